Background: an optimization exercise with open tools, aiming at small area and a short achievable clock period. Do not read the settings as production practice.
At most, simulation tests tie the RTL to the original design; equivalence was not proved.
The runs stand in the order in which they began. Some may have run side by side, so a run need not build on the results above it, and the first need not be the original design.
The series may have gaps, and a smaller design here may also do less where the tests do not look.
The RTL of runs 2 to 6 and 24 was laid out without a check of its function.
The flow treats the clock pin as an ideal source, which a real chip does not have.
Power and IR drop assume default switching activity.

**design/flow/config.mk**
```make
export PLATFORM = sky130hd
export DESIGN_NAME = SMC_top
export DESIGN_NICKNAME = SMC_top
export VERILOG_FILES = /design/flow/design.v
export SDC_FILE = /design/flow/constraint.sdc
export NUM_CORES = 4
export LEC_CHECK = 0
export ABC_AREA = 1
export CAP_MARGIN = 20
export CORE_MARGIN = 2
export CORE_UTILIZATION = 40
export SLEW_MARGIN = 20
```
**design/flow/constraint.sdc**
```tcl
create_clock -name core_clock -period 30.0 [get_ports {clk}]
set_input_delay 6.0000 -clock core_clock [delete_from_list [all_inputs] [get_ports {clk}]]
set_output_delay 6.0000 -clock core_clock [all_outputs]
set_load 0.01 [all_outputs]
```
**design/flow/design.v**
```verilog
module SMC_top (
    input            clk,
    input      [1:0] mode,
    input      [2:0] Vgs0, Vgs1, Vgs2, Vgs3, Vgs4, Vgs5,
    input      [2:0] Vds0, Vds1, Vds2, Vds3, Vds4, Vds5,
    input      [2:0] W0, W1, W2, W3, W4, W5,
    output reg [9:0] out
);
    reg [1:0] r_mode;
    reg [2:0] r_Vgs0, r_Vgs1, r_Vgs2, r_Vgs3, r_Vgs4, r_Vgs5;
    reg [2:0] r_Vds0, r_Vds1, r_Vds2, r_Vds3, r_Vds4, r_Vds5;
    reg [2:0] r_W0, r_W1, r_W2, r_W3, r_W4, r_W5;
    wire [9:0] core_out;
    always @(posedge clk) begin
        r_mode <= mode;
        r_Vgs0 <= Vgs0; r_Vgs1 <= Vgs1; r_Vgs2 <= Vgs2;
        r_Vgs3 <= Vgs3; r_Vgs4 <= Vgs4; r_Vgs5 <= Vgs5;
        r_Vds0 <= Vds0; r_Vds1 <= Vds1; r_Vds2 <= Vds2;
        r_Vds3 <= Vds3; r_Vds4 <= Vds4; r_Vds5 <= Vds5;
        r_W0 <= W0; r_W1 <= W1; r_W2 <= W2;
        r_W3 <= W3; r_W4 <= W4; r_W5 <= W5;
        out <= core_out;
    end
    SMC core (
        .out(core_out), .mode(r_mode),
        .Vgs0(r_Vgs0), .Vgs1(r_Vgs1), .Vgs2(r_Vgs2), .Vgs3(r_Vgs3), .Vgs4(r_Vgs4), .Vgs5(r_Vgs5),
        .Vds0(r_Vds0), .Vds1(r_Vds1), .Vds2(r_Vds2), .Vds3(r_Vds3), .Vds4(r_Vds4), .Vds5(r_Vds5),
        .W0(r_W0), .W1(r_W1), .W2(r_W2), .W3(r_W3), .W4(r_W4), .W5(r_W5)
    );
endmodule

`timescale 1ns / 1ps
module Calc(
    output reg [9:0]Calc_Id_out0, output reg [9:0]Calc_Id_out1, output reg [9:0]Calc_Id_out2, output reg [9:0]Calc_Id_out3, output reg [9:0]Calc_Id_out4, output reg [9:0]Calc_Id_out5,
    output reg [9:0]Calc_gm_out0, output reg [9:0]Calc_gm_out1, output reg [9:0]Calc_gm_out2, output reg [9:0]Calc_gm_out3, output reg [9:0]Calc_gm_out4, output reg [9:0]Calc_gm_out5, 
    input [2:0]Vgs0, input [2:0]Vgs1, input [2:0]Vgs2, input [2:0]Vgs3, input [2:0]Vgs4, input [2:0]Vgs5,
    input [2:0]Vds0, input [2:0]Vds1, input [2:0]Vds2, input [2:0]Vds3, input [2:0]Vds4, input [2:0]Vds5,
    input [2:0]W0, input [2:0]W1, input [2:0]W2, input [2:0]W3, input [2:0]W4, input [2:0]W5);
    always @(*) begin
        if ((Vgs0-1)>Vds0) begin
            Calc_Id_out0 = W0*(2*(Vgs0-1)*Vds0-Vds0*Vds0)/3;
            Calc_gm_out0 = 2*(W0*Vds0)/3;
        end
        else begin
            Calc_Id_out0 = (W0*(Vgs0-1)*(Vgs0-1))/3;
            Calc_gm_out0 = 2*(W0*(Vgs0-1))/3;
        end
    end
    always @(*) begin
        if ((Vgs1-1)>Vds1) begin
            Calc_Id_out1 = W1*(2*(Vgs1-1)*Vds1-Vds1*Vds1)/3;
            Calc_gm_out1 = (2*(W1*Vds1))/3;
        end
        else begin
            Calc_Id_out1 = (W1*(Vgs1-1)*(Vgs1-1))/3;
            Calc_gm_out1 = 2*(W1*(Vgs1-1))/3;
        end
    end
    always @(*) begin
        if ((Vgs2-1)>Vds2) begin
            Calc_Id_out2 = W2*(2*(Vgs2-1)*Vds2-Vds2*Vds2)/3;
            Calc_gm_out2 = 2*(W2*Vds2)/3;
        end
        else begin
            Calc_Id_out2 = (W2*(Vgs2-1)*(Vgs2-1))/3;
            Calc_gm_out2 = 2*(W2*(Vgs2-1))/3;
        end
    end
    always @(*) begin
        if ((Vgs3-1)>Vds3) begin
            Calc_Id_out3 = W3*(2*(Vgs3-1)*Vds3-Vds3*Vds3)/3;
            Calc_gm_out3 = 2*(W3*Vds3)/3;
        end
        else begin
            Calc_Id_out3 = (W3*(Vgs3-1)*(Vgs3-1))/3;
            Calc_gm_out3 = 2*(W3*(Vgs3-1))/3;
        end
    end
    always @(*) begin
        if ((Vgs4-1)>Vds4) begin
            Calc_Id_out4 = W4*(2*(Vgs4-1)*Vds4-Vds4*Vds4)/3;
            Calc_gm_out4 = 2*(W4*Vds4)/3;
        end
        else begin
            Calc_Id_out4 = (W4*(Vgs4-1)*(Vgs4-1))/3;
            Calc_gm_out4 = 2*(W4*(Vgs4-1))/3;
        end
    end
    always @(*) begin
        if ((Vgs5-1)>Vds5) begin
            Calc_Id_out5 = W5*(2*(Vgs5-1)*Vds5-Vds5*Vds5)/3;
            Calc_gm_out5 = 2*(W5*Vds5)/3;
        end
        else begin
            Calc_Id_out5 = (W5*(Vgs5-1)*(Vgs5-1))/3;
            Calc_gm_out5 = 2*(W5*(Vgs5-1))/3;
        end
    end
endmodule
`timescale 1ns / 1ps
module Sort(output reg [9:0]n0,
            output reg [9:0]n1,
            output reg [9:0]n2,
            output reg [9:0]n3,
            output reg [9:0]n4,
            output reg [9:0]n5,
            input [9:0]Clac_out0,
            input [9:0]Clac_out1,
            input [9:0]Clac_out2,
            input [9:0]Clac_out3,
            input [9:0]Clac_out4,
            input [9:0]Clac_out5);
    integer i;
    reg [2:0]count;
    reg [9:0] tmp_n0, tmp_n1, tmp_n2, tmp_n3, tmp_n4, tmp_n5, tmp;
    always @(*) begin  
        tmp = 0;
        tmp_n0 = Clac_out0;
        tmp_n1 = Clac_out1;
        tmp_n2 = Clac_out2;
        tmp_n3 = Clac_out3;
        tmp_n4 = Clac_out4;
        tmp_n5 = Clac_out5;
        for (i = 0; i < 6; i = i + 1)begin
            count = i;
            if (count[0] == 0) begin
                if (tmp_n0 >= tmp_n1) begin
                    tmp_n0 = tmp_n0;
                    tmp_n1 = tmp_n1;
                end
                else begin
                    tmp = tmp_n0;
                    tmp_n0 = tmp_n1;
                    tmp_n1 = tmp;
                end
                if (tmp_n2 >= tmp_n3) begin
                    tmp_n2 = tmp_n2;
                    tmp_n3 = tmp_n3;
                end
                else begin
                    tmp = tmp_n2;
                    tmp_n2 = tmp_n3;
                    tmp_n3 = tmp;
                end
                if (tmp_n4 >= tmp_n5) begin
                    tmp_n4 = tmp_n4;
                    tmp_n5 = tmp_n5;
                end
                else begin
                    tmp = tmp_n4;
                    tmp_n4 = tmp_n5;
                    tmp_n5 = tmp;
                end
            end
            else begin
                if (tmp_n1 >= tmp_n2) begin
                    tmp_n1 = tmp_n1;
                    tmp_n2 = tmp_n2;
                end
                else begin
                    tmp = tmp_n1;
                    tmp_n1 = tmp_n2;
                    tmp_n2 = tmp;
                end
                if (tmp_n3 >= tmp_n4) begin
                    tmp_n3 = tmp_n3;
                    tmp_n4 = tmp_n4;
                end
                else begin
                    tmp = tmp_n3;
                    tmp_n3 = tmp_n4;
                    tmp_n4 = tmp;
                end
            end
            count = count + 1;
        end
        n0 = tmp_n0;
        n1 = tmp_n1;
        n2 = tmp_n2;
        n3 = tmp_n3;
        n4 = tmp_n4;
        n5 = tmp_n5;
    end
endmodule
`timescale 1ns / 1ps
module Choose(
    output reg [9:0]out,
    input [1:0]mode,
    input [9:0]n0,
    input [9:0]n1, 
    input [9:0]n2, 
    input [9:0]n3, 
    input [9:0]n4, 
    input [9:0]n5
);
    always@ (*) begin
        case (mode) 
            2'b00: out <= n3 + n4 + n5;
            2'b01: out <= 3*n3 + 4*n4 + 5*n5;
            2'b10: out <= n0 + n1 + n2;
            2'b11: out <= 3*n0 + 4*n1 + 5*n2;
            default : out <= 0;
        endcase
    end
endmodule
`timescale 1ns / 1ps
module SMC(output reg [9:0]out,
           input [1:0] mode,
           input [2:0] Vgs0, Vgs1, Vgs2, Vgs3, Vgs4, Vgs5,
           input [2:0] Vds0, Vds1, Vds2, Vds3, Vds4, Vds5,
           input [2:0] W0, W1, W2, W3, W4, W5
           );
    wire [9:0]Id_n0, Id_n1, Id_n2, Id_n3, Id_n4, Id_n5, gm_n0, gm_n1, gm_n2, gm_n3, gm_n4, gm_n5 ;
    wire [9:0]gm_out, Id_out;
    wire [9:0] Calc_Id_out0, Calc_Id_out1, Calc_Id_out2, Calc_Id_out3, Calc_Id_out4, Calc_Id_out5;
    wire [9:0] Calc_gm_out0, Calc_gm_out1, Calc_gm_out2, Calc_gm_out3, Calc_gm_out4, Calc_gm_out5;
    Calc Calc1(
    .Calc_Id_out0(Calc_Id_out0), .Calc_Id_out1(Calc_Id_out1), .Calc_Id_out2(Calc_Id_out2), .Calc_Id_out3(Calc_Id_out3), .Calc_Id_out4(Calc_Id_out4), .Calc_Id_out5(Calc_Id_out5),
    .Calc_gm_out0(Calc_gm_out0), .Calc_gm_out1(Calc_gm_out1), .Calc_gm_out2(Calc_gm_out2), .Calc_gm_out3(Calc_gm_out3), .Calc_gm_out4(Calc_gm_out4), .Calc_gm_out5(Calc_gm_out5), 
    .Vgs0(Vgs0), .Vgs1(Vgs1), .Vgs2(Vgs2), .Vgs3(Vgs3), .Vgs4(Vgs4), .Vgs5(Vgs5), .Vds0(Vds0), .Vds1(Vds1), .Vds2(Vds2), .Vds3(Vds3), .Vds4(Vds4), .Vds5(Vds5),
    .W0(W0), .W1(W1), .W2(W2), .W3(W3), .W4(W4), .W5(W5));
    Sort sort_Id(
                .n0(Id_n0),
                .n1(Id_n1),
                .n2(Id_n2),
                .n3(Id_n3),
                .n4(Id_n4),
                .n5(Id_n5),
                . Clac_out0(Calc_Id_out0),
                . Clac_out1(Calc_Id_out1),
                . Clac_out2(Calc_Id_out2),
                . Clac_out3(Calc_Id_out3),
                . Clac_out4(Calc_Id_out4),
                . Clac_out5(Calc_Id_out5)
                );
    Sort sort_gm(
                .n0(gm_n0),
                .n1(gm_n1),
                .n2(gm_n2),
                .n3(gm_n3),
                .n4(gm_n4),
                .n5(gm_n5),
                . Clac_out0(Calc_gm_out0),
                . Clac_out1(Calc_gm_out1),
                . Clac_out2(Calc_gm_out2),
                . Clac_out3(Calc_gm_out3),
                . Clac_out4(Calc_gm_out4),
                . Clac_out5(Calc_gm_out5)
                );
    Choose choose_gm(
    .out(gm_out),
    .mode(mode),
    .n0(gm_n0),
    .n1(gm_n1), 
    .n2(gm_n2), 
    .n3(gm_n3), 
    .n4(gm_n4), 
    .n5(gm_n5)
     );
    Choose choose_Id(
    .out(Id_out),
    .mode(mode),
    .n0(Id_n0),
    .n1(Id_n1), 
    .n2(Id_n2), 
    .n3(Id_n3), 
    .n4(Id_n4), 
    .n5(Id_n5)
    );
    always@(*) begin
        case (mode) 
            2'b00: out = gm_out;
            2'b01: out = Id_out;
            2'b10: out = gm_out;
            2'b11: out = Id_out;
            default : out = 0;
        endcase
    end
endmodule
```
**design/flow/run.sh**
```bash
#!/bin/bash
# synth_recipe.tcl (not shown) runs the flow's synth.tcl, then flattens the netlist and writes it again
# the make line also repeats each setting of config.mk as NAME=value (left out here)
make -C /OpenROAD-flow-scripts/flow DESIGN_CONFIG=/design/flow/config.mk WORK_HOME=/design/flow/orfs CLKGATE_MAP_FILE= SYNTH_SCRIPT=/design/flow/synth_recipe.tcl finish
```
==> results.ini, run 1 <==
[timing]
period_share=0.930
worst_pin_slew_ns=1.13
setup_viol=0
fin_skew_ns=0.0152
fmax_ghz=0.0358
period_minus_slack_ns=27.90
slew_viol_final=0
maxSlewHeadroom=0.241
hold_viol=0

[clock_tree]
numCtsBuffers=9
cts_tree=yes
cts_buffer_depth=2
cts_hold_buf=0
clkLatencyLatePin_ns=0.47
cts_sinks=66
htreeDepth=3
root_buffer=clkbuf_16
clkTransAtPathRegs_ns=0.08

[routing]
avgViaCountPerCell=5.08
drtIter0Drc=5254
wl_per_cell_um=14.4
drt-pass1-iter-count=6
drc=0
antenna_left=0
totalWireLength_um=247000
routed-via-count=87200

[critical_path]
crit_type=reg2reg
crit_path_end_kind=register
cp.arrival_ns=28.26
required_ns=30.36
max_stage_delay_ns=0.55
cp-start-kind=register
crit_top_cell=nand2_1
worst-path-max-fanout=28
critPathSlowestCell=fa_1

[final_layout]
num_antenna_cells=0
mostFrequentLayoutCell=nand2_1
layout_common_cells=nand2_1 (3862), inv_1 (2623), nor2_1 (1055)
layout.nets=16200
syn_to_final_growth_pct=10.3
final_core_util=0.445
drive_gt1_frac=0.0974

[die]
rows=169
core_um2=212000
initial_utilization=0.403
die_y_um=467
io_pins=67
die_x_um=467
dieArea_um2=218000

[logic_synthesis]
synth_cell_types=80
synth_area_leaders=fa_1 (18%), nand2_1 (17%), ha_1 (16%), inv_1 (12%), o21ai_0 (5.5%)
dominantRegCellSynth=dfxtp_1
syn-num-nets=16100
synth_edf_count=0
synthCells=14200
synth.avg_cell_area_um2=6.02
async_flop_share=0
ys_seq_elements=66
yosysSeqAreaShare=0.0154
yosysTopAreaCellShare=0.175
yosys_warnings=5
syn-cell-area_um2=85600
yosysTopAreaCell=fa_1

[global_routing]
grt_overflow=0
grt_pass1_wl_um=404000
grt_max_degree=72
grt_pass1_vias=80900
antenna_found_initial=3
grt_usage=0.220

[min_path]
hold_path.class=reg2reg

[place]
place.gp.congestion=0.952
dp.final_hpwl_um=209000
port_buffers=66

[job]
max-cap-violations=0

[status]
status=complete, no violations

what timing repair did:
action                                  in CTS  in global routing
endpoints found under the hold margin        0                  0
endpoints found under the setup margin       6                 10
pin swaps                                    0                143
buffers inserted                             6                157
gates cloned                                 1                 28
resized for setup                           23                907
cell type report:
cell class | instances | area, um^2
fill | 23000 | 118000
timing repair inverter | 12 | 73.8
inverter | 2746 | 10400
sequential | 66 | 1340
timing repair buffer | 383 | 3240
multi-input combinational | 11100 | 75500
clock inverter | 1 | 7.51
clock buffer | 15 | 278
tap | 2821 | 3530
synth_stat cells (45+ instances only):
cell      instances
o21ai_1         314
o21ai_2          51
fa_1            748
or2_2           104
ha_1           1094
a21oi_1         816
o21a_1           69
xor2_1          248
xnor2_1          97
inv_2            71
o21bai_1         52
nand3_1         704
nor2_1         1115
a31oi_1          45
dfxtp_1          66
o211ai_1         51
inv_1          2657
nand2_2          81
o21ai_0         937
nand4_1          99
nand2_1        3939
a21boi_0         47
clkbuf_1        189
a32oi_1          46
nor3_1          103
metal layers:
metal | share of wire | wire length, um | GRT usage
met3 | 0.040 | 9810 | 0.0134
met4 | 0.014 | 3420 | 0.0351
met1 | 0.49 | 122000 | 0.320
met2 | 0.45 | 112000 | 0.363
met5 | 0.00014 | 34 | 0
worst paths after layout:
kind,startpoint,to,slack [ns],cells after the start
worst max-delay path,r_Vgs0[1],out[9],2.10,192
worst min-delay path,r_mode[0],out[8],0.70,1
worst max register to register,r_Vgs0[1],out[9],2.10,192
worst min register to register,r_mode[0],out[8],0.70,1
flip-flops by register name (all words and copies together) (netlist names):
register  flops
out          10
r_Vds0        3
r_Vds1        3
r_Vds2        3
r_Vds3        3
r_Vds4        3
r_Vds5        3
r_Vgs0        3
r_Vgs1        3
r_Vgs2        3
r_Vgs3        3
r_Vgs4        3
r_Vgs5        3
r_W0          3
r_W1          3
r_W2          3
r_W3          3
r_W4          3
r_W5          3
r_mode        2
per-stage QoR:
| stage | cell area (um^2) | TNS [ns] | setup WS [ns] | hold slack (ns) | cells |
|---|---|---|---|---|---|
| 6_report | 94400 | 0 | 2.10 | 0.703 | 17200 |
| 3_3_place_gp | 89400 | -1.51 | -0.879 | 0.655 | 17000 |
| 3_5_place_dp | 89400 | -2.54 | -1.03 | 0.654 | 17000 |
| 2_1_floorplan | 85600 | 0 | 1.58 | 0.585 | 14200 |
| 5_1_grt | 94400 | -0.695 | -0.451 | 0.727 | 17200 |
| 4_1_cts | 89800 | 0 | 0.00217 | 0.674 | 17000 |
kinds of logic after synthesis:
group | Yosys count | synth area share
buf+inv | 3031 | 0.138
compound gates | 2607 | 0.171
simple gates | 6315 | 0.305
flops | 66 | 0.0154
fa+ha+maj | 1842 | 0.335
xor+xnor | 346 | 0.0355
critical path, delay by kind of cell, from the launching register on:
family                   cells  cell delay (ns)
AO/OA/AOI/OAI               52             7.79
XOR/XNOR                     4             0.73
adder cells (fa/ha/maj)     19             6.30
buffers and inverters       32             3.06
flip-flops                   1             0.36
AND/OR/NAND/NOR             85             9.57
Power of run 1 is left out: the tool's default activity adds up to more than one toggle a clock period on the data nets, which glitch-free logic cannot reach.
==> inputs of run 2 (changes only) <==
==> design/flow/design.v (replaced) <==
module SMC_top (
    input            clk,
    input      [1:0] mode,
    input      [2:0] Vgs0, Vgs1, Vgs2, Vgs3, Vgs4, Vgs5,
    input      [2:0] Vds0, Vds1, Vds2, Vds3, Vds4, Vds5,
    input      [2:0] W0, W1, W2, W3, W4, W5,
    output reg [9:0] out
);
    reg [1:0] r_mode;
    reg [2:0] r_Vgs0, r_Vgs1, r_Vgs2, r_Vgs3, r_Vgs4, r_Vgs5;
    reg [2:0] r_Vds0, r_Vds1, r_Vds2, r_Vds3, r_Vds4, r_Vds5;
    reg [2:0] r_W0, r_W1, r_W2, r_W3, r_W4, r_W5;
    wire [9:0] core_out;
    always @(posedge clk) begin
        r_mode <= mode;
        r_Vgs0 <= Vgs0; r_Vgs1 <= Vgs1; r_Vgs2 <= Vgs2;
        r_Vgs3 <= Vgs3; r_Vgs4 <= Vgs4; r_Vgs5 <= Vgs5;
        r_Vds0 <= Vds0; r_Vds1 <= Vds1; r_Vds2 <= Vds2;
        r_Vds3 <= Vds3; r_Vds4 <= Vds4; r_Vds5 <= Vds5;
        r_W0 <= W0; r_W1 <= W1; r_W2 <= W2;
        r_W3 <= W3; r_W4 <= W4; r_W5 <= W5;
        out <= core_out;
    end
    SMC core (
        .out(core_out), .mode(r_mode),
        .Vgs0(r_Vgs0), .Vgs1(r_Vgs1), .Vgs2(r_Vgs2), .Vgs3(r_Vgs3), .Vgs4(r_Vgs4), .Vgs5(r_Vgs5),
        .Vds0(r_Vds0), .Vds1(r_Vds1), .Vds2(r_Vds2), .Vds3(r_Vds3), .Vds4(r_Vds4), .Vds5(r_Vds5),
        .W0(r_W0), .W1(r_W1), .W2(r_W2), .W3(r_W3), .W4(r_W4), .W5(r_W5)
    );
endmodule

module Calc(
    output [6:0] val,
    input m,
    input [2:0] Vgs, Vds, W);
    wire [2:0] v = Vgs - 3'd1;
    wire [2:0] x = (v > Vds) ? Vds : v;
    wire [3:0] a;
    wire [1:0] b;
    wire [2:0] c;
    assign a[0] = (m & x[1] & x[0]) | (m & v[2] & v[0] & ~x[2]) | (~m & x[2] & x[0]) | (~m & ~x[2] & x[1] & ~x[0]) | (m & v[1] & x[0]) | (~v[2] & ~v[0] & x[1]) | (m & ~v[1] & ~v[0] & x[2]);
    assign a[1] = (~m & x[1] & x[0]) | (m & v[2] & v[1] & ~x[2] & ~x[0]) | (~m & x[2] & ~x[1]) | (m & v[2] & ~x[2] & ~x[1]) | (v[1] & x[2] & ~x[1]) | (v[0] & x[1] & x[0]) | (m & v[1] & v[0] & x[1]);
    assign a[2] = (m & ~v[1] & x[1]) | (x[2] & x[1]) | (m & ~v[1] & ~v[0] & x[2]) | (m & v[2] & ~x[2] & ~x[0]);
    assign a[3] = (m & v[1] & x[2]) | (m & v[0] & x[2]) | (m & v[2] & v[1] & x[1] & x[0]);
    assign b[0] = (~m & x[2] & x[0]) | (~m & ~x[2] & x[1] & ~x[0]) | (m & v[2] & ~v[1] & ~v[0] & ~x[1]) | (~v[2] & ~v[0] & x[1]) | (v[0] & x[2] & x[0]) | (m & ~v[2] & ~v[1] & v[0]) | (~v[1] & v[0] & x[1] & ~x[0]);
    assign b[1] = (v[1] & v[0] & ~x[1]) | (m & v[2] & v[1] & ~x[2] & ~x[0]) | (~m & ~x[2] & ~x[1] & x[0]) | (~m & x[2] & ~x[1] & ~x[0]) | (m & v[2] & v[1] & ~x[1]) | (m & ~v[2] & v[0] & ~x[0]);
    assign c[0] = (b[1] & ~W[2] & ~W[0]) | (b[0] & W[2] & ~W[1]) | (b[0] & ~W[2] & W[1] & W[0]) | (b[1] & W[2] & ~W[1] & W[0]);
    assign c[1] = (b[1] & ~W[2] & W[1] & W[0]) | (b[1] & W[2] & ~W[1]) | (b[0] & W[2] & W[1]);
    assign c[2] = (b[1] & W[2] & W[1]);
    assign val = ({3'b0, {4{W[0]}} & a}) + ({2'b0, {4{W[1]}} & a, 1'b0})
               + ({1'b0, {4{W[2]}} & a, 2'b0}) + {4'b0, c};
endmodule
module Sort(
    output [5:0] r0, r1, r2, r3, r4, r5,
    input [6:0] n0, n1, n2, n3, n4, n5);
    wire [6:0] n [0:5];
    assign n[0] = n0; assign n[1] = n1; assign n[2] = n2;
    assign n[3] = n3; assign n[4] = n4; assign n[5] = n5;
    function ge7(input [6:0] a, input [6:0] b);
        reg [6:0] g, e;
        reg g10, e10, g32, e32, g54, e54, g30, e30, g64;
        begin
            g = a & ~b;
            e = ~(a ^ b);
            g10 = g[1] | (e[1] & (g[0] | e[0]));
            g32 = g[3] | (e[3] & g[2]); e32 = e[3] & e[2];
            g54 = g[5] | (e[5] & g[4]); e54 = e[5] & e[4];
            g30 = g32 | (e32 & g10);
            g64 = g[6] | (e[6] & g54); 
            ge7 = g64 | (e[6] & e54 & g30);
        end
    endfunction
    wire [5:0] beat [0:5];    
    genvar i, j;
    generate
        for (i = 0; i < 6; i = i + 1) begin : gi
            for (j = 0; j < 6; j = j + 1) begin : gj
                if (j < i) begin : lo
                    assign beat[i][j] = ge7(n[j], n[i]);
                end else if (j > i) begin : hi
                    assign beat[i][j] = ~ge7(n[i], n[j]);
                end
            end
        end
    endgenerate
    generate
        for (i = 0; i < 6; i = i + 1) begin : gc
            wire [4:0] b;
            if (i == 0) begin : b0 assign b = {beat[0][5], beat[0][4], beat[0][3], beat[0][2], beat[0][1]}; end
            if (i == 1) begin : b1 assign b = {beat[1][5], beat[1][4], beat[1][3], beat[1][2], beat[1][0]}; end
            if (i == 2) begin : b2 assign b = {beat[2][5], beat[2][4], beat[2][3], beat[2][1], beat[2][0]}; end
            if (i == 3) begin : b3 assign b = {beat[3][5], beat[3][4], beat[3][2], beat[3][1], beat[3][0]}; end
            if (i == 4) begin : b4 assign b = {beat[4][5], beat[4][3], beat[4][2], beat[4][1], beat[4][0]}; end
            if (i == 5) begin : b5 assign b = {beat[5][4], beat[5][3], beat[5][2], beat[5][1], beat[5][0]}; end
            wire p0 = ~b[0] & ~b[1], p1 = b[0] ^ b[1], p2 = b[0] & b[1];
            wire t0 = ~b[2] & ~b[3] & ~b[4];
            wire t3 = b[2] & b[3] & b[4];
            wire t1 = (b[2] ^ b[3] ^ b[4]) & ~t3;
            wire t2 = ~(b[2] ^ b[3] ^ b[4]) & ~t0;
            assign r0[i] = p0 & t0;
            assign r1[i] = (p0 & t1) | (p1 & t0);
            assign r2[i] = (p0 & t2) | (p1 & t1) | (p2 & t0);
            assign r3[i] = (p0 & t3) | (p1 & t2) | (p2 & t1);
            assign r4[i] = (p1 & t3) | (p2 & t2);
            assign r5[i] = p2 & t3;
        end
    endgenerate
endmodule
module Choose(
    output [9:0] out,
    input [1:0] mode,
    input [5:0] sp, sq, sr,
    input [6:0] n0, n1, n2, n3, n4, n5);
    wire [6:0] P = ({7{sp[0]}} & n0) | ({7{sp[1]}} & n1) | ({7{sp[2]}} & n2)
                 | ({7{sp[3]}} & n3) | ({7{sp[4]}} & n4) | ({7{sp[5]}} & n5);
    wire [6:0] Q = ({7{sq[0]}} & n0) | ({7{sq[1]}} & n1) | ({7{sq[2]}} & n2)
                 | ({7{sq[3]}} & n3) | ({7{sq[4]}} & n4) | ({7{sq[5]}} & n5);
    wire [6:0] R = ({7{sr[0]}} & n0) | ({7{sr[1]}} & n1) | ({7{sr[2]}} & n2)
                 | ({7{sr[3]}} & n3) | ({7{sr[4]}} & n4) | ({7{sr[5]}} & n5);
    wire [9:0] sum = P + Q + R;
    wire [9:0] wsum = {P, 1'b0} + P + {Q, 2'b0} + {R, 2'b0} + R;
    assign out = mode[0] ? wsum : sum;
endmodule
module SMC(output [9:0] out,
           input [1:0] mode,
           input [2:0] Vgs0, Vgs1, Vgs2, Vgs3, Vgs4, Vgs5,
           input [2:0] Vds0, Vds1, Vds2, Vds3, Vds4, Vds5,
           input [2:0] W0, W1, W2, W3, W4, W5
           );
    wire [6:0] n0, n1, n2, n3, n4, n5;
    Calc c0(.val(n0), .m(mode[0]), .Vgs(Vgs0), .Vds(Vds0), .W(W0));
    Calc c1(.val(n1), .m(mode[0]), .Vgs(Vgs1), .Vds(Vds1), .W(W1));
    Calc c2(.val(n2), .m(mode[0]), .Vgs(Vgs2), .Vds(Vds2), .W(W2));
    Calc c3(.val(n3), .m(mode[0]), .Vgs(Vgs3), .Vds(Vds3), .W(W3));
    Calc c4(.val(n4), .m(mode[0]), .Vgs(Vgs4), .Vds(Vds4), .W(W4));
    Calc c5(.val(n5), .m(mode[0]), .Vgs(Vgs5), .Vds(Vds5), .W(W5));
    wire [5:0] r0, r1, r2, r3, r4, r5;
    Sort sort_val(.r0(r0), .r1(r1), .r2(r2), .r3(r3), .r4(r4), .r5(r5),
                  .n0(n0), .n1(n1), .n2(n2), .n3(n3), .n4(n4), .n5(n5));
    wire [5:0] sp = mode[1] ? r0 : r3;
    wire [5:0] sq = mode[1] ? r1 : r4;
    wire [5:0] sr = mode[1] ? r2 : r5;
    Choose choose_out(.out(out), .mode(mode), .sp(sp), .sq(sq), .sr(sr),
                      .n0(n0), .n1(n1), .n2(n2), .n3(n3), .n4(n4), .n5(n5));
endmodule
==> results.ini, run 2 <==
[status]
status=complete, no violations  ; unchanged

[logic_synthesis]
synth_common_cells=nand2_1 (404), inv_1 (285), ha_1 (217), nand3_1 (188), nor2_1 (155)  ; was nand2_1 (3939), inv_1 (2657), nor2_1 (1115), ha_1 (1094), o21ai_0 (937)
synth_area_leaders=ha_1 (23%), nand2_1 (13%), dfxtp_1 (11%), fa_1 (9.5%), inv_1 (9.0%)  ; was fa_1 (18%), nand2_1 (17%), ha_1 (16%), inv_1 (12%), o21ai_0 (5.5%)
synth_edf_count=0  ; unchanged
syn-num-nets=2112  ; was 16100
syn-cell-area_um2=12000  ; was 85600 um^2
yosys_warnings=2  ; was 5
yosysSeqAreaShare=0.111  ; was 0.0154
yosysMostFrequentCell=nand2_1  ; unchanged
dominantRegCellSynth=dfxtp_1  ; unchanged
synth.avg_cell_area_um2=6.71  ; was 6.02 um^2
async_flop_share=0  ; unchanged
synth_cell_types=55  ; was 80
synthCells=1781  ; was 14200
yosysTopAreaCell=ha_1  ; was fa_1
ys_seq_elements=66  ; unchanged
yosysTopAreaCellShare=0.227  ; was 0.175

[timing]
fin_skew_ns=0.0178  ; was 0.0152 ns
maxSlewHeadroom=0.252  ; was 0.241
rsz0062_at_grt=no
hold_viol=0  ; unchanged
fin_tns_setup_ns=0  ; unchanged
period_minus_slack_ns=11.92  ; was 27.90 ns
slew_viol_final=0  ; unchanged
period_share=0.397  ; was 0.930
fmax_ghz=0.0839  ; was 0.0358 GHz
worst_pin_slew_ns=1.12  ; was 1.13 ns
setup_viol=0  ; unchanged

[critical_path]
cp.arrival_ns=12.16  ; was 28.26 ns
critPathTopFamily=adder cells  ; was simple AND/OR/NAND/NOR gates
max_stage_delay_ns=0.89  ; was 0.55 ns
crit_path_end_kind=register  ; unchanged
worst-path-max-fanout=8  ; was 28
cp-start-kind=register  ; unchanged
critPathSlowestCell=xor2_1  ; was fa_1
path_buf_inv=11  ; was 32
crit_type=reg2reg  ; unchanged
crit_top_cell=inv_1  ; was nand2_1
required_ns=30.24  ; was 30.36 ns

[die]
rows=63  ; was 169
die_y_um=177  ; was 467 um
dieArea_um2=31300  ; was 218000 um^2
die_x_um=177  ; was 467 um
initial_utilization=0.404  ; was 0.403
core_um2=29600  ; was 212000 um^2
io_pins=67  ; unchanged

[final_layout]
num_antenna_cells=0  ; unchanged
layout.nets=2179  ; was 16200
drive_gt1_frac=0.0535  ; was 0.0974
largest_reg_flops=10  ; unchanged
mostFrequentLayoutCell=nand2_1  ; unchanged
largest-register=out  ; unchanged
syn_to_final_growth_pct=11.9  ; was 10.3%
nFillCells=3037  ; was 23000
ff_latch_area_um2=1320  ; was 1340 um^2
layout_common_cells=nand2_1 (404), inv_1 (285), ha_1 (217)  ; was nand2_1 (3862), inv_1 (2623), nor2_1 (1055)
multi_input_area_um2=9460  ; was 75500 um^2

[clock_tree]
post-cts-setup-buffers=0  ; was 6
cts_sinks=66  ; unchanged
root_buffer=clkbuf_16  ; unchanged
cts_hold_buf=0  ; unchanged
clkTransAtPathRegs_ns=0.06  ; was 0.08 ns
clkLatencyLatePin_ns=0.36  ; was 0.47 ns
cts_buffer_depth=2  ; unchanged
cts_tree=yes  ; unchanged
htreeDepth=3  ; unchanged
numCtsBuffers=9  ; unchanged
post_cts_resized=0  ; was 23

[global_routing]
grt_pass1_wl_um=55500  ; was 404000 um
grt_max_degree=40  ; was 72
grt_pass1_vias=11200  ; was 80900
grt_usage=0.221  ; was 0.220
grt_overflow=0  ; unchanged
antenna_found_initial=0  ; was 3

[routing]
drtIter0Drc=1048  ; was 5254
drt-pass1-iter-count=6  ; unchanged
antenna_left=0  ; unchanged
drc=0  ; unchanged
routed-via-count=11900  ; was 87200
avgViaCountPerCell=5.30  ; was 5.08
totalWireLength_um=33400  ; was 247000 um
wl_per_cell_um=14.9  ; was 14.4 um

[place]
port_buffers=66  ; unchanged
dp.final_hpwl_um=27400  ; was 209000 um
place.gp.congestion=1.01  ; was 0.952

[min_path]
hold_path.class=reg2reg  ; unchanged

[job]
max-cap-violations=0  ; unchanged

run 2: per-stage QoR:
step	util	hold slack (ns)	setup slack [ns]	instance area [um^2]	std cells
2_1_floorplan	-	1.04	20.08	12000	1781
3_3_place_gp	0.443	0.818	18.25	13100	2227
3_5_place_dp	0.443	0.816	18.19	13100	2227
4_1_cts	0.452	0.819	18.19	13400	2241
5_1_grt	0.452	0.875	17.00	13400	2241
6_report	0.452	0.815	18.08	13400	2241
run 2: final timing paths:
path / start / endpoint / slack (ns) / cells after the start
max: r_Vgs2[0] / out[9] / 18.08 / 47
min: r_mode[0] / out[7] / 0.81 / 3
max reg2reg: r_Vgs2[0] / out[9] / 18.08 / 47
min reg2reg: r_mode[0] / out[7] / 0.81 / 3
run 2: cell type report:
cell class,count,share of cell area
clock buffer,12,0.0192
clock inverter,2,0.00281
inverter,294,0.0825
multi-input combinational,1405,0.707
sequential,66,0.0988
tap,390,0.0365
timing repair buffer,72,0.0528
run 2: metal layers:
layer  wire (um)  track usage
met1       15300        0.292
met2       15100        0.374
met3        2150       0.0251
met4         921       0.0771
met5           0            0
run 2: kinds of logic after synthesis:
group | share of synthesized area
AO/OA/AOI/OAI | 0.121
XOR/XNOR | 0.0147
flip-flops | 0.111
adder cells (fa/ha/maj) | 0.323
AND/OR/NAND/NOR | 0.333
buffers and inverters | 0.0978
run 2: worst min-delay path: cells and delay by family (launching register included):
family / cells / cell delay, ns
flops: 1 / 0.30
buf+inv: 2 / 0.36
compound gates: 1 / 0.10
Power of run 2 is left out for the same reason.
==> inputs of run 3 (changes only) <==
==> design/flow/flow/run.sh (new file) <==
#!/bin/bash
# Own flow: the standard synthesis, then the combinational cells are
# re-mapped by ABC with an area-oriented script (flip-flops kept as they are),
# then the standard layout from floorplan to finish.
set -euo pipefail
HERE=$(pwd)
R=$HERE/orfs/results/$FLOW_PLATFORM/SMC_top/base
LIB=$FLOW_HOME/platforms/sky130hd/lib/sky130_fd_sc_hd__tt_025C_1v80.lib
bash standard.sh synth > synth_std.log 2>&1
cp $R/1_2_yosys.v $HERE/synth_std.v
DU=$(grep -A40 "DONT_USE_CELLS +=" $FLOW_HOME/platforms/sky130hd/config.mk | grep -o "sky130_fd_sc_hd__[a-z0-9_]*" | sed 's/^/-dont_use /' | tr '\n' ' ')
cat > resynth.ys <<EOT
read_liberty -ignore_miss_func $LIB
blackbox sky130_fd_sc_hd__dfxtp_1
read_verilog $HERE/synth_std.v
hierarchy -top $FLOW_TOP
flatten
opt_clean
abc -script $HERE/flow/resynth.abc -liberty $LIB $DU
opt_clean -purge
hilomap -singleton -hicell sky130_fd_sc_hd__conb_1 HI -locell sky130_fd_sc_hd__conb_1 LO
stat -liberty $LIB
write_verilog -noattr -nohex -nodec $HERE/synth_re.v
EOT
yosys -s resynth.ys > resynth.log 2>&1
cp $HERE/synth_re.v $R/1_2_yosys.v
rm -f $R/1_synth.odb $R/1_synth.sdc
bash standard.sh > layout.log 2>&1
==> design/flow/flow/resynth.abc (new file) <==
strash; dch; amap
==> design/flow/standard.sh (new file) <==
#!/bin/bash
# synth_recipe.tcl (not shown) runs the flow's synth.tcl, then flattens the netlist and writes it again
# the make line also repeats each setting of config.mk as NAME=value (left out here)
make -C /OpenROAD-flow-scripts/flow DESIGN_CONFIG=/design/flow/config.mk WORK_HOME=/design/flow/orfs CLKGATE_MAP_FILE= SYNTH_SCRIPT=/design/flow/synth_recipe.tcl "${@:-finish}"
removed: design/flow/run.sh
==> results.ini, run 3 <==
[status]
status=complete, no violations  ; unchanged

[timing]
fin_skew_ns=0.00900  ; was 0.0178 ns
slew_viol_final=0  ; unchanged
fmax_ghz=0.0794  ; was 0.0839 GHz
period_share=0.420  ; was 0.397
period_minus_slack_ns=12.59  ; was 11.92 ns
maxSlewHeadroom=0.257  ; was 0.252
timing.hold.ws_ns=0.831  ; was 0.815 ns
setup_viol=0  ; unchanged
hold_viol=0  ; unchanged
worst_pin_slew_ns=1.11  ; was 1.12 ns
rsz0062_at_grt=no  ; unchanged
fin_tns_setup_ns=0  ; unchanged

[final_layout]
layout.nets=1727  ; was 2179
syn_to_final_growth_pct=16.9  ; was 11.9%
largest-register=out  ; unchanged
largest_reg_flops=10  ; unchanged
design_area_um2=10400  ; was 13400 um^2
mostFrequentLayoutCell=nor2_1  ; was nand2_1
drive_gt1_frac=0.0209  ; was 0.0535
layout_common_cells=nor2_1 (388), clkinv_1 (172), nand2_1 (168)  ; was nand2_1 (404), inv_1 (285), ha_1 (217)
num_antenna_cells=0  ; unchanged

[critical_path]
cp.depth=61  ; was 47
rrSetupSlack_ns=17.41  ; was 18.08 ns
r2r_cells=61  ; was 47
worst-path-max-fanout=9  ; was 8
critPathSlowestCell=o32ai_1  ; was xor2_1
cp.arrival_ns=12.85  ; was 12.16 ns
crit_path_end_kind=register  ; unchanged
max_stage_delay_ns=0.94  ; was 0.89 ns
path_buf_inv=7  ; was 11
cp-start-kind=register  ; unchanged
required_ns=30.26  ; was 30.24 ns
critPathTopFamily=compound AO/OA/AOI/OAI gates  ; was adder cells
crit_type=reg2reg  ; unchanged
r2r-start=r_Vgs1[0]  ; was r_Vgs2[0]
rr_endpoint=out[9]  ; unchanged

[die]
io_pins=67  ; unchanged
core_um2=21800  ; was 29600 um^2
rows=54  ; was 63
dieArea_um2=23400  ; was 31300 um^2
die_y_um=153  ; was 177 um
die_x_um=153  ; was 177 um
initial_utilization=0.407  ; was 0.404

[clock_tree]
htreeDepth=3  ; unchanged
cts_buffer_depth=2  ; unchanged
cts_hold_buf=0  ; unchanged
cts_sinks=66  ; unchanged
numCtsBuffers=9  ; unchanged
post-cts-setup-buffers=0  ; unchanged
post_cts_resized=0  ; unchanged
root_buffer=clkbuf_16  ; unchanged
cts_tree=yes  ; unchanged
clkTransAtPathRegs_ns=0.06  ; about the same
clkLatencyLatePin_ns=0.35  ; was 0.36 ns

[global_routing]
grt_pass1_wl_um=45900  ; was 55500 um
grt_overflow=0  ; unchanged
grt_max_degree=48  ; was 40
grt_pass1_vias=10000  ; was 11200
grt_usage=0.227  ; was 0.221
antenna_found_initial=0  ; unchanged

[min_path]
hold_depth=3  ; unchanged
hold_path.class=reg2reg  ; unchanged
holdPathEnd=out[4]  ; was out[7]
hold_start=r_mode[0]  ; unchanged

[routing]
totalWireLength_um=26900  ; was 33400 um
avgViaCountPerCell=5.82  ; was 5.30
routed-via-count=11400  ; was 11900
drc=0  ; unchanged
drt-pass1-iter-count=6  ; unchanged
wl_per_cell_um=13.8  ; was 14.9 um
drtIter0Drc=965  ; was 1048
antenna_left=0  ; unchanged

[place]
place.gp.congestion=1.02  ; was 1.01
dp.final_hpwl_um=21400  ; was 27400 um
port_buffers=66  ; unchanged
place_area_um2=10000  ; was 13100 um^2

[job]
max-cap-violations=0  ; unchanged

[logic_synthesis]
synthCells=1573  ; was 1781
synth.avg_cell_area_um2=5.63  ; was 6.71 um^2
syn-num-nets=1630  ; was 2112
syn-cell-area_um2=8860  ; was 12000 um^2
yosys_warnings=2  ; unchanged

-- run 3: changes by cell type in the layout (fill, tap and decap cells not counted), moves of 65 or more --
cell,delta
inv_1,-285
nand2_1,-236
nor2_1,+233
ha_1,-217
nand3_1,-173
clkinv_1,+168
o22ai_1,+118
o21ai_0,+110
a21oi_1,+65
-- run 3: cell type report --
| cell class | count | area, um^2 |
|---|---|---|
| timing repair buffer | 86 | 808 |
| fill | 2296 | 11400 |
| clock inverter | 6 | 113 |
| tap | 280 | 350 |
| inverter | 172 | 646 |
| clock buffer | 10 | 229 |
| multi-input combinational | 1335 | 6890 |
| sequential | 66 | 1320 |
-- run 3: stage by stage --
step,cells,setup WS (ns),util
floorplan,1573,19.75,-
global route,1955,15.63,0.476
finish,1955,17.41,0.476
CTS,1954,17.72,0.476
detailed placement,1938,17.75,0.460
global placement,1938,17.90,0.460
-- run 3: worst max path at each step --
stage	from	end
after floorplan	r_Vgs1[0]	out[9]
after global placement	r_Vgs1[0]	out[9]
after detailed placement	r_Vgs1[0]	out[9]
after CTS	r_Vgs1[0]	out[9]
after global routing	r_Vgs1[0]	out[9]
final	r_Vgs1[0]	out[9]
-- run 3: layer usage --
layer	wire, um	part of all wire	vias up	global-route usage
met1	12500	0.46	5006	0.300
met5	0	0	-	0
met3	1710	0.064	44	0.0366
li1	-	-	5962	-
met4	463	0.017	0	0.0604
met2	12300	0.45	375	0.383
-- run 3: worst reg2reg max path, delay by kind of cell, from the launching register on --
kind,cells,cell delay [ns]
buffers and inverters,7,1.18
flip-flops,1,0.42
AO/OA/AOI/OAI,29,7.45
AND/OR/NAND/NOR,25,3.44
Power of run 3 is not shown: the default activity estimate is doubtful for this run.
==> inputs of run 4 (changes only) <==
==> design/flow/design.v (replaced) <==
module SMC_top (
    input            clk,
    input      [1:0] mode,
    input      [2:0] Vgs0, Vgs1, Vgs2, Vgs3, Vgs4, Vgs5,
    input      [2:0] Vds0, Vds1, Vds2, Vds3, Vds4, Vds5,
    input      [2:0] W0, W1, W2, W3, W4, W5,
    output reg [9:0] out
);
    reg [1:0] r_mode;
    reg [2:0] r_Vgs0, r_Vgs1, r_Vgs2, r_Vgs3, r_Vgs4, r_Vgs5;
    reg [2:0] r_Vds0, r_Vds1, r_Vds2, r_Vds3, r_Vds4, r_Vds5;
    reg [2:0] r_W0, r_W1, r_W2, r_W3, r_W4, r_W5;
    wire [9:0] core_out;
    always @(posedge clk) begin
        r_mode <= mode;
        r_Vgs0 <= Vgs0; r_Vgs1 <= Vgs1; r_Vgs2 <= Vgs2;
        r_Vgs3 <= Vgs3; r_Vgs4 <= Vgs4; r_Vgs5 <= Vgs5;
        r_Vds0 <= Vds0; r_Vds1 <= Vds1; r_Vds2 <= Vds2;
        r_Vds3 <= Vds3; r_Vds4 <= Vds4; r_Vds5 <= Vds5;
        r_W0 <= W0; r_W1 <= W1; r_W2 <= W2;
        r_W3 <= W3; r_W4 <= W4; r_W5 <= W5;
        out <= core_out;
    end
    SMC core (
        .out(core_out), .mode(r_mode),
        .Vgs0(r_Vgs0), .Vgs1(r_Vgs1), .Vgs2(r_Vgs2), .Vgs3(r_Vgs3), .Vgs4(r_Vgs4), .Vgs5(r_Vgs5),
        .Vds0(r_Vds0), .Vds1(r_Vds1), .Vds2(r_Vds2), .Vds3(r_Vds3), .Vds4(r_Vds4), .Vds5(r_Vds5),
        .W0(r_W0), .W1(r_W1), .W2(r_W2), .W3(r_W3), .W4(r_W4), .W5(r_W5)
    );
endmodule

module Calc(
    output [6:0] val,
    input m,
    input [2:0] Vgs, Vds, W);
    wire [5:0] y; wire [3:0] y3; wire [4:0] y23;
    assign y[0] = (m & ~Vgs[2] & ~Vgs[0]) | (m & Vgs[2] & ~Vds[2] & Vds[0]) | (m & ~Vgs[0] & Vds[2] & Vds[1]) | (m & Vgs[1] & ~Vds[2] & ~Vds[1]) | (m & Vgs[2] & Vgs[1] & ~Vds[1] & Vds[0]) | (m & ~Vgs[1] & ~Vgs[0] & Vds[2]);
    assign y[1] = (~m & ~Vgs[2] & ~Vgs[0]) | (~m & ~Vgs[0] & Vds[2] & Vds[1]) | (Vgs[1] & Vgs[0] & ~Vds[2] & ~Vds[1]) | (Vgs[2] & Vgs[0] & ~Vds[2] & Vds[0]) | (Vgs[2] & Vgs[1] & Vgs[0] & ~Vds[1] & Vds[0]) | (~m & ~Vgs[0] & Vds[0]) | (~m & ~Vgs[1] & ~Vgs[0] & Vds[2]);
    assign y[2] = (~Vgs[2] & Vgs[1] & Vgs[0] & Vds[2]) | (~m & ~Vgs[1] & ~Vgs[0] & Vds[2]) | (~Vgs[2] & Vgs[1] & Vgs[0] & Vds[1]) | (Vgs[2] & Vgs[1] & ~Vgs[0] & ~Vds[2] & Vds[1] & Vds[0]) | (Vgs[1] & Vgs[0] & Vds[2] & Vds[1]) | (~m & Vgs[2] & ~Vds[2] & Vds[1]) | (m & Vgs[2] & ~Vgs[1] & Vgs[0] & ~Vds[2]) | (Vgs[1] & Vgs[0] & ~Vds[2] & ~Vds[0]) | (m & Vgs[2] & ~Vgs[1] & ~Vds[2] & ~Vds[1]);
    assign y[3] = (~m & Vgs[2] & Vgs[0] & Vds[2]) | (Vgs[2] & Vgs[1] & ~Vgs[0] & Vds[2]) | (m & ~Vgs[1] & ~Vgs[0] & Vds[2]) | (m & Vgs[2] & ~Vgs[1] & ~Vds[2] & Vds[1]) | (m & Vgs[2] & Vgs[1] & ~Vds[2] & ~Vds[1]) | (m & Vgs[2] & Vgs[1] & Vgs[0] & ~Vds[2] & Vds[0]);
    assign y[4] = (m & Vgs[2] & ~Vgs[1] & Vgs[0] & Vds[2]) | (m & Vgs[2] & Vgs[1] & ~Vgs[0] & Vds[2]) | (m & Vgs[2] & Vgs[1] & ~Vds[2] & Vds[1]);
    assign y[5] = (m & Vgs[2] & Vgs[1] & Vgs[0] & Vds[2]);
    assign y3[0] = (~Vgs[2] & Vgs[1] & Vgs[0] & Vds[1]) | (~m & Vgs[2] & ~Vds[2] & ~Vds[0]) | (m & Vgs[2] & ~Vgs[1] & Vds[2]) | (~Vgs[2] & Vgs[1] & Vgs[0] & Vds[2]) | (m & Vgs[2] & Vgs[1] & ~Vds[2] & Vds[0]) | (m & ~Vgs[1] & ~Vgs[0] & Vds[0]) | (Vgs[1] & Vgs[0] & Vds[2] & ~Vds[1] & Vds[0]) | (~m & Vgs[2] & Vgs[1] & ~Vgs[0] & Vds[2] & Vds[1]) | (m & ~Vgs[2] & Vgs[1] & Vgs[0]) | (Vgs[2] & Vgs[1] & ~Vgs[0] & ~Vds[2] & ~Vds[0]) | (m & Vgs[2] & ~Vgs[1] & Vds[1] & Vds[0]) | (~m & Vgs[2] & Vgs[1] & Vds[2] & ~Vds[1] & Vds[0]);
    assign y3[1] = (~Vgs[1] & ~Vgs[0] & Vds[2]) | (~m & Vgs[2] & ~Vgs[1] & Vds[2]) | (~m & Vgs[2] & ~Vgs[0] & Vds[2]) | (m & Vgs[2] & Vgs[0] & ~Vds[2] & ~Vds[1]) | (m & Vgs[2] & Vgs[1] & Vgs[0] & ~Vds[2] & ~Vds[0]) | (~m & Vgs[2] & ~Vds[2] & Vds[1] & Vds[0]) | (Vgs[2] & Vgs[1] & Vgs[0] & Vds[2] & ~Vds[1]) | (m & ~Vgs[1] & ~Vgs[0] & Vds[1]) | (m & Vgs[2] & Vgs[1] & ~Vgs[0] & ~Vds[2] & Vds[0]);
    assign y3[2] = (m & Vgs[2] & ~Vgs[1] & Vgs[0] & Vds[1]) | (m & Vgs[2] & ~Vgs[1] & Vgs[0] & Vds[2]) | (m & Vgs[2] & Vgs[1] & ~Vgs[0] & ~Vds[2] & Vds[1]) | (Vgs[2] & Vgs[1] & Vgs[0] & Vds[2] & Vds[1]) | (m & Vgs[2] & Vgs[0] & Vds[1] & ~Vds[0]);
    assign y3[3] = (m & Vgs[2] & Vgs[1] & Vds[2]) | (m & Vgs[2] & Vgs[1] & Vgs[0] & Vds[1] & Vds[0]);
    assign y23[0] = (~m & ~Vgs[2] & ~Vgs[0]) | (m & ~Vgs[1] & ~Vgs[0] & ~Vds[2] & ~Vds[0]) | (~Vgs[1] & ~Vgs[0] & ~Vds[2] & ~Vds[1]) | (~m & Vgs[2] & ~Vgs[1] & Vgs[0] & Vds[2]) | (m & Vgs[2] & Vgs[1] & Vgs[0] & ~Vds[2] & ~Vds[0]) | (m & Vgs[2] & Vgs[1] & Vgs[0] & ~Vds[1]) | (~m & Vgs[1] & ~Vds[2] & ~Vds[1]) | (~m & Vgs[2] & Vgs[1] & ~Vds[1] & ~Vds[0]) | (~m & Vgs[2] & ~Vds[2] & ~Vds[1]);
    assign y23[1] = (~Vgs[2] & Vgs[1] & Vgs[0] & Vds[1]) | (~m & Vgs[2] & ~Vds[2] & ~Vds[0]) | (m & Vgs[2] & ~Vgs[1] & Vds[2]) | (~Vgs[2] & Vgs[1] & Vgs[0] & Vds[2]) | (m & Vgs[2] & Vgs[1] & ~Vds[2] & Vds[0]) | (m & ~Vgs[1] & ~Vgs[0] & Vds[0]) | (Vgs[1] & Vgs[0] & Vds[2] & ~Vds[1] & Vds[0]) | (~m & Vgs[2] & Vgs[1] & ~Vgs[0] & Vds[2] & Vds[1]) | (m & ~Vgs[2] & Vgs[1] & Vgs[0]) | (Vgs[2] & Vgs[1] & ~Vgs[0] & ~Vds[2] & ~Vds[0]) | (m & Vgs[2] & ~Vgs[1] & Vds[1] & Vds[0]) | (~m & Vgs[2] & Vgs[1] & Vds[2] & ~Vds[1] & Vds[0]);
    assign y23[2] = (~Vgs[1] & ~Vgs[0] & Vds[2]) | (~m & Vgs[2] & ~Vgs[1] & Vds[2]) | (~m & Vgs[2] & ~Vgs[0] & Vds[2]) | (m & Vgs[2] & Vgs[0] & ~Vds[2] & ~Vds[1]) | (m & Vgs[2] & Vgs[1] & Vgs[0] & ~Vds[2] & ~Vds[0]) | (~m & Vgs[2] & ~Vds[2] & Vds[1] & Vds[0]) | (Vgs[2] & Vgs[1] & Vgs[0] & Vds[2] & ~Vds[1]) | (m & ~Vgs[1] & ~Vgs[0] & Vds[1]) | (m & Vgs[2] & Vgs[1] & ~Vgs[0] & ~Vds[2] & Vds[0]);
    assign y23[3] = (m & Vgs[2] & ~Vgs[1] & Vgs[0] & Vds[1]) | (m & Vgs[2] & ~Vgs[1] & Vgs[0] & Vds[2]) | (m & Vgs[2] & Vgs[1] & ~Vgs[0] & ~Vds[2] & Vds[1]) | (Vgs[2] & Vgs[1] & Vgs[0] & Vds[2] & Vds[1]) | (m & Vgs[2] & Vgs[0] & Vds[1] & ~Vds[0]);
    assign y23[4] = (m & Vgs[2] & Vgs[1] & Vds[2]) | (m & Vgs[2] & Vgs[1] & Vgs[0] & Vds[1] & Vds[0]);
    wire q2 = W[2] & W[1];
    wire q1 = ~q2 & (W[2] | (W[1] & W[0]));
    wire r1 = (W == 3'd1) | (W == 3'd4) | (W == 3'd7);
    wire r2 = (W == 3'd2) | (W == 3'd5);
    wire [6:0] A = ({7{q2}} & {y, 1'b0}) | ({7{q1}} & {1'b0, y});
    wire [4:0] B = ({5{r1}} & {1'b0, y3}) | ({5{r2}} & y23);
    wire _k0;
    wire _k1;
    wire _k2;
    wire _k3;
    wire _k4;
    wire _k5;
    wire _k6;
    wire _k7;
    wire _k8;
    wire _k9;
    wire _k10;
    wire _k11;
    wire _k12;
    wire _k13;
    assign _k0 = A[0] ^ B[0];
    assign _k1 = A[0] & B[0];
    assign _k2 = A[1] ^ B[1] ^ _k1;
    assign _k3 = (A[1] & B[1]) | (A[1] & _k1) | (B[1] & _k1);
    assign _k4 = A[2] ^ B[2] ^ _k3;
    assign _k5 = (A[2] & B[2]) | (A[2] & _k3) | (B[2] & _k3);
    assign _k6 = A[3] ^ B[3] ^ _k5;
    assign _k7 = (A[3] & B[3]) | (A[3] & _k5) | (B[3] & _k5);
    assign _k8 = A[4] ^ B[4] ^ _k7;
    assign _k9 = (A[4] & B[4]) | (A[4] & _k7) | (B[4] & _k7);
    assign _k10 = A[5] ^ _k9;
    assign _k11 = A[5] & _k9;
    assign _k12 = A[6] ^ _k11;
    assign _k13 = A[6] & _k11;
    assign val[0] = _k0;
    assign val[1] = _k2;
    assign val[2] = _k4;
    assign val[3] = _k6;
    assign val[4] = _k8;
    assign val[5] = _k10;
    assign val[6] = _k12;
endmodule
module Sort(
    output [5:0] sp, sq, sr,
    input top,
    input [6:0] n0, n1, n2, n3, n4, n5);
    wire _s0;
    wire _s1;
    wire _s2;
    wire _s3;
    wire _s4;
    wire _s5;
    wire _s6;
    wire _s7;
    wire _s8;
    wire _s9;
    wire _s10;
    wire _s11;
    wire _s12;
    wire _s13;
    wire _s14;
    wire _s15;
    wire _s16;
    wire _s17;
    wire _s18;
    wire _s19;
    wire _s20;
    wire _s21;
    wire _s22;
    wire _s23;
    wire _s24;
    wire _s25;
    wire _s26;
    wire _s27;
    wire _s28;
    wire _s29;
    wire _s30;
    wire _s31;
    wire _s32;
    wire _s33;
    wire _s34;
    wire _s35;
    wire _s36;
    wire _s37;
    wire _s38;
    wire _s39;
    wire _s40;
    wire _s41;
    wire _s42;
    wire _s43;
    wire _s44;
    wire _s45;
    wire _s46;
    wire _s47;
    wire _s48;
    wire _s49;
    wire _s50;
    wire _s51;
    wire _s52;
    wire _s53;
    wire _s54;
    wire _s55;
    wire _s56;
    wire _s57;
    wire _s58;
    wire _s59;
    wire _s60;
    wire _s61;
    wire _s62;
    wire _s63;
    wire _s64;
    wire _s65;
    wire _s66;
    wire _s67;
    wire _s68;
    wire _s69;
    wire _s70;
    wire _s71;
    wire _s72;
    wire _s73;
    wire _s74;
    wire _s75;
    wire _s76;
    wire _s77;
    wire _s78;
    wire _s79;
    wire _s80;
    wire _s81;
    wire _s82;
    wire _s83;
    wire _s84;
    wire _s85;
    wire _s86;
    wire _s87;
    wire _s88;
    wire _s89;
    wire _s90;
    wire _s91;
    wire _s92;
    wire _s93;
    wire _s94;
    wire _s95;
    wire _s96;
    wire _s97;
    wire _s98;
    wire _s99;
    wire _s100;
    wire _s101;
    wire _s102;
    wire _s103;
    wire _s104;
    wire _s105;
    wire _s106;
    wire _s107;
    wire _s108;
    wire _s109;
    wire _s110;
    wire _s111;
    wire _s112;
    wire _s113;
    wire _s114;
    wire _s115;
    wire _s116;
    wire _s117;
    wire _s118;
    wire _s119;
    wire _s120;
    wire _s121;
    wire _s122;
    wire _s123;
    wire _s124;
    wire _s125;
    wire _s126;
    wire _s127;
    wire _s128;
    wire _s129;
    wire _s130;
    wire _s131;
    wire _s132;
    wire _s133;
    wire _s134;
    wire _s135;
    wire _s136;
    wire _s137;
    wire _s138;
    wire _s139;
    wire _s140;
    wire _s141;
    wire _s142;
    wire _s143;
    wire _s144;
    wire _s145;
    wire _s146;
    wire _s147;
    wire _s148;
    wire _s149;
    wire _s150;
    wire _s151;
    wire _s152;
    wire _s153;
    wire _s154;
    wire _s155;
    wire _s156;
    wire _s157;
    wire _s158;
    wire _s159;
    wire _s160;
    wire _s161;
    wire _s162;
    wire _s163;
    wire _s164;
    wire _s165;
    wire _s166;
    wire _s167;
    wire _s168;
    wire _s169;
    wire _s170;
    wire _s171;
    wire _s172;
    wire _s173;
    wire _s174;
    wire _s175;
    wire _s176;
    wire _s177;
    wire _s178;
    wire _s179;
    wire _s180;
    wire _s181;
    wire _s182;
    wire _s183;
    wire _s184;
    wire _s185;
    wire _s186;
    wire _s187;
    wire _s188;
    wire _s189;
    wire _s190;
    wire _s191;
    wire _s192;
    wire _s193;
    wire _s194;
    wire _s195;
    wire _s196;
    wire _s197;
    wire _s198;
    wire _s199;
    wire _s200;
    wire _s201;
    wire _s202;
    wire _s203;
    wire _s204;
    wire _s205;
    wire _s206;
    wire _s207;
    wire _s208;
    wire _s209;
    wire _s210;
    wire _s211;
    wire _s212;
    wire _s213;
    wire _s214;
    wire _s215;
    wire _s216;
    wire _s217;
    wire _s218;
    wire _s219;
    wire _s220;
    wire _s221;
    wire _s222;
    wire _s223;
    wire _s224;
    wire _s225;
    wire _s226;
    wire _s227;
    wire _s228;
    wire _s229;
    wire _s230;
    wire _s231;
    wire _s232;
    wire _s233;
    wire _s234;
    wire _s235;
    wire _s236;
    wire _s237;
    wire _s238;
    wire _s239;
    wire _s240;
    wire _s241;
    wire _s242;
    wire _s243;
    wire _s244;
    wire _s245;
    wire _s246;
    wire _s247;
    wire _s248;
    wire _s249;
    wire _s250;
    wire _s251;
    wire _s252;
    wire _s253;
    wire _s254;
    wire _s255;
    wire _s256;
    wire _s257;
    wire _s258;
    wire _s259;
    wire _s260;
    wire _s261;
    wire _s262;
    wire _s263;
    wire _s264;
    wire _s265;
    wire _s266;
    wire _s267;
    wire _s268;
    wire _s269;
    wire _s270;
    wire _s271;
    wire _s272;
    wire _s273;
    wire _s274;
    wire _s275;
    wire _s276;
    wire _s277;
    wire _s278;
    wire _s279;
    wire _s280;
    wire _s281;
    wire _s282;
    wire _s283;
    wire _s284;
    wire _s285;
    wire _s286;
    wire _s287;
    wire _s288;
    wire _s289;
    wire _s290;
    wire _s291;
    wire _s292;
    wire _s293;
    wire _s294;
    wire _s295;
    wire _s296;
    wire _s297;
    wire _s298;
    wire _s299;
    wire _s300;
    wire _s301;
    wire _s302;
    wire _s303;
    wire _s304;
    wire _s305;
    wire _s306;
    wire _s307;
    wire _s308;
    wire _s309;
    wire _s310;
    wire _s311;
    wire _s312;
    wire _s313;
    wire _s314;
    wire _s315;
    wire _s316;
    wire _s317;
    wire _s318;
    wire _s319;
    wire _s320;
    wire _s321;
    wire _s322;
    wire _s323;
    wire _s324;
    wire _s325;
    wire _s326;
    wire _s327;
    wire _s328;
    wire _s329;
    wire _s330;
    wire _s331;
    wire _s332;
    wire _s333;
    wire _s334;
    wire _s335;
    wire _s336;
    wire _s337;
    wire _s338;
    wire _s339;
    wire _s340;
    wire _s341;
    wire _s342;
    wire _s343;
    wire _s344;
    wire _s345;
    wire _s346;
    wire _s347;
    wire _s348;
    wire _s349;
    wire _s350;
    wire _s351;
    wire _s352;
    wire _s353;
    wire _s354;
    wire _s355;
    wire _s356;
    wire _s357;
    wire _s358;
    wire _s359;
    wire _s360;
    wire _s361;
    wire _s362;
    wire _s363;
    wire _s364;
    wire _s365;
    wire _s366;
    wire _s367;
    wire _s368;
    wire _s369;
    wire _s370;
    wire _s371;
    wire _s372;
    wire _s373;
    wire _s374;
    wire _s375;
    wire _s376;
    wire _s377;
    wire _s378;
    wire _s379;
    wire _s380;
    wire _s381;
    wire _s382;
    wire _s383;
    wire _s384;
    wire _s385;
    wire _s386;
    wire _s387;
    wire _s388;
    wire _s389;
    wire _s390;
    wire _s391;
    wire _s392;
    wire _s393;
    wire _s394;
    wire _s395;
    wire _s396;
    wire _s397;
    wire _s398;
    wire _s399;
    wire _s400;
    wire _s401;
    wire _s402;
    wire _s403;
    wire _s404;
    wire _s405;
    wire _s406;
    wire _s407;
    wire _s408;
    wire _s409;
    wire _s410;
    wire _s411;
    wire _s412;
    wire _s413;
    wire _s414;
    wire _s415;
    wire _s416;
    wire _s417;
    wire _s418;
    wire _s419;
    assign _s0 = n0[0] & ~n1[0];
    assign _s1 = n0[1] & ~n1[1];
    assign _s2 = n0[2] & ~n1[2];
    assign _s3 = n0[3] & ~n1[3];
    assign _s4 = n0[4] & ~n1[4];
    assign _s5 = n0[5] & ~n1[5];
    assign _s6 = n0[6] & ~n1[6];
    assign _s7 = ~n0[0] & n1[0];
    assign _s8 = ~n0[1] & n1[1];
    assign _s9 = ~n0[2] & n1[2];
    assign _s10 = ~n0[3] & n1[3];
    assign _s11 = ~n0[4] & n1[4];
    assign _s12 = ~n0[5] & n1[5];
    assign _s13 = ~n0[6] & n1[6];
    assign _s14 = _s1 | (~_s8 & _s0);
    assign _s15 = _s8 | (~_s1 & _s7);
    assign _s16 = _s3 | (~_s10 & _s2);
    assign _s17 = _s10 | (~_s3 & _s9);
    assign _s18 = _s5 | (~_s12 & _s4);
    assign _s19 = _s12 | (~_s5 & _s11);
    assign _s20 = _s16 | (~_s17 & _s14);
    assign _s21 = _s17 | (~_s16 & _s15);
    assign _s22 = _s6 | (~_s13 & _s18);
    assign _s23 = _s13 | (~_s6 & _s19);
    assign _s24 = _s22 | (~_s23 & _s20);
    assign _s25 = _s23 | (~_s22 & _s21);
    assign _s26 = ~_s25;
    assign _s27 = ~_s26;
    assign _s28 = n0[0] & ~n2[0];
    assign _s29 = n0[1] & ~n2[1];
    assign _s30 = n0[2] & ~n2[2];
    assign _s31 = n0[3] & ~n2[3];
    assign _s32 = n0[4] & ~n2[4];
    assign _s33 = n0[5] & ~n2[5];
    assign _s34 = n0[6] & ~n2[6];
    assign _s35 = ~n0[0] & n2[0];
    assign _s36 = ~n0[1] & n2[1];
    assign _s37 = ~n0[2] & n2[2];
    assign _s38 = ~n0[3] & n2[3];
    assign _s39 = ~n0[4] & n2[4];
    assign _s40 = ~n0[5] & n2[5];
    assign _s41 = ~n0[6] & n2[6];
    assign _s42 = _s29 | (~_s36 & _s28);
    assign _s43 = _s36 | (~_s29 & _s35);
    assign _s44 = _s31 | (~_s38 & _s30);
    assign _s45 = _s38 | (~_s31 & _s37);
    assign _s46 = _s33 | (~_s40 & _s32);
    assign _s47 = _s40 | (~_s33 & _s39);
    assign _s48 = _s44 | (~_s45 & _s42);
    assign _s49 = _s45 | (~_s44 & _s43);
    assign _s50 = _s34 | (~_s41 & _s46);
    assign _s51 = _s41 | (~_s34 & _s47);
    assign _s52 = _s50 | (~_s51 & _s48);
    assign _s53 = _s51 | (~_s50 & _s49);
    assign _s54 = ~_s53;
    assign _s55 = ~_s54;
    assign _s56 = n0[0] & ~n3[0];
    assign _s57 = n0[1] & ~n3[1];
    assign _s58 = n0[2] & ~n3[2];
    assign _s59 = n0[3] & ~n3[3];
    assign _s60 = n0[4] & ~n3[4];
    assign _s61 = n0[5] & ~n3[5];
    assign _s62 = n0[6] & ~n3[6];
    assign _s63 = ~n0[0] & n3[0];
    assign _s64 = ~n0[1] & n3[1];
    assign _s65 = ~n0[2] & n3[2];
    assign _s66 = ~n0[3] & n3[3];
    assign _s67 = ~n0[4] & n3[4];
    assign _s68 = ~n0[5] & n3[5];
    assign _s69 = ~n0[6] & n3[6];
    assign _s70 = _s57 | (~_s64 & _s56);
    assign _s71 = _s64 | (~_s57 & _s63);
    assign _s72 = _s59 | (~_s66 & _s58);
    assign _s73 = _s66 | (~_s59 & _s65);
    assign _s74 = _s61 | (~_s68 & _s60);
    assign _s75 = _s68 | (~_s61 & _s67);
    assign _s76 = _s72 | (~_s73 & _s70);
    assign _s77 = _s73 | (~_s72 & _s71);
    assign _s78 = _s62 | (~_s69 & _s74);
    assign _s79 = _s69 | (~_s62 & _s75);
    assign _s80 = _s78 | (~_s79 & _s76);
    assign _s81 = _s79 | (~_s78 & _s77);
    assign _s82 = ~_s81;
    assign _s83 = ~_s82;
    assign _s84 = n0[0] & ~n4[0];
    assign _s85 = n0[1] & ~n4[1];
    assign _s86 = n0[2] & ~n4[2];
    assign _s87 = n0[3] & ~n4[3];
    assign _s88 = n0[4] & ~n4[4];
    assign _s89 = n0[5] & ~n4[5];
    assign _s90 = n0[6] & ~n4[6];
    assign _s91 = ~n0[0] & n4[0];
    assign _s92 = ~n0[1] & n4[1];
    assign _s93 = ~n0[2] & n4[2];
    assign _s94 = ~n0[3] & n4[3];
    assign _s95 = ~n0[4] & n4[4];
    assign _s96 = ~n0[5] & n4[5];
    assign _s97 = ~n0[6] & n4[6];
    assign _s98 = _s85 | (~_s92 & _s84);
    assign _s99 = _s92 | (~_s85 & _s91);
    assign _s100 = _s87 | (~_s94 & _s86);
    assign _s101 = _s94 | (~_s87 & _s93);
    assign _s102 = _s89 | (~_s96 & _s88);
    assign _s103 = _s96 | (~_s89 & _s95);
    assign _s104 = _s100 | (~_s101 & _s98);
    assign _s105 = _s101 | (~_s100 & _s99);
    assign _s106 = _s90 | (~_s97 & _s102);
    assign _s107 = _s97 | (~_s90 & _s103);
    assign _s108 = _s106 | (~_s107 & _s104);
    assign _s109 = _s107 | (~_s106 & _s105);
    assign _s110 = ~_s109;
    assign _s111 = ~_s110;
    assign _s112 = n0[0] & ~n5[0];
    assign _s113 = n0[1] & ~n5[1];
    assign _s114 = n0[2] & ~n5[2];
    assign _s115 = n0[3] & ~n5[3];
    assign _s116 = n0[4] & ~n5[4];
    assign _s117 = n0[5] & ~n5[5];
    assign _s118 = n0[6] & ~n5[6];
    assign _s119 = ~n0[0] & n5[0];
    assign _s120 = ~n0[1] & n5[1];
    assign _s121 = ~n0[2] & n5[2];
    assign _s122 = ~n0[3] & n5[3];
    assign _s123 = ~n0[4] & n5[4];
    assign _s124 = ~n0[5] & n5[5];
    assign _s125 = ~n0[6] & n5[6];
    assign _s126 = _s113 | (~_s120 & _s112);
    assign _s127 = _s120 | (~_s113 & _s119);
    assign _s128 = _s115 | (~_s122 & _s114);
    assign _s129 = _s122 | (~_s115 & _s121);
    assign _s130 = _s117 | (~_s124 & _s116);
    assign _s131 = _s124 | (~_s117 & _s123);
    assign _s132 = _s128 | (~_s129 & _s126);
    assign _s133 = _s129 | (~_s128 & _s127);
    assign _s134 = _s118 | (~_s125 & _s130);
    assign _s135 = _s125 | (~_s118 & _s131);
    assign _s136 = _s134 | (~_s135 & _s132);
    assign _s137 = _s135 | (~_s134 & _s133);
    assign _s138 = ~_s137;
    assign _s139 = ~_s138;
    assign _s140 = n1[0] & ~n2[0];
    assign _s141 = n1[1] & ~n2[1];
    assign _s142 = n1[2] & ~n2[2];
    assign _s143 = n1[3] & ~n2[3];
    assign _s144 = n1[4] & ~n2[4];
    assign _s145 = n1[5] & ~n2[5];
    assign _s146 = n1[6] & ~n2[6];
    assign _s147 = ~n1[0] & n2[0];
    assign _s148 = ~n1[1] & n2[1];
    assign _s149 = ~n1[2] & n2[2];
    assign _s150 = ~n1[3] & n2[3];
    assign _s151 = ~n1[4] & n2[4];
    assign _s152 = ~n1[5] & n2[5];
    assign _s153 = ~n1[6] & n2[6];
    assign _s154 = _s141 | (~_s148 & _s140);
    assign _s155 = _s148 | (~_s141 & _s147);
    assign _s156 = _s143 | (~_s150 & _s142);
    assign _s157 = _s150 | (~_s143 & _s149);
    assign _s158 = _s145 | (~_s152 & _s144);
    assign _s159 = _s152 | (~_s145 & _s151);
    assign _s160 = _s156 | (~_s157 & _s154);
    assign _s161 = _s157 | (~_s156 & _s155);
    assign _s162 = _s146 | (~_s153 & _s158);
    assign _s163 = _s153 | (~_s146 & _s159);
    assign _s164 = _s162 | (~_s163 & _s160);
    assign _s165 = _s163 | (~_s162 & _s161);
    assign _s166 = ~_s165;
    assign _s167 = ~_s166;
    assign _s168 = n1[0] & ~n3[0];
    assign _s169 = n1[1] & ~n3[1];
    assign _s170 = n1[2] & ~n3[2];
    assign _s171 = n1[3] & ~n3[3];
    assign _s172 = n1[4] & ~n3[4];
    assign _s173 = n1[5] & ~n3[5];
    assign _s174 = n1[6] & ~n3[6];
    assign _s175 = ~n1[0] & n3[0];
    assign _s176 = ~n1[1] & n3[1];
    assign _s177 = ~n1[2] & n3[2];
    assign _s178 = ~n1[3] & n3[3];
    assign _s179 = ~n1[4] & n3[4];
    assign _s180 = ~n1[5] & n3[5];
    assign _s181 = ~n1[6] & n3[6];
    assign _s182 = _s169 | (~_s176 & _s168);
    assign _s183 = _s176 | (~_s169 & _s175);
    assign _s184 = _s171 | (~_s178 & _s170);
    assign _s185 = _s178 | (~_s171 & _s177);
    assign _s186 = _s173 | (~_s180 & _s172);
    assign _s187 = _s180 | (~_s173 & _s179);
    assign _s188 = _s184 | (~_s185 & _s182);
    assign _s189 = _s185 | (~_s184 & _s183);
    assign _s190 = _s174 | (~_s181 & _s186);
    assign _s191 = _s181 | (~_s174 & _s187);
    assign _s192 = _s190 | (~_s191 & _s188);
    assign _s193 = _s191 | (~_s190 & _s189);
    assign _s194 = ~_s193;
    assign _s195 = ~_s194;
    assign _s196 = n1[0] & ~n4[0];
    assign _s197 = n1[1] & ~n4[1];
    assign _s198 = n1[2] & ~n4[2];
    assign _s199 = n1[3] & ~n4[3];
    assign _s200 = n1[4] & ~n4[4];
    assign _s201 = n1[5] & ~n4[5];
    assign _s202 = n1[6] & ~n4[6];
    assign _s203 = ~n1[0] & n4[0];
    assign _s204 = ~n1[1] & n4[1];
    assign _s205 = ~n1[2] & n4[2];
    assign _s206 = ~n1[3] & n4[3];
    assign _s207 = ~n1[4] & n4[4];
    assign _s208 = ~n1[5] & n4[5];
    assign _s209 = ~n1[6] & n4[6];
    assign _s210 = _s197 | (~_s204 & _s196);
    assign _s211 = _s204 | (~_s197 & _s203);
    assign _s212 = _s199 | (~_s206 & _s198);
    assign _s213 = _s206 | (~_s199 & _s205);
    assign _s214 = _s201 | (~_s208 & _s200);
    assign _s215 = _s208 | (~_s201 & _s207);
    assign _s216 = _s212 | (~_s213 & _s210);
    assign _s217 = _s213 | (~_s212 & _s211);
    assign _s218 = _s202 | (~_s209 & _s214);
    assign _s219 = _s209 | (~_s202 & _s215);
    assign _s220 = _s218 | (~_s219 & _s216);
    assign _s221 = _s219 | (~_s218 & _s217);
    assign _s222 = ~_s221;
    assign _s223 = ~_s222;
    assign _s224 = n1[0] & ~n5[0];
    assign _s225 = n1[1] & ~n5[1];
    assign _s226 = n1[2] & ~n5[2];
    assign _s227 = n1[3] & ~n5[3];
    assign _s228 = n1[4] & ~n5[4];
    assign _s229 = n1[5] & ~n5[5];
    assign _s230 = n1[6] & ~n5[6];
    assign _s231 = ~n1[0] & n5[0];
    assign _s232 = ~n1[1] & n5[1];
    assign _s233 = ~n1[2] & n5[2];
    assign _s234 = ~n1[3] & n5[3];
    assign _s235 = ~n1[4] & n5[4];
    assign _s236 = ~n1[5] & n5[5];
    assign _s237 = ~n1[6] & n5[6];
    assign _s238 = _s225 | (~_s232 & _s224);
    assign _s239 = _s232 | (~_s225 & _s231);
    assign _s240 = _s227 | (~_s234 & _s226);
    assign _s241 = _s234 | (~_s227 & _s233);
    assign _s242 = _s229 | (~_s236 & _s228);
    assign _s243 = _s236 | (~_s229 & _s235);
    assign _s244 = _s240 | (~_s241 & _s238);
    assign _s245 = _s241 | (~_s240 & _s239);
    assign _s246 = _s230 | (~_s237 & _s242);
    assign _s247 = _s237 | (~_s230 & _s243);
    assign _s248 = _s246 | (~_s247 & _s244);
    assign _s249 = _s247 | (~_s246 & _s245);
    assign _s250 = ~_s249;
    assign _s251 = ~_s250;
    assign _s252 = n2[0] & ~n3[0];
    assign _s253 = n2[1] & ~n3[1];
    assign _s254 = n2[2] & ~n3[2];
    assign _s255 = n2[3] & ~n3[3];
    assign _s256 = n2[4] & ~n3[4];
    assign _s257 = n2[5] & ~n3[5];
    assign _s258 = n2[6] & ~n3[6];
    assign _s259 = ~n2[0] & n3[0];
    assign _s260 = ~n2[1] & n3[1];
    assign _s261 = ~n2[2] & n3[2];
    assign _s262 = ~n2[3] & n3[3];
    assign _s263 = ~n2[4] & n3[4];
    assign _s264 = ~n2[5] & n3[5];
    assign _s265 = ~n2[6] & n3[6];
    assign _s266 = _s253 | (~_s260 & _s252);
    assign _s267 = _s260 | (~_s253 & _s259);
    assign _s268 = _s255 | (~_s262 & _s254);
    assign _s269 = _s262 | (~_s255 & _s261);
    assign _s270 = _s257 | (~_s264 & _s256);
    assign _s271 = _s264 | (~_s257 & _s263);
    assign _s272 = _s268 | (~_s269 & _s266);
    assign _s273 = _s269 | (~_s268 & _s267);
    assign _s274 = _s258 | (~_s265 & _s270);
    assign _s275 = _s265 | (~_s258 & _s271);
    assign _s276 = _s274 | (~_s275 & _s272);
    assign _s277 = _s275 | (~_s274 & _s273);
    assign _s278 = ~_s277;
    assign _s279 = ~_s278;
    assign _s280 = n2[0] & ~n4[0];
    assign _s281 = n2[1] & ~n4[1];
    assign _s282 = n2[2] & ~n4[2];
    assign _s283 = n2[3] & ~n4[3];
    assign _s284 = n2[4] & ~n4[4];
    assign _s285 = n2[5] & ~n4[5];
    assign _s286 = n2[6] & ~n4[6];
    assign _s287 = ~n2[0] & n4[0];
    assign _s288 = ~n2[1] & n4[1];
    assign _s289 = ~n2[2] & n4[2];
    assign _s290 = ~n2[3] & n4[3];
    assign _s291 = ~n2[4] & n4[4];
    assign _s292 = ~n2[5] & n4[5];
    assign _s293 = ~n2[6] & n4[6];
    assign _s294 = _s281 | (~_s288 & _s280);
    assign _s295 = _s288 | (~_s281 & _s287);
    assign _s296 = _s283 | (~_s290 & _s282);
    assign _s297 = _s290 | (~_s283 & _s289);
    assign _s298 = _s285 | (~_s292 & _s284);
    assign _s299 = _s292 | (~_s285 & _s291);
    assign _s300 = _s296 | (~_s297 & _s294);
    assign _s301 = _s297 | (~_s296 & _s295);
    assign _s302 = _s286 | (~_s293 & _s298);
    assign _s303 = _s293 | (~_s286 & _s299);
    assign _s304 = _s302 | (~_s303 & _s300);
    assign _s305 = _s303 | (~_s302 & _s301);
    assign _s306 = ~_s305;
    assign _s307 = ~_s306;
    assign _s308 = n2[0] & ~n5[0];
    assign _s309 = n2[1] & ~n5[1];
    assign _s310 = n2[2] & ~n5[2];
    assign _s311 = n2[3] & ~n5[3];
    assign _s312 = n2[4] & ~n5[4];
    assign _s313 = n2[5] & ~n5[5];
    assign _s314 = n2[6] & ~n5[6];
    assign _s315 = ~n2[0] & n5[0];
    assign _s316 = ~n2[1] & n5[1];
    assign _s317 = ~n2[2] & n5[2];
    assign _s318 = ~n2[3] & n5[3];
    assign _s319 = ~n2[4] & n5[4];
    assign _s320 = ~n2[5] & n5[5];
    assign _s321 = ~n2[6] & n5[6];
    assign _s322 = _s309 | (~_s316 & _s308);
    assign _s323 = _s316 | (~_s309 & _s315);
    assign _s324 = _s311 | (~_s318 & _s310);
    assign _s325 = _s318 | (~_s311 & _s317);
    assign _s326 = _s313 | (~_s320 & _s312);
    assign _s327 = _s320 | (~_s313 & _s319);
    assign _s328 = _s324 | (~_s325 & _s322);
    assign _s329 = _s325 | (~_s324 & _s323);
    assign _s330 = _s314 | (~_s321 & _s326);
    assign _s331 = _s321 | (~_s314 & _s327);
    assign _s332 = _s330 | (~_s331 & _s328);
    assign _s333 = _s331 | (~_s330 & _s329);
    assign _s334 = ~_s333;
    assign _s335 = ~_s334;
    assign _s336 = n3[0] & ~n4[0];
    assign _s337 = n3[1] & ~n4[1];
    assign _s338 = n3[2] & ~n4[2];
    assign _s339 = n3[3] & ~n4[3];
    assign _s340 = n3[4] & ~n4[4];
    assign _s341 = n3[5] & ~n4[5];
    assign _s342 = n3[6] & ~n4[6];
    assign _s343 = ~n3[0] & n4[0];
    assign _s344 = ~n3[1] & n4[1];
    assign _s345 = ~n3[2] & n4[2];
    assign _s346 = ~n3[3] & n4[3];
    assign _s347 = ~n3[4] & n4[4];
    assign _s348 = ~n3[5] & n4[5];
    assign _s349 = ~n3[6] & n4[6];
    assign _s350 = _s337 | (~_s344 & _s336);
    assign _s351 = _s344 | (~_s337 & _s343);
    assign _s352 = _s339 | (~_s346 & _s338);
    assign _s353 = _s346 | (~_s339 & _s345);
    assign _s354 = _s341 | (~_s348 & _s340);
    assign _s355 = _s348 | (~_s341 & _s347);
    assign _s356 = _s352 | (~_s353 & _s350);
    assign _s357 = _s353 | (~_s352 & _s351);
    assign _s358 = _s342 | (~_s349 & _s354);
    assign _s359 = _s349 | (~_s342 & _s355);
    assign _s360 = _s358 | (~_s359 & _s356);
    assign _s361 = _s359 | (~_s358 & _s357);
    assign _s362 = ~_s361;
    assign _s363 = ~_s362;
    assign _s364 = n3[0] & ~n5[0];
    assign _s365 = n3[1] & ~n5[1];
    assign _s366 = n3[2] & ~n5[2];
    assign _s367 = n3[3] & ~n5[3];
    assign _s368 = n3[4] & ~n5[4];
    assign _s369 = n3[5] & ~n5[5];
    assign _s370 = n3[6] & ~n5[6];
    assign _s371 = ~n3[0] & n5[0];
    assign _s372 = ~n3[1] & n5[1];
    assign _s373 = ~n3[2] & n5[2];
    assign _s374 = ~n3[3] & n5[3];
    assign _s375 = ~n3[4] & n5[4];
    assign _s376 = ~n3[5] & n5[5];
    assign _s377 = ~n3[6] & n5[6];
    assign _s378 = _s365 | (~_s372 & _s364);
    assign _s379 = _s372 | (~_s365 & _s371);
    assign _s380 = _s367 | (~_s374 & _s366);
    assign _s381 = _s374 | (~_s367 & _s373);
    assign _s382 = _s369 | (~_s376 & _s368);
    assign _s383 = _s376 | (~_s369 & _s375);
    assign _s384 = _s380 | (~_s381 & _s378);
    assign _s385 = _s381 | (~_s380 & _s379);
    assign _s386 = _s370 | (~_s377 & _s382);
    assign _s387 = _s377 | (~_s370 & _s383);
    assign _s388 = _s386 | (~_s387 & _s384);
    assign _s389 = _s387 | (~_s386 & _s385);
    assign _s390 = ~_s389;
    assign _s391 = ~_s390;
    assign _s392 = n4[0] & ~n5[0];
    assign _s393 = n4[1] & ~n5[1];
    assign _s394 = n4[2] & ~n5[2];
    assign _s395 = n4[3] & ~n5[3];
    assign _s396 = n4[4] & ~n5[4];
    assign _s397 = n4[5] & ~n5[5];
    assign _s398 = n4[6] & ~n5[6];
    assign _s399 = ~n4[0] & n5[0];
    assign _s400 = ~n4[1] & n5[1];
    assign _s401 = ~n4[2] & n5[2];
    assign _s402 = ~n4[3] & n5[3];
    assign _s403 = ~n4[4] & n5[4];
    assign _s404 = ~n4[5] & n5[5];
    assign _s405 = ~n4[6] & n5[6];
    assign _s406 = _s393 | (~_s400 & _s392);
    assign _s407 = _s400 | (~_s393 & _s399);
    assign _s408 = _s395 | (~_s402 & _s394);
    assign _s409 = _s402 | (~_s395 & _s401);
    assign _s410 = _s397 | (~_s404 & _s396);
    assign _s411 = _s404 | (~_s397 & _s403);
    assign _s412 = _s408 | (~_s409 & _s406);
    assign _s413 = _s409 | (~_s408 & _s407);
    assign _s414 = _s398 | (~_s405 & _s410);
    assign _s415 = _s405 | (~_s398 & _s411);
    assign _s416 = _s414 | (~_s415 & _s412);
    assign _s417 = _s415 | (~_s414 & _s413);
    assign _s418 = ~_s417;
    assign _s419 = ~_s418;
    wire [4:0] b0 = {_s139, _s111, _s83, _s55, _s27};
    wire p0_0 = ~b0[0] & ~b0[1], p2_0 = b0[0] & b0[1], p1_0 = ~p0_0 & ~p2_0;
    wire t0_0 = ~b0[2] & ~b0[3] & ~b0[4], t3_0 = b0[2] & b0[3] & b0[4];
    wire t1_0 = ~t0_0 & ~(b0[2] & b0[3]) & ~(b0[2] & b0[4]) & ~(b0[3] & b0[4]);
    wire t2_0 = ~t0_0 & ~t1_0 & ~t3_0;
    wire c0_0 = p0_0 & t0_0;
    wire c1_0 = (p0_0 & t1_0) | (p1_0 & t0_0);
    wire c2_0 = (p0_0 & t2_0) | (p1_0 & t1_0) | (p2_0 & t0_0);
    wire c3_0 = (p0_0 & t3_0) | (p1_0 & t2_0) | (p2_0 & t1_0);
    wire c4_0 = (p1_0 & t3_0) | (p2_0 & t2_0);
    wire c5_0 = p2_0 & t3_0;
    assign sp[0] = top ? c0_0 : c3_0;
    assign sq[0] = top ? c1_0 : c4_0;
    assign sr[0] = top ? c2_0 : c5_0;
    wire [4:0] b1 = {_s251, _s223, _s195, _s167, _s26};
    wire p0_1 = ~b1[0] & ~b1[1], p2_1 = b1[0] & b1[1], p1_1 = ~p0_1 & ~p2_1;
    wire t0_1 = ~b1[2] & ~b1[3] & ~b1[4], t3_1 = b1[2] & b1[3] & b1[4];
    wire t1_1 = ~t0_1 & ~(b1[2] & b1[3]) & ~(b1[2] & b1[4]) & ~(b1[3] & b1[4]);
    wire t2_1 = ~t0_1 & ~t1_1 & ~t3_1;
    wire c0_1 = p0_1 & t0_1;
    wire c1_1 = (p0_1 & t1_1) | (p1_1 & t0_1);
    wire c2_1 = (p0_1 & t2_1) | (p1_1 & t1_1) | (p2_1 & t0_1);
    wire c3_1 = (p0_1 & t3_1) | (p1_1 & t2_1) | (p2_1 & t1_1);
    wire c4_1 = (p1_1 & t3_1) | (p2_1 & t2_1);
    wire c5_1 = p2_1 & t3_1;
    assign sp[1] = top ? c0_1 : c3_1;
    assign sq[1] = top ? c1_1 : c4_1;
    assign sr[1] = top ? c2_1 : c5_1;
    wire [4:0] b2 = {_s335, _s307, _s279, _s166, _s54};
    wire p0_2 = ~b2[0] & ~b2[1], p2_2 = b2[0] & b2[1], p1_2 = ~p0_2 & ~p2_2;
    wire t0_2 = ~b2[2] & ~b2[3] & ~b2[4], t3_2 = b2[2] & b2[3] & b2[4];
    wire t1_2 = ~t0_2 & ~(b2[2] & b2[3]) & ~(b2[2] & b2[4]) & ~(b2[3] & b2[4]);
    wire t2_2 = ~t0_2 & ~t1_2 & ~t3_2;
    wire c0_2 = p0_2 & t0_2;
    wire c1_2 = (p0_2 & t1_2) | (p1_2 & t0_2);
    wire c2_2 = (p0_2 & t2_2) | (p1_2 & t1_2) | (p2_2 & t0_2);
    wire c3_2 = (p0_2 & t3_2) | (p1_2 & t2_2) | (p2_2 & t1_2);
    wire c4_2 = (p1_2 & t3_2) | (p2_2 & t2_2);
    wire c5_2 = p2_2 & t3_2;
    assign sp[2] = top ? c0_2 : c3_2;
    assign sq[2] = top ? c1_2 : c4_2;
    assign sr[2] = top ? c2_2 : c5_2;
    wire [4:0] b3 = {_s391, _s363, _s278, _s194, _s82};
    wire p0_3 = ~b3[0] & ~b3[1], p2_3 = b3[0] & b3[1], p1_3 = ~p0_3 & ~p2_3;
    wire t0_3 = ~b3[2] & ~b3[3] & ~b3[4], t3_3 = b3[2] & b3[3] & b3[4];
    wire t1_3 = ~t0_3 & ~(b3[2] & b3[3]) & ~(b3[2] & b3[4]) & ~(b3[3] & b3[4]);
    wire t2_3 = ~t0_3 & ~t1_3 & ~t3_3;
    wire c0_3 = p0_3 & t0_3;
    wire c1_3 = (p0_3 & t1_3) | (p1_3 & t0_3);
    wire c2_3 = (p0_3 & t2_3) | (p1_3 & t1_3) | (p2_3 & t0_3);
    wire c3_3 = (p0_3 & t3_3) | (p1_3 & t2_3) | (p2_3 & t1_3);
    wire c4_3 = (p1_3 & t3_3) | (p2_3 & t2_3);
    wire c5_3 = p2_3 & t3_3;
    assign sp[3] = top ? c0_3 : c3_3;
    assign sq[3] = top ? c1_3 : c4_3;
    assign sr[3] = top ? c2_3 : c5_3;
    wire [4:0] b4 = {_s419, _s362, _s306, _s222, _s110};
    wire p0_4 = ~b4[0] & ~b4[1], p2_4 = b4[0] & b4[1], p1_4 = ~p0_4 & ~p2_4;
    wire t0_4 = ~b4[2] & ~b4[3] & ~b4[4], t3_4 = b4[2] & b4[3] & b4[4];
    wire t1_4 = ~t0_4 & ~(b4[2] & b4[3]) & ~(b4[2] & b4[4]) & ~(b4[3] & b4[4]);
    wire t2_4 = ~t0_4 & ~t1_4 & ~t3_4;
    wire c0_4 = p0_4 & t0_4;
    wire c1_4 = (p0_4 & t1_4) | (p1_4 & t0_4);
    wire c2_4 = (p0_4 & t2_4) | (p1_4 & t1_4) | (p2_4 & t0_4);
    wire c3_4 = (p0_4 & t3_4) | (p1_4 & t2_4) | (p2_4 & t1_4);
    wire c4_4 = (p1_4 & t3_4) | (p2_4 & t2_4);
    wire c5_4 = p2_4 & t3_4;
    assign sp[4] = top ? c0_4 : c3_4;
    assign sq[4] = top ? c1_4 : c4_4;
    assign sr[4] = top ? c2_4 : c5_4;
    wire [4:0] b5 = {_s418, _s390, _s334, _s250, _s138};
    wire p0_5 = ~b5[0] & ~b5[1], p2_5 = b5[0] & b5[1], p1_5 = ~p0_5 & ~p2_5;
    wire t0_5 = ~b5[2] & ~b5[3] & ~b5[4], t3_5 = b5[2] & b5[3] & b5[4];
    wire t1_5 = ~t0_5 & ~(b5[2] & b5[3]) & ~(b5[2] & b5[4]) & ~(b5[3] & b5[4]);
    wire t2_5 = ~t0_5 & ~t1_5 & ~t3_5;
    wire c0_5 = p0_5 & t0_5;
    wire c1_5 = (p0_5 & t1_5) | (p1_5 & t0_5);
    wire c2_5 = (p0_5 & t2_5) | (p1_5 & t1_5) | (p2_5 & t0_5);
    wire c3_5 = (p0_5 & t3_5) | (p1_5 & t2_5) | (p2_5 & t1_5);
    wire c4_5 = (p1_5 & t3_5) | (p2_5 & t2_5);
    wire c5_5 = p2_5 & t3_5;
    assign sp[5] = top ? c0_5 : c3_5;
    assign sq[5] = top ? c1_5 : c4_5;
    assign sr[5] = top ? c2_5 : c5_5;
endmodule
module Choose(
    output [9:0] out,
    input w,
    input [5:0] sp, sq, sr,
    input [6:0] n0, n1, n2, n3, n4, n5);
    wire [6:0] P = ({7{sp[0]}} & n0)
        | ({7{sp[1]}} & n1)
        | ({7{sp[2]}} & n2)
        | ({7{sp[3]}} & n3)
        | ({7{sp[4]}} & n4)
        | ({7{sp[5]}} & n5);
    wire [6:0] Q = ({7{sq[0]}} & n0)
        | ({7{sq[1]}} & n1)
        | ({7{sq[2]}} & n2)
        | ({7{sq[3]}} & n3)
        | ({7{sq[4]}} & n4)
        | ({7{sq[5]}} & n5);
    wire [6:0] R = ({7{sr[0]}} & n0)
        | ({7{sr[1]}} & n1)
        | ({7{sr[2]}} & n2)
        | ({7{sr[3]}} & n3)
        | ({7{sr[4]}} & n4)
        | ({7{sr[5]}} & n5);
    wire _c0;
    wire _c1;
    wire _c2;
    wire _c3;
    wire _c4;
    wire _c5;
    wire _c6;
    wire _c7;
    wire _c8;
    wire _c9;
    wire _c10;
    wire _c11;
    wire _c12;
    wire _c13;
    wire _c14;
    wire _c15;
    wire _c16;
    wire _c17;
    wire _c18;
    wire _c19;
    wire _c20;
    wire _c21;
    wire _c22;
    wire _c23;
    wire _c24;
    wire _c25;
    wire _c26;
    wire _c27;
    wire _c28;
    wire _c29;
    wire _c30;
    wire _c31;
    wire _c32;
    wire _c33;
    wire _c34;
    wire _c35;
    wire _c36;
    wire _c37;
    wire _c38;
    wire _c39;
    wire _c40;
    wire _c41;
    wire _c42;
    wire _c43;
    wire _c44;
    wire _c45;
    wire _c46;
    wire _c47;
    wire _c48;
    wire _c49;
    wire _c50;
    wire _c51;
    wire _c52;
    wire _c53;
    wire _c54;
    wire _c55;
    wire _c56;
    wire _c57;
    wire _c58;
    wire _c59;
    wire _c60;
    wire _c61;
    wire _c62;
    wire _c63;
    wire _c64;
    wire _c65;
    wire _c66;
    wire _c67;
    wire _c68;
    wire _c69;
    wire _c70;
    wire _c71;
    wire _c72;
    wire _c73;
    wire _c74;
    wire _c75;
    wire _c76;
    wire _c77;
    wire _c78;
    wire _c79;
    wire _c80;
    wire _c81;
    wire _c82;
    wire _c83;
    wire _c84;
    wire _c85;
    wire _c86;
    wire _c87;
    wire _c88;
    wire _c89;
    wire _c90;
    wire _c91;
    wire _c92;
    wire _c93;
    wire _c94;
    wire _c95;
    wire _c96;
    wire _c97;
    wire _c98;
    wire _c99;
    wire _c100;
    wire _c101;
    wire _c102;
    wire _c103;
    wire _c104;
    wire _c105;
    wire _c106;
    wire _c107;
    wire _c108;
    wire _c109;
    wire _c110;
    wire _c111;
    wire _c112;
    wire _c113;
    wire _c114;
    wire _c115;
    wire _c116;
    wire _c117;
    wire _c118;
    wire _c119;
    wire _c120;
    wire _c121;
    wire _c122;
    assign _c0 = ~w & Q[0];
    assign _c1 = w ? P[0] : Q[1];
    assign _c2 = w ? P[1] : Q[2];
    assign _c3 = w ? P[2] : Q[3];
    assign _c4 = w ? P[3] : Q[4];
    assign _c5 = w ? P[4] : Q[5];
    assign _c6 = w ? P[5] : Q[6];
    assign _c7 = w & P[6];
    assign _c8 = w & Q[0];
    assign _c9 = w & R[0];
    assign _c10 = w & Q[1];
    assign _c11 = w & R[1];
    assign _c12 = w & Q[2];
    assign _c13 = w & R[2];
    assign _c14 = w & Q[3];
    assign _c15 = w & R[3];
    assign _c16 = w & Q[4];
    assign _c17 = w & R[4];
    assign _c18 = w & Q[5];
    assign _c19 = w & R[5];
    assign _c20 = w & Q[6];
    assign _c21 = w & R[6];
    assign _c22 = P[0] ^ R[0] ^ _c0;
    assign _c23 = (P[0] & R[0]) | (P[0] & _c0) | (R[0] & _c0);
    assign _c24 = P[1] ^ R[1] ^ _c1;
    assign _c25 = (P[1] & R[1]) | (P[1] & _c1) | (R[1] & _c1);
    assign _c26 = P[2] ^ R[2] ^ _c2;
    assign _c27 = (P[2] & R[2]) | (P[2] & _c2) | (R[2] & _c2);
    assign _c28 = P[3] ^ R[3] ^ _c3;
    assign _c29 = (P[3] & R[3]) | (P[3] & _c3) | (R[3] & _c3);
    assign _c30 = P[4] ^ R[4] ^ _c4;
    assign _c31 = (P[4] & R[4]) | (P[4] & _c4) | (R[4] & _c4);
    assign _c32 = P[5] ^ R[5] ^ _c5;
    assign _c33 = (P[5] & R[5]) | (P[5] & _c5) | (R[5] & _c5);
    assign _c34 = P[6] ^ R[6] ^ _c6;
    assign _c35 = (P[6] & R[6]) | (P[6] & _c6) | (R[6] & _c6);
    assign _c36 = _c7 ^ _c18 ^ _c19;
    assign _c37 = (_c7 & _c18) | (_c7 & _c19) | (_c18 & _c19);
    assign _c38 = _c25 ^ _c26 ^ _c8;
    assign _c39 = (_c25 & _c26) | (_c25 & _c8) | (_c26 & _c8);
    assign _c40 = _c27 ^ _c28 ^ _c10;
    assign _c41 = (_c27 & _c28) | (_c27 & _c10) | (_c28 & _c10);
    assign _c42 = _c29 ^ _c30 ^ _c12;
    assign _c43 = (_c29 & _c30) | (_c29 & _c12) | (_c30 & _c12);
    assign _c44 = _c31 ^ _c32 ^ _c14;
    assign _c45 = (_c31 & _c32) | (_c31 & _c14) | (_c32 & _c14);
    assign _c46 = _c33 ^ _c34 ^ _c16;
    assign _c47 = (_c33 & _c34) | (_c33 & _c16) | (_c34 & _c16);
    assign _c48 = _c37 ^ _c20 ^ _c21;
    assign _c49 = (_c37 & _c20) | (_c37 & _c21) | (_c20 & _c21);
    assign _c50 = _c39 ^ _c40 ^ _c11;
    assign _c51 = (_c39 & _c40) | (_c39 & _c11) | (_c40 & _c11);
    assign _c52 = _c41 ^ _c42 ^ _c13;
    assign _c53 = (_c41 & _c42) | (_c41 & _c13) | (_c42 & _c13);
    assign _c54 = _c43 ^ _c44 ^ _c15;
    assign _c55 = (_c43 & _c44) | (_c43 & _c15) | (_c44 & _c15);
    assign _c56 = _c45 ^ _c46 ^ _c17;
    assign _c57 = (_c45 & _c46) | (_c45 & _c17) | (_c46 & _c17);
    assign _c58 = _c47 ^ _c35 ^ _c36;
    assign _c59 = (_c47 & _c35) | (_c47 & _c36) | (_c35 & _c36);
    assign _c60 = _c23 & _c24;
    assign _c61 = _c23 ^ _c24;
    assign _c62 = _c38 & _c9;
    assign _c63 = _c38 ^ _c9;
    assign _c64 = _c51 & _c52;
    assign _c65 = _c51 ^ _c52;
    assign _c66 = _c53 & _c54;
    assign _c67 = _c53 ^ _c54;
    assign _c68 = _c55 & _c56;
    assign _c69 = _c55 ^ _c56;
    assign _c70 = _c57 & _c58;
    assign _c71 = _c57 ^ _c58;
    assign _c72 = _c59 & _c48;
    assign _c73 = _c59 ^ _c48;
    assign _c74 = _c61 & _c22;
    assign _c75 = _c50 & _c62;
    assign _c76 = _c50 & _c63;
    assign _c77 = _c67 & _c64;
    assign _c78 = _c66 | _c77;
    assign _c79 = _c67 & _c65;
    assign _c80 = _c71 & _c68;
    assign _c81 = _c70 | _c80;
    assign _c82 = _c71 & _c69;
    assign _c83 = _c49 & _c72;
    assign _c84 = _c49 & _c73;
    assign _c85 = _c63 & _c60;
    assign _c86 = _c62 | _c85;
    assign _c87 = _c63 & _c74;
    assign _c88 = _c76 & _c60;
    assign _c89 = _c75 | _c88;
    assign _c90 = _c76 & _c74;
    assign _c91 = _c69 & _c78;
    assign _c92 = _c68 | _c91;
    assign _c93 = _c69 & _c79;
    assign _c94 = _c82 & _c78;
    assign _c95 = _c81 | _c94;
    assign _c96 = _c82 & _c79;
    assign _c97 = _c65 & _c89;
    assign _c98 = _c64 | _c97;
    assign _c99 = _c65 & _c90;
    assign _c100 = _c79 & _c89;
    assign _c101 = _c78 | _c100;
    assign _c102 = _c79 & _c90;
    assign _c103 = _c93 & _c89;
    assign _c104 = _c92 | _c103;
    assign _c105 = _c93 & _c90;
    assign _c106 = _c96 & _c89;
    assign _c107 = _c95 | _c106;
    assign _c108 = _c96 & _c90;
    assign _c109 = _c73 & _c107;
    assign _c110 = _c72 | _c109;
    assign _c111 = _c73 & _c108;
    assign _c112 = _c84 & _c107;
    assign _c113 = _c83 | _c112;
    assign _c114 = _c84 & _c108;
    assign _c115 = _c63 ^ _c60;
    assign _c116 = _c50 ^ _c86;
    assign _c117 = _c65 ^ _c89;
    assign _c118 = _c67 ^ _c98;
    assign _c119 = _c69 ^ _c101;
    assign _c120 = _c71 ^ _c104;
    assign _c121 = _c73 ^ _c107;
    assign _c122 = _c49 ^ _c110;
    assign out[0] = _c22;
    assign out[1] = _c61;
    assign out[2] = _c115;
    assign out[3] = _c116;
    assign out[4] = _c117;
    assign out[5] = _c118;
    assign out[6] = _c119;
    assign out[7] = _c120;
    assign out[8] = _c121;
    assign out[9] = _c122;
endmodule
module SMC(output [9:0] out,
           input [1:0] mode,
           input [2:0] Vgs0, Vgs1, Vgs2, Vgs3, Vgs4, Vgs5,
           input [2:0] Vds0, Vds1, Vds2, Vds3, Vds4, Vds5,
           input [2:0] W0, W1, W2, W3, W4, W5
           );
    wire [6:0] n0, n1, n2, n3, n4, n5;
    Calc c0(.val(n0), .m(mode[0]), .Vgs(Vgs0), .Vds(Vds0), .W(W0));
    Calc c1(.val(n1), .m(mode[0]), .Vgs(Vgs1), .Vds(Vds1), .W(W1));
    Calc c2(.val(n2), .m(mode[0]), .Vgs(Vgs2), .Vds(Vds2), .W(W2));
    Calc c3(.val(n3), .m(mode[0]), .Vgs(Vgs3), .Vds(Vds3), .W(W3));
    Calc c4(.val(n4), .m(mode[0]), .Vgs(Vgs4), .Vds(Vds4), .W(W4));
    Calc c5(.val(n5), .m(mode[0]), .Vgs(Vgs5), .Vds(Vds5), .W(W5));
    wire [5:0] sp, sq, sr;
    Sort sort_val(.sp(sp), .sq(sq), .sr(sr), .top(mode[1]),
                  .n0(n0), .n1(n1), .n2(n2), .n3(n3), .n4(n4), .n5(n5));
    Choose choose_out(.out(out), .w(mode[0]), .sp(sp), .sq(sq), .sr(sr),
                      .n0(n0), .n1(n1), .n2(n2), .n3(n3), .n4(n4), .n5(n5));
endmodule
==> design/flow/run.sh (new file) <==
#!/bin/bash
# synth_recipe.tcl (not shown) runs the flow's synth.tcl, then flattens the netlist and writes it again
# the make line also repeats each setting of config.mk as NAME=value (left out here)
make -C /OpenROAD-flow-scripts/flow DESIGN_CONFIG=/design/flow/config.mk WORK_HOME=/design/flow/orfs CLKGATE_MAP_FILE= SYNTH_SCRIPT=/design/flow/synth_recipe.tcl finish
removed: design/flow/flow/run.sh
removed: design/flow/flow/resynth.abc
removed: design/flow/standard.sh
==> results.ini, run 4 <==
[status]
status=complete, no violations  ; unchanged

[critical_path]
critPathSlowestCell=fa_1  ; was o32ai_1
crit_top_cell=nand2_1
worst-path-max-fanout=58  ; was 9
r2r-start=r_mode[0]  ; was r_Vgs1[0]
r2r_cells=42  ; was 61
max_stage_delay_ns=0.57  ; was 0.94 ns
worstSetupStartpoint=r_mode[0]  ; was r_Vgs1[0]
crit_end=out[9]  ; unchanged
required_ns=30.25  ; was 30.26 ns
rrSetupSlack_ns=19.91  ; was 17.41 ns
cp.arrival_ns=10.34  ; was 12.85 ns
rr_endpoint=out[9]  ; unchanged
cp-start-kind=register  ; unchanged
crit_path_end_kind=register  ; unchanged
crit_type=reg2reg  ; unchanged

[clock_tree]
root_buffer=clkbuf_16  ; unchanged
clkTransAtPathRegs_ns=0.07  ; was 0.06 ns
htreeDepth=3  ; unchanged
cts_tree=yes  ; unchanged
cts_buffer_depth=2  ; unchanged
cts_sinks=66  ; unchanged
cts_hold_buf=0  ; unchanged
post_cts_resized=0  ; unchanged
numCtsBuffers=9  ; unchanged
post-cts-setup-buffers=0  ; unchanged
clkLatencyLatePin_ns=0.35  ; about the same

[final_layout]
nFillCells=2764  ; was 2296
largest_reg_flops=10  ; unchanged
mostFrequentLayoutCell=nand2_1  ; was nor2_1
stdcell_count=2217  ; was 1955
drive_gt1_frac=0.0457  ; was 0.0209
num_antenna_cells=0  ; unchanged
layout.nets=2010  ; was 1727
design_area_um2=11900  ; was 10400 um^2
layout_common_cells=nand2_1 (465), inv_1 (260), nor2_1 (228)  ; was nor2_1 (388), clkinv_1 (172), nand2_1 (168)
largest-register=out  ; unchanged
syn_to_final_growth_pct=10.7  ; was 16.9%
final_core_util=0.454  ; was 0.476

[timing]
fin_skew_ns=0.00930  ; was 0.00900 ns
fin_tns_setup_ns=0  ; unchanged
timing.hold.ws_ns=1.08  ; was 0.831 ns
hold_viol=0  ; unchanged
fmax_ghz=0.0991  ; was 0.0794 GHz
setup_ws_ns=19.91  ; was 17.41 ns
worst_pin_slew_ns=0.774  ; was 1.11 ns
rsz0062_at_grt=no  ; unchanged
period_minus_slack_ns=10.09  ; was 12.59 ns
period_share=0.336  ; was 0.420
maxSlewHeadroom=0.484  ; was 0.257
setup_viol=0  ; unchanged
slew_viol_final=0  ; unchanged

[routing]
routed-via-count=12900  ; was 11400
drc=0  ; unchanged
wl_per_cell_um=17.1  ; was 13.8 um
drtIter0Drc=1365  ; was 965
avgViaCountPerCell=5.83  ; was 5.82
drt-pass1-iter-count=6  ; unchanged
totalWireLength_um=37900  ; was 26900 um
antenna_left=0  ; unchanged

[global_routing]
grt_overflow=0  ; unchanged
grt_max_degree=59  ; was 48
grt_pass1_vias=11800  ; was 10000
grt_pass1_wl_um=60600  ; was 45900 um
grt_usage=0.266  ; was 0.227
antenna_found_initial=0  ; unchanged

[die]
die_x_um=168  ; was 153 um
core_um2=26200  ; was 21800 um^2
die_y_um=168  ; was 153 um
rows=59  ; was 54
dieArea_um2=28200  ; was 23400 um^2
io_pins=67  ; unchanged
initial_utilization=0.410  ; was 0.407

[logic_synthesis]
synth_edf_count=0
synth_cell_types=58
yosysMostFrequentCell=nand2_1
async_flop_share=0
yosysTopAreaCell=nand2_1
synth_area_leaders=nand2_1 (16%), dfxtp_1 (12%), nand3_1 (9.7%), inv_1 (9.1%), fa_1 (8.6%)
yosysSeqAreaShare=0.123
synthCells=1863  ; was 1573
yosys_warnings=1  ; was 2
dominantRegCellSynth=dfxtp_1
syn-cell-area_um2=10700  ; was 8860 um^2
syn-num-nets=1996  ; was 1630
yosysTopAreaCellShare=0.163
ys_seq_elements=66
synth.avg_cell_area_um2=5.76  ; was 5.63 um^2
synth_common_cells=nand2_1 (465), inv_1 (260), nor2_1 (228), nand3_1 (208), o21ai_0 (110)

[pwr]
switching_power_uw=489
switching_share=0.533
p_leak_nw=5.63
powerDensity_nw_per_um2=77.3
p_int_uw=429
comb_power_share=0.733
ir_drop_mv=0.0574
seqPwrFrac=0.126
power_uw=919
clockPowerShare=0.140

[place]
dp.final_hpwl_um=29200  ; was 21400 um
placed_cells=2201  ; was 1938
pre_cts_ws_ns=20.08  ; was 17.75 ns
place.gp.congestion=0.998  ; was 1.02
place_area_um2=11500  ; was 10000 um^2
port_buffers=66  ; unchanged

[min_path]
hold_path.class=reg2reg  ; unchanged

[job]
max-cap-violations=0  ; unchanged

run 4: cell count changes in the layout (fill, tap and decap cells not counted), moves of 22 or more:
cell / delta
nand2_1: +297
inv_1: +260
nand3_1: +193
clkinv_1: -165
nor2_1: -160
o22ai_1: -103
a21oi_1: -85
o21ai_0: -47
fa_1: +46
nor3_1: -37
ha_1: +30
or2_0: -30
nand4_1: +28
o21a_1: -22
run 4: routing by layer:
metal / wire (um) / GRT usage
met5: 0 / 0
met1: 16600 / 0.365
met3: 3260 / 0.0263
met2: 17000 / 0.434
met4: 1010 / 0.0949
run 4: power by group through the flow:
| stage | Clock [mW] | Sequential [mW] | Combinational (mW) |
|---|---|---|---|
| 2_1_floorplan | 0 | 0.114 | 0.502 |
| 3_3_place_gp | 0 | 0.118 | 0.663 |
| 3_5_place_dp | 0 | 0.118 | 0.666 |
| 4_1_cts | 0.132 | 0.116 | 0.669 |
| 5_1_grt | 0.136 | 0.117 | 0.776 |
| 6_report | 0.129 | 0.116 | 0.674 |
run 4: cells by family (layout without fill, tap and decap cells):
group	count (synthesis)	after routing	synth area share
AND/OR/NAND/NOR	1026	1026	0.416
adder cells (fa/ha/maj)	76	76	0.121
XOR/XNOR	5	5	0.00408
buffers and inverters	343	362	0.124
AO/OA/AOI/OAI	347	347	0.212
flip-flops	66	66	0.123
run 4: worst max-delay path: cells and delay by family (launching register included):
family	cells	cell delay [ns]
AND/OR/NAND/NOR	15	2.11
AO/OA/AOI/OAI	8	1.24
XOR/XNOR	1	0.17
adder cells (fa/ha/maj)	12	4.78
flip-flops	1	0.30
buffers and inverters	6	1.36
run 4: cell type report:
cell class | count | area [um^2] | share of cell area
well taps | 335 | 419 | 0.0353
inverters | 278 | 1040 | 0.0878
clock inverters | 6 | 115 | 0.00968
repair buffers | 68 | 676 | 0.0568
multi-input cells | 1454 | 8080 | 0.680
flip-flops and latches | 66 | 1320 | 0.111
clock buffers | 10 | 229 | 0.0193
run 4: worst min path at each step:
stage	start	end	slack [ns]	cells after the start
global placement	r_mode[0]	out[0]	1.06	3
detailed placement	r_mode[0]	out[0]	1.05	3
global route	r_mode[0]	out[0]	1.14	3
floorplan	r_mode[1]	out[0]	1.12	9
finish	r_mode[0]	out[0]	1.08	3
CTS	r_mode[0]	out[0]	1.06	3
==> inputs of run 5 (changes only) <==
==> design/flow/flow/run.sh (new file) <==
#!/bin/bash
# Own flow: the standard synthesis, then the combinational cells are
# re-mapped by ABC (flip-flops kept as they are, same names and cells), then
# the standard layout from floorplan to finish, with small port buffers.
set -euo pipefail
HERE=$(pwd)
R=$HERE/orfs/results/$FLOW_PLATFORM/SMC_top/base
LIB=$FLOW_HOME/platforms/sky130hd/lib/sky130_fd_sc_hd__tt_025C_1v80.lib
source $HERE/flow/params.sh
bash standard.sh synth > synth_std.log 2>&1
cp $R/1_2_yosys.v $HERE/synth_std.v
DU=$(grep -A40 "DONT_USE_CELLS +=" $FLOW_HOME/platforms/sky130hd/config.mk | grep -o "sky130_fd_sc_hd__[a-z0-9_]*" | sed 's/^/-dont_use /' | tr '\n' ' ')
cat > resynth.ys <<EOT
read_liberty -ignore_miss_func $LIB
blackbox sky130_fd_sc_hd__dfxtp_1
read_verilog $HERE/synth_std.v
hierarchy -top $FLOW_TOP
flatten
opt_clean
abc -script $HERE/flow/resynth.abc -liberty $LIB $DU -D $ABC_D
opt_clean -purge
hilomap -singleton -hicell sky130_fd_sc_hd__conb_1 HI -locell sky130_fd_sc_hd__conb_1 LO
stat -liberty $LIB
write_verilog -noattr -nohex -nodec $HERE/synth_re.v
EOT
yosys -s resynth.ys > resynth.log 2>&1
cp $HERE/synth_re.v $R/1_2_yosys.v
rm -f $R/1_synth.odb $R/1_synth.sdc
bash standard.sh "BUFFER_PORTS_ARGS=$PORT_BUF_ARGS" $EXTRA_MAKE finish > layout.log 2>&1
==> design/flow/flow/params.sh (new file) <==
ABC_D=6000
PORT_BUF_ARGS="-buffer_cell sky130_fd_sc_hd__buf_1"
EXTRA_MAKE="SETUP_SLACK_MARGIN=21"
==> design/flow/flow/resynth.abc (new file) <==
strash; dch; map -D 6000; topo; buffer -p; upsize -D 6000; dnsize -D 6000
==> design/flow/standard.sh (new file) <==
#!/bin/bash
# synth_recipe.tcl (not shown) runs the flow's synth.tcl, then flattens the netlist and writes it again
# the make line also repeats each setting of config.mk as NAME=value (left out here)
make -C /OpenROAD-flow-scripts/flow DESIGN_CONFIG=/design/flow/config.mk WORK_HOME=/design/flow/orfs CLKGATE_MAP_FILE= SYNTH_SCRIPT=/design/flow/synth_recipe.tcl "${@:-finish}"
--- a/design/flow/config.mk
+++ b/design/flow/config.mk
@@ -10,3 +10,4 @@
 export CORE_MARGIN = 2
 export CORE_UTILIZATION = 40
+export CTS_BUF_LIST = sky130_fd_sc_hd__clkbuf_8
 export SLEW_MARGIN = 20
removed: design/flow/run.sh
==> results.ini, run 5 <==
[critical_path]
critPathSlowestCell=nor3_1  ; was fa_1
rr_endpoint=out[9]  ; unchanged
worst-path-max-fanout=35  ; was 58
max_stage_delay_ns=0.48  ; was 0.57 ns
crit_path_end_kind=register  ; unchanged
required_ns=30.30  ; was 30.25 ns
rrSetupSlack_ns=21.85  ; was 19.91 ns
r2r_cells=49  ; was 42
worstSetupStartpoint=r_mode[0]  ; unchanged
r2r-start=r_mode[0]  ; unchanged
cp-start-kind=register  ; unchanged
cp.arrival_ns=8.45  ; was 10.34 ns
path_buf_inv=7  ; was 6
critPathTopFamily=simple AND/OR/NAND/NOR gates  ; was adder cells
crit_type=reg2reg  ; unchanged
crit_top_cell=nand2_1  ; unchanged

[place]
port_buffers=66  ; unchanged
place.gp.congestion=1.02  ; was 0.998
place_area_um2=10100  ; was 11500 um^2
dp.final_hpwl_um=25300  ; was 29200 um

[timing]
period_minus_slack_ns=8.15  ; was 10.09 ns
rsz0062_at_grt=no  ; unchanged
maxSlewHeadroom=0.366  ; was 0.484
worst_pin_slew_ns=0.950  ; was 0.774 ns
period_share=0.272  ; was 0.336
setup_viol=0  ; unchanged
slew_viol_final=0  ; unchanged
fin_tns_setup_ns=0  ; unchanged
fmax_ghz=0.123  ; was 0.0991 GHz
fin_skew_ns=0.0249  ; was 0.00930 ns
hold_viol=0  ; unchanged

[clock_tree]
cts_tree=yes  ; unchanged
htreeDepth=3  ; unchanged
cts_hold_buf=0  ; unchanged
clkLatencyLatePin_ns=0.38  ; was 0.35 ns
clkTransAtPathRegs_ns=0.09  ; was 0.07 ns
root_buffer=clkbuf_8  ; was clkbuf_16
cts_buffer_depth=2  ; unchanged
numCtsBuffers=9  ; unchanged
cts_sinks=66  ; unchanged

[logic_synthesis]
syn-cell-area_um2=9470  ; was 10700 um^2
synthCells=1690  ; was 1863
synth.avg_cell_area_um2=5.60  ; was 5.76 um^2
yosys_warnings=1  ; unchanged
syn-num-nets=1747  ; was 1996

[pwr]
p_int_uw=341  ; was 429 uW
power_uw=740  ; was 919 uW
seqPwrFrac=0.149  ; was 0.126
ir_drop_mv=0.0588  ; was 0.0574 mV
switching_power_uw=399  ; was 489 uW
powerDensity_nw_per_um2=69.4  ; was 77.3 nW/um^2
comb_power_share=0.736  ; was 0.733
clockPowerShare=0.114  ; was 0.140
p_leak_nw=4.80  ; was 5.63 nW
switching_share=0.539  ; was 0.533

[die]
dieArea_um2=24900  ; was 28200 um^2
io_pins=67  ; unchanged
rows=56  ; was 59
core_um2=23300  ; was 26200 um^2
initial_utilization=0.406  ; was 0.410
die_x_um=158  ; was 168 um
die_y_um=158  ; was 168 um

[job]
max-cap-violations=0  ; unchanged

[min_path]
hold_start=r_mode[0]  ; unchanged
holdPathEnd=out[0]  ; unchanged
hold_path.class=reg2reg  ; unchanged
hold_depth=3  ; unchanged

[routing]
wl_met3_um=3030  ; was 3260 um
drt-pass1-iter-count=6  ; unchanged
top_layer_used=met4  ; unchanged
drc=0  ; unchanged
drtIter0Drc=1242  ; was 1365
avgViaCountPerCell=5.88  ; was 5.83
wl_per_cell_um=15.8  ; was 17.1 um
totalWireLength_um=33100  ; was 37900 um
wl_met1_um=14400  ; was 16600 um
routed-via-count=12300  ; was 12900
wl_met2_um=14500  ; was 17000 um
antenna_left=0  ; unchanged

[status]
status=complete, no violations  ; unchanged

[final_layout]
layout_common_cells=nand2_1 (308), nor2_1 (306), inv_1 (272)  ; was nand2_1 (465), inv_1 (260), nor2_1 (228)
drive_gt1_frac=0.0614  ; was 0.0457
syn_to_final_growth_pct=12.7  ; was 10.7%
largest_reg_flops=10  ; unchanged
mostFrequentLayoutCell=nand2_1  ; unchanged
layout.nets=1828  ; was 2010
largest-register=out  ; unchanged
design_area_um2=10700  ; was 11900 um^2
final_core_util=0.457  ; was 0.454
num_antenna_cells=0  ; unchanged

[global_routing]
antenna_found_initial=0  ; unchanged
grt_pass1_wl_um=53600  ; was 60600 um
grt_max_degree=36  ; was 59
grt_pass1_vias=10900  ; was 11800
grt_usage=0.262  ; was 0.266
grt_overflow=0  ; unchanged

[run 5: cell count changes in the layout (fill, tap and decap cells not counted), sizes merged, moves of 56 or more]
cell and change:
a21oi +56, buf +75, nor2 +81, clkdlybuf4s50 -66
nand2 -177, nand3 -162
[run 5: metal layers]
layer  vias to the layer above  global-route usage
met1                      5390               0.350
li1                       6035                   -
met3                       128              0.0449
met4                         0              0.0996
met2                       761               0.420
met5                         -                   0
[run 5: power by group through the flow]
stage	clock network (mW)	registers (mW)	logic (mW)
2_1_floorplan	0	0.114	0.403
3_3_place_gp	0	0.113	0.510
3_5_place_dp	0	0.112	0.511
4_1_cts	0.0883	0.110	0.513
5_1_grt	0.0928	0.112	0.609
6_report	0.0847	0.111	0.545
[run 5: worst max-delay path by stage]
stage / end / slack (ns) / cells past startpoint
after detailed placement: out[9] / 21.14 / 44
after global placement: out[9] / 21.11 / 44
after global routing: out[9] / 20.95 / 51
after floorplan: out[9] / 22.92 / 49
after CTS: out[9] / 21.09 / 44
final: out[9] / 21.85 / 49
[run 5: final cells by class]
cell class	instances	area [um^2]
clock inverters	5	61.3
multi-input cells	1330	7300
fillers	2490	12700
inverters	287	1080
clock buffers	11	151
flip-flops and latches	66	1320
repair buffers	77	355
well taps	319	399
[run 5: metrics by stage]
step	hold slack (ns)	std cells	setup slack (ns)
3_3_place_gp	0.953	2074	21.11
3_5_place_dp	0.947	2074	21.14
6_report	0.886	2095	21.85
5_1_grt	0.945	2095	20.95
2_1_floorplan	0.925	1690	22.92
4_1_cts	0.975	2090	21.09
[run 5: worst min-delay path: stages, from the launching register on]
cell and delay (ns):
dfxtp_1 0.33, buf_12 0.18, nor2_1 0.20, xor2_1 0.10
[run 5: repair_timing]
| action | in CTS | in global routing |
|---|---|---|
| endpoints found under the setup margin | 0 | 7 |
| endpoints found under the hold margin | 0 | 0 |
| buffers inserted | 0 | 5 |
| gates resized for setup | 0 | 69 |
==> inputs of run 6 (changes only) <==
==> design/flow/flow/params.sh (replaced) <==
ABC_D=6000
PORT_BUF_ARGS="-buffer_cell sky130_fd_sc_hd__buf_1"
EXTRA_MAKE="SETUP_SLACK_MARGIN=23"
==> results.ini, run 6 <==
[status]
status=complete, no violations  ; unchanged

[critical_path]
crit_path_end_kind=register  ; unchanged
crit_type=reg2reg  ; unchanged
worst-path-max-fanout=6  ; was 35
rrSetupSlack_ns=22.78  ; was 21.85 ns
cp-start-kind=register  ; unchanged
r2r-start=r_mode[0]  ; unchanged
required_ns=30.29  ; was 30.30 ns
critPathSlowestCell=dfxtp_4  ; was nor3_1
worstSetupStartpoint=r_mode[0]  ; unchanged
max_stage_delay_ns=0.39  ; was 0.48 ns
cp.arrival_ns=7.50  ; was 8.45 ns

[global_routing]
grt_pass1_wl_um=59000  ; was 53600 um
grt_max_degree=26  ; was 36
antenna_found_initial=0  ; unchanged
grt_overflow=0  ; unchanged
grt_usage=0.289  ; was 0.262
grt_pass1_vias=12200  ; was 10900

[routing]
drt-pass1-iter-count=28  ; was 6
antenna_left=0  ; unchanged
wl_per_cell_um=17.3  ; was 15.8 um
drtIter0Drc=1579  ; was 1242
totalWireLength_um=39200  ; was 33100 um
drc=0  ; unchanged
routed-via-count=13700  ; was 12300
avgViaCountPerCell=6.06  ; was 5.88

[timing]
worst_pin_slew_ns=0.993  ; was 0.950 ns
period_share=0.241  ; was 0.272
fin_tns_setup_ns=0  ; unchanged
period_minus_slack_ns=7.22  ; was 8.15 ns
maxSlewHeadroom=0.337  ; was 0.366
slew_viol_final=0  ; unchanged
hold_viol=0  ; unchanged
fmax_ghz=0.139  ; was 0.123 GHz
fin_skew_ns=0.0176  ; was 0.0249 ns
rsz0062_at_grt=yes  ; was no
setup_viol=0  ; unchanged

[die]
core_um2=23300  ; unchanged
initial_utilization=0.406  ; unchanged
io_pins=67  ; unchanged
rows=56  ; unchanged
die_y_um=158  ; unchanged
dieArea_um2=24900  ; unchanged
die_x_um=158  ; unchanged

[clock_tree]
htreeDepth=3  ; unchanged
cts_tree=yes  ; unchanged
cts_sinks=66  ; unchanged
clkTransAtPathRegs_ns=0.09  ; about the same
cts_buffer_depth=2  ; unchanged
numCtsBuffers=9  ; unchanged
clkLatencyLatePin_ns=0.38  ; about the same
root_buffer=clkbuf_8  ; unchanged

[logic_synthesis]
synthCells=1690  ; unchanged
yosys_warnings=1  ; unchanged
syn-cell-area_um2=9470  ; unchanged
synth.avg_cell_area_um2=5.60  ; unchanged
syn-num-nets=1747  ; unchanged

[final_layout]
largest-register=out  ; unchanged
num_antenna_cells=0  ; unchanged
drive_gt1_frac=0.313  ; was 0.0614
layout_common_cells=nand2_1 (260), nor2_1 (225), inv_1 (220)  ; was nand2_1 (308), nor2_1 (306), inv_1 (272)
mostFrequentLayoutCell=nand2_1  ; unchanged
layout.nets=2001  ; was 1828
syn_to_final_growth_pct=44.0  ; was 12.7%
largest_reg_flops=10  ; unchanged
nFillCells=2180  ; was 2490
final_core_util=0.584  ; was 0.457

[place]
port_buffers=66  ; unchanged
place.gp.congestion=1.09  ; was 1.02
dp.final_hpwl_um=25500  ; was 25300 um

[pwr]
powerDensity_nw_per_um2=76.5  ; was 69.4 nW/um^2
ir_drop_mv=0.0661  ; was 0.0588 mV
p_leak_nw=5.95  ; was 4.80 nW

[min_path]
hold_start=r_mode[0]  ; unchanged
hold_path.class=reg2reg  ; unchanged

[job]
max-cap-violations=0  ; unchanged

[run 6: final timing paths]
kind	endpoint	cells after the start
worst min-delay path	out[0]	4
worst max register to register	out[8]	46
worst max-delay path	out[8]	46
worst min register to register	out[0]	4
[run 6: area by class of cell]
cell class                 instances  area, um^2  share of cell area
clock inverter                     7         119             0.00872
inverter                         287        1150              0.0842
tap                              319         399              0.0293
clock buffer                       9         124             0.00908
timing repair inverter             2        17.5             0.00128
sequential                        66        1360              0.0998
timing repair buffer             247        1760               0.129
multi-input combinational       1331        8710               0.639
[run 6: through the flow]
| stage | std cells | setup slack (ns) | total power [mW] | hold WS [ns] | instance area (um^2) |
|---|---|---|---|---|---|
| after floorplan | 1690 | 23.23 | 0.517 | 0.760 | 9470 |
| after global placement | 2073 | 21.02 | 0.622 | 0.951 | 10100 |
| after detailed placement | 2073 | 21.18 | 0.624 | 0.965 | 10100 |
| after CTS | 2188 | 22.99 | 0.880 | 1.12 | 12100 |
| after global routing | 2268 | 22.27 | 1.12 | 1.17 | 13600 |
| final | 2268 | 22.78 | 1.04 | 1.13 | 13600 |
[run 6: power by group]
part / internal, mW / leakage, nW / switching (mW)
Combinational: 0.358 / 5.27 / 0.476
Sequential: 0.102 / 0.558 / 0.00920
Clock: 0.0552 / 0.121 / 0.0432
[run 6: critical path, delay by kind of cell, from the launching register on]
family,cells,cell delay (ns)
xor+xnor,5,0.77
simple gates,18,2.51
compound gates,15,2.26
flops,1,0.39
buf+inv,8,1.16
[run 6: routing by layer]
metal  part of all wire  GRT usage  vias to the layer above
li1                   -          -                     6404
met1               0.39      0.366                     6122
met2               0.45      0.467                      943
met3               0.10     0.0567                      269
met4              0.063      0.146                        0
met5                  0          0                        -
[run 6: repair_timing]
action / CTS / global route
cloned: 3 / 3
setup buffers: 96 / 77
endpoints found under the setup margin: 10 / 8
pin swaps: 98 / 128
hold buffers: 0 / 0
resized for setup: 291 / 239
==> inputs of run 7 (changes only) <==
--- a/design/flow/design.v
+++ b/design/flow/design.v
@@ -30,24 +30,37 @@
 endmodule
 
-module Calc(
-    output [6:0] val,
-    input m,
-    input [2:0] Vgs, Vds, W);
-    wire [5:0] y; wire [3:0] y3; wire [4:0] y23;
-    assign y[0] = (m & ~Vgs[2] & ~Vgs[0]) | (m & Vgs[2] & ~Vds[2] & Vds[0]) | (m & ~Vgs[0] & Vds[2] & Vds[1]) | (m & Vgs[1] & ~Vds[2] & ~Vds[1]) | (m & Vgs[2] & Vgs[1] & ~Vds[1] & Vds[0]) | (m & ~Vgs[1] & ~Vgs[0] & Vds[2]);
-    assign y[1] = (~m & ~Vgs[2] & ~Vgs[0]) | (~m & ~Vgs[0] & Vds[2] & Vds[1]) | (Vgs[1] & Vgs[0] & ~Vds[2] & ~Vds[1]) | (Vgs[2] & Vgs[0] & ~Vds[2] & Vds[0]) | (Vgs[2] & Vgs[1] & Vgs[0] & ~Vds[1] & Vds[0]) | (~m & ~Vgs[0] & Vds[0]) | (~m & ~Vgs[1] & ~Vgs[0] & Vds[2]);
-    assign y[2] = (~Vgs[2] & Vgs[1] & Vgs[0] & Vds[2]) | (~m & ~Vgs[1] & ~Vgs[0] & Vds[2]) | (~Vgs[2] & Vgs[1] & Vgs[0] & Vds[1]) | (Vgs[2] & Vgs[1] & ~Vgs[0] & ~Vds[2] & Vds[1] & Vds[0]) | (Vgs[1] & Vgs[0] & Vds[2] & Vds[1]) | (~m & Vgs[2] & ~Vds[2] & Vds[1]) | (m & Vgs[2] & ~Vgs[1] & Vgs[0] & ~Vds[2]) | (Vgs[1] & Vgs[0] & ~Vds[2] & ~Vds[0]) | (m & Vgs[2] & ~Vgs[1] & ~Vds[2] & ~Vds[1]);
-    assign y[3] = (~m & Vgs[2] & Vgs[0] & Vds[2]) | (Vgs[2] & Vgs[1] & ~Vgs[0] & Vds[2]) | (m & ~Vgs[1] & ~Vgs[0] & Vds[2]) | (m & Vgs[2] & ~Vgs[1] & ~Vds[2] & Vds[1]) | (m & Vgs[2] & Vgs[1] & ~Vds[2] & ~Vds[1]) | (m & Vgs[2] & Vgs[1] & Vgs[0] & ~Vds[2] & Vds[0]);
-    assign y[4] = (m & Vgs[2] & ~Vgs[1] & Vgs[0] & Vds[2]) | (m & Vgs[2] & Vgs[1] & ~Vgs[0] & Vds[2]) | (m & Vgs[2] & Vgs[1] & ~Vds[2] & Vds[1]);
-    assign y[5] = (m & Vgs[2] & Vgs[1] & Vgs[0] & Vds[2]);
-    assign y3[0] = (~Vgs[2] & Vgs[1] & Vgs[0] & Vds[1]) | (~m & Vgs[2] & ~Vds[2] & ~Vds[0]) | (m & Vgs[2] & ~Vgs[1] & Vds[2]) | (~Vgs[2] & Vgs[1] & Vgs[0] & Vds[2]) | (m & Vgs[2] & Vgs[1] & ~Vds[2] & Vds[0]) | (m & ~Vgs[1] & ~Vgs[0] & Vds[0]) | (Vgs[1] & Vgs[0] & Vds[2] & ~Vds[1] & Vds[0]) | (~m & Vgs[2] & Vgs[1] & ~Vgs[0] & Vds[2] & Vds[1]) | (m & ~Vgs[2] & Vgs[1] & Vgs[0]) | (Vgs[2] & Vgs[1] & ~Vgs[0] & ~Vds[2] & ~Vds[0]) | (m & Vgs[2] & ~Vgs[1] & Vds[1] & Vds[0]) | (~m & Vgs[2] & Vgs[1] & Vds[2] & ~Vds[1] & Vds[0]);
-    assign y3[1] = (~Vgs[1] & ~Vgs[0] & Vds[2]) | (~m & Vgs[2] & ~Vgs[1] & Vds[2]) | (~m & Vgs[2] & ~Vgs[0] & Vds[2]) | (m & Vgs[2] & Vgs[0] & ~Vds[2] & ~Vds[1]) | (m & Vgs[2] & Vgs[1] & Vgs[0] & ~Vds[2] & ~Vds[0]) | (~m & Vgs[2] & ~Vds[2] & Vds[1] & Vds[0]) | (Vgs[2] & Vgs[1] & Vgs[0] & Vds[2] & ~Vds[1]) | (m & ~Vgs[1] & ~Vgs[0] & Vds[1]) | (m & Vgs[2] & Vgs[1] & ~Vgs[0] & ~Vds[2] & Vds[0]);
-    assign y3[2] = (m & Vgs[2] & ~Vgs[1] & Vgs[0] & Vds[1]) | (m & Vgs[2] & ~Vgs[1] & Vgs[0] & Vds[2]) | (m & Vgs[2] & Vgs[1] & ~Vgs[0] & ~Vds[2] & Vds[1]) | (Vgs[2] & Vgs[1] & Vgs[0] & Vds[2] & Vds[1]) | (m & Vgs[2] & Vgs[0] & Vds[1] & ~Vds[0]);
-    assign y3[3] = (m & Vgs[2] & Vgs[1] & Vds[2]) | (m & Vgs[2] & Vgs[1] & Vgs[0] & Vds[1] & Vds[0]);
-    assign y23[0] = (~m & ~Vgs[2] & ~Vgs[0]) | (m & ~Vgs[1] & ~Vgs[0] & ~Vds[2] & ~Vds[0]) | (~Vgs[1] & ~Vgs[0] & ~Vds[2] & ~Vds[1]) | (~m & Vgs[2] & ~Vgs[1] & Vgs[0] & Vds[2]) | (m & Vgs[2] & Vgs[1] & Vgs[0] & ~Vds[2] & ~Vds[0]) | (m & Vgs[2] & Vgs[1] & Vgs[0] & ~Vds[1]) | (~m & Vgs[1] & ~Vds[2] & ~Vds[1]) | (~m & Vgs[2] & Vgs[1] & ~Vds[1] & ~Vds[0]) | (~m & Vgs[2] & ~Vds[2] & ~Vds[1]);
-    assign y23[1] = (~Vgs[2] & Vgs[1] & Vgs[0] & Vds[1]) | (~m & Vgs[2] & ~Vds[2] & ~Vds[0]) | (m & Vgs[2] & ~Vgs[1] & Vds[2]) | (~Vgs[2] & Vgs[1] & Vgs[0] & Vds[2]) | (m & Vgs[2] & Vgs[1] & ~Vds[2] & Vds[0]) | (m & ~Vgs[1] & ~Vgs[0] & Vds[0]) | (Vgs[1] & Vgs[0] & Vds[2] & ~Vds[1] & Vds[0]) | (~m & Vgs[2] & Vgs[1] & ~Vgs[0] & Vds[2] & Vds[1]) | (m & ~Vgs[2] & Vgs[1] & Vgs[0]) | (Vgs[2] & Vgs[1] & ~Vgs[0] & ~Vds[2] & ~Vds[0]) | (m & Vgs[2] & ~Vgs[1] & Vds[1] & Vds[0]) | (~m & Vgs[2] & Vgs[1] & Vds[2] & ~Vds[1] & Vds[0]);
-    assign y23[2] = (~Vgs[1] & ~Vgs[0] & Vds[2]) | (~m & Vgs[2] & ~Vgs[1] & Vds[2]) | (~m & Vgs[2] & ~Vgs[0] & Vds[2]) | (m & Vgs[2] & Vgs[0] & ~Vds[2] & ~Vds[1]) | (m & Vgs[2] & Vgs[1] & Vgs[0] & ~Vds[2] & ~Vds[0]) | (~m & Vgs[2] & ~Vds[2] & Vds[1] & Vds[0]) | (Vgs[2] & Vgs[1] & Vgs[0] & Vds[2] & ~Vds[1]) | (m & ~Vgs[1] & ~Vgs[0] & Vds[1]) | (m & Vgs[2] & Vgs[1] & ~Vgs[0] & ~Vds[2] & Vds[0]);
-    assign y23[3] = (m & Vgs[2] & ~Vgs[1] & Vgs[0] & Vds[1]) | (m & Vgs[2] & ~Vgs[1] & Vgs[0] & Vds[2]) | (m & Vgs[2] & Vgs[1] & ~Vgs[0] & ~Vds[2] & Vds[1]) | (Vgs[2] & Vgs[1] & Vgs[0] & Vds[2] & Vds[1]) | (m & Vgs[2] & Vgs[0] & Vds[1] & ~Vds[0]);
-    assign y23[4] = (m & Vgs[2] & Vgs[1] & Vds[2]) | (m & Vgs[2] & Vgs[1] & Vgs[0] & Vds[1] & Vds[0]);
+module Calc(output [6:0] val, input m, input [2:0] Vgs, Vds, W);
+    wire [5:0] yI, yG; wire [3:0] y3I, y3G; wire [4:0] y23I, y23G;
+    assign yI[0] = (~Vgs[2] & ~Vgs[0]) | (Vgs[2] & ~Vds[2] & Vds[0]) | (~Vgs[0] & Vds[2] & Vds[1]) | (Vgs[1] & ~Vds[2] & ~Vds[1]) | (Vgs[2] & Vgs[1] & ~Vds[1] & Vds[0]) | (~Vgs[1] & ~Vgs[0] & Vds[2]);
+    assign yI[1] = (Vgs[2] & Vgs[0] & ~Vds[2] & Vds[0]) | (Vgs[1] & Vgs[0] & ~Vds[2] & ~Vds[1]) | (Vgs[2] & Vgs[1] & Vgs[0] & ~Vds[1] & Vds[0]);
+    assign yI[2] = (Vgs[2] & ~Vgs[1] & Vgs[0] & ~Vds[2]) | (Vgs[2] & Vgs[1] & ~Vgs[0] & ~Vds[2] & Vds[1] & Vds[0]) | (Vgs[1] & Vgs[0] & Vds[2] & Vds[1]) | (~Vgs[2] & Vgs[1] & Vgs[0] & Vds[1]) | (~Vgs[2] & Vgs[1] & Vgs[0] & Vds[2]) | (Vgs[2] & ~Vgs[1] & ~Vds[2] & ~Vds[1]) | (Vgs[1] & Vgs[0] & Vds[1] & ~Vds[0]);
+    assign yI[3] = (Vgs[2] & ~Vgs[0] & Vds[2]) | (Vgs[2] & ~Vgs[1] & ~Vds[2] & Vds[1]) | (Vgs[2] & Vgs[1] & ~Vds[2] & ~Vds[1]) | (Vgs[2] & Vgs[1] & Vgs[0] & ~Vds[2] & Vds[0]);
+    assign yI[4] = (Vgs[2] & ~Vgs[1] & Vgs[0] & Vds[2]) | (Vgs[2] & Vgs[1] & ~Vgs[0] & Vds[2]) | (Vgs[2] & Vgs[1] & ~Vds[2] & Vds[1]);
+    assign yI[5] = (Vgs[2] & Vgs[1] & Vgs[0] & Vds[2]);
+    assign y3I[0] = (~Vgs[2] & Vgs[1] & Vgs[0]) | (Vgs[2] & ~Vgs[1] & Vds[2]) | (Vgs[2] & Vgs[1] & ~Vgs[0] & ~Vds[2]) | (Vgs[2] & ~Vds[2] & Vds[1] & Vds[0]) | (Vgs[1] & Vgs[0] & ~Vds[1] & Vds[0]) | (~Vgs[1] & ~Vgs[0] & ~Vds[1]);
+    assign y3I[1] = (~Vgs[1] & ~Vgs[0] & Vds[2]) | (Vgs[2] & Vgs[0] & ~Vds[2] & ~Vds[1]) | (Vgs[2] & Vgs[1] & Vgs[0] & ~Vds[2] & ~Vds[0]) | (Vgs[2] & Vgs[1] & Vgs[0] & ~Vds[1]) | (~Vgs[1] & ~Vgs[0] & Vds[1]) | (Vgs[2] & Vgs[1] & ~Vgs[0] & ~Vds[2] & Vds[0]);
+    assign y3I[2] = (Vgs[2] & ~Vgs[1] & Vgs[0] & Vds[1]) | (Vgs[2] & ~Vgs[1] & Vgs[0] & Vds[2]) | (Vgs[2] & Vgs[1] & ~Vgs[0] & ~Vds[2] & Vds[1]) | (Vgs[2] & Vgs[0] & Vds[2] & Vds[1]) | (Vgs[2] & Vgs[0] & Vds[1] & ~Vds[0]);
+    assign y3I[3] = (Vgs[2] & Vgs[1] & Vds[2]) | (Vgs[2] & Vgs[1] & Vgs[0] & Vds[1] & Vds[0]);
+    assign y23I[0] = (~Vgs[1] & ~Vgs[0] & ~Vds[2] & ~Vds[1]) | (~Vgs[1] & ~Vgs[0] & ~Vds[2] & ~Vds[0]) | (Vgs[2] & Vgs[1] & Vgs[0] & ~Vds[1]) | (Vgs[2] & Vgs[1] & Vgs[0] & ~Vds[2] & ~Vds[0]);
+    assign y23I[1] = (~Vgs[2] & Vgs[1] & Vgs[0]) | (Vgs[2] & ~Vgs[1] & Vds[2]) | (Vgs[2] & Vgs[1] & ~Vgs[0] & ~Vds[2]) | (Vgs[2] & ~Vds[2] & Vds[1] & Vds[0]) | (Vgs[1] & Vgs[0] & ~Vds[1] & Vds[0]) | (~Vgs[1] & ~Vgs[0] & ~Vds[1]);
+    assign y23I[2] = (~Vgs[1] & ~Vgs[0] & Vds[2]) | (Vgs[2] & Vgs[0] & ~Vds[2] & ~Vds[1]) | (Vgs[2] & Vgs[1] & Vgs[0] & ~Vds[2] & ~Vds[0]) | (Vgs[2] & Vgs[1] & Vgs[0] & ~Vds[1]) | (~Vgs[1] & ~Vgs[0] & Vds[1]) | (Vgs[2] & Vgs[1] & ~Vgs[0] & ~Vds[2] & Vds[0]);
+    assign y23I[3] = (Vgs[2] & ~Vgs[1] & Vgs[0] & Vds[1]) | (Vgs[2] & ~Vgs[1] & Vgs[0] & Vds[2]) | (Vgs[2] & Vgs[1] & ~Vgs[0] & ~Vds[2] & Vds[1]) | (Vgs[2] & Vgs[0] & Vds[2] & Vds[1]) | (Vgs[2] & Vgs[0] & Vds[1] & ~Vds[0]);
+    assign y23I[4] = (Vgs[2] & Vgs[1] & Vds[2]) | (Vgs[2] & Vgs[1] & Vgs[0] & Vds[1] & Vds[0]);
+    assign yG[0] = 1'b0;
+    assign yG[1] = (~Vgs[2] & ~Vgs[0]) | (Vgs[2] & ~Vds[2] & Vds[0]) | (~Vgs[0] & Vds[2] & Vds[1]) | (Vgs[1] & ~Vds[2] & ~Vds[1]) | (Vgs[2] & Vgs[1] & ~Vds[1] & Vds[0]) | (~Vgs[1] & ~Vgs[0] & Vds[2]);
+    assign yG[2] = (Vgs[1] & Vgs[0] & Vds[1]) | (~Vgs[1] & ~Vgs[0] & Vds[2]) | (Vgs[2] & ~Vds[2] & Vds[1]) | (~Vgs[2] & Vgs[1] & Vgs[0] & Vds[2]);
+    assign yG[3] = (Vgs[2] & Vgs[0] & Vds[2]) | (Vgs[2] & Vgs[1] & Vds[2]);
+    assign yG[4] = 1'b0;
+    assign yG[5] = 1'b0;
+    assign y3G[0] = (Vgs[2] & ~Vds[2] & ~Vds[0]) | (~Vgs[2] & Vgs[1] & Vgs[0] & Vds[1]) | (~Vgs[2] & Vgs[1] & Vgs[0] & Vds[2]) | (Vgs[2] & Vgs[1] & Vds[2] & ~Vds[1] & Vds[0]) | (Vgs[2] & Vgs[1] & ~Vgs[0] & Vds[2] & Vds[1]);
+    assign y3G[1] = (Vgs[2] & ~Vgs[1] & Vds[2]) | (Vgs[2] & ~Vgs[0] & Vds[2]) | (Vgs[2] & ~Vds[2] & Vds[1] & Vds[0]) | (Vgs[2] & Vds[2] & ~Vds[1]);
+    assign y3G[2] = (Vgs[2] & Vgs[1] & Vgs[0] & Vds[2] & Vds[1]);
+    assign y3G[3] = 1'b0;
+    assign y23G[0] = (~Vgs[2] & ~Vgs[0]) | (Vgs[2] & ~Vgs[1] & Vgs[0] & Vds[2]) | (Vgs[1] & ~Vds[2] & ~Vds[1]) | (Vgs[2] & ~Vds[2] & ~Vds[1]) | (Vgs[2] & Vgs[1] & ~Vds[1] & ~Vds[0]);
+    assign y23G[1] = (Vgs[2] & ~Vds[2] & ~Vds[0]) | (~Vgs[2] & Vgs[1] & Vgs[0] & Vds[1]) | (~Vgs[2] & Vgs[1] & Vgs[0] & Vds[2]) | (Vgs[2] & Vgs[1] & Vds[2] & ~Vds[1] & Vds[0]) | (Vgs[2] & Vgs[1] & ~Vgs[0] & Vds[2] & Vds[1]);
+    assign y23G[2] = (Vgs[2] & ~Vgs[1] & Vds[2]) | (Vgs[2] & ~Vgs[0] & Vds[2]) | (Vgs[2] & ~Vds[2] & Vds[1] & Vds[0]) | (Vgs[2] & Vds[2] & ~Vds[1]);
+    assign y23G[3] = (Vgs[2] & Vgs[1] & Vgs[0] & Vds[2] & Vds[1]);
+    assign y23G[4] = 1'b0;
+    wire [5:0] y = m ? yI : yG; wire [3:0] y3 = m ? y3I : y3G; wire [4:0] y23 = m ? y23I : y23G;
     wire q2 = W[2] & W[1];
     wire q1 = ~q2 & (W[2] | (W[1] & W[0]));
@@ -56,39 +69,5 @@
     wire [6:0] A = ({7{q2}} & {y, 1'b0}) | ({7{q1}} & {1'b0, y});
     wire [4:0] B = ({5{r1}} & {1'b0, y3}) | ({5{r2}} & y23);
-    wire _k0;
-    wire _k1;
-    wire _k2;
-    wire _k3;
-    wire _k4;
-    wire _k5;
-    wire _k6;
-    wire _k7;
-    wire _k8;
-    wire _k9;
-    wire _k10;
-    wire _k11;
-    wire _k12;
-    wire _k13;
-    assign _k0 = A[0] ^ B[0];
-    assign _k1 = A[0] & B[0];
-    assign _k2 = A[1] ^ B[1] ^ _k1;
-    assign _k3 = (A[1] & B[1]) | (A[1] & _k1) | (B[1] & _k1);
-    assign _k4 = A[2] ^ B[2] ^ _k3;
-    assign _k5 = (A[2] & B[2]) | (A[2] & _k3) | (B[2] & _k3);
-    assign _k6 = A[3] ^ B[3] ^ _k5;
-    assign _k7 = (A[3] & B[3]) | (A[3] & _k5) | (B[3] & _k5);
-    assign _k8 = A[4] ^ B[4] ^ _k7;
-    assign _k9 = (A[4] & B[4]) | (A[4] & _k7) | (B[4] & _k7);
-    assign _k10 = A[5] ^ _k9;
-    assign _k11 = A[5] & _k9;
-    assign _k12 = A[6] ^ _k11;
-    assign _k13 = A[6] & _k11;
-    assign val[0] = _k0;
-    assign val[1] = _k2;
-    assign val[2] = _k4;
-    assign val[3] = _k6;
-    assign val[4] = _k8;
-    assign val[5] = _k10;
-    assign val[6] = _k12;
+    assign val = A + B;
 endmodule
 module Sort(
==> design/flow/flow/params.sh (replaced) <==
ABC_D=6000
PORT_BUF_ARGS="-buffer_cell sky130_fd_sc_hd__buf_1"
EXTRA_MAKE="SETUP_SLACK_MARGIN=21"
==> results.ini, run 7 <==
[final_layout]
num_antenna_cells=0  ; unchanged
largest-register=out  ; unchanged
drive_gt1_frac=0.0503  ; was 0.313
largest_reg_flops=10  ; unchanged
mostFrequentLayoutCell=nand2_1  ; unchanged
layout.nets=1783  ; was 2001
layout_common_cells=nand2_1 (299), nor2_1 (274), inv_1 (267)  ; was nand2_1 (260), nor2_1 (225), inv_1 (220)
stdcell_count=2016  ; was 2268
syn_to_final_growth_pct=10.3  ; was 44.0%
design_area_um2=10200  ; was 13600 um^2

[clock_tree]
clkTransAtPathRegs_ns=0.09  ; about the same
cts_hold_buf=0  ; unchanged
numCtsBuffers=9  ; unchanged
cts_sinks=66  ; unchanged
post-cts-setup-buffers=0  ; was 96
cts_tree=yes  ; unchanged
htreeDepth=3  ; unchanged
root_buffer=clkbuf_8  ; unchanged
clkLatencyLatePin_ns=0.37  ; was 0.38 ns
cts_buffer_depth=2  ; unchanged

[global_routing]
grt_pass1_vias=10700  ; was 12200
grt_overflow=0  ; unchanged
grt_pass1_wl_um=52000  ; was 59000 um
grt_usage=0.256  ; was 0.289
grt_max_degree=65  ; was 26
antenna_found_initial=0  ; unchanged

[die]
rows=55  ; was 56
io_pins=67  ; unchanged
dieArea_um2=24500  ; was 24900 um^2
die_y_um=156  ; was 158 um
core_um2=22700  ; was 23300 um^2
die_x_um=156  ; was 158 um
initial_utilization=0.409  ; was 0.406

[timing]
maxSlewHeadroom=0.333  ; was 0.337
fin_skew_ns=0.0152  ; was 0.0176 ns
timing.hold.ws_ns=1.15  ; was 1.13 ns
fmax_ghz=0.123  ; was 0.139 GHz
setup_viol=0  ; unchanged
fin_tns_setup_ns=0  ; unchanged
rsz0062_at_grt=no  ; was yes
period_minus_slack_ns=8.16  ; was 7.22 ns
period_share=0.272  ; was 0.241
slew_viol_final=0  ; unchanged
hold_viol=0  ; unchanged
worst_pin_slew_ns=0.997  ; was 0.993 ns

[critical_path]
worst-path-max-fanout=13  ; was 6
critPathSlowestCell=xor2_1  ; was dfxtp_4
max_stage_delay_ns=0.79  ; was 0.39 ns
required_ns=30.26  ; was 30.29 ns
crit_top_cell=inv_1
rrSetupSlack_ns=21.84  ; was 22.78 ns
r2r-start=r_Vgs3[2]  ; was r_mode[0]
crit_path_end_kind=register  ; unchanged
cp.arrival_ns=8.42  ; was 7.50 ns
crit_type=reg2reg  ; unchanged
cp-start-kind=register  ; unchanged
r2r_cells=42  ; was 46
rr_endpoint=out[9]  ; was out[8]

[routing]
drt-pass1-iter-count=5  ; was 28
totalWireLength_um=31700  ; was 39200 um
antenna_left=0  ; unchanged
routed-via-count=11900  ; was 13700
drtIter0Drc=1057  ; was 1579
wl_per_cell_um=15.7  ; was 17.3 um
avgViaCountPerCell=5.91  ; was 6.06
drc=0  ; unchanged

[pwr]
ir_drop_mv=0.0736  ; was 0.0661 mV
powerDensity_nw_per_um2=77.6  ; was 76.5 nW/um^2
p_leak_nw=4.61  ; was 5.95 nW

[min_path]
holdPathEnd=out[0]  ; unchanged
hold_path.class=reg2reg  ; unchanged
hold_start=r_mode[0]  ; unchanged
hold_depth=6  ; was 4

[logic_synthesis]
syn-num-nets=1713  ; was 1747
synth.avg_cell_area_um2=5.61  ; was 5.60 um^2
synthCells=1656  ; was 1690
syn-cell-area_um2=9290  ; was 9470 um^2
yosys_warnings=1  ; unchanged

[job]
max-cap-violations=0  ; unchanged

[place]
port_buffers=66  ; unchanged
placed_cells=2000  ; was 2073
dp.final_hpwl_um=24600  ; was 25500 um
place_area_um2=9870  ; was 10100 um^2
place.gp.congestion=1.05  ; was 1.09

[status]
status=complete, no violations  ; unchanged

[run 7: cell type report]
cell class	count	area, um^2
clock buffers	9	124
clock inverters	7	119
fillers	2419	12500
inverters	283	1060
multi-input cells	1296	6970
flip-flops and latches	66	1320
well taps	285	357
repair buffers	70	292
[run 7: worst max path at each step]
stage	slack (ns)	cells after the start	end	startpoint
floorplan	22.66	41	out[9]	r_mode[0]
global placement	21.39	45	out[9]	r_mode[0]
detailed placement	21.39	45	out[9]	r_mode[0]
CTS	21.34	45	out[9]	r_mode[0]
global route	21.04	48	out[9]	r_Vgs5[1]
finish	21.84	42	out[9]	r_Vgs3[2]
[run 7: per-stage QoR]
step	total power [mW]	worst slack, ns	utilization
floorplan	0.565	22.66	-
global placement	0.675	21.39	0.435
detailed placement	0.678	21.39	0.435
CTS	0.781	21.34	0.445
global route	0.883	21.04	0.451
finish	0.795	21.84	0.451
[run 7: where the power goes]
part           internal (mW)  switching [mW]
clock network         0.0553          0.0422
registers              0.104         0.00711
logic                  0.207           0.380
total                  0.366           0.429
[run 7: worst max-delay path, delay by kind of cell (launching register included)]
family	cells	cell delay [ns]
flops	1	0.48
buf+inv	6	0.93
xor+xnor	4	1.24
compound gates	15	2.84
fa+ha+maj	1	0.32
simple gates	16	2.23
[run 7: routing by layer]
layer / global-route usage / wire length (um) / vias to the layer above
li1: - / - / 5902
met4: 0.0734 / 692 / 0
met1: 0.342 / 14100 / 5315
met3: 0.0349 / 2650 / 71
met2: 0.430 / 14200 / 622
met5: 0 / 0 / -
[run 7: timing repair]
item	CTS	global route
setup endpoints to repair	0	4
gates resized for setup	0	30
endpoints found under the hold margin	0	0
==> inputs of run 8 (changes only) <==
==> design/flow/flow/resynth.abc (replaced) <==
strash; dch; amap
==> results.ini, run 8 <==
[logic_synthesis]
syn-cell-area_um2=8460  ; was 9290 um^2
synth.avg_cell_area_um2=5.73  ; was 5.61 um^2
synthCells=1478  ; was 1656
yosys_warnings=1  ; unchanged
syn-num-nets=1535  ; was 1713

[final_layout]
num_antenna_cells=0  ; unchanged
largest-register=out  ; unchanged
drive_gt1_frac=0.129  ; was 0.0503
layout_common_cells=nor2_1 (335), nand2_1 (165), o22ai_1 (131)  ; was nand2_1 (299), nor2_1 (274), inv_1 (267)
layout.nets=1647  ; was 1783
syn_to_final_growth_pct=20.0  ; was 10.3%
nFillCells=2161  ; was 2419
largest_reg_flops=10  ; unchanged
mostFrequentLayoutCell=nor2_1  ; was nand2_1

[routing]
avgViaCountPerCell=6.16  ; was 5.91
drc=0  ; unchanged
wl_met3_um=2360  ; was 2650 um
totalWireLength_um=28800  ; was 31700 um
drt-pass1-iter-count=6  ; was 5
top_layer_used=met4  ; unchanged
drtIter0Drc=1450  ; was 1057
routed-via-count=11500  ; was 11900
antenna_left=0  ; unchanged
wl_met2_um=13200  ; was 14200 um
wl_per_cell_um=15.4  ; was 15.7 um
wl_met1_um=12400  ; was 14100 um

[clock_tree]
cts_hold_buf=0  ; unchanged
root_buffer=clkbuf_8  ; unchanged
clkTransAtPathRegs_ns=0.10  ; was 0.09 ns
cts_tree=yes  ; unchanged
clkLatencyLatePin_ns=0.38  ; was 0.37 ns
cts_buffer_depth=2  ; unchanged
cts_sinks=66  ; unchanged
htreeDepth=3  ; unchanged
numCtsBuffers=9  ; unchanged

[critical_path]
r2r_cells=44  ; was 42
cp-start-kind=register  ; unchanged
rrSetupSlack_ns=21.79  ; was 21.84 ns
critPathSlowestCell=nor4_2  ; was xor2_1
rr_endpoint=out[9]  ; unchanged
crit_path_end_kind=register  ; unchanged
crit_type=reg2reg  ; unchanged
cp.arrival_ns=8.53  ; was 8.42 ns
crit_top_cell=nor2_1  ; was inv_1
max_stage_delay_ns=0.43  ; was 0.79 ns
worst-path-max-fanout=8  ; was 13
r2r-start=r_Vds3[2]  ; was r_Vgs3[2]
required_ns=30.32  ; was 30.26 ns

[place]
place.gp.congestion=0.976  ; was 1.05
pre_cts_ws_ns=19.60  ; was 21.39 ns
dp.final_hpwl_um=21400  ; was 24600 um
port_buffers=66  ; unchanged

[die]
dieArea_um2=22300  ; was 24500 um^2
initial_utilization=0.405  ; was 0.409
io_pins=67  ; unchanged
die_y_um=149  ; was 156 um
core_um2=20900  ; was 22700 um^2
rows=53  ; was 55
die_x_um=149  ; was 156 um

[global_routing]
grt_pass1_vias=10100  ; was 10700
grt_overflow=0  ; unchanged
antenna_found_initial=0  ; unchanged
grt_max_degree=62  ; was 65
grt_pass1_wl_um=46600  ; was 52000 um
grt_usage=0.246  ; was 0.256

[pwr]
clockPowerShare=0.102  ; was 0.123
p_int_uw=327  ; was 366 uW
switching_share=0.551  ; was 0.539
powerDensity_nw_per_um2=71.6  ; was 77.6 nW/um^2
seqPwrFrac=0.151  ; was 0.140
switching_power_uw=401  ; was 429 uW
comb_power_share=0.747  ; was 0.738
ir_drop_mv=0.0360  ; was 0.0736 mV
p_leak_nw=3.36  ; was 4.61 nW
power_uw=728  ; was 795 uW

[status]
status=complete, no violations  ; unchanged

[timing]
slew_viol_final=0  ; unchanged
setup_viol=0  ; unchanged
setup_ws_ns=21.79  ; was 21.84 ns
rsz0062_at_grt=no  ; unchanged
fin_tns_setup_ns=0  ; unchanged
period_minus_slack_ns=8.21  ; was 8.16 ns
hold_viol=0  ; unchanged
fmax_ghz=0.122  ; was 0.123 GHz
fin_skew_ns=0.0188  ; was 0.0152 ns
maxSlewHeadroom=0.306  ; was 0.333
worst_pin_slew_ns=1.03  ; was 0.997 ns
period_share=0.274  ; was 0.272

[min_path]
hold_start=r_mode[0]  ; unchanged
holdPathEnd=out[0]  ; unchanged
hold_depth=4  ; was 6
hold_path.class=reg2reg  ; unchanged

[job]
max-cap-violations=0  ; unchanged

run 8: layout make-up:
cell class / count / area [um^2] / area share
clock inverter: 7 / 53.8 / 0.00530
tap: 275 / 344 / 0.0339
multi-input combinational: 1254 / 7120 / 0.701
sequential: 66 / 1350 / 0.133
timing repair buffer: 101 / 523 / 0.0515
clock buffer: 9 / 124 / 0.0122
inverter: 158 / 642 / 0.0632
run 8: what timing repair did:
action / CTS / global route
resized for setup: 51 / 161
setup endpoints to repair: 8 / 7
pin swaps: 1 / 20
buffers inserted: 0 / 24
run 8: worst max-delay path, delay by kind of cell, from the launching register on:
family	cells	cell delay, ns
simple gates	15	2.30
flops	1	0.42
buf+inv	4	0.58
xor+xnor	1	0.13
compound gates	24	4.70
run 8: metal layers:
| layer | vias up | GRT usage |
|---|---|---|
| li1 | 5734 | - |
| met1 | 5072 | 0.323 |
| met2 | 619 | 0.408 |
| met3 | 95 | 0.0409 |
| met4 | 0 | 0.0857 |
| met5 | - | 0 |
run 8: worst max-delay path by stage:
stage	slack (ns)	start	cells past startpoint	end
final	21.79	r_Vds3[2]	44	out[9]
after CTS	21.07	r_Vgs2[1]	49	out[9]
after floorplan	21.45	r_mode[0]	44	out[9]
after global placement	19.87	r_mode[0]	44	out[9]
after global routing	20.94	r_Vds4[2]	40	out[9]
after detailed placement	19.60	r_mode[0]	44	out[9]
run 8: power groups by stage:
stage | clock [mW] | sequential, mW | combinational (mW)
after global routing | 0.0801 | 0.111 | 0.607
after floorplan | 0 | 0.113 | 0.369
after detailed placement | 0 | 0.111 | 0.473
final | 0.0744 | 0.110 | 0.543
after global placement | 0 | 0.111 | 0.466
after CTS | 0.0769 | 0.109 | 0.487
run 8: stage by stage:
| step | cell area, um^2 | hold slack, ns | utilization | cells |
|---|---|---|---|---|
| 6_report | 10200 | 1.07 | 0.486 | 1870 |
| 5_1_grt | 10200 | 1.13 | 0.486 | 1870 |
| 4_1_cts | 9490 | 1.11 | 0.454 | 1846 |
| 3_5_place_dp | 9140 | 1.17 | 0.438 | 1830 |
| 3_3_place_gp | 9140 | 1.15 | 0.438 | 1830 |
| 2_1_floorplan | 8470 | 0.996 | - | 1478 |
==> inputs of run 9 (changes only) <==
==> design/flow/design.v (replaced) <==
module SMC_top (
    input            clk,
    input      [1:0] mode,
    input      [2:0] Vgs0, Vgs1, Vgs2, Vgs3, Vgs4, Vgs5,
    input      [2:0] Vds0, Vds1, Vds2, Vds3, Vds4, Vds5,
    input      [2:0] W0, W1, W2, W3, W4, W5,
    output reg [9:0] out
);
    reg [1:0] r_mode;
    reg [2:0] r_Vgs0, r_Vgs1, r_Vgs2, r_Vgs3, r_Vgs4, r_Vgs5;
    reg [2:0] r_Vds0, r_Vds1, r_Vds2, r_Vds3, r_Vds4, r_Vds5;
    reg [2:0] r_W0, r_W1, r_W2, r_W3, r_W4, r_W5;
    wire [9:0] core_out;
    always @(posedge clk) begin
        r_mode <= mode;
        r_Vgs0 <= Vgs0; r_Vgs1 <= Vgs1; r_Vgs2 <= Vgs2;
        r_Vgs3 <= Vgs3; r_Vgs4 <= Vgs4; r_Vgs5 <= Vgs5;
        r_Vds0 <= Vds0; r_Vds1 <= Vds1; r_Vds2 <= Vds2;
        r_Vds3 <= Vds3; r_Vds4 <= Vds4; r_Vds5 <= Vds5;
        r_W0 <= W0; r_W1 <= W1; r_W2 <= W2;
        r_W3 <= W3; r_W4 <= W4; r_W5 <= W5;
        out <= core_out;
    end
    SMC core (
        .out(core_out), .mode(r_mode),
        .Vgs0(r_Vgs0), .Vgs1(r_Vgs1), .Vgs2(r_Vgs2), .Vgs3(r_Vgs3), .Vgs4(r_Vgs4), .Vgs5(r_Vgs5),
        .Vds0(r_Vds0), .Vds1(r_Vds1), .Vds2(r_Vds2), .Vds3(r_Vds3), .Vds4(r_Vds4), .Vds5(r_Vds5),
        .W0(r_W0), .W1(r_W1), .W2(r_W2), .W3(r_W3), .W4(r_W4), .W5(r_W5)
    );
endmodule

module Calc(val, m, Vgs, Vds, W);
  output [6:0] val;
  wire [6:0] val;
  input m;
  wire m;
  input [2:0] Vgs;
  wire [2:0] Vgs;
  input [2:0] Vds;
  wire [2:0] Vds;
  input [2:0] W;
  wire [2:0] W;
  wire _0_;
  wire _100_;
  wire _101_;
  wire _102_;
  wire _103_;
  wire _104_;
  wire _105_;
  wire _106_;
  wire _107_;
  wire _108_;
  wire _109_;
  wire _10_;
  wire _110_;
  wire _111_;
  wire _112_;
  wire _113_;
  wire _114_;
  wire _115_;
  wire _116_;
  wire _117_;
  wire _118_;
  wire _119_;
  wire _11_;
  wire _120_;
  wire _121_;
  wire _122_;
  wire _123_;
  wire _124_;
  wire _125_;
  wire _126_;
  wire _127_;
  wire _128_;
  wire _129_;
  wire _12_;
  wire _130_;
  wire _131_;
  wire _132_;
  wire _133_;
  wire _134_;
  wire _135_;
  wire _136_;
  wire _137_;
  wire _138_;
  wire _139_;
  wire _13_;
  wire _140_;
  wire _141_;
  wire _142_;
  wire _143_;
  wire _144_;
  wire _145_;
  wire _146_;
  wire _147_;
  wire _14_;
  wire _15_;
  wire _16_;
  wire _17_;
  wire _18_;
  wire _19_;
  wire _1_;
  wire _20_;
  wire _21_;
  wire _22_;
  wire _23_;
  wire _24_;
  wire _25_;
  wire _26_;
  wire _27_;
  wire _28_;
  wire _29_;
  wire _2_;
  wire _30_;
  wire _31_;
  wire _32_;
  wire _33_;
  wire _34_;
  wire _35_;
  wire _36_;
  wire _37_;
  wire _38_;
  wire _39_;
  wire _3_;
  wire _40_;
  wire _41_;
  wire _42_;
  wire _43_;
  wire _44_;
  wire _45_;
  wire _46_;
  wire _47_;
  wire _48_;
  wire _49_;
  wire _4_;
  wire _50_;
  wire _51_;
  wire _52_;
  wire _53_;
  wire _54_;
  wire _55_;
  wire _56_;
  wire _57_;
  wire _58_;
  wire _59_;
  wire _5_;
  wire _60_;
  wire _61_;
  wire _62_;
  wire _63_;
  wire _64_;
  wire _65_;
  wire _66_;
  wire _67_;
  wire _68_;
  wire _69_;
  wire _6_;
  wire _70_;
  wire _71_;
  wire _72_;
  wire _73_;
  wire _74_;
  wire _75_;
  wire _76_;
  wire _77_;
  wire _78_;
  wire _79_;
  wire _7_;
  wire _80_;
  wire _81_;
  wire _82_;
  wire _83_;
  wire _84_;
  wire _85_;
  wire _86_;
  wire _87_;
  wire _88_;
  wire _89_;
  wire _8_;
  wire _90_;
  wire _91_;
  wire _92_;
  wire _93_;
  wire _94_;
  wire _95_;
  wire _96_;
  wire _97_;
  wire _98_;
  wire _99_;
  wire _9_;
  assign _130_ = Vgs[1] & ~(Vds[1]);
  assign _129_ = Vds[2] & ~(_130_);
  assign _128_ = Vgs[2] & ~(_129_);
  assign _127_ = _128_ & ~(Vds[0]);
  assign _126_ = Vgs[0] & ~(_128_);
  assign _125_ = _126_ | _127_;
  assign _124_ = ~Vgs[1];
  assign _123_ = ~(Vds[1] | Vds[2]);
  assign _122_ = _123_ & ~(_124_);
  assign _121_ = _125_ & ~(_122_);
  assign _120_ = m & ~(_121_);
  assign _119_ = W[2] & ~(W[1]);
  assign _118_ = W[2] | ~(W[1]);
  assign _117_ = _118_ & ~(_119_);
  assign _116_ = W[0] & ~(_117_);
  assign _115_ = _116_ | _119_;
  assign _114_ = ~(_115_ & _120_);
  assign _113_ = ~W[0];
  assign _112_ = _113_ & ~(_119_);
  assign _111_ = ~(_112_ | _116_);
  assign _110_ = ~(Vds[0] | Vds[2]);
  assign _109_ = _110_ | _123_;
  assign _108_ = _109_ | ~(Vgs[2]);
  assign _107_ = Vgs[1] | m;
  assign _106_ = ~(_107_ & Vds[2]);
  assign _105_ = Vds[1] | Vgs[1];
  assign _104_ = ~(Vds[1] & Vgs[1]);
  assign _103_ = _104_ & _105_;
  assign _102_ = m & ~(_103_);
  assign _101_ = Vgs[2] & ~(_102_);
  assign _100_ = Vds[2] | ~(Vgs[1]);
  assign _99_ = _124_ & ~(_123_);
  assign _98_ = _100_ & ~(_99_);
  assign _97_ = m & ~(_98_);
  assign _96_ = ~(_97_ | _110_);
  assign _95_ = ~m;
  assign _94_ = _110_ & ~(_95_);
  assign _93_ = _94_ | _96_;
  assign _92_ = Vgs[2] & ~(_93_);
  assign _91_ = ~(Vgs[0] & Vds[2]);
  assign _90_ = _91_ | _104_;
  assign _89_ = Vgs[0] | ~(m);
  assign _88_ = ~_89_;
  assign _87_ = _88_ & ~(_99_);
  assign _86_ = _90_ & ~(_87_);
  assign _85_ = _86_ | _92_;
  assign _84_ = _108_ | ~(_93_);
  assign _83_ = _123_ | ~(Vds[0]);
  assign _82_ = ~(Vgs[2] & m);
  assign _81_ = _82_ | _99_;
  assign _80_ = _83_ & ~(_81_);
  assign _79_ = _80_ | _88_;
  assign _78_ = _84_ & ~(_79_);
  assign _77_ = _85_ & ~(_78_);
  assign _76_ = _121_ | m;
  assign _75_ = ~(Vgs[0] | Vgs[2]);
  assign _74_ = Vgs[2] & ~(Vds[1]);
  assign _73_ = _74_ | _75_;
  assign _72_ = _76_ & ~(_73_);
  assign _71_ = _72_ | _77_;
  assign _70_ = _78_ | ~(_85_);
  assign _69_ = _76_ & ~(_70_);
  assign _68_ = _71_ & ~(_69_);
  assign _67_ = _68_ ^ _101_;
  assign _66_ = _106_ & ~(_67_);
  assign _65_ = _66_ | _108_;
  assign _64_ = _88_ | _121_;
  assign _63_ = _64_ | _65_;
  assign _62_ = Vgs[2] & ~(_100_);
  assign _61_ = _105_ & ~(_62_);
  assign _60_ = _61_ | Vgs[0];
  assign _59_ = Vgs[1] & Vgs[0];
  assign _58_ = _59_ & ~(Vgs[2]);
  assign _57_ = _60_ & ~(_58_);
  assign _56_ = _76_ & ~(_57_);
  assign _55_ = _56_ | _92_;
  assign _54_ = _63_ & ~(_55_);
  assign _53_ = _54_ | ~(_111_);
  assign _52_ = ~(_119_ & W[0]);
  assign _51_ = _113_ & ~(_118_);
  assign _50_ = _52_ & ~(_51_);
  assign _49_ = Vgs[1] | Vgs[0];
  assign _48_ = _49_ | ~(_109_);
  assign _47_ = _59_ | _95_;
  assign _46_ = _48_ & ~(_47_);
  assign _45_ = ~(_46_ | _50_);
  assign _44_ = _45_ & ~(_68_);
  assign _43_ = _53_ & ~(_44_);
  assign val[0] = _43_ ^ _114_;
  assign _42_ = W[2] & W[1];
  assign _41_ = ~_42_;
  assign _40_ = _103_ & ~(_82_);
  assign _39_ = _65_ & ~(_40_);
  assign _38_ = ~(_82_ | _91_);
  assign _37_ = _38_ | _39_;
  assign _36_ = ~(_37_ | _41_);
  assign _35_ = _38_ & ~(_124_);
  assign _34_ = _123_ | _124_;
  assign _33_ = _34_ & _91_;
  assign _32_ = _33_ | _82_;
  assign _31_ = _32_ | _35_;
  assign _30_ = _115_ & ~(_31_);
  assign _29_ = ~(_30_ | _36_);
  assign _28_ = _65_ | _81_;
  assign _27_ = _28_ | _50_;
  assign _26_ = ~(_28_ & _37_);
  assign _25_ = _31_ & ~(_26_);
  assign _24_ = _34_ | ~(_126_);
  assign _23_ = ~(Vgs[2] | Vds[2]);
  assign _22_ = _66_ & ~(_23_);
  assign _21_ = _24_ & ~(_22_);
  assign _20_ = _21_ & _26_;
  assign _19_ = _20_ | _25_;
  assign _18_ = _19_ | _50_;
  assign _17_ = _111_ & ~(_28_);
  assign _16_ = _18_ & ~(_17_);
  assign _15_ = ~(_21_ | _41_);
  assign _14_ = _115_ & ~(_37_);
  assign _13_ = ~(_14_ | _15_);
  assign _12_ = ~(_13_ & _16_);
  assign _11_ = _13_ ^ _16_;
  assign _10_ = ~(_41_ | _64_);
  assign _9_ = _115_ & ~(_21_);
  assign _8_ = _9_ | _10_;
  assign _7_ = ~(_50_ | _54_);
  assign _6_ = _111_ & ~(_70_);
  assign _5_ = _6_ | _7_;
  assign _4_ = _64_ | ~(_115_);
  assign _3_ = _120_ & ~(_41_);
  assign _2_ = _4_ & ~(_3_);
  assign _1_ = _5_ | ~(_2_);
  assign _0_ = _43_ | _114_;
  assign _147_ = _2_ ^ _5_;
  assign _146_ = _0_ & ~(_147_);
  assign _145_ = _1_ & ~(_146_);
  assign _144_ = _145_ | _8_;
  assign _143_ = _77_ & ~(_50_);
  assign _142_ = _111_ & ~(_19_);
  assign _141_ = ~(_142_ | _143_);
  assign _140_ = ~(_145_ ^ _8_);
  assign _139_ = _141_ & ~(_140_);
  assign _138_ = _144_ & ~(_139_);
  assign _137_ = _11_ & ~(_138_);
  assign _136_ = _12_ & ~(_137_);
  assign _135_ = _27_ & ~(_136_);
  assign val[4] = _135_ ^ _29_;
  assign val[2] = _140_ ^ _141_;
  assign val[6] = _35_ & ~(_41_);
  assign val[1] = _147_ ^ _0_;
  assign _134_ = ~(_135_ | _29_);
  assign _133_ = _42_ & ~(_31_);
  assign _132_ = _35_ & _115_;
  assign _131_ = _132_ | _133_;
  assign val[5] = _131_ | _134_;
  assign val[3] = _138_ ^ _11_;
endmodule
module Cmp7(a, b, ge);
  input [6:0] a;
  wire [6:0] a;
  input [6:0] b;
  wire [6:0] b;
  output ge;
  wire ge;
  wire _0_;
  wire _10_;
  wire _11_;
  wire _12_;
  wire _13_;
  wire _14_;
  wire _15_;
  wire _16_;
  wire _17_;
  wire _18_;
  wire _19_;
  wire _1_;
  wire _20_;
  wire _21_;
  wire _22_;
  wire _23_;
  wire _2_;
  wire _3_;
  wire _4_;
  wire _5_;
  wire _6_;
  wire _7_;
  wire _8_;
  wire _9_;
  assign _8_ = a[6] | ~(b[6]);
  assign _7_ = b[6] | ~(a[6]);
  assign _6_ = a[5] | ~(b[5]);
  assign _5_ = b[5] | ~(a[5]);
  assign _4_ = a[4] | ~(b[4]);
  assign _3_ = b[4] | ~(a[4]);
  assign _2_ = a[3] | ~(b[3]);
  assign _1_ = b[1] | ~(a[1]);
  assign _0_ = a[0] | ~(b[0]);
  assign _23_ = _1_ & ~(_0_);
  assign _22_ = b[2] & ~(a[2]);
  assign _21_ = b[1] & ~(a[1]);
  assign _20_ = _21_ | _22_;
  assign _19_ = _20_ | _23_;
  assign _18_ = a[3] & ~(b[3]);
  assign _17_ = a[2] & ~(b[2]);
  assign _16_ = _17_ | _18_;
  assign _15_ = _19_ & ~(_16_);
  assign _9_ = _2_ & ~(_15_);
  assign _10_ = _3_ & ~(_9_);
  assign _11_ = _4_ & ~(_10_);
  assign _12_ = _5_ & ~(_11_);
  assign _13_ = _6_ & ~(_12_);
  assign _14_ = _7_ & ~(_13_);
  assign ge = _8_ & ~(_14_);
endmodule
module Dec5(b, top, sp, sq, sr);
  input [4:0] b;
  wire [4:0] b;
  input top;
  wire top;
  output sp;
  wire sp;
  output sq;
  wire sq;
  output sr;
  wire sr;
  wire _0_;
  wire _10_;
  wire _11_;
  wire _12_;
  wire _13_;
  wire _14_;
  wire _15_;
  wire _16_;
  wire _17_;
  wire _18_;
  wire _19_;
  wire _1_;
  wire _20_;
  wire _2_;
  wire _3_;
  wire _4_;
  wire _5_;
  wire _6_;
  wire _7_;
  wire _8_;
  wire _9_;
  assign _11_ = b[2] & b[4];
  assign _10_ = b[0] ^ b[1];
  assign _9_ = ~(_10_ ^ b[3]);
  assign _8_ = b[2] ^ b[4];
  assign _7_ = _8_ & ~(_9_);
  assign _6_ = _7_ | _11_;
  assign _5_ = b[0] | b[1];
  assign _4_ = _10_ & ~(b[3]);
  assign _3_ = _5_ & ~(_4_);
  assign _2_ = _3_ & _6_;
  assign _1_ = _2_ ^ top;
  assign _0_ = ~(_8_ ^ _9_);
  assign _20_ = ~(_0_ ^ top);
  assign _19_ = ~(_3_ ^ _6_);
  assign _12_ = ~(_19_ & _20_);
  assign sq = _1_ & ~(_12_);
  assign _13_ = ~(_0_ & top);
  assign _14_ = _19_ | ~(_0_);
  assign _15_ = _3_ | _6_;
  assign _16_ = top & ~(_15_);
  assign _17_ = _14_ & ~(_16_);
  assign sp = _13_ & ~(_17_);
  assign _18_ = _16_ | _20_;
  assign sr = _1_ & ~(_18_);
endmodule
module Sort(
    output [5:0] sp, sq, sr,
    input top,
    input [6:0] n0, n1, n2, n3, n4, n5);
    wire g01;   
    Cmp7 k01(.a(n0), .b(n1), .ge(g01));
    wire g02;   
    Cmp7 k02(.a(n0), .b(n2), .ge(g02));
    wire g03;   
    Cmp7 k03(.a(n0), .b(n3), .ge(g03));
    wire g04;   
    Cmp7 k04(.a(n0), .b(n4), .ge(g04));
    wire g05;   
    Cmp7 k05(.a(n0), .b(n5), .ge(g05));
    wire g12;   
    Cmp7 k12(.a(n1), .b(n2), .ge(g12));
    wire g13;   
    Cmp7 k13(.a(n1), .b(n3), .ge(g13));
    wire g14;   
    Cmp7 k14(.a(n1), .b(n4), .ge(g14));
    wire g15;   
    Cmp7 k15(.a(n1), .b(n5), .ge(g15));
    wire g23;   
    Cmp7 k23(.a(n2), .b(n3), .ge(g23));
    wire g24;   
    Cmp7 k24(.a(n2), .b(n4), .ge(g24));
    wire g25;   
    Cmp7 k25(.a(n2), .b(n5), .ge(g25));
    wire g34;   
    Cmp7 k34(.a(n3), .b(n4), .ge(g34));
    wire g35;   
    Cmp7 k35(.a(n3), .b(n5), .ge(g35));
    wire g45;   
    Cmp7 k45(.a(n4), .b(n5), .ge(g45));
    Dec5 d0(.b({~g05, ~g04, ~g03, ~g02, ~g01}), .top(top), .sp(sp[0]), .sq(sq[0]), .sr(sr[0]));
    Dec5 d1(.b({~g15, ~g14, ~g13, ~g12, g01}), .top(top), .sp(sp[1]), .sq(sq[1]), .sr(sr[1]));
    Dec5 d2(.b({~g25, ~g24, ~g23, g12, g02}), .top(top), .sp(sp[2]), .sq(sq[2]), .sr(sr[2]));
    Dec5 d3(.b({~g35, ~g34, g23, g13, g03}), .top(top), .sp(sp[3]), .sq(sq[3]), .sr(sr[3]));
    Dec5 d4(.b({~g45, g34, g24, g14, g04}), .top(top), .sp(sp[4]), .sq(sq[4]), .sr(sr[4]));
    Dec5 d5(.b({g45, g35, g25, g15, g05}), .top(top), .sp(sp[5]), .sq(sq[5]), .sr(sr[5]));
endmodule
module Choose(out, w, sp, sq, sr, n0, n1, n2, n3, n4, n5);
  output [9:0] out;
  wire [9:0] out;
  input w;
  wire w;
  input [5:0] sp;
  wire [5:0] sp;
  input [5:0] sq;
  wire [5:0] sq;
  input [5:0] sr;
  wire [5:0] sr;
  input [6:0] n0;
  wire [6:0] n0;
  input [6:0] n1;
  wire [6:0] n1;
  input [6:0] n2;
  wire [6:0] n2;
  input [6:0] n3;
  wire [6:0] n3;
  input [6:0] n4;
  wire [6:0] n4;
  input [6:0] n5;
  wire [6:0] n5;
  wire _0_;
  wire _100_;
  wire _101_;
  wire _102_;
  wire _103_;
  wire _104_;
  wire _105_;
  wire _106_;
  wire _107_;
  wire _108_;
  wire _109_;
  wire _10_;
  wire _110_;
  wire _111_;
  wire _112_;
  wire _113_;
  wire _114_;
  wire _115_;
  wire _116_;
  wire _117_;
  wire _118_;
  wire _119_;
  wire _11_;
  wire _120_;
  wire _121_;
  wire _122_;
  wire _123_;
  wire _124_;
  wire _125_;
  wire _126_;
  wire _127_;
  wire _128_;
  wire _129_;
  wire _12_;
  wire _130_;
  wire _131_;
  wire _132_;
  wire _133_;
  wire _134_;
  wire _135_;
  wire _136_;
  wire _137_;
  wire _138_;
  wire _139_;
  wire _13_;
  wire _140_;
  wire _141_;
  wire _142_;
  wire _143_;
  wire _144_;
  wire _145_;
  wire _146_;
  wire _147_;
  wire _148_;
  wire _149_;
  wire _14_;
  wire _150_;
  wire _151_;
  wire _152_;
  wire _153_;
  wire _154_;
  wire _155_;
  wire _156_;
  wire _157_;
  wire _158_;
  wire _159_;
  wire _15_;
  wire _160_;
  wire _161_;
  wire _162_;
  wire _163_;
  wire _164_;
  wire _165_;
  wire _166_;
  wire _167_;
  wire _168_;
  wire _169_;
  wire _16_;
  wire _170_;
  wire _171_;
  wire _172_;
  wire _173_;
  wire _174_;
  wire _175_;
  wire _176_;
  wire _177_;
  wire _178_;
  wire _179_;
  wire _17_;
  wire _180_;
  wire _181_;
  wire _182_;
  wire _183_;
  wire _184_;
  wire _185_;
  wire _186_;
  wire _187_;
  wire _188_;
  wire _189_;
  wire _18_;
  wire _190_;
  wire _191_;
  wire _192_;
  wire _193_;
  wire _194_;
  wire _195_;
  wire _196_;
  wire _197_;
  wire _198_;
  wire _199_;
  wire _19_;
  wire _1_;
  wire _200_;
  wire _201_;
  wire _202_;
  wire _203_;
  wire _204_;
  wire _205_;
  wire _206_;
  wire _207_;
  wire _208_;
  wire _209_;
  wire _20_;
  wire _210_;
  wire _211_;
  wire _212_;
  wire _213_;
  wire _214_;
  wire _215_;
  wire _216_;
  wire _217_;
  wire _218_;
  wire _219_;
  wire _21_;
  wire _220_;
  wire _221_;
  wire _222_;
  wire _223_;
  wire _224_;
  wire _225_;
  wire _226_;
  wire _227_;
  wire _228_;
  wire _229_;
  wire _22_;
  wire _230_;
  wire _231_;
  wire _232_;
  wire _233_;
  wire _234_;
  wire _235_;
  wire _236_;
  wire _237_;
  wire _238_;
  wire _239_;
  wire _23_;
  wire _240_;
  wire _241_;
  wire _242_;
  wire _243_;
  wire _244_;
  wire _245_;
  wire _246_;
  wire _247_;
  wire _248_;
  wire _249_;
  wire _24_;
  wire _250_;
  wire _251_;
  wire _252_;
  wire _253_;
  wire _254_;
  wire _255_;
  wire _256_;
  wire _257_;
  wire _258_;
  wire _259_;
  wire _25_;
  wire _260_;
  wire _261_;
  wire _262_;
  wire _263_;
  wire _264_;
  wire _265_;
  wire _266_;
  wire _267_;
  wire _268_;
  wire _269_;
  wire _26_;
  wire _270_;
  wire _271_;
  wire _272_;
  wire _273_;
  wire _274_;
  wire _275_;
  wire _276_;
  wire _277_;
  wire _278_;
  wire _279_;
  wire _27_;
  wire _280_;
  wire _281_;
  wire _282_;
  wire _283_;
  wire _284_;
  wire _285_;
  wire _286_;
  wire _287_;
  wire _288_;
  wire _289_;
  wire _28_;
  wire _290_;
  wire _291_;
  wire _292_;
  wire _293_;
  wire _294_;
  wire _295_;
  wire _296_;
  wire _297_;
  wire _298_;
  wire _299_;
  wire _29_;
  wire _2_;
  wire _300_;
  wire _301_;
  wire _302_;
  wire _303_;
  wire _304_;
  wire _305_;
  wire _306_;
  wire _307_;
  wire _308_;
  wire _309_;
  wire _30_;
  wire _310_;
  wire _311_;
  wire _312_;
  wire _313_;
  wire _314_;
  wire _315_;
  wire _316_;
  wire _317_;
  wire _318_;
  wire _319_;
  wire _31_;
  wire _320_;
  wire _321_;
  wire _322_;
  wire _323_;
  wire _324_;
  wire _325_;
  wire _326_;
  wire _327_;
  wire _328_;
  wire _329_;
  wire _32_;
  wire _330_;
  wire _331_;
  wire _332_;
  wire _333_;
  wire _334_;
  wire _335_;
  wire _336_;
  wire _337_;
  wire _338_;
  wire _339_;
  wire _33_;
  wire _340_;
  wire _341_;
  wire _342_;
  wire _343_;
  wire _344_;
  wire _345_;
  wire _346_;
  wire _347_;
  wire _348_;
  wire _349_;
  wire _34_;
  wire _350_;
  wire _351_;
  wire _352_;
  wire _353_;
  wire _354_;
  wire _355_;
  wire _356_;
  wire _357_;
  wire _358_;
  wire _359_;
  wire _35_;
  wire _360_;
  wire _361_;
  wire _362_;
  wire _363_;
  wire _364_;
  wire _365_;
  wire _366_;
  wire _367_;
  wire _368_;
  wire _369_;
  wire _36_;
  wire _370_;
  wire _371_;
  wire _372_;
  wire _373_;
  wire _374_;
  wire _375_;
  wire _376_;
  wire _377_;
  wire _378_;
  wire _379_;
  wire _37_;
  wire _380_;
  wire _381_;
  wire _382_;
  wire _383_;
  wire _384_;
  wire _38_;
  wire _39_;
  wire _3_;
  wire _40_;
  wire _41_;
  wire _42_;
  wire _43_;
  wire _44_;
  wire _45_;
  wire _46_;
  wire _47_;
  wire _48_;
  wire _49_;
  wire _4_;
  wire _50_;
  wire _51_;
  wire _52_;
  wire _53_;
  wire _54_;
  wire _55_;
  wire _56_;
  wire _57_;
  wire _58_;
  wire _59_;
  wire _5_;
  wire _60_;
  wire _61_;
  wire _62_;
  wire _63_;
  wire _64_;
  wire _65_;
  wire _66_;
  wire _67_;
  wire _68_;
  wire _69_;
  wire _6_;
  wire _70_;
  wire _71_;
  wire _72_;
  wire _73_;
  wire _74_;
  wire _75_;
  wire _76_;
  wire _77_;
  wire _78_;
  wire _79_;
  wire _7_;
  wire _80_;
  wire _81_;
  wire _82_;
  wire _83_;
  wire _84_;
  wire _85_;
  wire _86_;
  wire _87_;
  wire _88_;
  wire _89_;
  wire _8_;
  wire _90_;
  wire _91_;
  wire _92_;
  wire _93_;
  wire _94_;
  wire _95_;
  wire _96_;
  wire _97_;
  wire _98_;
  wire _99_;
  wire _9_;
  wire _c115;
  wire _c116;
  wire _c117;
  wire _c118;
  wire _c119;
  wire _c120;
  wire _c121;
  wire _c122;
  wire _c22;
  wire _c61;
  assign _313_ = ~(n5[0] & sr[5]);
  assign _312_ = n0[0] & sr[0];
  assign _311_ = _313_ & ~(_312_);
  assign _310_ = n3[0] & sr[3];
  assign _309_ = n4[0] & sr[4];
  assign _308_ = _309_ | _310_;
  assign _307_ = n1[0] & sr[1];
  assign _306_ = n2[0] & sr[2];
  assign _305_ = _306_ | _307_;
  assign _304_ = _305_ | _308_;
  assign _303_ = _311_ & ~(_304_);
  assign _302_ = w & ~(_303_);
  assign _301_ = ~(n4[1] & sp[4]);
  assign _300_ = n0[1] & sp[0];
  assign _299_ = _301_ & ~(_300_);
  assign _298_ = n2[1] & sp[2];
  assign _297_ = n5[1] & sp[5];
  assign _296_ = _297_ | _298_;
  assign _295_ = n3[1] & sp[3];
  assign _294_ = n1[1] & sp[1];
  assign _293_ = _294_ | _295_;
  assign _292_ = _293_ | _296_;
  assign _291_ = _299_ & ~(_292_);
  assign _290_ = ~(sr[4] & n4[1]);
  assign _289_ = sr[0] & n0[1];
  assign _288_ = _290_ & ~(_289_);
  assign _287_ = sr[5] & n5[1];
  assign _286_ = sr[3] & n3[1];
  assign _285_ = _286_ | _287_;
  assign _284_ = sr[2] & n2[1];
  assign _283_ = sr[1] & n1[1];
  assign _282_ = _283_ | _284_;
  assign _281_ = _282_ | _285_;
  assign _280_ = _288_ & ~(_281_);
  assign _279_ = _280_ ^ _291_;
  assign _278_ = ~(sq[5] & n5[1]);
  assign _277_ = sq[1] & n1[1];
  assign _276_ = _278_ & ~(_277_);
  assign _275_ = sq[2] & n2[1];
  assign _274_ = sq[3] & n3[1];
  assign _273_ = _274_ | _275_;
  assign _272_ = sq[4] & n4[1];
  assign _271_ = sq[0] & n0[1];
  assign _270_ = _271_ | _272_;
  assign _269_ = _270_ | _273_;
  assign _268_ = _276_ & ~(_269_);
  assign _267_ = _268_ | w;
  assign _266_ = ~(n3[0] & sp[3]);
  assign _265_ = n0[0] & sp[0];
  assign _264_ = _266_ & ~(_265_);
  assign _263_ = n4[0] & sp[4];
  assign _262_ = n5[0] & sp[5];
  assign _261_ = _262_ | _263_;
  assign _260_ = n2[0] & sp[2];
  assign _259_ = n1[0] & sp[1];
  assign _258_ = _259_ | _260_;
  assign _257_ = _258_ | _261_;
  assign _256_ = _264_ & ~(_257_);
  assign _255_ = w & ~(_256_);
  assign _254_ = _267_ & ~(_255_);
  assign _253_ = _254_ ^ _279_;
  assign _252_ = _256_ | _303_;
  assign _251_ = ~w;
  assign _250_ = ~(n4[0] & sq[4]);
  assign _249_ = n2[0] & sq[2];
  assign _248_ = _250_ & ~(_249_);
  assign _247_ = n3[0] & sq[3];
  assign _246_ = n5[0] & sq[5];
  assign _245_ = _246_ | _247_;
  assign _244_ = n1[0] & sq[1];
  assign _243_ = n0[0] & sq[0];
  assign _242_ = _243_ | _244_;
  assign _241_ = _242_ | _245_;
  assign _240_ = _248_ & ~(_241_);
  assign _239_ = _251_ & ~(_240_);
  assign _238_ = ~(_256_ ^ _303_);
  assign _237_ = _239_ & ~(_238_);
  assign _236_ = _252_ & ~(_237_);
  assign _235_ = _236_ | _253_;
  assign _234_ = ~(n2[2] & sp[2]);
  assign _233_ = n1[2] & sp[1];
  assign _232_ = _234_ & ~(_233_);
  assign _231_ = n5[2] & sp[5];
  assign _230_ = n4[2] & sp[4];
  assign _229_ = _230_ | _231_;
  assign _228_ = n0[2] & sp[0];
  assign _227_ = n3[2] & sp[3];
  assign _226_ = _227_ | _228_;
  assign _225_ = _226_ | _229_;
  assign _224_ = _232_ & ~(_225_);
  assign _223_ = ~(n2[2] & sr[2]);
  assign _222_ = n1[2] & sr[1];
  assign _221_ = _223_ & ~(_222_);
  assign _220_ = n5[2] & sr[5];
  assign _219_ = n3[2] & sr[3];
  assign _218_ = _219_ | _220_;
  assign _217_ = n0[2] & sr[0];
  assign _216_ = n4[2] & sr[4];
  assign _215_ = _216_ | _217_;
  assign _214_ = _215_ | _218_;
  assign _213_ = _221_ & ~(_214_);
  assign _212_ = _213_ ^ _224_;
  assign _211_ = ~(n5[2] & sq[5]);
  assign _210_ = n0[2] & sq[0];
  assign _209_ = _211_ & ~(_210_);
  assign _208_ = n3[2] & sq[3];
  assign _207_ = n4[2] & sq[4];
  assign _206_ = _207_ | _208_;
  assign _205_ = n2[2] & sq[2];
  assign _204_ = n1[2] & sq[1];
  assign _203_ = _204_ | _205_;
  assign _202_ = _203_ | _206_;
  assign _201_ = _209_ & ~(_202_);
  assign _200_ = _201_ | w;
  assign _199_ = w & ~(_291_);
  assign _198_ = _200_ & ~(_199_);
  assign _197_ = _198_ ^ _212_;
  assign _196_ = w & ~(_240_);
  assign _195_ = _280_ | _291_;
  assign _194_ = _279_ & ~(_254_);
  assign _193_ = _195_ & ~(_194_);
  assign _192_ = ~(_193_ ^ _196_);
  assign _191_ = _192_ ^ _197_;
  assign _190_ = ~(_191_ ^ _235_);
  assign _c115 = ~(_190_ ^ _302_);
  assign _189_ = w & ~(_280_);
  assign _188_ = _196_ | ~(_193_);
  assign _187_ = _192_ & _197_;
  assign _186_ = _188_ & ~(_187_);
  assign _185_ = _186_ ^ _189_;
  assign _184_ = ~(n3[3] & sr[3]);
  assign _183_ = n2[3] & sr[2];
  assign _182_ = _184_ & ~(_183_);
  assign _181_ = n5[3] & sr[5];
  assign _180_ = n4[3] & sr[4];
  assign _179_ = _180_ | _181_;
  assign _178_ = n0[3] & sr[0];
  assign _177_ = n1[3] & sr[1];
  assign _176_ = _177_ | _178_;
  assign _175_ = _176_ | _179_;
  assign _174_ = _182_ & ~(_175_);
  assign _173_ = ~(n4[3] & sp[4]);
  assign _172_ = n2[3] & sp[2];
  assign _171_ = _173_ & ~(_172_);
  assign _170_ = n5[3] & sp[5];
  assign _169_ = n3[3] & sp[3];
  assign _168_ = _169_ | _170_;
  assign _167_ = n0[3] & sp[0];
  assign _166_ = n1[3] & sp[1];
  assign _165_ = _166_ | _167_;
  assign _164_ = _165_ | _168_;
  assign _163_ = _171_ & ~(_164_);
  assign _162_ = _163_ ^ _174_;
  assign _161_ = ~(n1[3] & sq[1]);
  assign _160_ = n3[3] & sq[3];
  assign _159_ = _161_ & ~(_160_);
  assign _158_ = n5[3] & sq[5];
  assign _157_ = n4[3] & sq[4];
  assign _156_ = _157_ | _158_;
  assign _155_ = n0[3] & sq[0];
  assign _154_ = n2[3] & sq[2];
  assign _153_ = _154_ | _155_;
  assign _152_ = _153_ | _156_;
  assign _151_ = _159_ & ~(_152_);
  assign _150_ = _151_ | w;
  assign _149_ = w & ~(_224_);
  assign _148_ = _150_ & ~(_149_);
  assign _147_ = _148_ ^ _162_;
  assign _146_ = w & ~(_268_);
  assign _145_ = _213_ | _224_;
  assign _144_ = _212_ & ~(_198_);
  assign _143_ = _145_ & ~(_144_);
  assign _142_ = ~(_143_ ^ _146_);
  assign _141_ = _142_ ^ _147_;
  assign _140_ = _141_ ^ _185_;
  assign _139_ = _191_ | _235_;
  assign _138_ = _302_ & ~(_190_);
  assign _137_ = _139_ & ~(_138_);
  assign _c116 = _137_ ^ _140_;
  assign _136_ = _137_ | _140_;
  assign _135_ = _186_ | _189_;
  assign _134_ = _141_ & _185_;
  assign _133_ = _134_ | ~(_135_);
  assign _132_ = w & ~(_213_);
  assign _131_ = _146_ | ~(_143_);
  assign _130_ = _142_ & _147_;
  assign _129_ = _131_ & ~(_130_);
  assign _128_ = _129_ ^ _132_;
  assign _127_ = ~(n2[4] & sr[2]);
  assign _126_ = n3[4] & sr[3];
  assign _125_ = _127_ & ~(_126_);
  assign _124_ = n5[4] & sr[5];
  assign _123_ = n4[4] & sr[4];
  assign _122_ = _123_ | _124_;
  assign _121_ = n1[4] & sr[1];
  assign _120_ = n0[4] & sr[0];
  assign _119_ = _120_ | _121_;
  assign _118_ = _119_ | _122_;
  assign _117_ = _125_ & ~(_118_);
  assign _116_ = ~(n3[4] & sp[3]);
  assign _115_ = n2[4] & sp[2];
  assign _114_ = _116_ & ~(_115_);
  assign _113_ = n5[4] & sp[5];
  assign _112_ = n4[4] & sp[4];
  assign _111_ = _112_ | _113_;
  assign _110_ = n0[4] & sp[0];
  assign _109_ = n1[4] & sp[1];
  assign _108_ = _109_ | _110_;
  assign _107_ = _108_ | _111_;
  assign _106_ = _114_ & ~(_107_);
  assign _105_ = _106_ ^ _117_;
  assign _104_ = ~(n3[4] & sq[3]);
  assign _103_ = n2[4] & sq[2];
  assign _102_ = _104_ & ~(_103_);
  assign _101_ = n5[4] & sq[5];
  assign _100_ = n4[4] & sq[4];
  assign _99_ = _100_ | _101_;
  assign _98_ = n0[4] & sq[0];
  assign _97_ = n1[4] & sq[1];
  assign _96_ = _97_ | _98_;
  assign _95_ = _96_ | _99_;
  assign _94_ = _102_ & ~(_95_);
  assign _93_ = _94_ | w;
  assign _92_ = w & ~(_163_);
  assign _91_ = _93_ & ~(_92_);
  assign _90_ = _91_ ^ _105_;
  assign _89_ = w & ~(_201_);
  assign _88_ = _163_ | _174_;
  assign _87_ = _162_ & ~(_148_);
  assign _86_ = _88_ & ~(_87_);
  assign _85_ = ~(_86_ ^ _89_);
  assign _84_ = _85_ ^ _90_;
  assign _83_ = ~(_84_ ^ _128_);
  assign _82_ = _83_ ^ _133_;
  assign _c117 = _82_ ^ _136_;
  assign _81_ = ~(n1[5] & sr[1]);
  assign _80_ = n3[5] & sr[3];
  assign _79_ = _81_ & ~(_80_);
  assign _78_ = n4[5] & sr[4];
  assign _77_ = n5[5] & sr[5];
  assign _76_ = _77_ | _78_;
  assign _75_ = n0[5] & sr[0];
  assign _74_ = n2[5] & sr[2];
  assign _73_ = _74_ | _75_;
  assign _72_ = _73_ | _76_;
  assign _71_ = _79_ & ~(_72_);
  assign _70_ = ~(n1[5] & sp[1]);
  assign _69_ = n4[5] & sp[4];
  assign _68_ = _70_ & ~(_69_);
  assign _67_ = n3[5] & sp[3];
  assign _66_ = n5[5] & sp[5];
  assign _65_ = _66_ | _67_;
  assign _64_ = n0[5] & sp[0];
  assign _63_ = n2[5] & sp[2];
  assign _62_ = _63_ | _64_;
  assign _61_ = _62_ | _65_;
  assign _60_ = _68_ & ~(_61_);
  assign _59_ = _60_ ^ _71_;
  assign _58_ = ~(n1[5] & sq[1]);
  assign _57_ = n3[5] & sq[3];
  assign _56_ = _58_ & ~(_57_);
  assign _55_ = n4[5] & sq[4];
  assign _54_ = n5[5] & sq[5];
  assign _53_ = _54_ | _55_;
  assign _52_ = n0[5] & sq[0];
  assign _51_ = n2[5] & sq[2];
  assign _50_ = _51_ | _52_;
  assign _49_ = _50_ | _53_;
  assign _48_ = _56_ & ~(_49_);
  assign _47_ = _48_ | w;
  assign _46_ = w & ~(_106_);
  assign _45_ = _47_ & ~(_46_);
  assign _44_ = ~(_45_ ^ _59_);
  assign _43_ = w & ~(_151_);
  assign _42_ = _106_ | _117_;
  assign _41_ = _105_ & ~(_91_);
  assign _40_ = _42_ & ~(_41_);
  assign _39_ = ~(_40_ ^ _43_);
  assign _38_ = ~(_39_ ^ _44_);
  assign _37_ = w & ~(_174_);
  assign _36_ = _89_ | ~(_86_);
  assign _35_ = _85_ & _90_;
  assign _34_ = _36_ & ~(_35_);
  assign _33_ = _34_ ^ _37_;
  assign _32_ = ~(_33_ ^ _38_);
  assign _31_ = _129_ | _132_;
  assign _30_ = _84_ & _128_;
  assign _29_ = _31_ & ~(_30_);
  assign _28_ = _29_ ^ _32_;
  assign _27_ = _133_ & ~(_83_);
  assign _26_ = _136_ & ~(_82_);
  assign _25_ = _26_ | _27_;
  assign _c118 = ~(_25_ ^ _28_);
  assign _24_ = ~(n5[6] & sp[5]);
  assign _23_ = n2[6] & sp[2];
  assign _22_ = _24_ & ~(_23_);
  assign _21_ = n4[6] & sp[4];
  assign _20_ = n3[6] & sp[3];
  assign _19_ = _20_ | _21_;
  assign _18_ = n0[6] & sp[0];
  assign _17_ = n1[6] & sp[1];
  assign _16_ = _17_ | _18_;
  assign _15_ = _16_ | _19_;
  assign _14_ = _22_ & ~(_15_);
  assign _13_ = n1[6] & sr[1];
  assign _12_ = n3[6] & sr[3];
  assign _11_ = ~(_12_ | _13_);
  assign _10_ = n4[6] & sr[4];
  assign _9_ = n5[6] & sr[5];
  assign _8_ = _9_ | _10_;
  assign _7_ = n0[6] & sr[0];
  assign _6_ = n2[6] & sr[2];
  assign _5_ = _6_ | _7_;
  assign _4_ = _5_ | _8_;
  assign _3_ = _11_ & ~(_4_);
  assign _2_ = _3_ ^ _14_;
  assign _1_ = ~(n2[6] & sq[2]);
  assign _0_ = n3[6] & sq[3];
  assign _384_ = _1_ & ~(_0_);
  assign _383_ = n5[6] & sq[5];
  assign _382_ = n4[6] & sq[4];
  assign _381_ = _382_ | _383_;
  assign _380_ = n0[6] & sq[0];
  assign _379_ = n1[6] & sq[1];
  assign _378_ = _379_ | _380_;
  assign _377_ = _378_ | _381_;
  assign _376_ = _384_ & ~(_377_);
  assign _375_ = _376_ | w;
  assign _374_ = w & ~(_60_);
  assign _373_ = _375_ & ~(_374_);
  assign _372_ = ~(_373_ ^ _2_);
  assign _371_ = _94_ | _251_;
  assign _370_ = ~(_60_ & _71_);
  assign _369_ = _45_ & _59_;
  assign _368_ = _370_ & ~(_369_);
  assign _367_ = ~(_368_ ^ _371_);
  assign _366_ = ~(_367_ ^ _372_);
  assign _365_ = w & ~(_117_);
  assign _364_ = ~_365_;
  assign _363_ = _43_ & ~(_40_);
  assign _362_ = _39_ & _44_;
  assign _361_ = ~(_362_ | _363_);
  assign _360_ = _361_ ^ _364_;
  assign _359_ = _360_ ^ _366_;
  assign _358_ = _34_ | _37_;
  assign _357_ = _33_ & _38_;
  assign _356_ = _358_ & ~(_357_);
  assign _355_ = ~(_356_ ^ _359_);
  assign _354_ = ~(_29_ & _32_);
  assign _353_ = _28_ & ~(_25_);
  assign _352_ = _354_ & ~(_353_);
  assign _c119 = ~(_352_ ^ _355_);
  assign _351_ = _14_ ^ _48_;
  assign _350_ = _351_ ^ _71_;
  assign _349_ = w & ~(_350_);
  assign _348_ = _371_ | ~(_368_);
  assign _347_ = _367_ & _372_;
  assign _346_ = _348_ & ~(_347_);
  assign _345_ = ~(_346_ ^ _349_);
  assign _344_ = ~(_3_ & _14_);
  assign _343_ = _373_ & _2_;
  assign _342_ = _344_ & ~(_343_);
  assign _341_ = ~(_342_ ^ _345_);
  assign _314_ = ~(_361_ & _364_);
  assign _315_ = _360_ & _366_;
  assign _316_ = _314_ & ~(_315_);
  assign _317_ = ~(_316_ ^ _341_);
  assign _318_ = _359_ | ~(_356_);
  assign _319_ = _355_ & ~(_352_);
  assign _320_ = _318_ & ~(_319_);
  assign _c120 = ~(_320_ ^ _317_);
  assign _321_ = ~(_376_ ^ _3_);
  assign _322_ = ~(_14_ & _48_);
  assign _323_ = _351_ & _71_;
  assign _324_ = _322_ & ~(_323_);
  assign _325_ = _324_ ^ _321_;
  assign _326_ = w & ~(_325_);
  assign _327_ = _349_ & ~(_346_);
  assign _328_ = _342_ & _345_;
  assign _329_ = _328_ | _327_;
  assign _330_ = _341_ | ~(_316_);
  assign _331_ = _317_ & ~(_320_);
  assign _332_ = _330_ & ~(_331_);
  assign _333_ = ~(_332_ ^ _329_);
  assign _c121 = _333_ ^ _326_;
  assign _334_ = _329_ & ~(_332_);
  assign _335_ = _333_ & _326_;
  assign _336_ = _335_ | _334_;
  assign _337_ = _324_ | _321_;
  assign _338_ = _376_ & _3_;
  assign _339_ = _338_ | _251_;
  assign _340_ = _337_ & ~(_339_);
  assign _c122 = _340_ ^ _336_;
  assign _c61 = _236_ ^ _253_;
  assign _c22 = ~(_238_ ^ _239_);
  assign out = { _c122, _c121, _c120, _c119, _c118, _c117, _c116, _c115, _c61, _c22 };
endmodule
module SMC(output [9:0] out,
           input [1:0] mode,
           input [2:0] Vgs0, Vgs1, Vgs2, Vgs3, Vgs4, Vgs5,
           input [2:0] Vds0, Vds1, Vds2, Vds3, Vds4, Vds5,
           input [2:0] W0, W1, W2, W3, W4, W5
           );
    wire [6:0] n0, n1, n2, n3, n4, n5;
    Calc c0(.val(n0), .m(mode[0]), .Vgs(Vgs0), .Vds(Vds0), .W(W0));
    Calc c1(.val(n1), .m(mode[0]), .Vgs(Vgs1), .Vds(Vds1), .W(W1));
    Calc c2(.val(n2), .m(mode[0]), .Vgs(Vgs2), .Vds(Vds2), .W(W2));
    Calc c3(.val(n3), .m(mode[0]), .Vgs(Vgs3), .Vds(Vds3), .W(W3));
    Calc c4(.val(n4), .m(mode[0]), .Vgs(Vgs4), .Vds(Vds4), .W(W4));
    Calc c5(.val(n5), .m(mode[0]), .Vgs(Vgs5), .Vds(Vds5), .W(W5));
    wire [5:0] sp, sq, sr;
    Sort sort_val(.sp(sp), .sq(sq), .sr(sr), .top(mode[1]),
                  .n0(n0), .n1(n1), .n2(n2), .n3(n3), .n4(n4), .n5(n5));
    Choose choose_out(.out(out), .w(mode[0]), .sp(sp), .sq(sq), .sr(sr),
                      .n0(n0), .n1(n1), .n2(n2), .n3(n3), .n4(n4), .n5(n5));
endmodule
==> results.ini, run 9 <==
[routing]
antenna_left=0  ; unchanged
routed-via-count=11500  ; unchanged
avgViaCountPerCell=6.29  ; was 6.16
drc=0  ; unchanged
totalWireLength_um=32200  ; was 28800 um
wl_per_cell_um=17.6  ; was 15.4 um
drt-pass1-iter-count=10  ; was 6
drtIter0Drc=1169  ; was 1450

[place]
dp.final_hpwl_um=18800  ; was 21400 um
port_buffers=66  ; unchanged
place_area_um2=8430  ; was 9140 um^2
place.gp.congestion=1.00  ; was 0.976

[critical_path]
max_stage_delay_ns=0.43  ; about the same
crit_top_cell=a21oi_2  ; was nor2_1
cp-start-kind=register  ; unchanged
cp.arrival_ns=9.79  ; was 8.53 ns
worstSetupStartpoint=r_mode[0]  ; was r_Vds3[2]
crit_end=out[9]  ; unchanged
r2r-start=r_mode[0]  ; was r_Vds3[2]
r2r_cells=63  ; was 44
required_ns=30.34  ; was 30.32 ns
rr_endpoint=out[9]  ; unchanged
crit_type=reg2reg  ; unchanged
worst-path-max-fanout=7  ; was 8
rrSetupSlack_ns=20.55  ; was 21.79 ns
critPathSlowestCell=a222oi_1  ; was nor4_2
crit_path_end_kind=register  ; unchanged

[final_layout]
largest_reg_flops=10  ; unchanged
layout_common_cells=nor2_1 (275), buf_4 (181), nand2_1 (102)  ; was nor2_1 (335), nand2_1 (165), o22ai_1 (131)
largest-register=out  ; unchanged
design_area_um2=12000  ; was 10200 um^2
layout.nets=1650  ; was 1647
num_antenna_cells=0  ; unchanged
mostFrequentLayoutCell=nor2_1  ; unchanged
drive_gt1_frac=0.382  ; was 0.129
syn_to_final_growth_pct=56.0  ; was 20.0%

[status]
status=complete, no violations  ; unchanged

[pwr]
p_int_uw=666  ; was 327 uW
comb_power_share=0.846  ; was 0.747
switching_share=0.509  ; was 0.551
switching_power_uw=690  ; was 401 uW
ir_drop_mv=0.0906  ; was 0.0360 mV
clockPowerShare=0.073  ; was 0.102
p_leak_nw=4.32  ; was 3.36 nW
seqPwrFrac=0.081  ; was 0.151
powerDensity_nw_per_um2=113  ; was 71.6 nW/um^2

[timing]
maxSlewHeadroom=0.396  ; was 0.306
fin_skew_ns=0.0255  ; was 0.0188 ns
slew_viol_final=0  ; unchanged
fmax_ghz=0.106  ; was 0.122 GHz
period_minus_slack_ns=9.45  ; was 8.21 ns
rsz0062_at_grt=yes  ; was no
worst_pin_slew_ns=0.897  ; was 1.03 ns
period_share=0.315  ; was 0.274
fin_tns_setup_ns=0  ; unchanged
hold_viol=0  ; unchanged
setup_viol=0  ; unchanged

[min_path]
hold_depth=5  ; was 4
hold_path.class=reg2reg  ; unchanged

[clock_tree]
cts_buffer_depth=2  ; unchanged
cts_sinks=66  ; unchanged
htreeDepth=3  ; unchanged
numCtsBuffers=9  ; unchanged
root_buffer=clkbuf_8  ; unchanged
cts_hold_buf=0  ; unchanged
clkLatencyLatePin_ns=0.40  ; was 0.38 ns
cts_tree=yes  ; unchanged
clkTransAtPathRegs_ns=0.10  ; about the same

[logic_synthesis]
syn-num-nets=1381  ; was 1535
yosys_warnings=1  ; unchanged
synthCells=1324  ; was 1478
synth.avg_cell_area_um2=5.81  ; was 5.73 um^2
syn-cell-area_um2=7690  ; was 8460 um^2

[die]
rows=50  ; was 53
core_um2=18800  ; was 20900 um^2
die_x_um=143  ; was 149 um
initial_utilization=0.410  ; was 0.405
die_y_um=143  ; was 149 um
dieArea_um2=20400  ; was 22300 um^2
io_pins=67  ; unchanged

[global_routing]
grt_max_degree=29  ; was 62
antenna_found_initial=1  ; was 0
grt_overflow=0  ; unchanged
grt_pass1_vias=10400  ; was 10100
grt_usage=0.292  ; was 0.246
grt_pass1_wl_um=48800  ; was 46600 um

[job]
max-cap-violations=0  ; unchanged

-- run 9: changes by cell type in the layout (fill, tap and decap cells not counted), sizes merged, moves of 11 or more --
cell and change:
a21oi +42, a31oi -12, and2 -11, buf +154
clkinv -13, nand2 -55, nand3 -18, nor3 -17
nor4 -14, o21a +13, o21ai -19, o22ai -23
o32ai -17
-- run 9: critical path, delay by kind of cell (launching register included) --
family,cells,cell delay [ns]
compound gates,31,4.57
simple gates,24,3.18
buf+inv,8,1.18
flops,1,0.39
-- run 9: power by group through the flow --
stage | combinational (mW) | clock [mW] | sequential, mW
6_report | 1.15 | 0.0987 | 0.110
5_1_grt | 1.23 | 0.104 | 0.111
4_1_cts | 0.892 | 0.101 | 0.109
3_5_place_dp | 0.638 | 0 | 0.111
3_3_place_gp | 0.632 | 0 | 0.111
2_1_floorplan | 0.510 | 0 | 0.112
-- run 9: worst min path at each step --
stage	startpoint	to	slack (ns)
floorplan	r_mode[0]	out[0]	0.71
global placement	r_mode[0]	out[0]	0.83
detailed placement	r_mode[0]	out[0]	0.84
CTS	r_mode[0]	out[9]	1.05
global route	r_mode[0]	out[9]	1.12
finish	r_mode[0]	out[9]	1.09
-- run 9: what timing repair did --
item                                    4_1_cts  5_1_grt
endpoints found under the setup margin        8        8
pin swaps                                    95      106
gates resized for setup                     332      199
setup buffers                               132       55
cloned                                        3        0
-- run 9: cell type report --
type,count,area [um^2]
timing repair inverter,3,48.8
clock inverter,7,116
tap,234,293
inverter,135,593
sequential,66,1380
clock buffer,9,124
multi-input combinational,1123,7710
fill,1624,6760
timing repair buffer,255,1740
-- run 9: metrics by stage --
stage / power (mW) / setup slack (ns) / std cells / hold slack [ns] / util
2_1_floorplan: 0.622 / 21.03 / 1324 / 0.714 / -
3_3_place_gp: 0.743 / 19.08 / 1626 / 0.832 / 0.449
3_5_place_dp: 0.749 / 19.09 / 1626 / 0.835 / 0.449
4_1_cts: 1.10 / 21.00 / 1777 / 1.05 / 0.580
5_1_grt: 1.44 / 19.85 / 1832 / 1.12 / 0.640
6_report: 1.36 / 20.55 / 1832 / 1.09 / 0.640
-- run 9: per-layer routing --
metal | global-route usage | routed length [um] | vias up
li1 | - | - | 5461
met1 | 0.355 | 12700 | 5263
met2 | 0.499 | 15200 | 621
met3 | 0.0577 | 2730 | 173
met4 | 0.132 | 1560 | 2
met5 | 0 | 13 | -
==> inputs of run 10 (changes only) <==
==> design/flow/flow/resynth.abc (replaced) <==
strash; dch; map -D 6000; topo; buffer -p; upsize -D 6000; dnsize -D 6000
==> results.ini, run 10 <==
[status]
status=complete, no violations  ; unchanged

[clock_tree]
htreeDepth=3  ; unchanged
cts_buffer_depth=2  ; unchanged
clkTransAtPathRegs_ns=0.10  ; about the same
root_buffer=clkbuf_8  ; unchanged
cts_tree=yes  ; unchanged
clkLatencyLatePin_ns=0.38  ; was 0.40 ns
cts_hold_buf=0  ; unchanged
cts_sinks=66  ; unchanged
numCtsBuffers=9  ; unchanged

[critical_path]
cp.arrival_ns=8.53  ; was 9.79 ns
max_stage_delay_ns=0.43  ; about the same
crit_path_end_kind=register  ; unchanged
cp-start-kind=register  ; unchanged
critPathSlowestCell=dfxtp_2  ; was a222oi_1
worst-path-max-fanout=30  ; was 7
required_ns=30.28  ; was 30.34 ns
crit_top_cell=nand2_1  ; was a21oi_2
crit_type=reg2reg  ; unchanged

[logic_synthesis]
synth.avg_cell_area_um2=5.98  ; was 5.81 um^2
syn-cell-area_um2=9070  ; was 7690 um^2
yosys_warnings=1  ; unchanged
syn-num-nets=1574  ; was 1381
synthCells=1517  ; was 1324

[place]
placed_cells=1862  ; was 1626
port_buffers=66  ; unchanged
place.gp.congestion=1.09  ; was 1.00
dp.final_hpwl_um=22200  ; was 18800 um

[final_layout]
stdcell_count=1883  ; was 1832
drive_gt1_frac=0.130  ; was 0.382
mostFrequentLayoutCell=nand2_1  ; was nor2_1
layout_common_cells=nand2_1 (337), nor2_1 (188), inv_1 (164)  ; was nor2_1 (275), buf_4 (181), nand2_1 (102)
nFillCells=2409  ; was 1624
num_antenna_cells=0  ; unchanged
layout.nets=1650  ; unchanged
largest-register=out  ; unchanged
syn_to_final_growth_pct=11.4  ; was 56.0%
largest_reg_flops=10  ; unchanged

[timing]
maxSlewHeadroom=0.426  ; was 0.396
fmax_ghz=0.121  ; was 0.106 GHz
setup_viol=0  ; unchanged
hold_viol=0  ; unchanged
fin_skew_ns=0.0169  ; was 0.0255 ns
rsz0062_at_grt=no  ; was yes
period_minus_slack_ns=8.25  ; was 9.45 ns
fin_tns_setup_ns=0  ; unchanged
period_share=0.275  ; was 0.315
worst_pin_slew_ns=0.858  ; was 0.897 ns
slew_viol_final=0  ; unchanged

[global_routing]
grt_usage=0.235  ; was 0.292
grt_most_used_layer=met2  ; unchanged
grt_overflow=0  ; unchanged
grt_max_degree=58  ; was 29
antenna_found_initial=0  ; was 1
grt_pass1_wl_um=46800  ; was 48800 um
grtUsageMet1=0.310  ; was 0.355
grt_pass1_vias=9726  ; was 10400
use_met3=0.0317  ; was 0.0577
groute.layer.met2.usage=0.394  ; was 0.499

[die]
die_y_um=155  ; was 143 um
dieArea_um2=23900  ; was 20400 um^2
initial_utilization=0.404  ; was 0.410
io_pins=67  ; unchanged
die_x_um=155  ; was 143 um
core_um2=22400  ; was 18800 um^2
rows=55  ; was 50

[routing]
drtIter0Drc=1079  ; was 1169
totalWireLength_um=28800  ; was 32200 um
avgViaCountPerCell=5.67  ; was 6.29
drc=0  ; unchanged
antenna_left=0  ; unchanged
wl_per_cell_um=15.3  ; was 17.6 um
drt-pass1-iter-count=9  ; was 10
routed-via-count=10700  ; was 11500

[min_path]
hold_path.class=reg2reg  ; unchanged

[job]
max-cap-violations=0  ; unchanged

[run 10: cell count changes in the layout (fill, tap and decap cells not counted), sizes merged, moves of 24 or more]
| cell | previous run | this run |
|---|---|---|
| clkinv | 119 | 6 |
| nor3 | 42 | 18 |
| nand3 | 0 | 59 |
| nor2 | 348 | 208 |
| inv | 20 | 222 |
| a21oi | 128 | 92 |
| nand2 | 111 | 359 |
| o22ai | 121 | 86 |
| xor2 | 5 | 41 |
| buf | 255 | 71 |
[run 10: layout make-up]
type / count / area, um^2 / area share
clock inverters: 6 / 87.6 / 0.00866
clock buffers: 10 / 138 / 0.0136
flip-flops and latches: 66 / 1330 / 0.131
repair buffers: 72 / 323 / 0.0319
well taps: 285 / 357 / 0.0353
multi-input cells: 1220 / 7000 / 0.693
inverters: 224 / 877 / 0.0868
[run 10: per-stage QoR]
step	setup slack (ns)	hold slack [ns]	utilization	instance area (um^2)
2_1_floorplan	22.32	1.11	-	9070
3_3_place_gp	21.32	0.959	0.430	9650
3_5_place_dp	21.32	0.956	0.430	9650
4_1_cts	21.25	0.958	0.440	9880
5_1_grt	20.99	0.884	0.451	10100
6_report	21.75	0.866	0.451	10100
[run 10: critical path, delay by kind of cell (launching register included)]
kind | cells | cell delay (ns)
buffers and inverters | 6 | 0.81
and+or+nand+nor | 19 | 2.67
AOI/OAI and AO/OA | 19 | 3.27
DFF | 1 | 0.43
xor gates and xnor gates | 3 | 1.01
[run 10: final timing paths]
| kind | startpoint | endpoint | slack, ns | cells after the start |
|---|---|---|---|---|
| max | r_mode[0] | out[9] | 21.75 | 47 |
| min | r_mode[0] | out[2] | 0.87 | 3 |
| max reg2reg | r_mode[0] | out[9] | 21.75 | 47 |
| min reg2reg | r_mode[0] | out[2] | 0.87 | 3 |
[run 10: timing repair]
action / 4_1_cts / 5_1_grt
endpoints found under the hold margin: 0 / 0
gates resized for setup: 0 / 38
endpoints found under the setup margin: 0 / 5
setup buffers: 0 / 4
[run 10: per-layer routing]
metal / vias up / wire length, um
li1: 5408 / -
met1: 4752 / 12900
met2: 456 / 13100
met3: 63 / 2060
met4: 0 / 694
met5: - / 0
Power of run 10 is not shown: the default activity estimate is doubtful for this run.
==> inputs of run 11 (changes only) <==
--- a/design/flow/flow/run.sh
+++ b/design/flow/flow/run.sh
@@ -1,6 +1,9 @@
 #!/bin/bash
 # Own flow: the standard synthesis, then the combinational cells are
-# re-mapped by ABC (flip-flops kept as they are, same names and cells), then
-# the standard layout from floorplan to finish, with small port buffers.
+# re-mapped by ABC (flip-flops kept as they are, same names and cells); the standard flow's
+# standard layout with small port buffers. After clock tree synthesis the
+# output registers' clock pins get a short buffer chain of their own, so they
+# are clocked a little later than the input registers (skew that helps the
+# register-to-register paths; it only lengthens the paths to the outputs).
 set -euo pipefail
 HERE=$(pwd)
@@ -27,3 +30,8 @@
 cp $HERE/synth_re.v $R/1_2_yosys.v
 rm -f $R/1_synth.odb $R/1_synth.sdc
+bash standard.sh "BUFFER_PORTS_ARGS=$PORT_BUF_ARGS" $EXTRA_MAKE cts > layout_cts.log 2>&1
+if [[ -n "$SKEW_CELLS" ]]; then
+  cp $R/4_cts.odb $HERE/4_cts_noskew.odb
+  R=$R LIB=$LIB SKEW_CELLS="$SKEW_CELLS" openroad -no_init -exit $HERE/flow/skew.tcl > skew.log 2>&1
+fi
 bash standard.sh "BUFFER_PORTS_ARGS=$PORT_BUF_ARGS" $EXTRA_MAKE finish > layout.log 2>&1
==> design/flow/flow/params.sh (replaced) <==
ABC_D=6000
PORT_BUF_ARGS="-buffer_cell sky130_fd_sc_hd__buf_1"
EXTRA_MAKE="SETUP_SLACK_MARGIN=21"
SKEW_CELLS="sky130_fd_sc_hd__clkdlybuf4s50_1 sky130_fd_sc_hd__clkbuf_4"
==> design/flow/flow/resynth.abc (replaced) <==
strash; dch; amap
==> design/flow/flow/skew.tcl (new file) <==
# Give the output registers (out[*]) a clock branch of their own: a chain of
# the cells in SKEW_CELLS (first nearest the clock tree), the last one driving
# all of their clock pins. Edits 4_cts.odb in place.
read_db $::env(R)/4_cts.odb
read_liberty $::env(LIB)
read_sdc $::env(R)/4_cts.sdc
set_propagated_clock [all_clocks]
source $::env(FLOW_HOME)/platforms/sky130hd/setRC.tcl
estimate_parasitics -placement
set pins {}
set xs 0; set ys 0
foreach c [get_cells *] {
  if {[regexp {^out\[} [get_full_name $c]] && [string match "sky130_fd_sc_hd__dfxtp_*" [get_property $c ref_name]]} {
    lappend pins [get_pins -of_objects $c -filter "name == CLK"]
    set bb [[sta::sta_to_db_inst $c] getBBox]
    set xs [expr {$xs + [$bb xMin]}]; set ys [expr {$ys + [$bb yMin]}]
  }
}
set n [llength $pins]
puts "output registers: $n"
set loc [list [expr {$xs / $n / 1000.0}] [expr {$ys / $n / 1000.0}]]
puts "before:"
report_clock_skew
set tip $pins
set diff 1
foreach cell [lreverse $::env(SKEW_CELLS)] {
  if {$diff} {
    insert_buffer -buffer_cell $cell -load_pins $tip -load_pins_on_diff_nets -location $loc
  } else {
    insert_buffer -buffer_cell $cell -load_pins $tip -location $loc
  }
  set diff 0
  set drv [get_pins -of_objects [get_nets -of_objects [lindex $tip 0]] -filter "direction == output"]
  set buf [get_cells -of_objects $drv]
  puts "inserted [get_full_name $buf] ([get_property $buf ref_name])"
  set tip [list [get_pins -of_objects $buf -filter "direction == input"]]
}
detailed_placement
check_placement -verbose
estimate_parasitics -placement
puts "after:"
report_clock_skew
report_checks -path_delay max -digits 3
report_checks -path_delay min -digits 3
report_checks -to [all_outputs] -path_delay max -digits 3
write_db $::env(R)/4_cts.odb
==> results.ini, run 11 <==
[status]
status=complete, no violations  ; unchanged

[clock_tree]
cts_sinks=66  ; unchanged
htreeDepth=3  ; unchanged
root_buffer=clkbuf_8  ; unchanged
cts_buffer_depth=2  ; unchanged
cts_hold_buf=0  ; unchanged
clkTransAtPathRegs_ns=0.11  ; was 0.10 ns
cts_tree=yes  ; unchanged
clkLatencyLatePin_ns=1.05  ; was 0.38 ns
numCtsBuffers=9  ; unchanged

[routing]
wl_per_cell_um=17.8  ; was 15.3 um
drtIter0Drc=1200  ; was 1079
avgViaCountPerCell=6.34  ; was 5.67
drt-pass1-iter-count=8  ; was 9
totalWireLength_um=32800  ; was 28800 um
routed-via-count=11700  ; was 10700
drc=0  ; unchanged
antenna_left=0  ; unchanged

[min_path]
hold_depth=5  ; was 3
hold_start=r_mode[0]  ; unchanged
holdPathEnd=out[2]  ; unchanged
hold_path.class=reg2reg  ; unchanged

[timing]
worst_pin_slew_ns=0.904  ; was 0.858 ns
fin_skew_ns=0.676  ; was 0.0169 ns
maxSlewHeadroom=0.391  ; was 0.426
fmax_ghz=0.115  ; was 0.121 GHz
period_minus_slack_ns=8.73  ; was 8.25 ns
fin_tns_setup_ns=0  ; unchanged
period_share=0.291  ; was 0.275
setup_viol=0  ; unchanged
hold_viol=0  ; unchanged
rsz0062_at_grt=yes  ; was no
setup_ws_ns=21.27  ; was 21.75 ns
slew_viol_final=0  ; unchanged

[critical_path]
critPathTopFamily=compound AO/OA/AOI/OAI gates  ; unchanged
required_ns=30.99  ; was 30.28 ns
worst-path-max-fanout=7  ; was 30
path_buf_inv=8  ; was 6
crit_path_end_kind=register  ; unchanged
cp.arrival_ns=9.72  ; was 8.53 ns
cp-start-kind=register  ; unchanged
max_stage_delay_ns=0.47  ; was 0.43 ns
r2r-start=r_mode[0]  ; unchanged
rrSetupSlack_ns=21.27  ; was 21.75 ns
rr_endpoint=out[9]  ; unchanged
r2r_cells=63  ; was 47
crit_type=reg2reg  ; unchanged
crit_top_cell=nor2_2  ; was nand2_1
critPathSlowestCell=or3_4  ; was dfxtp_2

[pwr]
comb_power_share=0.844
switching_power_uw=693
ir_drop_mv=0.0919
powerDensity_nw_per_um2=113
p_int_uw=668
clockPowerShare=0.075
seqPwrFrac=0.080
p_leak_nw=4.35
switching_share=0.509

[die]
initial_utilization=0.410  ; was 0.404
core_um2=18800  ; was 22400 um^2
die_x_um=143  ; was 155 um
dieArea_um2=20400  ; was 23900 um^2
rows=50  ; was 55
io_pins=67  ; unchanged
die_y_um=143  ; was 155 um

[place]
place.gp.congestion=1.00  ; was 1.09
pre_cts_ws_ns=19.09  ; was 21.32 ns
placed_cells=1626  ; was 1862
dp.final_hpwl_um=18800  ; was 22200 um
port_buffers=66  ; unchanged

[final_layout]
layout.nets=1656  ; was 1650
stdcell_count=1838  ; was 1883
drive_gt1_frac=0.388  ; was 0.130
largest_reg_flops=10  ; unchanged
syn_to_final_growth_pct=56.7  ; was 11.4%
largest-register=out  ; unchanged
num_antenna_cells=0  ; unchanged
mostFrequentLayoutCell=nor2_1  ; was nand2_1
layout_common_cells=nor2_1 (273), buf_4 (185), nand2_1 (101)  ; was nand2_1 (337), nor2_1 (188), inv_1 (164)
nFillCells=1626  ; was 2409
ff_latch_area_um2=1390  ; was 1330 um^2
multi_input_area_um2=7710  ; was 7000 um^2

[logic_synthesis]
yosys_warnings=1  ; unchanged
syn-cell-area_um2=7690  ; was 9070 um^2
syn-num-nets=1381  ; was 1574
synth.avg_cell_area_um2=5.81  ; was 5.98 um^2
synthCells=1324  ; was 1517

[global_routing]
antenna_found_initial=1  ; was 0
grt_max_degree=29  ; was 58
grt_pass1_wl_um=48800  ; was 46800 um
grt_overflow=0  ; unchanged
grt_usage=0.293  ; was 0.235
grt_pass1_vias=10400  ; was 9726

[job]
max-cap-violations=0  ; unchanged

==> run 11: timing repair <==
item,in CTS,in global routing
gates resized for setup,332,207
pin swaps,95,117
gates cloned,3,0
setup endpoints to repair,8,4
setup buffers,132,59
==> run 11: power by group through the flow <==
stage               combinational (mW)  clock, mW  sequential, mW
floorplan                        0.510          0           0.112
CTS                              0.892      0.101           0.109
detailed placement               0.638          0           0.111
global placement                 0.632          0           0.111
global route                      1.23      0.109           0.110
finish                            1.15      0.103           0.109
==> run 11: worst max-delay path by stage <==
stage | startpoint | to | slack [ns] | cells after the start
after floorplan | r_mode[0] | out[9] | 21.03 | 59
after global placement | r_mode[0] | out[9] | 19.08 | 56
after detailed placement | r_mode[0] | out[9] | 19.09 | 58
after CTS | r_mode[0] | out[9] | 21.00 | 61
after global routing | r_Vgs1[1] | out[9] | 20.67 | 64
final | r_mode[0] | out[9] | 21.27 | 63
==> run 11: tightest hold or removal path, stage by stage, from the launching register on <==
cell	delay, ns
dfxtp_4	0.37
buf_4	0.14
buf_4	0.16
clkinv_8	0.16
nor2_1	0.09
a21oi_1	0.12
==> run 11: stage by stage <==
stage	area, um^2	utilization	total power, mW	hold slack (ns)
after global placement	8430	0.449	0.743	0.832
after floorplan	7880	-	0.622	0.714
after CTS	10900	0.580	1.10	1.05
final	12100	0.642	1.36	0.395
after global routing	12100	0.642	1.45	0.350
after detailed placement	8430	0.449	0.749	0.835
==> run 11: cell type report <==
cell class                 instances  share of cell area
timing repair buffer             259               0.146
tap                              234              0.0243
timing repair inverter             3             0.00405
inverter                         135              0.0493
clock buffer                      11              0.0117
multi-input combinational       1123               0.640
sequential                        66               0.115
clock inverter                     7             0.00965
==> run 11: metal layers <==
| metal | wire length (um) | vias to the layer above | global-route usage |
|---|---|---|---|
| met5 | 13 | - | 0 |
| met4 | 1560 | 2 | 0.130 |
| met3 | 2950 | 168 | 0.0563 |
| met2 | 15400 | 680 | 0.498 |
| met1 | 12800 | 5352 | 0.358 |
| li1 | - | 5453 | - |
==> inputs of run 12 (changes only) <==
==> design/flow/flow/params.sh (replaced) <==
ABC_D=6000
PORT_BUF_ARGS="-buffer_cell sky130_fd_sc_hd__buf_1"
EXTRA_MAKE=""
SKEW_CELLS="sky130_fd_sc_hd__clkdlybuf4s50_1 sky130_fd_sc_hd__clkbuf_4"
==> design/flow/flow/resynth.abc (replaced) <==
strash; dch; map -D 6000; topo; buffer -p; upsize -D 6000; dnsize -D 6000
==> results.ini, run 12 <==
[status]
status=complete, no violations  ; unchanged

[timing]
period_minus_slack_ns=8.22  ; was 8.73 ns
fmax_ghz=0.122  ; was 0.115 GHz
slew_viol_final=0  ; unchanged
worst_pin_slew_ns=1.02  ; was 0.904 ns
setup_viol=0  ; unchanged
fin_tns_setup_ns=0  ; unchanged
maxSlewHeadroom=0.318  ; was 0.391
hold_viol=0  ; unchanged
period_share=0.274  ; was 0.291
rsz0062_at_grt=no  ; was yes
fin_skew_ns=0.690  ; was 0.676 ns

[die]
core_um2=22400  ; was 18800 um^2
initial_utilization=0.404  ; was 0.410
rows=55  ; was 50
die_y_um=155  ; was 143 um
die_x_um=155  ; was 143 um
dieArea_um2=23900  ; was 20400 um^2
io_pins=67  ; unchanged

[critical_path]
crit_top_cell=nand2_1  ; was nor2_2
max_stage_delay_ns=0.76  ; was 0.47 ns
rr_endpoint=out[9]  ; unchanged
worst-path-max-fanout=57  ; was 7
required_ns=30.95  ; was 30.99 ns
crit_type=reg2reg  ; unchanged
rrSetupSlack_ns=21.78  ; was 21.27 ns
cp-start-kind=register  ; unchanged
critPathSlowestCell=nor3b_1  ; was or3_4
r2r-start=r_mode[0]  ; unchanged
cp.arrival_ns=9.18  ; was 9.72 ns
crit_path_end_kind=register  ; unchanged
crit_end=out[9]  ; unchanged
worstSetupStartpoint=r_mode[0]  ; unchanged
r2r_cells=49  ; was 63

[clock_tree]
cts_tree=yes  ; unchanged
clkTransAtPathRegs_ns=0.11  ; about the same
numCtsBuffers=9  ; unchanged
cts_hold_buf=0  ; unchanged
clkLatencyLatePin_ns=1.05  ; about the same
post-cts-setup-buffers=0  ; was 132
htreeDepth=3  ; unchanged
cts_buffer_depth=2  ; unchanged
post_cts_resized=0  ; was 332
cts_sinks=66  ; unchanged
root_buffer=clkbuf_8  ; unchanged

[routing]
routed-via-count=10600  ; was 11700
wl_per_cell_um=15.0  ; was 17.8 um
drc=0  ; unchanged
drt-pass1-iter-count=7  ; was 8
antenna_left=0  ; unchanged
totalWireLength_um=28100  ; was 32800 um
drtIter0Drc=961  ; was 1200
avgViaCountPerCell=5.65  ; was 6.34

[place]
place.gp.congestion=1.09  ; was 1.00
dp.final_hpwl_um=22200  ; was 18800 um
port_buffers=66  ; unchanged

[final_layout]
num_antenna_cells=0  ; unchanged
drive_gt1_frac=0.112  ; was 0.388
largest-register=out  ; unchanged
nFillCells=2420  ; was 1626
layout_common_cells=nand2_1 (341), nor2_1 (190), inv_1 (165)  ; was nor2_1 (273), buf_4 (185), nand2_1 (101)
largest_reg_flops=10  ; unchanged
mostFrequentLayoutCell=nand2_1  ; was nor2_1
syn_to_final_growth_pct=9.06  ; was 56.7%
layout.nets=1647  ; was 1656

[global_routing]
grt_usage=0.235  ; was 0.293
grt_pass1_vias=9742  ; was 10400
grt_overflow=0  ; unchanged
antenna_found_initial=0  ; was 1
grt_max_degree=58  ; was 29
grt_pass1_wl_um=46900  ; was 48800 um

[logic_synthesis]
yosys_warnings=1  ; unchanged
synthCells=1517  ; was 1324
syn-cell-area_um2=9070  ; was 7690 um^2
synth.avg_cell_area_um2=5.98  ; was 5.81 um^2
syn-num-nets=1574  ; was 1381

[job]
max-cap-violations=0  ; unchanged

[min_path]
hold_path.class=reg2reg  ; unchanged

-- run 12: final cells by class --
cell class / instances / area, um^2 / area share
repair buffers: 67 / 255 / 0.0258
inverters: 224 / 875 / 0.0884
clock inverters: 6 / 87.6 / 0.00885
multi-input cells: 1220 / 6840 / 0.692
flip-flops and latches: 66 / 1320 / 0.134
clock buffers: 12 / 155 / 0.0157
well taps: 285 / 357 / 0.0360
-- run 12: worst min path at each step --
stage,start,to,slack (ns),cells after the start
final,r_mode[0],out[2],0.29,3
after global routing,r_mode[0],out[2],0.27,3
after CTS,r_mode[0],out[2],0.96,3
after detailed placement,r_mode[0],out[2],0.96,3
after global placement,r_mode[0],out[2],0.96,3
after floorplan,r_mode[0],out[2],1.11,2
-- run 12: through the flow --
stage          std cells  utilization  hold slack [ns]  setup WS, ns  cell area (um^2)
2_1_floorplan       1517            -             1.11         22.32              9070
3_3_place_gp        1862        0.430            0.959         21.32              9650
3_5_place_dp        1862        0.430            0.956         21.32              9650
4_1_cts             1878        0.440            0.958         21.25              9880
5_1_grt             1880        0.441            0.274         21.00              9890
6_report            1880        0.441            0.289         21.78              9890
-- run 12: layer usage --
metal,GRT usage,up-vias,part of all wire
met5,0,-,0
met4,0.0776,0,0.025
met3,0.0319,69,0.076
met2,0.393,473,0.45
met1,0.312,4686,0.45
li1,-,5387,-
-- run 12: critical path, delay by kind of cell, from the launching register on --
family                 cells  cell delay, ns
AND/OR/NAND/NOR           24            3.70
XOR/XNOR                   3            1.09
buffers and inverters      2            0.61
AO/OA/AOI/OAI             20            3.12
flip-flops                 1            0.32
Power of run 12 is not shown: the default activity estimate is doubtful for this run.
==> inputs of run 13 (changes only) <==
==> design/flow/flow/params.sh (replaced) <==
ABC_D=7000
PORT_BUF_ARGS="-buffer_cell sky130_fd_sc_hd__buf_1"
EXTRA_MAKE=""
SKEW_CELLS="sky130_fd_sc_hd__clkdlybuf4s50_1 sky130_fd_sc_hd__clkbuf_4"
==> design/flow/flow/resynth.abc (replaced) <==
strash; dch; map -D 7000; topo; buffer -p; upsize -D 7000; dnsize -D 7000
==> results.ini, run 13 <==
[die]
die_y_um=149  ; was 155 um
die_x_um=149  ; was 155 um
dieArea_um2=22300  ; was 23900 um^2
rows=53  ; was 55
io_pins=67  ; unchanged
core_um2=20800  ; was 22400 um^2
initial_utilization=0.405  ; was 0.404

[routing]
drtIter0Drc=948  ; was 961
avgViaCountPerCell=5.51  ; was 5.65
routed-via-count=10100  ; was 10600
drt-pass1-iter-count=8  ; was 7
drc=0  ; unchanged
totalWireLength_um=26000  ; was 28100 um
wl_per_cell_um=14.2  ; was 15.0 um
antenna_left=0  ; unchanged

[final_layout]
num_antenna_cells=0  ; unchanged
drive_gt1_frac=0.0416  ; was 0.112
largest-register=out  ; unchanged
layout_common_cells=nand2_1 (327), nor2_1 (228), inv_1 (207)  ; was nand2_1 (341), nor2_1 (190), inv_1 (165)
design_area_um2=9210  ; was 9890 um^2
layout.nets=1614  ; was 1647
syn_to_final_growth_pct=9.28  ; was 9.06%
mostFrequentLayoutCell=nand2_1  ; unchanged
largest_reg_flops=10  ; unchanged
nFillCells=2240  ; was 2420

[place]
dp.final_hpwl_um=20500  ; was 22200 um
place.gp.congestion=0.986  ; was 1.09
port_buffers=66  ; unchanged
place_area_um2=9010  ; was 9650 um^2

[timing]
worst_pin_slew_ns=1.07  ; was 1.02 ns
slew_viol_final=0  ; unchanged
rsz0062_at_grt=no  ; unchanged
fin_skew_ns=0.656  ; was 0.690 ns
maxSlewHeadroom=0.286  ; was 0.318
setup_viol=0  ; unchanged
period_share=0.317  ; was 0.274
fmax_ghz=0.105  ; was 0.122 GHz
hold_viol=0  ; unchanged
period_minus_slack_ns=9.52  ; was 8.22 ns
fin_tns_setup_ns=0  ; unchanged

[logic_synthesis]
syn-cell-area_um2=8430  ; was 9070 um^2
syn-num-nets=1540  ; was 1574
synth.avg_cell_area_um2=5.68  ; was 5.98 um^2
synthCells=1483  ; was 1517
yosys_warnings=1  ; unchanged

[clock_tree]
cts_hold_buf=0  ; unchanged
numCtsBuffers=9  ; unchanged
cts_buffer_depth=2  ; unchanged
cts_tree=yes  ; unchanged
htreeDepth=3  ; unchanged
clkLatencyLatePin_ns=1.01  ; was 1.05 ns
clkTransAtPathRegs_ns=0.10  ; was 0.11 ns
post_cts_resized=0  ; unchanged
root_buffer=clkbuf_8  ; unchanged
post-cts-setup-buffers=0  ; unchanged
cts_sinks=66  ; unchanged

[global_routing]
grt_pass1_vias=9268  ; was 9742
grt_max_degree=52  ; was 58
grt_pass1_wl_um=43000  ; was 46900 um
grt_overflow=0  ; unchanged
grt_usage=0.234  ; was 0.235
antenna_found_initial=0  ; unchanged

[status]
status=complete, no violations  ; unchanged

[critical_path]
worst-path-max-fanout=51  ; was 57
crit_type=reg2reg  ; unchanged
cp.arrival_ns=10.43  ; was 9.18 ns
cp-start-kind=register  ; unchanged
required_ns=30.91  ; was 30.95 ns
critPathSlowestCell=xor2_1  ; was nor3b_1
max_stage_delay_ns=0.66  ; was 0.76 ns
crit_path_end_kind=register  ; unchanged
crit_top_cell=nand2_1  ; unchanged

[job]
max-cap-violations=0  ; unchanged

[min_path]
hold_path.class=reg2reg  ; unchanged

run 13: final timing paths:
kind | endpoint | slack, ns | from | depth (start not counted)
max | out[8] | 20.48 | r_mode[0] | 52
min | out[9] | 0.28 | r_mode[0] | 3
max reg2reg | out[8] | 20.48 | r_mode[0] | 52
min reg2reg | out[9] | 0.28 | r_mode[0] | 3
run 13: area by class of cell:
cell class / instances / area [um^2] / share of cell area
Multi-Input combinational cell: 1184 / 6230 / 0.677
Clock buffer: 11 / 141 / 0.0153
Tap cell: 275 / 344 / 0.0374
Clock inverter: 7 / 60.1 / 0.00652
Inverter: 226 / 848 / 0.0921
Timing Repair Buffer: 68 / 263 / 0.0285
Sequential cell: 66 / 1320 / 0.144
run 13: metrics by stage:
stage,util,setup WS [ns],cells,hold WS [ns]
2_1_floorplan,-,21.65,1483,1.02
3_3_place_gp,0.433,20.05,1819,0.900
3_5_place_dp,0.433,20.06,1819,0.891
4_1_cts,0.442,20.03,1835,0.906
5_1_grt,0.442,19.40,1837,0.317
6_report,0.442,20.48,1837,0.280
run 13: routing by layer:
| layer | GRT usage | vias up | wire (um) | share of wire |
|---|---|---|---|---|
| met5 | 0 | - | 0 | 0 |
| met4 | 0.0833 | 0 | 724 | 0.028 |
| met3 | 0.0361 | 56 | 1950 | 0.075 |
| met2 | 0.401 | 394 | 12000 | 0.46 |
| met1 | 0.298 | 4468 | 11400 | 0.44 |
| li1 | - | 5202 | - | - |
run 13: worst max-delay path, delay by kind of cell, from the launching register on:
kind | cells | cell delay, ns
AOI/OAI and AO/OA | 20 | 3.81
xor gates and xnor gates | 7 | 1.60
buffers and inverters | 6 | 1.58
DFF | 1 | 0.32
and+or+nand+nor | 19 | 2.68
Power of run 13 is not shown: the default activity estimate is doubtful for this run.
==> inputs of run 14 (changes only) <==
==> design/flow/flow/params.sh (replaced) <==
ABC_D=6000
PORT_BUF_ARGS="-buffer_cell sky130_fd_sc_hd__buf_1"
EXTRA_MAKE=""
SKEW_CELLS="sky130_fd_sc_hd__clkdlybuf4s50_1 sky130_fd_sc_hd__clkdlybuf4s50_1 sky130_fd_sc_hd__clkbuf_4"
==> design/flow/flow/resynth.abc (replaced) <==
strash; dch; map -D 6000; topo; buffer -p; upsize -D 6000; dnsize -D 6000
==> results.ini, run 14 <==
[routing]
wl_per_cell_um=15.0  ; was 14.2 um
routed-via-count=10700  ; was 10100
drt-pass1-iter-count=9  ; was 8
drc=0  ; unchanged
totalWireLength_um=28100  ; was 26000 um
antenna_left=0  ; unchanged
drtIter0Drc=991  ; was 948
avgViaCountPerCell=5.66  ; was 5.51

[timing]
maxSlewHeadroom=0.318  ; was 0.286
period_share=0.274  ; was 0.317
setup_viol=0  ; unchanged
period_minus_slack_ns=8.22  ; was 9.52 ns
fmax_ghz=0.122  ; was 0.105 GHz
fin_skew_ns=1.18  ; was 0.656 ns
worst_pin_slew_ns=1.02  ; was 1.07 ns
rsz0062_at_grt=no  ; unchanged
hold_viol=0  ; unchanged
fin_tns_setup_ns=0  ; unchanged
slew_viol_final=0  ; unchanged

[global_routing]
grt_pass1_wl_um=46900  ; was 43000 um
grt_pass1_vias=9750  ; was 9268
antenna_found_initial=0  ; unchanged
grt_overflow=0  ; unchanged
grt_usage=0.235  ; was 0.234
grt_max_degree=58  ; was 52

[critical_path]
worst-path-max-fanout=57  ; was 51
cp-start-kind=register  ; unchanged
crit_type=reg2reg  ; unchanged
critPathSlowestCell=xor2_1  ; unchanged
required_ns=31.45  ; was 30.91 ns
max_stage_delay_ns=0.84  ; was 0.66 ns
cp.arrival_ns=9.67  ; was 10.43 ns
r2r_cells=50  ; was 52
crit_path_end_kind=register  ; unchanged
crit_top_cell=nand2_1  ; unchanged

[die]
rows=55  ; was 53
io_pins=67  ; unchanged
dieArea_um2=23900  ; was 22300 um^2
initial_utilization=0.404  ; was 0.405
die_x_um=155  ; was 149 um
core_um2=22400  ; was 20800 um^2
die_y_um=155  ; was 149 um

[min_path]
hold_path.class=reg2reg  ; unchanged
hold_depth=6  ; was 3

[clock_tree]
clkLatencyLatePin_ns=1.55  ; was 1.01 ns
numCtsBuffers=9  ; unchanged
htreeDepth=3  ; unchanged
clkTransAtPathRegs_ns=0.11  ; was 0.10 ns
cts_buffer_depth=2  ; unchanged
root_buffer=clkbuf_8  ; unchanged
cts_sinks=66  ; unchanged
cts_tree=yes  ; unchanged
post_cts_resized=0  ; unchanged

[logic_synthesis]
syn-num-nets=1574  ; was 1540
yosys_warnings=1  ; unchanged
syn-cell-area_um2=9070  ; was 8430 um^2
synthCells=1517  ; was 1483
synth.avg_cell_area_um2=5.98  ; was 5.68 um^2

[final_layout]
syn_to_final_growth_pct=9.28  ; about the same
layout.nets=1649  ; was 1614
num_antenna_cells=0  ; unchanged
nFillCells=2418  ; was 2240
largest-register=out  ; unchanged
drive_gt1_frac=0.112  ; was 0.0416
layout_common_cells=nand2_1 (341), nor2_1 (190), inv_1 (165)  ; was nand2_1 (327), nor2_1 (228), inv_1 (207)
mostFrequentLayoutCell=nand2_1  ; unchanged
largest_reg_flops=10  ; unchanged

[status]
status=complete, no violations  ; unchanged

[place]
dp.final_hpwl_um=22200  ; was 20500 um
port_buffers=66  ; unchanged
place.gp.congestion=1.09  ; was 0.986

[job]
max-cap-violations=0  ; unchanged

==> run 14: cell type report <==
type	count	area [um^2]	area share
Clock buffer	13	165	0.0167
Clock inverter	6	87.6	0.00883
Inverter	224	875	0.0882
Multi-Input combinational cell	1220	6840	0.690
Sequential cell	66	1320	0.133
Tap cell	285	357	0.0360
Timing Repair Buffer	68	265	0.0268
==> run 14: stage by stage <==
stage | setup slack (ns) | hold WS [ns] | cell area, um^2 | std cells | util
after floorplan | 22.32 | 1.11 | 9070 | 1517 | -
after CTS | 21.25 | 0.958 | 9880 | 1878 | 0.440
final | 21.78 | 0.328 | 9910 | 1882 | 0.442
after detailed placement | 21.32 | 0.956 | 9650 | 1862 | 0.430
after global routing | 20.96 | 0.322 | 9910 | 1882 | 0.442
after global placement | 21.32 | 0.959 | 9650 | 1862 | 0.430
==> run 14: worst paths after layout <==
path                                start     end  slack, ns
worst min register to register  r_mode[1]  out[2]       0.33
worst min-delay path            r_mode[1]  out[2]       0.33
worst max register to register  r_mode[0]  out[9]      21.78
worst max-delay path            r_mode[0]  out[9]      21.78
==> run 14: per-layer routing <==
layer / track usage / vias to the layer above / wire length, um
met4: 0.0785 / 0 / 826
met1: 0.312 / 4674 / 12500
met3: 0.0322 / 86 / 2270
met2: 0.393 / 484 / 12600
li1: - / 5406 / -
met5: 0 / - / 0
==> run 14: critical path, delay by kind of cell, from the launching register on <==
family                    cells  cell delay (ns)
buffers and inverters         5             1.63
DFF                           1             0.31
and+or+nand+nor              19             2.45
AOI/OAI and AO/OA            22             3.35
xor gates and xnor gates      4             1.54
==> run 14: repair_timing <==
action / CTS / global route
endpoints found under the hold margin: 0 / 2
hold buffers: 0 / 1
buffers inserted: 0 / 0
Power of run 14 is not shown: the default activity estimate is doubtful for this run.
==> inputs of run 15 (changes only) <==
--- a/design/flow/flow/run.sh
+++ b/design/flow/flow/run.sh
@@ -32,6 +32,26 @@
 bash standard.sh "BUFFER_PORTS_ARGS=$PORT_BUF_ARGS" $EXTRA_MAKE cts > layout_cts.log 2>&1
 if [[ -n "$SKEW_CELLS" ]]; then
+  # SKEW_CELLS: candidate chains separated by ';'. Each is tried on the placed
+  # design; the one that leaves the largest worst setup slack (with no hold
+  # violation) is kept.
   cp $R/4_cts.odb $HERE/4_cts_noskew.odb
-  R=$R LIB=$LIB SKEW_CELLS="$SKEW_CELLS" openroad -no_init -exit $HERE/flow/skew.tcl > skew.log 2>&1
+  best=""; best_ws=-1000; i=0
+  IFS=';' read -ra CANDS <<< "$SKEW_CELLS"
+  for chain in "${CANDS[@]}"; do
+    i=$((i+1))
+    cp $HERE/4_cts_noskew.odb $R/4_cts.odb
+    R=$R LIB=$LIB SKEW_CELLS="$chain" HOLD_FIX="${HOLD_FIX:-}" SKEW_WRITE=0 openroad -no_init -exit $HERE/flow/skew.tcl > skew_try$i.log 2>&1 || true
+    res=$(grep '^RESULT' skew_try$i.log | tail -1 || true)
+    ws=$(echo "$res" | awk '{print $2}'); wh=$(echo "$res" | awk '{print $3}')
+    echo "candidate $i {$chain}: setup $ws hold $wh" >> skew_choice.log
+    if [[ -n "$ws" ]] && awk -v ws="$ws" -v wh="$wh" -v b="$best_ws" 'BEGIN { exit !(wh >= 0 && ws > b) }'; then
+      best="$chain"; best_ws=$ws
+    fi
+  done
+  echo "chosen {$best}" >> skew_choice.log
+  cp $HERE/4_cts_noskew.odb $R/4_cts.odb
+  if [[ -n "$best" ]]; then
+    R=$R LIB=$LIB SKEW_CELLS="$best" HOLD_FIX="${HOLD_FIX:-}" SKEW_WRITE=1 openroad -no_init -exit $HERE/flow/skew.tcl > skew.log 2>&1
+  fi
 fi
 bash standard.sh "BUFFER_PORTS_ARGS=$PORT_BUF_ARGS" $EXTRA_MAKE finish > layout.log 2>&1
==> design/flow/flow/params.sh (replaced) <==
ABC_D=7000
PORT_BUF_ARGS="-buffer_cell sky130_fd_sc_hd__buf_1"
EXTRA_MAKE=""
SKEW_CELLS="sky130_fd_sc_hd__clkdlybuf4s50_1 sky130_fd_sc_hd__clkbuf_8;sky130_fd_sc_hd__clkdlybuf4s50_1 sky130_fd_sc_hd__clkdlybuf4s15_1 sky130_fd_sc_hd__clkbuf_8;sky130_fd_sc_hd__clkdlybuf4s50_1 sky130_fd_sc_hd__clkdlybuf4s25_1 sky130_fd_sc_hd__clkbuf_8;sky130_fd_sc_hd__clkdlybuf4s50_1 sky130_fd_sc_hd__clkdlybuf4s50_1 sky130_fd_sc_hd__clkbuf_8;sky130_fd_sc_hd__clkdlybuf4s50_1 sky130_fd_sc_hd__clkdlybuf4s50_1 sky130_fd_sc_hd__clkdlybuf4s25_1 sky130_fd_sc_hd__clkbuf_8"
HOLD_FIX="sky130_fd_sc_hd__dlygate4sd3_1 0.15 1.5"
==> design/flow/flow/resynth.abc (replaced) <==
strash; dch; map -D 7000; topo; buffer -p; upsize -D 7000; dnsize -D 7000
==> design/flow/flow/skew.tcl (replaced) <==
# Give the output registers (out[*]) a clock branch of their own: a chain of
# the cells in SKEW_CELLS (first nearest the clock tree), the last one driving
# all of their clock pins. Edits 4_cts.odb in place.
proc load {} {
  read_db $::env(R)/4_cts.odb
  read_liberty $::env(LIB)
  read_sdc $::env(R)/4_cts.sdc
  set_propagated_clock [all_clocks]
  source $::env(FLOW_HOME)/platforms/sky130hd/setRC.tcl
  estimate_parasitics -placement
}
proc apply_chain {chain} {
  set pins {}
  set xs 0; set ys 0
  foreach c [get_cells *] {
    if {[regexp {^out\[} [get_full_name $c]] && [string match "sky130_fd_sc_hd__dfxtp_*" [get_property $c ref_name]]} {
      lappend pins [get_pins -of_objects $c -filter "name == CLK"]
      set bb [[sta::sta_to_db_inst $c] getBBox]
      set xs [expr {$xs + [$bb xMin]}]; set ys [expr {$ys + [$bb yMin]}]
    }
  }
  set n [llength $pins]
  puts "output registers: $n"
  set loc [list [expr {$xs / $n / 1000.0}] [expr {$ys / $n / 1000.0}]]
  puts "before:"
  report_clock_skew
  set tip $pins
  set diff 1
  foreach cell [lreverse $chain] {
    if {$diff} {
      insert_buffer -buffer_cell $cell -load_pins $tip -load_pins_on_diff_nets -location $loc
    } else {
      insert_buffer -buffer_cell $cell -load_pins $tip -location $loc
    }
    set diff 0
    set drv [get_pins -of_objects [get_nets -of_objects [lindex $tip 0]] -filter "direction == output"]
    set buf [get_cells -of_objects $drv]
    puts "inserted [get_full_name $buf] ([get_property $buf ref_name])"
    set tip [list [get_pins -of_objects $buf -filter "direction == input"]]
  }
  detailed_placement
  estimate_parasitics -placement
  # Hold: the mode registers reach the outputs both through long paths and
  # through short ones. Delay only the short branches (loads whose paths have
  # setup slack to spare), so that the long paths keep the skew's gain.
  proc mode_loads {net} {
    set out {}
    foreach p [get_pins -of_objects $net -filter "direction == input"] {
      set c [get_cells -of_objects $p]
      if {[regexp {^sky130_fd_sc_hd__(buf|clkbuf|inv|clkinv)_} [get_property $c ref_name]]} {
        set o [get_pins -of_objects $c -filter "direction == output"]
        set out [concat $out [mode_loads [get_nets -of_objects $o]]]
      } else {
        lappend out $p
      }
    }
    return $out
  }
  if {[info exists ::env(HOLD_FIX)] && $::env(HOLD_FIX) ne ""} {
    lassign $::env(HOLD_FIX) hold_cell hold_target setup_guard
    set ws [worst_slack -max]; puts "worst setup slack $ws"
    foreach r [get_cells r_mode*] {
      set q [get_pins -of_objects $r -filter "direction == output"]
      set pick {}
      foreach p [mode_loads [get_nets -of_objects $q]] {
        set smin [get_property $p slack_min]
        set smax [get_property $p slack_max]
        if {$smin < $hold_target && $smax > $ws + $setup_guard} { lappend pick $p; puts "  pick [get_full_name $p] min $smin max $smax" }
      }
      puts "[get_full_name $r]: [llength $pick] short-path loads delayed"
      if {[llength $pick] > 0} {
        insert_buffer -buffer_cell $hold_cell -load_pins $pick -load_pins_on_diff_nets
      }
    }
    detailed_placement
    estimate_parasitics -placement
  }
}
load
apply_chain $::env(SKEW_CELLS)
puts "RESULT [worst_slack -max] [worst_slack -min]"
if {$::env(SKEW_WRITE) eq "0"} { exit 0 }
check_placement -verbose
puts "after:"
report_clock_skew
report_checks -path_delay max -digits 3
puts "reg2reg:"
report_checks -path_delay max -to [all_registers -data_pins] -digits 3 -format end
report_checks -path_delay min -digits 3
report_checks -to [all_outputs] -path_delay max -digits 3
write_db $::env(R)/4_cts.odb
==> results.ini, run 15 <==
[status]
status=complete, no violations  ; unchanged

[place]
port_buffers=66  ; unchanged
placed_cells=1819  ; was 1862
place.gp.congestion=0.986  ; was 1.09
dp.final_hpwl_um=20500  ; was 22200 um

[die]
die_y_um=149  ; was 155 um
io_pins=67  ; unchanged
core_um2=20800  ; was 22400 um^2
die_x_um=149  ; was 155 um
rows=53  ; was 55
dieArea_um2=22300  ; was 23900 um^2
initial_utilization=0.405  ; was 0.404

[clock_tree]
cts_hold_buf=0  ; unchanged
clkTransAtPathRegs_ns=0.09  ; was 0.11 ns
htreeDepth=3  ; unchanged
numCtsBuffers=9  ; unchanged
cts_buffer_depth=2  ; unchanged
post_cts_resized=0  ; unchanged
post-cts-setup-buffers=0  ; unchanged
cts_tree=yes  ; unchanged
root_buffer=clkbuf_8  ; unchanged
clkLatencyLatePin_ns=1.74  ; was 1.55 ns
cts_sinks=66  ; unchanged

[routing]
top_layer_used=met4  ; unchanged
routed-via-count=10100  ; was 10700
avgViaCountPerCell=5.51  ; was 5.66
wl_met3_um=1630  ; was 2270 um
drtIter0Drc=927  ; was 991
wl_per_cell_um=14.2  ; was 15.0 um
wl_met2_um=12100  ; was 12600 um
wl_met1_um=11600  ; was 12500 um
totalWireLength_um=26100  ; was 28100 um
drc=0  ; unchanged
drt-pass1-iter-count=7  ; was 9
antenna_left=0  ; unchanged

[final_layout]
num_antenna_cells=0  ; unchanged
largest-register=out  ; unchanged
layout.nets=1618  ; was 1649
stdcell_count=1841  ; was 1882
drive_gt1_frac=0.0415  ; was 0.112
syn_to_final_growth_pct=9.83  ; was 9.28%
mostFrequentLayoutCell=nand2_1  ; unchanged
layout_common_cells=nand2_1 (327), nor2_1 (228), inv_1 (207)  ; was nand2_1 (341), nor2_1 (190), inv_1 (165)
final_core_util=0.445  ; was 0.442
largest_reg_flops=10  ; unchanged

[global_routing]
grt_usage=0.235  ; about the same
antenna_found_initial=0  ; unchanged
grt_pass1_wl_um=43200  ; was 46900 um
grt_pass1_vias=9300  ; was 9750
grt_overflow=0  ; unchanged
grt_max_degree=44  ; was 58

[timing]
hold_viol=0  ; unchanged
maxSlewHeadroom=0.310  ; was 0.318
period_share=0.288  ; was 0.274
fin_tns_setup_ns=0  ; unchanged
fmax_ghz=0.116  ; was 0.122 GHz
fin_skew_ns=1.39  ; was 1.18 ns
timing.hold.ws_ns=0.107  ; was 0.328 ns
period_minus_slack_ns=8.63  ; was 8.22 ns
worst_pin_slew_ns=1.03  ; was 1.02 ns
slew_viol_final=0  ; unchanged
setup_viol=0  ; unchanged
rsz0062_at_grt=no  ; unchanged

[job]
max-cap-violations=0  ; unchanged

[critical_path]
r2r_cells=53  ; was 50
rrSetupSlack_ns=21.37  ; was 21.78 ns
crit_type=reg2reg  ; unchanged
r2r-start=r_mode[0]  ; unchanged
cp.arrival_ns=10.26  ; was 9.67 ns
required_ns=31.63  ; was 31.45 ns
rr_endpoint=out[8]  ; was out[9]
worst-path-max-fanout=43  ; was 57
critPathSlowestCell=xor2_1  ; unchanged
max_stage_delay_ns=0.66  ; was 0.84 ns
cp-start-kind=register  ; unchanged
crit_top_cell=nand2_1  ; unchanged
crit_path_end_kind=register  ; unchanged

[min_path]
hold_start=r_W4[1]  ; was r_mode[1]
hold_depth=11  ; was 6
hold_path.class=reg2reg  ; unchanged
holdPathEnd=out[9]  ; was out[2]

[logic_synthesis]
synthCells=1483  ; was 1517
synth.avg_cell_area_um2=5.68  ; was 5.98 um^2
syn-cell-area_um2=8430  ; was 9070 um^2
yosys_warnings=1  ; unchanged
syn-num-nets=1540  ; was 1574

run 15: worst max path at each step:
stage,start,endpoint,slack (ns),cells after the start
final,r_mode[0],out[8],21.37,53
after global routing,r_mode[0],out[9],20.24,52
after CTS,r_mode[0],out[8],20.03,52
after detailed placement,r_mode[0],out[8],20.06,52
after global placement,r_mode[0],out[8],20.05,53
after floorplan,r_mode[0],out[9],21.65,49
run 15: critical path: cells and delay by family, from the launching register on:
family / cells / cell delay (ns)
xor+xnor: 7 / 1.60
simple gates: 19 / 2.52
buf+inv: 6 / 1.55
flops: 1 / 0.32
compound gates: 21 / 3.85
run 15: final cells by class:
| type | count | area [um^2] |
|---|---|---|
| Fill cell | 2241 | 11600 |
| Clock inverter | 7 | 60.1 |
| Clock buffer | 13 | 168 |
| Multi-Input combinational cell | 1184 | 6230 |
| Timing Repair Buffer | 70 | 283 |
| Tap cell | 275 | 344 |
| Sequential cell | 66 | 1320 |
| Inverter | 226 | 848 |
run 15: metrics by stage:
stage               setup slack (ns)  cell area [um^2]
finish                         21.37              9260
global route                   20.24              9260
CTS                            20.03              9190
detailed placement             20.06              9010
global placement               20.05              9010
floorplan                      21.65              8430
run 15: layer usage:
metal | GRT usage | up-vias
li1 | - | 5216
met1 | 0.299 | 4495
met2 | 0.402 | 370
met3 | 0.0355 | 60
met4 | 0.0862 | 0
met5 | 0 | -
Power of run 15 is not shown: the default activity estimate is doubtful for this run.
==> inputs of run 16 (changes only) <==
--- a/design/flow/flow/params.sh
+++ b/design/flow/flow/params.sh
@@ -1,3 +1,3 @@
-ABC_D=7000
+ABC_D=6000
 PORT_BUF_ARGS="-buffer_cell sky130_fd_sc_hd__buf_1"
 EXTRA_MAKE=""
==> design/flow/flow/resynth.abc (replaced) <==
strash; dch; map -D 6000; topo; buffer -p; upsize -D 6000; dnsize -D 6000
==> results.ini, run 16 <==
[status]
status=complete, no violations  ; unchanged

[clock_tree]
cts_buffer_depth=2  ; unchanged
htreeDepth=3  ; unchanged
post-cts-setup-buffers=0  ; unchanged
clkTransAtPathRegs_ns=0.08  ; was 0.09 ns
cts_hold_buf=0  ; unchanged
cts_tree=yes  ; unchanged
clkLatencyLatePin_ns=1.26  ; was 1.74 ns
root_buffer=clkbuf_8  ; unchanged
cts_sinks=66  ; unchanged
post_cts_resized=0  ; unchanged
numCtsBuffers=9  ; unchanged

[logic_synthesis]
synthCells=1517  ; was 1483
syn-num-nets=1574  ; was 1540
synth.avg_cell_area_um2=5.98  ; was 5.68 um^2
syn-cell-area_um2=9070  ; was 8430 um^2
yosys_warnings=1  ; unchanged

[critical_path]
critPathSlowestCell=xor2_1  ; unchanged
r2r_cells=49  ; was 53
crit_type=reg2reg  ; unchanged
required_ns=31.15  ; was 31.63 ns
crit_path_end_kind=register  ; unchanged
worstSetupStartpoint=r_mode[0]  ; unchanged
cp.arrival_ns=9.11  ; was 10.26 ns
worst-path-max-fanout=56  ; was 43
crit_end=out[9]  ; was out[8]
rrSetupSlack_ns=22.03  ; was 21.37 ns
rr_endpoint=out[9]  ; was out[8]
cp-start-kind=register  ; unchanged
crit_top_cell=nand2_1  ; unchanged
r2r-start=r_mode[0]  ; unchanged
max_stage_delay_ns=0.72  ; was 0.66 ns

[timing]
period_share=0.266  ; was 0.288
hold_viol=0  ; unchanged
setup_viol=0  ; unchanged
worst_pin_slew_ns=1.00  ; was 1.03 ns
fin_tns_setup_ns=0  ; unchanged
maxSlewHeadroom=0.328  ; was 0.310
slew_viol_final=0  ; unchanged
timing.hold.ws_ns=0.331  ; was 0.107 ns
period_minus_slack_ns=7.97  ; was 8.63 ns
fin_skew_ns=0.893  ; was 1.39 ns
fmax_ghz=0.126  ; was 0.116 GHz
rsz0062_at_grt=no  ; unchanged

[job]
max-cap-violations=0  ; unchanged

[final_layout]
final_core_util=0.442  ; was 0.445
layout.nets=1649  ; was 1618
multi_input_area_um2=6840  ; was 6230 um^2
drive_gt1_frac=0.112  ; was 0.0415
ff_latch_area_um2=1320  ; unchanged
largest-register=out  ; unchanged
mostFrequentLayoutCell=nand2_1  ; unchanged
nFillCells=2420  ; was 2241
largest_reg_flops=10  ; unchanged
num_antenna_cells=0  ; unchanged
syn_to_final_growth_pct=9.35  ; was 9.83%
layout_common_cells=nand2_1 (341), nor2_1 (190), inv_1 (165)  ; was nand2_1 (327), nor2_1 (228), inv_1 (207)

[global_routing]
grt_pass1_vias=9752  ; was 9300
grt_pass1_wl_um=47000  ; was 43200 um
grt_max_degree=57  ; was 44
use_met3=0.0322  ; was 0.0355
grt_usage=0.236  ; was 0.235
groute.layer.met2.usage=0.394  ; was 0.402
grtUsageMet1=0.313  ; was 0.299
grt_overflow=0  ; unchanged
antenna_found_initial=0  ; unchanged
grt_most_used_layer=met2  ; unchanged

[routing]
drc=0  ; unchanged
drtIter0Drc=1053  ; was 927
drt-pass1-iter-count=6  ; was 7
avgViaCountPerCell=5.67  ; was 5.51
wl_per_cell_um=15.0  ; was 14.2 um
antenna_left=0  ; unchanged
routed-via-count=10700  ; was 10100
totalWireLength_um=28200  ; was 26100 um

[die]
die_x_um=155  ; was 149 um
io_pins=67  ; unchanged
rows=55  ; was 53
core_um2=22400  ; was 20800 um^2
initial_utilization=0.404  ; was 0.405
dieArea_um2=23900  ; was 22300 um^2
die_y_um=155  ; was 149 um

[place]
dp.final_hpwl_um=22200  ; was 20500 um
port_buffers=66  ; unchanged
place.gp.congestion=1.09  ; was 0.986

[min_path]
hold_depth=6  ; was 11
hold_path.class=reg2reg  ; unchanged

[run 16: layout make-up]
class	instances	area share
inverters	224	0.0882
multi-input cells	1220	0.690
repair buffers	68	0.0267
clock buffers	13	0.0173
well taps	285	0.0359
flip-flops and latches	66	0.133
clock inverters	6	0.00883
[run 16: per-stage QoR]
stage                     worst slack (ns)  instance area (um^2)  std cells
after global placement               21.32                  9650       1862
final                                22.03                  9920       1882
after CTS                            21.25                  9880       1878
after floorplan                      22.32                  9070       1517
after detailed placement             21.32                  9650       1862
after global routing                 21.20                  9920       1882
[run 16: how the worst min path moves through the flow]
stage | from | to | slack (ns)
floorplan | r_mode[0] | out[2] | 1.11
finish | r_mode[0] | out[1] | 0.33
CTS | r_mode[0] | out[2] | 0.96
detailed placement | r_mode[0] | out[2] | 0.96
global placement | r_mode[0] | out[2] | 0.96
global route | r_mode[0] | out[1] | 0.40
[run 16: critical path, delay by kind of cell, from the launching register on]
kind	cells	cell delay, ns
compound gates	20	3.10
xor+xnor	3	1.10
flops	1	0.32
simple gates	24	3.64
buf+inv	2	0.60
[run 16: metal layers]
layer  vias to the layer above  wire [um]
met2                       470      12700
met4                         0        725
met3                        79       2100
li1                       5392          -
met1                      4730      12700
met5                         -          0
Power of run 16 is not shown: the default activity estimate is doubtful for this run.
==> inputs of run 17 (changes only) <==
--- a/design/flow/flow/run.sh
+++ b/design/flow/flow/run.sh
@@ -41,8 +41,8 @@
     i=$((i+1))
     cp $HERE/4_cts_noskew.odb $R/4_cts.odb
-    R=$R LIB=$LIB SKEW_CELLS="$chain" HOLD_FIX="${HOLD_FIX:-}" SKEW_WRITE=0 openroad -no_init -exit $HERE/flow/skew.tcl > skew_try$i.log 2>&1 || true
+    R=$R LIB=$LIB SKEW_CELLS="$chain" HOLD_FIX="${HOLD_FIX:-}" RR_DERATE=${RR_DERATE:-0} ROOT_REGS="${ROOT_REGS:-}" SKEW_WRITE=0 openroad -no_init -exit $HERE/flow/skew.tcl > skew_try$i.log 2>&1 || true
     res=$(grep '^RESULT' skew_try$i.log | tail -1 || true)
     ws=$(echo "$res" | awk '{print $2}'); wh=$(echo "$res" | awk '{print $3}')
-    echo "candidate $i {$chain}: setup $ws hold $wh" >> skew_choice.log
+    echo "candidate $i {$chain}: $res" >> skew_choice.log
     if [[ -n "$ws" ]] && awk -v ws="$ws" -v wh="$wh" -v b="$best_ws" 'BEGIN { exit !(wh >= 0 && ws > b) }'; then
       best="$chain"; best_ws=$ws
@@ -52,5 +52,5 @@
   cp $HERE/4_cts_noskew.odb $R/4_cts.odb
   if [[ -n "$best" ]]; then
-    R=$R LIB=$LIB SKEW_CELLS="$best" HOLD_FIX="${HOLD_FIX:-}" SKEW_WRITE=1 openroad -no_init -exit $HERE/flow/skew.tcl > skew.log 2>&1
+    R=$R LIB=$LIB SKEW_CELLS="$best" HOLD_FIX="${HOLD_FIX:-}" RR_DERATE=${RR_DERATE:-0} ROOT_REGS="${ROOT_REGS:-}" SKEW_WRITE=1 openroad -no_init -exit $HERE/flow/skew.tcl > skew.log 2>&1
   fi
 fi
==> design/flow/flow/params.sh (replaced) <==
ABC_D=6000
PORT_BUF_ARGS="-buffer_cell sky130_fd_sc_hd__buf_1"
EXTRA_MAKE=""
SKEW_CELLS="sky130_fd_sc_hd__clkdlybuf4s50_1 sky130_fd_sc_hd__clkbuf_8;sky130_fd_sc_hd__clkdlybuf4s50_1 sky130_fd_sc_hd__clkdlybuf4s15_1 sky130_fd_sc_hd__clkbuf_8;sky130_fd_sc_hd__clkdlybuf4s50_1 sky130_fd_sc_hd__clkdlybuf4s25_1 sky130_fd_sc_hd__clkbuf_8;sky130_fd_sc_hd__clkdlybuf4s50_1 sky130_fd_sc_hd__clkdlybuf4s50_1 sky130_fd_sc_hd__clkbuf_8;sky130_fd_sc_hd__clkdlybuf4s50_1 sky130_fd_sc_hd__clkdlybuf4s50_1 sky130_fd_sc_hd__clkdlybuf4s25_1 sky130_fd_sc_hd__clkbuf_8"
HOLD_FIX="sky130_fd_sc_hd__dlygate4sd3_1 0.15 1.5"
RR_DERATE=0.4
--- a/design/flow/flow/skew.tcl
+++ b/design/flow/flow/skew.tcl
@@ -11,4 +11,21 @@
 }
 proc apply_chain {chain} {
+  # ROOT_REGS: registers whose clock pins move to the clock tree's root
+  # buffer output (earlier clock than the tree's leaves).
+  if {[info exists ::env(ROOT_REGS)] && $::env(ROOT_REGS) ne ""} {
+    set cp [get_pins -of_objects [get_nets clk] -filter "direction == input"]
+    set root [get_cells -of_objects $cp]
+    set rnet [get_nets -of_objects [get_pins -of_objects $root -filter "direction == output"]]
+    puts "root buffer [get_full_name $root] net [get_full_name $rnet]"
+    foreach rn $::env(ROOT_REGS) {
+      foreach c [get_cells $rn] {
+        set it [[sta::sta_to_db_inst $c] findITerm CLK]
+        $it disconnect
+        $it connect [sta::sta_to_db_net $rnet]
+        puts "moved [get_full_name $c] to the root clock net"
+      }
+    }
+    estimate_parasitics -placement
+  }
   set pins {}
   set xs 0; set ys 0
@@ -79,5 +96,7 @@
 load
 apply_chain $::env(SKEW_CELLS)
-puts "RESULT [worst_slack -max] [worst_slack -min]"
+set rr [get_property [lindex [find_timing_paths -to [all_registers -data_pins] -path_delay max] 0] slack]
+set ou [get_property [lindex [find_timing_paths -to [all_outputs] -path_delay max] 0] slack]
+puts "RESULT [expr {min($rr - $::env(RR_DERATE), $ou)}] [worst_slack -min] $rr $ou"
 if {$::env(SKEW_WRITE) eq "0"} { exit 0 }
 check_placement -verbose
==> results.ini, run 17 <==
[status]
status=complete, no violations  ; unchanged

[die]
core_um2=22400  ; unchanged
die_x_um=155  ; unchanged
rows=55  ; unchanged
initial_utilization=0.404  ; unchanged
io_pins=67  ; unchanged
die_y_um=155  ; unchanged
dieArea_um2=23900  ; unchanged

[clock_tree]
post-cts-setup-buffers=0  ; unchanged
cts_sinks=66  ; unchanged
clkTransAtPathRegs_ns=0.08  ; about the same
numCtsBuffers=9  ; unchanged
htreeDepth=3  ; unchanged
cts_tree=yes  ; unchanged
clkLatencyLatePin_ns=1.55  ; was 1.26 ns
root_buffer=clkbuf_8  ; unchanged
cts_buffer_depth=2  ; unchanged
post_cts_resized=0  ; unchanged
cts_hold_buf=0  ; unchanged

[global_routing]
grt_overflow=0  ; unchanged
grt_pass1_vias=9761  ; was 9752
grt_usage=0.236  ; about the same
antenna_found_initial=0  ; unchanged
grt_pass1_wl_um=47000  ; about the same
grt_max_degree=54  ; was 57

[routing]
routed-via-count=10700  ; about the same
drtIter0Drc=1064  ; was 1053
drt-pass1-iter-count=10  ; was 6
totalWireLength_um=28200  ; about the same
wl_per_cell_um=15.0  ; about the same
drc=0  ; unchanged
antenna_left=0  ; unchanged
avgViaCountPerCell=5.66  ; was 5.67

[timing]
maxSlewHeadroom=0.326  ; was 0.328
period_minus_slack_ns=8.02  ; was 7.97 ns
setup_viol=0  ; unchanged
period_share=0.267  ; was 0.266
worst_pin_slew_ns=1.01  ; was 1.00 ns
timing.hold.ws_ns=0.239  ; was 0.331 ns
fmax_ghz=0.125  ; was 0.126 GHz
fin_tns_setup_ns=0  ; unchanged
hold_viol=0  ; unchanged
rsz0062_at_grt=no  ; unchanged
slew_viol_final=0  ; unchanged
fin_skew_ns=1.19  ; was 0.893 ns

[place]
place.gp.congestion=1.09  ; unchanged
port_buffers=66  ; unchanged
dp.final_hpwl_um=22200  ; unchanged

[critical_path]
max_stage_delay_ns=0.31  ; was 0.72 ns
path_buf_inv=1  ; was 2
crit_type=reg2out  ; was reg2reg
cp-start-kind=register  ; unchanged
critPathTopFamily=flip-flops  ; was simple AND/OR/NAND/NOR gates
worst-path-max-fanout=1  ; was 56
crit_path_end_kind=output port  ; was register
required_ns=24.00  ; was 31.15 ns
cp.arrival_ns=2.02  ; was 9.11 ns
critPathSlowestCell=dfxtp_1  ; was xor2_1
worstPathCellList=buf_1

[final_layout]
layout.nets=1649  ; unchanged
largest_reg_flops=10  ; unchanged
nFillCells=2420  ; unchanged
multi_input_area_um2=6840  ; unchanged
drive_gt1_frac=0.112  ; unchanged
layout_common_cells=nand2_1 (341), nor2_1 (190), inv_1 (165)  ; unchanged
mostFrequentLayoutCell=nand2_1  ; unchanged
ff_latch_area_um2=1320  ; unchanged
syn_to_final_growth_pct=9.35  ; unchanged
largest-register=out  ; unchanged
num_antenna_cells=0  ; unchanged
final_core_util=0.442  ; unchanged

[logic_synthesis]
syn-num-nets=1574  ; unchanged
syn-cell-area_um2=9070  ; unchanged
synthCells=1517  ; unchanged
synth.avg_cell_area_um2=5.98  ; unchanged
yosys_warnings=1  ; unchanged

[min_path]
hold_path.class=reg2reg  ; unchanged

[job]
max-cap-violations=0  ; unchanged

==> run 17: tightest hold or removal path: cells and delay by family, from the launching register on <==
kind                      cells  cell delay (ns)
buffers and inverters         1             0.30
DFF                           1             0.31
and+or+nand+nor               3             0.43
xor gates and xnor gates      2             0.30
==> run 17: per-stage QoR <==
stage                     worst slack (ns)  cell area [um^2]  std cells
after global placement               21.32              9650       1862
after floorplan                      22.32              9070       1517
after detailed placement             21.32              9650       1862
final                                21.98              9920       1882
after global routing                 21.54              9920       1882
after CTS                            21.25              9880       1878
==> run 17: final cells by class <==
cell class,instances,share of cell area
timing repair buffer,68,0.0267
tap,285,0.0359
sequential,66,0.133
clock buffer,13,0.0173
inverter,224,0.0882
multi-input combinational,1220,0.690
clock inverter,6,0.00883
==> run 17: routing by layer <==
metal / GRT usage / vias up / wire length [um]
li1: - / 5402 / -
met2: 0.393 / 457 / 12600
met3: 0.0322 / 80 / 2210
met1: 0.313 / 4720 / 12600
met4: 0.0789 / 0 / 773
met5: 0 / - / 0
==> run 17: final timing paths <==
check,from,to,slack [ns],cells after the start
worst min-delay path,r_mode[0],out[5],0.24,6
worst max register to register,r_mode[0],out[9],22.35,49
worst min register to register,r_mode[0],out[5],0.24,6
worst max-delay path,out[8],out[8],21.98,1
Power of run 17 is not shown: the default activity estimate is doubtful for this run.
==> inputs of run 18 (changes only) <==
--- a/design/flow/flow/params.sh
+++ b/design/flow/flow/params.sh
@@ -1,3 +1,3 @@
-ABC_D=6000
+ABC_D=6500
 PORT_BUF_ARGS="-buffer_cell sky130_fd_sc_hd__buf_1"
 EXTRA_MAKE=""
==> design/flow/flow/resynth.abc (replaced) <==
strash; dch; map -D 6500; topo; buffer -p; upsize -D 6500; dnsize -D 6500
==> results.ini, run 18 <==
[timing]
fmax_ghz=0.121  ; was 0.125 GHz
period_share=0.275  ; was 0.267
maxSlewHeadroom=0.261  ; was 0.326
fin_skew_ns=1.40  ; was 1.19 ns
rsz0062_at_grt=no  ; unchanged
setup_viol=0  ; unchanged
slew_viol_final=0  ; unchanged
period_minus_slack_ns=8.24  ; was 8.02 ns
fin_tns_setup_ns=0  ; unchanged
worst_pin_slew_ns=1.10  ; was 1.01 ns
hold_viol=0  ; unchanged

[routing]
wl_per_cell_um=14.3  ; was 15.0 um
totalWireLength_um=26400  ; was 28200 um
avgViaCountPerCell=5.53  ; was 5.66
antenna_left=0  ; unchanged
routed-via-count=10200  ; was 10700
drt-pass1-iter-count=6  ; was 10
drc=0  ; unchanged
drtIter0Drc=962  ; was 1064

[die]
initial_utilization=0.409  ; was 0.404
die_x_um=151  ; was 155 um
die_y_um=151  ; was 155 um
core_um2=21000  ; was 22400 um^2
io_pins=67  ; unchanged
dieArea_um2=22700  ; was 23900 um^2
rows=53  ; was 55

[place]
place.gp.congestion=1.01  ; was 1.09
port_buffers=66  ; unchanged
dp.final_hpwl_um=20800  ; was 22200 um
placed_cells=1822  ; was 1862

[global_routing]
grt_max_degree=51  ; was 54
grt_usage=0.233  ; was 0.236
antenna_found_initial=1  ; was 0
grt_pass1_vias=9176  ; was 9761
grt_pass1_wl_um=43200  ; was 47000 um
grt_overflow=0  ; unchanged

[status]
status=complete, no violations  ; unchanged

[min_path]
hold_path.class=reg2reg  ; unchanged

[clock_tree]
clkTransAtPathRegs_ns=0.08  ; about the same
root_buffer=clkbuf_8  ; unchanged
numCtsBuffers=9  ; unchanged
htreeDepth=3  ; unchanged
cts_sinks=66  ; unchanged
post_cts_resized=0  ; unchanged
clkLatencyLatePin_ns=1.77  ; was 1.55 ns
cts_buffer_depth=2  ; unchanged
cts_hold_buf=0  ; unchanged
cts_tree=yes  ; unchanged
post-cts-setup-buffers=0  ; unchanged

[final_layout]
largest-register=out  ; unchanged
stdcell_count=1845  ; was 1882
final_core_util=0.448  ; was 0.442
nFillCells=2263  ; was 2420
drive_gt1_frac=0.0631  ; was 0.112
mostFrequentLayoutCell=nand2_1  ; unchanged
syn_to_final_growth_pct=9.63  ; was 9.35%
layout_common_cells=nand2_1 (353), nor2_1 (197), inv_1 (188)  ; was nand2_1 (341), nor2_1 (190), inv_1 (165)
layout.nets=1621  ; was 1649
largest_reg_flops=10  ; unchanged

[critical_path]
critPathTopFamily=flip-flops  ; unchanged
r2r_cells=48  ; was 49
cp.depth=1  ; unchanged
required_ns=24.00  ; about the same
path_buf_inv=1  ; unchanged
critPathSlowestCell=dfxtp_1  ; unchanged
crit_type=reg2out  ; unchanged
crit_end=out[9]  ; was out[8]
cp.arrival_ns=2.24  ; was 2.02 ns
worstSetupStartpoint=out[9]  ; was out[8]
r2r-start=r_mode[0]  ; unchanged
cp-start-kind=register  ; unchanged
rr_endpoint=out[9]  ; unchanged
worst-path-max-fanout=1  ; unchanged
worstPathCellList=buf_1  ; unchanged
rrSetupSlack_ns=21.97  ; was 22.35 ns
max_stage_delay_ns=0.32  ; was 0.31 ns
crit_path_end_kind=output port  ; unchanged

[logic_synthesis]
yosys_warnings=1  ; unchanged
syn-cell-area_um2=8590  ; was 9070 um^2
syn-num-nets=1542  ; was 1574
synth.avg_cell_area_um2=5.79  ; was 5.98 um^2
synthCells=1485  ; was 1517

[job]
max-cap-violations=0  ; unchanged

==> run 18: how the worst min path moves through the flow <==
stage                     endpoint  startpoint  cells past startpoint  slack, ns
after floorplan             out[9]   r_Vds1[2]                      9       1.11
after global placement      out[9]   r_mode[0]                      4       0.98
after detailed placement    out[9]   r_mode[0]                      4       0.98
after CTS                   out[9]   r_mode[0]                      4        1.0
after global routing        out[9]     r_W4[1]                      9       0.14
final                       out[9]   r_Vds1[2]                      9       0.07
==> run 18: stage by stage <==
stage / cell area [um^2] / hold WS [ns] / worst slack (ns)
after floorplan: 8590 / 1.11 / 21.95
after global placement: 9170 / 0.977 / 20.79
after detailed placement: 9170 / 0.980 / 20.71
after CTS: 9350 / 0.998 / 20.67
after global routing: 9420 / 0.141 / 20.92
final: 9420 / 0.0660 / 21.76
==> run 18: area by class of cell <==
| type | count | area (um^2) | area share |
|---|---|---|---|
| clock inverters | 7 | 53.8 | 0.00571 |
| clock buffers | 13 | 168 | 0.0178 |
| diodes | 1 | 2.50 | 0.000266 |
| flip-flops and latches | 66 | 1320 | 0.140 |
| repair buffers | 70 | 283 | 0.0300 |
| well taps | 275 | 344 | 0.0365 |
| inverters | 219 | 825 | 0.0876 |
| multi-input cells | 1194 | 6420 | 0.682 |
==> run 18: per-layer routing <==
layer,up-vias,part of all wire,GRT usage
met5,-,0,0
met3,47,0.073,0.0427
met4,0,0.018,0.0788
met2,388,0.46,0.388
li1,5255,-,-
met1,4508,0.45,0.302
Power of run 18 is not shown: the default activity estimate is doubtful for this run.
==> inputs of run 19 (changes only) <==
--- a/design/flow/flow/params.sh
+++ b/design/flow/flow/params.sh
@@ -1,3 +1,3 @@
-ABC_D=6500
+ABC_D=6000
 PORT_BUF_ARGS="-buffer_cell sky130_fd_sc_hd__buf_1"
 EXTRA_MAKE=""
==> design/flow/flow/resynth.abc (replaced) <==
strash; dch; map -D 6000; topo; buffer -p; upsize -D 6000; dnsize -D 6000
--- a/design/flow/flow/skew.tcl
+++ b/design/flow/flow/skew.tcl
@@ -86,6 +86,10 @@
       }
       puts "[get_full_name $r]: [llength $pick] short-path loads delayed"
-      if {[llength $pick] > 0} {
-        insert_buffer -buffer_cell $hold_cell -load_pins $pick -load_pins_on_diff_nets
+      # one delay cell per net, so that every load keeps the signal (and the
+      # polarity) it had
+      set bynet [dict create]
+      foreach p $pick { dict lappend bynet [get_full_name [get_nets -of_objects $p]] $p }
+      dict for {nn ps} $bynet {
+        insert_buffer -buffer_cell $hold_cell -load_pins $ps
       }
     }
==> results.ini, run 19 <==
[timing]
maxSlewHeadroom=0.314  ; was 0.261
period_share=0.268  ; was 0.275
rsz0062_at_grt=no  ; unchanged
fmax_ghz=0.125  ; was 0.121 GHz
timing.hold.ws_ns=0.235  ; was 0.0660 ns
worst_pin_slew_ns=1.03  ; was 1.10 ns
setup_ws_ns=21.97  ; was 21.76 ns
fin_skew_ns=1.19  ; was 1.40 ns
slew_viol_final=0  ; unchanged
period_minus_slack_ns=8.03  ; was 8.24 ns
hold_viol=0  ; unchanged
fin_tns_setup_ns=0  ; unchanged
setup_viol=0  ; unchanged

[place]
place.gp.congestion=1.09  ; was 1.01
place_area_um2=9650  ; was 9170 um^2
pre_cts_ws_ns=21.32  ; was 20.71 ns
dp.final_hpwl_um=22200  ; was 20800 um
port_buffers=66  ; unchanged

[logic_synthesis]
synth.avg_cell_area_um2=5.98  ; was 5.79 um^2
syn-num-nets=1574  ; was 1542
syn-cell-area_um2=9070  ; was 8590 um^2
yosys_warnings=1  ; unchanged
synthCells=1517  ; was 1485

[status]
status=complete, no violations  ; unchanged

[clock_tree]
clkTransAtPathRegs_ns=0.08  ; about the same
post-cts-setup-buffers=0  ; unchanged
clkLatencyLatePin_ns=1.56  ; was 1.77 ns
cts_tree=yes  ; unchanged
root_buffer=clkbuf_8  ; unchanged
cts_buffer_depth=2  ; unchanged
numCtsBuffers=9  ; unchanged
post_cts_resized=0  ; unchanged
htreeDepth=3  ; unchanged
cts_hold_buf=0  ; unchanged
cts_sinks=66  ; unchanged

[die]
initial_utilization=0.404  ; was 0.409
die_x_um=155  ; was 151 um
core_um2=22400  ; was 21000 um^2
io_pins=67  ; unchanged
die_y_um=155  ; was 151 um
dieArea_um2=23900  ; was 22700 um^2
rows=55  ; was 53

[routing]
wl_per_cell_um=15.0  ; was 14.3 um
drc=0  ; unchanged
routed-via-count=10600  ; was 10200
antenna_left=0  ; unchanged
drt-pass1-iter-count=6  ; unchanged
totalWireLength_um=28300  ; was 26400 um
wl_met1_um=12800  ; was 12000 um
avgViaCountPerCell=5.65  ; was 5.53
wl_met3_um=2000  ; was 1920 um
drtIter0Drc=1043  ; was 962
top_layer_used=met4  ; unchanged
wl_met2_um=12800  ; was 12100 um

[critical_path]
crit_path_end_kind=output port  ; unchanged
worstPathCellList=buf_1  ; unchanged
cp-start-kind=register  ; unchanged
required_ns=24.00  ; about the same
critPathTopFamily=flip-flops  ; unchanged
r2r_cells=49  ; was 48
rr_endpoint=out[9]  ; unchanged
crit_type=reg2out  ; unchanged
max_stage_delay_ns=0.31  ; was 0.32 ns
critPathSlowestCell=dfxtp_1  ; unchanged
r2r-start=r_mode[0]  ; unchanged
rrSetupSlack_ns=22.35  ; was 21.97 ns
path_buf_inv=1  ; unchanged
worst-path-max-fanout=1  ; unchanged
cp.arrival_ns=2.03  ; was 2.24 ns

[min_path]
holdPathEnd=out[5]  ; was out[9]
hold_start=r_mode[0]  ; was r_Vds1[2]
hold_path.class=reg2reg  ; unchanged
hold_depth=6  ; was 9

[final_layout]
ff_latch_area_um2=1320  ; unchanged
drive_gt1_frac=0.112  ; was 0.0631
layout.nets=1650  ; was 1621
syn_to_final_growth_pct=9.46  ; was 9.63%
mostFrequentLayoutCell=nand2_1  ; unchanged
design_area_um2=9930  ; was 9420 um^2
nFillCells=2420  ; was 2263
largest_reg_flops=10  ; unchanged
layout_common_cells=nand2_1 (341), nor2_1 (190), inv_1 (165)  ; was nand2_1 (353), nor2_1 (197), inv_1 (188)
multi_input_area_um2=6840  ; was 6420 um^2
largest-register=out  ; unchanged
num_antenna_cells=0  ; was 1

[global_routing]
antenna_found_initial=0  ; was 1
grt_pass1_wl_um=47100  ; was 43200 um
grt_max_degree=54  ; was 51
grt_overflow=0  ; unchanged
grt_usage=0.236  ; was 0.233
grt_pass1_vias=9760  ; was 9176

[job]
max-cap-violations=0  ; unchanged

-- run 19: worst max path at each step --
| stage | slack, ns | depth (start not counted) | from | endpoint |
|---|---|---|---|---|
| 4_1_cts | 21.25 | 49 | r_mode[0] | out[9] |
| 5_1_grt | 21.53 | 49 | r_mode[0] | out[9] |
| 6_report | 21.97 | 1 | out[8] | out[8] |
| 3_3_place_gp | 21.32 | 43 | r_mode[0] | out[9] |
| 2_1_floorplan | 22.32 | 46 | r_mode[0] | out[9] |
| 3_5_place_dp | 21.32 | 49 | r_mode[0] | out[9] |
-- run 19: final cells by class --
cell class / count / share of cell area
Clock buffer: 13 / 0.0173
Clock inverter: 6 / 0.00882
Inverter: 224 / 0.0881
Multi-Input combinational cell: 1220 / 0.689
Sequential cell: 66 / 0.133
Tap cell: 285 / 0.0359
Timing Repair Buffer: 69 / 0.0277
-- run 19: per-stage QoR --
step	utilization	instances
after floorplan	-	1517
after global placement	0.430	1862
after detailed placement	0.430	1862
after CTS	0.440	1878
after global routing	0.443	1883
final	0.443	1883
-- run 19: per-layer routing --
layer,vias to the layer above,global-route usage
met2,434,0.394
met5,-,0
li1,5407,-
met4,0,0.0758
met3,62,0.0322
met1,4744,0.315
Power of run 19 is not shown: the default activity estimate is doubtful for this run.
==> inputs of run 20 (changes only) <==
--- a/design/flow/flow/params.sh
+++ b/design/flow/flow/params.sh
@@ -1,3 +1,3 @@
-ABC_D=6000
+ABC_D=6500
 PORT_BUF_ARGS="-buffer_cell sky130_fd_sc_hd__buf_1"
 EXTRA_MAKE=""
==> design/flow/flow/resynth.abc (replaced) <==
strash; dch; map -D 6500; topo; buffer -p; upsize -D 6500; dnsize -D 6500
==> results.ini, run 20 <==
[status]
status=complete, no violations  ; unchanged

[place]
placed_cells=1822  ; was 1862
port_buffers=66  ; unchanged
place.gp.congestion=1.01  ; was 1.09
pre_cts_ws_ns=20.71  ; was 21.32 ns
dp.final_hpwl_um=20800  ; was 22200 um

[routing]
routed-via-count=10300  ; was 10600
avgViaCountPerCell=5.58  ; was 5.65
antenna_left=0  ; unchanged
totalWireLength_um=26600  ; was 28300 um
drt-pass1-iter-count=6  ; unchanged
drc=0  ; unchanged
wl_per_cell_um=14.4  ; was 15.0 um
drtIter0Drc=921  ; was 1043

[timing]
slew_viol_final=0  ; unchanged
maxSlewHeadroom=0.262  ; was 0.314
setup_ws_ns=21.76  ; was 21.97 ns
fin_tns_setup_ns=0  ; unchanged
fmax_ghz=0.121  ; was 0.125 GHz
period_minus_slack_ns=8.24  ; was 8.03 ns
setup_viol=0  ; unchanged
worst_pin_slew_ns=1.10  ; was 1.03 ns
period_share=0.275  ; was 0.268
fin_skew_ns=1.40  ; was 1.19 ns
timing.hold.ws_ns=0.0570  ; was 0.235 ns
rsz0062_at_grt=no  ; unchanged
hold_viol=0  ; unchanged

[die]
core_um2=21000  ; was 22400 um^2
die_y_um=151  ; was 155 um
initial_utilization=0.409  ; was 0.404
rows=53  ; was 55
die_x_um=151  ; was 155 um
io_pins=67  ; unchanged
dieArea_um2=22700  ; was 23900 um^2

[critical_path]
worst-path-max-fanout=1  ; unchanged
path_buf_inv=1  ; unchanged
crit_path_end_kind=output port  ; unchanged
cp-start-kind=register  ; unchanged
crit_type=reg2out  ; unchanged
cp.arrival_ns=2.24  ; was 2.03 ns
required_ns=24.00  ; about the same
max_stage_delay_ns=0.32  ; was 0.31 ns
worstPathCellList=buf_1  ; unchanged
critPathTopFamily=flip-flops  ; unchanged
critPathSlowestCell=dfxtp_1  ; unchanged

[clock_tree]
post-cts-setup-buffers=0  ; unchanged
clkTransAtPathRegs_ns=0.08  ; about the same
cts_buffer_depth=2  ; unchanged
clkLatencyLatePin_ns=1.77  ; was 1.56 ns
post_cts_resized=0  ; unchanged
root_buffer=clkbuf_8  ; unchanged
cts_hold_buf=0  ; unchanged
htreeDepth=3  ; unchanged
numCtsBuffers=9  ; unchanged
cts_tree=yes  ; unchanged
cts_sinks=66  ; unchanged

[final_layout]
layout.nets=1622  ; was 1650
layout_common_cells=nand2_1 (353), nor2_1 (197), inv_1 (188)  ; was nand2_1 (341), nor2_1 (190), inv_1 (165)
drive_gt1_frac=0.0631  ; was 0.112
largest-register=out  ; unchanged
largest_reg_flops=10  ; unchanged
syn_to_final_growth_pct=9.74  ; was 9.46%
stdcell_count=1846  ; was 1883
mostFrequentLayoutCell=nand2_1  ; unchanged

[global_routing]
antenna_found_initial=1  ; was 0
grt_max_degree=51  ; was 54
grt_overflow=0  ; unchanged
grt_pass1_wl_um=43400  ; was 47100 um
grt_pass1_vias=9180  ; was 9760
grt_usage=0.234  ; was 0.236

[logic_synthesis]
synth.avg_cell_area_um2=5.79  ; was 5.98 um^2
syn-cell-area_um2=8590  ; was 9070 um^2
synthCells=1485  ; was 1517
yosys_warnings=1  ; unchanged
syn-num-nets=1542  ; was 1574

[job]
max-cap-violations=0  ; unchanged

[min_path]
hold_path.class=reg2reg  ; unchanged

==> run 20: metal layers <==
metal,track usage,part of all wire
met5,0,0
met4,0.0788,0.025
met3,0.0427,0.073
met2,0.389,0.45
met1,0.305,0.45
==> run 20: path summary, 6_finish.rpt <==
check                           startpoint      to  slack (ns)  cells after the start
worst min register to register   r_Vds1[2]  out[9]        0.06                      9
worst min-delay path             r_Vds1[2]  out[9]        0.06                      9
worst max-delay path                out[9]  out[9]       21.76                      1
worst max register to register   r_mode[0]  out[9]       21.91                     48
==> run 20: through the flow <==
step / util / area, um^2
floorplan: - / 8590
global placement: 0.436 / 9170
detailed placement: 0.436 / 9170
CTS: 0.445 / 9350
global route: 0.448 / 9430
finish: 0.448 / 9430
==> run 20: final cells by class <==
class,instances,area [um^2]
timing repair buffer,71,293
antenna,1,2.50
fill,2263,11600
sequential,66,1320
inverter,219,825
multi-input combinational,1194,6420
clock inverter,7,53.8
clock buffer,13,168
tap,275,344
Power of run 20 is not shown: the default activity estimate is doubtful for this run.
==> inputs of run 21 (changes only) <==
--- a/design/flow/flow/run.sh
+++ b/design/flow/flow/run.sh
@@ -30,5 +30,5 @@
 cp $HERE/synth_re.v $R/1_2_yosys.v
 rm -f $R/1_synth.odb $R/1_synth.sdc
-bash standard.sh "BUFFER_PORTS_ARGS=$PORT_BUF_ARGS" $EXTRA_MAKE cts > layout_cts.log 2>&1
+bash standard.sh "BUFFER_PORTS_ARGS=$PORT_BUF_ARGS" ${CTS_ARGS:+"CTS_ARGS=$CTS_ARGS"} $EXTRA_MAKE cts > layout_cts.log 2>&1
 if [[ -n "$SKEW_CELLS" ]]; then
   # SKEW_CELLS: candidate chains separated by ';'. Each is tried on the placed
@@ -55,3 +55,3 @@
   fi
 fi
-bash standard.sh "BUFFER_PORTS_ARGS=$PORT_BUF_ARGS" $EXTRA_MAKE finish > layout.log 2>&1
+bash standard.sh "BUFFER_PORTS_ARGS=$PORT_BUF_ARGS" ${CTS_ARGS:+"CTS_ARGS=$CTS_ARGS"} $EXTRA_MAKE finish > layout.log 2>&1
--- a/design/flow/flow/params.sh
+++ b/design/flow/flow/params.sh
@@ -5,2 +5,3 @@
 HOLD_FIX="sky130_fd_sc_hd__dlygate4sd3_1 0.15 1.5"
 RR_DERATE=0.4
+CTS_ARGS="-sink_clustering_enable -repair_clock_nets -dont_use_dummy_load -buf_list sky130_fd_sc_hd__clkbuf_8"
==> results.ini, run 21 <==
[status]
status=complete, no violations  ; unchanged

[die]
die_x_um=151  ; unchanged
initial_utilization=0.409  ; unchanged
dieArea_um2=22700  ; unchanged
die_y_um=151  ; unchanged
core_um2=21000  ; unchanged
io_pins=67  ; unchanged
rows=53  ; unchanged

[routing]
avgViaCountPerCell=5.57  ; was 5.58
routed-via-count=10300  ; about the same
totalWireLength_um=26500  ; was 26600 um
wl_per_cell_um=14.4  ; about the same
drc=0  ; unchanged
drtIter0Drc=893  ; was 921
drt-pass1-iter-count=6  ; unchanged
antenna_left=0  ; unchanged

[timing]
setup_viol=0  ; unchanged
period_share=0.274  ; was 0.275
slew_viol_final=0  ; unchanged
hold_viol=0  ; unchanged
maxSlewHeadroom=0.272  ; was 0.262
fmax_ghz=0.121  ; about the same
fin_skew_ns=1.41  ; was 1.40 ns
rsz0062_at_grt=no  ; unchanged
worst_pin_slew_ns=1.09  ; was 1.10 ns
fin_tns_setup_ns=0  ; unchanged
timing.hold.ws_ns=0.0729  ; was 0.0570 ns
period_minus_slack_ns=8.23  ; was 8.24 ns

[final_layout]
design_area_um2=9370  ; was 9430 um^2
drive_gt1_frac=0.0589  ; was 0.0631
syn_to_final_growth_pct=9.12  ; was 9.74%
largest_reg_flops=10  ; unchanged
mostFrequentLayoutCell=nand2_1  ; unchanged
largest-register=out  ; unchanged
nFillCells=2266  ; was 2263
layout.nets=1622  ; unchanged
layout_common_cells=nand2_1 (353), nor2_1 (197), inv_1 (188)  ; unchanged

[logic_synthesis]
yosys_warnings=1  ; unchanged
synth.avg_cell_area_um2=5.79  ; unchanged
syn-cell-area_um2=8590  ; unchanged
syn-num-nets=1542  ; unchanged
synthCells=1485  ; unchanged

[critical_path]
crit_type=reg2out  ; unchanged
critPathTopFamily=flip-flops  ; unchanged
max_stage_delay_ns=0.32  ; about the same
cp.arrival_ns=2.23  ; was 2.24 ns
worstPathCellList=buf_1  ; unchanged
critPathSlowestCell=dfxtp_1  ; unchanged
cp-start-kind=register  ; unchanged
crit_path_end_kind=output port  ; unchanged
worst-path-max-fanout=1  ; unchanged
required_ns=24.00  ; about the same
path_buf_inv=1  ; unchanged

[clock_tree]
cts_tree=yes  ; unchanged
cts_sinks=66  ; unchanged
clkLatencyLatePin_ns=1.75  ; was 1.77 ns
post-cts-setup-buffers=0  ; unchanged
numCtsBuffers=9  ; unchanged
clkTransAtPathRegs_ns=0.07  ; was 0.08 ns
cts_hold_buf=0  ; unchanged
cts_buffer_depth=2  ; unchanged
htreeDepth=3  ; unchanged
root_buffer=clkbuf_8  ; unchanged
post_cts_resized=0  ; unchanged

[place]
dp.final_hpwl_um=20800  ; unchanged
port_buffers=66  ; unchanged
place.gp.congestion=1.01  ; unchanged
place_area_um2=9170  ; unchanged

[global_routing]
antenna_found_initial=1  ; unchanged
grt_overflow=0  ; unchanged
grt_usage=0.234  ; about the same
grt_pass1_wl_um=43300  ; was 43400 um
grt_max_degree=51  ; unchanged
grt_pass1_vias=9143  ; was 9180

[job]
max-cap-violations=0  ; unchanged

[min_path]
hold_path.class=reg2reg  ; unchanged

run 21: per-stage QoR:
stage	utilization	setup WS, ns	std cells
2_1_floorplan	-	21.95	1485
3_3_place_gp	0.436	20.79	1822
3_5_place_dp	0.436	20.71	1822
4_1_cts	0.442	20.64	1831
5_1_grt	0.446	20.88	1838
6_report	0.446	21.77	1839
run 21: final timing paths:
check	from	end	slack, ns	cells past startpoint
max reg2reg	r_mode[0]	out[9]	21.96	48
min reg2reg	r_Vds1[2]	out[9]	0.07	9
max	out[9]	out[9]	21.77	1
min	r_Vds1[2]	out[9]	0.07	9
run 21: cell type report:
cell class	count	area [um^2]	area share
diodes	1	2.50	0.000267
clock buffers	13	168	0.0179
inverters	219	825	0.0880
multi-input cells	1194	6420	0.685
flip-flops and latches	66	1320	0.141
well taps	275	344	0.0367
repair buffers	71	293	0.0312
run 21: worst min-delay path, cell delays in order (launching register included):
cell and delay, ns:
dfxtp_1 0.34, nand2_1 0.13, nor2_1 0.07, inv_1 0.05, nor2_1 0.16, a22oi_1 0.32, nand3_1 0.12, nand3_1 0.11
a21oi_1 0.04, nor2_1 0.09
run 21: metal layers:
metal	vias to the layer above	wire (um)	global-route usage	part of all wire
li1	5246	-	-	-
met1	4540	12000	0.305	0.45
met2	403	12000	0.389	0.45
met3	61	1990	0.0424	0.075
met4	0	618	0.0783	0.023
met5	-	0	0	0
Power of run 21 is not shown: the default activity estimate is doubtful for this run.
==> inputs of run 22 (changes only) <==
--- a/design/flow/flow/run.sh
+++ b/design/flow/flow/run.sh
@@ -55,3 +55,3 @@
   fi
 fi
-bash standard.sh "BUFFER_PORTS_ARGS=$PORT_BUF_ARGS" ${CTS_ARGS:+"CTS_ARGS=$CTS_ARGS"} $EXTRA_MAKE finish > layout.log 2>&1
+bash standard.sh "BUFFER_PORTS_ARGS=$PORT_BUF_ARGS" ${CTS_ARGS:+"CTS_ARGS=$CTS_ARGS"} $EXTRA_MAKE ${FINISH_MAKE:-} finish > layout.log 2>&1
--- a/design/flow/flow/params.sh
+++ b/design/flow/flow/params.sh
@@ -6,2 +6,3 @@
 RR_DERATE=0.4
 CTS_ARGS="-sink_clustering_enable -repair_clock_nets -dont_use_dummy_load -buf_list sky130_fd_sc_hd__clkbuf_8"
+FINISH_MAKE="SETUP_SLACK_MARGIN=22.0"
==> results.ini, run 22 <==
[die]
io_pins=67  ; unchanged
dieArea_um2=22700  ; unchanged
rows=53  ; unchanged
die_x_um=151  ; unchanged
core_um2=21000  ; unchanged
die_y_um=151  ; unchanged
initial_utilization=0.409  ; unchanged

[critical_path]
path_buf_inv=1  ; unchanged
crit_end=out[9]  ; unchanged
crit_type=reg2out  ; unchanged
worstPathCellList=buf_2  ; was buf_1
rr_endpoint=out[9]  ; unchanged
cp-start-kind=register  ; unchanged
critPathTopFamily=flip-flops  ; unchanged
cp.arrival_ns=2.20  ; was 2.23 ns
worst-path-max-fanout=1  ; unchanged
r2r_cells=54  ; was 48
cp.depth=1  ; unchanged
required_ns=24.00  ; about the same
crit_path_end_kind=output port  ; unchanged
worstSetupStartpoint=out[9]  ; unchanged
rrSetupSlack_ns=22.71  ; was 21.96 ns
r2r-start=r_mode[0]  ; unchanged
critPathSlowestCell=dfxtp_1  ; unchanged
max_stage_delay_ns=0.31  ; was 0.32 ns

[clock_tree]
root_buffer=clkbuf_8  ; unchanged
cts_sinks=66  ; unchanged
cts_tree=yes  ; unchanged
clkLatencyLatePin_ns=1.76  ; was 1.75 ns
cts_buffer_depth=2  ; unchanged
htreeDepth=3  ; unchanged
numCtsBuffers=9  ; unchanged
clkTransAtPathRegs_ns=0.07  ; about the same

[status]
status=complete, no violations  ; unchanged

[place]
dp.final_hpwl_um=20800  ; unchanged
place.gp.congestion=1.01  ; unchanged
port_buffers=66  ; unchanged

[job]
max-cap-violations=0  ; unchanged

[min_path]
hold_path.class=reg2reg  ; unchanged

[timing]
period_share=0.273  ; was 0.274
maxSlewHeadroom=0.433  ; was 0.272
fmax_ghz=0.122  ; was 0.121 GHz
fin_skew_ns=1.41  ; about the same
period_minus_slack_ns=8.20  ; was 8.23 ns
setup_viol=0  ; unchanged
hold_viol=0  ; unchanged
worst_pin_slew_ns=0.847  ; was 1.09 ns
rsz0062_at_grt=yes  ; was no
fin_tns_setup_ns=0  ; unchanged
slew_viol_final=0  ; unchanged

[final_layout]
layout.nets=1626  ; was 1622
mostFrequentLayoutCell=nand2_1  ; unchanged
largest-register=out  ; unchanged
drive_gt1_frac=0.0785  ; was 0.0589
ff_latch_area_um2=1320  ; about the same
largest_reg_flops=10  ; unchanged
layout_common_cells=nand2_1 (349), nor2_1 (194), inv_1 (187)  ; was nand2_1 (353), nor2_1 (197), inv_1 (188)
syn_to_final_growth_pct=11.9  ; was 9.12%
nFillCells=2253  ; was 2266
multi_input_area_um2=6590  ; was 6420 um^2

[logic_synthesis]
synth.avg_cell_area_um2=5.79  ; unchanged
syn-num-nets=1542  ; unchanged
synthCells=1485  ; unchanged
yosys_warnings=1  ; unchanged
syn-cell-area_um2=8590  ; unchanged

[global_routing]
grt_max_degree=51  ; unchanged
antenna_found_initial=1  ; unchanged
grt_pass1_vias=9143  ; unchanged
grt_overflow=0  ; unchanged
grt_pass1_wl_um=43300  ; unchanged
grt_usage=0.234  ; unchanged

[routing]
drc=0  ; unchanged
totalWireLength_um=26700  ; was 26500 um
routed-via-count=10300  ; about the same
drt-pass1-iter-count=8  ; was 6
drtIter0Drc=868  ; was 893
wl_per_cell_um=14.5  ; was 14.4 um
avgViaCountPerCell=5.57  ; about the same
antenna_left=0  ; unchanged

[run 22: cell type report]
type,count,share of cell area
clock buffers,13,0.0174
multi-input cells,1194,0.685
flip-flops and latches,66,0.138
diodes,1,0.000260
well taps,275,0.0358
inverters,219,0.0864
repair buffers,75,0.0371
[run 22: worst min path at each step]
stage              start  cells past startpoint  slack [ns]     end
6_report       r_Vds1[2]                      9        0.05  out[9]
5_1_grt        r_mode[0]                      7        0.12  out[3]
4_1_cts        r_mode[0]                      4        1.03  out[9]
3_5_place_dp   r_mode[0]                      4        0.98  out[9]
3_3_place_gp   r_mode[0]                      4        0.98  out[9]
2_1_floorplan  r_Vds1[2]                      9        1.11  out[9]
[run 22: per-layer routing]
metal | up-vias | routed length, um | GRT usage
li1 | 5257 | - | -
met1 | 4564 | 12000 | 0.305
met2 | 400 | 12200 | 0.389
met3 | 44 | 1890 | 0.0424
met4 | 0 | 592 | 0.0783
met5 | - | 0 | 0
[run 22: per-stage QoR]
| stage | util | cell area [um^2] | hold slack [ns] | cells | setup WS, ns |
|---|---|---|---|---|---|
| after floorplan | - | 8590 | 1.11 | 1485 | 21.95 |
| after global placement | 0.436 | 9170 | 0.977 | 1822 | 20.79 |
| after detailed placement | 0.436 | 9170 | 0.980 | 1822 | 20.71 |
| after CTS | 0.442 | 9300 | 1.03 | 1831 | 20.64 |
| after global routing | 0.457 | 9610 | 0.122 | 1842 | 21.69 |
| final | 0.457 | 9610 | 0.0515 | 1843 | 21.80 |
[run 22: repair_timing]
item / 4_1_cts / 5_1_grt
resized for setup: 0 / 59
endpoints found under the hold margin: 0 / 2
endpoints found under the setup margin: 0 / 16
hold buffers: 0 / 1
buffers inserted: 0 / 3
Power of run 22 is not shown: the default activity estimate is doubtful for this run.
==> inputs of run 23 (changes only) <==
--- a/design/flow/design.v
+++ b/design/flow/design.v
@@ -30,68 +30,26 @@
 endmodule
 
-module Calc(val, m, Vgs, Vds, W);
-  output [6:0] val;
-  wire [6:0] val;
-  input m;
-  wire m;
+module CalcLut(Vgs, Vds, yI, yG, y3I, y3G, y23I, y23G);
   input [2:0] Vgs;
   wire [2:0] Vgs;
   input [2:0] Vds;
   wire [2:0] Vds;
-  input [2:0] W;
-  wire [2:0] W;
+  output [5:0] yI;
+  wire [5:0] yI;
+  output [5:0] yG;
+  wire [5:0] yG;
+  output [3:0] y3I;
+  wire [3:0] y3I;
+  output [3:0] y3G;
+  wire [3:0] y3G;
+  output [4:0] y23I;
+  wire [4:0] y23I;
+  output [4:0] y23G;
+  wire [4:0] y23G;
   wire _0_;
-  wire _100_;
-  wire _101_;
-  wire _102_;
-  wire _103_;
-  wire _104_;
-  wire _105_;
-  wire _106_;
-  wire _107_;
-  wire _108_;
-  wire _109_;
   wire _10_;
-  wire _110_;
-  wire _111_;
-  wire _112_;
-  wire _113_;
-  wire _114_;
-  wire _115_;
-  wire _116_;
-  wire _117_;
-  wire _118_;
-  wire _119_;
   wire _11_;
-  wire _120_;
-  wire _121_;
-  wire _122_;
-  wire _123_;
-  wire _124_;
-  wire _125_;
-  wire _126_;
-  wire _127_;
-  wire _128_;
-  wire _129_;
   wire _12_;
-  wire _130_;
-  wire _131_;
-  wire _132_;
-  wire _133_;
-  wire _134_;
-  wire _135_;
-  wire _136_;
-  wire _137_;
-  wire _138_;
-  wire _139_;
   wire _13_;
-  wire _140_;
-  wire _141_;
-  wire _142_;
-  wire _143_;
-  wire _144_;
-  wire _145_;
-  wire _146_;
-  wire _147_;
   wire _14_;
   wire _15_;
@@ -148,200 +106,105 @@
   wire _61_;
   wire _62_;
-  wire _63_;
-  wire _64_;
-  wire _65_;
-  wire _66_;
-  wire _67_;
-  wire _68_;
-  wire _69_;
   wire _6_;
-  wire _70_;
-  wire _71_;
-  wire _72_;
-  wire _73_;
-  wire _74_;
-  wire _75_;
-  wire _76_;
-  wire _77_;
-  wire _78_;
-  wire _79_;
   wire _7_;
-  wire _80_;
-  wire _81_;
-  wire _82_;
-  wire _83_;
-  wire _84_;
-  wire _85_;
-  wire _86_;
-  wire _87_;
-  wire _88_;
-  wire _89_;
   wire _8_;
-  wire _90_;
-  wire _91_;
-  wire _92_;
-  wire _93_;
-  wire _94_;
-  wire _95_;
-  wire _96_;
-  wire _97_;
-  wire _98_;
-  wire _99_;
   wire _9_;
-  assign _130_ = Vgs[1] & ~(Vds[1]);
-  assign _129_ = Vds[2] & ~(_130_);
-  assign _128_ = Vgs[2] & ~(_129_);
-  assign _127_ = _128_ & ~(Vds[0]);
-  assign _126_ = Vgs[0] & ~(_128_);
-  assign _125_ = _126_ | _127_;
-  assign _124_ = ~Vgs[1];
-  assign _123_ = ~(Vds[1] | Vds[2]);
-  assign _122_ = _123_ & ~(_124_);
-  assign _121_ = _125_ & ~(_122_);
-  assign _120_ = m & ~(_121_);
-  assign _119_ = W[2] & ~(W[1]);
-  assign _118_ = W[2] | ~(W[1]);
-  assign _117_ = _118_ & ~(_119_);
-  assign _116_ = W[0] & ~(_117_);
-  assign _115_ = _116_ | _119_;
-  assign _114_ = ~(_115_ & _120_);
-  assign _113_ = ~W[0];
-  assign _112_ = _113_ & ~(_119_);
-  assign _111_ = ~(_112_ | _116_);
-  assign _110_ = ~(Vds[0] | Vds[2]);
-  assign _109_ = _110_ | _123_;
-  assign _108_ = _109_ | ~(Vgs[2]);
-  assign _107_ = Vgs[1] | m;
-  assign _106_ = ~(_107_ & Vds[2]);
-  assign _105_ = Vds[1] | Vgs[1];
-  assign _104_ = ~(Vds[1] & Vgs[1]);
-  assign _103_ = _104_ & _105_;
-  assign _102_ = m & ~(_103_);
-  assign _101_ = Vgs[2] & ~(_102_);
-  assign _100_ = Vds[2] | ~(Vgs[1]);
-  assign _99_ = _124_ & ~(_123_);
-  assign _98_ = _100_ & ~(_99_);
-  assign _97_ = m & ~(_98_);
-  assign _96_ = ~(_97_ | _110_);
-  assign _95_ = ~m;
-  assign _94_ = _110_ & ~(_95_);
-  assign _93_ = _94_ | _96_;
-  assign _92_ = Vgs[2] & ~(_93_);
-  assign _91_ = ~(Vgs[0] & Vds[2]);
-  assign _90_ = _91_ | _104_;
-  assign _89_ = Vgs[0] | ~(m);
-  assign _88_ = ~_89_;
-  assign _87_ = _88_ & ~(_99_);
-  assign _86_ = _90_ & ~(_87_);
-  assign _85_ = _86_ | _92_;
-  assign _84_ = _108_ | ~(_93_);
-  assign _83_ = _123_ | ~(Vds[0]);
-  assign _82_ = ~(Vgs[2] & m);
-  assign _81_ = _82_ | _99_;
-  assign _80_ = _83_ & ~(_81_);
-  assign _79_ = _80_ | _88_;
-  assign _78_ = _84_ & ~(_79_);
-  assign _77_ = _85_ & ~(_78_);
-  assign _76_ = _121_ | m;
-  assign _75_ = ~(Vgs[0] | Vgs[2]);
-  assign _74_ = Vgs[2] & ~(Vds[1]);
-  assign _73_ = _74_ | _75_;
-  assign _72_ = _76_ & ~(_73_);
-  assign _71_ = _72_ | _77_;
-  assign _70_ = _78_ | ~(_85_);
-  assign _69_ = _76_ & ~(_70_);
-  assign _68_ = _71_ & ~(_69_);
-  assign _67_ = _68_ ^ _101_;
-  assign _66_ = _106_ & ~(_67_);
-  assign _65_ = _66_ | _108_;
-  assign _64_ = _88_ | _121_;
-  assign _63_ = _64_ | _65_;
-  assign _62_ = Vgs[2] & ~(_100_);
-  assign _61_ = _105_ & ~(_62_);
-  assign _60_ = _61_ | Vgs[0];
-  assign _59_ = Vgs[1] & Vgs[0];
-  assign _58_ = _59_ & ~(Vgs[2]);
-  assign _57_ = _60_ & ~(_58_);
-  assign _56_ = _76_ & ~(_57_);
-  assign _55_ = _56_ | _92_;
-  assign _54_ = _63_ & ~(_55_);
-  assign _53_ = _54_ | ~(_111_);
-  assign _52_ = ~(_119_ & W[0]);
-  assign _51_ = _113_ & ~(_118_);
-  assign _50_ = _52_ & ~(_51_);
-  assign _49_ = Vgs[1] | Vgs[0];
-  assign _48_ = _49_ | ~(_109_);
-  assign _47_ = _59_ | _95_;
+  assign _5_ = ~(_6_ | _34_);
+  assign _4_ = ~(Vds[0] & Vds[1]);
+  assign _3_ = _4_ & ~(Vds[2]);
+  assign _2_ = _3_ | _31_;
+  assign _1_ = Vgs[1] & ~(_2_);
+  assign y23I[4] = _1_ & ~(_5_);
+  assign _0_ = Vgs[0] | ~(Vds[2]);
+  assign _62_ = _21_ & ~(_39_);
+  assign _61_ = _0_ & ~(_62_);
+  assign _60_ = Vgs[2] & ~(_61_);
+  assign yI[3] = _60_ | _33_;
+  assign _59_ = ~(_28_ | Vds[0]);
+  assign _58_ = _28_ & ~(_32_);
+  assign _57_ = ~(_58_ | _59_);
+  assign _56_ = ~(_57_ | _62_);
+  assign yG[1] = ~_56_;
+  assign y23G[3] = yI[5] & ~(_36_);
+  assign y23G[2] = ~(y23G[3] | _2_);
+  assign _55_ = y23G[2] & _37_;
+  assign _54_ = _25_ & ~(_7_);
+  assign _53_ = _36_ & ~(_22_);
+  assign _52_ = _53_ | _15_;
+  assign _51_ = _52_ | _54_;
+  assign y23I[1] = _51_ | _55_;
+  assign _50_ = _3_ & ~(_22_);
+  assign _49_ = Vgs[1] & ~(_26_);
+  assign y23I[0] = _49_ | _50_;
+  assign _48_ = _10_ | _20_;
+  assign yI[2] = _5_ | ~(_48_);
+  assign _47_ = _8_ & ~(yI[3]);
   assign _46_ = _48_ & ~(_47_);
-  assign _45_ = ~(_46_ | _50_);
-  assign _44_ = _45_ & ~(_68_);
-  assign _43_ = _53_ & ~(_44_);
-  assign val[0] = _43_ ^ _114_;
-  assign _42_ = W[2] & W[1];
-  assign _41_ = ~_42_;
-  assign _40_ = _103_ & ~(_82_);
-  assign _39_ = _65_ & ~(_40_);
-  assign _38_ = ~(_82_ | _91_);
+  assign y23I[3] = _18_ & ~(_46_);
+  assign yI[1] = Vgs[0] & ~(_56_);
+  assign yG[2] = _12_ | ~(_34_);
+  assign yG[3] = _22_ & ~(_9_);
+  assign _45_ = _59_ & ~(yG[3]);
+  assign _44_ = _56_ | _18_;
+  assign _43_ = yG[2] | _31_;
+  assign _42_ = ~(_43_ | _57_);
+  assign y23G[0] = _42_ | ~(_44_);
+  assign _41_ = _15_ | ~(_43_);
+  assign _40_ = _41_ & ~(y23G[0]);
+  assign y23G[1] = _40_ | _45_;
+  assign _39_ = ~Vgs[1];
+  assign _38_ = Vds[0] & Vgs[0];
   assign _37_ = _38_ | _39_;
-  assign _36_ = ~(_37_ | _41_);
-  assign _35_ = _38_ & ~(_124_);
-  assign _34_ = _123_ | _124_;
-  assign _33_ = _34_ & _91_;
-  assign _32_ = _33_ | _82_;
-  assign _31_ = _32_ | _35_;
-  assign _30_ = _115_ & ~(_31_);
-  assign _29_ = ~(_30_ | _36_);
-  assign _28_ = _65_ | _81_;
-  assign _27_ = _28_ | _50_;
-  assign _26_ = ~(_28_ & _37_);
-  assign _25_ = _31_ & ~(_26_);
-  assign _24_ = _34_ | ~(_126_);
-  assign _23_ = ~(Vgs[2] | Vds[2]);
-  assign _22_ = _66_ & ~(_23_);
-  assign _21_ = _24_ & ~(_22_);
-  assign _20_ = _21_ & _26_;
-  assign _19_ = _20_ | _25_;
-  assign _18_ = _19_ | _50_;
-  assign _17_ = _111_ & ~(_28_);
-  assign _16_ = _18_ & ~(_17_);
-  assign _15_ = ~(_21_ | _41_);
-  assign _14_ = _115_ & ~(_37_);
-  assign _13_ = ~(_14_ | _15_);
-  assign _12_ = ~(_13_ & _16_);
-  assign _11_ = _13_ ^ _16_;
-  assign _10_ = ~(_41_ | _64_);
-  assign _9_ = _115_ & ~(_21_);
-  assign _8_ = _9_ | _10_;
-  assign _7_ = ~(_50_ | _54_);
-  assign _6_ = _111_ & ~(_70_);
-  assign _5_ = _6_ | _7_;
-  assign _4_ = _64_ | ~(_115_);
-  assign _3_ = _120_ & ~(_41_);
-  assign _2_ = _4_ & ~(_3_);
-  assign _1_ = _5_ | ~(_2_);
-  assign _0_ = _43_ | _114_;
-  assign _147_ = _2_ ^ _5_;
-  assign _146_ = _0_ & ~(_147_);
-  assign _145_ = _1_ & ~(_146_);
-  assign _144_ = _145_ | _8_;
-  assign _143_ = _77_ & ~(_50_);
-  assign _142_ = _111_ & ~(_19_);
-  assign _141_ = ~(_142_ | _143_);
-  assign _140_ = ~(_145_ ^ _8_);
-  assign _139_ = _141_ & ~(_140_);
-  assign _138_ = _144_ & ~(_139_);
-  assign _137_ = _11_ & ~(_138_);
-  assign _136_ = _12_ & ~(_137_);
-  assign _135_ = _27_ & ~(_136_);
-  assign val[4] = _135_ ^ _29_;
-  assign val[2] = _140_ ^ _141_;
-  assign val[6] = _35_ & ~(_41_);
-  assign val[1] = _147_ ^ _0_;
-  assign _134_ = ~(_135_ | _29_);
-  assign _133_ = _42_ & ~(_31_);
-  assign _132_ = _35_ & _115_;
-  assign _131_ = _132_ | _133_;
-  assign val[5] = _131_ | _134_;
-  assign val[3] = _138_ ^ _11_;
+  assign _36_ = ~Vds[1];
+  assign _35_ = Vds[2] | ~(Vgs[2]);
+  assign _34_ = _35_ | _36_;
+  assign _33_ = _37_ & ~(_34_);
+  assign _32_ = ~Vgs[0];
+  assign _31_ = ~Vgs[2];
+  assign _30_ = Vgs[1] & ~(Vds[1]);
+  assign _29_ = Vds[2] & ~(_30_);
+  assign _28_ = _29_ | _31_;
+  assign _27_ = _28_ | _32_;
+  assign _26_ = _27_ | _33_;
+  assign _25_ = Vgs[1] & ~(_35_);
+  assign _24_ = Vgs[0] | ~(Vds[0]);
+  assign _23_ = _25_ & ~(_24_);
+  assign _22_ = Vgs[1] | Vgs[0];
+  assign _21_ = ~(Vds[1] | Vds[2]);
+  assign _20_ = ~(_21_ | _22_);
+  assign _19_ = ~(_20_ | _23_);
+  assign y23I[2] = ~(_19_ & _26_);
+  assign _18_ = Vgs[2] & ~(_21_);
+  assign _17_ = ~(Vgs[1] & Vgs[0]);
+  assign _16_ = Vds[1] & ~(_17_);
+  assign _15_ = _31_ & ~(_17_);
+  assign _14_ = _22_ & ~(_15_);
+  assign _13_ = Vds[2] & ~(_14_);
+  assign _12_ = _13_ | _16_;
+  assign _11_ = _35_ & ~(_12_);
+  assign _10_ = _11_ | _25_;
+  assign _9_ = ~(Vgs[2] & Vds[2]);
+  assign yI[5] = ~(_9_ | _17_);
+  assign _8_ = _10_ & ~(yI[5]);
+  assign yI[4] = _8_ & _18_;
+  assign _7_ = Vgs[0] & ~(Vds[0]);
+  assign _6_ = ~(_7_ | _23_);
+  assign y23G[4] = 1'h0;
+  assign y3G = { 1'h0, y23G[3:1] };
+  assign y3I = y23I[4:1];
+  assign { yG[5:4], yG[0] } = 3'h0;
+  assign yI[0] = yG[1];
+endmodule
+module Calc(output [6:0] val, input m, input [2:0] Vgs, Vds, W);
+    wire [5:0] yI, yG; wire [3:0] y3I, y3G; wire [4:0] y23I, y23G;
+    CalcLut t(.Vgs(Vgs), .Vds(Vds), .yI(yI), .yG(yG), .y3I(y3I), .y3G(y3G), .y23I(y23I), .y23G(y23G));
+    wire [5:0] y = m ? yI : yG; wire [3:0] y3 = m ? y3I : y3G; wire [4:0] y23 = m ? y23I : y23G;
+    wire q2 = W[2] & W[1];
+    wire q1 = ~q2 & (W[2] | (W[1] & W[0]));
+    wire r1 = (W == 3'd1) | (W == 3'd4) | (W == 3'd7);
+    wire r2 = (W == 3'd2) | (W == 3'd5);
+    wire [6:0] A = ({7{q2}} & {y, 1'b0}) | ({7{q1}} & {1'b0, y});
+    wire [4:0] B = ({5{r1}} & {1'b0, y3}) | ({5{r2}} & y23);
+    assign val = A + B;
 endmodule
 module Cmp7(a, b, ge);
--- a/design/flow/flow/params.sh
+++ b/design/flow/flow/params.sh
@@ -6,3 +6,2 @@
 RR_DERATE=0.4
 CTS_ARGS="-sink_clustering_enable -repair_clock_nets -dont_use_dummy_load -buf_list sky130_fd_sc_hd__clkbuf_8"
-FINISH_MAKE="SETUP_SLACK_MARGIN=22.0"
==> results.ini, run 23 <==
[status]
status=complete, no violations  ; unchanged

[critical_path]
r2r_cells=47  ; was 54
worst-path-max-fanout=45  ; was 1
critPathSlowestCell=nor4_1  ; was dfxtp_1
crit_top_cell=nand2_1
crit_type=reg2reg  ; was reg2out
required_ns=31.42  ; was 24.00 ns
max_stage_delay_ns=0.51  ; was 0.31 ns
rrSetupSlack_ns=22.01  ; was 22.71 ns
crit_path_end_kind=register  ; was output port
cp-start-kind=register  ; unchanged
cp.arrival_ns=9.41  ; was 2.20 ns

[die]
initial_utilization=0.410  ; was 0.409
die_x_um=151  ; about the same
io_pins=67  ; unchanged
die_y_um=151  ; about the same
rows=53  ; unchanged
core_um2=21200  ; was 21000 um^2
dieArea_um2=22900  ; was 22700 um^2

[clock_tree]
htreeDepth=3  ; unchanged
root_buffer=clkbuf_8  ; unchanged
clkTransAtPathRegs_ns=0.09  ; was 0.07 ns
cts_hold_buf=0  ; unchanged
numCtsBuffers=9  ; unchanged
cts_sinks=66  ; unchanged
clkLatencyLatePin_ns=1.49  ; was 1.76 ns
cts_buffer_depth=2  ; unchanged
post_cts_resized=0  ; unchanged
cts_tree=yes  ; unchanged
post-cts-setup-buffers=0  ; unchanged

[timing]
fin_tns_setup_ns=0  ; unchanged
maxSlewHeadroom=0.313  ; was 0.433
fmax_ghz=0.125  ; was 0.122 GHz
setup_ws_ns=22.01  ; was 21.80 ns
fin_skew_ns=1.14  ; was 1.41 ns
period_minus_slack_ns=7.99  ; was 8.20 ns
slew_viol_final=0  ; unchanged
period_share=0.266  ; was 0.273
hold_viol=0  ; unchanged
worst_pin_slew_ns=1.02  ; was 0.847 ns
rsz0062_at_grt=no  ; was yes
setup_viol=0  ; unchanged

[global_routing]
antenna_found_initial=0  ; was 1
grt_overflow=0  ; unchanged
grt_usage=0.241  ; was 0.234
grt_max_degree=46  ; was 51
grt_pass1_vias=9668  ; was 9143
grt_pass1_wl_um=45300  ; was 43300 um

[job]
max-cap-violations=0  ; unchanged

[min_path]
hold_path.class=reg2reg  ; unchanged
hold_depth=8  ; was 9

[final_layout]
largest_reg_flops=10  ; unchanged
drive_gt1_frac=0.0388  ; was 0.0785
num_antenna_cells=0  ; was 1
layout.nets=1682  ; was 1626
largest-register=out  ; unchanged
mostFrequentLayoutCell=nand2_1  ; unchanged
syn_to_final_growth_pct=8.66  ; was 11.9%
stdcell_count=1898  ; was 1843
layout_common_cells=nand2_1 (315), inv_1 (251), nor2_1 (245)  ; was nand2_1 (349), nor2_1 (194), inv_1 (187)

[place]
port_buffers=66  ; unchanged
dp.final_hpwl_um=21900  ; was 20800 um
pre_cts_ws_ns=21.14  ; was 20.71 ns
placed_cells=1884  ; was 1822
place.gp.congestion=0.990  ; was 1.01

[logic_synthesis]
syn-cell-area_um2=8670  ; was 8590 um^2
synth.avg_cell_area_um2=5.59  ; was 5.79 um^2
syn-num-nets=1607  ; was 1542
synthCells=1550  ; was 1485
yosys_warnings=1  ; unchanged

[routing]
totalWireLength_um=27500  ; was 26700 um
drc=0  ; unchanged
drtIter0Drc=882  ; was 868
antenna_left=0  ; unchanged
wl_per_cell_um=14.5  ; about the same
avgViaCountPerCell=5.64  ; was 5.57
drt-pass1-iter-count=6  ; was 8
routed-via-count=10700  ; was 10300

run 23: stage by stage:
step / utilization / area, um^2 / hold WS (ns)
floorplan: - / 8670 / 1.03
global route: 0.445 / 9420 / 0.272
global placement: 0.437 / 9240 / 0.947
finish: 0.445 / 9420 / 0.196
CTS: 0.443 / 9370 / 0.996
detailed placement: 0.437 / 9240 / 0.944
run 23: worst paths after layout:
path	from	to
setup / recovery	r_mode[0]	out[9]
hold / removal	r_mode[0]	out[5]
setup reg to reg	r_mode[0]	out[9]
hold reg to reg	r_mode[0]	out[5]
run 23: per-layer routing:
| metal | share of wire | GRT usage |
|---|---|---|
| met1 | 0.45 | 0.318 |
| met4 | 0.024 | 0.0832 |
| met5 | 0 | 0 |
| met2 | 0.45 | 0.401 |
| met3 | 0.073 | 0.0361 |
run 23: critical path, delay by kind of cell, from the launching register on:
| kind | cells | cell delay (ns) |
|---|---|---|
| AOI/OAI and AO/OA | 16 | 2.90 |
| xor gates and xnor gates | 5 | 1.03 |
| DFF | 1 | 0.32 |
| buffers and inverters | 7 | 1.84 |
| and+or+nand+nor | 19 | 2.92 |
run 23: layout make-up:
type | count | area, um^2
fillers | 2288 | 11700
multi-input cells | 1205 | 6300
flip-flops and latches | 66 | 1320
inverters | 269 | 1010
well taps | 275 | 344
repair buffers | 71 | 288
clock buffers | 12 | 158
Power of run 23 is not shown: the default activity estimate is doubtful for this run.
==> inputs of run 24 (changes only) <==
--- a/design/flow/design.v
+++ b/design/flow/design.v
@@ -199,11 +199,14 @@
     wire [5:0] yI, yG; wire [3:0] y3I, y3G; wire [4:0] y23I, y23G;
     CalcLut t(.Vgs(Vgs), .Vds(Vds), .yI(yI), .yG(yG), .y3I(y3I), .y3G(y3G), .y23I(y23I), .y23G(y23G));
-    wire [5:0] y = m ? yI : yG; wire [3:0] y3 = m ? y3I : y3G; wire [4:0] y23 = m ? y23I : y23G;
     wire q2 = W[2] & W[1];
     wire q1 = ~q2 & (W[2] | (W[1] & W[0]));
     wire r1 = (W == 3'd1) | (W == 3'd4) | (W == 3'd7);
     wire r2 = (W == 3'd2) | (W == 3'd5);
-    wire [6:0] A = ({7{q2}} & {y, 1'b0}) | ({7{q1}} & {1'b0, y});
-    wire [4:0] B = ({5{r1}} & {1'b0, y3}) | ({5{r2}} & y23);
+    wire q2I = q2 & m, q1I = q1 & m, r1I = r1 & m, r2I = r2 & m;
+    wire q2G = q2 & ~m, q1G = q1 & ~m, r1G = r1 & ~m, r2G = r2 & ~m;
+    wire [6:0] A = ({7{q2I}} & {yI, 1'b0}) | ({7{q1I}} & {1'b0, yI})
+                 | ({7{q2G}} & {yG, 1'b0}) | ({7{q1G}} & {1'b0, yG});
+    wire [4:0] B = ({5{r1I}} & {1'b0, y3I}) | ({5{r2I}} & y23I)
+                 | ({5{r1G}} & {1'b0, y3G}) | ({5{r2G}} & y23G);
     assign val = A + B;
 endmodule
==> design/flow/flow/params.sh (replaced) <==
ABC_D=6500
PORT_BUF_ARGS="-buffer_cell sky130_fd_sc_hd__buf_1"
EXTRA_MAKE=""
SKEW_CELLS="sky130_fd_sc_hd__clkdlybuf4s50_1 sky130_fd_sc_hd__clkbuf_8;sky130_fd_sc_hd__clkdlybuf4s50_1 sky130_fd_sc_hd__clkdlybuf4s25_1 sky130_fd_sc_hd__clkbuf_8;sky130_fd_sc_hd__clkdlybuf4s50_1 sky130_fd_sc_hd__clkdlybuf4s50_1 sky130_fd_sc_hd__clkbuf_8;sky130_fd_sc_hd__clkdlybuf4s50_1 sky130_fd_sc_hd__clkdlybuf4s50_1 sky130_fd_sc_hd__clkdlybuf4s15_1 sky130_fd_sc_hd__clkbuf_8;sky130_fd_sc_hd__clkdlybuf4s50_1 sky130_fd_sc_hd__clkdlybuf4s50_1 sky130_fd_sc_hd__clkdlybuf4s25_1 sky130_fd_sc_hd__clkbuf_8;sky130_fd_sc_hd__clkdlybuf4s50_1 sky130_fd_sc_hd__clkdlybuf4s50_1 sky130_fd_sc_hd__clkdlybuf4s50_1 sky130_fd_sc_hd__clkbuf_8"
HOLD_FIX="sky130_fd_sc_hd__dlygate4sd3_1 0.15 1.0"
RR_DERATE=0.5
CTS_ARGS="-sink_clustering_enable -repair_clock_nets -dont_use_dummy_load -buf_list sky130_fd_sc_hd__clkbuf_8"
--- a/design/flow/flow/skew.tcl
+++ b/design/flow/flow/skew.tcl
@@ -77,20 +77,26 @@
     lassign $::env(HOLD_FIX) hold_cell hold_target setup_guard
     set ws [worst_slack -max]; puts "worst setup slack $ws"
-    foreach r [get_cells r_mode*] {
-      set q [get_pins -of_objects $r -filter "direction == output"]
-      set pick {}
-      foreach p [mode_loads [get_nets -of_objects $q]] {
-        set smin [get_property $p slack_min]
-        set smax [get_property $p slack_max]
-        if {$smin < $hold_target && $smax > $ws + $setup_guard} { lappend pick $p; puts "  pick [get_full_name $p] min $smin max $smax" }
+    for {set round 0} {$round < 3} {incr round} {
+      set ws [worst_slack -max]
+      foreach r [get_cells r_mode*] {
+        set q [get_pins -of_objects $r -filter "direction == output"]
+        set pick {}
+        foreach p [mode_loads [get_nets -of_objects $q]] {
+          set smin [get_property $p slack_min]
+          set smax [get_property $p slack_max]
+          if {$smin < $hold_target && $smax > $ws + $setup_guard} { lappend pick $p; puts "  pick [get_full_name $p] min $smin max $smax" }
+        }
+        puts "[get_full_name $r]: [llength $pick] short-path loads delayed"
+        # one delay cell per net, so that every load keeps the signal (and the
+        # polarity) it had
+        set bynet [dict create]
+        foreach p $pick { dict lappend bynet [get_full_name [get_nets -of_objects $p]] $p }
+        dict for {nn ps} $bynet {
+          insert_buffer -buffer_cell $hold_cell -load_pins $ps
+        }
       }
-      puts "[get_full_name $r]: [llength $pick] short-path loads delayed"
-      # one delay cell per net, so that every load keeps the signal (and the
-      # polarity) it had
-      set bynet [dict create]
-      foreach p $pick { dict lappend bynet [get_full_name [get_nets -of_objects $p]] $p }
-      dict for {nn ps} $bynet {
-        insert_buffer -buffer_cell $hold_cell -load_pins $ps
-      }
+      detailed_placement
+      estimate_parasitics -placement
+      if {[worst_slack -min] >= $hold_target} { break }
     }
     detailed_placement
==> results.ini, run 24 <==
[final_layout]
syn_to_final_growth_pct=7.96  ; was 8.66%
largest_reg_flops=10  ; unchanged
num_antenna_cells=0  ; unchanged
largest-register=out  ; unchanged
mostFrequentLayoutCell=nand2_1  ; unchanged
drive_gt1_frac=0.0338  ; was 0.0388
layout.nets=1774  ; was 1682
layout_common_cells=nand2_1 (330), nor2_1 (306), inv_1 (271)  ; was nand2_1 (315), inv_1 (251), nor2_1 (245)
nFillCells=2401  ; was 2288
stdcell_count=1995  ; was 1898

[clock_tree]
cts_sinks=66  ; unchanged
post_cts_resized=0  ; unchanged
cts_tree=yes  ; unchanged
clkLatencyLatePin_ns=1.69  ; was 1.49 ns
cts_buffer_depth=2  ; unchanged
post-cts-setup-buffers=0  ; unchanged
cts_hold_buf=0  ; unchanged
numCtsBuffers=9  ; unchanged
clkTransAtPathRegs_ns=0.07  ; was 0.09 ns
htreeDepth=3  ; unchanged
root_buffer=clkbuf_8  ; unchanged

[min_path]
hold_depth=10  ; was 8
hold_path.class=reg2reg  ; unchanged

[status]
status=complete, no violations  ; unchanged

[die]
rows=54  ; was 53
core_um2=22000  ; was 21200 um^2
die_y_um=154  ; was 151 um
initial_utilization=0.410  ; about the same
io_pins=67  ; unchanged
die_x_um=154  ; was 151 um
dieArea_um2=23700  ; was 22900 um^2

[pwr]
ir_drop_mv=0.0941
p_leak_nw=4.68
powerDensity_nw_per_um2=97.3

[timing]
rsz0062_at_grt=no  ; unchanged
hold_viol=0  ; unchanged
setup_viol=0  ; unchanged
period_share=0.271  ; was 0.266
slew_viol_final=0  ; unchanged
fmax_ghz=0.123  ; was 0.125 GHz
maxSlewHeadroom=0.344  ; was 0.313
fin_skew_ns=1.35  ; was 1.14 ns
fin_tns_setup_ns=0  ; unchanged
period_minus_slack_ns=8.14  ; was 7.99 ns
worst_pin_slew_ns=0.983  ; was 1.02 ns

[global_routing]
grt_max_degree=61  ; was 46
grt_overflow=0  ; unchanged
antenna_found_initial=0  ; unchanged
grt_usage=0.236  ; was 0.241
grt_pass1_vias=10100  ; was 9668
grt_pass1_wl_um=46900  ; was 45300 um

[critical_path]
cp.arrival_ns=2.14  ; was 9.41 ns
cp.depth=1  ; was 47
path_buf_inv=1  ; was 7
worst-path-max-fanout=1  ; was 45
cp-start-kind=register  ; unchanged
crit_end=out[1]  ; was out[9]
max_stage_delay_ns=0.31  ; was 0.51 ns
crit_path_end_kind=output port  ; was register
worstPathCellList=buf_1
crit_type=reg2out  ; was reg2reg
worstSetupStartpoint=out[1]  ; was r_mode[0]
critPathTopFamily=flip-flops  ; was simple AND/OR/NAND/NOR gates
r2r_cells=51  ; was 47
critPathSlowestCell=dfxtp_1  ; was nor4_1
r2r-start=r_mode[0]  ; unchanged
rrSetupSlack_ns=22.21  ; was 22.01 ns
required_ns=24.00  ; was 31.42 ns
rr_endpoint=out[9]  ; unchanged

[place]
placed_cells=1979  ; was 1884
dp.final_hpwl_um=22700  ; was 21900 um
port_buffers=66  ; unchanged
place.gp.congestion=1.02  ; was 0.990

[routing]
wl_per_cell_um=14.4  ; was 14.5 um
drc=0  ; unchanged
avgViaCountPerCell=5.65  ; was 5.64
antenna_left=0  ; unchanged
totalWireLength_um=28800  ; was 27500 um
drt-pass1-iter-count=7  ; was 6
drtIter0Drc=1176  ; was 882
routed-via-count=11300  ; was 10700

[logic_synthesis]
synth.avg_cell_area_um2=5.48  ; was 5.59 um^2
synthCells=1643  ; was 1550
yosys_warnings=1  ; unchanged
syn-cell-area_um2=9010  ; was 8670 um^2
syn-num-nets=1700  ; was 1607

[job]
max-cap-violations=0  ; unchanged

-- run 24: area by class of cell --
class,instances,area [um^2],area share
multi-input cells,1282,6520,0.670
flip-flops and latches,66,1320,0.136
inverters,284,1080,0.111
well taps,280,350,0.0360
repair buffers,70,285,0.0293
clock buffers,13,168,0.0172
-- run 24: layer usage --
metal,GRT usage,vias up,wire [um]
li1,-,5689,-
met1,0.305,4999,12900
met2,0.399,524,13000
met3,0.0355,69,2080
met4,0.0850,0,750
met5,0,-,0
-- run 24: worst min path at each step --
| stage | slack [ns] | end | startpoint |
|---|---|---|---|
| after floorplan | 0.88 | out[0] | r_mode[0] |
| after global placement | 0.90 | out[0] | r_mode[0] |
| after detailed placement | 0.88 | out[0] | r_mode[0] |
| after CTS | 0.91 | out[0] | r_mode[0] |
| after global routing | 0.22 | out[9] | r_mode[1] |
| final | 0.20 | out[0] | r_mode[1] |
-- run 24: per-stage QoR --
stage               cell area (um^2)   util  power, mW  hold slack (ns)  setup slack, ns
floorplan                       9010      -      0.714            0.878            22.75
global placement                9530  0.434      0.858            0.898            21.17
detailed placement              9530  0.434      0.864            0.880            21.10
CTS                             9650  0.439      0.931            0.907            21.03
global route                    9720  0.443       1.05            0.221            21.47
finish                          9720  0.443      0.946            0.196            21.86
-- run 24: report_power, final --
| part | switching (mW) | internal (mW) | leakage [nW] |
|---|---|---|---|
| Combinational | 0.497 | 0.265 | 4.04 |
| Clock | 0.0379 | 0.0355 | 0.0843 |
| Sequential | 0.00544 | 0.105 | 0.556 |
==> inputs of run 25 (changes only) <==
--- a/design/flow/design.v
+++ b/design/flow/design.v
@@ -199,14 +199,11 @@
     wire [5:0] yI, yG; wire [3:0] y3I, y3G; wire [4:0] y23I, y23G;
     CalcLut t(.Vgs(Vgs), .Vds(Vds), .yI(yI), .yG(yG), .y3I(y3I), .y3G(y3G), .y23I(y23I), .y23G(y23G));
+    wire [5:0] y = m ? yI : yG; wire [3:0] y3 = m ? y3I : y3G; wire [4:0] y23 = m ? y23I : y23G;
     wire q2 = W[2] & W[1];
     wire q1 = ~q2 & (W[2] | (W[1] & W[0]));
     wire r1 = (W == 3'd1) | (W == 3'd4) | (W == 3'd7);
     wire r2 = (W == 3'd2) | (W == 3'd5);
-    wire q2I = q2 & m, q1I = q1 & m, r1I = r1 & m, r2I = r2 & m;
-    wire q2G = q2 & ~m, q1G = q1 & ~m, r1G = r1 & ~m, r2G = r2 & ~m;
-    wire [6:0] A = ({7{q2I}} & {yI, 1'b0}) | ({7{q1I}} & {1'b0, yI})
-                 | ({7{q2G}} & {yG, 1'b0}) | ({7{q1G}} & {1'b0, yG});
-    wire [4:0] B = ({5{r1I}} & {1'b0, y3I}) | ({5{r2I}} & y23I)
-                 | ({5{r1G}} & {1'b0, y3G}) | ({5{r2G}} & y23G);
+    wire [6:0] A = ({7{q2}} & {y, 1'b0}) | ({7{q1}} & {1'b0, y});
+    wire [4:0] B = ({5{r1}} & {1'b0, y3}) | ({5{r2}} & y23);
     assign val = A + B;
 endmodule
==> results.ini, run 25 <==
[routing]
wl_per_cell_um=14.5  ; was 14.4 um
avgViaCountPerCell=5.63  ; was 5.65
antenna_left=0  ; unchanged
drtIter0Drc=882  ; was 1176
drt-pass1-iter-count=6  ; was 7
drc=0  ; unchanged
totalWireLength_um=27500  ; was 28800 um
routed-via-count=10700  ; was 11300

[die]
dieArea_um2=22900  ; was 23700 um^2
die_x_um=151  ; was 154 um
initial_utilization=0.410  ; about the same
io_pins=67  ; unchanged
die_y_um=151  ; was 154 um
core_um2=21200  ; was 22000 um^2
rows=53  ; was 54

[logic_synthesis]
yosys_warnings=1  ; unchanged
syn-cell-area_um2=8670  ; was 9010 um^2
syn-num-nets=1607  ; was 1700
synth.avg_cell_area_um2=5.59  ; was 5.48 um^2
synthCells=1550  ; was 1643

[global_routing]
grt_usage=0.242  ; was 0.236
grt_pass1_wl_um=45400  ; was 46900 um
grt_pass1_vias=9669  ; was 10100
grt_overflow=0  ; unchanged
antenna_found_initial=0  ; unchanged
grt_max_degree=46  ; was 61

[timing]
fin_tns_setup_ns=0  ; unchanged
hold_viol=0  ; unchanged
rsz0062_at_grt=no  ; unchanged
slew_viol_final=0  ; unchanged
worst_pin_slew_ns=0.992  ; was 0.983 ns
fin_skew_ns=1.31  ; was 1.35 ns
setup_viol=0  ; unchanged
period_share=0.271  ; about the same
fmax_ghz=0.123  ; about the same
maxSlewHeadroom=0.334  ; was 0.344
period_minus_slack_ns=8.12  ; was 8.14 ns

[place]
dp.final_hpwl_um=21900  ; was 22700 um
place.gp.congestion=0.990  ; was 1.02
port_buffers=66  ; unchanged
place_area_um2=9240  ; was 9530 um^2

[critical_path]
max_stage_delay_ns=0.32  ; was 0.31 ns
worst-path-max-fanout=1  ; unchanged
worstPathCellList=buf_1  ; unchanged
path_buf_inv=1  ; unchanged
crit_type=reg2out  ; unchanged
r2r-start=r_mode[0]  ; unchanged
required_ns=24.00  ; about the same
critPathSlowestCell=dfxtp_1  ; unchanged
critPathTopFamily=flip-flops  ; unchanged
crit_path_end_kind=output port  ; unchanged
cp.arrival_ns=2.12  ; was 2.14 ns
worstSetupStartpoint=out[9]  ; was out[1]
cp-start-kind=register  ; unchanged

[job]
max-cap-violations=0  ; unchanged

[clock_tree]
cts_sinks=66  ; unchanged
cts_buffer_depth=2  ; unchanged
root_buffer=clkbuf_8  ; unchanged
htreeDepth=3  ; unchanged
clkTransAtPathRegs_ns=0.07  ; about the same
post_cts_resized=0  ; unchanged
clkLatencyLatePin_ns=1.66  ; was 1.69 ns
cts_hold_buf=0  ; unchanged
numCtsBuffers=9  ; unchanged
cts_tree=yes  ; unchanged
post-cts-setup-buffers=0  ; unchanged

[final_layout]
design_area_um2=9430  ; was 9720 um^2
drive_gt1_frac=0.0388  ; was 0.0338
layout.nets=1683  ; was 1774
largest_reg_flops=10  ; unchanged
syn_to_final_growth_pct=8.78  ; was 7.96%
final_core_util=0.446  ; was 0.443
nFillCells=2287  ; was 2401
ff_latch_area_um2=1320  ; unchanged
num_antenna_cells=0  ; unchanged
mostFrequentLayoutCell=nand2_1  ; unchanged
multi_input_area_um2=6300  ; was 6520 um^2
layout_common_cells=nand2_1 (315), inv_1 (251), nor2_1 (245)  ; was nand2_1 (330), nor2_1 (306), inv_1 (271)
largest-register=out  ; unchanged

[min_path]
hold_start=r_W0[1]  ; was r_mode[1]
hold_path.class=reg2reg  ; unchanged

[status]
status=complete, no violations  ; unchanged

[run 25: cell count changes in the layout (fill, tap and decap cells not counted), sizes merged, moves of 6 or more]
cell,before,now
a221oi,23,10
a32o,2,8
a32oi,2,11
inv,281,268
nand2,333,315
nand3,55,43
nor2,309,248
o21ai,105,135
o221ai,30,53
o22ai,80,48
[run 25: routing by layer]
metal,GRT usage,part of all wire
met5,0,0
met4,0.0841,0.024
met3,0.0364,0.069
met2,0.401,0.45
met1,0.320,0.46
[run 25: worst paths after layout]
kind                 end  depth (start not counted)  slack [ns]
setup / recovery  out[9]                          1       21.88
hold reg to reg   out[9]                          8        0.05
hold / removal    out[9]                          8        0.05
setup reg to reg  out[9]                         47       22.16
[run 25: final cells by class]
cell class / count / area share
Multi-Input combinational cell: 1205 / 0.668
Sequential cell: 66 / 0.140
Clock buffer: 13 / 0.0178
Inverter: 269 / 0.107
Timing Repair Buffer: 71 / 0.0305
Tap cell: 275 / 0.0365
[run 25: through the flow]
step | setup slack, ns | instances | hold WS (ns)
2_1_floorplan | 22.38 | 1550 | 1.03
3_3_place_gp | 21.30 | 1884 | 0.947
3_5_place_dp | 21.14 | 1884 | 0.944
4_1_cts | 21.05 | 1893 | 0.996
5_1_grt | 21.05 | 1899 | 0.138
6_report | 21.88 | 1899 | 0.0490
Power of run 25 is not shown: the default activity estimate is doubtful for this run.
==> inputs of run 26 (changes only) <==
--- a/design/flow/flow/run.sh
+++ b/design/flow/flow/run.sh
@@ -41,5 +41,5 @@
     i=$((i+1))
     cp $HERE/4_cts_noskew.odb $R/4_cts.odb
-    R=$R LIB=$LIB SKEW_CELLS="$chain" HOLD_FIX="${HOLD_FIX:-}" RR_DERATE=${RR_DERATE:-0} ROOT_REGS="${ROOT_REGS:-}" SKEW_WRITE=0 openroad -no_init -exit $HERE/flow/skew.tcl > skew_try$i.log 2>&1 || true
+    R=$R LIB=$LIB SKEW_CELLS="$chain" HOLD_FIX="${HOLD_FIX:-}" RR_DERATE=${RR_DERATE:-0} ROOT_REGS="${ROOT_REGS:-}" PRE_REPAIR="${PRE_REPAIR:-}" SKEW_WRITE=0 openroad -no_init -exit $HERE/flow/skew.tcl > skew_try$i.log 2>&1 || true
     res=$(grep '^RESULT' skew_try$i.log | tail -1 || true)
     ws=$(echo "$res" | awk '{print $2}'); wh=$(echo "$res" | awk '{print $3}')
@@ -52,5 +52,5 @@
   cp $HERE/4_cts_noskew.odb $R/4_cts.odb
   if [[ -n "$best" ]]; then
-    R=$R LIB=$LIB SKEW_CELLS="$best" HOLD_FIX="${HOLD_FIX:-}" RR_DERATE=${RR_DERATE:-0} ROOT_REGS="${ROOT_REGS:-}" SKEW_WRITE=1 openroad -no_init -exit $HERE/flow/skew.tcl > skew.log 2>&1
+    R=$R LIB=$LIB SKEW_CELLS="$best" HOLD_FIX="${HOLD_FIX:-}" RR_DERATE=${RR_DERATE:-0} ROOT_REGS="${ROOT_REGS:-}" PRE_REPAIR="${PRE_REPAIR:-}" SKEW_WRITE=1 openroad -no_init -exit $HERE/flow/skew.tcl > skew.log 2>&1
   fi
 fi
==> design/flow/flow/params.sh (replaced) <==
ABC_D=6500
PORT_BUF_ARGS="-buffer_cell sky130_fd_sc_hd__buf_1"
EXTRA_MAKE=""
SKEW_CELLS="sky130_fd_sc_hd__clkdlybuf4s50_1 sky130_fd_sc_hd__clkbuf_8;sky130_fd_sc_hd__clkdlybuf4s50_1 sky130_fd_sc_hd__clkdlybuf4s25_1 sky130_fd_sc_hd__clkbuf_8;sky130_fd_sc_hd__clkdlybuf4s50_1 sky130_fd_sc_hd__clkdlybuf4s50_1 sky130_fd_sc_hd__clkbuf_8;sky130_fd_sc_hd__clkdlybuf4s50_1 sky130_fd_sc_hd__clkdlybuf4s50_1 sky130_fd_sc_hd__clkdlybuf4s15_1 sky130_fd_sc_hd__clkbuf_8;sky130_fd_sc_hd__clkdlybuf4s50_1 sky130_fd_sc_hd__clkdlybuf4s50_1 sky130_fd_sc_hd__clkdlybuf4s25_1 sky130_fd_sc_hd__clkbuf_8;sky130_fd_sc_hd__clkdlybuf4s50_1 sky130_fd_sc_hd__clkdlybuf4s50_1 sky130_fd_sc_hd__clkdlybuf4s50_1 sky130_fd_sc_hd__clkbuf_8;sky130_fd_sc_hd__clkdlybuf4s50_1 sky130_fd_sc_hd__clkdlybuf4s50_1 sky130_fd_sc_hd__clkdlybuf4s50_1 sky130_fd_sc_hd__clkdlybuf4s15_1 sky130_fd_sc_hd__clkbuf_8"
HOLD_FIX="sky130_fd_sc_hd__dlygate4sd3_1 0.15 1.0"
RR_DERATE=0.5
CTS_ARGS="-sink_clustering_enable -repair_clock_nets -dont_use_dummy_load -buf_list sky130_fd_sc_hd__clkbuf_8"
PRE_REPAIR=0.9
--- a/design/flow/flow/skew.tcl
+++ b/design/flow/flow/skew.tcl
@@ -11,4 +11,16 @@
 }
 proc apply_chain {chain} {
+  # PRE_REPAIR d: first speed up the register-to-register paths (before the
+  # skew is added) until their worst slack has improved by d ns, or as far as
+  # the resizer gets.
+  if {[info exists ::env(PRE_REPAIR)] && $::env(PRE_REPAIR) ne ""} {
+    set rr0 [get_property [lindex [find_timing_paths -to [all_registers -data_pins] -path_delay max] 0] slack]
+    set_dont_use [get_lib_cells {sky130_fd_sc_hd__probe_p_8 sky130_fd_sc_hd__probec_p_8 sky130_fd_sc_hd__lpflow_*}]
+    repair_timing -setup -setup_margin [expr {$rr0 + $::env(PRE_REPAIR)}] -repair_tns 100 -sequence "unbuffer,sizeup,swap,buffer"
+    detailed_placement
+    estimate_parasitics -placement
+    set rr1 [get_property [lindex [find_timing_paths -to [all_registers -data_pins] -path_delay max] 0] slack]
+    puts "pre-repair: reg-to-reg worst slack $rr0 -> $rr1"
+  }
   # ROOT_REGS: registers whose clock pins move to the clock tree's root
   # buffer output (earlier clock than the tree's leaves).
==> results.ini, run 26 <==
[global_routing]
grt_usage=0.245  ; was 0.242
grt_pass1_wl_um=45900  ; was 45400 um
antenna_found_initial=0  ; unchanged
grt_max_degree=46  ; unchanged
grt_overflow=0  ; unchanged
grt_pass1_vias=9816  ; was 9669

[die]
die_y_um=151  ; unchanged
dieArea_um2=22900  ; unchanged
initial_utilization=0.410  ; unchanged
rows=53  ; unchanged
io_pins=67  ; unchanged
die_x_um=151  ; unchanged
core_um2=21200  ; unchanged

[min_path]
hold_depth=8  ; unchanged
hold_start=r_mode[0]  ; was r_W0[1]
hold_path.class=reg2reg  ; unchanged

[logic_synthesis]
synthCells=1550  ; unchanged
synth.avg_cell_area_um2=5.59  ; unchanged
syn-num-nets=1607  ; unchanged
syn-cell-area_um2=8670  ; unchanged
yosys_warnings=1  ; unchanged

[critical_path]
r2r-start=r_Vgs2[1]  ; was r_mode[0]
max_stage_delay_ns=0.32  ; about the same
crit_type=reg2out  ; unchanged
cp.arrival_ns=1.73  ; was 2.12 ns
worst-path-max-fanout=1  ; unchanged
critPathSlowestCell=dfxtp_1  ; unchanged
critPathTopFamily=flip-flops  ; unchanged
path_buf_inv=1  ; unchanged
required_ns=24.00  ; about the same
worstPathCellList=buf_1  ; unchanged
r2r_cells=54  ; was 47
worstSetupStartpoint=out[9]  ; unchanged
cp-start-kind=register  ; unchanged
crit_path_end_kind=output port  ; unchanged
cp.depth=1  ; unchanged

[clock_tree]
post_cts_resized=0  ; unchanged
clkLatencyLatePin_ns=1.27  ; was 1.66 ns
cts_buffer_depth=2  ; unchanged
root_buffer=clkbuf_8  ; unchanged
post-cts-setup-buffers=0  ; unchanged
htreeDepth=3  ; unchanged
clkTransAtPathRegs_ns=0.09  ; was 0.07 ns
cts_sinks=66  ; unchanged
cts_hold_buf=0  ; unchanged
numCtsBuffers=9  ; unchanged
cts_tree=yes  ; unchanged

[routing]
avgViaCountPerCell=5.63  ; about the same
drtIter0Drc=941  ; was 882
antenna_left=0  ; unchanged
drt-pass1-iter-count=6  ; unchanged
drc=0  ; unchanged
wl_per_cell_um=14.6  ; was 14.5 um
routed-via-count=10800  ; was 10700
totalWireLength_um=27800  ; was 27500 um

[final_layout]
layout_common_cells=nand2_1 (306), inv_1 (246), nor2_1 (237)  ; was nand2_1 (315), inv_1 (251), nor2_1 (245)
nFillCells=2279  ; was 2287
largest-register=out  ; unchanged
final_core_util=0.461  ; was 0.446
num_antenna_cells=0  ; unchanged
ff_latch_area_um2=1330  ; was 1320 um^2
multi_input_area_um2=6530  ; was 6300 um^2
mostFrequentLayoutCell=nand2_1  ; unchanged
drive_gt1_frac=0.0777  ; was 0.0388
layout.nets=1694  ; was 1683
largest_reg_flops=10  ; unchanged
design_area_um2=9760  ; was 9430 um^2
syn_to_final_growth_pct=12.6  ; was 8.78%

[timing]
fin_tns_setup_ns=0  ; unchanged
slew_viol_final=0  ; unchanged
worst_pin_slew_ns=0.988  ; was 0.992 ns
rsz0062_at_grt=no  ; unchanged
period_minus_slack_ns=7.73  ; was 8.12 ns
maxSlewHeadroom=0.336  ; was 0.334
fmax_ghz=0.129  ; was 0.123 GHz
fin_skew_ns=0.918  ; was 1.31 ns
period_share=0.258  ; was 0.271
setup_viol=0  ; unchanged
hold_viol=0  ; unchanged

[job]
max-cap-violations=0  ; unchanged

[place]
place.gp.congestion=0.990  ; unchanged
port_buffers=66  ; unchanged
dp.final_hpwl_um=21900  ; unchanged
place_area_um2=9240  ; unchanged

[status]
status=complete, no violations  ; unchanged

run 26: final cells by class:
cell class | count | area share
tap | 275 | 0.0353
timing repair buffer | 83 | 0.0399
clock buffer | 12 | 0.0162
sequential | 66 | 0.136
multi-input combinational | 1205 | 0.669
inverter | 269 | 0.104
run 26: per-layer routing:
metal,part of all wire,vias to the layer above,track usage,routed length [um]
li1,-,5451,-,-
met1,0.45,4744,0.323,12500
met2,0.45,492,0.410,12600
met3,0.073,65,0.0337,2030
met4,0.023,0,0.0799,642
met5,0,-,0,0
run 26: per-stage QoR:
stage | setup slack [ns] | std cells | hold WS, ns
floorplan | 22.38 | 1550 | 1.03
global placement | 21.30 | 1884 | 0.947
detailed placement | 21.14 | 1884 | 0.944
CTS | 21.05 | 1893 | 0.996
global route | 21.55 | 1910 | 0.390
finish | 22.27 | 1910 | 0.313
run 26: worst reg2reg max path: cells and delay by family (launching register included):
family	cells	cell delay, ns
xor+xnor	4	0.71
buf+inv	4	0.54
fa+ha+maj	1	0.33
compound gates	20	3.23
flops	1	0.41
simple gates	25	3.03
run 26: final timing paths:
path / to / slack, ns
max: out[9] / 22.27
min: out[5] / 0.31
max reg2reg: out[9] / 22.60
min reg2reg: out[5] / 0.31
Power of run 26 is not shown: the default activity estimate is doubtful for this run.
==> inputs of run 27 (changes only) <==
==> design/flow/flow/params.sh (replaced) <==
ABC_D=6500
PORT_BUF_ARGS="-buffer_cell sky130_fd_sc_hd__buf_1"
EXTRA_MAKE=""
SKEW_CELLS="sky130_fd_sc_hd__clkdlybuf4s50_1 sky130_fd_sc_hd__clkbuf_8;sky130_fd_sc_hd__clkdlybuf4s50_1 sky130_fd_sc_hd__clkdlybuf4s25_1 sky130_fd_sc_hd__clkbuf_8;sky130_fd_sc_hd__clkdlybuf4s50_1 sky130_fd_sc_hd__clkdlybuf4s50_1 sky130_fd_sc_hd__clkbuf_8;sky130_fd_sc_hd__clkdlybuf4s50_1 sky130_fd_sc_hd__clkdlybuf4s50_1 sky130_fd_sc_hd__clkdlybuf4s15_1 sky130_fd_sc_hd__clkbuf_8;sky130_fd_sc_hd__clkdlybuf4s50_1 sky130_fd_sc_hd__clkdlybuf4s50_1 sky130_fd_sc_hd__clkdlybuf4s25_1 sky130_fd_sc_hd__clkbuf_8;sky130_fd_sc_hd__clkdlybuf4s50_1 sky130_fd_sc_hd__clkdlybuf4s50_1 sky130_fd_sc_hd__clkdlybuf4s50_1 sky130_fd_sc_hd__clkbuf_8"
HOLD_FIX="sky130_fd_sc_hd__dlygate4sd3_1 0.15 1.0"
RR_DERATE=0.5
CTS_ARGS="-sink_clustering_enable -repair_clock_nets -dont_use_dummy_load -buf_list sky130_fd_sc_hd__clkbuf_8"
PRE_REPAIR=0.6
==> results.ini, run 27 <==
[status]
status=complete, no violations  ; unchanged

[global_routing]
grt_overflow=0  ; unchanged
grt_max_degree=46  ; unchanged
grt_usage=0.242  ; was 0.245
grt_pass1_vias=9703  ; was 9816
antenna_found_initial=0  ; unchanged
grt_pass1_wl_um=45400  ; was 45900 um

[clock_tree]
clkTransAtPathRegs_ns=0.09  ; about the same
htreeDepth=3  ; unchanged
cts_hold_buf=0  ; unchanged
post_cts_resized=0  ; unchanged
root_buffer=clkbuf_8  ; unchanged
numCtsBuffers=9  ; unchanged
cts_buffer_depth=2  ; unchanged
post-cts-setup-buffers=0  ; unchanged
cts_sinks=66  ; unchanged
clkLatencyLatePin_ns=1.26  ; was 1.27 ns
cts_tree=yes  ; unchanged

[final_layout]
ff_latch_area_um2=1320  ; was 1330 um^2
drive_gt1_frac=0.0468  ; was 0.0777
largest-register=out  ; unchanged
num_antenna_cells=0  ; unchanged
syn_to_final_growth_pct=9.48  ; was 12.6%
mostFrequentLayoutCell=nand2_1  ; unchanged
layout_common_cells=nand2_1 (313), inv_1 (251), nor2_1 (241)  ; was nand2_1 (306), inv_1 (246), nor2_1 (237)
layout.nets=1683  ; was 1694
nFillCells=2280  ; was 2279
largest_reg_flops=10  ; unchanged
multi_input_area_um2=6360  ; was 6530 um^2

[die]
die_x_um=151  ; unchanged
die_y_um=151  ; unchanged
rows=53  ; unchanged
io_pins=67  ; unchanged
dieArea_um2=22900  ; unchanged
core_um2=21200  ; unchanged
initial_utilization=0.410  ; unchanged

[timing]
period_minus_slack_ns=7.73  ; about the same
hold_viol=0  ; unchanged
slew_viol_final=0  ; unchanged
maxSlewHeadroom=0.363  ; was 0.336
rsz0062_at_grt=no  ; unchanged
fin_skew_ns=0.914  ; was 0.918 ns
worst_pin_slew_ns=0.948  ; was 0.988 ns
fin_tns_setup_ns=0  ; unchanged
period_share=0.258  ; about the same
setup_viol=0  ; unchanged
fmax_ghz=0.129  ; about the same

[critical_path]
crit_type=reg2out  ; unchanged
worstPathCellList=buf_1  ; unchanged
worst-path-max-fanout=1  ; unchanged
critPathTopFamily=flip-flops  ; unchanged
cp-start-kind=register  ; unchanged
cp.arrival_ns=1.73  ; about the same
required_ns=24.00  ; about the same
r2r_cells=50  ; was 54
max_stage_delay_ns=0.32  ; about the same
path_buf_inv=1  ; unchanged
crit_path_end_kind=output port  ; unchanged
r2r-start=r_Vgs2[1]  ; unchanged
rrSetupSlack_ns=22.40  ; was 22.60 ns
rr_endpoint=out[9]  ; unchanged
critPathSlowestCell=dfxtp_1  ; unchanged

[routing]
totalWireLength_um=27500  ; was 27800 um
avgViaCountPerCell=5.64  ; was 5.63
drt-pass1-iter-count=7  ; was 6
antenna_left=0  ; unchanged
routed-via-count=10700  ; was 10800
drc=0  ; unchanged
wl_per_cell_um=14.5  ; was 14.6 um
drtIter0Drc=897  ; was 941

[place]
port_buffers=66  ; unchanged
place.gp.congestion=0.990  ; unchanged
dp.final_hpwl_um=21900  ; unchanged

[min_path]
hold_depth=8  ; unchanged
holdPathEnd=out[5]  ; unchanged
hold_path.class=reg2reg  ; unchanged
hold_start=r_mode[0]  ; unchanged

[logic_synthesis]
synthCells=1550  ; unchanged
yosys_warnings=1  ; unchanged
synth.avg_cell_area_um2=5.59  ; unchanged
syn-num-nets=1607  ; unchanged
syn-cell-area_um2=8670  ; unchanged

[job]
max-cap-violations=0  ; unchanged

-- run 27: routing by layer --
layer | routed length [um] | share of wire | track usage | up-vias
li1 | - | - | - | 5426
met4 | 626 | 0.023 | 0.0827 | 0
met1 | 12500 | 0.46 | 0.319 | 4758
met5 | 0 | 0 | 0 | -
met2 | 12400 | 0.45 | 0.402 | 465
met3 | 1970 | 0.071 | 0.0346 | 70
-- run 27: per-stage QoR --
stage	instance area, um^2	cells	setup WS [ns]	utilization	hold slack, ns
5_1_grt	9490	1899	21.22	0.449	0.408
2_1_floorplan	8670	1550	22.38	-	1.03
6_report	9490	1899	22.27	0.449	0.339
4_1_cts	9370	1893	21.05	0.443	0.996
3_3_place_gp	9240	1884	21.30	0.437	0.947
3_5_place_dp	9240	1884	21.14	0.437	0.944
-- run 27: worst max path at each step --
| stage | startpoint | to | slack [ns] | depth (start not counted) |
|---|---|---|---|---|
| 2_1_floorplan | r_mode[0] | out[9] | 22.38 | 44 |
| 3_5_place_dp | r_mode[0] | out[9] | 21.14 | 47 |
| 4_1_cts | r_mode[0] | out[9] | 21.05 | 47 |
| 6_report | out[9] | out[9] | 22.27 | 1 |
| 5_1_grt | r_Vgs1[1] | out[9] | 21.22 | 52 |
| 3_3_place_gp | r_mode[0] | out[9] | 21.30 | 47 |
-- run 27: cell type report --
type	instances	share of cell area
Inverter	269	0.107
Tap cell	275	0.0363
Timing Repair Buffer	72	0.0315
Multi-Input combinational cell	1205	0.670
Sequential cell	66	0.139
Clock buffer	12	0.0166
Power of run 27 is not shown: the default activity estimate is doubtful for this run.
==> inputs of run 28 (changes only) <==
==> design/flow/flow/params.sh (replaced) <==
ABC_D=7500
PORT_BUF_ARGS="-buffer_cell sky130_fd_sc_hd__buf_1"
EXTRA_MAKE=""
SKEW_CELLS="sky130_fd_sc_hd__clkdlybuf4s50_1 sky130_fd_sc_hd__clkbuf_8;sky130_fd_sc_hd__clkdlybuf4s50_1 sky130_fd_sc_hd__clkdlybuf4s25_1 sky130_fd_sc_hd__clkbuf_8;sky130_fd_sc_hd__clkdlybuf4s50_1 sky130_fd_sc_hd__clkdlybuf4s50_1 sky130_fd_sc_hd__clkbuf_8;sky130_fd_sc_hd__clkdlybuf4s50_1 sky130_fd_sc_hd__clkdlybuf4s50_1 sky130_fd_sc_hd__clkdlybuf4s15_1 sky130_fd_sc_hd__clkbuf_8;sky130_fd_sc_hd__clkdlybuf4s50_1 sky130_fd_sc_hd__clkdlybuf4s50_1 sky130_fd_sc_hd__clkdlybuf4s25_1 sky130_fd_sc_hd__clkbuf_8;sky130_fd_sc_hd__clkdlybuf4s50_1 sky130_fd_sc_hd__clkdlybuf4s50_1 sky130_fd_sc_hd__clkdlybuf4s50_1 sky130_fd_sc_hd__clkbuf_8;sky130_fd_sc_hd__clkdlybuf4s50_1 sky130_fd_sc_hd__clkdlybuf4s50_1 sky130_fd_sc_hd__clkdlybuf4s50_1 sky130_fd_sc_hd__clkdlybuf4s15_1 sky130_fd_sc_hd__clkbuf_8"
HOLD_FIX="sky130_fd_sc_hd__dlygate4sd3_1 0.15 1.0"
RR_DERATE=0.5
CTS_ARGS="-sink_clustering_enable -repair_clock_nets -dont_use_dummy_load -buf_list sky130_fd_sc_hd__clkbuf_8"
PRE_REPAIR=1.0
==> design/flow/flow/resynth.abc (replaced) <==
strash; dch; map -D 7500; topo; buffer -p; upsize -D 7500; dnsize -D 7500
==> results.ini, run 28 <==
[clock_tree]
cts_tree=yes  ; unchanged
post-cts-setup-buffers=0  ; unchanged
post_cts_resized=0  ; unchanged
cts_sinks=66  ; unchanged
clkTransAtPathRegs_ns=0.07  ; was 0.09 ns
clkLatencyLatePin_ns=1.51  ; was 1.26 ns
root_buffer=clkbuf_8  ; unchanged
cts_hold_buf=0  ; unchanged
htreeDepth=3  ; unchanged
numCtsBuffers=9  ; unchanged
cts_buffer_depth=2  ; unchanged

[timing]
setup_ws_ns=21.99  ; was 22.27 ns
worst_pin_slew_ns=0.942  ; was 0.948 ns
hold_viol=0  ; unchanged
maxSlewHeadroom=0.367  ; was 0.363
period_minus_slack_ns=8.01  ; was 7.73 ns
fin_tns_setup_ns=0  ; unchanged
setup_viol=0  ; unchanged
fmax_ghz=0.125  ; was 0.129 GHz
rsz0062_at_grt=no  ; unchanged
fin_skew_ns=1.17  ; was 0.914 ns
slew_viol_final=0  ; unchanged
timing.hold.ws_ns=0.158  ; was 0.339 ns
period_share=0.267  ; was 0.258

[critical_path]
critPathSlowestCell=nor2_1  ; was dfxtp_1
crit_path_end_kind=register  ; was output port
crit_top_cell=inv_1
r2r-start=r_Vds3[1]  ; was r_Vgs2[1]
required_ns=31.45  ; was 24.00 ns
worst-path-max-fanout=7  ; was 1
cp-start-kind=register  ; unchanged
crit_type=reg2reg  ; was reg2out
cp.arrival_ns=9.46  ; was 1.73 ns
worstSetupStartpoint=r_Vds3[1]  ; was out[9]
path_buf_inv=11  ; was 1
critPathTopFamily=compound AO/OA/AOI/OAI gates  ; was flip-flops
max_stage_delay_ns=0.48  ; was 0.32 ns

[global_routing]
grt_pass1_wl_um=45100  ; was 45400 um
grt_max_degree=55  ; was 46
antenna_found_initial=0  ; unchanged
grt_overflow=0  ; unchanged
grt_usage=0.239  ; was 0.242
grt_pass1_vias=9631  ; was 9703

[die]
die_x_um=151  ; about the same
rows=53  ; unchanged
die_y_um=151  ; about the same
initial_utilization=0.409  ; was 0.410
io_pins=67  ; unchanged
dieArea_um2=22800  ; was 22900 um^2
core_um2=21200  ; unchanged

[routing]
drc=0  ; unchanged
routed-via-count=10700  ; about the same
totalWireLength_um=27200  ; was 27500 um
drtIter0Drc=982  ; was 897
drt-pass1-iter-count=7  ; unchanged
antenna_left=0  ; unchanged
wl_per_cell_um=14.0  ; was 14.5 um
avgViaCountPerCell=5.53  ; was 5.64

[status]
status=complete, no violations  ; unchanged

[final_layout]
mostFrequentLayoutCell=inv_1  ; was nand2_1
layout_common_cells=inv_1 (300), nor2_1 (297), nand2_1 (290)  ; was nand2_1 (313), inv_1 (251), nor2_1 (241)
nFillCells=2303  ; was 2280
drive_gt1_frac=0.0294  ; was 0.0468
layout.nets=1727  ; was 1683
largest-register=out  ; unchanged
ff_latch_area_um2=1320  ; about the same
multi_input_area_um2=6230  ; was 6360 um^2
largest_reg_flops=10  ; unchanged
syn_to_final_growth_pct=10.0  ; was 9.48%
num_antenna_cells=0  ; unchanged

[min_path]
hold_path.class=reg2reg  ; unchanged
hold_start=r_Vgs4[1]  ; was r_mode[0]

[place]
dp.final_hpwl_um=21500  ; was 21900 um
port_buffers=66  ; unchanged
pre_cts_ws_ns=20.10  ; was 21.14 ns
place.gp.congestion=1.04  ; was 0.990

[logic_synthesis]
syn-cell-area_um2=8660  ; was 8670 um^2
synth.avg_cell_area_um2=5.45  ; was 5.59 um^2
synthCells=1589  ; was 1550
syn-num-nets=1646  ; was 1607
yosys_warnings=1  ; unchanged

[job]
max-cap-violations=0  ; unchanged

-- run 28: final timing paths --
check / endpoint / slack, ns / cells after the start
max: out[9] / 21.99 / 62
min: out[9] / 0.16 / 8
max reg2reg: out[9] / 21.99 / 62
min reg2reg: out[9] / 0.16 / 8
-- run 28: through the flow --
step                       util  instance area [um^2]  std cells
after CTS                 0.444                  9380       1935
final                     0.450                  9530       1943
after global placement    0.438                  9260       1926
after global routing      0.450                  9530       1943
after floorplan               -                  8660       1589
after detailed placement  0.438                  9260       1926
-- run 28: worst min-delay path: stages, from the launching register on --
cell and delay [ns]:
dfxtp_1 0.34, nand2_1 0.09, nor2_1 0.08, nand2_1 0.08, nor2_1 0.15, nand2_1 0.11
o211ai_1 0.11, o22ai_1 0.22, xor2_1 0.09
-- run 28: area by class of cell --
type | instances | share of cell area
tap | 275 | 0.0361
timing repair buffer | 77 | 0.0353
sequential | 66 | 0.139
multi-input combinational | 1210 | 0.654
inverter | 303 | 0.119
clock buffer | 12 | 0.0165
-- run 28: metal layers --
| layer | GRT usage | wire length, um | vias up |
|---|---|---|---|
| met5 | 0 | 0 | - |
| met3 | 0.0361 | 1920 | 55 |
| met4 | 0.0813 | 603 | 0 |
| met2 | 0.395 | 12200 | 470 |
| li1 | - | - | 5502 |
| met1 | 0.318 | 12500 | 4714 |
Power of run 28 is not shown: the default activity estimate is doubtful for this run.
==> inputs of run 29 (changes only) <==
--- a/design/flow/flow/params.sh
+++ b/design/flow/flow/params.sh
@@ -1,3 +1,3 @@
-ABC_D=7500
+ABC_D=6500
 PORT_BUF_ARGS="-buffer_cell sky130_fd_sc_hd__buf_1"
 EXTRA_MAKE=""
@@ -6,3 +6,3 @@
 RR_DERATE=0.5
 CTS_ARGS="-sink_clustering_enable -repair_clock_nets -dont_use_dummy_load -buf_list sky130_fd_sc_hd__clkbuf_8"
-PRE_REPAIR=1.0
+PRE_REPAIR=1.5
==> design/flow/flow/resynth.abc (replaced) <==
strash; dch; amap
==> results.ini, run 29 <==
[die]
rows=51  ; was 53
initial_utilization=0.405  ; was 0.409
die_y_um=144  ; was 151 um
core_um2=19300  ; was 21200 um^2
io_pins=67  ; unchanged
dieArea_um2=20700  ; was 22800 um^2
die_x_um=144  ; was 151 um

[final_layout]
layout.nets=1520  ; was 1727
layout_common_cells=nor2_1 (299), o22ai_1 (147), nand2_1 (133)  ; was inv_1 (300), nor2_1 (297), nand2_1 (290)
drive_gt1_frac=0.0938  ; was 0.0294
stdcell_count=1726  ; was 1943
largest-register=out  ; unchanged
nFillCells=1997  ; was 2303
syn_to_final_growth_pct=18.7  ; was 10.0%
final_core_util=0.480  ; was 0.450
num_antenna_cells=0  ; unchanged
mostFrequentLayoutCell=nor2_1  ; was inv_1
largest_reg_flops=10  ; unchanged

[timing]
fin_skew_ns=1.32  ; was 1.17 ns
period_minus_slack_ns=8.14  ; was 8.01 ns
slew_viol_final=0  ; unchanged
maxSlewHeadroom=0.255  ; was 0.367
rsz0062_at_grt=no  ; unchanged
worst_pin_slew_ns=1.11  ; was 0.942 ns
setup_viol=0  ; unchanged
timing.hold.ws_ns=0.0734  ; was 0.158 ns
period_share=0.271  ; was 0.267
fin_tns_setup_ns=0  ; unchanged
fmax_ghz=0.123  ; was 0.125 GHz
hold_viol=0  ; unchanged

[clock_tree]
post-cts-setup-buffers=0  ; unchanged
clkLatencyLatePin_ns=1.65  ; was 1.51 ns
htreeDepth=3  ; unchanged
cts_hold_buf=0  ; unchanged
root_buffer=clkbuf_8  ; unchanged
clkTransAtPathRegs_ns=0.07  ; about the same
numCtsBuffers=9  ; unchanged
cts_sinks=66  ; unchanged
cts_buffer_depth=2  ; unchanged
cts_tree=yes  ; unchanged
post_cts_resized=0  ; unchanged

[critical_path]
critPathSlowestCell=dfxtp_1  ; was nor2_1
crit_type=reg2out  ; was reg2reg
cp.arrival_ns=2.14  ; was 9.46 ns
path_buf_inv=1  ; was 11
worst-path-max-fanout=1  ; was 7
cp-start-kind=register  ; unchanged
max_stage_delay_ns=0.31  ; was 0.48 ns
crit_path_end_kind=output port  ; was register
worstPathCellList=buf_1
required_ns=24.00  ; was 31.45 ns
critPathTopFamily=flip-flops  ; was compound AO/OA/AOI/OAI gates

[pwr]
switching_power_uw=528
ir_drop_mv=0.0816
comb_power_share=0.811
powerDensity_nw_per_um2=103
p_int_uw=432
seqPwrFrac=0.115
p_leak_nw=3.13
switching_share=0.550
power_uw=959
clockPowerShare=0.074

[routing]
totalWireLength_um=25200  ; was 27200 um
drt-pass1-iter-count=8  ; was 7
avgViaCountPerCell=5.96  ; was 5.53
routed-via-count=10300  ; was 10700
antenna_left=0  ; unchanged
drc=0  ; unchanged
wl_per_cell_um=14.6  ; was 14.0 um
drtIter0Drc=891  ; was 982

[global_routing]
grtUsageMet1=0.318  ; about the same
grt_overflow=0  ; unchanged
grt_max_degree=68  ; was 55
grt_pass1_wl_um=41900  ; was 45100 um
groute.layer.met2.usage=0.399  ; was 0.395
antenna_found_initial=0  ; unchanged
use_met3=0.0443  ; was 0.0361
grt_pass1_vias=9103  ; was 9631
grt_usage=0.242  ; was 0.239
grt_most_used_layer=met2  ; unchanged

[status]
status=complete, no violations  ; unchanged

[logic_synthesis]
synth.avg_cell_area_um2=5.82  ; was 5.45 um^2
syn-cell-area_um2=7830  ; was 8660 um^2
yosys_warnings=1  ; unchanged
syn-num-nets=1401  ; was 1646
synthCells=1344  ; was 1589

[min_path]
hold_path.class=reg2reg  ; unchanged

[place]
place.gp.congestion=0.990  ; was 1.04
placed_cells=1691  ; was 1926
port_buffers=66  ; unchanged
dp.final_hpwl_um=18800  ; was 21500 um

[job]
max-cap-violations=0  ; unchanged

-- run 29: worst paths after layout --
check	slack [ns]	cells after the start	endpoint	start
worst max-delay path	21.86	1	out[9]	out[9]
worst max register to register	21.99	52	out[9]	r_Vgs5[2]
worst min register to register	0.07	5	out[8]	r_mode[0]
worst min-delay path	0.07	5	out[8]	r_mode[0]
-- run 29: layer usage --
layer,vias up,share of wire
met5,-,0
met4,0,0.023
met3,70,0.075
met2,448,0.45
met1,4534,0.45
li1,5239,-
-- run 29: final cells by class --
class | instances | area [um^2] | area share
multi-input cells | 1132 | 6350 | 0.683
flip-flops and latches | 66 | 1330 | 0.143
repair buffers | 104 | 564 | 0.0607
inverters | 146 | 552 | 0.0594
well taps | 265 | 332 | 0.0357
clock buffers | 13 | 168 | 0.0180
-- run 29: per-stage QoR --
| stage | setup WS (ns) | area, um^2 |
|---|---|---|
| after floorplan | 19.50 | 7830 |
| after global placement | 19.57 | 8530 |
| after detailed placement | 19.50 | 8530 |
| after CTS | 19.46 | 8650 |
| after global routing | 20.69 | 9290 |
| final | 21.86 | 9290 |
-- run 29: power by group through the flow --
stage / registers (mW) / logic (mW) / clock network, mW
2_1_floorplan: 0.115 / 0.544 / 0
3_3_place_gp: 0.112 / 0.675 / 0
3_5_place_dp: 0.112 / 0.682 / 0
4_1_cts: 0.110 / 0.686 / 0.0628
5_1_grt: 0.112 / 0.882 / 0.0774
6_report: 0.110 / 0.778 / 0.0710
==> inputs of run 30 (changes only) <==
==> design/flow/flow/params.sh (replaced) <==
ABC_D=6000
PORT_BUF_ARGS="-buffer_cell sky130_fd_sc_hd__buf_1"
EXTRA_MAKE=""
SKEW_CELLS="sky130_fd_sc_hd__clkdlybuf4s50_1 sky130_fd_sc_hd__clkbuf_8;sky130_fd_sc_hd__clkdlybuf4s50_1 sky130_fd_sc_hd__clkdlybuf4s25_1 sky130_fd_sc_hd__clkbuf_8;sky130_fd_sc_hd__clkdlybuf4s50_1 sky130_fd_sc_hd__clkdlybuf4s50_1 sky130_fd_sc_hd__clkbuf_8;sky130_fd_sc_hd__clkdlybuf4s50_1 sky130_fd_sc_hd__clkdlybuf4s50_1 sky130_fd_sc_hd__clkdlybuf4s15_1 sky130_fd_sc_hd__clkbuf_8;sky130_fd_sc_hd__clkdlybuf4s50_1 sky130_fd_sc_hd__clkdlybuf4s50_1 sky130_fd_sc_hd__clkdlybuf4s25_1 sky130_fd_sc_hd__clkbuf_8;sky130_fd_sc_hd__clkdlybuf4s50_1 sky130_fd_sc_hd__clkdlybuf4s50_1 sky130_fd_sc_hd__clkdlybuf4s50_1 sky130_fd_sc_hd__clkbuf_8"
HOLD_FIX="sky130_fd_sc_hd__dlygate4sd3_1 0.15 1.0"
RR_DERATE=0.5
CTS_ARGS="-sink_clustering_enable -repair_clock_nets -dont_use_dummy_load -buf_list sky130_fd_sc_hd__clkbuf_8"
PRE_REPAIR=0.6
==> design/flow/flow/resynth.abc (replaced) <==
strash; dch; map -D 6000; topo; buffer -p; upsize -D 6000; dnsize -D 6000
==> results.ini, run 30 <==
[final_layout]
nFillCells=2368  ; was 1997
syn_to_final_growth_pct=11.1  ; was 18.7%
largest-register=out  ; unchanged
largest_reg_flops=10  ; unchanged
num_antenna_cells=0  ; unchanged
layout.nets=1720  ; was 1520
layout_common_cells=nand2_1 (335), inv_1 (248), nor2_1 (237)  ; was nor2_1 (299), o22ai_1 (147), nand2_1 (133)
multi_input_area_um2=6730  ; was 6350 um^2
mostFrequentLayoutCell=nand2_1  ; was nor2_1
ff_latch_area_um2=1320  ; was 1330 um^2
drive_gt1_frac=0.0819  ; was 0.0938

[global_routing]
grt_pass1_vias=10100  ; was 9103
grt_pass1_wl_um=48500  ; was 41900 um
antenna_found_initial=0  ; unchanged
grt_overflow=0  ; unchanged
grt_max_degree=78  ; was 68
grt_usage=0.243  ; was 0.242

[die]
core_um2=21900  ; was 19300 um^2
io_pins=67  ; unchanged
dieArea_um2=23600  ; was 20700 um^2
initial_utilization=0.409  ; was 0.405
die_y_um=154  ; was 144 um
die_x_um=154  ; was 144 um
rows=54  ; was 51

[critical_path]
worstPathCellList=buf_1  ; unchanged
cp.arrival_ns=1.53  ; was 2.14 ns
critPathSlowestCell=dfxtp_1  ; unchanged
path_buf_inv=1  ; unchanged
max_stage_delay_ns=0.31  ; about the same
worst-path-max-fanout=1  ; unchanged
cp-start-kind=register  ; unchanged
crit_path_end_kind=output port  ; unchanged
required_ns=24.00  ; about the same
r2r_cells=50  ; was 52
cp.depth=1  ; unchanged
critPathTopFamily=flip-flops  ; unchanged
crit_type=reg2out  ; unchanged

[timing]
fmax_ghz=0.133  ; was 0.123 GHz
hold_viol=0  ; unchanged
fin_skew_ns=0.704  ; was 1.32 ns
fin_tns_setup_ns=0  ; unchanged
maxSlewHeadroom=0.394  ; was 0.255
period_minus_slack_ns=7.53  ; was 8.14 ns
worst_pin_slew_ns=0.907  ; was 1.11 ns
rsz0062_at_grt=no  ; unchanged
slew_viol_final=0  ; unchanged
period_share=0.251  ; was 0.271
setup_viol=0  ; unchanged

[clock_tree]
htreeDepth=3  ; unchanged
cts_sinks=66  ; unchanged
clkLatencyLatePin_ns=1.05  ; was 1.65 ns
numCtsBuffers=9  ; unchanged
cts_tree=yes  ; unchanged
cts_hold_buf=0  ; unchanged
post-cts-setup-buffers=0  ; unchanged
clkTransAtPathRegs_ns=0.08  ; was 0.07 ns
root_buffer=clkbuf_8  ; unchanged
post_cts_resized=0  ; unchanged
cts_buffer_depth=2  ; unchanged

[routing]
drt-pass1-iter-count=6  ; was 8
drc=0  ; unchanged
routed-via-count=10900  ; was 10300
antenna_left=0  ; unchanged
avgViaCountPerCell=5.62  ; was 5.96
wl_per_cell_um=14.8  ; was 14.6 um
drtIter0Drc=837  ; was 891
totalWireLength_um=28700  ; was 25200 um

[logic_synthesis]
synthCells=1587  ; was 1344
syn-num-nets=1644  ; was 1401
syn-cell-area_um2=8950  ; was 7830 um^2
synth.avg_cell_area_um2=5.64  ; was 5.82 um^2
yosys_warnings=1  ; unchanged

[place]
port_buffers=66  ; unchanged
place.gp.congestion=1.01  ; was 0.990
dp.final_hpwl_um=22800  ; was 18800 um

[min_path]
hold_depth=3  ; was 5
hold_path.class=reg2reg  ; unchanged

[status]
status=complete, no violations  ; unchanged

[job]
max-cap-violations=0  ; unchanged

## run 30: worst register-to-register path: cells and delay by family (launching register included)
| family | cells | cell delay, ns |
|---|---|---|
| XOR/XNOR | 2 | 0.39 |
| AO/OA/AOI/OAI | 17 | 2.76 |
| flip-flops | 1 | 0.49 |
| AND/OR/NAND/NOR | 26 | 3.57 |
| buffers and inverters | 5 | 0.51 |
## run 30: final timing paths
path	start	endpoint	slack [ns]
setup / recovery	out[9]	out[9]	22.47
hold reg to reg	r_mode[0]	out[0]	0.21
hold / removal	r_mode[0]	out[0]	0.21
setup reg to reg	r_Vgs3[0]	out[9]	22.86
## run 30: final cells by class
cell class                 count  share of cell area
clock buffer                  11              0.0148
multi-input combinational   1230               0.677
inverter                     277               0.105
tap                          280              0.0352
timing repair buffer          77              0.0352
sequential                    66               0.133
## run 30: through the flow
stage	cells	util	setup WS (ns)	hold slack, ns	area (um^2)
final	1941	0.454	22.47	0.213	9950
after global routing	1941	0.454	21.87	0.263	9950
after CTS	1933	0.441	21.73	1.01	9650
after detailed placement	1924	0.435	21.80	1.00	9530
after global placement	1924	0.435	21.72	0.992	9530
after floorplan	1587	-	22.83	1.07	8950
## run 30: per-layer routing
metal | vias to the layer above | wire (um) | track usage
met4 | 0 | 809 | 0.0808
met2 | 473 | 13000 | 0.405
li1 | 5540 | - | -
met3 | 73 | 2000 | 0.0304
met1 | 4826 | 12900 | 0.327
met5 | - | 0 | 0
Power of run 30 is not shown: the default activity estimate is doubtful for this run.
==> inputs of run 31 (changes only) <==
--- a/design/flow/flow/params.sh
+++ b/design/flow/flow/params.sh
@@ -1,3 +1,3 @@
-ABC_D=6000
+ABC_D=6500
 PORT_BUF_ARGS="-buffer_cell sky130_fd_sc_hd__buf_1"
 EXTRA_MAKE=""
@@ -6,3 +6,3 @@
 RR_DERATE=0.5
 CTS_ARGS="-sink_clustering_enable -repair_clock_nets -dont_use_dummy_load -buf_list sky130_fd_sc_hd__clkbuf_8"
-PRE_REPAIR=0.6
+PRE_REPAIR=0.4
==> design/flow/flow/resynth.abc (replaced) <==
strash; dch; map -D 6500; topo; buffer -p; upsize -D 6500; dnsize -D 6500
==> results.ini, run 31 <==
[critical_path]
crit_type=reg2out  ; unchanged
worstSetupStartpoint=out[9]  ; unchanged
worst-path-max-fanout=1  ; unchanged
r2r_cells=45  ; was 50
crit_path_end_kind=output port  ; unchanged
cp.arrival_ns=1.96  ; was 1.53 ns
worstPathCellList=buf_1  ; unchanged
r2r-start=r_Vgs0[0]  ; was r_Vgs3[0]
critPathSlowestCell=dfxtp_1  ; unchanged
critPathTopFamily=flip-flops  ; unchanged
rr_endpoint=out[9]  ; unchanged
path_buf_inv=1  ; unchanged
rrSetupSlack_ns=22.44  ; was 22.86 ns
required_ns=24.00  ; about the same
cp-start-kind=register  ; unchanged
max_stage_delay_ns=0.32  ; was 0.31 ns

[place]
port_buffers=66  ; unchanged
place.gp.congestion=0.990  ; was 1.01
dp.final_hpwl_um=21900  ; was 22800 um

[global_routing]
antenna_found_initial=0  ; unchanged
grt_max_degree=46  ; was 78
grt_pass1_wl_um=45500  ; was 48500 um
grt_overflow=0  ; unchanged
grt_pass1_vias=9686  ; was 10100
grt_usage=0.242  ; was 0.243

[logic_synthesis]
syn-cell-area_um2=8670  ; was 8950 um^2
synth.avg_cell_area_um2=5.59  ; was 5.64 um^2
synthCells=1550  ; was 1587
syn-num-nets=1607  ; was 1644
yosys_warnings=1  ; unchanged

[final_layout]
nFillCells=2285  ; was 2368
layout_common_cells=nand2_1 (315), inv_1 (251), nor2_1 (243)  ; was nand2_1 (335), inv_1 (248), nor2_1 (237)
syn_to_final_growth_pct=8.85  ; was 11.1%
largest-register=out  ; unchanged
num_antenna_cells=0  ; unchanged
drive_gt1_frac=0.0407  ; was 0.0819
mostFrequentLayoutCell=nand2_1  ; unchanged
layout.nets=1682  ; was 1720
largest_reg_flops=10  ; unchanged

[routing]
routed-via-count=10700  ; was 10900
avgViaCountPerCell=5.64  ; was 5.62
totalWireLength_um=27600  ; was 28700 um
drc=0  ; unchanged
drt-pass1-iter-count=6  ; unchanged
drtIter0Drc=894  ; was 837
wl_per_cell_um=14.5  ; was 14.8 um
antenna_left=0  ; unchanged

[clock_tree]
post-cts-setup-buffers=0  ; unchanged
htreeDepth=3  ; unchanged
cts_buffer_depth=2  ; unchanged
cts_hold_buf=0  ; unchanged
clkLatencyLatePin_ns=1.49  ; was 1.05 ns
cts_tree=yes  ; unchanged
cts_sinks=66  ; unchanged
root_buffer=clkbuf_8  ; unchanged
post_cts_resized=0  ; unchanged
numCtsBuffers=9  ; unchanged
clkTransAtPathRegs_ns=0.07  ; was 0.08 ns

[min_path]
hold_path.class=reg2reg  ; unchanged
holdPathEnd=out[9]  ; was out[0]
hold_depth=8  ; was 3
hold_start=r_W0[1]  ; was r_mode[0]

[die]
rows=53  ; was 54
die_y_um=151  ; was 154 um
io_pins=67  ; unchanged
die_x_um=151  ; was 154 um
initial_utilization=0.410  ; was 0.409
core_um2=21200  ; was 21900 um^2
dieArea_um2=22900  ; was 23600 um^2

[timing]
worst_pin_slew_ns=0.965  ; was 0.907 ns
period_minus_slack_ns=7.96  ; was 7.53 ns
rsz0062_at_grt=no  ; unchanged
maxSlewHeadroom=0.352  ; was 0.394
period_share=0.265  ; was 0.251
fmax_ghz=0.126  ; was 0.133 GHz
fin_skew_ns=1.14  ; was 0.704 ns
slew_viol_final=0  ; unchanged
setup_viol=0  ; unchanged
hold_viol=0  ; unchanged
fin_tns_setup_ns=0  ; unchanged

[status]
status=complete, no violations  ; unchanged

[job]
max-cap-violations=0  ; unchanged

==> run 31: worst max path at each step <==
stage / to / slack [ns] / cells past startpoint
global placement: out[9] / 21.30 / 47
detailed placement: out[9] / 21.14 / 47
finish: out[9] / 22.04 / 1
global route: out[9] / 21.38 / 52
floorplan: out[9] / 22.38 / 44
CTS: out[9] / 21.05 / 47
==> run 31: cell type report <==
cell class              instances  area (um^2)  share of cell area
repair buffers                 71          292              0.0309
multi-input cells            1205         6310               0.669
well taps                     275          344              0.0365
flip-flops and latches         66         1320               0.140
clock buffers                  12          158              0.0167
inverters                     269         1010               0.107
==> run 31: layer usage <==
layer	vias up	track usage	routed length, um
li1	5427	-	-
met1	4715	0.320	12500
met2	495	0.402	12300
met3	75	0.0364	2020
met4	0	0.0841	708
met5	-	0	0
==> run 31: per-stage QoR <==
stage          hold WS [ns]  utilization  worst slack (ns)  area (um^2)  std cells
6_report              0.214        0.446             22.04         9440       1898
5_1_grt               0.308        0.446             21.38         9440       1898
4_1_cts               0.996        0.443             21.05         9370       1893
3_5_place_dp          0.944        0.437             21.14         9240       1884
3_3_place_gp          0.947        0.437             21.30         9240       1884
2_1_floorplan          1.03            -             22.38         8670       1550
Power of run 31 is not shown: the default activity estimate is doubtful for this run.
==> inputs of run 32 (changes only) <==
==> design/flow/flow/params.sh (replaced) <==
ABC_D=6500
PORT_BUF_ARGS="-buffer_cell sky130_fd_sc_hd__buf_1"
EXTRA_MAKE=""
SKEW_CELLS="none"
HOLD_FIX=""
RR_DERATE=0.5
CTS_ARGS="-sink_clustering_enable -repair_clock_nets -dont_use_dummy_load -buf_list sky130_fd_sc_hd__clkbuf_8"
PRE_REPAIR=0.6
--- a/design/flow/flow/skew.tcl
+++ b/design/flow/flow/skew.tcl
@@ -56,4 +56,5 @@
   set tip $pins
   set diff 1
+  if {$chain eq "none"} { set chain {} }
   foreach cell [lreverse $chain] {
     if {$diff} {
==> results.ini, run 32 <==
[status]
status=complete, no violations  ; unchanged

[routing]
drc=0  ; unchanged
routed-via-count=10700  ; about the same
wl_per_cell_um=14.5  ; about the same
drt-pass1-iter-count=6  ; unchanged
drtIter0Drc=914  ; was 894
avgViaCountPerCell=5.63  ; was 5.64
antenna_left=0  ; unchanged
totalWireLength_um=27500  ; was 27600 um

[logic_synthesis]
syn-num-nets=1607  ; unchanged
synthCells=1550  ; unchanged
syn-cell-area_um2=8670  ; unchanged
yosys_warnings=1  ; unchanged
synth.avg_cell_area_um2=5.59  ; unchanged

[final_layout]
mostFrequentLayoutCell=nand2_1  ; unchanged
largest-register=out  ; unchanged
syn_to_final_growth_pct=8.98  ; was 8.85%
largest_reg_flops=10  ; unchanged
drive_gt1_frac=0.0463  ; was 0.0407
layout.nets=1679  ; was 1682
num_antenna_cells=0  ; unchanged
layout_common_cells=nand2_1 (313), inv_1 (251), nor2_1 (241)  ; was nand2_1 (315), inv_1 (251), nor2_1 (243)

[global_routing]
grt_max_degree=46  ; unchanged
grt_usage=0.242  ; about the same
grt_pass1_vias=9674  ; was 9686
antenna_found_initial=0  ; unchanged
grt_overflow=0  ; unchanged
grt_pass1_wl_um=45300  ; was 45500 um

[clock_tree]
root_buffer=clkbuf_8  ; unchanged
post-cts-setup-buffers=0  ; unchanged
cts_tree=yes  ; unchanged
numCtsBuffers=9  ; unchanged
cts_sinks=66  ; unchanged
clkLatencyLatePin_ns=0.38  ; was 1.49 ns
htreeDepth=3  ; unchanged
cts_buffer_depth=2  ; unchanged
clkTransAtPathRegs_ns=0.09  ; was 0.07 ns
post_cts_resized=0  ; unchanged
cts_hold_buf=0  ; unchanged

[die]
die_x_um=151  ; unchanged
io_pins=67  ; unchanged
dieArea_um2=22900  ; unchanged
rows=53  ; unchanged
die_y_um=151  ; unchanged
initial_utilization=0.410  ; unchanged
core_um2=21200  ; unchanged

[timing]
slew_viol_final=0  ; unchanged
fmax_ghz=0.118  ; was 0.126 GHz
period_share=0.284  ; was 0.265
fin_skew_ns=0.0258  ; was 1.14 ns
worst_pin_slew_ns=0.952  ; was 0.965 ns
rsz0062_at_grt=no  ; unchanged
period_minus_slack_ns=8.51  ; was 7.96 ns
fin_tns_setup_ns=0  ; unchanged
setup_viol=0  ; unchanged
hold_viol=0  ; unchanged
maxSlewHeadroom=0.360  ; was 0.352

[place]
port_buffers=66  ; unchanged
dp.final_hpwl_um=21900  ; unchanged
place.gp.congestion=0.990  ; unchanged

[critical_path]
worst-path-max-fanout=8  ; was 1
crit_top_cell=nand2_1
required_ns=30.28  ; was 24.00 ns
crit_path_end_kind=register  ; was output port
cp.arrival_ns=8.79  ; was 1.96 ns
critPathSlowestCell=dfxtp_1  ; unchanged
crit_type=reg2reg  ; was reg2out
max_stage_delay_ns=0.41  ; was 0.32 ns
cp-start-kind=register  ; unchanged

[job]
max-cap-violations=0  ; unchanged

[min_path]
hold_path.class=reg2reg  ; unchanged

## run 32: changes by cell type in the layout (fill, tap and decap cells not counted), moves of 2 or more
| cell | delta |
|---|---|
| nor2_1 | -2 |
| clkdlybuf4s50_1 | -2 |
| nor2_2 | +2 |
| nand2_2 | +2 |
| nand2_1 | -2 |
## run 32: metrics by stage
stage	instance area, um^2	utilization	cells	worst slack, ns	hold slack [ns]
after CTS	9370	0.443	1893	21.05	0.996
after floorplan	8670	-	1550	22.38	1.03
after detailed placement	9240	0.437	1884	21.14	0.944
after global placement	9240	0.437	1884	21.30	0.947
after global routing	9450	0.447	1895	20.25	0.966
final	9450	0.447	1895	21.49	0.922
## run 32: worst max-delay path, delay by kind of cell (launching register included)
family / cells / cell delay (ns)
AOI/OAI and AO/OA: 25 / 4.16
xor gates and xnor gates: 4 / 0.76
adders and majority gates: 1 / 0.33
buffers and inverters: 2 / 0.29
DFF: 1 / 0.41
and+or+nand+nor: 18 / 2.47
## run 32: final timing paths
path,end,slack (ns),startpoint,depth (start not counted)
worst max-delay path,out[9],21.49,r_Vgs2[1],50
worst min-delay path,out[0],0.92,r_mode[0],3
worst min register to register,out[0],0.92,r_mode[0],3
worst max register to register,out[9],21.49,r_Vgs2[1],50
## run 32: routing by layer
metal  wire [um]  vias up  global-route usage
li1            -     5428                   -
met4         773        0              0.0893
met3        2010       75              0.0343
met1       12500     4687               0.318
met5           0        -                   0
met2       12300      483               0.401
## run 32: cell type report
cell class	count	area, um^2
Tap cell	275	344
Fill cell	2282	11700
Inverter	269	1010
Clock buffer	9	124
Timing Repair Buffer	71	289
Multi-Input combinational cell	1205	6360
Sequential cell	66	1320
Power of run 32 is not shown: the default activity estimate is doubtful for this run.
==> inputs of run 33 (changes only) <==
--- a/design/flow/flow/run.sh
+++ b/design/flow/flow/run.sh
@@ -41,5 +41,5 @@
     i=$((i+1))
     cp $HERE/4_cts_noskew.odb $R/4_cts.odb
-    R=$R LIB=$LIB SKEW_CELLS="$chain" HOLD_FIX="${HOLD_FIX:-}" RR_DERATE=${RR_DERATE:-0} ROOT_REGS="${ROOT_REGS:-}" PRE_REPAIR="${PRE_REPAIR:-}" SKEW_WRITE=0 openroad -no_init -exit $HERE/flow/skew.tcl > skew_try$i.log 2>&1 || true
+    R=$R LIB=$LIB SKEW_CELLS="$chain" HOLD_FIX="${HOLD_FIX:-}" RR_DERATE=${RR_DERATE:-0} ROOT_REGS="${ROOT_REGS:-}" PRE_REPAIR="${PRE_REPAIR:-}" PRE_REPAIR_SEQ="${PRE_REPAIR_SEQ:-unbuffer,sizeup,swap,buffer}" OUT_BUF="${OUT_BUF:-}" SKEW_WRITE=0 openroad -no_init -exit $HERE/flow/skew.tcl > skew_try$i.log 2>&1 || true
     res=$(grep '^RESULT' skew_try$i.log | tail -1 || true)
     ws=$(echo "$res" | awk '{print $2}'); wh=$(echo "$res" | awk '{print $3}')
@@ -52,5 +52,5 @@
   cp $HERE/4_cts_noskew.odb $R/4_cts.odb
   if [[ -n "$best" ]]; then
-    R=$R LIB=$LIB SKEW_CELLS="$best" HOLD_FIX="${HOLD_FIX:-}" RR_DERATE=${RR_DERATE:-0} ROOT_REGS="${ROOT_REGS:-}" PRE_REPAIR="${PRE_REPAIR:-}" SKEW_WRITE=1 openroad -no_init -exit $HERE/flow/skew.tcl > skew.log 2>&1
+    R=$R LIB=$LIB SKEW_CELLS="$best" HOLD_FIX="${HOLD_FIX:-}" RR_DERATE=${RR_DERATE:-0} ROOT_REGS="${ROOT_REGS:-}" PRE_REPAIR="${PRE_REPAIR:-}" PRE_REPAIR_SEQ="${PRE_REPAIR_SEQ:-unbuffer,sizeup,swap,buffer}" OUT_BUF="${OUT_BUF:-}" SKEW_WRITE=1 openroad -no_init -exit $HERE/flow/skew.tcl > skew.log 2>&1
   fi
 fi
==> design/flow/flow/params.sh (replaced) <==
ABC_D=6500
PORT_BUF_ARGS="-buffer_cell sky130_fd_sc_hd__buf_1"
EXTRA_MAKE=""
SKEW_CELLS="sky130_fd_sc_hd__clkdlybuf4s50_1 sky130_fd_sc_hd__clkbuf_8;sky130_fd_sc_hd__clkdlybuf4s50_1 sky130_fd_sc_hd__clkdlybuf4s25_1 sky130_fd_sc_hd__clkbuf_8;sky130_fd_sc_hd__clkdlybuf4s50_1 sky130_fd_sc_hd__clkdlybuf4s50_1 sky130_fd_sc_hd__clkbuf_8;sky130_fd_sc_hd__clkdlybuf4s50_1 sky130_fd_sc_hd__clkdlybuf4s50_1 sky130_fd_sc_hd__clkdlybuf4s15_1 sky130_fd_sc_hd__clkbuf_8;sky130_fd_sc_hd__clkdlybuf4s50_1 sky130_fd_sc_hd__clkdlybuf4s50_1 sky130_fd_sc_hd__clkdlybuf4s25_1 sky130_fd_sc_hd__clkbuf_8;sky130_fd_sc_hd__clkdlybuf4s50_1 sky130_fd_sc_hd__clkdlybuf4s50_1 sky130_fd_sc_hd__clkdlybuf4s50_1 sky130_fd_sc_hd__clkbuf_8"
HOLD_FIX="sky130_fd_sc_hd__dlygate4sd3_1 0.15 1.0"
RR_DERATE=0.4
CTS_ARGS="-sink_clustering_enable -repair_clock_nets -dont_use_dummy_load -buf_list sky130_fd_sc_hd__clkbuf_8"
PRE_REPAIR=0.6
PRE_REPAIR_SEQ="unbuffer,sizeup,swap,buffer,clone"
--- a/design/flow/flow/skew.tcl
+++ b/design/flow/flow/skew.tcl
@@ -11,4 +11,15 @@
 }
 proc apply_chain {chain} {
+  # OUT_BUF: cell for the output ports' buffers (bigger than the input ones,
+  # they drive the port load).
+  if {[info exists ::env(OUT_BUF)] && $::env(OUT_BUF) ne ""} {
+    foreach c [get_cells output*] {
+      if {[string match "sky130_fd_sc_hd__buf_*" [get_property $c ref_name]]} {
+        replace_cell $c $::env(OUT_BUF)
+      }
+    }
+    detailed_placement
+    estimate_parasitics -placement
+  }
   # PRE_REPAIR d: first speed up the register-to-register paths (before the
   # skew is added) until their worst slack has improved by d ns, or as far as
@@ -17,5 +28,5 @@
     set rr0 [get_property [lindex [find_timing_paths -to [all_registers -data_pins] -path_delay max] 0] slack]
     set_dont_use [get_lib_cells {sky130_fd_sc_hd__probe_p_8 sky130_fd_sc_hd__probec_p_8 sky130_fd_sc_hd__lpflow_*}]
-    repair_timing -setup -setup_margin [expr {$rr0 + $::env(PRE_REPAIR)}] -repair_tns 100 -sequence "unbuffer,sizeup,swap,buffer"
+    repair_timing -setup -setup_margin [expr {$rr0 + $::env(PRE_REPAIR)}] -repair_tns 100 -sequence $::env(PRE_REPAIR_SEQ)
     detailed_placement
     estimate_parasitics -placement
==> results.ini, run 33 <==
[status]
status=complete, no violations  ; unchanged

[critical_path]
r2r-start=r_Vgs2[1]  ; unchanged
cp-start-kind=register  ; unchanged
r2r_cells=50  ; unchanged
worst-path-max-fanout=1  ; was 8
path_buf_inv=1  ; was 2
max_stage_delay_ns=0.32  ; was 0.41 ns
rr_endpoint=out[9]  ; unchanged
required_ns=24.00  ; was 30.28 ns
rrSetupSlack_ns=22.40  ; was 21.49 ns
crit_type=reg2out  ; was reg2reg
cp.arrival_ns=1.73  ; was 8.79 ns
critPathTopFamily=flip-flops  ; was compound AO/OA/AOI/OAI gates
crit_path_end_kind=output port  ; was register
cp.depth=1  ; was 50
worstPathCellList=buf_1
critPathSlowestCell=dfxtp_1  ; unchanged

[clock_tree]
post-cts-setup-buffers=0  ; unchanged
cts_buffer_depth=2  ; unchanged
cts_sinks=66  ; unchanged
post_cts_resized=0  ; unchanged
cts_hold_buf=0  ; unchanged
clkLatencyLatePin_ns=1.26  ; was 0.38 ns
clkTransAtPathRegs_ns=0.09  ; about the same
htreeDepth=3  ; unchanged
numCtsBuffers=9  ; unchanged
cts_tree=yes  ; unchanged
root_buffer=clkbuf_8  ; unchanged

[place]
dp.final_hpwl_um=21900  ; unchanged
port_buffers=66  ; unchanged
place_area_um2=9240  ; unchanged
place.gp.congestion=0.990  ; unchanged

[die]
die_x_um=151  ; unchanged
die_y_um=151  ; unchanged
core_um2=21200  ; unchanged
initial_utilization=0.410  ; unchanged
rows=53  ; unchanged
dieArea_um2=22900  ; unchanged
io_pins=67  ; unchanged

[routing]
routed-via-count=10700  ; about the same
totalWireLength_um=27500  ; about the same
antenna_left=0  ; unchanged
avgViaCountPerCell=5.64  ; was 5.63
drt-pass1-iter-count=7  ; was 6
drc=0  ; unchanged
drtIter0Drc=897  ; was 914
wl_per_cell_um=14.5  ; about the same

[global_routing]
antenna_found_initial=0  ; unchanged
grt_pass1_vias=9703  ; was 9674
grt_overflow=0  ; unchanged
grt_max_degree=46  ; unchanged
grt_usage=0.242  ; about the same
grt_pass1_wl_um=45400  ; was 45300 um

[logic_synthesis]
syn-cell-area_um2=8670  ; unchanged
synth.avg_cell_area_um2=5.59  ; unchanged
synthCells=1550  ; unchanged
syn-num-nets=1607  ; unchanged
yosys_warnings=1  ; unchanged

[min_path]
hold_path.class=reg2reg  ; unchanged
hold_start=r_mode[0]  ; unchanged
hold_depth=8  ; was 3
holdPathEnd=out[5]  ; was out[0]

[timing]
hold_viol=0  ; unchanged
period_share=0.258  ; was 0.284
maxSlewHeadroom=0.363  ; was 0.360
period_minus_slack_ns=7.73  ; was 8.51 ns
fmax_ghz=0.129  ; was 0.118 GHz
fin_tns_setup_ns=0  ; unchanged
worst_pin_slew_ns=0.948  ; was 0.952 ns
fin_skew_ns=0.914  ; was 0.0258 ns
setup_viol=0  ; unchanged
rsz0062_at_grt=no  ; unchanged
slew_viol_final=0  ; unchanged

[job]
max-cap-violations=0  ; unchanged

[final_layout]
syn_to_final_growth_pct=9.48  ; was 8.98%
layout_common_cells=nand2_1 (313), inv_1 (251), nor2_1 (241)  ; unchanged
mostFrequentLayoutCell=nand2_1  ; unchanged
num_antenna_cells=0  ; unchanged
largest-register=out  ; unchanged
design_area_um2=9490  ; was 9450 um^2
layout.nets=1683  ; was 1679
largest_reg_flops=10  ; unchanged
drive_gt1_frac=0.0468  ; was 0.0463

## run 33: changes by cell type in the layout (fill, tap and decap cells not counted), sizes merged
| cell | before | now |
|---|---|---|
| clkdlybuf4s25 | 0 | 1 |
| clkbuf | 10 | 11 |
| dlygate4sd3 | 0 | 1 |
| clkdlybuf4s50 | 0 | 1 |
## run 33: layer usage
layer | wire [um] | vias to the layer above | track usage
met2 | 12400 | 465 | 0.402
li1 | - | 5426 | -
met4 | 626 | 0 | 0.0827
met1 | 12500 | 4758 | 0.319
met3 | 1970 | 70 | 0.0346
met5 | 0 | - | 0
## run 33: tightest hold or removal path, stage by stage (launching register included)
cell and delay, ns:
dfxtp_1 0.32, buf_6 0.21, nand4_1 0.16, nand2_1 0.06
inv_1 0.06, nand2_1 0.06, nand2_1 0.07, xor2_1 0.08
xor2_1 0.15
## run 33: metrics by stage
| stage | setup WS (ns) | hold WS (ns) | util | instances |
|---|---|---|---|---|
| 2_1_floorplan | 22.38 | 1.03 | - | 1550 |
| 3_3_place_gp | 21.30 | 0.947 | 0.437 | 1884 |
| 3_5_place_dp | 21.14 | 0.944 | 0.437 | 1884 |
| 4_1_cts | 21.05 | 0.996 | 0.443 | 1893 |
| 5_1_grt | 21.22 | 0.408 | 0.449 | 1899 |
| 6_report | 22.27 | 0.339 | 0.449 | 1899 |
## run 33: worst max-delay path by stage
| stage | startpoint | to | slack, ns |
|---|---|---|---|
| 2_1_floorplan | r_mode[0] | out[9] | 22.38 |
| 3_3_place_gp | r_mode[0] | out[9] | 21.30 |
| 3_5_place_dp | r_mode[0] | out[9] | 21.14 |
| 4_1_cts | r_mode[0] | out[9] | 21.05 |
| 5_1_grt | r_Vgs1[1] | out[9] | 21.22 |
| 6_report | out[9] | out[9] | 22.27 |
## run 33: final cells by class
| cell class | count | area [um^2] |
|---|---|---|
| Clock buffer | 12 | 158 |
| Fill cell | 2280 | 11700 |
| Tap cell | 275 | 344 |
| Sequential cell | 66 | 1320 |
| Multi-Input combinational cell | 1205 | 6360 |
| Inverter | 269 | 1010 |
| Timing Repair Buffer | 72 | 299 |
Power of run 33 is not shown: the default activity estimate is doubtful for this run.
==> inputs of run 34 (changes only) <==
--- a/design/flow/flow/params.sh
+++ b/design/flow/flow/params.sh
@@ -7,3 +7,2 @@
 CTS_ARGS="-sink_clustering_enable -repair_clock_nets -dont_use_dummy_load -buf_list sky130_fd_sc_hd__clkbuf_8"
 PRE_REPAIR=0.6
-PRE_REPAIR_SEQ="unbuffer,sizeup,swap,buffer,clone"
==> results.ini, run 34 <==
[clock_tree]
cts_sinks=66  ; unchanged
cts_buffer_depth=2  ; unchanged
clkTransAtPathRegs_ns=0.09  ; about the same
cts_tree=yes  ; unchanged
cts_hold_buf=0  ; unchanged
clkLatencyLatePin_ns=1.26  ; about the same
numCtsBuffers=9  ; unchanged
post_cts_resized=0  ; unchanged
htreeDepth=3  ; unchanged
post-cts-setup-buffers=0  ; unchanged
root_buffer=clkbuf_8  ; unchanged

[timing]
period_minus_slack_ns=7.73  ; unchanged
maxSlewHeadroom=0.363  ; unchanged
fin_skew_ns=0.914  ; unchanged
fmax_ghz=0.129  ; unchanged
fin_tns_setup_ns=0  ; unchanged
slew_viol_final=0  ; unchanged
period_share=0.258  ; unchanged
hold_viol=0  ; unchanged
worst_pin_slew_ns=0.948  ; unchanged
rsz0062_at_grt=no  ; unchanged
setup_viol=0  ; unchanged

[critical_path]
cp.depth=1  ; unchanged
cp-start-kind=register  ; unchanged
path_buf_inv=1  ; unchanged
crit_end=out[9]  ; unchanged
r2r_cells=50  ; unchanged
critPathSlowestCell=dfxtp_1  ; unchanged
critPathTopFamily=flip-flops  ; unchanged
rr_endpoint=out[9]  ; unchanged
r2r-start=r_Vgs2[1]  ; unchanged
required_ns=24.00  ; about the same
worst-path-max-fanout=1  ; unchanged
rrSetupSlack_ns=22.40  ; about the same
cp.arrival_ns=1.73  ; about the same
max_stage_delay_ns=0.32  ; about the same
crit_type=reg2out  ; unchanged
worstPathCellList=buf_1  ; unchanged
crit_path_end_kind=output port  ; unchanged
worstSetupStartpoint=out[9]  ; unchanged

[final_layout]
ff_latch_area_um2=1320  ; unchanged
layout_common_cells=nand2_1 (313), inv_1 (251), nor2_1 (241)  ; unchanged
syn_to_final_growth_pct=9.48  ; unchanged
nFillCells=2280  ; unchanged
largest-register=out  ; unchanged
largest_reg_flops=10  ; unchanged
stdcell_count=1899  ; unchanged
mostFrequentLayoutCell=nand2_1  ; unchanged
multi_input_area_um2=6360  ; unchanged
num_antenna_cells=0  ; unchanged
drive_gt1_frac=0.0468  ; unchanged
layout.nets=1683  ; unchanged

[logic_synthesis]
syn-num-nets=1607  ; unchanged
synthCells=1550  ; unchanged
synth.avg_cell_area_um2=5.59  ; unchanged
yosys_warnings=1  ; unchanged
syn-cell-area_um2=8670  ; unchanged

[min_path]
hold_path.class=reg2reg  ; unchanged

[place]
port_buffers=66  ; unchanged
dp.final_hpwl_um=21900  ; unchanged
placed_cells=1884  ; unchanged
place.gp.congestion=0.990  ; unchanged

[die]
initial_utilization=0.410  ; unchanged
dieArea_um2=22900  ; unchanged
rows=53  ; unchanged
io_pins=67  ; unchanged
die_y_um=151  ; unchanged
die_x_um=151  ; unchanged
core_um2=21200  ; unchanged

[global_routing]
grt_usage=0.242  ; unchanged
grt_pass1_vias=9703  ; unchanged
grt_overflow=0  ; unchanged
grt_max_degree=46  ; unchanged
antenna_found_initial=0  ; unchanged
grt_pass1_wl_um=45400  ; unchanged

[routing]
avgViaCountPerCell=5.64  ; unchanged
drtIter0Drc=897  ; unchanged
antenna_left=0  ; unchanged
drt-pass1-iter-count=7  ; unchanged
drc=0  ; unchanged
wl_per_cell_um=14.5  ; unchanged
totalWireLength_um=27500  ; unchanged
routed-via-count=10700  ; unchanged

[job]
max-cap-violations=0  ; unchanged

[status]
status=complete, no violations  ; unchanged

## run 34: stage by stage
| stage | setup WS [ns] | hold WS, ns | utilization | area (um^2) |
|---|---|---|---|---|
| floorplan | 22.38 | 1.03 | - | 8670 |
| CTS | 21.05 | 0.996 | 0.443 | 9370 |
| detailed placement | 21.14 | 0.944 | 0.437 | 9240 |
| finish | 22.27 | 0.339 | 0.449 | 9490 |
| global placement | 21.30 | 0.947 | 0.437 | 9240 |
| global route | 21.22 | 0.408 | 0.449 | 9490 |
## run 34: worst min path at each step
stage | from | end | slack, ns | depth (start not counted)
2_1_floorplan | r_mode[0] | out[0] | 1.03 | 2
3_3_place_gp | r_mode[0] | out[0] | 0.95 | 3
3_5_place_dp | r_mode[0] | out[0] | 0.94 | 3
4_1_cts | r_mode[0] | out[0] | 1.0 | 3
5_1_grt | r_mode[0] | out[5] | 0.41 | 8
6_report | r_mode[0] | out[5] | 0.34 | 8
## run 34: per-layer routing
metal | GRT usage | share of wire | vias up
met5 | 0 | 0 | -
met4 | 0.0827 | 0.023 | 0
met3 | 0.0346 | 0.071 | 70
met2 | 0.402 | 0.45 | 465
met1 | 0.319 | 0.46 | 4758
li1 | - | - | 5426
## run 34: cell type report
cell class / count / share of cell area
Clock buffer: 12 / 0.0166
Inverter: 269 / 0.107
Multi-Input combinational cell: 1205 / 0.670
Sequential cell: 66 / 0.139
Tap cell: 275 / 0.0363
Timing Repair Buffer: 72 / 0.0315
Power of run 34 is not shown: the default activity estimate is doubtful for this run.

## afterwards: timing with drivers on the ports
No port has a modelled driver above. Below, the same layouts with a new extraction and two added sets of constraints.
Step 1 assumes that a clkbuf_16 drives the clock port and a buf_2 every other input.
Step 2, shift: input delay + t, output delay - t, t = (earliest + latest rising clock arrival at the registers) / 2. This alone moves slack from input paths to output paths.
Three values: ideal ports, drivers, drivers and shift; two values: the first two.
| run | t, ns | setup WS [ns] | clock arrival spread, ns | worst register clock-pin slew, ns |
|---|---|---|---|---|
| run 1 | 0.552 | 2.099 / 2.099 / 2.099 | 0.015 / 0.015 | 0.08 / 0.08 |
| run 2 | 0.401 | 18.077 / 18.077 / 18.077 | 0.018 / 0.017 | 0.06 / 0.06 |
| run 3 | 0.388 | 17.406 / 17.406 / 17.406 | 0.009 / 0.009 | 0.06 / 0.06 |
| run 4 | 0.402 | 19.909 / 19.909 / 19.909 | 0.009 / 0.009 | 0.07 / 0.07 |
| run 5 | 0.406 | 21.850 / 21.850 / 21.850 | 0.025 / 0.025 | 0.10 / 0.10 |
| run 6 | 0.413 | 22.783 / 22.783 / 22.783 | 0.018 / 0.018 | 0.09 / 0.09 |
| run 7 | 0.408 | 21.845 / 21.845 / 21.845 | 0.015 / 0.015 | 0.09 / 0.09 |
| run 8 | 0.411 | 21.792 / 21.792 / 21.792 | 0.020 / 0.020 | 0.10 / 0.10 |
| run 9 | 0.431 | 20.546 / 20.546 / 20.546 | 0.026 / 0.026 | 0.10 / 0.10 |
| run 10 | 0.417 | 21.748 / 21.748 / 21.748 | 0.017 / 0.017 | 0.10 / 0.10 |
| run 11 | 0.755 | 21.273 / 21.273 / 21.273 | 0.676 / 0.676 | 0.11 / 0.11 |
| run 12 | 0.751 | 21.776 / 21.776 / 21.776 | 0.690 / 0.690 | 0.11 / 0.11 |
| run 13 | 0.725 | 20.476 / 20.476 / 20.476 | 0.656 / 0.655 | 0.10 / 0.10 |
| run 14 | 0.996 | 21.781 / 21.781 / 21.781 | 1.184 / 1.185 | 0.11 / 0.11 |
| run 15 | 1.087 | 21.370 / 21.370 / 21.370 | 1.386 / 1.386 | 0.10 / 0.10 |
| run 16 | 0.852 | 22.034 / 22.034 / 22.034 | 0.893 / 0.893 | 0.09 / 0.09 |
| run 17 | 0.998 | 21.976 / 21.933 / 22.354 | 1.191 / 1.190 | 0.09 / 0.09 |
| run 18 | 1.103 | 21.758 / 21.718 / 21.975 | 1.402 / 1.403 | 0.09 / 0.09 |
| run 19 | 1.004 | 21.970 / 21.927 / 22.346 | 1.193 / 1.193 | 0.09 / 0.09 |
| run 20 | 1.107 | 21.756 / 21.715 / 21.911 | 1.402 / 1.402 | 0.09 / 0.09 |
| run 21 | 1.088 | 21.769 / 21.730 / 21.965 | 1.410 / 1.410 | 0.09 / 0.09 |
| run 22 | 1.091 | 21.803 / 21.763 / 22.705 | 1.411 / 1.411 | 0.09 / 0.09 |
| run 23 | 0.964 | 22.015 / 22.002 / 22.015 | 1.141 / 1.141 | 0.09 / 0.09 |
| run 24 | 1.053 | 21.860 / 21.818 / 22.207 | 1.351 / 1.352 | 0.10 / 0.10 |
| run 25 | 1.046 | 21.880 / 21.837 / 22.159 | 1.306 / 1.307 | 0.09 / 0.09 |
| run 26 | 0.852 | 22.269 / 22.226 / 22.603 | 0.918 / 0.918 | 0.09 / 0.09 |
| run 27 | 0.852 | 22.273 / 22.228 / 22.395 | 0.914 / 0.914 | 0.09 / 0.09 |
| run 28 | 0.972 | 21.990 / 21.960 / 21.990 | 1.167 / 1.167 | 0.09 / 0.09 |
| run 29 | 1.036 | 21.858 / 21.818 / 21.989 | 1.317 / 1.317 | 0.08 / 0.08 |
| run 30 | 0.742 | 22.468 / 22.426 / 22.857 | 0.704 / 0.704 | 0.09 / 0.09 |
| run 31 | 0.966 | 22.042 / 22.000 / 22.441 | 1.143 / 1.143 | 0.10 / 0.10 |
| run 32 | 0.407 | 21.489 / 21.489 / 21.489 | 0.026 / 0.027 | 0.09 / 0.09 |
| run 33 | 0.852 | 22.273 / 22.228 / 22.395 | 0.914 / 0.914 | 0.09 / 0.09 |
| run 34 | 0.852 | 22.273 / 22.228 / 22.395 | 0.914 / 0.914 | 0.09 / 0.09 |
Clock arrivals are far apart in 23 of these runs, so t is only a midpoint there and step 2 fits no single register.
